Context: an optimization exercise on an open-source flow, tuned for small area and a short achievable clock period. The choices shown serve that exercise and are no tape-out recipe. At most, simulation tests tie the RTL to the original design; equivalence was not proved. The runs stand in the order in which they began. Some may have run side by side, so a run need not build on the results above it, and the first need not be the original design. Some runs may be left out. An edit can pass the tests and still lose a function that they never use. The RTL of runs 2 to 9, 12, 13, 15 to 32, 34 to 38, 40, 41, 43 and 46 was laid out without a check of its function.

File: design/flow/design.v
`timescale 1ns / 1ps
module pipelined_iir(clk, reset, x, y) ;
output wire signed [31:0] y;
input wire signed [31:0] x;
wire signed [31:0] b1, b2, b3, b4, b5, b6, b7, b8, b9, b10, b11, b12, b13,
                   a2, a3, a4, a5, a6, a7, a8, a9, a10, a11, a12, a13;
input wire clk, reset ;
wire signed [63:0] b1_in, b2_in, b3_in, b4_in, b5_in, b6_in, b7_in, b8_in, b9_in, b10_in, b11_in, b12_in, b13_in;
wire signed [63:0] a2_out, a3_out, a4_out, a5_out, a6_out, a7_out, a8_out, a9_out, a10_out, a11_out, a12_out, a13_out;
reg signed [63:0] f1_n1, f1_n2, f1_n3, f1_n4, f1_n5, f1_n6, f1_n7, f1_n8, f1_n9, f1_n10, f1_n11, f1_n12; 
wire signed [63:0] f1_n1_input, f1_n2_input, f1_n3_input, f1_n4_input, f1_n5_input, f1_n6_input, f1_n7_input, 
                   f1_n8_input, f1_n9_input, f1_n10_input, f1_n11_input, f1_n12_input, f1_n0; 
assign a2 = -8218189;
assign a3 = 32107544;
assign a4 = -81217352;
assign a5 = 147076592;
assign a6 = -199990256;
assign a7 = 208937824;
assign a8 = -168854944;
assign a9 = 104844152;
assign a10 = -48879952;
assign a11 = 16314139;
assign a12 = -3525584;
assign a13 = 379931;
assign b1 = 631178;
assign b2 = -5401947;
assign b3 = 23050644;
assign b4 = -63646908;
assign b5 = 125716872;
assign b6 = -186294288;
assign b7 = 211911376;
assign b8 = -186294288;
assign b9 = 125716872;
assign b10 = -63646908;
assign b11 = 23050644;
assign b12 = -5401947;
assign b13 = 631178;
assign b1_in = b1*x;
assign b2_in = b2*x;
assign b3_in = b3*x;
assign b4_in = b4*x;
assign b5_in = b5*x;
assign b6_in = b6*x;
assign b7_in = b7*x;
assign b8_in = b8*x;
assign b9_in = b9*x;
assign b10_in = b10*x;
assign b11_in = b11*x;
assign b12_in = b12*x;
assign b13_in = b13*x;
assign a2_out = a2*f1_n0;
assign a3_out = a3*f1_n0;
assign a4_out = a4*f1_n0;
assign a5_out = a5*f1_n0;
assign a6_out = a6*f1_n0;
assign a7_out = a7*f1_n0;
assign a8_out = a8*f1_n0;
assign a9_out = a9*f1_n0;
assign a10_out = a10*f1_n0;
assign a11_out = a11*f1_n0;
assign a12_out = a12*f1_n0;
assign a13_out = a13*f1_n0;
assign f1_n1_input = b2_in + f1_n2 - a2_out;
assign f1_n2_input = b3_in + f1_n3 - a3_out;
assign f1_n3_input = b4_in + f1_n4 - a4_out;
assign f1_n4_input = b5_in + f1_n5 - a5_out;
assign f1_n5_input = b6_in + f1_n6 - a6_out;
assign f1_n6_input = b7_in + f1_n7 - a7_out;
assign f1_n7_input = b8_in + f1_n8 - a8_out;
assign f1_n8_input = b9_in + f1_n9 - a9_out;
assign f1_n9_input = b10_in + f1_n10 - a10_out;
assign f1_n10_input = b11_in + f1_n11 - a11_out;
assign f1_n11_input = b12_in + f1_n12 - a12_out;
assign f1_n12_input = b13_in - a13_out;
assign f1_n0 = (f1_n1 + b1_in) >>> 20;
assign y = f1_n0;
always @ (posedge clk) 
begin
    if (reset)
    begin
        f1_n1 <= 0;
        f1_n2 <= 0; 
        f1_n3 <= 0;
        f1_n4 <= 0;
        f1_n5 <= 0;
        f1_n6 <= 0; 
        f1_n7 <= 0;
        f1_n8 <= 0; 
        f1_n9 <= 0;
        f1_n10 <= 0;
        f1_n11 <= 0;
        f1_n12 <= 0;            
    end
    else 
    begin
        f1_n1 <= f1_n1_input;
        f1_n2 <= f1_n2_input;  
        f1_n3 <= f1_n3_input;
        f1_n4 <= f1_n4_input;
        f1_n5 <= f1_n5_input;
        f1_n6 <= f1_n6_input;      
        f1_n7 <= f1_n7_input;
        f1_n8 <= f1_n8_input;  
        f1_n9 <= f1_n9_input;
        f1_n10 <= f1_n10_input;
        f1_n11 <= f1_n11_input;
        f1_n12 <= f1_n12_input;            
    end
end 
endmodule
File: design/flow/run.sh
#!/bin/bash
# synth_recipe.tcl (not shown) runs the flow's synth.tcl, then flattens the netlist and writes it again
# the make line also repeats each setting of config.mk as NAME=value (left out here)
make -C /OpenROAD-flow-scripts/flow DESIGN_CONFIG=/design/flow/config.mk WORK_HOME=/design/flow/orfs CLKGATE_MAP_FILE= SYNTH_SCRIPT=/design/flow/synth_recipe.tcl finish
File: design/flow/config.mk
export PLATFORM = sky130hd
export DESIGN_NAME = pipelined_iir
export DESIGN_NICKNAME = pipelined_iir
export VERILOG_FILES = /design/flow/design.v
export SDC_FILE = /design/flow/constraint.sdc
export NUM_CORES = 8
export LEC_CHECK = 0
export CAP_MARGIN = 40
export CORE_MARGIN = 2
export CORE_UTILIZATION = 35
export SLEW_MARGIN = 40
File: design/flow/constraint.sdc
create_clock -name core_clock -period 32.0 [get_ports {clk}]
set_input_delay 6.4000 -clock core_clock [delete_from_list [all_inputs] [get_ports {clk}]]
set_output_delay 6.4000 -clock core_clock [all_outputs]
set_load 0.01 [all_outputs]
==> flow_metrics.py, run 1 <==
metrics = {
    "run_status": {
        "run_status": "finished clean",
    },
    "flow_run": {
        "drv_cap": 0,
    },
    "setup_path": {
        "timing.critical_path.slowest_cell_delay_ns": 0.75,
        "timing.critical_path.from": "x[30]",
        "setup.worst_path.class": "in -> reg",
        "crit_path_max_fanout": 18,
        "timing.rr.start": "f1_n1[13]",
        "critical_path.slowest_cell": "sky130_fd_sc_hd__ha_1",
        "timing.critical_path.arrival_ns": 30.49,
        "cp.required_ns": 32.91,
        "setup_crit_end_kind": "flip-flop",
        "setup.worst_path.start_class": "input port",
    },
    "synth": {
        "yosysSeqAreaShare": 0.0444,
        "post_syn_area_per_cell_um2": 9.46,
        "commonest_register_cell_after_synthesis": "sky130_fd_sc_hd__dfxtp_1",
        "synth_top_cell_by_area": "sky130_fd_sc_hd__fa_1",
        "synth-compound-area-share": 0.0910,
        "ys_ff_latch": 767,
        "synth_enable_flop_cells": 0,
        "synth-xor-area-share": 0.0481,
        "synth_top_family_by_area": "adder cells",
        "synth_adder_area_share": 0.627,
        "portion_of_synthesized_cell_area_occupied_by_the_leading_cell_type": 0.445,
        "yosysWarnings": 1,
        "synth.area.top_cells": "sky130_fd_sc_hd__fa_1, sky130_fd_sc_hd__ha_1, sky130_fd_sc_hd__inv_1",
        "synth-async-reset-ratio": 0,
        "post_synth_num_cell_types": 110,
        "post_synthesis_cell_count": 36582,
        "synth_area_um2": 346000,
        "synth_simple_gate_area_frac": 0.0562,
        "synth.area.mux_share": 0.00106,
    },
    "global_routing": {
        "grt_pass1_wl_um": 2780000,
        "maximum_number_of_pins_on_one_net_before_global_route_repair": 133,
        "globalRoute.totalOverflow": 0,
        "globalRouteTotalUtil": 0.428,
        "grt_pass1_vias": 281888,
        "grt_antenna_before_repair": 240,
    },
    "place": {
        "dp_hpwl_um": 1880000,
        "placed_area_um2": 376000,
        "place_congestion": 1.15,
        "buffer_ports.inserted": 65,
    },
    "floorplan": {
        "initial_core_util": 0.351,
        "num_io_pins": 66,
        "placement_rows": 365,
        "dieArea_um2": 996000,
        "die-height_um": 998,
        "die_x_um": 998,
        "core_region_area_um2": 986000,
    },
    "finish": {
        "utilization": 0.387,
        "num-nets-final": 50534,
        "layout-area-overhead-vs-synth_pct": 10.3,
        "design_area_um2": 382000,
        "share_of_final_layout_standard_cells_stronger_than_drive_strength_1": 0.0607,
    },
    "clock_tree": {
        "clock_tree.htree_level_count": 3,
        "clkLatencyLatePin_ns": 1.03,
        "cts_resized": 0,
        "postCtsHoldBufs": 0,
        "tritoncts_clock_tree": "yes",
        "clkSinkCount": 767,
        "post-cts-setup-buffers": 0,
        "clkSlewWorstSetupHoldPaths_ns": 0.06,
        "cts_made_buffers": 121,
        "cts-root-buf": "sky130_fd_sc_hd__clkbuf_16",
        "clock_path_buffers": 4,
    },
    "hold_path": {
        "worstHoldPathType": "reg -> reg",
        "holdCritStartpoint": "f1_n4[0]",
    },
    "sta": {
        "report.final.hold_viol_count": 0,
        "finalClockSkew_ns": 0.120,
        "crit_path_time_final_ns": 29.58,
        "fmax_mhz": 33.8,
        "timing.hold.ws_ns": 0.443,
        "max_slew.worst_pin.slew_ns": 1.11,
        "post-route-period-util": 0.924,
        "timing.setup.tns_ns": 0,
        "timing.final.setup_violations": 0,
        "timing.final.max_slew_violations": 0,
        "grt_setup_unrepaired": "no",
        "maxSlewHeadroom": 0.259,
    },
    "route": {
        "via_count": 281521,
        "routed_wire_length_per_instance_um": 41.8,
        "post_drt_via_cell_ratio": 5.48,
        "detailedRoute.firstIterationViolations": 35195,
        "finalWirelength_um": 2150000,
        "drt-pass1-iter-count": 10,
        "drc": 0,
        "post_route_ant_nets": 0,
    },
}
per-stage QoR:
stage	cells	setup WS, ns
after floorplan	36582	5.53
final	51342	2.42
after global placement	50655	0.237
after CTS	50908	3.30
after detailed placement	50688	2.37
after global routing	51237	2.37
sequential cells by signal, indices dropped and copies added (netlist names):
name / count
f1_n4: 64
f1_n10: 64
f1_n5: 64
f1_n6: 64
f1_n9: 64
f1_n11: 64
f1_n12: 64
f1_n1: 63
f1_n8: 64
f1_n7: 64
f1_n3: 64
f1_n2: 64
cell usage after synthesis (18+ instances only):
cell / instances
sky130_fd_sc_hd__a2111oi_0: 34
sky130_fd_sc_hd__a211o_1: 49
sky130_fd_sc_hd__a211oi_1: 140
sky130_fd_sc_hd__a21boi_0: 33
sky130_fd_sc_hd__a21o_1: 1025
sky130_fd_sc_hd__a21oi_1: 1544
sky130_fd_sc_hd__a221o_1: 28
sky130_fd_sc_hd__a221oi_1: 43
sky130_fd_sc_hd__a311oi_1: 22
sky130_fd_sc_hd__a31o_2: 42
sky130_fd_sc_hd__a31oi_1: 141
sky130_fd_sc_hd__a41oi_1: 27
sky130_fd_sc_hd__and2_1: 127
sky130_fd_sc_hd__and3_1: 176
sky130_fd_sc_hd__and4_1: 47
sky130_fd_sc_hd__clkbuf_1: 254
sky130_fd_sc_hd__dfxtp_1: 767
sky130_fd_sc_hd__fa_1: 7694
sky130_fd_sc_hd__ha_1: 5016
sky130_fd_sc_hd__inv_1: 11911
sky130_fd_sc_hd__mux2i_1: 31
sky130_fd_sc_hd__nand2_1: 895
sky130_fd_sc_hd__nand2b_1: 259
sky130_fd_sc_hd__nand3_1: 276
sky130_fd_sc_hd__nand3b_1: 18
sky130_fd_sc_hd__nand4_1: 173
sky130_fd_sc_hd__nor2_1: 1441
sky130_fd_sc_hd__nor2b_1: 221
sky130_fd_sc_hd__nor3_1: 208
sky130_fd_sc_hd__nor3b_1: 28
sky130_fd_sc_hd__nor4_1: 40
sky130_fd_sc_hd__o2111ai_1: 35
sky130_fd_sc_hd__o211a_1: 20
sky130_fd_sc_hd__o211ai_1: 95
sky130_fd_sc_hd__o21a_1: 225
sky130_fd_sc_hd__o21ai_0: 823
sky130_fd_sc_hd__o21ai_1: 33
sky130_fd_sc_hd__o21bai_1: 248
sky130_fd_sc_hd__o22ai_1: 19
sky130_fd_sc_hd__o31a_1: 35
sky130_fd_sc_hd__o31ai_1: 64
sky130_fd_sc_hd__or2_2: 70
sky130_fd_sc_hd__or3_1: 65
sky130_fd_sc_hd__xnor2_1: 1162
sky130_fd_sc_hd__xor2_1: 702
cell families after synthesis:
group,Yosys count
xor gates and xnor gates,1878
muxes,36
DFF,767
buffers and inverters,12197
and+or+nand+nor,4094
AOI/OAI and AO/OA,4896
adders and majority gates,12714
worst max-delay path, delay by kind of cell:
kind                     cells  cell delay (ns)
AO/OA/AOI/OAI               13             4.33
XOR/XNOR                     6             1.31
adder cells (fa/ha/maj)     18             9.01
buffers and inverters       19             5.34
AND/OR/NAND/NOR             14             3.85
layout make-up:
cell class / instances / area, um2
fillers: 100544 / 605000
multi-input cells: 23618 / 289000
inverters: 11915 / 44800
well taps: 13028 / 16300
flip-flops and latches: 767 / 15400
repair buffers: 1367 / 11000
clock buffers: 140 / 3230
diodes: 427 / 1070
clock inverters: 80 / 1020
cell usage in the layout, fill, tap and decap left out, drive strengths merged, types with 65 or more instances in the layout:
| cell | n |
|---|---|
| xor2 | 702 |
| o21a | 226 |
| clkbuf | 141 |
| inv | 11918 |
| and2 | 130 |
| nand4 | 173 |
| xnor2 | 1168 |
| o211ai | 96 |
| a211oi | 142 |
| nand2 | 895 |
| o31ai | 68 |
| nor2 | 1442 |
| a31oi | 143 |
| a21o | 1025 |
| nor3 | 209 |
| nor2b | 221 |
| ha | 5016 |
| nand3 | 276 |
| o21bai | 248 |
| and3 | 176 |
| or3 | 65 |
| or2 | 72 |
| a21oi | 1547 |
| o21ai | 856 |
| nand2b | 259 |
| fa | 7694 |
| diode | 427 |
| buf | 1334 |
| dfxtp | 767 |
per-layer routing:
| metal | share of wire | global-route usage | vias up |
|---|---|---|---|
| li1 | - | - | 113424 |
| met1 | 0.38 | 0.528 | 145977 |
| met2 | 0.40 | 0.595 | 17316 |
| met3 | 0.098 | 0.112 | 4746 |
| met4 | 0.13 | 0.425 | 58 |
| met5 | 0.00026 | 0 | - |
final timing paths:
path | endpoint | slack [ns] | cells after the start
worst max register to register | f1_n3[63] | 13.79 | 55
worst min register to register | f1_n3[0] | 0.44 | 1
worst max-delay path | f1_n9[63] | 2.42 | 70
worst min-delay path | f1_n3[0] | 0.44 | 1
Power of run 1 is left out: the tool's default activity adds up to more than one toggle a clock period on the data nets, which glitch-free logic cannot reach.
## Run 2: large edit since run 1, in outline
design/flow/design.v: 110 -> 6226 lines; modules unchanged: 0
  iir_fa: new, 4 lines
  iir_ha: new, 4 lines
  pipelined_iir: edited, 109 -> 6218 lines, not shown
  code outside the modules changed too, not shown
==> module iir_fa as of run 2 <==
module iir_fa(input wire a, input wire b, input wire c, output wire s, output wire co);
  assign s = a ^ b ^ c;
  assign co = (a & b) | (a & c) | (b & c);
endmodule
==> module iir_ha as of run 2 <==
module iir_ha(input wire a, input wire b, output wire s, output wire co);
  assign s = a ^ b;
  assign co = a & b;
endmodule
--- a/design/flow/config.mk
+++ b/design/flow/config.mk
@@ -9,3 +9,5 @@
 export CORE_MARGIN = 2
 export CORE_UTILIZATION = 35
 export SLEW_MARGIN = 40
+export SYNTH_HIERARCHICAL = 1
+export SYNTH_MINIMUM_KEEP_SIZE = 0
==> flow_metrics.py, run 2 <==
metrics = {
    "run_status": {
        "run_status": "finished clean",
    },
    "floorplan": {
        "die-height_um": 645,
        "placement_rows": 235,
        "dieArea_um2": 416000,
        "initial_core_util": 0.351,
        "num_io_pins": 66,
        "core_region_area_um2": 410000,
        "die_x_um": 645,
    },
    "setup_path": {
        "worst-path-buf-inv": 4,
        "cp.required_ns": 25.60,
        "timing.critical_path.mode_cell": "sky130_fd_sc_hd__fa_1",
        "crit_path_max_fanout": 14,
        "critical_path.slowest_cell": "sky130_fd_sc_hd__dfxtp_2",
        "critical_path.top_delay_family": "adder cells",
        "timing.critical_path.slowest_cell_delay_ns": 0.77,
        "setup_crit_end_kind": "primary output",
        "setup.worst_path.start_class": "flip-flop",
        "setup.worst_path.class": "reg -> out",
        "timing.critical_path.arrival_ns": 18.27,
    },
    "finish": {
        "final_cell_count_no_fill": 16883,
        "filler_cell_count_in_the_final_layout": 38741,
        "utilization": 0.395,
        "share_of_final_layout_standard_cells_stronger_than_drive_strength_1": 0.140,
        "layout-area-overhead-vs-synth_pct": 12.3,
        "final_cell_mix": "sky130_fd_sc_hd__fa_1, sky130_fd_sc_hd__inv_1, sky130_fd_sc_hd__dfxtp_1, sky130_fd_sc_hd__ha_1, sky130_fd_sc_hd__buf_4",
        "final-seq-area_um2": 16400,
        "num-nets-final": 16730,
        "combined_area_of_the_multi_input_logic_cells_um2": 125000,
        "layout_commonest_cell": "sky130_fd_sc_hd__fa_1",
        "design_area_um2": 162000,
    },
    "route": {
        "routed_wire_length_per_instance_um": 39.3,
        "drt-pass1-iter-count": 10,
        "post_route_ant_nets": 0,
        "drc": 0,
        "post_drt_via_cell_ratio": 5.67,
        "detailedRoute.firstIterationViolations": 10635,
        "finalWirelength_um": 663000,
        "via_count": 95696,
    },
    "global_routing": {
        "globalRouteTotalUtil": 0.328,
        "globalRoute.totalOverflow": 0,
        "grt_antenna_before_repair": 52,
        "grt_pass1_wl_um": 907000,
        "maximum_number_of_pins_on_one_net_before_global_route_repair": 90,
        "grt_pass1_vias": 102707,
    },
    "synth": {
        "yosysSeqAreaShare": 0.113,
        "synth_top_cells_by_count": "sky130_fd_sc_hd__fa_1, sky130_fd_sc_hd__inv_1, sky130_fd_sc_hd__dfxtp_1, sky130_fd_sc_hd__ha_1, sky130_fd_sc_hd__nor2b_1",
        "post_synth_num_cell_types": 85,
        "portion_of_synthesized_cell_area_occupied_by_the_leading_cell_type": 0.650,
        "synth.area.top_cells": "sky130_fd_sc_hd__fa_1, sky130_fd_sc_hd__dfxtp_1, sky130_fd_sc_hd__ha_1",
        "commonest_register_cell_after_synthesis": "sky130_fd_sc_hd__dfxtp_1",
        "synth-async-reset-ratio": 0,
        "synth_enable_flop_cells": 0,
        "post_synthesis_cell_count": 10676,
        "post_syn_area_per_cell_um2": 13.5,
        "synthMostInstantiatedCell": "sky130_fd_sc_hd__fa_1",
        "yosysWarnings": 7,
        "synth_area_um2": 144000,
        "ys_ff_latch": 813,
        "synth_top_cell_by_area": "sky130_fd_sc_hd__fa_1",
    },
    "place": {
        "buffer_ports.inserted": 65,
        "placed_area_um2": 158000,
        "pre_cts_ws_ns": 7.74,
        "dp_cells": 16636,
        "dp_hpwl_um": 523000,
        "place_congestion": 1.05,
    },
    "sta": {
        "crit_path_time_final_ns": 24.67,
        "layout_setup_ws_ns": 7.33,
        "timing.hold.ws_ns": 0.400,
        "timing.setup.tns_ns": 0,
        "finalClockSkew_ns": 0.0692,
        "fmax_mhz": 40.5,
        "report.final.hold_viol_count": 0,
        "timing.final.max_slew_violations": 0,
        "grt_setup_unrepaired": "no",
        "timing.final.setup_violations": 0,
        "max_slew.worst_pin.slew_ns": 0.985,
        "post-route-period-util": 0.771,
        "maxSlewHeadroom": 0.343,
    },
    "clock_tree": {
        "clock_tree.htree_level_count": 3,
        "tritoncts_clock_tree": "yes",
        "clkSinkCount": 813,
        "cts_resized": 0,
        "cts_made_buffers": 106,
        "clkLatencyLatePin_ns": 0.88,
        "cts-root-buf": "sky130_fd_sc_hd__clkbuf_16",
        "postCtsHoldBufs": 0,
        "post-cts-setup-buffers": 0,
        "clkSlewWorstSetupHoldPaths_ns": 0.06,
        "clock_path_buffers": 3,
    },
    "flow_run": {
        "drv_cap": 0,
    },
    "hold_path": {
        "worstHoldPathType": "reg -> reg",
    },
}
## run 2: changes by cell type in the layout (fill, tap and decap cells not counted), sizes merged, moves of 691 or more
cell    delta
a21o     -776
a21oi   -1212
buf      -691
fa      -3023
ha      -4284
inv    -10783
nand2    -701
nor2    -1223
o21ai    -697
xnor2    -906
## run 2: worst paths after layout
kind / start / end / slack, ns / depth (start not counted)
worst min register to register: w2[1] / w1[1] / 0.40 / 1
worst max-delay path: qr[6] / y[31] / 7.33 / 48
worst min-delay path: w2[1] / w1[1] / 0.40 / 1
worst max register to register: qr[0] / w6[63] / 10.93 / 60
## run 2: worst reg2reg max path: cells and delay by family (launching register included)
family / cells / cell delay, ns
AO/OA/AOI/OAI: 5 / 2.32
AND/OR/NAND/NOR: 1 / 0.27
flip-flops: 1 / 0.68
adder cells (fa/ha/maj): 47 / 16.32
XOR/XNOR: 1 / 0.08
buffers and inverters: 6 / 1.24
## run 2: area by class of cell
cell class                 instances  area share
antenna                           47    0.000727
inverter                        1130      0.0262
clock buffer                     146      0.0183
multi-input combinational       8537       0.772
timing repair buffer             705      0.0343
sequential                       813       0.101
tap                             5451      0.0422
clock inverter                    54     0.00441
## run 2: kinds of logic (layout without fill, tap and decap cells)
kind of cell / Yosys count / count (layout) / synth area share
compound gates: 1124 / 1124 / 0.0516
xor+xnor: 402 / 402 / 0.0245
fa+ha+maj: 5403 / 5403 / 0.713
buf+inv: 1326 / 2035 / 0.0354
flops: 813 / 813 / 0.113
mux: 4 / 4 / 0.000296
other cells: 0 / 47 / 0
simple gates: 1604 / 1604 / 0.0620
## run 2: routing by layer
metal | GRT usage | part of all wire | routed length (um)
met2 | 0.467 | 0.42 | 277000
met3 | 0.124 | 0.12 | 80200
met1 | 0.378 | 0.34 | 223000
met4 | 0.311 | 0.12 | 82600
met5 | 0 | 0.00028 | 187
## run 2: per-module statistics from Yosys, one instance, submodules excluded
module         flip-flops and latches  cells  copies in the design  cell area [um2]
iir_ha                              0      1                   331             12.5
pipelined_iir                     813   5682                     1            46500
iir_fa                              0      1                  4663             20.0
Power of run 2 is left out for the same reason.
--- run 3: outline of the changes from run 2 ---
design/flow/design.v: 6226 -> 6695 lines; modules unchanged: 2
  iir_hb: new, 4 lines
  pipelined_iir: edited, 6218 -> 6683 lines, shown in part
==> module iir_hb as of run 3 <==
module iir_hb(input wire a, input wire b, output wire s, output wire co);
  assign s = ~(a ^ b);
  assign co = a | b;
endmodule
==> module pipelined_iir, changes in run 3, first 12 of 12824 lines <==
@@ -26,6193 +26,6658 @@
   reg [2:0] wc2;  
   reg [63:0] w1;   
   reg [2:0] wc1;  
-  wire signed [46:0] fq5 = ($signed(qr) <<< 0) + ($signed(qr) <<< 2);
-  wire signed [47:0] fq11 = ($signed(qr) <<< 0) + ($signed(fq5) <<< 1);
-  wire signed [47:0] fq13 = ($signed(qr) <<< 3) + ($signed(fq5) <<< 0);
-  wire signed [47:0] fq15 = ($signed(qr) <<< 4) - ($signed(qr) <<< 0);
-  wire signed [49:0] fq37 = ($signed(qr) <<< 5) + ($signed(fq5) <<< 0);
+  wire signed [45:0] fq3 = ($signed(qr) <<< 0) + ($signed(qr) <<< 1);
+  wire signed [48:0] fq23 = ($signed(fq3) <<< 3) - ($signed(qr) <<< 0);
+  wire signed [48:0] fq25 = ($signed(qr) <<< 0) + ($signed(fq3) <<< 3);
--- a/design/flow/config.mk
+++ b/design/flow/config.mk
@@ -7,7 +7,7 @@
 export LEC_CHECK = 0
 export CAP_MARGIN = 40
 export CORE_MARGIN = 2
-export CORE_UTILIZATION = 35
+export CORE_UTILIZATION = 60
 export SLEW_MARGIN = 40
 export SYNTH_HIERARCHICAL = 1
 export SYNTH_MINIMUM_KEEP_SIZE = 0
==> flow_metrics.py, run 3 <==
metrics = {
    "run_status": {
        "run_status": "finished clean",
    },
    "setup_path": {
        "setup.worst_path.class": "in -> out",
        "capture_instance_of_the_worst_register_to_register_path": "w2[63]",
        "r2r_setup_slack_ns": 13.44,
        "setup.worst_path.start_class": "input port",
        "timing.critical_path.arrival_ns": 13.47,
        "worst-r2r-cell-count": 49,
        "cp.required_ns": 25.60,
        "crit_path_max_fanout": 9,
        "timing.rr.start": "qr[9]",
        "timing.critical_path.from": "x[15]",
        "setup_crit_end_kind": "primary output",
    },
    "clock_tree": {
        "clock_tree.htree_level_count": 3,
        "cts_resized": 0,
        "clkSlewWorstSetupHoldPaths_ns": 0.06,
        "post-cts-setup-buffers": 0,
        "clkSinkCount": 813,
        "cts_made_buffers": 114,
        "postCtsHoldBufs": 0,
        "clock_path_buffers": 3,
        "cts-root-buf": "sky130_fd_sc_hd__clkbuf_16",
        "tritoncts_clock_tree": "yes",
        "clkLatencyLatePin_ns": 0.86,
    },
    "sta": {
        "max_slew.worst_pin.slew_ns": 1.00,
        "timing.final.setup_violations": 0,
        "crit_path_time_final_ns": 19.87,
        "fmax_mhz": 50.3,
        "maxSlewHeadroom": 0.332,
        "finalClockSkew_ns": 0.0407,
        "timing.final.max_slew_violations": 0,
        "timing.setup.tns_ns": 0,
        "post-route-period-util": 0.621,
        "report.final.hold_viol_count": 0,
        "grt_setup_unrepaired": "no",
        "layout_setup_ws_ns": 12.13,
    },
    "floorplan": {
        "core_region_area_um2": 249000,
        "initial_core_util": 0.604,
        "dieArea_um2": 255000,
        "die-height_um": 505,
        "placement_rows": 183,
        "die_x_um": 505,
        "num_io_pins": 66,
    },
    "hold_path": {
        "worstHoldPathType": "reg -> reg",
        "hold_depth": 1,
        "holdCritStartpoint": "w5[1]",
        "min_to": "w4[1]",
    },
    "global_routing": {
        "globalRoute.totalOverflow": 0,
        "globalRouteTotalUtil": 0.519,
        "grt_antenna_before_repair": 52,
        "grt_pass1_wl_um": 885000,
        "maximum_number_of_pins_on_one_net_before_global_route_repair": 213,
        "grt_pass1_vias": 112791,
    },
    "finish": {
        "design_area_um2": 165000,
        "num-nets-final": 18159,
        "layout-area-overhead-vs-synth_pct": 9.73,
        "final-seq-area_um2": 16400,
        "combined_area_of_the_multi_input_logic_cells_um2": 126000,
        "filler_cell_count_in_the_final_layout": 18820,
        "layout_commonest_cell": "sky130_fd_sc_hd__fa_1",
        "final_cell_mix": "sky130_fd_sc_hd__fa_1, sky130_fd_sc_hd__inv_1, sky130_fd_sc_hd__ha_1, sky130_fd_sc_hd__dfxtp_1, sky130_fd_sc_hd__buf_4",
        "share_of_final_layout_standard_cells_stronger_than_drive_strength_1": 0.118,
        "utilization": 0.663,
    },
    "place": {
        "pre_cts_ws_ns": 11.64,
        "place_congestion": 1.07,
        "buffer_ports.inserted": 65,
        "dp_hpwl_um": 485000,
        "placed_area_um2": 161000,
    },
    "route": {
        "detailedRoute.firstIterationViolations": 11272,
        "finalWirelength_um": 629000,
        "routed_wire_length_per_instance_um": 39.3,
        "post_route_ant_nets": 0,
        "drc": 0,
        "drt-pass1-iter-count": 8,
        "via_count": 101943,
        "post_drt_via_cell_ratio": 6.36,
    },
    "flow_run": {
        "drv_cap": 0,
    },
    "synth": {
        "yosysWarnings": 7,
        "synth_area_um2": 150000,
        "post_syn_area_per_cell_um2": 12.5,
        "post_synthesis_cell_count": 12050,
    },
}
-- run 3: worst max-delay path by stage --
stage,end,slack [ns],depth (start not counted)
3_5_place_dp,y[29],11.64,18
4_1_cts,y[29],11.61,18
6_report,y[29],12.13,19
3_3_place_gp,y[29],11.54,18
2_1_floorplan,w9[63],14.00,50
5_1_grt,y[29],11.91,19
-- run 3: per-layer routing --
layer	track usage	wire length, um	up-vias
li1	-	-	36934
met3	0.232	89000	3393
met4	0.499	84900	32
met1	0.589	192000	53515
met5	0.0120	428	-
met2	0.722	263000	8069
-- run 3: stage by stage --
stage	cells	hold slack (ns)
6_report	16026	0.409
5_1_grt	15986	0.422
4_1_cts	15976	0.412
3_5_place_dp	15760	0.395
3_3_place_gp	15759	0.392
2_1_floorplan	12050	0.389
-- run 3: final cells by class --
class,count,share of cell area
multi-input combinational,8382,0.762
sequential,813,0.0994
inverter,2664,0.0606
timing repair buffer,576,0.0275
tap,3330,0.0252
clock buffer,150,0.0192
clock inverter,66,0.00591
antenna,45,0.000682
-- run 3: critical path, stage by stage --
cell and delay (ns):
sky130_fd_sc_hd__clkdlybuf4s50_1 0.47, sky130_fd_sc_hd__buf_4 0.26, sky130_fd_sc_hd__fa_1 0.47, sky130_fd_sc_hd__fa_1 0.40, sky130_fd_sc_hd__fa_1 0.40, sky130_fd_sc_hd__inv_1 0.09, sky130_fd_sc_hd__fa_1 0.43, sky130_fd_sc_hd__fa_1 0.45
sky130_fd_sc_hd__ha_1 0.39, sky130_fd_sc_hd__a21o_1 0.24, sky130_fd_sc_hd__a211oi_1 0.58, sky130_fd_sc_hd__o221ai_1 0.26, sky130_fd_sc_hd__nor3b_2 0.47, sky130_fd_sc_hd__o31ai_2 0.24, sky130_fd_sc_hd__a22oi_1 0.44, sky130_fd_sc_hd__nand2_1 0.24
sky130_fd_sc_hd__a311oi_1 0.42, sky130_fd_sc_hd__xnor2_1 0.22, sky130_fd_sc_hd__clkdlybuf4s50_1 0.59
Power of run 3 is left out for the same reason.
==> inputs of run 4 (changes only) <==
--- a/design/flow/config.mk
+++ b/design/flow/config.mk
@@ -7,7 +7,7 @@
 export LEC_CHECK = 0
 export CAP_MARGIN = 40
 export CORE_MARGIN = 2
-export CORE_UTILIZATION = 60
+export CORE_UTILIZATION = 35
 export SLEW_MARGIN = 40
 export SYNTH_HIERARCHICAL = 1
 export SYNTH_MINIMUM_KEEP_SIZE = 0
==> flow_metrics.py, run 4 <==
metrics = {
    "clock_tree": {
        "clkLatencyLatePin_ns": 0.88,
        "clock_tree.htree_level_count": 3,
        "clkSlewWorstSetupHoldPaths_ns": 0.06,
        "tritoncts_clock_tree": "yes",
        "cts-root-buf": "sky130_fd_sc_hd__clkbuf_16",
        "post-cts-setup-buffers": 0,
        "cts_made_buffers": 112,
        "postCtsHoldBufs": 0,
        "cts_resized": 0,
        "clkSinkCount": 813,
        "clock_path_buffers": 3,
    },
    "route": {
        "drc": 0,
        "finalWirelength_um": 614000,
        "post_drt_via_cell_ratio": 5.23,
        "routed_wire_length_per_instance_um": 33.5,
        "dr.max_layer_used": "met5",
        "post_route_ant_nets": 0,
        "detailedRoute.firstIterationViolations": 8582,
        "wl_met3_um": 59600,
        "wirelength_met1_um": 217000,
        "drt-pass1-iter-count": 7,
        "via_count": 95892,
        "wl_met2_um": 271000,
    },
    "global_routing": {
        "maximum_number_of_pins_on_one_net_before_global_route_repair": 112,
        "grt_pass1_wl_um": 866000,
        "globalRouteTotalUtil": 0.293,
        "globalRoute.totalOverflow": 0,
        "grt_pass1_vias": 107171,
        "grt_antenna_before_repair": 20,
    },
    "hold_path": {
        "worstHoldPathType": "reg -> reg",
        "hold_depth": 1,
    },
    "setup_path": {
        "setup.worst_path.start_class": "input port",
        "worst-r2r-cell-count": 51,
        "cp.required_ns": 25.60,
        "timing.critical_path.arrival_ns": 14.01,
        "setup.worst_path.class": "in -> out",
        "setup_crit_end_kind": "primary output",
        "crit_path_max_fanout": 9,
    },
    "synth": {
        "post_synthesis_cell_count": 12050,
        "post_syn_area_per_cell_um2": 12.5,
        "yosysWarnings": 7,
        "synth_area_um2": 150000,
    },
    "place": {
        "buffer_ports.inserted": 65,
        "place_congestion": 1.02,
        "dp_cells": 18116,
        "dp_hpwl_um": 484000,
        "placed_area_um2": 164000,
    },
    "finish": {
        "filler_cell_count_in_the_final_layout": 41143,
        "design_area_um2": 168000,
        "final_cell_mix": "sky130_fd_sc_hd__fa_1, sky130_fd_sc_hd__inv_1, sky130_fd_sc_hd__ha_1, sky130_fd_sc_hd__dfxtp_1, sky130_fd_sc_hd__buf_4",
        "layout-area-overhead-vs-synth_pct": 11.5,
        "num-nets-final": 18152,
        "layout_commonest_cell": "sky130_fd_sc_hd__fa_1",
        "final_cell_count_no_fill": 18347,
        "share_of_final_layout_standard_cells_stronger_than_drive_strength_1": 0.117,
    },
    "floorplan": {
        "die-height_um": 660,
        "die_x_um": 660,
        "num_io_pins": 66,
        "dieArea_um2": 435000,
        "initial_core_util": 0.352,
        "placement_rows": 240,
        "core_region_area_um2": 428000,
    },
    "run_status": {
        "run_status": "finished clean",
    },
    "sta": {
        "fmax_mhz": 49.0,
        "timing.final.max_slew_violations": 0,
        "grt_setup_unrepaired": "no",
        "post-route-period-util": 0.638,
        "maxSlewHeadroom": 0.331,
        "timing.setup.tns_ns": 0,
        "report.final.hold_viol_count": 0,
        "max_slew.worst_pin.slew_ns": 1.00,
        "crit_path_time_final_ns": 20.41,
        "timing.final.setup_violations": 0,
        "finalClockSkew_ns": 0.0959,
    },
    "flow_run": {
        "drv_cap": 0,
    },
}
## run 4: metal layers
metal,vias up,track usage
li1,36909,-
met1,51640,0.348
met2,5188,0.445
met3,2149,0.0821
met4,6,0.236
met5,-,0.00211
## run 4: cell type report
cell class              count  area, um2  share of cell area
diodes                     19       47.5            0.000283
multi-input cells        8382     126000               0.749
repair buffers            571       4480              0.0267
flip-flops and latches    813      16400              0.0980
clock inverters            63        905             0.00539
clock buffers             148       3100              0.0185
inverters                2664      10000              0.0596
well taps                5687       7120              0.0424
## run 4: worst max-delay path, cell delays in order
cell and delay [ns]:
sky130_fd_sc_hd__clkdlybuf4s50_1 0.45, sky130_fd_sc_hd__buf_4 0.27, sky130_fd_sc_hd__fa_1 0.50, sky130_fd_sc_hd__fa_1 0.46
sky130_fd_sc_hd__fa_1 0.37, sky130_fd_sc_hd__inv_1 0.08, sky130_fd_sc_hd__fa_1 0.42, sky130_fd_sc_hd__fa_1 0.44
sky130_fd_sc_hd__ha_1 0.40, sky130_fd_sc_hd__a21o_1 0.23, sky130_fd_sc_hd__a211oi_1 0.65, sky130_fd_sc_hd__o221ai_1 0.26
sky130_fd_sc_hd__nor3b_1 0.79, sky130_fd_sc_hd__o31ai_2 0.31, sky130_fd_sc_hd__a22oi_1 0.37, sky130_fd_sc_hd__nand2_1 0.20
sky130_fd_sc_hd__a21oi_1 0.32, sky130_fd_sc_hd__xnor2_1 0.22, sky130_fd_sc_hd__clkdlybuf4s50_1 0.85
## run 4: worst paths after layout
| check | slack, ns | endpoint | start |
|---|---|---|---|
| setup / recovery | 11.59 | y[26] | x[16] |
| hold / removal | 0.40 | w3[0] | w4[0] |
| setup reg to reg | 13.52 | w2[63] | qr[2] |
| hold reg to reg | 0.40 | w3[0] | w4[0] |
## run 4: through the flow
| step | setup slack [ns] | utilization | hold slack, ns |
|---|---|---|---|
| after floorplan | 14.00 | - | 0.389 |
| after global placement | 11.35 | 0.382 | 0.394 |
| after CTS | 11.62 | 0.392 | 0.406 |
| final | 11.59 | 0.392 | 0.404 |
| after detailed placement | 11.65 | 0.383 | 0.393 |
| after global routing | 11.30 | 0.392 | 0.421 |
Power of run 4 is left out for the same reason.
--- run 5: outline of the changes from run 4 ---
design/flow/design.v: 6695 -> 6691 lines; modules unchanged: 3
  pipelined_iir: edited, 6683 -> 6679 lines, shown in part
==> module pipelined_iir, changes in run 5, first 11 of 4722 lines <==
@@ -42,7 +42,7 @@
   wire n10, n11; iir_fa un10 (.a(fq27[9]), .b(fx11[8]), .c(n9), .s(n10), .co(n11));
   wire n12, n13; iir_fa un12 (.a(fq3[0]), .b(fq27[10]), .c(fx11[9]), .s(n12), .co(n13));
   wire n14 = ~fx13[5];
-  wire n15, n16; iir_hb un15 (.a(n14), .b(n12), .s(n15), .co(n16));
+  wire n15, n16; iir_ha un15 (.a(n14), .b(n12), .s(n15), .co(n16));
   wire n17, n18; iir_fa un17 (.a(fq3[1]), .b(fq27[11]), .c(fx11[10]), .s(n17), .co(n18));
   wire n19 = ~fx13[6];
   wire n20, n21; iir_fa un20 (.a(n19), .b(n13), .c(n17), .s(n20), .co(n21));
@@ -178,7 +178,7 @@
   wire n268, n269; iir_fa un268 (.a(n254), .b(n264), .c(n258), .s(n268), .co(n269));
removed: design/flow/run.sh
==> design/flow/flow/run.sh (new file) <==
#!/bin/bash
set -euo pipefail
export SETUP_SLACK_MARGIN=14
bash standard.sh > standard.log 2>&1
==> design/flow/standard.sh (new file) <==
#!/bin/bash
# synth_recipe.tcl (not shown) runs the flow's synth.tcl, then flattens the netlist and writes it again
# the make line also repeats each setting of config.mk as NAME=value (left out here)
make -C /OpenROAD-flow-scripts/flow DESIGN_CONFIG=/design/flow/config.mk WORK_HOME=/design/flow/orfs CLKGATE_MAP_FILE= SYNTH_SCRIPT=/design/flow/synth_recipe.tcl "${@:-finish}"
==> flow_metrics.py, run 5 <==
metrics = {
    "run_status": {
        "run_status": "finished clean",
    },
    "sta": {
        "timing.final.setup_violations": 0,
        "layout_setup_ws_ns": 14.14,
        "crit_path_time_final_ns": 17.86,
        "finalClockSkew_ns": 0.0976,
        "fmax_mhz": 56.0,
        "maxSlewHeadroom": 0.321,
        "report.final.hold_viol_count": 0,
        "timing.setup.tns_ns": 0,
        "grt_setup_unrepaired": "yes",
        "max_slew.worst_pin.slew_ns": 1.01,
        "post-route-period-util": 0.558,
        "timing.final.max_slew_violations": 0,
    },
    "clock_tree": {
        "clkSlewWorstSetupHoldPaths_ns": 0.05,
        "clkLatencyLatePin_ns": 0.93,
        "cts_made_buffers": 112,
        "postCtsHoldBufs": 0,
        "tritoncts_clock_tree": "yes",
        "clock_tree.htree_level_count": 3,
        "clkSinkCount": 813,
        "cts-root-buf": "sky130_fd_sc_hd__clkbuf_16",
        "clock_path_buffers": 3,
    },
    "floorplan": {
        "dieArea_um2": 426000,
        "placement_rows": 238,
        "initial_core_util": 0.351,
        "core_region_area_um2": 420000,
        "die-height_um": 653,
        "die_x_um": 653,
        "num_io_pins": 66,
    },
    "route": {
        "detailedRoute.firstIterationViolations": 10026,
        "drt-pass1-iter-count": 6,
        "finalWirelength_um": 630000,
        "post_route_ant_nets": 0,
        "post_drt_via_cell_ratio": 5.51,
        "drc": 0,
        "routed_wire_length_per_instance_um": 36.5,
        "via_count": 95120,
    },
    "finish": {
        "final-seq-area_um2": 16400,
        "layout_commonest_cell": "sky130_fd_sc_hd__fa_1",
        "layout-area-overhead-vs-synth_pct": 12.2,
        "num-nets-final": 17246,
        "final_cell_mix": "sky130_fd_sc_hd__fa_1, sky130_fd_sc_hd__inv_1, sky130_fd_sc_hd__ha_1, sky130_fd_sc_hd__dfxtp_1, sky130_fd_sc_hd__buf_4",
        "share_of_final_layout_standard_cells_stronger_than_drive_strength_1": 0.137,
        "filler_cell_count_in_the_final_layout": 39625,
        "utilization": 0.394,
        "combined_area_of_the_multi_input_logic_cells_um2": 127000,
    },
    "synth": {
        "yosysWarnings": 7,
        "synth_top_cells_by_count": "sky130_fd_sc_hd__fa_1, sky130_fd_sc_hd__inv_1, sky130_fd_sc_hd__dfxtp_1, sky130_fd_sc_hd__ha_1, sky130_fd_sc_hd__nor2b_1",
        "post_synth_num_cell_types": 100,
        "ys_ff_latch": 813,
        "post_synthesis_cell_count": 11125,
        "commonest_register_cell_after_synthesis": "sky130_fd_sc_hd__dfxtp_1",
        "synth-async-reset-ratio": 0,
        "synth_enable_flop_cells": 0,
        "synth_area_um2": 147000,
        "portion_of_synthesized_cell_area_occupied_by_the_leading_cell_type": 0.648,
        "yosysSeqAreaShare": 0.110,
        "synth_top_cell_by_area": "sky130_fd_sc_hd__fa_1",
        "post_syn_area_per_cell_um2": 13.2,
        "synth.area.top_cells": "sky130_fd_sc_hd__fa_1, sky130_fd_sc_hd__dfxtp_1, sky130_fd_sc_hd__ha_1",
        "synthMostInstantiatedCell": "sky130_fd_sc_hd__fa_1",
    },
    "setup_path": {
        "crit_path_max_fanout": 8,
        "setup.worst_path.class": "in -> out",
        "crit_chain": "buf_4 > fa_1 > fa_1 > fa_1 > fa_1 > ha_2 > and4_1 > nand3_1 > or2_2 > o2111ai_2 > a41oi_2 > buf_4 > o31ai_1 > xor2_1 > clkdlybuf4s50_1",
        "setup.worst_path.start_class": "input port",
        "critical_path.top_delay_family": "adder cells",
        "cp.required_ns": 25.60,
        "worst-path-buf-inv": 3,
        "timing.critical_path.mode_cell": "sky130_fd_sc_hd__fa_1",
        "critical_path.slowest_cell": "sky130_fd_sc_hd__clkdlybuf4s50_1",
        "timing.critical_path.slowest_cell_delay_ns": 0.57,
        "setup_crit_end_kind": "primary output",
        "timing.critical_path.arrival_ns": 11.46,
    },
    "global_routing": {
        "grt_pass1_wl_um": 877000,
        "globalRouteTotalUtil": 0.306,
        "globalRoute.totalOverflow": 0,
        "grt_antenna_before_repair": 34,
        "grt_pass1_vias": 104573,
        "maximum_number_of_pins_on_one_net_before_global_route_repair": 85,
    },
    "flow_run": {
        "drv_cap": 0,
    },
    "place": {
        "dp_hpwl_um": 494000,
        "place_congestion": 1.04,
        "pre_cts_ws_ns": 12.41,
        "buffer_ports.inserted": 65,
    },
    "hold_path": {
        "worstHoldPathType": "reg -> reg",
    },
}
## run 5: worst register-to-register path: cells and delay by family, from the launching register on
family	cells	cell delay (ns)
flip-flops	1	0.67
AND/OR/NAND/NOR	6	1.14
buffers and inverters	5	1.37
adder cells (fa/ha/maj)	26	10.53
XOR/XNOR	2	0.51
AO/OA/AOI/OAI	11	3.24
## run 5: per-module statistics from Yosys, one instance, submodules excluded
module | flip-flops and latches | cell area, um2 | copies in the design
iir_fa | 0 | 20.0 | 4763
iir_ha | 0 | 12.5 | 408
iir_hb | 0 | 27.5 | 26
pipelined_iir | 813 | 46200 | 1
## run 5: layer usage
| layer | share of wire | track usage | wire length, um |
|---|---|---|---|
| met2 | 0.43 | 0.446 | 270000 |
| met4 | 0.11 | 0.253 | 69200 |
| met5 | 0.00047 | 0 | 294 |
| met1 | 0.36 | 0.371 | 224000 |
| met3 | 0.11 | 0.0949 | 66600 |
## run 5: path summary, 6_finish.rpt
check | start | endpoint | slack (ns) | cells past startpoint
hold reg to reg | w7[2] | w6[2] | 0.41 | 1
setup reg to reg | qr[15] | w2[63] | 14.34 | 50
hold / removal | w7[2] | w6[2] | 0.41 | 1
setup / recovery | x[11] | y[8] | 14.14 | 15
## run 5: final cells by class
| cell class | instances | share of cell area |
|---|---|---|
| well taps | 5520 | 0.0418 |
| inverters | 1514 | 0.0344 |
| diodes | 19 | 0.000287 |
| clock inverters | 59 | 0.00474 |
| clock buffers | 153 | 0.0194 |
| multi-input cells | 8587 | 0.771 |
| repair buffers | 613 | 0.0295 |
| flip-flops and latches | 813 | 0.0993 |
## run 5: repair_timing
item	CTS	global route
setup endpoints to repair	32	28
cloned	1	0
gates resized for setup	186	70
pin swaps	24	20
buffers inserted	16	11
## run 5: cells by family (layout without fill, tap and decap cells)
kind of cell,Yosys count,in the layout,share of synthesized area
adders and majority gates,5571,5571,0.716
buffers and inverters,1725,2339,0.0451
AOI/OAI and AO/OA,1095,1095,0.0486
muxes,7,7,0.000492
and+or+nand+nor,1582,1582,0.0598
other,0,19,0
xor gates and xnor gates,332,332,0.0197
DFF,813,813,0.110
## run 5: metrics by stage
stage / hold slack, ns / area (um2) / instances
5_1_grt: 0.432 / 165000 / 17260
3_3_place_gp: 0.395 / 160000 / 17011
6_report: 0.411 / 165000 / 17278
2_1_floorplan: 0.389 / 147000 / 11125
4_1_cts: 0.417 / 165000 / 17247
3_5_place_dp: 0.399 / 160000 / 17018
Power of run 5 is left out for the same reason.
==> inputs of run 6 (changes only) <==
==> design/flow/flow/run.sh (replaced) <==
#!/bin/bash
set -euo pipefail
export SETUP_SLACK_MARGIN=15
bash standard.sh MATCH_CELL_FOOTPRINT=0 finish > standard.log 2>&1
==> flow_metrics.py, run 6 <==
metrics = {
    "floorplan": {
        "dieArea_um2": 426000,
        "placement_rows": 238,
        "initial_core_util": 0.351,
        "die_x_um": 653,
        "num_io_pins": 66,
        "die-height_um": 653,
        "core_region_area_um2": 420000,
    },
    "finish": {
        "layout-area-overhead-vs-synth_pct": 13.5,
        "share_of_final_layout_standard_cells_stronger_than_drive_strength_1": 0.155,
        "combined_area_of_the_multi_input_logic_cells_um2": 128000,
        "final_cell_mix": "sky130_fd_sc_hd__fa_1, sky130_fd_sc_hd__inv_1, sky130_fd_sc_hd__ha_1, sky130_fd_sc_hd__dfxtp_1, sky130_fd_sc_hd__buf_4",
        "layout_commonest_cell": "sky130_fd_sc_hd__fa_1",
        "num-nets-final": 17377,
        "final-seq-area_um2": 16400,
        "filler_cell_count_in_the_final_layout": 39680,
    },
    "route": {
        "detailedRoute.firstIterationViolations": 9497,
        "post_route_ant_nets": 0,
        "wl_met3_um": 66100,
        "dr.max_layer_used": "met5",
        "drt-pass1-iter-count": 10,
        "wl_met2_um": 278000,
        "post_drt_via_cell_ratio": 5.49,
        "drc": 0,
        "routed_wire_length_per_instance_um": 36.9,
        "wirelength_met1_um": 227000,
        "finalWirelength_um": 642000,
        "via_count": 95658,
    },
    "synth": {
        "synth-async-reset-ratio": 0,
        "yosysSeqAreaShare": 0.110,
        "post_syn_area_per_cell_um2": 13.2,
        "synthMostInstantiatedCell": "sky130_fd_sc_hd__fa_1",
        "synth_top_cell_by_area": "sky130_fd_sc_hd__fa_1",
        "synth_area_um2": 147000,
        "yosysWarnings": 7,
        "synth.area.top_cells": "sky130_fd_sc_hd__fa_1, sky130_fd_sc_hd__dfxtp_1, sky130_fd_sc_hd__ha_1",
        "synth_enable_flop_cells": 0,
        "post_synth_num_cell_types": 100,
        "post_synthesis_cell_count": 11125,
        "ys_ff_latch": 813,
        "portion_of_synthesized_cell_area_occupied_by_the_leading_cell_type": 0.648,
        "commonest_register_cell_after_synthesis": "sky130_fd_sc_hd__dfxtp_1",
        "synth_top_cells_by_count": "sky130_fd_sc_hd__fa_1, sky130_fd_sc_hd__inv_1, sky130_fd_sc_hd__dfxtp_1, sky130_fd_sc_hd__ha_1, sky130_fd_sc_hd__nor2b_1",
    },
    "sta": {
        "max_slew.worst_pin.slew_ns": 0.950,
        "timing.final.max_slew_violations": 0,
        "post-route-period-util": 0.553,
        "timing.final.setup_violations": 0,
        "finalClockSkew_ns": 0.101,
        "fmax_mhz": 56.5,
        "grt_setup_unrepaired": "yes",
        "timing.setup.tns_ns": 0,
        "report.final.hold_viol_count": 0,
        "maxSlewHeadroom": 0.364,
        "crit_path_time_final_ns": 17.69,
    },
    "setup_path": {
        "timing.critical_path.slowest_cell_delay_ns": 0.56,
        "critical_path.slowest_cell": "sky130_fd_sc_hd__fa_2",
        "cp.required_ns": 25.60,
        "setup.worst_path.start_class": "input port",
        "timing.critical_path.arrival_ns": 11.29,
        "timing.critical_path.mode_cell": "sky130_fd_sc_hd__fa_2",
        "setup_crit_end_kind": "primary output",
        "worst-path-buf-inv": 6,
        "setup.worst_path.class": "in -> out",
        "crit_chain": "buf_8 > buf_12 > buf_4 > fa_1 > fa_2 > fa_1 > inv_1 > fa_2 > fa_2 > ha_4 > a21o_1 > a21o_1 > a2111oi_4 > o21ai_2 > a221oi_2 > buf_4 > o221ai_4 > xnor2_2 > buf_2",
        "r2r_setup_slack_ns": 15.37,
        "crit_path_max_fanout": 4,
        "critical_path.top_delay_family": "adder cells",
    },
    "place": {
        "place_congestion": 1.05,
        "dp_hpwl_um": 505000,
        "buffer_ports.inserted": 65,
    },
    "clock_tree": {
        "postCtsHoldBufs": 0,
        "clock_tree.htree_level_count": 3,
        "clock_path_buffers": 4,
        "clkLatencyLatePin_ns": 1.02,
        "cts-root-buf": "sky130_fd_sc_hd__clkbuf_16",
        "tritoncts_clock_tree": "yes",
        "cts_made_buffers": 118,
        "clkSinkCount": 813,
        "clkSlewWorstSetupHoldPaths_ns": 0.06,
    },
    "global_routing": {
        "globalRouteTotalUtil": 0.310,
        "grt_antenna_before_repair": 28,
        "maximum_number_of_pins_on_one_net_before_global_route_repair": 98,
        "globalRoute.totalOverflow": 0,
        "grt_pass1_wl_um": 888000,
        "grt_pass1_vias": 104956,
    },
    "flow_run": {
        "drv_cap": 0,
    },
    "hold_path": {
        "worstHoldPathType": "reg -> reg",
    },
    "run_status": {
        "run_status": "finished clean",
    },
}
[run 6: logic make-up after synthesis]
group / share of synthesized area
buffers and inverters: 0.0451
AOI/OAI and AO/OA: 0.0486
xor gates and xnor gates: 0.0197
and+or+nand+nor: 0.0598
muxes: 0.000492
DFF: 0.110
adders and majority gates: 0.716
[run 6: per-module statistics from Yosys (local to each module, per instance)]
module	copies in the design	flops+latches
iir_hb	26	0
iir_ha	408	0
iir_fa	4763	0
pipelined_iir	1	813
[run 6: layout make-up]
cell class                 count  share of cell area
inverter                    1514              0.0341
clock inverter                51             0.00390
multi-input combinational   8587               0.766
antenna                       23            0.000344
sequential                   813              0.0983
timing repair buffer         738              0.0358
tap                         5520              0.0413
clock buffer                 165              0.0203
[run 6: per-stage QoR]
step / util / std cells / instance area [um2] / hold slack (ns) / worst slack (ns)
after floorplan: - / 11125 / 147000 / 0.389 / 14.97
after global placement: 0.382 / 17032 / 160000 / 0.396 / 12.58
after detailed placement: 0.383 / 17035 / 160000 / 0.402 / 12.62
after CTS: 0.396 / 17331 / 166000 / 0.415 / 14.27
after global routing: 0.398 / 17389 / 167000 / 0.423 / 14.19
final: 0.398 / 17411 / 167000 / 0.411 / 14.31
[run 6: path summary, 6_finish.rpt]
path | start | endpoint | cells after the start
setup / recovery | x[16] | y[23] | 19
hold / removal | w7[2] | w6[2] | 1
setup reg to reg | qr[2] | w5[47] | 50
hold reg to reg | w7[2] | w6[2] | 1
[run 6: worst reg2reg max path, delay by kind of cell, from the launching register on]
family	cells	cell delay, ns
buffers and inverters	7	1.76
and+or+nand+nor	4	0.82
xor gates and xnor gates	2	0.74
AOI/OAI and AO/OA	10	2.11
DFF	1	0.54
adders and majority gates	27	10.54
[run 6: timing repair]
| action | in CTS | in global routing |
|---|---|---|
| setup buffers | 77 | 57 |
| pin swaps | 64 | 66 |
| cloned | 3 | 0 |
| gates resized for setup | 371 | 110 |
| setup endpoints to repair | 36 | 46 |
[run 6: per-layer routing]
| metal | track usage | up-vias |
|---|---|---|
| met5 | 0.00158 | - |
| met4 | 0.260 | 19 |
| met3 | 0.0895 | 2152 |
| met2 | 0.456 | 5532 |
| met1 | 0.376 | 52145 |
| li1 | - | 35810 |
Power of run 6 is left out for the same reason.
==> inputs of run 7 (changes only) <==
--- a/design/flow/config.mk
+++ b/design/flow/config.mk
@@ -7,7 +7,7 @@
 export LEC_CHECK = 0
 export CAP_MARGIN = 40
 export CORE_MARGIN = 2
-export CORE_UTILIZATION = 35
+export CORE_UTILIZATION = 60
 export SLEW_MARGIN = 40
 export SYNTH_HIERARCHICAL = 1
 export SYNTH_MINIMUM_KEEP_SIZE = 0
==> flow_metrics.py, run 7 <==
metrics = {
    "floorplan": {
        "die-height_um": 500,
        "die_x_um": 500,
        "initial_core_util": 0.605,
        "dieArea_um2": 250000,
        "core_region_area_um2": 244000,
        "placement_rows": 181,
        "num_io_pins": 66,
    },
    "synth": {
        "synthMostInstantiatedCell": "sky130_fd_sc_hd__fa_1",
        "synth_top_cells_by_count": "sky130_fd_sc_hd__fa_1, sky130_fd_sc_hd__inv_1, sky130_fd_sc_hd__dfxtp_1, sky130_fd_sc_hd__ha_1, sky130_fd_sc_hd__nor2b_1",
        "synth_top_cell_by_area": "sky130_fd_sc_hd__fa_1",
        "commonest_register_cell_after_synthesis": "sky130_fd_sc_hd__dfxtp_1",
        "synth_enable_flop_cells": 0,
        "post_synthesis_cell_count": 11125,
        "synth-async-reset-ratio": 0,
        "yosysSeqAreaShare": 0.110,
        "yosysWarnings": 7,
        "synth_area_um2": 147000,
        "ys_ff_latch": 813,
        "post_synth_num_cell_types": 100,
        "portion_of_synthesized_cell_area_occupied_by_the_leading_cell_type": 0.648,
        "synth.area.top_cells": "sky130_fd_sc_hd__fa_1, sky130_fd_sc_hd__dfxtp_1, sky130_fd_sc_hd__ha_1",
        "post_syn_area_per_cell_um2": 13.2,
    },
    "place": {
        "buffer_ports.inserted": 65,
        "place_congestion": 1.05,
        "dp_hpwl_um": 490000,
    },
    "setup_path": {
        "critical_path.slowest_cell": "sky130_fd_sc_hd__fa_1",
        "setup_crit_end_kind": "primary output",
        "setup.worst_path.class": "in -> out",
        "crit_path_max_fanout": 5,
        "critical_path.top_delay_family": "adder cells",
        "setup.worst_path.start_class": "input port",
        "cp.required_ns": 25.60,
        "crit_chain": "buf_6 > buf_12 > fa_1 > fa_1 > inv_1 > fa_2 > fa_1 > fa_1 > ha_4 > a21oi_4 > o21ai_4 > a21oi_4 > nor3_4 > a2111oi_4 > o21ai_4 > a221oi_4 > buf_4 > o221ai_4 > xnor2_2 > buf_2",
        "timing.critical_path.arrival_ns": 11.24,
        "timing.critical_path.mode_cell": "sky130_fd_sc_hd__fa_1",
        "timing.critical_path.slowest_cell_delay_ns": 0.55,
        "worst-path-buf-inv": 5,
    },
    "route": {
        "drt-pass1-iter-count": 7,
        "detailedRoute.firstIterationViolations": 11796,
        "post_drt_via_cell_ratio": 6.75,
        "finalWirelength_um": 647000,
        "routed_wire_length_per_instance_um": 42.9,
        "post_route_ant_nets": 0,
        "drc": 0,
        "via_count": 101687,
    },
    "clock_tree": {
        "cts-root-buf": "sky130_fd_sc_hd__clkbuf_16",
        "clkLatencyLatePin_ns": 0.87,
        "clock_tree.htree_level_count": 3,
        "cts_made_buffers": 112,
        "clkSinkCount": 813,
        "clkSlewWorstSetupHoldPaths_ns": 0.06,
        "tritoncts_clock_tree": "yes",
        "clock_path_buffers": 3,
    },
    "flow_run": {
        "drv_cap": 0,
    },
    "hold_path": {
        "worstHoldPathType": "reg -> reg",
    },
    "finish": {
        "share_of_final_layout_standard_cells_stronger_than_drive_strength_1": 0.156,
        "layout-area-overhead-vs-synth_pct": 11.4,
        "final_cell_mix": "sky130_fd_sc_hd__fa_1, sky130_fd_sc_hd__inv_1, sky130_fd_sc_hd__ha_1, sky130_fd_sc_hd__dfxtp_1, sky130_fd_sc_hd__buf_4",
        "filler_cell_count_in_the_final_layout": 17406,
        "num-nets-final": 17331,
        "layout_commonest_cell": "sky130_fd_sc_hd__fa_1",
    },
    "global_routing": {
        "maximum_number_of_pins_on_one_net_before_global_route_repair": 188,
        "grt_antenna_before_repair": 60,
        "globalRouteTotalUtil": 0.545,
        "grt_pass1_wl_um": 904000,
        "grt_pass1_vias": 112787,
        "globalRoute.totalOverflow": 0,
    },
    "sta": {
        "post-route-period-util": 0.551,
        "finalClockSkew_ns": 0.0430,
        "timing.setup.tns_ns": 0,
        "grt_setup_unrepaired": "yes",
        "max_slew.worst_pin.slew_ns": 1.03,
        "fmax_mhz": 56.7,
        "maxSlewHeadroom": 0.313,
        "report.final.hold_viol_count": 0,
        "crit_path_time_final_ns": 17.64,
        "timing.final.max_slew_violations": 0,
        "timing.final.setup_violations": 0,
    },
    "run_status": {
        "run_status": "finished clean",
    },
}
run 7: kinds of logic (layout without fill, tap and decap cells):
logic type	Yosys count	after routing	synth area share
fa+ha+maj	5571	5571	0.716
mux	7	7	0.000492
other cells	0	45	0
simple gates	1582	1582	0.0598
xor+xnor	332	332	0.0197
compound gates	1095	1095	0.0486
flops	813	813	0.110
buf+inv	1725	2423	0.0451
run 7: final timing paths:
check / endpoint / cells past startpoint / start / slack (ns)
worst max register to register: w2[63] / 50 / xr[2] / 15.21
worst min-delay path: w6[2] / 1 / w7[2] / 0.41
worst max-delay path: y[23] / 20 / x[14] / 14.36
worst min register to register: w6[2] / 1 / w7[2] / 0.41
run 7: area by class of cell:
| type | instances | area (um2) | area share |
|---|---|---|---|
| multi-input combinational | 8587 | 128000 | 0.781 |
| sequential | 813 | 16400 | 0.100 |
| timing repair buffer | 698 | 5820 | 0.0354 |
| inverter | 1514 | 5700 | 0.0347 |
| tap | 3202 | 4010 | 0.0244 |
| clock buffer | 147 | 3150 | 0.0192 |
| clock inverter | 64 | 759 | 0.00463 |
| antenna | 45 | 113 | 0.000686 |
run 7: routing by layer:
metal,vias to the layer above,part of all wire,track usage
li1,35711,-,-
met1,53469,0.30,0.619
met2,8854,0.41,0.738
met3,3601,0.15,0.275
met4,52,0.13,0.515
met5,-,0.0012,0.0160
run 7: worst reg2reg max path: cells and delay by family (launching register included):
kind                       cells  cell delay [ns]
adders and majority gates     26            10.16
DFF                            1             0.55
xor gates and xnor gates       1             0.16
AOI/OAI and AO/OA             13             3.58
and+or+nand+nor                5             0.72
buffers and inverters          5             1.49
run 7: per-module statistics from Yosys (local to each module, per instance):
module,times used,cells
iir_fa,4763,1
iir_ha,408,1
iir_hb,26,5
pipelined_iir,1,5824
run 7: timing repair:
action / in CTS / in global routing
gates resized for setup: 380 / 158
setup endpoints to repair: 45 / 46
pin swaps: 64 / 83
hold buffers: 0 / 0
buffers inserted: 63 / 71
gates cloned: 1 / 0
run 7: metrics by stage:
step | utilization | hold WS (ns) | setup slack (ns) | instance area, um2 | std cells
after floorplan | - | 0.389 | 14.97 | 147000 | 11125
after global placement | 0.644 | 0.402 | 12.47 | 157000 | 14670
after detailed placement | 0.646 | 0.399 | 12.52 | 157000 | 14672
after CTS | 0.668 | 0.416 | 14.18 | 163000 | 14947
after global routing | 0.673 | 0.431 | 14.21 | 164000 | 15030
final | 0.674 | 0.415 | 14.36 | 164000 | 15070
Power of run 7 is left out for the same reason.
==> run 8: too many edits to list; what changed since run 7 <==
design/flow/design.v: 6691 -> 10938 lines; modules unchanged: 2
  iir_xn: new, 3 lines
  iir_or: new, 3 lines
  pipelined_iir: edited, 6679 -> 10924 lines, shown in part
  removed: iir_hb
==> module iir_xn as of run 8 <==
module iir_xn(input wire a, input wire b, output wire y);
  assign y = ~(a ^ b);
endmodule
==> module iir_or as of run 8 <==
module iir_or(input wire a, input wire b, output wire y);
  assign y = a | b;
endmodule
==> module pipelined_iir as of run 8, first 21 of 10924 lines <==
module pipelined_iir(clk, reset, x, y);
  input wire clk, reset;
  input wire signed [31:0] x;
  output wire signed [31:0] y;
  reg [31:0] xr;    
  reg [43:0] qr;    
  wire [63:0] t;
  wire [43:0] q = t[63:20];
  reg [63:0] w11;   
  reg [2:0] wc11;  
  reg [63:0] w10;   
  reg [2:0] wc10;  
  reg [63:0] w9;   
  reg [2:0] wc9;  
  reg [63:0] w8;   
  reg [2:0] wc8;  
  reg [63:0] w7;   
  reg [2:0] wc7;  
  reg [63:0] w6;   
  reg [2:0] wc6;  
  reg [63:0] w5;   
==> design/flow/flow/run.sh (replaced) <==
#!/bin/bash
set -euo pipefail
export SETUP_SLACK_MARGIN=16
bash standard.sh MATCH_CELL_FOOTPRINT=0 finish > standard.log 2>&1
--- a/design/flow/config.mk
+++ b/design/flow/config.mk
@@ -7,7 +7,7 @@
 export LEC_CHECK = 0
 export CAP_MARGIN = 40
 export CORE_MARGIN = 2
-export CORE_UTILIZATION = 60
+export CORE_UTILIZATION = 45
 export SLEW_MARGIN = 40
 export SYNTH_HIERARCHICAL = 1
 export SYNTH_MINIMUM_KEEP_SIZE = 0
==> flow_metrics.py, run 8 <==
metrics = {
    "finish": {
        "final-seq-area_um2": 16300,
        "filler_cell_count_in_the_final_layout": 27943,
        "combined_area_of_the_multi_input_logic_cells_um2": 124000,
        "layout_commonest_cell": "sky130_fd_sc_hd__fa_1",
        "share_of_final_layout_standard_cells_stronger_than_drive_strength_1": 0.123,
        "layout-area-overhead-vs-synth_pct": 13.5,
        "final_cell_mix": "sky130_fd_sc_hd__fa_1, sky130_fd_sc_hd__inv_1, sky130_fd_sc_hd__ha_1, sky130_fd_sc_hd__dfxtp_1, sky130_fd_sc_hd__buf_4",
        "num-nets-final": 17643,
        "utilization": 0.513,
    },
    "setup_path": {
        "critical_path.top_delay_family": "adder cells",
        "r2r_setup_slack_ns": 16.02,
        "critical_path.slowest_cell": "sky130_fd_sc_hd__fa_1",
        "worst-path-buf-inv": 12,
        "timing.critical_path.mode_cell": "sky130_fd_sc_hd__buf_6",
        "timing.critical_path.from": "x[15]",
        "worst-r2r-cell-count": 47,
        "setup.worst_path.class": "in -> out",
        "crit_path_max_fanout": 6,
        "timing.critical_path.slowest_cell_delay_ns": 0.53,
        "capture_instance_of_the_worst_register_to_register_path": "s1[62]",
        "timing.critical_path.arrival_ns": 11.56,
        "crit_cells": 27,
        "cp.required_ns": 25.60,
        "setup_crit_end_kind": "primary output",
        "timing.rr.start": "xr[7]",
        "setup.worst_path.start_class": "input port",
    },
    "sta": {
        "grt_setup_unrepaired": "yes",
        "timing.setup.tns_ns": 0,
        "report.final.hold_viol_count": 0,
        "max_slew.worst_pin.slew_ns": 0.929,
        "timing.final.setup_violations": 0,
        "post-route-period-util": 0.561,
        "timing.hold.ws_ns": 0.376,
        "crit_path_time_final_ns": 17.96,
        "finalClockSkew_ns": 0.0724,
        "timing.final.max_slew_violations": 0,
        "fmax_mhz": 55.7,
        "maxSlewHeadroom": 0.377,
    },
    "synth": {
        "synth-async-reset-ratio": 0,
        "synth.area.mux_share": 0.000461,
        "post_synth_num_cell_types": 70,
        "synthMostInstantiatedCell": "sky130_fd_sc_hd__fa_1",
        "post_synthesis_cell_count": 11180,
        "synth_enable_flop_cells": 0,
        "synth_adder_area_share": 0.735,
        "post_syn_area_per_cell_um2": 13.1,
        "ys_ff_latch": 809,
        "synth-compound-area-share": 0.0270,
        "synth_simple_gate_area_frac": 0.0449,
        "synth.area.top_cells": "sky130_fd_sc_hd__fa_1, sky130_fd_sc_hd__dfxtp_1, sky130_fd_sc_hd__ha_1",
        "synth-xor-area-share": 0.0173,
        "commonest_register_cell_after_synthesis": "sky130_fd_sc_hd__dfxtp_1",
        "yosysWarnings": 7,
        "synth_top_cell_by_area": "sky130_fd_sc_hd__fa_1",
        "yosysSeqAreaShare": 0.111,
        "synth_area_um2": 146000,
        "synth_top_family_by_area": "adder cells",
        "synth_top_cells_by_count": "sky130_fd_sc_hd__fa_1, sky130_fd_sc_hd__inv_1, sky130_fd_sc_hd__ha_1, sky130_fd_sc_hd__dfxtp_1, sky130_fd_sc_hd__nor2_1",
        "portion_of_synthesized_cell_area_occupied_by_the_leading_cell_type": 0.665,
    },
    "route": {
        "drc": 0,
        "post_drt_via_cell_ratio": 5.75,
        "routed_wire_length_per_instance_um": 37.5,
        "drt-pass1-iter-count": 6,
        "detailedRoute.firstIterationViolations": 8910,
        "post_route_ant_nets": 0,
        "finalWirelength_um": 614000,
        "via_count": 94054,
    },
    "clock_tree": {
        "clock_path_buffers": 4,
        "clock_tree.htree_level_count": 3,
        "postCtsHoldBufs": 0,
        "clkLatencyLatePin_ns": 0.97,
        "clkSinkCount": 809,
        "clkSlewWorstSetupHoldPaths_ns": 0.06,
        "cts-root-buf": "sky130_fd_sc_hd__clkbuf_16",
        "cts_made_buffers": 121,
        "tritoncts_clock_tree": "yes",
    },
    "global_routing": {
        "maximum_number_of_pins_on_one_net_before_global_route_repair": 101,
        "globalRouteTotalUtil": 0.390,
        "globalRoute.totalOverflow": 0,
        "grt_antenna_before_repair": 43,
        "grt_pass1_vias": 108650,
        "grt_pass1_wl_um": 867000,
    },
    "flow_run": {
        "drv_cap": 0,
    },
    "floorplan": {
        "die-height_um": 575,
        "dieArea_um2": 330000,
        "die_x_um": 575,
        "num_io_pins": 66,
        "placement_rows": 209,
        "initial_core_util": 0.452,
        "core_region_area_um2": 324000,
    },
    "hold_path": {
        "hold_depth": 1,
        "worstHoldPathType": "reg -> reg",
        "holdCritStartpoint": "w8[1]",
        "min_to": "w7[1]",
    },
    "place": {
        "place_congestion": 1.01,
        "dp_hpwl_um": 466000,
        "buffer_ports.inserted": 65,
    },
    "run_status": {
        "run_status": "finished clean",
    },
}
-- run 8: worst max-delay path by stage --
| stage | endpoint | slack, ns |
|---|---|---|
| after floorplan | y[28] | 14.58 |
| after global placement | y[27] | 12.12 |
| after detailed placement | y[27] | 12.08 |
| after CTS | y[28] | 14.06 |
| after global routing | y[20] | 13.91 |
| final | y[25] | 14.04 |
-- run 8: worst reg2reg max path: cells and delay by family (launching register included) --
family                     cells  cell delay [ns]
adders and majority gates     17             8.04
xor gates and xnor gates       1             0.42
DFF                            1             0.88
AOI/OAI and AO/OA             15             4.06
buffers and inverters          9             1.93
and+or+nand+nor                5             0.58
-- run 8: repair_timing --
item,in CTS,in global routing
gates cloned,4,0
gates resized for setup,569,142
buffers inserted,203,53
endpoints found under the setup margin,79,74
pin swaps,118,94
-- run 8: cells by family after synthesis --
kind of cell               Yosys count
muxes                                6
and+or+nand+nor                   1289
DFF                                809
xor gates and xnor gates           290
buffers and inverters             2512
adders and majority gates         5682
AOI/OAI and AO/OA                  592
-- run 8: metal layers --
metal | global-route usage | wire length, um
met4 | 0.321 | 67500
met2 | 0.583 | 272000
met5 | 0.00803 | 554
met3 | 0.125 | 65800
met1 | 0.461 | 208000
-- run 8: metrics by stage --
stage                     cells  worst slack [ns]  cell area (um2)
after floorplan           11180             14.58           147000
after global placement    15865             12.12           157000
after detailed placement  15868             12.08           157000
after CTS                 16295             14.06           165000
after global routing      16354             13.91           166000
final                     16371             14.04           166000
-- run 8: area by class of cell --
cell class                 instances  share of cell area
antenna                           22            0.000331
clock buffer                     169              0.0212
inverter                        2365              0.0541
timing repair buffer             771              0.0425
clock inverter                    51             0.00489
sequential                       809              0.0979
tap                             4325              0.0325
multi-input combinational       7859               0.747
-- run 8: per-module statistics from Yosys (local to each module, per instance) --
module	copies in the design	cell area [um2]	flip-flops and latches	cells
iir_or	70	6.26	0	1
pipelined_iir	1	46600	809	5951
iir_xn	72	8.76	0	1
iir_ha	406	12.5	0	1
iir_fa	4681	20.0	0	1
Power of run 8 is left out for the same reason.
==> inputs of run 9 (changes only) <==
==> design/flow/flow/run.sh (replaced) <==
#!/bin/bash
set -euo pipefail
export SETUP_SLACK_MARGIN=15
bash standard.sh MATCH_CELL_FOOTPRINT=0 finish > standard.log 2>&1
==> flow_metrics.py, run 9 <==
metrics = {
    "run_status": {
        "run_status": "finished clean",
    },
    "finish": {
        "layout_commonest_cell": "sky130_fd_sc_hd__fa_1",
        "final_cell_mix": "sky130_fd_sc_hd__fa_1, sky130_fd_sc_hd__inv_1, sky130_fd_sc_hd__ha_1, sky130_fd_sc_hd__dfxtp_1, sky130_fd_sc_hd__buf_4",
        "design_area_um2": 165000,
        "utilization": 0.509,
        "layout-area-overhead-vs-synth_pct": 12.5,
        "share_of_final_layout_standard_cells_stronger_than_drive_strength_1": 0.112,
        "final_cell_count_no_fill": 16344,
        "num-nets-final": 17614,
    },
    "route": {
        "routed_wire_length_per_instance_um": 37.4,
        "drc": 0,
        "finalWirelength_um": 612000,
        "post_route_ant_nets": 0,
        "drt-pass1-iter-count": 7,
        "detailedRoute.firstIterationViolations": 9257,
        "via_count": 94642,
        "post_drt_via_cell_ratio": 5.79,
    },
    "sta": {
        "fmax_mhz": 55.7,
        "layout_setup_ws_ns": 14.05,
        "post-route-period-util": 0.561,
        "crit_path_time_final_ns": 17.95,
        "timing.final.setup_violations": 0,
        "max_slew.worst_pin.slew_ns": 0.986,
        "grt_setup_unrepaired": "yes",
        "timing.hold.ws_ns": 0.379,
        "maxSlewHeadroom": 0.338,
        "finalClockSkew_ns": 0.0974,
        "report.final.hold_viol_count": 0,
        "timing.final.max_slew_violations": 0,
        "timing.setup.tns_ns": 0,
    },
    "synth": {
        "post_synth_num_cell_types": 70,
        "synthMostInstantiatedCell": "sky130_fd_sc_hd__fa_1",
        "yosysWarnings": 7,
        "ys_ff_latch": 809,
        "post_syn_area_per_cell_um2": 13.1,
        "synth_top_cell_by_area": "sky130_fd_sc_hd__fa_1",
        "synth_adder_area_share": 0.735,
        "synth_top_family_by_area": "adder cells",
        "synth_enable_flop_cells": 0,
        "synth.area.mux_share": 0.000461,
        "synth-compound-area-share": 0.0270,
        "synth-async-reset-ratio": 0,
        "commonest_register_cell_after_synthesis": "sky130_fd_sc_hd__dfxtp_1",
        "yosysSeqAreaShare": 0.111,
        "synth_simple_gate_area_frac": 0.0449,
        "post_synthesis_cell_count": 11180,
        "synth-xor-area-share": 0.0173,
        "portion_of_synthesized_cell_area_occupied_by_the_leading_cell_type": 0.665,
        "synth_area_um2": 146000,
        "synth_top_cells_by_count": "sky130_fd_sc_hd__fa_1, sky130_fd_sc_hd__inv_1, sky130_fd_sc_hd__ha_1, sky130_fd_sc_hd__dfxtp_1, sky130_fd_sc_hd__nor2_1",
        "synth.area.top_cells": "sky130_fd_sc_hd__fa_1, sky130_fd_sc_hd__dfxtp_1, sky130_fd_sc_hd__ha_1",
    },
    "flow_run": {
        "drv_cap": 0,
    },
    "clock_tree": {
        "cts-root-buf": "sky130_fd_sc_hd__clkbuf_16",
        "tritoncts_clock_tree": "yes",
        "clkLatencyLatePin_ns": 0.96,
        "cts_made_buffers": 121,
        "post-cts-setup-buffers": 164,
        "clkSlewWorstSetupHoldPaths_ns": 0.06,
        "clkSinkCount": 809,
        "postCtsHoldBufs": 0,
        "clock_path_buffers": 4,
        "clock_tree.htree_level_count": 3,
        "cts_resized": 393,
    },
    "global_routing": {
        "globalRoute.totalOverflow": 0,
        "grt_antenna_before_repair": 50,
        "grt_pass1_wl_um": 863000,
        "globalRouteTotalUtil": 0.387,
        "maximum_number_of_pins_on_one_net_before_global_route_repair": 103,
        "grt_pass1_vias": 108896,
    },
    "setup_path": {
        "crit_path_max_fanout": 19,
        "timing.critical_path.arrival_ns": 11.55,
        "setup.worst_path.class": "in -> out",
        "setup.worst_path.start_class": "input port",
        "cp.required_ns": 25.60,
        "setup_crit_end_kind": "primary output",
    },
    "place": {
        "dp_hpwl_um": 464000,
        "buffer_ports.inserted": 65,
        "pre_cts_ws_ns": 12.04,
        "placed_area_um2": 157000,
        "dp_cells": 15878,
        "place_congestion": 1.02,
    },
    "floorplan": {
        "dieArea_um2": 330000,
        "core_region_area_um2": 324000,
        "placement_rows": 209,
        "die_x_um": 575,
        "die-height_um": 575,
        "initial_core_util": 0.452,
        "num_io_pins": 66,
    },
    "hold_path": {
        "worstHoldPathType": "reg -> reg",
    },
}
## run 9: cell types whose count changed in the layout (fill, tap and decap cells not counted), moves of 6 or more
cell	change
sky130_fd_sc_hd__fa_2	-34
sky130_fd_sc_hd__o21ai_0	+7
sky130_fd_sc_hd__ha_4	-14
sky130_fd_sc_hd__buf_6	-19
sky130_fd_sc_hd__a21oi_1	+15
sky130_fd_sc_hd__buf_12	-12
sky130_fd_sc_hd__xnor2_4	-10
sky130_fd_sc_hd__clkbuf_8	-16
sky130_fd_sc_hd__fa_1	+34
sky130_fd_sc_hd__diode_2	+6
sky130_fd_sc_hd__a21oi_4	-11
sky130_fd_sc_hd__ha_1	+10
sky130_fd_sc_hd__xnor2_1	+7
sky130_fd_sc_hd__clkinv_2	+8
## run 9: worst paths after layout
path | start | to | slack [ns] | cells after the start
worst min register to register | w4[2] | w3[2] | 0.38 | 1
worst min-delay path | w4[2] | w3[2] | 0.38 | 1
worst max register to register | qr[8] | w2[63] | 15.13 | 48
worst max-delay path | x[21] | y[28] | 14.05 | 19
## run 9: per-layer routing
metal,share of wire,global-route usage,up-vias
li1,-,-,34470
met1,0.33,0.455,51599
met2,0.45,0.586,5952
met3,0.11,0.121,2585
met4,0.11,0.321,36
met5,0.00072,0.00330,-
## run 9: area by class of cell
type	count	area, um2
fill	28045	159000
multi-input combinational	7859	123000
sequential	809	16300
inverter	2365	8940
timing repair buffer	742	6600
tap	4325	5410
clock buffer	154	3340
clock inverter	62	878
antenna	28	70.1
## run 9: worst max-delay path: stages
cell                        delay (ns)
sky130_fd_sc_hd__buf_2            0.11
sky130_fd_sc_hd__buf_12           0.22
sky130_fd_sc_hd__fa_1             0.47
sky130_fd_sc_hd__fa_1             0.47
sky130_fd_sc_hd__fa_1             0.51
sky130_fd_sc_hd__fa_1             0.52
sky130_fd_sc_hd__ha_4             0.32
sky130_fd_sc_hd__nand3_4          0.08
sky130_fd_sc_hd__nor2_4           0.10
sky130_fd_sc_hd__nand4_1          0.15
sky130_fd_sc_hd__a21oi_4          0.18
sky130_fd_sc_hd__buf_12           0.14
sky130_fd_sc_hd__o2111ai_4        0.17
sky130_fd_sc_hd__a21boi_4         0.25
sky130_fd_sc_hd__a31oi_4          0.17
sky130_fd_sc_hd__o2111a_2         0.32
sky130_fd_sc_hd__o41a_1           0.41
sky130_fd_sc_hd__xnor2_4          0.30
sky130_fd_sc_hd__buf_2            0.18
Power of run 9 is left out for the same reason.
==> inputs of run 10 (changes only) <==
--- a/design/flow/design.v
+++ b/design/flow/design.v
@@ -6,6 +6,13 @@
   assign s = a ^ b;
   assign co = a & b;
 endmodule
+module iir_gp(input wire gh, input wire ph, input wire gl, input wire pl, output wire g, output wire p);
+  assign g = gh | (ph & gl);
+  assign p = ph & pl;
+endmodule
+module iir_g(input wire gh, input wire ph, input wire gl, output wire g);
+  assign g = gh | (ph & gl);
+endmodule
 module iir_xn(input wire a, input wire b, output wire y);
   assign y = ~(a ^ b);
 endmodule
@@ -10882,7 +10889,326 @@
   wire n15989, n15990; iir_xn un15989 (.a(s1[50]), .b(x[31]), .y(n15989)); iir_or vn15989 (.a(s1[50]), .b(x[31]), .y(n15990));
   wire [63:0] ta = {~s1[63], ~s1[62], ~s1[61], ~s1[60], ~s1[59], ~s1[58], ~s1[57], ~s1[56], ~s1[55], ~s1[54], ~s1[53], ~s1[52], ~s1[51], ~n15989, n15987, n15982, n15979, n15976, ~n15973, n15970, n15969, n15964, ~n15961, n15958, ~n15955, ~n15952, n15949, n15946, n15943, n15940, n15937, n15934, n15931, n15928, n15925, n15922, n15919, n15916, n15913, n15910, n15907, n15904, ~n15901, n15898, n15895, ~n15892, n15889, n15886, n15883, ~n15880, ~n15877, ~n15874, n15871, ~n15868, ~n15865, n15862, n15859, n15856, n15853, n15850, x[2], ~s1[2], ~s1[1], ~s1[0]};
   wire [63:0] tb = {1'b0, 1'b0, 1'b0, 1'b0, 1'b0, 1'b0, 1'b0, 1'b0, 1'b0, 1'b0, 1'b0, 1'b0, ~n15990, n15988, n15985, n15984, n15981, n15978, n15975, ~n15972, n15967, n15966, n15963, ~n15960, n15957, ~n15954, ~n15951, n15948, n15945, n15942, n15939, n15936, n15933, n15930, n15927, n15924, n15921, n15918, n15915, n15912, n15909, n15906, n15903, ~n15900, n15897, n15894, ~n15891, n15888, n15885, n15882, ~n15879, ~n15876, ~n15873, n15870, ~n15867, ~n15864, n15861, n15858, n15855, n15852, n15849, x[1], x[0], 1'b0};
-  assign t = ta + tb;
+  wire n115991, n115992; iir_ha un115991 (.a(ta[0]), .b(tb[0]), .s(n115991), .co(n115992));
+  wire n115993, n115994; iir_ha un115993 (.a(ta[1]), .b(tb[1]), .s(n115993), .co(n115994));
+  wire n115995, n115996; iir_ha un115995 (.a(ta[2]), .b(tb[2]), .s(n115995), .co(n115996));
+  wire n115997, n115998; iir_ha un115997 (.a(ta[3]), .b(tb[3]), .s(n115997), .co(n115998));
+  wire n115999, n116000; iir_ha un115999 (.a(ta[4]), .b(tb[4]), .s(n115999), .co(n116000));
+  wire n116001, n116002; iir_ha un116001 (.a(ta[5]), .b(tb[5]), .s(n116001), .co(n116002));
+  wire n116003, n116004; iir_ha un116003 (.a(ta[6]), .b(tb[6]), .s(n116003), .co(n116004));
+  wire n116005, n116006; iir_ha un116005 (.a(ta[7]), .b(tb[7]), .s(n116005), .co(n116006));
+  wire n116007, n116008; iir_ha un116007 (.a(ta[8]), .b(tb[8]), .s(n116007), .co(n116008));
+  wire n116009, n116010; iir_ha un116009 (.a(ta[9]), .b(tb[9]), .s(n116009), .co(n116010));
+  wire n116011, n116012; iir_ha un116011 (.a(ta[10]), .b(tb[10]), .s(n116011), .co(n116012));
+  wire n116013, n116014; iir_ha un116013 (.a(ta[11]), .b(tb[11]), .s(n116013), .co(n116014));
+  wire n116015, n116016; iir_ha un116015 (.a(ta[12]), .b(tb[12]), .s(n116015), .co(n116016));
+  wire n116017, n116018; iir_ha un116017 (.a(ta[13]), .b(tb[13]), .s(n116017), .co(n116018));
+  wire n116019, n116020; iir_ha un116019 (.a(ta[14]), .b(tb[14]), .s(n116019), .co(n116020));
+  wire n116021, n116022; iir_ha un116021 (.a(ta[15]), .b(tb[15]), .s(n116021), .co(n116022));
+  wire n116023, n116024; iir_ha un116023 (.a(ta[16]), .b(tb[16]), .s(n116023), .co(n116024));
+  wire n116025, n116026; iir_ha un116025 (.a(ta[17]), .b(tb[17]), .s(n116025), .co(n116026));
+  wire n116027, n116028; iir_ha un116027 (.a(ta[18]), .b(tb[18]), .s(n116027), .co(n116028));
+  wire n116029, n116030; iir_ha un116029 (.a(ta[19]), .b(tb[19]), .s(n116029), .co(n116030));
+  wire n116031, n116032; iir_ha un116031 (.a(ta[20]), .b(tb[20]), .s(n116031), .co(n116032));
+  wire n116033, n116034; iir_ha un116033 (.a(ta[21]), .b(tb[21]), .s(n116033), .co(n116034));
+  wire n116035, n116036; iir_ha un116035 (.a(ta[22]), .b(tb[22]), .s(n116035), .co(n116036));
+  wire n116037, n116038; iir_ha un116037 (.a(ta[23]), .b(tb[23]), .s(n116037), .co(n116038));
+  wire n116039, n116040; iir_ha un116039 (.a(ta[24]), .b(tb[24]), .s(n116039), .co(n116040));
+  wire n116041, n116042; iir_ha un116041 (.a(ta[25]), .b(tb[25]), .s(n116041), .co(n116042));
+  wire n116043, n116044; iir_ha un116043 (.a(ta[26]), .b(tb[26]), .s(n116043), .co(n116044));
+  wire n116045, n116046; iir_ha un116045 (.a(ta[27]), .b(tb[27]), .s(n116045), .co(n116046));
+  wire n116047, n116048; iir_ha un116047 (.a(ta[28]), .b(tb[28]), .s(n116047), .co(n116048));
+  wire n116049, n116050; iir_ha un116049 (.a(ta[29]), .b(tb[29]), .s(n116049), .co(n116050));
+  wire n116051, n116052; iir_ha un116051 (.a(ta[30]), .b(tb[30]), .s(n116051), .co(n116052));
+  wire n116053, n116054; iir_ha un116053 (.a(ta[31]), .b(tb[31]), .s(n116053), .co(n116054));
+  wire n116055, n116056; iir_ha un116055 (.a(ta[32]), .b(tb[32]), .s(n116055), .co(n116056));
+  wire n116057, n116058; iir_ha un116057 (.a(ta[33]), .b(tb[33]), .s(n116057), .co(n116058));
+  wire n116059, n116060; iir_ha un116059 (.a(ta[34]), .b(tb[34]), .s(n116059), .co(n116060));
+  wire n116061, n116062; iir_ha un116061 (.a(ta[35]), .b(tb[35]), .s(n116061), .co(n116062));
+  wire n116063, n116064; iir_ha un116063 (.a(ta[36]), .b(tb[36]), .s(n116063), .co(n116064));
+  wire n116065, n116066; iir_ha un116065 (.a(ta[37]), .b(tb[37]), .s(n116065), .co(n116066));
+  wire n116067, n116068; iir_ha un116067 (.a(ta[38]), .b(tb[38]), .s(n116067), .co(n116068));
+  wire n116069, n116070; iir_ha un116069 (.a(ta[39]), .b(tb[39]), .s(n116069), .co(n116070));
+  wire n116071, n116072; iir_ha un116071 (.a(ta[40]), .b(tb[40]), .s(n116071), .co(n116072));
+  wire n116073, n116074; iir_ha un116073 (.a(ta[41]), .b(tb[41]), .s(n116073), .co(n116074));
+  wire n116075, n116076; iir_ha un116075 (.a(ta[42]), .b(tb[42]), .s(n116075), .co(n116076));
+  wire n116077, n116078; iir_ha un116077 (.a(ta[43]), .b(tb[43]), .s(n116077), .co(n116078));
+  wire n116079, n116080; iir_ha un116079 (.a(ta[44]), .b(tb[44]), .s(n116079), .co(n116080));
+  wire n116081, n116082; iir_ha un116081 (.a(ta[45]), .b(tb[45]), .s(n116081), .co(n116082));
+  wire n116083, n116084; iir_ha un116083 (.a(ta[46]), .b(tb[46]), .s(n116083), .co(n116084));
+  wire n116085, n116086; iir_ha un116085 (.a(ta[47]), .b(tb[47]), .s(n116085), .co(n116086));
+  wire n116087, n116088; iir_ha un116087 (.a(ta[48]), .b(tb[48]), .s(n116087), .co(n116088));
+  wire n116089, n116090; iir_ha un116089 (.a(ta[49]), .b(tb[49]), .s(n116089), .co(n116090));
+  wire n116091, n116092; iir_ha un116091 (.a(ta[50]), .b(tb[50]), .s(n116091), .co(n116092));
+  wire n116093, n116094; iir_ha un116093 (.a(ta[51]), .b(tb[51]), .s(n116093), .co(n116094));
+  wire n116095, n116096; iir_ha un116095 (.a(ta[52]), .b(tb[52]), .s(n116095), .co(n116096));
+  wire n116097, n116098; iir_ha un116097 (.a(ta[53]), .b(tb[53]), .s(n116097), .co(n116098));
+  wire n116099, n116100; iir_ha un116099 (.a(ta[54]), .b(tb[54]), .s(n116099), .co(n116100));
+  wire n116101, n116102; iir_ha un116101 (.a(ta[55]), .b(tb[55]), .s(n116101), .co(n116102));
+  wire n116103, n116104; iir_ha un116103 (.a(ta[56]), .b(tb[56]), .s(n116103), .co(n116104));
+  wire n116105, n116106; iir_ha un116105 (.a(ta[57]), .b(tb[57]), .s(n116105), .co(n116106));
+  wire n116107, n116108; iir_ha un116107 (.a(ta[58]), .b(tb[58]), .s(n116107), .co(n116108));
+  wire n116109, n116110; iir_ha un116109 (.a(ta[59]), .b(tb[59]), .s(n116109), .co(n116110));
+  wire n116111, n116112; iir_ha un116111 (.a(ta[60]), .b(tb[60]), .s(n116111), .co(n116112));
+  wire n116113, n116114; iir_ha un116113 (.a(ta[61]), .b(tb[61]), .s(n116113), .co(n116114));
+  wire n116115, n116116; iir_ha un116115 (.a(ta[62]), .b(tb[62]), .s(n116115), .co(n116116));
+  wire n116117, n116118; iir_ha un116117 (.a(ta[63]), .b(tb[63]), .s(n116117), .co(n116118));
+  wire n116119; iir_g un116119 (.gh(n115994), .ph(n115993), .gl(n115992), .g(n116119));
+  wire n116121, n116122; iir_gp un116121 (.gh(n115998), .ph(n115997), .gl(n115996), .pl(n115995), .g(n116121), .p(n116122));
+  wire n116123, n116124; iir_gp un116123 (.gh(n116002), .ph(n116001), .gl(n116000), .pl(n115999), .g(n116123), .p(n116124));
+  wire n116125, n116126; iir_gp un116125 (.gh(n116006), .ph(n116005), .gl(n116004), .pl(n116003), .g(n116125), .p(n116126));
+  wire n116127, n116128; iir_gp un116127 (.gh(n116010), .ph(n116009), .gl(n116008), .pl(n116007), .g(n116127), .p(n116128));
+  wire n116129, n116130; iir_gp un116129 (.gh(n116014), .ph(n116013), .gl(n116012), .pl(n116011), .g(n116129), .p(n116130));
+  wire n116131, n116132; iir_gp un116131 (.gh(n116018), .ph(n116017), .gl(n116016), .pl(n116015), .g(n116131), .p(n116132));
+  wire n116133, n116134; iir_gp un116133 (.gh(n116022), .ph(n116021), .gl(n116020), .pl(n116019), .g(n116133), .p(n116134));
+  wire n116135, n116136; iir_gp un116135 (.gh(n116026), .ph(n116025), .gl(n116024), .pl(n116023), .g(n116135), .p(n116136));
+  wire n116137, n116138; iir_gp un116137 (.gh(n116030), .ph(n116029), .gl(n116028), .pl(n116027), .g(n116137), .p(n116138));
+  wire n116139, n116140; iir_gp un116139 (.gh(n116034), .ph(n116033), .gl(n116032), .pl(n116031), .g(n116139), .p(n116140));
+  wire n116141, n116142; iir_gp un116141 (.gh(n116038), .ph(n116037), .gl(n116036), .pl(n116035), .g(n116141), .p(n116142));
+  wire n116143, n116144; iir_gp un116143 (.gh(n116042), .ph(n116041), .gl(n116040), .pl(n116039), .g(n116143), .p(n116144));
+  wire n116145, n116146; iir_gp un116145 (.gh(n116046), .ph(n116045), .gl(n116044), .pl(n116043), .g(n116145), .p(n116146));
+  wire n116147, n116148; iir_gp un116147 (.gh(n116050), .ph(n116049), .gl(n116048), .pl(n116047), .g(n116147), .p(n116148));
+  wire n116149, n116150; iir_gp un116149 (.gh(n116054), .ph(n116053), .gl(n116052), .pl(n116051), .g(n116149), .p(n116150));
+  wire n116151, n116152; iir_gp un116151 (.gh(n116058), .ph(n116057), .gl(n116056), .pl(n116055), .g(n116151), .p(n116152));
+  wire n116153, n116154; iir_gp un116153 (.gh(n116062), .ph(n116061), .gl(n116060), .pl(n116059), .g(n116153), .p(n116154));
+  wire n116155, n116156; iir_gp un116155 (.gh(n116066), .ph(n116065), .gl(n116064), .pl(n116063), .g(n116155), .p(n116156));
+  wire n116157, n116158; iir_gp un116157 (.gh(n116070), .ph(n116069), .gl(n116068), .pl(n116067), .g(n116157), .p(n116158));
+  wire n116159, n116160; iir_gp un116159 (.gh(n116074), .ph(n116073), .gl(n116072), .pl(n116071), .g(n116159), .p(n116160));
+  wire n116161, n116162; iir_gp un116161 (.gh(n116078), .ph(n116077), .gl(n116076), .pl(n116075), .g(n116161), .p(n116162));
+  wire n116163, n116164; iir_gp un116163 (.gh(n116082), .ph(n116081), .gl(n116080), .pl(n116079), .g(n116163), .p(n116164));
+  wire n116165, n116166; iir_gp un116165 (.gh(n116086), .ph(n116085), .gl(n116084), .pl(n116083), .g(n116165), .p(n116166));
+  wire n116167, n116168; iir_gp un116167 (.gh(n116090), .ph(n116089), .gl(n116088), .pl(n116087), .g(n116167), .p(n116168));
+  wire n116169, n116170; iir_gp un116169 (.gh(n116094), .ph(n116093), .gl(n116092), .pl(n116091), .g(n116169), .p(n116170));
+  wire n116171, n116172; iir_gp un116171 (.gh(n116098), .ph(n116097), .gl(n116096), .pl(n116095), .g(n116171), .p(n116172));
+  wire n116173, n116174; iir_gp un116173 (.gh(n116102), .ph(n116101), .gl(n116100), .pl(n116099), .g(n116173), .p(n116174));
+  wire n116175, n116176; iir_gp un116175 (.gh(n116106), .ph(n116105), .gl(n116104), .pl(n116103), .g(n116175), .p(n116176));
+  wire n116177, n116178; iir_gp un116177 (.gh(n116110), .ph(n116109), .gl(n116108), .pl(n116107), .g(n116177), .p(n116178));
+  wire n116179, n116180; iir_gp un116179 (.gh(n116114), .ph(n116113), .gl(n116112), .pl(n116111), .g(n116179), .p(n116180));
+  wire n116181, n116182; iir_gp un116181 (.gh(n116118), .ph(n116117), .gl(n116116), .pl(n116115), .g(n116181), .p(n116182));
+  wire n116183; iir_g un116183 (.gh(n115996), .ph(n115995), .gl(n116119), .g(n116183));
+  wire n116185; iir_g un116185 (.gh(n116121), .ph(n116122), .gl(n116119), .g(n116185));
+  wire n116187, n116188; iir_gp un116187 (.gh(n116004), .ph(n116003), .gl(n116123), .pl(n116124), .g(n116187), .p(n116188));
+  wire n116189, n116190; iir_gp un116189 (.gh(n116125), .ph(n116126), .gl(n116123), .pl(n116124), .g(n116189), .p(n116190));
+  wire n116191, n116192; iir_gp un116191 (.gh(n116012), .ph(n116011), .gl(n116127), .pl(n116128), .g(n116191), .p(n116192));
+  wire n116193, n116194; iir_gp un116193 (.gh(n116129), .ph(n116130), .gl(n116127), .pl(n116128), .g(n116193), .p(n116194));
+  wire n116195, n116196; iir_gp un116195 (.gh(n116020), .ph(n116019), .gl(n116131), .pl(n116132), .g(n116195), .p(n116196));
+  wire n116197, n116198; iir_gp un116197 (.gh(n116133), .ph(n116134), .gl(n116131), .pl(n116132), .g(n116197), .p(n116198));
+  wire n116199, n116200; iir_gp un116199 (.gh(n116028), .ph(n116027), .gl(n116135), .pl(n116136), .g(n116199), .p(n116200));
+  wire n116201, n116202; iir_gp un116201 (.gh(n116137), .ph(n116138), .gl(n116135), .pl(n116136), .g(n116201), .p(n116202));
+  wire n116203, n116204; iir_gp un116203 (.gh(n116036), .ph(n116035), .gl(n116139), .pl(n116140), .g(n116203), .p(n116204));
+  wire n116205, n116206; iir_gp un116205 (.gh(n116141), .ph(n116142), .gl(n116139), .pl(n116140), .g(n116205), .p(n116206));
+  wire n116207, n116208; iir_gp un116207 (.gh(n116044), .ph(n116043), .gl(n116143), .pl(n116144), .g(n116207), .p(n116208));
+  wire n116209, n116210; iir_gp un116209 (.gh(n116145), .ph(n116146), .gl(n116143), .pl(n116144), .g(n116209), .p(n116210));
+  wire n116211, n116212; iir_gp un116211 (.gh(n116052), .ph(n116051), .gl(n116147), .pl(n116148), .g(n116211), .p(n116212));
+  wire n116213, n116214; iir_gp un116213 (.gh(n116149), .ph(n116150), .gl(n116147), .pl(n116148), .g(n116213), .p(n116214));
+  wire n116215, n116216; iir_gp un116215 (.gh(n116060), .ph(n116059), .gl(n116151), .pl(n116152), .g(n116215), .p(n116216));
+  wire n116217, n116218; iir_gp un116217 (.gh(n116153), .ph(n116154), .gl(n116151), .pl(n116152), .g(n116217), .p(n116218));
+  wire n116219, n116220; iir_gp un116219 (.gh(n116068), .ph(n116067), .gl(n116155), .pl(n116156), .g(n116219), .p(n116220));
+  wire n116221, n116222; iir_gp un116221 (.gh(n116157), .ph(n116158), .gl(n116155), .pl(n116156), .g(n116221), .p(n116222));
+  wire n116223, n116224; iir_gp un116223 (.gh(n116076), .ph(n116075), .gl(n116159), .pl(n116160), .g(n116223), .p(n116224));
+  wire n116225, n116226; iir_gp un116225 (.gh(n116161), .ph(n116162), .gl(n116159), .pl(n116160), .g(n116225), .p(n116226));
+  wire n116227, n116228; iir_gp un116227 (.gh(n116084), .ph(n116083), .gl(n116163), .pl(n116164), .g(n116227), .p(n116228));
+  wire n116229, n116230; iir_gp un116229 (.gh(n116165), .ph(n116166), .gl(n116163), .pl(n116164), .g(n116229), .p(n116230));
+  wire n116231, n116232; iir_gp un116231 (.gh(n116092), .ph(n116091), .gl(n116167), .pl(n116168), .g(n116231), .p(n116232));
+  wire n116233, n116234; iir_gp un116233 (.gh(n116169), .ph(n116170), .gl(n116167), .pl(n116168), .g(n116233), .p(n116234));
+  wire n116235, n116236; iir_gp un116235 (.gh(n116100), .ph(n116099), .gl(n116171), .pl(n116172), .g(n116235), .p(n116236));
+  wire n116237, n116238; iir_gp un116237 (.gh(n116173), .ph(n116174), .gl(n116171), .pl(n116172), .g(n116237), .p(n116238));
+  wire n116239, n116240; iir_gp un116239 (.gh(n116108), .ph(n116107), .gl(n116175), .pl(n116176), .g(n116239), .p(n116240));
+  wire n116241, n116242; iir_gp un116241 (.gh(n116177), .ph(n116178), .gl(n116175), .pl(n116176), .g(n116241), .p(n116242));
+  wire n116243, n116244; iir_gp un116243 (.gh(n116116), .ph(n116115), .gl(n116179), .pl(n116180), .g(n116243), .p(n116244));
+  wire n116245, n116246; iir_gp un116245 (.gh(n116181), .ph(n116182), .gl(n116179), .pl(n116180), .g(n116245), .p(n116246));
+  wire n116247; iir_g un116247 (.gh(n116000), .ph(n115999), .gl(n116185), .g(n116247));
+  wire n116249; iir_g un116249 (.gh(n116123), .ph(n116124), .gl(n116185), .g(n116249));
+  wire n116251; iir_g un116251 (.gh(n116187), .ph(n116188), .gl(n116185), .g(n116251));
+  wire n116253; iir_g un116253 (.gh(n116189), .ph(n116190), .gl(n116185), .g(n116253));
+  wire n116255, n116256; iir_gp un116255 (.gh(n116016), .ph(n116015), .gl(n116193), .pl(n116194), .g(n116255), .p(n116256));
+  wire n116257, n116258; iir_gp un116257 (.gh(n116131), .ph(n116132), .gl(n116193), .pl(n116194), .g(n116257), .p(n116258));
+  wire n116259, n116260; iir_gp un116259 (.gh(n116195), .ph(n116196), .gl(n116193), .pl(n116194), .g(n116259), .p(n116260));
+  wire n116261, n116262; iir_gp un116261 (.gh(n116197), .ph(n116198), .gl(n116193), .pl(n116194), .g(n116261), .p(n116262));
+  wire n116263, n116264; iir_gp un116263 (.gh(n116032), .ph(n116031), .gl(n116201), .pl(n116202), .g(n116263), .p(n116264));
+  wire n116265, n116266; iir_gp un116265 (.gh(n116139), .ph(n116140), .gl(n116201), .pl(n116202), .g(n116265), .p(n116266));
+  wire n116267, n116268; iir_gp un116267 (.gh(n116203), .ph(n116204), .gl(n116201), .pl(n116202), .g(n116267), .p(n116268));
+  wire n116269, n116270; iir_gp un116269 (.gh(n116205), .ph(n116206), .gl(n116201), .pl(n116202), .g(n116269), .p(n116270));
+  wire n116271, n116272; iir_gp un116271 (.gh(n116048), .ph(n116047), .gl(n116209), .pl(n116210), .g(n116271), .p(n116272));
+  wire n116273, n116274; iir_gp un116273 (.gh(n116147), .ph(n116148), .gl(n116209), .pl(n116210), .g(n116273), .p(n116274));
+  wire n116275, n116276; iir_gp un116275 (.gh(n116211), .ph(n116212), .gl(n116209), .pl(n116210), .g(n116275), .p(n116276));
+  wire n116277, n116278; iir_gp un116277 (.gh(n116213), .ph(n116214), .gl(n116209), .pl(n116210), .g(n116277), .p(n116278));
+  wire n116279, n116280; iir_gp un116279 (.gh(n116064), .ph(n116063), .gl(n116217), .pl(n116218), .g(n116279), .p(n116280));
+  wire n116281, n116282; iir_gp un116281 (.gh(n116155), .ph(n116156), .gl(n116217), .pl(n116218), .g(n116281), .p(n116282));
+  wire n116283, n116284; iir_gp un116283 (.gh(n116219), .ph(n116220), .gl(n116217), .pl(n116218), .g(n116283), .p(n116284));
+  wire n116285, n116286; iir_gp un116285 (.gh(n116221), .ph(n116222), .gl(n116217), .pl(n116218), .g(n116285), .p(n116286));
+  wire n116287, n116288; iir_gp un116287 (.gh(n116080), .ph(n116079), .gl(n116225), .pl(n116226), .g(n116287), .p(n116288));
+  wire n116289, n116290; iir_gp un116289 (.gh(n116163), .ph(n116164), .gl(n116225), .pl(n116226), .g(n116289), .p(n116290));
+  wire n116291, n116292; iir_gp un116291 (.gh(n116227), .ph(n116228), .gl(n116225), .pl(n116226), .g(n116291), .p(n116292));
+  wire n116293, n116294; iir_gp un116293 (.gh(n116229), .ph(n116230), .gl(n116225), .pl(n116226), .g(n116293), .p(n116294));
+  wire n116295, n116296; iir_gp un116295 (.gh(n116096), .ph(n116095), .gl(n116233), .pl(n116234), .g(n116295), .p(n116296));
+  wire n116297, n116298; iir_gp un116297 (.gh(n116171), .ph(n116172), .gl(n116233), .pl(n116234), .g(n116297), .p(n116298));
+  wire n116299, n116300; iir_gp un116299 (.gh(n116235), .ph(n116236), .gl(n116233), .pl(n116234), .g(n116299), .p(n116300));
+  wire n116301, n116302; iir_gp un116301 (.gh(n116237), .ph(n116238), .gl(n116233), .pl(n116234), .g(n116301), .p(n116302));
+  wire n116303, n116304; iir_gp un116303 (.gh(n116112), .ph(n116111), .gl(n116241), .pl(n116242), .g(n116303), .p(n116304));
+  wire n116305, n116306; iir_gp un116305 (.gh(n116179), .ph(n116180), .gl(n116241), .pl(n116242), .g(n116305), .p(n116306));
+  wire n116307, n116308; iir_gp un116307 (.gh(n116243), .ph(n116244), .gl(n116241), .pl(n116242), .g(n116307), .p(n116308));
+  wire n116309, n116310; iir_gp un116309 (.gh(n116245), .ph(n116246), .gl(n116241), .pl(n116242), .g(n116309), .p(n116310));
+  wire n116311; iir_g un116311 (.gh(n116008), .ph(n116007), .gl(n116253), .g(n116311));
+  wire n116313; iir_g un116313 (.gh(n116127), .ph(n116128), .gl(n116253), .g(n116313));
+  wire n116315; iir_g un116315 (.gh(n116191), .ph(n116192), .gl(n116253), .g(n116315));
+  wire n116317; iir_g un116317 (.gh(n116193), .ph(n116194), .gl(n116253), .g(n116317));
+  wire n116319; iir_g un116319 (.gh(n116255), .ph(n116256), .gl(n116253), .g(n116319));
+  wire n116321; iir_g un116321 (.gh(n116257), .ph(n116258), .gl(n116253), .g(n116321));
+  wire n116323; iir_g un116323 (.gh(n116259), .ph(n116260), .gl(n116253), .g(n116323));
+  wire n116325; iir_g un116325 (.gh(n116261), .ph(n116262), .gl(n116253), .g(n116325));
+  wire n116327, n116328; iir_gp un116327 (.gh(n116040), .ph(n116039), .gl(n116269), .pl(n116270), .g(n116327), .p(n116328));
+  wire n116329, n116330; iir_gp un116329 (.gh(n116143), .ph(n116144), .gl(n116269), .pl(n116270), .g(n116329), .p(n116330));
+  wire n116331, n116332; iir_gp un116331 (.gh(n116207), .ph(n116208), .gl(n116269), .pl(n116270), .g(n116331), .p(n116332));
+  wire n116333, n116334; iir_gp un116333 (.gh(n116209), .ph(n116210), .gl(n116269), .pl(n116270), .g(n116333), .p(n116334));
+  wire n116335, n116336; iir_gp un116335 (.gh(n116271), .ph(n116272), .gl(n116269), .pl(n116270), .g(n116335), .p(n116336));
+  wire n116337, n116338; iir_gp un116337 (.gh(n116273), .ph(n116274), .gl(n116269), .pl(n116270), .g(n116337), .p(n116338));
+  wire n116339, n116340; iir_gp un116339 (.gh(n116275), .ph(n116276), .gl(n116269), .pl(n116270), .g(n116339), .p(n116340));
+  wire n116341, n116342; iir_gp un116341 (.gh(n116277), .ph(n116278), .gl(n116269), .pl(n116270), .g(n116341), .p(n116342));
+  wire n116343, n116344; iir_gp un116343 (.gh(n116072), .ph(n116071), .gl(n116285), .pl(n116286), .g(n116343), .p(n116344));
+  wire n116345, n116346; iir_gp un116345 (.gh(n116159), .ph(n116160), .gl(n116285), .pl(n116286), .g(n116345), .p(n116346));
+  wire n116347, n116348; iir_gp un116347 (.gh(n116223), .ph(n116224), .gl(n116285), .pl(n116286), .g(n116347), .p(n116348));
+  wire n116349, n116350; iir_gp un116349 (.gh(n116225), .ph(n116226), .gl(n116285), .pl(n116286), .g(n116349), .p(n116350));
+  wire n116351, n116352; iir_gp un116351 (.gh(n116287), .ph(n116288), .gl(n116285), .pl(n116286), .g(n116351), .p(n116352));
+  wire n116353, n116354; iir_gp un116353 (.gh(n116289), .ph(n116290), .gl(n116285), .pl(n116286), .g(n116353), .p(n116354));
+  wire n116355, n116356; iir_gp un116355 (.gh(n116291), .ph(n116292), .gl(n116285), .pl(n116286), .g(n116355), .p(n116356));
+  wire n116357, n116358; iir_gp un116357 (.gh(n116293), .ph(n116294), .gl(n116285), .pl(n116286), .g(n116357), .p(n116358));
+  wire n116359, n116360; iir_gp un116359 (.gh(n116104), .ph(n116103), .gl(n116301), .pl(n116302), .g(n116359), .p(n116360));
+  wire n116361, n116362; iir_gp un116361 (.gh(n116175), .ph(n116176), .gl(n116301), .pl(n116302), .g(n116361), .p(n116362));
+  wire n116363, n116364; iir_gp un116363 (.gh(n116239), .ph(n116240), .gl(n116301), .pl(n116302), .g(n116363), .p(n116364));
+  wire n116365, n116366; iir_gp un116365 (.gh(n116241), .ph(n116242), .gl(n116301), .pl(n116302), .g(n116365), .p(n116366));
+  wire n116367, n116368; iir_gp un116367 (.gh(n116303), .ph(n116304), .gl(n116301), .pl(n116302), .g(n116367), .p(n116368));
+  wire n116369, n116370; iir_gp un116369 (.gh(n116305), .ph(n116306), .gl(n116301), .pl(n116302), .g(n116369), .p(n116370));
+  wire n116371, n116372; iir_gp un116371 (.gh(n116307), .ph(n116308), .gl(n116301), .pl(n116302), .g(n116371), .p(n116372));
+  wire n116373, n116374; iir_gp un116373 (.gh(n116309), .ph(n116310), .gl(n116301), .pl(n116302), .g(n116373), .p(n116374));
+  wire n116375; iir_g un116375 (.gh(n116024), .ph(n116023), .gl(n116325), .g(n116375));
+  wire n116377; iir_g un116377 (.gh(n116135), .ph(n116136), .gl(n116325), .g(n116377));
+  wire n116379; iir_g un116379 (.gh(n116199), .ph(n116200), .gl(n116325), .g(n116379));
+  wire n116381; iir_g un116381 (.gh(n116201), .ph(n116202), .gl(n116325), .g(n116381));
+  wire n116383; iir_g un116383 (.gh(n116263), .ph(n116264), .gl(n116325), .g(n116383));
+  wire n116385; iir_g un116385 (.gh(n116265), .ph(n116266), .gl(n116325), .g(n116385));
+  wire n116387; iir_g un116387 (.gh(n116267), .ph(n116268), .gl(n116325), .g(n116387));
+  wire n116389; iir_g un116389 (.gh(n116269), .ph(n116270), .gl(n116325), .g(n116389));
+  wire n116391; iir_g un116391 (.gh(n116327), .ph(n116328), .gl(n116325), .g(n116391));
+  wire n116393; iir_g un116393 (.gh(n116329), .ph(n116330), .gl(n116325), .g(n116393));
+  wire n116395; iir_g un116395 (.gh(n116331), .ph(n116332), .gl(n116325), .g(n116395));
+  wire n116397; iir_g un116397 (.gh(n116333), .ph(n116334), .gl(n116325), .g(n116397));
+  wire n116399; iir_g un116399 (.gh(n116335), .ph(n116336), .gl(n116325), .g(n116399));
+  wire n116401; iir_g un116401 (.gh(n116337), .ph(n116338), .gl(n116325), .g(n116401));
+  wire n116403; iir_g un116403 (.gh(n116339), .ph(n116340), .gl(n116325), .g(n116403));
+  wire n116405; iir_g un116405 (.gh(n116341), .ph(n116342), .gl(n116325), .g(n116405));
+  wire n116407, n116408; iir_gp un116407 (.gh(n116088), .ph(n116087), .gl(n116357), .pl(n116358), .g(n116407), .p(n116408));
+  wire n116409, n116410; iir_gp un116409 (.gh(n116167), .ph(n116168), .gl(n116357), .pl(n116358), .g(n116409), .p(n116410));
+  wire n116411, n116412; iir_gp un116411 (.gh(n116231), .ph(n116232), .gl(n116357), .pl(n116358), .g(n116411), .p(n116412));
+  wire n116413, n116414; iir_gp un116413 (.gh(n116233), .ph(n116234), .gl(n116357), .pl(n116358), .g(n116413), .p(n116414));
+  wire n116415, n116416; iir_gp un116415 (.gh(n116295), .ph(n116296), .gl(n116357), .pl(n116358), .g(n116415), .p(n116416));
+  wire n116417, n116418; iir_gp un116417 (.gh(n116297), .ph(n116298), .gl(n116357), .pl(n116358), .g(n116417), .p(n116418));
+  wire n116419, n116420; iir_gp un116419 (.gh(n116299), .ph(n116300), .gl(n116357), .pl(n116358), .g(n116419), .p(n116420));
+  wire n116421, n116422; iir_gp un116421 (.gh(n116301), .ph(n116302), .gl(n116357), .pl(n116358), .g(n116421), .p(n116422));
+  wire n116423, n116424; iir_gp un116423 (.gh(n116359), .ph(n116360), .gl(n116357), .pl(n116358), .g(n116423), .p(n116424));
+  wire n116425, n116426; iir_gp un116425 (.gh(n116361), .ph(n116362), .gl(n116357), .pl(n116358), .g(n116425), .p(n116426));
+  wire n116427, n116428; iir_gp un116427 (.gh(n116363), .ph(n116364), .gl(n116357), .pl(n116358), .g(n116427), .p(n116428));
+  wire n116429, n116430; iir_gp un116429 (.gh(n116365), .ph(n116366), .gl(n116357), .pl(n116358), .g(n116429), .p(n116430));
+  wire n116431, n116432; iir_gp un116431 (.gh(n116367), .ph(n116368), .gl(n116357), .pl(n116358), .g(n116431), .p(n116432));
+  wire n116433, n116434; iir_gp un116433 (.gh(n116369), .ph(n116370), .gl(n116357), .pl(n116358), .g(n116433), .p(n116434));
+  wire n116435, n116436; iir_gp un116435 (.gh(n116371), .ph(n116372), .gl(n116357), .pl(n116358), .g(n116435), .p(n116436));
+  wire n116437, n116438; iir_gp un116437 (.gh(n116373), .ph(n116374), .gl(n116357), .pl(n116358), .g(n116437), .p(n116438));
+  wire n116439; iir_g un116439 (.gh(n116056), .ph(n116055), .gl(n116405), .g(n116439));
+  wire n116441; iir_g un116441 (.gh(n116151), .ph(n116152), .gl(n116405), .g(n116441));
+  wire n116443; iir_g un116443 (.gh(n116215), .ph(n116216), .gl(n116405), .g(n116443));
+  wire n116445; iir_g un116445 (.gh(n116217), .ph(n116218), .gl(n116405), .g(n116445));
+  wire n116447; iir_g un116447 (.gh(n116279), .ph(n116280), .gl(n116405), .g(n116447));
+  wire n116449; iir_g un116449 (.gh(n116281), .ph(n116282), .gl(n116405), .g(n116449));
+  wire n116451; iir_g un116451 (.gh(n116283), .ph(n116284), .gl(n116405), .g(n116451));
+  wire n116453; iir_g un116453 (.gh(n116285), .ph(n116286), .gl(n116405), .g(n116453));
+  wire n116455; iir_g un116455 (.gh(n116343), .ph(n116344), .gl(n116405), .g(n116455));
+  wire n116457; iir_g un116457 (.gh(n116345), .ph(n116346), .gl(n116405), .g(n116457));
+  wire n116459; iir_g un116459 (.gh(n116347), .ph(n116348), .gl(n116405), .g(n116459));
+  wire n116461; iir_g un116461 (.gh(n116349), .ph(n116350), .gl(n116405), .g(n116461));
+  wire n116463; iir_g un116463 (.gh(n116351), .ph(n116352), .gl(n116405), .g(n116463));
+  wire n116465; iir_g un116465 (.gh(n116353), .ph(n116354), .gl(n116405), .g(n116465));
+  wire n116467; iir_g un116467 (.gh(n116355), .ph(n116356), .gl(n116405), .g(n116467));
+  wire n116469; iir_g un116469 (.gh(n116357), .ph(n116358), .gl(n116405), .g(n116469));
+  wire n116471; iir_g un116471 (.gh(n116407), .ph(n116408), .gl(n116405), .g(n116471));
+  wire n116473; iir_g un116473 (.gh(n116409), .ph(n116410), .gl(n116405), .g(n116473));
+  wire n116475; iir_g un116475 (.gh(n116411), .ph(n116412), .gl(n116405), .g(n116475));
+  wire n116477; iir_g un116477 (.gh(n116413), .ph(n116414), .gl(n116405), .g(n116477));
+  wire n116479; iir_g un116479 (.gh(n116415), .ph(n116416), .gl(n116405), .g(n116479));
+  wire n116481; iir_g un116481 (.gh(n116417), .ph(n116418), .gl(n116405), .g(n116481));
+  wire n116483; iir_g un116483 (.gh(n116419), .ph(n116420), .gl(n116405), .g(n116483));
+  wire n116485; iir_g un116485 (.gh(n116421), .ph(n116422), .gl(n116405), .g(n116485));
+  wire n116487; iir_g un116487 (.gh(n116423), .ph(n116424), .gl(n116405), .g(n116487));
+  wire n116489; iir_g un116489 (.gh(n116425), .ph(n116426), .gl(n116405), .g(n116489));
+  wire n116491; iir_g un116491 (.gh(n116427), .ph(n116428), .gl(n116405), .g(n116491));
+  wire n116493; iir_g un116493 (.gh(n116429), .ph(n116430), .gl(n116405), .g(n116493));
+  wire n116495; iir_g un116495 (.gh(n116431), .ph(n116432), .gl(n116405), .g(n116495));
+  wire n116497; iir_g un116497 (.gh(n116433), .ph(n116434), .gl(n116405), .g(n116497));
+  wire n116499; iir_g un116499 (.gh(n116435), .ph(n116436), .gl(n116405), .g(n116499));
+  wire n116501; iir_g un116501 (.gh(n116437), .ph(n116438), .gl(n116405), .g(n116501));
+  wire n116503 = n115993 ^ n115992;
+  wire n116504 = n115995 ^ n116119;
+  wire n116505 = n115997 ^ n116183;
+  wire n116506 = n115999 ^ n116185;
+  wire n116507 = n116001 ^ n116247;
+  wire n116508 = n116003 ^ n116249;
+  wire n116509 = n116005 ^ n116251;
+  wire n116510 = n116007 ^ n116253;
+  wire n116511 = n116009 ^ n116311;
+  wire n116512 = n116011 ^ n116313;
+  wire n116513 = n116013 ^ n116315;
+  wire n116514 = n116015 ^ n116317;
+  wire n116515 = n116017 ^ n116319;
+  wire n116516 = n116019 ^ n116321;
+  wire n116517 = n116021 ^ n116323;
+  wire n116518 = n116023 ^ n116325;
+  wire n116519 = n116025 ^ n116375;
+  wire n116520 = n116027 ^ n116377;
+  wire n116521 = n116029 ^ n116379;
+  wire n116522 = n116031 ^ n116381;
+  wire n116523 = n116033 ^ n116383;
+  wire n116524 = n116035 ^ n116385;
+  wire n116525 = n116037 ^ n116387;
+  wire n116526 = n116039 ^ n116389;
+  wire n116527 = n116041 ^ n116391;
+  wire n116528 = n116043 ^ n116393;
+  wire n116529 = n116045 ^ n116395;
+  wire n116530 = n116047 ^ n116397;
+  wire n116531 = n116049 ^ n116399;
+  wire n116532 = n116051 ^ n116401;
+  wire n116533 = n116053 ^ n116403;
+  wire n116534 = n116055 ^ n116405;
+  wire n116535 = n116057 ^ n116439;
+  wire n116536 = n116059 ^ n116441;
+  wire n116537 = n116061 ^ n116443;
+  wire n116538 = n116063 ^ n116445;
+  wire n116539 = n116065 ^ n116447;
+  wire n116540 = n116067 ^ n116449;
+  wire n116541 = n116069 ^ n116451;
+  wire n116542 = n116071 ^ n116453;
+  wire n116543 = n116073 ^ n116455;
+  wire n116544 = n116075 ^ n116457;
+  wire n116545 = n116077 ^ n116459;
+  wire n116546 = n116079 ^ n116461;
+  wire n116547 = n116081 ^ n116463;
+  wire n116548 = n116083 ^ n116465;
+  wire n116549 = n116085 ^ n116467;
+  wire n116550 = n116087 ^ n116469;
+  wire n116551 = n116089 ^ n116471;
+  wire n116552 = n116091 ^ n116473;
+  wire n116553 = n116093 ^ n116475;
+  wire n116554 = n116095 ^ n116477;
+  wire n116555 = n116097 ^ n116479;
+  wire n116556 = n116099 ^ n116481;
+  wire n116557 = n116101 ^ n116483;
+  wire n116558 = n116103 ^ n116485;
+  wire n116559 = n116105 ^ n116487;
+  wire n116560 = n116107 ^ n116489;
+  wire n116561 = n116109 ^ n116491;
+  wire n116562 = n116111 ^ n116493;
+  wire n116563 = n116113 ^ n116495;
+  wire n116564 = n116115 ^ n116497;
+  wire n116565 = n116117 ^ n116499;
+  assign t = {n116565, n116564, n116563, n116562, n116561, n116560, n116559, n116558, n116557, n116556, n116555, n116554, n116553, n116552, n116551, n116550, n116549, n116548, n116547, n116546, n116545, n116544, n116543, n116542, n116541, n116540, n116539, n116538, n116537, n116536, n116535, n116534, n116533, n116532, n116531, n116530, n116529, n116528, n116527, n116526, n116525, n116524, n116523, n116522, n116521, n116520, n116519, n116518, n116517, n116516, n116515, n116514, n116513, n116512, n116511, n116510, n116509, n116508, n116507, n116506, n116505, n116504, n116503, n115991};
   assign y = t[51:20];
   always @(posedge clk) begin
     if (reset) begin
==> flow_metrics.py, run 10 <==
metrics = {
    "run_status": {
        "run_status": "finished clean",
    },
    "synth": {
        "post_syn_area_per_cell_um2": 13.1,
        "synth-async-reset-ratio": 0,
        "synthMostInstantiatedCell": "sky130_fd_sc_hd__fa_1",
        "synth_top_cell_by_area": "sky130_fd_sc_hd__fa_1",
        "yosysWarnings": 7,
        "synth_area_um2": 147000,
        "ys_ff_latch": 810,
        "synth.area.top_cells": "sky130_fd_sc_hd__fa_1, sky130_fd_sc_hd__dfxtp_1, sky130_fd_sc_hd__ha_1",
        "yosysSeqAreaShare": 0.110,
        "synth_enable_flop_cells": 0,
        "commonest_register_cell_after_synthesis": "sky130_fd_sc_hd__dfxtp_1",
        "synth_top_cells_by_count": "sky130_fd_sc_hd__fa_1, sky130_fd_sc_hd__inv_1, sky130_fd_sc_hd__ha_1, sky130_fd_sc_hd__dfxtp_1, sky130_fd_sc_hd__nor2_1",
        "post_synth_num_cell_types": 78,
        "portion_of_synthesized_cell_area_occupied_by_the_leading_cell_type": 0.661,
        "post_synthesis_cell_count": 11217,
    },
    "sta": {
        "max_slew.worst_pin.slew_ns": 0.996,
        "report.final.hold_viol_count": 0,
        "fmax_mhz": 57.6,
        "timing.hold.ws_ns": 0.377,
        "timing.setup.tns_ns": 0,
        "timing.final.setup_violations": 0,
        "finalClockSkew_ns": 0.0567,
        "timing.final.max_slew_violations": 0,
        "maxSlewHeadroom": 0.332,
        "crit_path_time_final_ns": 17.37,
        "grt_setup_unrepaired": "yes",
        "layout_setup_ws_ns": 14.63,
        "post-route-period-util": 0.543,
    },
    "setup_path": {
        "cp.required_ns": 25.60,
        "timing.critical_path.slowest_cell_delay_ns": 0.57,
        "timing.rr.start": "qr[1]",
        "crit_chain": "buf_6 > buf_12 > fa_1 > fa_2 > fa_2 > inv_2 > fa_1 > inv_2 > ha_4 > and2_4 > and2_4 > a21o_4 > a21o_4 > a21o_4 > buf_6 > buf_6 > a21o_1 > xnor2_2 > bufinv_8 > buf_6",
        "setup_crit_end_kind": "primary output",
        "timing.critical_path.mode_cell": "sky130_fd_sc_hd__buf_6",
        "critical_path.slowest_cell": "sky130_fd_sc_hd__fa_1",
        "crit_path_max_fanout": 7,
        "setup.worst_path.start_class": "input port",
        "timing.critical_path.from": "x[17]",
        "critical_path.top_delay_family": "adder cells",
        "setup.worst_path.class": "in -> out",
        "timing.critical_path.arrival_ns": 10.97,
        "worst-path-buf-inv": 8,
    },
    "clock_tree": {
        "tritoncts_clock_tree": "yes",
        "clock_tree.htree_level_count": 3,
        "cts_made_buffers": 121,
        "clkSlewWorstSetupHoldPaths_ns": 0.06,
        "clock_path_buffers": 4,
        "postCtsHoldBufs": 0,
        "cts-root-buf": "sky130_fd_sc_hd__clkbuf_16",
        "clkLatencyLatePin_ns": 0.94,
        "clkSinkCount": 810,
    },
    "global_routing": {
        "maximum_number_of_pins_on_one_net_before_global_route_repair": 110,
        "grt_pass1_vias": 107968,
        "globalRouteTotalUtil": 0.385,
        "grt_antenna_before_repair": 44,
        "grt_pass1_wl_um": 861000,
        "globalRoute.totalOverflow": 0,
    },
    "finish": {
        "layout_commonest_cell": "sky130_fd_sc_hd__fa_1",
        "design_area_um2": 165000,
        "num-nets-final": 17664,
        "layout-area-overhead-vs-synth_pct": 12.1,
        "share_of_final_layout_standard_cells_stronger_than_drive_strength_1": 0.105,
        "final_cell_mix": "sky130_fd_sc_hd__fa_1, sky130_fd_sc_hd__inv_1, sky130_fd_sc_hd__ha_1, sky130_fd_sc_hd__dfxtp_1, sky130_fd_sc_hd__buf_4",
        "utilization": 0.506,
        "final_cell_count_no_fill": 16402,
    },
    "hold_path": {
        "worstHoldPathType": "reg -> reg",
        "holdCritStartpoint": "w8[0]",
    },
    "route": {
        "drt-pass1-iter-count": 6,
        "finalWirelength_um": 609000,
        "routed_wire_length_per_instance_um": 37.1,
        "post_drt_via_cell_ratio": 5.76,
        "post_route_ant_nets": 0,
        "detailedRoute.firstIterationViolations": 8438,
        "drc": 0,
        "via_count": 94478,
    },
    "place": {
        "dp_hpwl_um": 464000,
        "place_congestion": 1.02,
        "dp_cells": 15979,
        "placed_area_um2": 158000,
        "buffer_ports.inserted": 65,
        "pre_cts_ws_ns": 12.53,
    },
    "flow_run": {
        "drv_cap": 0,
    },
    "floorplan": {
        "num_io_pins": 66,
        "core_region_area_um2": 326000,
        "dieArea_um2": 332000,
        "die_x_um": 576,
        "die-height_um": 576,
        "initial_core_util": 0.451,
        "placement_rows": 210,
    },
}
==> run 10: changes by cell type in the layout (fill, tap and decap cells not counted), sizes merged, moves of 15 or more <==
cell,before,now
a21o,151,308
a21oi,183,146
and2,9,124
buf,726,696
ha,818,833
nor2,519,476
nor2b,79,64
nor3,36,17
o21ai,72,56
xor2,109,129
==> run 10: final timing paths <==
kind	slack (ns)	endpoint	depth (start not counted)
setup / recovery	14.63	y[31]	20
setup reg to reg	15.10	w2[47]	43
hold reg to reg	0.38	w7[0]	1
hold / removal	0.38	w7[0]	1
==> run 10: what timing repair did <==
action | 4_1_cts | 5_1_grt
resized for setup | 369 | 80
pin swaps | 80 | 50
setup buffers | 145 | 24
setup endpoints to repair | 57 | 45
gates cloned | 7 | 0
==> run 10: cells by family (layout without fill, tap and decap cells) <==
| group | Yosys count | count (layout) | share of synthesized area |
|---|---|---|---|
| fa+ha+maj | 5697 | 5697 | 0.732 |
| simple gates | 1275 | 1275 | 0.0451 |
| xor+xnor | 297 | 297 | 0.0177 |
| flops | 810 | 810 | 0.110 |
| buf+inv | 2499 | 3294 | 0.0647 |
| compound gates | 638 | 641 | 0.0301 |
| other cells | 1 | 42 | 0.0000255 |
==> run 10: routing by layer <==
layer | vias up | track usage | wire length, um
met2 | 5925 | 0.577 | 271000
met4 | 34 | 0.329 | 68900
li1 | 34481 | - | -
met5 | - | 0.000717 | 225
met1 | 51462 | 0.453 | 203000
met3 | 2576 | 0.122 | 65900
==> run 10: worst reg2reg max path, delay by kind of cell (launching register included) <==
| kind | cells | cell delay (ns) |
|---|---|---|
| compound gates | 11 | 3.19 |
| xor+xnor | 1 | 0.43 |
| fa+ha+maj | 23 | 9.99 |
| buf+inv | 5 | 1.85 |
| flops | 1 | 0.52 |
| simple gates | 3 | 0.79 |
==> run 10: cell type report <==
class                   instances  area (um2)
well taps                    4346        5440
clock buffers                 166        3440
repair buffers                714        6370
fillers                     28586      161000
inverters                    2363        8920
clock inverters                51         677
diodes                         29        72.6
multi-input cells            7923      124000
flip-flops and latches        810       16300
==> run 10: modules after synthesis, one instance, submodules excluded <==
module / cells inside / area, um2
iir_g: 1 / 7.51
iir_fa: 1 / 20.0
pipelined_iir: 5642 / 44600
iir_or: 1 / 6.26
iir_gp: 2 / 13.8
iir_ha: 1 / 12.5
iir_xn: 1 / 8.76
Power of run 10 is left out for the same reason.
==> inputs of run 11 (changes only) <==
--- a/design/flow/config.mk
+++ b/design/flow/config.mk
@@ -8,6 +8,7 @@
 export CAP_MARGIN = 40
 export CORE_MARGIN = 2
 export CORE_UTILIZATION = 45
+export CTS_BUF_LIST = sky130_fd_sc_hd__clkbuf_4 sky130_fd_sc_hd__clkbuf_8
 export SLEW_MARGIN = 40
 export SYNTH_HIERARCHICAL = 1
 export SYNTH_MINIMUM_KEEP_SIZE = 0
==> flow_metrics.py, run 11 <==
metrics = {
    "clock_tree": {
        "clock_path_buffers": 4,
        "clkSinkCount": 810,
        "tritoncts_clock_tree": "yes",
        "clkLatencyLatePin_ns": 1.10,
        "postCtsHoldBufs": 0,
        "clkSlewWorstSetupHoldPaths_ns": 0.06,
        "cts_made_buffers": 186,
        "clock_tree.htree_level_count": 4,
        "cts-root-buf": "sky130_fd_sc_hd__clkbuf_8",
    },
    "floorplan": {
        "initial_core_util": 0.451,
        "die-height_um": 576,
        "core_region_area_um2": 326000,
        "placement_rows": 210,
        "dieArea_um2": 332000,
        "num_io_pins": 66,
        "die_x_um": 576,
    },
    "setup_path": {
        "crit_chain": "buf_6 > buf_12 > fa_1 > fa_2 > fa_2 > inv_2 > fa_1 > inv_2 > ha_4 > and2_4 > and2_4 > a21o_4 > a21o_4 > a21o_4 > buf_6 > buf_6 > a21o_1 > xnor2_2 > bufinv_8 > buf_6",
        "crit_path_max_fanout": 7,
        "timing.critical_path.slowest_cell_delay_ns": 0.57,
        "critical_path.slowest_cell": "sky130_fd_sc_hd__fa_1",
        "worst-r2r-cell-count": 43,
        "timing.critical_path.mode_cell": "sky130_fd_sc_hd__buf_6",
        "cp.required_ns": 25.60,
        "capture_instance_of_the_worst_register_to_register_path": "w2[47]",
        "timing.critical_path.arrival_ns": 10.96,
        "r2r_setup_slack_ns": 15.22,
        "timing.rr.start": "qr[1]",
        "setup_crit_end_kind": "primary output",
        "setup.worst_path.start_class": "input port",
        "setup.worst_path.class": "in -> out",
    },
    "global_routing": {
        "grt_pass1_vias": 108689,
        "grt_pass1_wl_um": 863000,
        "global_route.peak_usage_layer": "met2",
        "maximum_number_of_pins_on_one_net_before_global_route_repair": 110,
        "globalRoute.totalOverflow": 0,
        "globalRouteTotalUtil": 0.386,
        "grt_util_met1": 0.450,
        "grt_util_met2": 0.576,
        "grt_util_met3": 0.128,
        "grt_antenna_before_repair": 43,
    },
    "synth": {
        "synth_enable_flop_cells": 0,
        "ys_ff_latch": 810,
        "synth_top_cells_by_count": "sky130_fd_sc_hd__fa_1, sky130_fd_sc_hd__inv_1, sky130_fd_sc_hd__ha_1, sky130_fd_sc_hd__dfxtp_1, sky130_fd_sc_hd__nor2_1",
        "synth_area_um2": 147000,
        "post_synthesis_cell_count": 11217,
        "post_syn_area_per_cell_um2": 13.1,
        "commonest_register_cell_after_synthesis": "sky130_fd_sc_hd__dfxtp_1",
        "synth-async-reset-ratio": 0,
        "yosysWarnings": 7,
        "synth.area.top_cells": "sky130_fd_sc_hd__fa_1, sky130_fd_sc_hd__dfxtp_1, sky130_fd_sc_hd__ha_1",
        "post_synth_num_cell_types": 78,
        "synthMostInstantiatedCell": "sky130_fd_sc_hd__fa_1",
        "yosysSeqAreaShare": 0.110,
        "portion_of_synthesized_cell_area_occupied_by_the_leading_cell_type": 0.661,
        "synth_top_cell_by_area": "sky130_fd_sc_hd__fa_1",
    },
    "sta": {
        "max_slew.worst_pin.slew_ns": 1.03,
        "report.final.hold_viol_count": 0,
        "timing.setup.tns_ns": 0,
        "grt_setup_unrepaired": "yes",
        "fmax_mhz": 57.6,
        "post-route-period-util": 0.543,
        "finalClockSkew_ns": 0.0858,
        "timing.final.max_slew_violations": 0,
        "timing.final.setup_violations": 0,
        "crit_path_time_final_ns": 17.36,
        "maxSlewHeadroom": 0.308,
    },
    "finish": {
        "share_of_final_layout_standard_cells_stronger_than_drive_strength_1": 0.115,
        "layout_commonest_cell": "sky130_fd_sc_hd__fa_1",
        "num-nets-final": 17729,
        "layout-area-overhead-vs-synth_pct": 12.1,
        "filler_cell_count_in_the_final_layout": 28650,
        "utilization": 0.506,
        "final_cell_mix": "sky130_fd_sc_hd__fa_1, sky130_fd_sc_hd__inv_1, sky130_fd_sc_hd__ha_1, sky130_fd_sc_hd__dfxtp_1, sky130_fd_sc_hd__buf_4",
    },
    "hold_path": {
        "worstHoldPathType": "reg -> reg",
        "min_to": "w7[0]",
        "holdCritStartpoint": "w8[0]",
        "hold_depth": 1,
    },
    "route": {
        "post_drt_via_cell_ratio": 5.72,
        "routed_wire_length_per_instance_um": 37.0,
        "drc": 0,
        "drt-pass1-iter-count": 6,
        "finalWirelength_um": 611000,
        "post_route_ant_nets": 0,
        "detailedRoute.firstIterationViolations": 8688,
        "via_count": 94532,
    },
    "run_status": {
        "run_status": "finished clean",
    },
    "place": {
        "place_congestion": 1.02,
        "dp_hpwl_um": 464000,
        "buffer_ports.inserted": 65,
    },
    "flow_run": {
        "drv_cap": 0,
    },
}
## run 11: cell families (layout without fill, tap and decap cells)
family          after synthesis  after routing  synth area share
buf+inv                    2499           3408            0.0647
compound gates              638            641            0.0301
simple gates               1275           1275            0.0451
fa+ha+maj                  5697           5697             0.732
xor+xnor                    297            297            0.0177
other cells                   1             40         0.0000255
flops                       810            810             0.110
## run 11: Yosys stat by module (local to each module, per instance)
module,cells,cell area (um2)
iir_or,1,6.26
iir_fa,1,20.0
iir_g,1,7.51
pipelined_iir,5642,44600
iir_ha,1,12.5
iir_gp,2,13.8
iir_xn,1,8.76
## run 11: how the worst max path moves through the flow
stage	startpoint	end	slack, ns	depth (start not counted)
6_report	x[17]	y[31]	14.64	20
5_1_grt	x[17]	y[31]	14.54	20
4_1_cts	x[14]	y[22]	14.66	18
3_5_place_dp	x[31]	y[29]	12.53	18
3_3_place_gp	x[31]	y[29]	12.58	16
2_1_floorplan	x[31]	y[31]	15.00	17
## run 11: what timing repair did
item / in CTS / in global routing
cloned: 7 / 0
pin swaps: 80 / 50
buffers inserted: 145 / 24
resized for setup: 369 / 79
setup endpoints to repair: 56 / 48
## run 11: cell type report
class	count	area, um2	share of cell area
tap	4346	5440	0.0329
timing repair buffer	714	6370	0.0386
antenna	27	67.6	0.000409
inverter	2363	8920	0.0541
sequential	810	16300	0.0986
multi-input combinational	7923	124000	0.750
clock buffer	287	3620	0.0219
clock inverter	44	492	0.00298
## run 11: metal layers
layer / vias to the layer above / wire, um
met2: 5804 / 271000
met5: - / 263
met4: 32 / 69100
met3: 2663 / 66800
met1: 51417 / 203000
li1: 34616 / -
## run 11: through the flow
step	hold slack [ns]	instance area [um2]	cells	setup slack [ns]
after global placement	0.359	158000	15974	12.58
after detailed placement	0.365	158000	15979	12.53
after global routing	0.385	165000	16488	14.54
after floorplan	0.356	148000	11229	15.00
after CTS	0.382	164000	16462	14.66
final	0.377	165000	16514	14.64
## run 11: worst max-delay path, delay by kind of cell
kind                       cells  cell delay [ns]
buffers and inverters          8             0.89
and+or+nand+nor                2             0.30
adders and majority gates      5             2.27
xor gates and xnor gates       1             0.18
AOI/OAI and AO/OA              4             0.89
Power of run 11 is left out for the same reason.
--- run 12: outline of the changes from run 11 ---
design/flow/design.v: 11264 -> 11315 lines; modules unchanged: 6
  pipelined_iir: edited, 11243 -> 11294 lines, not shown
==> design/flow/flow/run.sh (replaced) <==
#!/bin/bash
set -euo pipefail
export SETUP_SLACK_MARGIN=16
bash standard.sh MATCH_CELL_FOOTPRINT=0 finish > standard.log 2>&1
--- a/design/flow/config.mk
+++ b/design/flow/config.mk
@@ -8,7 +8,6 @@
 export CAP_MARGIN = 40
 export CORE_MARGIN = 2
 export CORE_UTILIZATION = 45
-export CTS_BUF_LIST = sky130_fd_sc_hd__clkbuf_4 sky130_fd_sc_hd__clkbuf_8
 export SLEW_MARGIN = 40
 export SYNTH_HIERARCHICAL = 1
 export SYNTH_MINIMUM_KEEP_SIZE = 0
==> flow_metrics.py, run 12 <==
metrics = {
    "run_status": {
        "run_status": "finished clean",
    },
    "setup_path": {
        "cp.required_ns": 25.60,
        "setup.worst_path.class": "in -> out",
        "worst-r2r-cell-count": 57,
        "crit_path_max_fanout": 5,
        "setup_crit_end_kind": "primary output",
        "worst-path-buf-inv": 7,
        "timing.critical_path.slowest_cell_delay_ns": 0.58,
        "timing.critical_path.arrival_ns": 10.98,
        "timing.critical_path.mode_cell": "sky130_fd_sc_hd__a21o_4",
        "r2r_setup_slack_ns": 16.06,
        "crit_chain": "buf_8 > buf_12 > fa_2 > fa_2 > fa_1 > inv_2 > fa_2 > inv_2 > ha_4 > and2_4 > and2_4 > a21o_4 > a21o_4 > buf_4 > buf_8 > a21o_4 > a21o_4 > xor2_4 > buf_6",
        "timing.rr.start": "xr[2]",
        "setup.worst_path.start_class": "input port",
        "critical_path.top_delay_family": "adder cells",
        "critical_path.slowest_cell": "sky130_fd_sc_hd__fa_2",
        "capture_instance_of_the_worst_register_to_register_path": "s1[63]",
    },
    "route": {
        "via_count": 94797,
        "detailedRoute.firstIterationViolations": 8436,
        "post_route_ant_nets": 0,
        "routed_wire_length_per_instance_um": 36.8,
        "finalWirelength_um": 607000,
        "post_drt_via_cell_ratio": 5.74,
        "drc": 0,
        "drt-pass1-iter-count": 6,
    },
    "clock_tree": {
        "clkLatencyLatePin_ns": 0.91,
        "tritoncts_clock_tree": "yes",
        "clkSlewWorstSetupHoldPaths_ns": 0.06,
        "clock_path_buffers": 3,
        "clkSinkCount": 829,
        "cts-root-buf": "sky130_fd_sc_hd__clkbuf_16",
        "cts_made_buffers": 114,
        "clock_tree.htree_level_count": 3,
    },
    "sta": {
        "finalClockSkew_ns": 0.105,
        "timing.setup.tns_ns": 0,
        "crit_path_time_final_ns": 17.38,
        "max_slew.worst_pin.slew_ns": 1.00,
        "report.final.hold_viol_count": 0,
        "timing.hold.ws_ns": 0.375,
        "grt_setup_unrepaired": "yes",
        "timing.final.setup_violations": 0,
        "maxSlewHeadroom": 0.331,
        "post-route-period-util": 0.543,
        "timing.final.max_slew_violations": 0,
        "fmax_mhz": 57.5,
    },
    "synth": {
        "ys_ff_latch": 829,
        "synth.area.top_cells": "sky130_fd_sc_hd__fa_1, sky130_fd_sc_hd__dfxtp_1, sky130_fd_sc_hd__ha_1",
        "synth_top_cells_by_count": "sky130_fd_sc_hd__fa_1, sky130_fd_sc_hd__inv_1, sky130_fd_sc_hd__ha_1, sky130_fd_sc_hd__dfxtp_1, sky130_fd_sc_hd__nor2_1",
        "synth_area_um2": 148000,
        "synthMostInstantiatedCell": "sky130_fd_sc_hd__fa_1",
        "post_synthesis_cell_count": 11304,
        "synth_enable_flop_cells": 0,
        "post_syn_area_per_cell_um2": 13.1,
        "yosysWarnings": 7,
        "synth_top_cell_by_area": "sky130_fd_sc_hd__fa_1",
        "yosysSeqAreaShare": 0.112,
        "portion_of_synthesized_cell_area_occupied_by_the_leading_cell_type": 0.658,
        "synth-async-reset-ratio": 0,
        "post_synth_num_cell_types": 65,
        "commonest_register_cell_after_synthesis": "sky130_fd_sc_hd__dfxtp_1",
    },
    "global_routing": {
        "globalRouteTotalUtil": 0.383,
        "grt_pass1_wl_um": 859000,
        "grt_util_met2": 0.570,
        "grt_util_met1": 0.449,
        "maximum_number_of_pins_on_one_net_before_global_route_repair": 161,
        "global_route.peak_usage_layer": "met2",
        "globalRoute.totalOverflow": 0,
        "grt_util_met3": 0.124,
        "grt_antenna_before_repair": 37,
        "grt_pass1_vias": 109227,
    },
    "finish": {
        "design_area_um2": 167000,
        "utilization": 0.509,
        "final_cell_mix": "sky130_fd_sc_hd__fa_1, sky130_fd_sc_hd__inv_1, sky130_fd_sc_hd__ha_1, sky130_fd_sc_hd__dfxtp_1, sky130_fd_sc_hd__buf_4",
        "layout_commonest_cell": "sky130_fd_sc_hd__fa_1",
        "num-nets-final": 17806,
        "layout-area-overhead-vs-synth_pct": 12.5,
        "share_of_final_layout_standard_cells_stronger_than_drive_strength_1": 0.110,
    },
    "floorplan": {
        "initial_core_util": 0.452,
        "core_region_area_um2": 327000,
        "num_io_pins": 66,
        "dieArea_um2": 334000,
        "die-height_um": 578,
        "placement_rows": 210,
        "die_x_um": 578,
    },
    "hold_path": {
        "min_to": "w3[0]",
        "worstHoldPathType": "reg -> reg",
        "holdCritStartpoint": "w4[0]",
        "hold_depth": 1,
    },
    "place": {
        "placed_area_um2": 159000,
        "buffer_ports.inserted": 65,
        "dp_hpwl_um": 458000,
        "place_congestion": 1.00,
    },
    "flow_run": {
        "drv_cap": 0,
    },
}
## run 12: cells by family after synthesis
logic type | count (synthesis) | synth area share
adders and majority gates | 5714 | 0.730
buffers and inverters | 2522 | 0.0648
and+or+nand+nor | 1293 | 0.0455
DFF | 829 | 0.112
AOI/OAI and AO/OA | 644 | 0.0300
xor gates and xnor gates | 301 | 0.0178
other | 1 | 0.0000253
## run 12: how the worst max path moves through the flow
stage                     startpoint  endpoint  slack (ns)  cells after the start
after floorplan                x[31]     y[29]       15.09                     16
after global placement         x[31]     y[31]       12.88                     19
after detailed placement       x[31]     y[31]       12.81                     19
after CTS                      x[16]     y[31]       14.67                     18
after global routing           x[11]     y[31]       14.57                     20
final                          x[11]     y[18]       14.62                     19
## run 12: modules after synthesis, one instance, submodules excluded
| module | cells inside | copies in the design | area [um2] | flops+latches |
|---|---|---|---|---|
| iir_ha | 1 | 478 | 12.5 | 0 |
| iir_g | 1 | 48 | 7.51 | 0 |
| iir_gp | 2 | 117 | 13.8 | 0 |
| iir_xn | 1 | 76 | 8.76 | 0 |
| pipelined_iir | 5709 | 1 | 45200 | 829 |
| iir_fa | 1 | 4686 | 20.0 | 0 |
| iir_or | 1 | 73 | 6.26 | 0 |
## run 12: through the flow
step,instances,setup slack [ns]
after global placement,16044,12.88
after CTS,16418,14.67
after global routing,16503,14.57
after floorplan,11316,15.09
after detailed placement,16048,12.81
final,16524,14.62
## run 12: worst reg2reg max path, delay by kind of cell, from the launching register on
kind                     cells  cell delay [ns]
AO/OA/AOI/OAI               19             4.09
flip-flops                   1             0.32
buffers and inverters       11             1.68
XOR/XNOR                     1             0.16
adder cells (fa/ha/maj)     20             8.79
AND/OR/NAND/NOR              6             0.80
## run 12: area by class of cell
cell class / instances / area, um2
clock inverters: 58 / 802
repair buffers: 756 / 6870
fillers: 28676 / 161000
clock buffers: 154 / 3140
diodes: 24 / 60.1
multi-input cells: 7966 / 124000
inverters: 2391 / 9120
flip-flops and latches: 829 / 16700
well taps: 4346 / 5440
## run 12: what timing repair did
action,in CTS,in global routing
resized for setup,431,153
endpoints found under the setup margin,65,54
pin swaps,62,83
endpoints found under the hold margin,0,0
gates cloned,8,1
setup buffers,150,79
hold buffers,0,0
## run 12: routing by layer
layer / routed length [um] / vias up
li1: - / 34811
met1: 204000 / 51646
met2: 267000 / 5742
met3: 65100 / 2570
met4: 70200 / 28
met5: 255 / -
Power of run 12 is left out for the same reason.
==> inputs of run 13 (changes only) <==
==> design/flow/flow/run.sh (replaced) <==
#!/bin/bash
set -euo pipefail
export SETUP_SLACK_MARGIN=15
bash standard.sh MATCH_CELL_FOOTPRINT=0 finish > standard.log 2>&1
==> flow_metrics.py, run 13 <==
metrics = {
    "run_status": {
        "run_status": "finished clean",
    },
    "setup_path": {
        "worst-r2r-cell-count": 55,
        "critical_path.slowest_cell": "sky130_fd_sc_hd__fa_1",
        "capture_instance_of_the_worst_register_to_register_path": "s1[63]",
        "cp.required_ns": 25.60,
        "setup.worst_path.start_class": "input port",
        "crit_path_max_fanout": 7,
        "r2r_setup_slack_ns": 15.19,
        "worst-path-buf-inv": 6,
        "timing.critical_path.arrival_ns": 10.95,
        "crit_chain": "buf_16 > buf_16 > fa_1 > fa_1 > fa_1 > fa_1 > ha_4 > a21o_1 > a21o_1 > a21o_1 > a21o_4 > a21o_4 > buf_6 > buf_6 > a21o_1 > xor2_4 > buf_12 > buf_6",
        "timing.critical_path.slowest_cell_delay_ns": 0.61,
        "setup.worst_path.class": "in -> out",
        "timing.rr.start": "qr[6]",
        "critical_path.top_delay_family": "adder cells",
        "setup_crit_end_kind": "primary output",
    },
    "route": {
        "via_count": 94248,
        "post_route_ant_nets": 0,
        "finalWirelength_um": 601000,
        "detailedRoute.firstIterationViolations": 8607,
        "routed_wire_length_per_instance_um": 36.5,
        "post_drt_via_cell_ratio": 5.72,
        "drc": 0,
        "drt-pass1-iter-count": 6,
    },
    "sta": {
        "crit_path_time_final_ns": 17.36,
        "layout_setup_ws_ns": 14.65,
        "timing.final.max_slew_violations": 0,
        "report.final.hold_viol_count": 0,
        "finalClockSkew_ns": 0.103,
        "maxSlewHeadroom": 0.219,
        "fmax_mhz": 57.6,
        "max_slew.worst_pin.slew_ns": 1.17,
        "grt_setup_unrepaired": "yes",
        "timing.setup.tns_ns": 0,
        "post-route-period-util": 0.542,
        "timing.final.setup_violations": 0,
        "timing.hold.ws_ns": 0.376,
    },
    "place": {
        "dp_hpwl_um": 454000,
        "place_congestion": 1.00,
        "buffer_ports.inserted": 65,
        "pre_cts_ws_ns": 12.80,
    },
    "finish": {
        "final_cell_mix": "sky130_fd_sc_hd__fa_1, sky130_fd_sc_hd__inv_1, sky130_fd_sc_hd__ha_1, sky130_fd_sc_hd__dfxtp_1, sky130_fd_sc_hd__buf_4",
        "layout-area-overhead-vs-synth_pct": 12.0,
        "share_of_final_layout_standard_cells_stronger_than_drive_strength_1": 0.103,
        "num-nets-final": 17771,
        "filler_cell_count_in_the_final_layout": 28579,
        "layout_commonest_cell": "sky130_fd_sc_hd__fa_1",
        "utilization": 0.506,
        "combined_area_of_the_multi_input_logic_cells_um2": 124000,
        "final-seq-area_um2": 16700,
    },
    "global_routing": {
        "maximum_number_of_pins_on_one_net_before_global_route_repair": 164,
        "grt_pass1_wl_um": 850000,
        "grt_pass1_vias": 108469,
        "globalRouteTotalUtil": 0.378,
        "grt_antenna_before_repair": 39,
        "globalRoute.totalOverflow": 0,
    },
    "synth": {
        "synth-async-reset-ratio": 0,
        "post_syn_area_per_cell_um2": 13.1,
        "yosysSeqAreaShare": 0.112,
        "synth_top_cells_by_count": "sky130_fd_sc_hd__fa_1, sky130_fd_sc_hd__inv_1, sky130_fd_sc_hd__ha_1, sky130_fd_sc_hd__dfxtp_1, sky130_fd_sc_hd__nor2_1",
        "post_synth_num_cell_types": 65,
        "synth_area_um2": 148000,
        "synth_top_cell_by_area": "sky130_fd_sc_hd__fa_1",
        "synth.area.top_cells": "sky130_fd_sc_hd__fa_1, sky130_fd_sc_hd__dfxtp_1, sky130_fd_sc_hd__ha_1",
        "portion_of_synthesized_cell_area_occupied_by_the_leading_cell_type": 0.658,
        "synth_enable_flop_cells": 0,
        "commonest_register_cell_after_synthesis": "sky130_fd_sc_hd__dfxtp_1",
        "ys_ff_latch": 829,
        "yosysWarnings": 7,
        "post_synthesis_cell_count": 11304,
        "synthMostInstantiatedCell": "sky130_fd_sc_hd__fa_1",
    },
    "clock_tree": {
        "postCtsHoldBufs": 0,
        "clock_tree.htree_level_count": 3,
        "clock_path_buffers": 4,
        "tritoncts_clock_tree": "yes",
        "cts-root-buf": "sky130_fd_sc_hd__clkbuf_16",
        "clkLatencyLatePin_ns": 0.98,
        "cts_made_buffers": 122,
        "clkSinkCount": 829,
        "clkSlewWorstSetupHoldPaths_ns": 0.06,
    },
    "floorplan": {
        "num_io_pins": 66,
        "placement_rows": 210,
        "die_x_um": 578,
        "core_region_area_um2": 327000,
        "dieArea_um2": 334000,
        "initial_core_util": 0.452,
        "die-height_um": 578,
    },
    "hold_path": {
        "hold_depth": 1,
        "min_to": "w7[1]",
        "worstHoldPathType": "reg -> reg",
        "holdCritStartpoint": "w8[1]",
    },
    "flow_run": {
        "drv_cap": 0,
    },
}
-- run 13: Yosys stat by module (local to each module, per instance) --
module	times used	cells inside	area (um2)	flip-flops and latches
iir_g	48	1	7.51	0
iir_or	73	1	6.26	0
pipelined_iir	1	5709	45200	829
iir_ha	478	1	12.5	0
iir_xn	76	1	8.76	0
iir_gp	117	2	13.8	0
iir_fa	4686	1	20.0	0
-- run 13: final cells by class --
class / instances / area share
timing repair buffer: 710 / 0.0382
tap: 4346 / 0.0328
clock buffer: 166 / 0.0209
antenna: 17 / 0.000257
clock inverter: 55 / 0.00438
multi-input combinational: 7969 / 0.749
sequential: 829 / 0.101
inverter: 2391 / 0.0544
-- run 13: metal layers --
| layer | up-vias | part of all wire | track usage |
|---|---|---|---|
| li1 | 34727 | - | - |
| met1 | 51379 | 0.33 | 0.442 |
| met2 | 5673 | 0.44 | 0.564 |
| met3 | 2429 | 0.11 | 0.129 |
| met4 | 40 | 0.11 | 0.316 |
| met5 | - | 0.00047 | 0 |
-- run 13: kinds of logic (layout without fill, tap and decap cells) --
family,after synthesis,count (layout),synth area share
flip-flops,829,829,0.112
AND/OR/NAND/NOR,1293,1293,0.0455
XOR/XNOR,301,301,0.0178
buffers and inverters,2522,3322,0.0648
other,1,30,0.0000253
AO/OA/AOI/OAI,644,648,0.0300
adder cells (fa/ha/maj),5714,5714,0.730
-- run 13: what timing repair did --
item                                    CTS  global route
gates cloned                              4             3
resized for setup                       341           111
endpoints found under the setup margin   54            51
setup buffers                           130            63
pin swaps                                64            44
-- run 13: worst max-delay path by stage --
stage,end,slack (ns),startpoint,cells after the start
after global routing,y[31],14.55,x[22],18
after floorplan,y[20],15.02,x[11],15
final,y[24],14.65,x[22],18
after global placement,y[30],12.83,x[31],19
after detailed placement,y[30],12.80,x[31],19
after CTS,y[24],14.63,x[20],18
-- run 13: through the flow --
stage | instance area (um2) | std cells
floorplan | 148000 | 11316
global placement | 158000 | 16038
detailed placement | 159000 | 16044
CTS | 165000 | 16399
global route | 166000 | 16468
finish | 166000 | 16483
Power of run 13 is left out for the same reason.
==> inputs of run 14 (changes only) <==
==> design/flow/design.v: back to that of run 10 <==
==> flow_metrics.py, run 14 <==
metrics = {
    "sta": {
        "post-route-period-util": 0.543,
        "max_slew.worst_pin.slew_ns": 0.996,
        "finalClockSkew_ns": 0.0567,
        "grt_setup_unrepaired": "yes",
        "timing.setup.tns_ns": 0,
        "report.final.hold_viol_count": 0,
        "layout_setup_ws_ns": 14.63,
        "fmax_mhz": 57.6,
        "timing.final.max_slew_violations": 0,
        "timing.final.setup_violations": 0,
        "crit_path_time_final_ns": 17.37,
        "maxSlewHeadroom": 0.332,
    },
    "finish": {
        "utilization": 0.506,
        "filler_cell_count_in_the_final_layout": 28586,
        "final_cell_mix": "sky130_fd_sc_hd__fa_1, sky130_fd_sc_hd__inv_1, sky130_fd_sc_hd__ha_1, sky130_fd_sc_hd__dfxtp_1, sky130_fd_sc_hd__buf_4",
        "num-nets-final": 17664,
        "layout_commonest_cell": "sky130_fd_sc_hd__fa_1",
        "layout-area-overhead-vs-synth_pct": 12.1,
        "share_of_final_layout_standard_cells_stronger_than_drive_strength_1": 0.105,
    },
    "synth": {
        "synth_top_family_by_area": "adder cells",
        "synth_simple_gate_area_frac": 0.0451,
        "synth.area.mux_share": 0,
        "synth-async-reset-ratio": 0,
        "commonest_register_cell_after_synthesis": "sky130_fd_sc_hd__dfxtp_1",
        "yosysWarnings": 7,
        "synth_top_cells_by_count": "sky130_fd_sc_hd__fa_1, sky130_fd_sc_hd__inv_1, sky130_fd_sc_hd__ha_1, sky130_fd_sc_hd__dfxtp_1, sky130_fd_sc_hd__nor2_1",
        "synthMostInstantiatedCell": "sky130_fd_sc_hd__fa_1",
        "post_syn_area_per_cell_um2": 13.1,
        "synth-compound-area-share": 0.0301,
        "synth-xor-area-share": 0.0177,
        "portion_of_synthesized_cell_area_occupied_by_the_leading_cell_type": 0.661,
        "post_synthesis_cell_count": 11217,
        "yosysSeqAreaShare": 0.110,
        "synth_enable_flop_cells": 0,
        "synth_adder_area_share": 0.732,
        "synth_top_cell_by_area": "sky130_fd_sc_hd__fa_1",
        "synth_area_um2": 147000,
        "ys_ff_latch": 810,
        "synth.area.top_cells": "sky130_fd_sc_hd__fa_1, sky130_fd_sc_hd__dfxtp_1, sky130_fd_sc_hd__ha_1",
        "post_synth_num_cell_types": 78,
    },
    "run_status": {
        "run_status": "finished clean",
    },
    "route": {
        "routed_wire_length_per_instance_um": 37.1,
        "post_route_ant_nets": 0,
        "via_count": 94478,
        "post_drt_via_cell_ratio": 5.76,
        "finalWirelength_um": 609000,
        "drc": 0,
        "detailedRoute.firstIterationViolations": 8438,
        "drt-pass1-iter-count": 6,
    },
    "setup_path": {
        "timing.critical_path.from": "x[17]",
        "cp.required_ns": 25.60,
        "setup.worst_path.start_class": "input port",
        "crit_path_max_fanout": 7,
        "timing.critical_path.arrival_ns": 10.97,
        "setup.worst_path.class": "in -> out",
        "worst-r2r-cell-count": 43,
        "timing.rr.start": "qr[1]",
        "setup_crit_end_kind": "primary output",
    },
    "floorplan": {
        "placement_rows": 210,
        "initial_core_util": 0.451,
        "core_region_area_um2": 326000,
        "die-height_um": 576,
        "dieArea_um2": 332000,
        "die_x_um": 576,
        "num_io_pins": 66,
    },
    "hold_path": {
        "worstHoldPathType": "reg -> reg",
        "holdCritStartpoint": "w8[0]",
        "hold_depth": 1,
    },
    "place": {
        "pre_cts_ws_ns": 12.53,
        "buffer_ports.inserted": 65,
        "dp_hpwl_um": 464000,
        "place_congestion": 1.02,
    },
    "clock_tree": {
        "clkLatencyLatePin_ns": 0.94,
        "clock_tree.htree_level_count": 3,
        "clock_path_buffers": 4,
        "postCtsHoldBufs": 0,
        "cts_made_buffers": 121,
        "clkSinkCount": 810,
        "tritoncts_clock_tree": "yes",
        "cts-root-buf": "sky130_fd_sc_hd__clkbuf_16",
        "clkSlewWorstSetupHoldPaths_ns": 0.06,
    },
    "global_routing": {
        "grt_pass1_vias": 107968,
        "globalRouteTotalUtil": 0.385,
        "grt_antenna_before_repair": 44,
        "globalRoute.totalOverflow": 0,
        "grt_pass1_wl_um": 861000,
        "maximum_number_of_pins_on_one_net_before_global_route_repair": 110,
    },
    "flow_run": {
        "drv_cap": 0,
    },
}
run 14: layout make-up:
type,instances,area (um2),share of cell area
multi-input cells,7923,124000,0.750
flip-flops and latches,810,16300,0.0986
repair buffers,714,6370,0.0386
well taps,4346,5440,0.0329
inverters,2363,8920,0.0541
clock buffers,166,3440,0.0208
diodes,29,72.6,0.000440
clock inverters,51,677,0.00410
run 14: critical path, cell delays in order:
cell and delay (ns):
sky130_fd_sc_hd__buf_6 0.10, sky130_fd_sc_hd__buf_12 0.14, sky130_fd_sc_hd__fa_1 0.57, sky130_fd_sc_hd__fa_2 0.45, sky130_fd_sc_hd__fa_2 0.54, sky130_fd_sc_hd__inv_2 0.04, sky130_fd_sc_hd__fa_1 0.48, sky130_fd_sc_hd__inv_2 0.05
sky130_fd_sc_hd__ha_4 0.23, sky130_fd_sc_hd__and2_4 0.14, sky130_fd_sc_hd__and2_4 0.16, sky130_fd_sc_hd__a21o_4 0.23, sky130_fd_sc_hd__a21o_4 0.26, sky130_fd_sc_hd__a21o_4 0.21, sky130_fd_sc_hd__buf_6 0.13, sky130_fd_sc_hd__buf_6 0.11
sky130_fd_sc_hd__a21o_1 0.18, sky130_fd_sc_hd__xnor2_2 0.18, sky130_fd_sc_hd__bufinv_8 0.21, sky130_fd_sc_hd__buf_6 0.11
run 14: worst paths after layout:
check	endpoint	slack, ns
worst max-delay path	y[31]	14.63
worst min-delay path	w7[0]	0.38
worst max register to register	w2[47]	15.10
worst min register to register	w7[0]	0.38
run 14: metrics by stage:
step,hold slack [ns],instances,instance area (um2)
global placement,0.359,15974,158000
finish,0.377,16402,165000
floorplan,0.356,11229,148000
global route,0.387,16375,165000
CTS,0.380,16348,164000
detailed placement,0.365,15979,158000
run 14: cells by family (layout without fill, tap and decap cells):
family,count (synthesis),after routing
AO/OA/AOI/OAI,638,641
XOR/XNOR,297,297
adder cells (fa/ha/maj),5697,5697
buffers and inverters,2499,3294
flip-flops,810,810
other,1,42
AND/OR/NAND/NOR,1275,1275
run 14: routing by layer:
| layer | global-route usage | share of wire |
|---|---|---|
| met1 | 0.453 | 0.33 |
| met2 | 0.577 | 0.45 |
| met3 | 0.122 | 0.11 |
| met4 | 0.329 | 0.11 |
| met5 | 0.000717 | 0.00037 |
run 14: timing repair:
action | CTS | global route
buffers inserted | 145 | 24
resized for setup | 369 | 80
cloned | 7 | 0
endpoints found under the setup margin | 57 | 45
pin swaps | 80 | 50
Power of run 14 is left out for the same reason.
--- run 15: outline of the changes from run 14 ---
design/flow/design.v: 11264 -> 10947 lines; modules unchanged: 6
  iir_gpn: new, 4 lines, not shown
  iir_gn: new, 3 lines
  iir_gpi: new, 4 lines, not shown
  iir_gi: new, 3 lines
  iir_xo: new, 3 lines
  pipelined_iir: edited, 11243 -> 10909 lines, not shown
==> module iir_gn as of run 15 <==
module iir_gn(input wire gh, input wire ph, input wire gl, output wire g);
  assign g = ~(gh | (ph & gl));
endmodule
==> module iir_gi as of run 15 <==
module iir_gi(input wire gh, input wire ph, input wire gl, output wire g);
  assign g = ~(gh & (ph | gl));
endmodule
==> module iir_xo as of run 15 <==
module iir_xo(input wire a, input wire b, output wire y);
  assign y = a ^ b;
endmodule
==> design/flow/flow/run.sh (replaced) <==
#!/bin/bash
set -euo pipefail
export SETUP_SLACK_MARGIN=16
bash standard.sh MATCH_CELL_FOOTPRINT=0 finish > standard.log 2>&1
==> flow_metrics.py, run 15 <==
metrics = {
    "synth": {
        "synthMostInstantiatedCell": "sky130_fd_sc_hd__fa_1",
        "yosysSeqAreaShare": 0.110,
        "post_synth_num_cell_types": 67,
        "portion_of_synthesized_cell_area_occupied_by_the_leading_cell_type": 0.643,
        "synth_top_cells_by_count": "sky130_fd_sc_hd__fa_1, sky130_fd_sc_hd__inv_1, sky130_fd_sc_hd__ha_1, sky130_fd_sc_hd__dfxtp_1, sky130_fd_sc_hd__nor2_1",
        "commonest_register_cell_after_synthesis": "sky130_fd_sc_hd__dfxtp_1",
        "synth_enable_flop_cells": 0,
        "synth-async-reset-ratio": 0,
        "synth_area_um2": 150000,
        "synth_top_cell_by_area": "sky130_fd_sc_hd__fa_1",
        "ys_ff_latch": 829,
        "post_syn_area_per_cell_um2": 13.0,
        "synth.area.top_cells": "sky130_fd_sc_hd__fa_1, sky130_fd_sc_hd__dfxtp_1, sky130_fd_sc_hd__ha_1",
        "post_synthesis_cell_count": 11586,
        "yosysWarnings": 7,
    },
    "finish": {
        "n_clock_buffer": 166,
        "final_cell_count_no_fill": 16825,
        "bufAreaShareNonClock": 0.0363,
        "final-seq-area_um2": 16700,
        "seq_cells": 829,
        "layout.non_clock_buffers": 720,
        "share_of_final_layout_standard_cells_stronger_than_drive_strength_1": 0.161,
        "multi_input_comb_cells": 8666,
        "layout_commonest_cell": "sky130_fd_sc_hd__fa_1",
        "layout.clock.cell_area_share": 0.0241,
        "combined_area_of_the_multi_input_logic_cells_um2": 130000,
        "num_antenna_cells": 32,
        "dominant_cells": "multi-input combinational cells",
        "layout-area-overhead-vs-synth_pct": 13.0,
        "non_clock_inverter_count": 1972,
        "design_area_um2": 170000,
        "filler_cell_count_in_the_final_layout": 28949,
        "utilization": 0.510,
        "num-nets-final": 18038,
        "multi_input_gate_share_of_the_layout_cell_area": 0.765,
        "final_cell_mix": "sky130_fd_sc_hd__fa_1, sky130_fd_sc_hd__inv_1, sky130_fd_sc_hd__ha_1, sky130_fd_sc_hd__dfxtp_1, sky130_fd_sc_hd__nor2_1",
        "seqAreaFraction": 0.0982,
    },
    "floorplan": {
        "initial_core_util": 0.451,
        "num_io_pins": 66,
        "core_region_area_um2": 333000,
        "die_x_um": 582,
        "nWellTaps": 4387,
        "dieArea_um2": 339000,
        "die-height_um": 582,
        "placement_rows": 212,
    },
    "route": {
        "drt-pass1-iter-count": 9,
        "post_drt_via_cell_ratio": 5.92,
        "via_count": 99650,
        "routed_wire_length_per_instance_um": 39.4,
        "drc": 0,
        "finalWirelength_um": 662000,
        "detailedRoute.firstIterationViolations": 10449,
        "post_route_ant_nets": 0,
    },
    "hold_path": {
        "hold_depth": 1,
        "min_to": "w3[0]",
        "holdCritStartpoint": "w4[0]",
        "worstHoldPathType": "reg -> reg",
    },
    "setup_path": {
        "timing.critical_path.arrival_ns": 10.41,
        "worst-r2r-cell-count": 49,
        "timing.rr.start": "qr[5]",
        "capture_instance_of_the_worst_register_to_register_path": "s1[58]",
        "setup.worst_path.class": "in -> out",
        "cp.required_ns": 25.60,
        "crit_path_max_fanout": 4,
        "r2r_setup_slack_ns": 16.37,
        "setup.worst_path.start_class": "input port",
        "setup_crit_end_kind": "primary output",
    },
    "clock_tree": {
        "clkSlewWorstSetupHoldPaths_ns": 0.06,
        "clkSinkCount": 829,
        "clkLatencyLatePin_ns": 0.97,
        "cts-root-buf": "sky130_fd_sc_hd__clkbuf_16",
        "tritoncts_clock_tree": "yes",
        "postCtsHoldBufs": 0,
        "clock_tree.htree_level_count": 3,
        "clock_path_buffers": 4,
        "cts_made_buffers": 121,
    },
    "place": {
        "pre_cts_ws_ns": 13.44,
        "dp_cells": 16376,
        "place_congestion": 1.02,
        "dp_hpwl_um": 516000,
        "buffer_ports.inserted": 65,
        "placed_area_um2": 162000,
    },
    "sta": {
        "crit_path_time_final_ns": 16.81,
        "layout_setup_ws_ns": 15.19,
        "finalClockSkew_ns": 0.102,
        "timing.final.setup_violations": 0,
        "max_slew.worst_pin.slew_ns": 0.966,
        "grt_setup_unrepaired": "yes",
        "maxSlewHeadroom": 0.356,
        "timing.setup.tns_ns": 0,
        "report.final.hold_viol_count": 0,
        "post-route-period-util": 0.525,
        "timing.final.max_slew_violations": 0,
        "timing.hold.ws_ns": 0.376,
        "fmax_mhz": 59.5,
    },
    "global_routing": {
        "grt_pass1_vias": 112229,
        "globalRouteTotalUtil": 0.408,
        "grt_pass1_wl_um": 926000,
        "globalRoute.totalOverflow": 0,
        "maximum_number_of_pins_on_one_net_before_global_route_repair": 159,
        "grt_antenna_before_repair": 41,
    },
    "flow_run": {
        "drv_cap": 0,
    },
    "run_status": {
        "run_status": "finished clean",
    },
}
## run 15: changes by cell type after synthesis, sizes merged, moves of 17 or more
cell and change:
inv -391, a21oi +308, o21ai +292, nand2 +276
a21o -226, nor2 +216, and2 -113, or2 -42
fa -34, xnor2 +33, ha +31, nand2b +23
dfxtp +19, nor2b +17
## run 15: critical path: stages
cell and delay, ns:
sky130_fd_sc_hd__buf_2 0.11, sky130_fd_sc_hd__buf_12 0.13, sky130_fd_sc_hd__clkinvlp_4 0.07, sky130_fd_sc_hd__buf_6 0.13, sky130_fd_sc_hd__fa_2 0.45, sky130_fd_sc_hd__fa_2 0.35
sky130_fd_sc_hd__fa_1 0.51, sky130_fd_sc_hd__fa_1 0.46, sky130_fd_sc_hd__ha_4 0.38, sky130_fd_sc_hd__nand2_4 0.08, sky130_fd_sc_hd__buf_4 0.14, sky130_fd_sc_hd__nor2_4 0.17
sky130_fd_sc_hd__nand2_2 0.20, sky130_fd_sc_hd__nor2_4 0.16, sky130_fd_sc_hd__nand2_1 0.10, sky130_fd_sc_hd__o21ai_4 0.21, sky130_fd_sc_hd__xor2_1 0.18, sky130_fd_sc_hd__buf_2 0.15
## run 15: timing repair
action	CTS	global route
pin swaps	171	109
setup endpoints to repair	54	61
hold endpoints to repair	0	0
gates resized for setup	524	95
setup buffers	158	36
## run 15: how the worst max path moves through the flow
stage / startpoint / end
after floorplan: x[10] / y[17]
after global placement: x[19] / y[29]
after detailed placement: x[31] / y[29]
after CTS: x[12] / y[22]
after global routing: x[13] / y[22]
final: x[31] / y[19]
## run 15: routing by layer
| metal | vias to the layer above | routed length [um] | GRT usage | share of wire |
|---|---|---|---|---|
| met4 | 26 | 63200 | 0.295 | 0.095 |
| met2 | 6414 | 275000 | 0.568 | 0.42 |
| met5 | - | 226 | 0 | 0.00034 |
| met1 | 54414 | 240000 | 0.516 | 0.36 |
| li1 | 36381 | - | - | - |
| met3 | 2415 | 83400 | 0.162 | 0.13 |
## run 15: cells by family after synthesis
group           Yosys count  synth area share
simple gates           1626            0.0505
flops                   829             0.110
buf+inv                2105            0.0534
xor+xnor                328            0.0191
fa+ha+maj              5694             0.715
compound gates         1003            0.0511
other cells               1         0.0000250
Power of run 15 is left out for the same reason.
==> inputs of run 16 (changes only) <==
==> design/flow/flow/run.sh (replaced) <==
#!/bin/bash
set -euo pipefail
export SETUP_SLACK_MARGIN=15
bash standard.sh MATCH_CELL_FOOTPRINT=0 finish > standard.log 2>&1
==> flow_metrics.py, run 16 <==
metrics = {
    "setup_path": {
        "timing.critical_path.mode_cell": "sky130_fd_sc_hd__fa_1",
        "timing.critical_path.arrival_ns": 10.62,
        "critical_path.slowest_cell": "sky130_fd_sc_hd__fa_1",
        "crit_path_max_fanout": 7,
        "setup.worst_path.class": "in -> out",
        "timing.critical_path.slowest_cell_delay_ns": 0.52,
        "setup.worst_path.start_class": "input port",
        "crit_chain": "buf_2 > buf_12 > buf_12 > fa_1 > fa_1 > fa_1 > fa_1 > ha_4 > nand2_4 > o21ai_4 > a21oi_4 > o21ai_4 > buf_4 > a21oi_2 > o21ai_4 > xor2_4 > clkbuf_2",
        "setup_crit_end_kind": "primary output",
        "cp.required_ns": 25.60,
    },
    "synth": {
        "synth-async-reset-ratio": 0,
        "portion_of_synthesized_cell_area_occupied_by_the_leading_cell_type": 0.643,
        "post_synthesis_cell_count": 11586,
        "synth-xor-area-share": 0.0191,
        "synthMostInstantiatedCell": "sky130_fd_sc_hd__fa_1",
        "commonest_register_cell_after_synthesis": "sky130_fd_sc_hd__dfxtp_1",
        "synth_enable_flop_cells": 0,
        "synth_top_cells_by_count": "sky130_fd_sc_hd__fa_1, sky130_fd_sc_hd__inv_1, sky130_fd_sc_hd__ha_1, sky130_fd_sc_hd__dfxtp_1, sky130_fd_sc_hd__nor2_1",
        "synth.area.top_cells": "sky130_fd_sc_hd__fa_1, sky130_fd_sc_hd__dfxtp_1, sky130_fd_sc_hd__ha_1",
        "yosysSeqAreaShare": 0.110,
        "synth_adder_area_share": 0.715,
        "ys_ff_latch": 829,
        "synth-compound-area-share": 0.0511,
        "post_syn_area_per_cell_um2": 13.0,
        "synth_top_cell_by_area": "sky130_fd_sc_hd__fa_1",
        "synth_top_family_by_area": "adder cells",
        "post_synth_num_cell_types": 67,
        "synth.area.mux_share": 0,
        "synth_simple_gate_area_frac": 0.0505,
        "yosysWarnings": 7,
        "synth_area_um2": 150000,
    },
    "floorplan": {
        "die_x_um": 582,
        "die-height_um": 582,
        "core_region_area_um2": 333000,
        "initial_core_util": 0.451,
        "num_io_pins": 66,
        "placement_rows": 212,
        "dieArea_um2": 339000,
    },
    "finish": {
        "filler_cell_count_in_the_final_layout": 28932,
        "combined_area_of_the_multi_input_logic_cells_um2": 130000,
        "num-nets-final": 18029,
        "share_of_final_layout_standard_cells_stronger_than_drive_strength_1": 0.155,
        "final_cell_mix": "sky130_fd_sc_hd__fa_1, sky130_fd_sc_hd__inv_1, sky130_fd_sc_hd__ha_1, sky130_fd_sc_hd__dfxtp_1, sky130_fd_sc_hd__nor2_1",
        "layout-area-overhead-vs-synth_pct": 12.9,
        "layout_commonest_cell": "sky130_fd_sc_hd__fa_1",
        "final-seq-area_um2": 16700,
    },
    "sta": {
        "timing.hold.ws_ns": 0.378,
        "max_slew.worst_pin.slew_ns": 0.942,
        "crit_path_time_final_ns": 17.02,
        "finalClockSkew_ns": 0.0653,
        "timing.final.setup_violations": 0,
        "grt_setup_unrepaired": "yes",
        "timing.final.max_slew_violations": 0,
        "post-route-period-util": 0.532,
        "fmax_mhz": 58.8,
        "report.final.hold_viol_count": 0,
        "timing.setup.tns_ns": 0,
        "maxSlewHeadroom": 0.368,
    },
    "clock_tree": {
        "clkSinkCount": 829,
        "tritoncts_clock_tree": "yes",
        "clock_path_buffers": 4,
        "postCtsHoldBufs": 0,
        "clkSlewWorstSetupHoldPaths_ns": 0.06,
        "clkLatencyLatePin_ns": 0.97,
        "clock_tree.htree_level_count": 3,
        "cts_made_buffers": 125,
        "cts-root-buf": "sky130_fd_sc_hd__clkbuf_16",
    },
    "hold_path": {
        "worstHoldPathType": "reg -> reg",
    },
    "flow_run": {
        "drv_cap": 0,
    },
    "route": {
        "drc": 0,
        "post_route_ant_nets": 0,
        "detailedRoute.firstIterationViolations": 10127,
        "finalWirelength_um": 679000,
        "via_count": 99339,
        "drt-pass1-iter-count": 8,
        "post_drt_via_cell_ratio": 5.91,
        "routed_wire_length_per_instance_um": 40.4,
    },
    "global_routing": {
        "grt_antenna_before_repair": 26,
        "grt_pass1_wl_um": 943000,
        "globalRouteTotalUtil": 0.418,
        "maximum_number_of_pins_on_one_net_before_global_route_repair": 180,
        "grt_pass1_vias": 111978,
        "globalRoute.totalOverflow": 0,
    },
    "place": {
        "dp_hpwl_um": 529000,
        "place_congestion": 1.04,
        "buffer_ports.inserted": 65,
    },
    "run_status": {
        "run_status": "finished clean",
    },
}
==> run 16: path summary, 6_finish.rpt <==
check / endpoint / slack (ns) / cells past startpoint / start
worst min-delay path: w5[1] / 0.38 / 1 / w6[1]
worst min register to register: w5[1] / 0.38 / 1 / w6[1]
worst max-delay path: y[26] / 14.98 / 17 / x[13]
worst max register to register: s1[58] / 15.19 / 50 / qr[9]
==> run 16: final cells by class <==
| class | count | share of cell area |
|---|---|---|
| Timing Repair Buffer | 707 | 0.0359 |
| Clock inverter | 60 | 0.00418 |
| Clock buffer | 166 | 0.0210 |
| Sequential cell | 829 | 0.0982 |
| Antenna cell | 30 | 0.000442 |
| Multi-Input combinational cell | 8666 | 0.764 |
| Inverter | 1972 | 0.0437 |
| Tap cell | 4387 | 0.0323 |
==> run 16: logic make-up after synthesis <==
group                    Yosys count
other                              1
buffers and inverters           2105
adder cells (fa/ha/maj)         5694
flip-flops                       829
XOR/XNOR                         328
AO/OA/AOI/OAI                   1003
AND/OR/NAND/NOR                 1626
==> run 16: metrics by stage <==
stage / cells / setup WS (ns) / area, um2 / utilization
CTS: 16716 / 14.92 / 169000 / 0.507
global route: 16788 / 14.94 / 170000 / 0.510
finish: 16817 / 14.98 / 170000 / 0.510
detailed placement: 16385 / 12.62 / 161000 / 0.484
global placement: 16379 / 12.52 / 161000 / 0.482
floorplan: 11600 / 15.64 / 150000 / -
==> run 16: routing by layer <==
layer / vias to the layer above / global-route usage / share of wire
met5: - / 0.00709 / 0.00093
met4: 22 / 0.296 / 0.094
met3: 2336 / 0.154 / 0.12
met2: 6272 / 0.577 / 0.41
met1: 54333 / 0.544 / 0.37
li1: 36376 / - / -
==> run 16: Yosys stat by module, one instance, submodules excluded <==
module / flip-flops and latches / copies in the design
iir_fa: 0 / 4679
iir_gi: 0 / 82
iir_gn: 0 / 42
iir_gpi: 0 / 212
iir_gpn: 0 / 294
iir_ha: 0 / 558
iir_or: 0 / 38
iir_xn: 0 / 53
iir_xo: 0 / 19
pipelined_iir: 829 / 1
==> run 16: repair_timing <==
action	CTS	global route
setup buffers	105	69
endpoints found under the hold margin	0	0
gates resized for setup	578	76
endpoints found under the setup margin	43	40
pin swaps	104	72
==> run 16: worst max-delay path, delay by kind of cell <==
family | cells | cell delay, ns
xor+xnor | 1 | 0.22
compound gates | 5 | 0.90
fa+ha+maj | 5 | 2.22
simple gates | 1 | 0.11
buf+inv | 5 | 0.75
Power of run 16 is left out for the same reason.
--- run 17: outline of the changes from run 16 ---
design/flow/design.v: 10947 -> 10987 lines; modules unchanged: 11
  pipelined_iir: edited, 10909 -> 10949 lines, not shown
==> design/flow/flow/run.sh (replaced) <==
#!/bin/bash
set -euo pipefail
export SETUP_SLACK_MARGIN=16
bash standard.sh MATCH_CELL_FOOTPRINT=0 finish > standard.log 2>&1
==> flow_metrics.py, run 17 <==
metrics = {
    "run_status": {
        "run_status": "finished clean",
    },
    "sta": {
        "maxSlewHeadroom": 0.349,
        "timing.final.setup_violations": 0,
        "grt_setup_unrepaired": "yes",
        "report.final.hold_viol_count": 0,
        "max_slew.worst_pin.slew_ns": 0.970,
        "post-route-period-util": 0.529,
        "timing.setup.tns_ns": 0,
        "finalClockSkew_ns": 0.0571,
        "crit_path_time_final_ns": 16.93,
        "fmax_mhz": 59.1,
        "timing.final.max_slew_violations": 0,
    },
    "setup_path": {
        "critical_path.top_delay_family": "adder cells",
        "timing.critical_path.arrival_ns": 10.53,
        "worst-path-buf-inv": 8,
        "crit_path_max_fanout": 6,
        "setup.worst_path.start_class": "input port",
        "crit_chain": "buf_2 > buf_12 > fa_1 > fa_2 > fa_2 > fa_1 > ha_4 > nand2_2 > nor2_2 > buf_4 > a21oi_2 > o21ai_4 > a21oi_4 > buf_4 > buf_6 > clkbuf_16 > buf_8 > o21ai_4 > xor2_1 > buf_2",
        "critical_path.slowest_cell": "sky130_fd_sc_hd__fa_2",
        "setup_crit_end_kind": "primary output",
        "cp.required_ns": 25.60,
        "setup.worst_path.class": "in -> out",
        "timing.rr.start": "qr[19]",
        "timing.critical_path.from": "x[24]",
        "timing.critical_path.slowest_cell_delay_ns": 0.55,
    },
    "synth": {
        "synth.area.top_cells": "sky130_fd_sc_hd__fa_1, sky130_fd_sc_hd__dfxtp_1, sky130_fd_sc_hd__ha_1",
        "post_syn_area_per_cell_um2": 13.4,
        "synth_top_cells_by_count": "sky130_fd_sc_hd__fa_1, sky130_fd_sc_hd__inv_1, sky130_fd_sc_hd__ha_1, sky130_fd_sc_hd__dfxtp_1, sky130_fd_sc_hd__nor2_1",
        "post_synth_num_cell_types": 73,
        "synth_enable_flop_cells": 0,
        "synth-async-reset-ratio": 0,
        "synth_area_um2": 146000,
        "ys_ff_latch": 810,
        "portion_of_synthesized_cell_area_occupied_by_the_leading_cell_type": 0.667,
        "commonest_register_cell_after_synthesis": "sky130_fd_sc_hd__dfxtp_1",
        "synth_top_cell_by_area": "sky130_fd_sc_hd__fa_1",
        "yosysWarnings": 7,
        "synthMostInstantiatedCell": "sky130_fd_sc_hd__fa_1",
        "post_synthesis_cell_count": 10918,
        "yosysSeqAreaShare": 0.111,
    },
    "clock_tree": {
        "clock_tree.htree_level_count": 3,
        "clkSlewWorstSetupHoldPaths_ns": 0.06,
        "clock_path_buffers": 3,
        "cts_made_buffers": 112,
        "tritoncts_clock_tree": "yes",
        "cts-root-buf": "sky130_fd_sc_hd__clkbuf_16",
        "clkSinkCount": 810,
        "clkLatencyLatePin_ns": 0.88,
    },
    "place": {
        "place_congestion": 1.00,
        "dp_hpwl_um": 445000,
        "buffer_ports.inserted": 65,
    },
    "floorplan": {
        "num_io_pins": 66,
        "placement_rows": 209,
        "core_region_area_um2": 324000,
        "die_x_um": 574,
        "die-height_um": 574,
        "initial_core_util": 0.451,
        "dieArea_um2": 329000,
    },
    "hold_path": {
        "holdCritStartpoint": "w6[3]",
        "worstHoldPathType": "reg -> reg",
    },
    "route": {
        "drt-pass1-iter-count": 6,
        "drc": 0,
        "post_drt_via_cell_ratio": 5.74,
        "detailedRoute.firstIterationViolations": 8332,
        "routed_wire_length_per_instance_um": 36.3,
        "post_route_ant_nets": 0,
        "finalWirelength_um": 583000,
        "via_count": 92165,
    },
    "flow_run": {
        "drv_cap": 0,
    },
    "global_routing": {
        "globalRoute.totalOverflow": 0,
        "grt_antenna_before_repair": 30,
        "maximum_number_of_pins_on_one_net_before_global_route_repair": 127,
        "grt_pass1_vias": 106309,
        "grt_pass1_wl_um": 830000,
        "globalRouteTotalUtil": 0.371,
    },
    "finish": {
        "share_of_final_layout_standard_cells_stronger_than_drive_strength_1": 0.123,
        "num-nets-final": 17388,
        "layout-area-overhead-vs-synth_pct": 12.2,
        "layout_commonest_cell": "sky130_fd_sc_hd__fa_1",
        "final_cell_mix": "sky130_fd_sc_hd__fa_1, sky130_fd_sc_hd__inv_1, sky130_fd_sc_hd__ha_1, sky130_fd_sc_hd__dfxtp_1, sky130_fd_sc_hd__buf_4",
    },
}
[run 17: area by class of cell]
class | instances | area [um2]
Multi-Input combinational cell | 7953 | 124000
Fill cell | 28165 | 160000
Antenna cell | 28 | 70.1
Sequential cell | 810 | 16300
Clock inverter | 59 | 866
Timing Repair Buffer | 711 | 6120
Inverter | 2033 | 7690
Tap cell | 4325 | 5410
Clock buffer | 147 | 3100
[run 17: modules after synthesis (local to each module, per instance)]
module         times used  area, um2  flops+latches
iir_fa               4686       20.0              0
iir_gi                 23       5.00              0
iir_gn                 25       8.76              0
iir_gpi                45       12.5              0
iir_gpn                72       12.5              0
iir_ha                501       12.5              0
iir_or                 41       6.26              0
iir_xn                 58       8.76              0
iir_xo                 15       8.76              0
pipelined_iir           1      43300            810
[run 17: timing repair]
item                                    4_1_cts  5_1_grt
hold buffers                                  0        0
buffers inserted                            117       50
endpoints found under the setup margin       89       62
cloned                                        2        0
gates resized for setup                     395      119
pin swaps                                    59       36
[run 17: path summary, 6_finish.rpt]
check             slack (ns)  cells past startpoint      to
setup / recovery       15.07                     20   y[29]
hold / removal          0.38                      1   w5[3]
setup reg to reg       16.26                     47  w2[63]
hold reg to reg         0.38                      1   w5[3]
[run 17: cells by family (layout without fill, tap and decap cells)]
| family | count (synthesis) | count (layout) | share of synthesized area |
|---|---|---|---|
| adders and majority gates | 5733 | 5733 | 0.741 |
| buffers and inverters | 2168 | 2950 | 0.0565 |
| and+or+nand+nor | 1281 | 1281 | 0.0435 |
| DFF | 810 | 810 | 0.111 |
| AOI/OAI and AO/OA | 627 | 627 | 0.0300 |
| xor gates and xnor gates | 298 | 298 | 0.0179 |
| other | 1 | 42 | 0.0000257 |
[run 17: layer usage]
layer,part of all wire,GRT usage
met5,0.00045,0.00330
met4,0.11,0.309
met3,0.11,0.121
met2,0.44,0.547
met1,0.34,0.443
[run 17: stage by stage]
step,instances,area [um2],hold slack [ns],util,setup slack [ns]
floorplan,10931,146000,0.356,-,15.19
global placement,15661,157000,0.365,0.484,13.11
detailed placement,15662,157000,0.365,0.484,13.10
CTS,15987,163000,0.379,0.503,15.15
global route,16041,164000,0.388,0.506,14.98
finish,16066,164000,0.379,0.506,15.07
Power of run 17 is left out for the same reason.
--- run 18: outline of the changes from run 17 ---
design/flow/design.v: 10987 -> 10771 lines; modules unchanged: 11
  pipelined_iir: edited, 10949 -> 10733 lines, shown in part
==> module pipelined_iir, changes in run 18, first 40 of 15342 lines <==
@@ -7,25 +7,25 @@
   wire [63:0] t;
   wire [43:0] q = t[63:20];
   reg [63:0] w11;   
-  reg [2:0] wc11;  
+  reg [4:0] wc11;  
   reg [63:0] w10;   
-  reg [2:0] wc10;  
+  reg [4:0] wc10;  
   reg [63:0] w9;   
-  reg [2:0] wc9;  
+  reg [4:0] wc9;  
   reg [63:0] w8;   
-  reg [2:0] wc8;  
+  reg [4:0] wc8;  
   reg [63:0] w7;   
-  reg [2:0] wc7;  
+  reg [4:0] wc7;  
   reg [63:0] w6;   
-  reg [2:0] wc6;  
+  reg [4:0] wc6;  
   reg [63:0] w5;   
-  reg [2:0] wc5;  
+  reg [4:0] wc5;  
   reg [63:0] w4;   
-  reg [2:0] wc4;  
+  reg [4:0] wc4;  
   reg [63:0] w3;   
-  reg [2:0] wc3;  
+  reg [4:0] wc3;  
   reg [63:0] w2;   
-  reg [2:0] wc2;  
+  reg [4:0] wc2;  
   reg [63:0] s1;    
   wire n1 = qr[1] ^ qr[0];
   wire n2 = qr[2] ^ qr[1];
@@ -3112,13 +3112,13 @@
   wire n3269, n3270; iir_fa un3269 (.a(n3120), .b(n3122), .c(n3268), .s(n3269), .co(n3270));
   wire n3271, n3272; iir_fa un3271 (.a(n3123), .b(n3125), .c(n3270), .s(n3271), .co(n3272));
   wire n3273, n3274; iir_fa un3273 (.a(n3126), .b(n3128), .c(n3272), .s(n3273), .co(n3274));
==> flow_metrics.py, run 18 <==
metrics = {
    "synth": {
        "synth.area.mux_share": 0,
        "synth_top_family_by_area": "adder cells",
        "post_synthesis_cell_count": 11119,
        "post_syn_area_per_cell_um2": 13.2,
        "synth_top_cell_by_area": "sky130_fd_sc_hd__fa_1",
        "synth-async-reset-ratio": 0,
        "synthMostInstantiatedCell": "sky130_fd_sc_hd__fa_1",
        "yosysSeqAreaShare": 0.113,
        "commonest_register_cell_after_synthesis": "sky130_fd_sc_hd__dfxtp_1",
        "synth-compound-area-share": 0.0377,
        "yosysWarnings": 7,
        "synth_enable_flop_cells": 0,
        "synth_area_um2": 146000,
        "ys_ff_latch": 829,
        "synth.area.top_cells": "sky130_fd_sc_hd__fa_1, sky130_fd_sc_hd__dfxtp_1, sky130_fd_sc_hd__ha_1",
        "synth_adder_area_share": 0.734,
        "post_synth_num_cell_types": 76,
        "synth-xor-area-share": 0.0196,
        "portion_of_synthesized_cell_area_occupied_by_the_leading_cell_type": 0.660,
        "synth_simple_gate_area_frac": 0.0387,
        "synth_top_cells_by_count": "sky130_fd_sc_hd__fa_1, sky130_fd_sc_hd__inv_1, sky130_fd_sc_hd__ha_1, sky130_fd_sc_hd__dfxtp_1, sky130_fd_sc_hd__nor2_1",
    },
    "place": {
        "placed_area_um2": 157000,
        "buffer_ports.inserted": 65,
        "pre_cts_ws_ns": 13.10,
        "dp_cells": 15841,
        "dp_hpwl_um": 446000,
        "place_congestion": 1.00,
    },
    "sta": {
        "grt_setup_unrepaired": "yes",
        "post-route-period-util": 0.528,
        "max_slew.worst_pin.slew_ns": 1.02,
        "report.final.hold_viol_count": 0,
        "fmax_mhz": 59.2,
        "timing.final.max_slew_violations": 0,
        "crit_path_time_final_ns": 16.89,
        "layout_setup_ws_ns": 15.11,
        "timing.hold.ws_ns": 0.361,
        "finalClockSkew_ns": 0.0892,
        "timing.final.setup_violations": 0,
        "maxSlewHeadroom": 0.314,
        "timing.setup.tns_ns": 0,
    },
    "clock_tree": {
        "clkSinkCount": 829,
        "tritoncts_clock_tree": "yes",
        "clkLatencyLatePin_ns": 0.87,
        "cts-root-buf": "sky130_fd_sc_hd__clkbuf_16",
        "cts_made_buffers": 117,
        "clkSlewWorstSetupHoldPaths_ns": 0.06,
        "clock_tree.htree_level_count": 3,
        "clock_path_buffers": 3,
    },
    "floorplan": {
        "die-height_um": 575,
        "dieArea_um2": 330000,
        "core_region_area_um2": 324000,
        "num_io_pins": 66,
        "initial_core_util": 0.452,
        "die_x_um": 575,
        "placement_rows": 209,
    },
    "finish": {
        "layout-area-overhead-vs-synth_pct": 11.8,
        "design_area_um2": 164000,
        "filler_cell_count_in_the_final_layout": 28085,
        "share_of_final_layout_standard_cells_stronger_than_drive_strength_1": 0.130,
        "layout_commonest_cell": "sky130_fd_sc_hd__fa_1",
        "final_cell_count_no_fill": 16226,
        "final_cell_mix": "sky130_fd_sc_hd__fa_1, sky130_fd_sc_hd__inv_1, sky130_fd_sc_hd__ha_1, sky130_fd_sc_hd__dfxtp_1, sky130_fd_sc_hd__nor2_1",
        "num-nets-final": 17507,
        "utilization": 0.505,
    },
    "global_routing": {
        "grt_util_met2": 0.557,
        "grt_pass1_wl_um": 841000,
        "grt_util_met3": 0.119,
        "grt_pass1_vias": 108195,
        "grt_util_met1": 0.444,
        "globalRouteTotalUtil": 0.375,
        "globalRoute.totalOverflow": 0,
        "global_route.peak_usage_layer": "met2",
        "maximum_number_of_pins_on_one_net_before_global_route_repair": 111,
        "grt_antenna_before_repair": 29,
    },
    "route": {
        "post_drt_via_cell_ratio": 5.77,
        "drt-pass1-iter-count": 6,
        "wl_met3_um": 63900,
        "finalWirelength_um": 588000,
        "routed_wire_length_per_instance_um": 36.2,
        "drc": 0,
        "dr.max_layer_used": "met5",
        "wirelength_met1_um": 198000,
        "via_count": 93586,
        "post_route_ant_nets": 0,
        "detailedRoute.firstIterationViolations": 8377,
        "wl_met2_um": 260000,
    },
    "run_status": {
        "run_status": "finished clean",
    },
    "setup_path": {
        "setup.worst_path.class": "in -> out",
        "timing.rr.start": "qr[2]",
        "cp.required_ns": 25.60,
        "r2r_setup_slack_ns": 16.40,
        "timing.critical_path.arrival_ns": 10.49,
        "setup_crit_end_kind": "primary output",
        "crit_path_max_fanout": 11,
        "capture_instance_of_the_worst_register_to_register_path": "s1[57]",
        "worst-r2r-cell-count": 43,
        "setup.worst_path.start_class": "input port",
    },
    "hold_path": {
        "worstHoldPathType": "reg -> reg",
        "min_to": "w5[0]",
        "holdCritStartpoint": "w6[0]",
        "hold_depth": 1,
    },
    "flow_run": {
        "drv_cap": 0,
    },
}
## run 18: cell types whose count changed after synthesis, moves of 44 or more
cell                       previous run  this run
sky130_fd_sc_hd__a21oi_2             98       207
sky130_fd_sc_hd__nor2b_1             96        51
sky130_fd_sc_hd__nand2_1            141       550
sky130_fd_sc_hd__nand2b_1           365        16
sky130_fd_sc_hd__nor2_1             519       563
sky130_fd_sc_hd__o21ai_2             45        94
## run 18: area by class of cell
cell class	instances	area, um2	area share
multi-input combinational	8123	124000	0.757
sequential	829	16700	0.102
inverter	2050	7740	0.0473
timing repair buffer	658	5540	0.0338
tap	4325	5410	0.0330
clock buffer	146	3250	0.0198
clock inverter	77	1120	0.00683
antenna	18	45.0	0.000275
## run 18: repair_timing
action,in CTS,in global routing
pin swaps,84,25
hold buffers,0,0
gates resized for setup,372,54
endpoints found under the setup margin,62,52
gates cloned,2,0
buffers inserted,110,30
## run 18: worst max-delay path by stage
stage | from | to | slack [ns] | cells past startpoint
global route | x[17] | y[30] | 14.99 | 18
global placement | x[13] | y[22] | 13.11 | 15
finish | x[17] | y[30] | 15.11 | 18
floorplan | x[4] | y[13] | 15.19 | 14
detailed placement | x[1] | y[30] | 13.10 | 15
CTS | x[17] | y[30] | 15.18 | 18
## run 18: critical path: stages
cell	delay, ns
sky130_fd_sc_hd__buf_8	0.11
sky130_fd_sc_hd__buf_12	0.14
sky130_fd_sc_hd__fa_2	0.40
sky130_fd_sc_hd__fa_2	0.58
sky130_fd_sc_hd__fa_1	0.43
sky130_fd_sc_hd__fa_1	0.57
sky130_fd_sc_hd__ha_4	0.23
sky130_fd_sc_hd__a21oi_4	0.16
sky130_fd_sc_hd__o21ai_2	0.10
sky130_fd_sc_hd__a21oi_4	0.18
sky130_fd_sc_hd__o21ai_2	0.11
sky130_fd_sc_hd__a21oi_4	0.19
sky130_fd_sc_hd__buf_6	0.13
sky130_fd_sc_hd__clkinvlp_4	0.08
sky130_fd_sc_hd__buf_12	0.17
sky130_fd_sc_hd__a21oi_4	0.18
sky130_fd_sc_hd__xnor2_1	0.13
sky130_fd_sc_hd__buf_2	0.16
## run 18: Yosys stat by module, one instance, submodules excluded, a selection
module | times used | flops+latches
iir_fa | 4679 | 0
iir_gi | 53 | 0
iir_gn | 57 | 0
iir_gpn | 149 | 0
iir_ha | 558 | 0
iir_xn | 57 | 0
iir_xo | 15 | 0
pipelined_iir | 1 | 829
Power of run 18 is left out for the same reason.
==> inputs of run 19 (changes only) <==
--- a/design/flow/config.mk
+++ b/design/flow/config.mk
@@ -8,6 +8,7 @@
 export CAP_MARGIN = 40
 export CORE_MARGIN = 2
 export CORE_UTILIZATION = 45
+export PLACE_DENSITY = 0.75
 export SLEW_MARGIN = 40
 export SYNTH_HIERARCHICAL = 1
 export SYNTH_MINIMUM_KEEP_SIZE = 0
==> flow_metrics.py, run 19 <==
metrics = {
    "hold_path": {
        "min_to": "w4[2]",
        "holdCritStartpoint": "w5[2]",
        "hold_depth": 1,
        "worstHoldPathType": "reg -> reg",
    },
    "synth": {
        "post_synth_num_cell_types": 76,
        "yosysSeqAreaShare": 0.113,
        "synth.area.top_cells": "sky130_fd_sc_hd__fa_1, sky130_fd_sc_hd__dfxtp_1, sky130_fd_sc_hd__ha_1",
        "synth-async-reset-ratio": 0,
        "synth_enable_flop_cells": 0,
        "synth_top_cells_by_count": "sky130_fd_sc_hd__fa_1, sky130_fd_sc_hd__inv_1, sky130_fd_sc_hd__ha_1, sky130_fd_sc_hd__dfxtp_1, sky130_fd_sc_hd__nor2_1",
        "commonest_register_cell_after_synthesis": "sky130_fd_sc_hd__dfxtp_1",
        "synth_area_um2": 146000,
        "portion_of_synthesized_cell_area_occupied_by_the_leading_cell_type": 0.660,
        "yosysWarnings": 7,
        "ys_ff_latch": 829,
        "post_syn_area_per_cell_um2": 13.2,
        "synthMostInstantiatedCell": "sky130_fd_sc_hd__fa_1",
        "post_synthesis_cell_count": 11119,
        "synth_top_cell_by_area": "sky130_fd_sc_hd__fa_1",
    },
    "global_routing": {
        "grt_antenna_before_repair": 52,
        "globalRouteTotalUtil": 0.348,
        "grt_pass1_vias": 106590,
        "grt_pass1_wl_um": 790000,
        "maximum_number_of_pins_on_one_net_before_global_route_repair": 89,
        "globalRoute.totalOverflow": 0,
    },
    "finish": {
        "share_of_final_layout_standard_cells_stronger_than_drive_strength_1": 0.125,
        "layout_commonest_cell": "sky130_fd_sc_hd__fa_1",
        "final_cell_mix": "sky130_fd_sc_hd__fa_1, sky130_fd_sc_hd__inv_1, sky130_fd_sc_hd__ha_1, sky130_fd_sc_hd__dfxtp_1, sky130_fd_sc_hd__nor2_1",
        "design_area_um2": 163000,
        "layout-area-overhead-vs-synth_pct": 11.3,
        "num-nets-final": 17471,
    },
    "place": {
        "buffer_ports.inserted": 65,
        "place_congestion": 1.05,
        "dp_hpwl_um": 404000,
        "placed_area_um2": 157000,
    },
    "setup_path": {
        "r2r_setup_slack_ns": 16.32,
        "timing.critical_path.mode_cell": "sky130_fd_sc_hd__buf_12",
        "cp.required_ns": 25.60,
        "setup_crit_end_kind": "primary output",
        "crit_path_max_fanout": 7,
        "worst-r2r-cell-count": 49,
        "timing.critical_path.slowest_cell_delay_ns": 0.55,
        "timing.rr.start": "xr[9]",
        "capture_instance_of_the_worst_register_to_register_path": "s1[60]",
        "crit_chain": "buf_2 > buf_12 > fa_2 > fa_2 > fa_1 > fa_1 > ha_4 > nand2_2 > nor2_4 > nand2_2 > o21ai_2 > a21oi_4 > buf_12 > buf_12 > clkbuf_16 > buf_4 > o21ai_4 > xor2_1 > buf_2",
        "setup.worst_path.class": "in -> out",
        "setup.worst_path.start_class": "input port",
        "critical_path.slowest_cell": "sky130_fd_sc_hd__fa_2",
        "timing.critical_path.arrival_ns": 10.50,
    },
    "sta": {
        "crit_path_time_final_ns": 16.90,
        "fmax_mhz": 59.2,
        "post-route-period-util": 0.528,
        "grt_setup_unrepaired": "yes",
        "max_slew.worst_pin.slew_ns": 1.02,
        "maxSlewHeadroom": 0.316,
        "timing.final.setup_violations": 0,
        "timing.setup.tns_ns": 0,
        "timing.final.max_slew_violations": 0,
        "report.final.hold_viol_count": 0,
        "finalClockSkew_ns": 0.0732,
        "timing.hold.ws_ns": 0.360,
    },
    "floorplan": {
        "num_io_pins": 66,
        "die_x_um": 575,
        "initial_core_util": 0.452,
        "die-height_um": 575,
        "core_region_area_um2": 324000,
        "dieArea_um2": 330000,
        "placement_rows": 209,
    },
    "route": {
        "via_count": 95725,
        "detailedRoute.firstIterationViolations": 10570,
        "post_drt_via_cell_ratio": 5.91,
        "routed_wire_length_per_instance_um": 34.0,
        "drc": 0,
        "post_route_ant_nets": 0,
        "finalWirelength_um": 550000,
        "drt-pass1-iter-count": 8,
    },
    "clock_tree": {
        "clock_path_buffers": 3,
        "tritoncts_clock_tree": "yes",
        "clkLatencyLatePin_ns": 0.84,
        "clock_tree.htree_level_count": 3,
        "cts-root-buf": "sky130_fd_sc_hd__clkbuf_16",
        "clkSlewWorstSetupHoldPaths_ns": 0.07,
        "clkSinkCount": 829,
        "cts_made_buffers": 107,
    },
    "run_status": {
        "run_status": "finished clean",
    },
    "flow_run": {
        "drv_cap": 0,
    },
}
==> run 19: cell counts after synthesis <==
Identical to the previous run, type by type.
==> run 19: worst max-delay path by stage <==
stage,cells after the start,to,start
3_3_place_gp,15,y[31],x[19]
2_1_floorplan,14,y[13],x[4]
5_1_grt,19,y[30],x[6]
3_5_place_dp,15,y[31],x[13]
4_1_cts,18,y[31],x[0]
6_report,19,y[26],x[24]
==> run 19: what timing repair did <==
action	in CTS	in global routing
setup buffers	101	38
setup endpoints to repair	58	53
gates cloned	2	0
resized for setup	384	67
pin swaps	66	41
hold buffers	0	0
==> run 19: kinds of logic after synthesis <==
kind of cell,count (synthesis),synth area share
XOR/XNOR,328,0.0196
other,1,0.0000256
AND/OR/NAND/NOR,1349,0.0387
buffers and inverters,2181,0.0568
flip-flops,829,0.113
AO/OA/AOI/OAI,737,0.0377
adder cells (fa/ha/maj),5694,0.734
==> run 19: area by class of cell <==
cell class | instances | area (um2)
Sequential cell | 829 | 16700
Clock inverter | 56 | 698
Fill cell | 27021 | 161000
Clock buffer | 143 | 3010
Tap cell | 4325 | 5410
Timing Repair Buffer | 632 | 5410
Antenna cell | 31 | 77.6
Multi-Input combinational cell | 8123 | 124000
Inverter | 2050 | 7740
==> run 19: modules after synthesis, one instance, submodules excluded, excerpt <==
module | flip-flops and latches | copies in the design | cells
iir_fa | 0 | 4679 | 1
iir_gi | 0 | 53 | 1
iir_gn | 0 | 57 | 1
iir_gpi | 0 | 92 | 2
iir_gpn | 0 | 149 | 2
iir_ha | 0 | 558 | 1
iir_xn | 0 | 57 | 1
iir_xo | 0 | 15 | 1
pipelined_iir | 829 | 1 | 5180
==> run 19: worst max-delay path, delay by kind of cell <==
kind / cells / cell delay (ns)
buffers and inverters: 7 / 0.99
xor gates and xnor gates: 1 / 0.16
adders and majority gates: 5 / 2.23
and+or+nand+nor: 3 / 0.32
AOI/OAI and AO/OA: 3 / 0.37
==> run 19: per-stage QoR <==
stage                util  cells  setup WS (ns)
floorplan               -  11133          15.19
global placement    0.483  15815          12.73
detailed placement  0.484  15817          12.72
CTS                 0.501  16119          15.11
global route        0.503  16160          15.01
finish              0.503  16189          15.10
==> run 19: metal layers <==
| metal | global-route usage | share of wire | wire, um |
|---|---|---|---|
| met5 | 0.0135 | 0.0016 | 875 |
| met3 | 0.188 | 0.17 | 91900 |
| met2 | 0.480 | 0.41 | 224000 |
| met1 | 0.391 | 0.30 | 167000 |
| met4 | 0.300 | 0.12 | 66000 |
Power of run 19 is left out for the same reason.
==> inputs of run 20 (changes only) <==
==> design/flow/flow/run.sh (replaced) <==
#!/bin/bash
set -euo pipefail
export SETUP_SLACK_MARGIN=17
bash standard.sh MATCH_CELL_FOOTPRINT=0 finish > standard.log 2>&1
--- a/design/flow/config.mk
+++ b/design/flow/config.mk
@@ -8,7 +8,6 @@
 export CAP_MARGIN = 40
 export CORE_MARGIN = 2
 export CORE_UTILIZATION = 45
-export PLACE_DENSITY = 0.75
 export SLEW_MARGIN = 40
 export SYNTH_HIERARCHICAL = 1
 export SYNTH_MINIMUM_KEEP_SIZE = 0
==> flow_metrics.py, run 20 <==
metrics = {
    "run_status": {
        "run_status": "finished clean",
    },
    "synth": {
        "post_synthesis_cell_count": 11119,
        "yosysWarnings": 7,
        "synth_area_um2": 146000,
        "synth.area.top_cells": "sky130_fd_sc_hd__fa_1, sky130_fd_sc_hd__dfxtp_1, sky130_fd_sc_hd__ha_1",
        "portion_of_synthesized_cell_area_occupied_by_the_leading_cell_type": 0.660,
        "synth_adder_area_share": 0.734,
        "synth_simple_gate_area_frac": 0.0387,
        "yosysSeqAreaShare": 0.113,
        "synth_enable_flop_cells": 0,
        "commonest_register_cell_after_synthesis": "sky130_fd_sc_hd__dfxtp_1",
        "synth_top_cells_by_count": "sky130_fd_sc_hd__fa_1, sky130_fd_sc_hd__inv_1, sky130_fd_sc_hd__ha_1, sky130_fd_sc_hd__dfxtp_1, sky130_fd_sc_hd__nor2_1",
        "post_syn_area_per_cell_um2": 13.2,
        "synth_top_family_by_area": "adder cells",
        "synthMostInstantiatedCell": "sky130_fd_sc_hd__fa_1",
        "post_synth_num_cell_types": 76,
        "synth-compound-area-share": 0.0377,
        "synth-xor-area-share": 0.0196,
        "synth_top_cell_by_area": "sky130_fd_sc_hd__fa_1",
        "synth-async-reset-ratio": 0,
        "synth.area.mux_share": 0,
        "ys_ff_latch": 829,
    },
    "clock_tree": {
        "clock_path_buffers": 3,
        "cts_made_buffers": 114,
        "clkSlewWorstSetupHoldPaths_ns": 0.06,
        "clkLatencyLatePin_ns": 0.88,
        "cts-root-buf": "sky130_fd_sc_hd__clkbuf_16",
        "clock_tree.htree_level_count": 3,
        "tritoncts_clock_tree": "yes",
        "clkSinkCount": 829,
    },
    "route": {
        "post_drt_via_cell_ratio": 5.76,
        "dr.max_layer_used": "met5",
        "routed_wire_length_per_instance_um": 36.5,
        "detailedRoute.firstIterationViolations": 8537,
        "drt-pass1-iter-count": 6,
        "wl_met2_um": 261000,
        "drc": 0,
        "finalWirelength_um": 594000,
        "via_count": 93900,
        "wirelength_met1_um": 200000,
        "post_route_ant_nets": 0,
        "wl_met3_um": 63800,
    },
    "setup_path": {
        "crit_end": "y[30]",
        "timing.critical_path.arrival_ns": 10.47,
        "cp.required_ns": 25.60,
        "setup_crit_end_kind": "primary output",
        "crit_path_max_fanout": 10,
        "r2r_setup_slack_ns": 17.23,
        "worst-r2r-cell-count": 49,
        "setup.worst_path.start_class": "input port",
        "timing.rr.start": "xr[13]",
        "timing.critical_path.from": "x[25]",
        "setup.worst_path.class": "in -> out",
        "capture_instance_of_the_worst_register_to_register_path": "s1[56]",
    },
    "sta": {
        "max_slew.worst_pin.slew_ns": 0.984,
        "maxSlewHeadroom": 0.339,
        "crit_path_time_final_ns": 16.87,
        "post-route-period-util": 0.527,
        "timing.setup.tns_ns": 0,
        "timing.hold.ws_ns": 0.368,
        "layout_setup_ws_ns": 15.13,
        "timing.final.setup_violations": 0,
        "timing.final.max_slew_violations": 0,
        "grt_setup_unrepaired": "yes",
        "fmax_mhz": 59.3,
        "finalClockSkew_ns": 0.0837,
        "report.final.hold_viol_count": 0,
    },
    "floorplan": {
        "die_x_um": 575,
        "core_region_area_um2": 324000,
        "placement_rows": 209,
        "num_io_pins": 66,
        "die-height_um": 575,
        "initial_core_util": 0.452,
        "dieArea_um2": 330000,
    },
    "global_routing": {
        "maximum_number_of_pins_on_one_net_before_global_route_repair": 66,
        "global_route.peak_usage_layer": "met2",
        "grt_antenna_before_repair": 34,
        "grt_pass1_vias": 108256,
        "grt_util_met2": 0.560,
        "grt_pass1_wl_um": 845000,
        "grt_util_met3": 0.122,
        "grt_util_met1": 0.446,
        "globalRoute.totalOverflow": 0,
        "globalRouteTotalUtil": 0.377,
    },
    "place": {
        "buffer_ports.inserted": 65,
        "place_congestion": 1.01,
        "placed_area_um2": 157000,
        "dp_cells": 15841,
        "dp_hpwl_um": 450000,
        "pre_cts_ws_ns": 13.07,
    },
    "finish": {
        "combined_area_of_the_multi_input_logic_cells_um2": 125000,
        "filler_cell_count_in_the_final_layout": 27987,
        "share_of_final_layout_standard_cells_stronger_than_drive_strength_1": 0.137,
        "final_cell_mix": "sky130_fd_sc_hd__fa_1, sky130_fd_sc_hd__inv_1, sky130_fd_sc_hd__ha_1, sky130_fd_sc_hd__dfxtp_1, sky130_fd_sc_hd__buf_4",
        "design_area_um2": 165000,
        "utilization": 0.509,
        "layout_commonest_cell": "sky130_fd_sc_hd__fa_1",
        "final-seq-area_um2": 16700,
        "num-nets-final": 17570,
        "layout-area-overhead-vs-synth_pct": 12.5,
        "final_cell_count_no_fill": 16289,
    },
    "flow_run": {
        "drv_cap": 0,
    },
    "hold_path": {
        "holdCritStartpoint": "w5[2]",
        "worstHoldPathType": "reg -> reg",
        "hold_depth": 1,
        "min_to": "w4[2]",
    },
}
## run 20: cell families (layout without fill, tap and decap cells)
| family | count (synthesis) | after routing |
|---|---|---|
| other | 1 | 37 |
| flip-flops | 829 | 829 |
| buffers and inverters | 2181 | 2990 |
| XOR/XNOR | 328 | 328 |
| adder cells (fa/ha/maj) | 5694 | 5694 |
| AO/OA/AOI/OAI | 737 | 737 |
| AND/OR/NAND/NOR | 1349 | 1349 |
## run 20: critical path, cell delays in order
cell	delay, ns
sky130_fd_sc_hd__buf_2	0.11
sky130_fd_sc_hd__buf_12	0.14
sky130_fd_sc_hd__fa_1	0.44
sky130_fd_sc_hd__fa_1	0.51
sky130_fd_sc_hd__fa_1	0.43
sky130_fd_sc_hd__fa_1	0.58
sky130_fd_sc_hd__ha_4	0.25
sky130_fd_sc_hd__a21oi_4	0.16
sky130_fd_sc_hd__o21ai_2	0.09
sky130_fd_sc_hd__a21oi_2	0.17
sky130_fd_sc_hd__o21ai_4	0.09
sky130_fd_sc_hd__a21oi_4	0.17
sky130_fd_sc_hd__buf_6	0.13
sky130_fd_sc_hd__clkinvlp_4	0.09
sky130_fd_sc_hd__buf_12	0.17
sky130_fd_sc_hd__a21oi_4	0.21
sky130_fd_sc_hd__xnor2_2	0.13
sky130_fd_sc_hd__buf_2	0.15
## run 20: modules after synthesis (local to each module, per instance)
| module | flops+latches | area [um2] | cells inside |
|---|---|---|---|
| pipelined_iir | 829 | 41200 | 5180 |
| iir_fa | 0 | 20.0 | 1 |
| iir_gpi | 0 | 12.5 | 2 |
| iir_gpn | 0 | 12.5 | 2 |
| iir_ha | 0 | 12.5 | 1 |
| iir_gn | 0 | 8.76 | 1 |
| iir_xn | 0 | 8.76 | 1 |
| iir_xo | 0 | 8.76 | 1 |
| iir_or | 0 | 6.26 | 1 |
| iir_gi | 0 | 5.00 | 1 |
## run 20: repair_timing
item | 4_1_cts | 5_1_grt
gates resized for setup | 438 | 142
pin swaps | 80 | 33
hold buffers | 0 | 0
buffers inserted | 132 | 76
cloned | 1 | 0
endpoints found under the hold margin | 0 | 0
setup endpoints to repair | 83 | 62
## run 20: layout make-up
| cell class | instances | area share |
|---|---|---|
| antenna | 22 | 0.000334 |
| clock buffer | 157 | 0.0194 |
| clock inverter | 59 | 0.00525 |
| inverter | 2050 | 0.0473 |
| multi-input combinational | 8123 | 0.756 |
| sequential | 829 | 0.101 |
| tap | 4325 | 0.0328 |
| timing repair buffer | 724 | 0.0381 |
Power of run 20 is left out for the same reason.
--- run 21: outline of the changes from run 20 ---
design/flow/design.v: 10771 -> 11075 lines; modules unchanged: 11
  pipelined_iir: edited, 10733 -> 11037 lines, not shown
==> design/flow/flow/run.sh (replaced) <==
#!/bin/bash
set -euo pipefail
export SETUP_SLACK_MARGIN=16
bash standard.sh MATCH_CELL_FOOTPRINT=0 finish > standard.log 2>&1
==> flow_metrics.py, run 21 <==
metrics = {
    "run_status": {
        "run_status": "finished clean",
    },
    "synth": {
        "synth_top_cells_by_count": "sky130_fd_sc_hd__fa_1, sky130_fd_sc_hd__inv_1, sky130_fd_sc_hd__ha_1, sky130_fd_sc_hd__dfxtp_1, sky130_fd_sc_hd__nor2_1",
        "ys_ff_latch": 810,
        "synth-async-reset-ratio": 0,
        "synthMostInstantiatedCell": "sky130_fd_sc_hd__fa_1",
        "post_synth_num_cell_types": 70,
        "yosysSeqAreaShare": 0.110,
        "post_syn_area_per_cell_um2": 13.2,
        "synth.area.top_cells": "sky130_fd_sc_hd__fa_1, sky130_fd_sc_hd__dfxtp_1, sky130_fd_sc_hd__ha_1",
        "portion_of_synthesized_cell_area_occupied_by_the_leading_cell_type": 0.659,
        "synth_top_cell_by_area": "sky130_fd_sc_hd__fa_1",
        "synth_enable_flop_cells": 0,
        "yosysWarnings": 7,
        "commonest_register_cell_after_synthesis": "sky130_fd_sc_hd__dfxtp_1",
        "synth_area_um2": 148000,
        "post_synthesis_cell_count": 11187,
    },
    "sta": {
        "finalClockSkew_ns": 0.114,
        "post-route-period-util": 0.524,
        "grt_setup_unrepaired": "yes",
        "report.final.hold_viol_count": 0,
        "layout_setup_ws_ns": 15.23,
        "max_slew.worst_pin.slew_ns": 1.03,
        "maxSlewHeadroom": 0.307,
        "timing.setup.tns_ns": 0,
        "fmax_mhz": 59.6,
        "timing.final.max_slew_violations": 0,
        "crit_path_time_final_ns": 16.77,
        "timing.final.setup_violations": 0,
    },
    "route": {
        "via_count": 95836,
        "routed_wire_length_per_instance_um": 37.8,
        "drt-pass1-iter-count": 6,
        "post_route_ant_nets": 0,
        "finalWirelength_um": 621000,
        "drc": 0,
        "post_drt_via_cell_ratio": 5.82,
        "detailedRoute.firstIterationViolations": 9328,
    },
    "finish": {
        "final_cell_mix": "sky130_fd_sc_hd__fa_1, sky130_fd_sc_hd__inv_1, sky130_fd_sc_hd__ha_1, sky130_fd_sc_hd__dfxtp_1, sky130_fd_sc_hd__buf_4",
        "share_of_final_layout_standard_cells_stronger_than_drive_strength_1": 0.154,
        "layout-area-overhead-vs-synth_pct": 13.8,
        "filler_cell_count_in_the_final_layout": 28236,
        "num-nets-final": 17761,
        "layout_commonest_cell": "sky130_fd_sc_hd__fa_1",
        "design_area_um2": 168000,
    },
    "clock_tree": {
        "clkLatencyLatePin_ns": 0.95,
        "cts_made_buffers": 118,
        "clock_path_buffers": 4,
        "postCtsHoldBufs": 0,
        "tritoncts_clock_tree": "yes",
        "cts-root-buf": "sky130_fd_sc_hd__clkbuf_16",
        "clkSlewWorstSetupHoldPaths_ns": 0.06,
        "clock_tree.htree_level_count": 3,
        "clkSinkCount": 810,
    },
    "place": {
        "placed_area_um2": 159000,
        "place_congestion": 1.02,
        "pre_cts_ws_ns": 13.80,
        "buffer_ports.inserted": 65,
        "dp_hpwl_um": 480000,
    },
    "setup_path": {
        "cp.required_ns": 25.60,
        "crit_path_max_fanout": 15,
        "r2r_setup_slack_ns": 16.22,
        "setup.worst_path.class": "in -> out",
        "timing.critical_path.slowest_cell_delay_ns": 0.56,
        "worst-r2r-cell-count": 49,
        "setup.worst_path.start_class": "input port",
        "critical_path.slowest_cell": "sky130_fd_sc_hd__fa_2",
        "timing.rr.start": "qr[2]",
        "capture_instance_of_the_worst_register_to_register_path": "w9[63]",
        "worst-path-buf-inv": 4,
        "crit_chain": "buf_2 > buf_12 > fa_2 > fa_2 > fa_1 > fa_1 > ha_4 > nand2_8 > nor2_4 > nand2_4 > nor2_4 > buf_4 > a21oi_2 > o21ai_4 > xor2_2 > buf_2",
        "setup_crit_end_kind": "primary output",
        "critical_path.top_delay_family": "adder cells",
        "timing.critical_path.arrival_ns": 10.37,
    },
    "floorplan": {
        "die-height_um": 577,
        "core_region_area_um2": 327000,
        "num_io_pins": 66,
        "placement_rows": 210,
        "dieArea_um2": 333000,
        "die_x_um": 577,
        "initial_core_util": 0.452,
    },
    "global_routing": {
        "maximum_number_of_pins_on_one_net_before_global_route_repair": 109,
        "globalRoute.totalOverflow": 0,
        "globalRouteTotalUtil": 0.390,
        "grt_pass1_vias": 109612,
        "grt_pass1_wl_um": 874000,
        "grt_antenna_before_repair": 28,
    },
    "hold_path": {
        "worstHoldPathType": "reg -> reg",
        "hold_depth": 1,
        "holdCritStartpoint": "w6[1]",
        "min_to": "w5[1]",
    },
    "flow_run": {
        "drv_cap": 0,
    },
}
-- run 21: layout make-up --
type | instances | area (um2) | area share
multi-input cells | 8251 | 128000 | 0.761
clock inverters | 45 | 484 | 0.00288
clock buffers | 169 | 3440 | 0.0204
diodes | 19 | 47.5 | 0.000283
repair buffers | 808 | 7020 | 0.0417
flip-flops and latches | 810 | 16300 | 0.0968
inverters | 2005 | 7570 | 0.0450
well taps | 4346 | 5440 | 0.0323
-- run 21: what timing repair did --
item / in CTS / in global routing
endpoints found under the setup margin: 71 / 62
pin swaps: 189 / 123
gates cloned: 4 / 0
setup buffers: 201 / 88
resized for setup: 621 / 180
endpoints found under the hold margin: 0 / 0
-- run 21: through the flow --
stage	hold WS (ns)	cells	utilization
4_1_cts	0.378	16346	0.510
5_1_grt	0.389	16436	0.514
6_report	0.373	16453	0.514
2_1_floorplan	0.356	11200	-
3_3_place_gp	0.365	15922	0.485
3_5_place_dp	0.363	15927	0.486
-- run 21: routing by layer --
metal,part of all wire,vias to the layer above,track usage
met5,0.00098,-,0.0106
li1,-,35111,-
met1,0.35,52362,0.483
met3,0.12,2262,0.130
met4,0.097,25,0.283
met2,0.43,6076,0.571
-- run 21: worst max path at each step --
stage                      from  endpoint  cells past startpoint
after global routing      x[10]     y[15]                     16
after CTS                  x[8]     y[15]                     16
after detailed placement  x[31]     y[15]                     16
after global placement     x[7]     y[15]                     14
final                     x[28]     y[15]                     16
after floorplan           x[31]     y[25]                     14
-- run 21: Yosys stat by module, one instance, submodules excluded, excerpt --
| module | cells | flops+latches |
|---|---|---|
| iir_xn | 1 | 0 |
| iir_ha | 1 | 0 |
| iir_fa | 1 | 0 |
| iir_gpn | 2 | 0 |
| iir_gn | 1 | 0 |
| iir_gi | 1 | 0 |
-- run 21: logic make-up after synthesis --
family,share of synthesized area
AND/OR/NAND/NOR,0.0472
AO/OA/AOI/OAI,0.0378
XOR/XNOR,0.0177
other,0.0000254
buffers and inverters,0.0552
flip-flops,0.110
adder cells (fa/ha/maj),0.732
Power of run 21 is left out for the same reason.
==> inputs of run 22 (changes only) <==
==> design/flow/design.v: back to that of run 18 <==
--- a/design/flow/config.mk
+++ b/design/flow/config.mk
@@ -8,6 +8,7 @@
 export CAP_MARGIN = 40
 export CORE_MARGIN = 2
 export CORE_UTILIZATION = 45
+export PLACE_DENSITY = 0.85
 export SLEW_MARGIN = 40
 export SYNTH_HIERARCHICAL = 1
 export SYNTH_MINIMUM_KEEP_SIZE = 0
==> flow_metrics.py, run 22 <==
metrics = {
    "clock_tree": {
        "cts_made_buffers": 104,
        "postCtsHoldBufs": 0,
        "clkSlewWorstSetupHoldPaths_ns": 0.06,
        "clkLatencyLatePin_ns": 0.86,
        "tritoncts_clock_tree": "yes",
        "clkSinkCount": 829,
        "clock_path_buffers": 3,
        "clock_tree.htree_level_count": 3,
        "cts-root-buf": "sky130_fd_sc_hd__clkbuf_16",
    },
    "global_routing": {
        "globalRoute.totalOverflow": 0,
        "grt_util_met2": 0.503,
        "grt_util_met1": 0.390,
        "global_route.peak_usage_layer": "met2",
        "grt_antenna_before_repair": 66,
        "globalRouteTotalUtil": 0.376,
        "grt_util_met3": 0.248,
        "grt_pass1_vias": 112554,
        "grt_pass1_wl_um": 847000,
        "maximum_number_of_pins_on_one_net_before_global_route_repair": 127,
    },
    "setup_path": {
        "timing.critical_path.arrival_ns": 11.10,
        "crit_path_max_fanout": 7,
        "setup.worst_path.class": "in -> out",
        "capture_instance_of_the_worst_register_to_register_path": "s1[51]",
        "setup.worst_path.start_class": "input port",
        "crit_cells": 20,
        "crit_end": "y[16]",
        "timing.rr.start": "xr[8]",
        "timing.critical_path.slowest_cell_delay_ns": 0.66,
        "worst-path-buf-inv": 8,
        "critical_path.top_delay_family": "adder cells",
        "r2r_setup_slack_ns": 16.10,
        "worst-r2r-cell-count": 50,
        "setup_crit_end_kind": "primary output",
        "timing.critical_path.mode_cell": "sky130_fd_sc_hd__buf_12",
        "cp.required_ns": 25.60,
        "crit_chain": "buf_6 > buf_12 > buf_6 > fa_2 > fa_2 > fa_1 > fa_1 > ha_4 > nand2_4 > nor2_4 > nand2_4 > o21ai_4 > a21oi_4 > buf_12 > clkinvlp_4 > buf_12 > buf_8 > a21oi_4 > xnor2_4 > buf_2",
        "timing.critical_path.from": "x[21]",
        "critical_path.slowest_cell": "sky130_fd_sc_hd__xnor2_4",
    },
    "synth": {
        "yosysSeqAreaShare": 0.113,
        "synth-xor-area-share": 0.0196,
        "post_synthesis_cell_count": 11119,
        "yosysWarnings": 7,
        "synth_simple_gate_area_frac": 0.0387,
        "synth-async-reset-ratio": 0,
        "synth_area_um2": 146000,
        "commonest_register_cell_after_synthesis": "sky130_fd_sc_hd__dfxtp_1",
        "synth-compound-area-share": 0.0377,
        "synth.area.top_cells": "sky130_fd_sc_hd__fa_1, sky130_fd_sc_hd__dfxtp_1, sky130_fd_sc_hd__ha_1",
        "post_synth_num_cell_types": 76,
        "synth_adder_area_share": 0.734,
        "synth_top_cell_by_area": "sky130_fd_sc_hd__fa_1",
        "synth.area.mux_share": 0,
        "synth_top_family_by_area": "adder cells",
        "post_syn_area_per_cell_um2": 13.2,
        "synthMostInstantiatedCell": "sky130_fd_sc_hd__fa_1",
        "portion_of_synthesized_cell_area_occupied_by_the_leading_cell_type": 0.660,
        "ys_ff_latch": 829,
        "synth_top_cells_by_count": "sky130_fd_sc_hd__fa_1, sky130_fd_sc_hd__inv_1, sky130_fd_sc_hd__ha_1, sky130_fd_sc_hd__dfxtp_1, sky130_fd_sc_hd__nor2_1",
        "synth_enable_flop_cells": 0,
    },
    "flow_run": {
        "drv_cap": 0,
    },
    "sta": {
        "fmax_mhz": 57.2,
        "crit_path_time_final_ns": 17.50,
        "timing.setup.tns_ns": 0,
        "report.final.hold_viol_count": 0,
        "timing.final.setup_violations": 0,
        "maxSlewHeadroom": 0.269,
        "finalClockSkew_ns": 0.0973,
        "max_slew.worst_pin.slew_ns": 1.10,
        "post-route-period-util": 0.547,
        "grt_setup_unrepaired": "yes",
        "timing.final.max_slew_violations": 0,
    },
    "floorplan": {
        "num_io_pins": 66,
        "placement_rows": 209,
        "die_x_um": 575,
        "die-height_um": 575,
        "core_region_area_um2": 324000,
        "initial_core_util": 0.452,
        "dieArea_um2": 330000,
    },
    "finish": {
        "share_of_final_layout_standard_cells_stronger_than_drive_strength_1": 0.144,
        "num-nets-final": 17629,
        "layout_commonest_cell": "sky130_fd_sc_hd__fa_1",
        "layout-area-overhead-vs-synth_pct": 13.1,
        "final_cell_mix": "sky130_fd_sc_hd__fa_1, sky130_fd_sc_hd__inv_1, sky130_fd_sc_hd__ha_1, sky130_fd_sc_hd__dfxtp_1, sky130_fd_sc_hd__buf_4",
    },
    "route": {
        "post_drt_via_cell_ratio": 6.22,
        "post_route_ant_nets": 0,
        "detailedRoute.firstIterationViolations": 13370,
        "drc": 0,
        "via_count": 101863,
        "finalWirelength_um": 602000,
        "routed_wire_length_per_instance_um": 36.8,
        "drt-pass1-iter-count": 9,
    },
    "run_status": {
        "run_status": "finished clean",
    },
    "place": {
        "buffer_ports.inserted": 65,
        "dp_hpwl_um": 437000,
        "place_congestion": 1.12,
    },
    "hold_path": {
        "worstHoldPathType": "reg -> reg",
    },
}
-- run 22: cell types whose count changed after synthesis, moves of 28 or more --
cell,previous run,this run
sky130_fd_sc_hd__nand2_1,220,550
sky130_fd_sc_hd__nor2b_1,93,51
sky130_fd_sc_hd__fa_1,4868,4830
sky130_fd_sc_hd__xnor2_1,176,204
sky130_fd_sc_hd__nand2b_1,365,16
sky130_fd_sc_hd__a21oi_1,146,114
sky130_fd_sc_hd__a21oi_2,169,207
sky130_fd_sc_hd__and2_1,4,32
sky130_fd_sc_hd__inv_1,2005,2049
-- run 22: metal layers --
| metal | vias to the layer above | share of wire |
|---|---|---|
| met2 | 10317 | 0.40 |
| met5 | - | 0.0058 |
| met1 | 52296 | 0.28 |
| li1 | 34817 | - |
| met4 | 102 | 0.13 |
| met3 | 4331 | 0.19 |
-- run 22: final cells by class --
type,instances,area [um2]
antenna,69,173
clock buffer,139,2930
clock inverter,58,902
fill,25871,158000
inverter,2050,7750
multi-input combinational,8123,125000
sequential,829,16700
tap,4325,5410
timing repair buffer,793,6910
-- run 22: logic make-up after synthesis --
group	Yosys count
buf+inv	2181
xor+xnor	328
flops	829
compound gates	737
other cells	1
fa+ha+maj	5694
simple gates	1349
-- run 22: timing repair --
action                                  in CTS  in global routing
gates resized for setup                    518                107
endpoints found under the setup margin      68                 59
pin swaps                                  169                108
cloned                                       1                  1
setup buffers                              176                103
-- run 22: how the worst min path moves through the flow --
| stage | end | cells past startpoint | from | slack (ns) |
|---|---|---|---|---|
| 2_1_floorplan | w3[0] | 1 | w4[0] | 0.34 |
| 3_3_place_gp | w6[2] | 1 | w7[2] | 0.35 |
| 3_5_place_dp | w5[3] | 1 | w6[3] | 0.35 |
| 4_1_cts | w5[3] | 1 | w6[3] | 0.37 |
| 5_1_grt | w3[1] | 1 | w4[1] | 0.38 |
| 6_report | w6[2] | 1 | w7[2] | 0.37 |
-- run 22: through the flow --
stage | hold slack [ns] | std cells | worst slack (ns) | util | instance area, um2
6_report | 0.368 | 16386 | 14.50 | 0.511 | 166000
5_1_grt | 0.380 | 16329 | 14.55 | 0.511 | 166000
4_1_cts | 0.371 | 16209 | 14.78 | 0.506 | 164000
3_5_place_dp | 0.350 | 15835 | 12.46 | 0.485 | 157000
3_3_place_gp | 0.348 | 15833 | 12.41 | 0.483 | 157000
2_1_floorplan | 0.343 | 11133 | 15.19 | - | 147000
Power of run 22 is left out for the same reason.
## Run 23: large edit since run 22, in outline
design/flow/design.v: 10771 -> 11515 lines; modules unchanged: 11
  iir_nor: new, 3 lines
  iir_nand: new, 3 lines
  iir_andn: new, 3 lines
  pipelined_iir: edited, 10733 -> 11468 lines, not shown
==> module iir_nor as of run 23 <==
module iir_nor(input wire a, input wire b, output wire y);
  assign y = ~(a | b);
endmodule
==> module iir_nand as of run 23 <==
module iir_nand(input wire a, input wire b, output wire y);
  assign y = ~(a & b);
endmodule
==> module iir_andn as of run 23 <==
module iir_andn(input wire a, input wire b, output wire y);
  assign y = ~a & b;
endmodule
--- a/design/flow/config.mk
+++ b/design/flow/config.mk
@@ -8,7 +8,7 @@
 export CAP_MARGIN = 40
 export CORE_MARGIN = 2
 export CORE_UTILIZATION = 45
-export PLACE_DENSITY = 0.85
+export PLACE_DENSITY = 0.75
 export SLEW_MARGIN = 40
 export SYNTH_HIERARCHICAL = 1
 export SYNTH_MINIMUM_KEEP_SIZE = 0
==> flow_metrics.py, run 23 <==
metrics = {
    "clock_tree": {
        "cts-root-buf": "sky130_fd_sc_hd__clkbuf_16",
        "cts_made_buffers": 107,
        "clock_tree.htree_level_count": 3,
        "clkSlewWorstSetupHoldPaths_ns": 0.06,
        "clkLatencyLatePin_ns": 0.89,
        "clkSinkCount": 829,
        "tritoncts_clock_tree": "yes",
        "clock_path_buffers": 3,
        "postCtsHoldBufs": 0,
    },
    "hold_path": {
        "hold_depth": 1,
        "min_to": "w6[2]",
        "worstHoldPathType": "reg -> reg",
        "holdCritStartpoint": "w7[2]",
    },
    "sta": {
        "post-route-period-util": 0.533,
        "timing.final.max_slew_violations": 0,
        "layout_setup_ws_ns": 14.93,
        "max_slew.worst_pin.slew_ns": 1.04,
        "maxSlewHeadroom": 0.306,
        "fmax_mhz": 58.6,
        "finalClockSkew_ns": 0.0896,
        "report.final.hold_viol_count": 0,
        "grt_setup_unrepaired": "yes",
        "timing.final.setup_violations": 0,
        "timing.hold.ws_ns": 0.365,
        "crit_path_time_final_ns": 17.07,
        "timing.setup.tns_ns": 0,
    },
    "global_routing": {
        "grt_pass1_wl_um": 787000,
        "maximum_number_of_pins_on_one_net_before_global_route_repair": 137,
        "grt_antenna_before_repair": 39,
        "globalRoute.totalOverflow": 0,
        "grt_pass1_vias": 104999,
        "globalRouteTotalUtil": 0.350,
    },
    "setup_path": {
        "timing.critical_path.slowest_cell_delay_ns": 0.57,
        "r2r_setup_slack_ns": 16.40,
        "setup.worst_path.start_class": "input port",
        "critical_path.slowest_cell": "sky130_fd_sc_hd__fa_1",
        "critical_path.top_delay_family": "adder cells",
        "cp.required_ns": 25.60,
        "timing.rr.start": "qr[4]",
        "setup.worst_path.class": "in -> out",
        "crit_chain": "buf_12 > buf_12 > fa_1 > fa_2 > fa_2 > fa_1 > ha_4 > a21oi_4 > o21ai_4 > a21oi_4 > o21ai_2 > a21oi_4 > buf_6 > buf_12 > clkbuf_16 > buf_8 > o21ai_4 > xor2_4 > buf_6",
        "worst-r2r-cell-count": 51,
        "setup_crit_end_kind": "primary output",
        "crit_path_max_fanout": 5,
        "capture_instance_of_the_worst_register_to_register_path": "s1[63]",
        "timing.critical_path.arrival_ns": 10.67,
        "worst-path-buf-inv": 7,
    },
    "synth": {
        "synthMostInstantiatedCell": "sky130_fd_sc_hd__fa_1",
        "synth_top_cell_by_area": "sky130_fd_sc_hd__fa_1",
        "ys_ff_latch": 829,
        "synth-async-reset-ratio": 0,
        "post_synthesis_cell_count": 11049,
        "commonest_register_cell_after_synthesis": "sky130_fd_sc_hd__dfxtp_1",
        "yosysWarnings": 7,
        "yosysSeqAreaShare": 0.113,
        "synth.area.top_cells": "sky130_fd_sc_hd__fa_1, sky130_fd_sc_hd__dfxtp_1, sky130_fd_sc_hd__ha_1",
        "synth_enable_flop_cells": 0,
        "synth_top_cells_by_count": "sky130_fd_sc_hd__fa_1, sky130_fd_sc_hd__inv_1, sky130_fd_sc_hd__ha_1, sky130_fd_sc_hd__dfxtp_1, sky130_fd_sc_hd__nand2_1",
        "synth_area_um2": 146000,
        "post_synth_num_cell_types": 64,
        "portion_of_synthesized_cell_area_occupied_by_the_leading_cell_type": 0.661,
        "post_syn_area_per_cell_um2": 13.2,
    },
    "finish": {
        "layout-area-overhead-vs-synth_pct": 11.3,
        "num-nets-final": 17453,
        "design_area_um2": 163000,
        "layout_commonest_cell": "sky130_fd_sc_hd__fa_1",
        "share_of_final_layout_standard_cells_stronger_than_drive_strength_1": 0.125,
        "filler_cell_count_in_the_final_layout": 27015,
        "final_cell_count_no_fill": 16165,
        "final_cell_mix": "sky130_fd_sc_hd__fa_1, sky130_fd_sc_hd__inv_1, sky130_fd_sc_hd__ha_1, sky130_fd_sc_hd__dfxtp_1, sky130_fd_sc_hd__nand2_1",
        "utilization": 0.503,
    },
    "route": {
        "routed_wire_length_per_instance_um": 34.2,
        "detailedRoute.firstIterationViolations": 10909,
        "finalWirelength_um": 553000,
        "drt-pass1-iter-count": 25,
        "via_count": 95142,
        "post_route_ant_nets": 0,
        "drc": 0,
        "post_drt_via_cell_ratio": 5.89,
    },
    "place": {
        "dp_hpwl_um": 403000,
        "dp_cells": 15830,
        "place_congestion": 1.04,
        "pre_cts_ws_ns": 12.99,
        "placed_area_um2": 157000,
        "buffer_ports.inserted": 65,
    },
    "floorplan": {
        "die_x_um": 574,
        "die-height_um": 574,
        "dieArea_um2": 330000,
        "placement_rows": 209,
        "num_io_pins": 66,
        "core_region_area_um2": 324000,
        "initial_core_util": 0.452,
    },
    "flow_run": {
        "drv_cap": 0,
    },
    "run_status": {
        "run_status": "finished clean",
    },
}
[run 23: cell types whose count changed in the layout (fill, tap and decap cells not counted), sizes merged, moves of 8 or more]
cell and change:
buf -185, nor2b +27, and2 +8, o21ai +13
or2 +23, nor2 -24, a21o -28, diode -44
nand4 +8, a21oi +18, clkbuf +8
[run 23: per-layer routing]
layer	global-route usage	wire, um	vias to the layer above
li1	-	-	34393
met1	0.399	171000	50196
met2	0.485	228000	7690
met3	0.181	89000	2808
met4	0.292	64100	55
met5	0.0123	891	-
[run 23: final cells by class]
class | instances | area, um2 | area share
Inverter | 2049 | 7730 | 0.0474
Clock buffer | 145 | 2990 | 0.0184
Timing Repair Buffer | 612 | 5200 | 0.0319
Multi-Input combinational cell | 8129 | 124000 | 0.762
Tap cell | 4325 | 5410 | 0.0332
Sequential cell | 829 | 16700 | 0.102
Clock inverter | 51 | 678 | 0.00416
Antenna cell | 25 | 62.6 | 0.000384
[run 23: logic make-up (layout without fill, tap and decap cells)]
logic type / after synthesis / after routing / share of synthesized area
other: 1 / 40 / 0.0000256
AOI/OAI and AO/OA: 725 / 725 / 0.0360
xor gates and xnor gates: 328 / 328 / 0.0196
DFF: 829 / 829 / 0.113
and+or+nand+nor: 1370 / 1370 / 0.0420
adders and majority gates: 5691 / 5691 / 0.734
buffers and inverters: 2105 / 2857 / 0.0548
[run 23: worst max path at each step]
stage	slack [ns]	start	cells past startpoint	end
after floorplan	15.19	x[4]	14	y[13]
after global placement	13.01	x[19]	15	y[31]
after detailed placement	12.99	x[31]	17	y[31]
after CTS	14.95	x[21]	16	y[31]
after global routing	14.78	x[15]	19	y[29]
final	14.93	x[15]	19	y[29]
[run 23: worst register-to-register path, delay by kind of cell (launching register included)]
| family | cells | cell delay, ns |
|---|---|---|
| buf+inv | 9 | 1.50 |
| xor+xnor | 2 | 0.36 |
| flops | 1 | 0.60 |
| simple gates | 9 | 1.71 |
| fa+ha+maj | 18 | 8.27 |
| compound gates | 13 | 2.98 |
[run 23: timing repair]
action / CTS / global route
setup endpoints to repair: 52 / 59
gates cloned: 2 / 0
gates resized for setup: 329 / 58
pin swaps: 57 / 24
setup buffers: 77 / 31
Power of run 23 is left out for the same reason.
--- run 24: outline of the changes from run 23 ---
design/flow/design.v: 11515 -> 11692 lines; modules unchanged: 14
  pipelined_iir: edited, 11468 -> 11645 lines, shown in part
==> module pipelined_iir, changes in run 24, first 11 of 5531 lines <==
@@ -8072,2612 +8072,2789 @@
   wire n11790, n11791; iir_fa un11790 (.a(n11644), .b(n11645), .c(n11789), .s(n11790), .co(n11791));
   wire n11792, n11793; iir_fa un11792 (.a(n11647), .b(n11646), .c(n11791), .s(n11792), .co(n11793));
   wire n11794, n11795; iir_fa un11794 (.a(n11648), .b(n11649), .c(n11793), .s(n11794), .co(n11795));
-  wire n11796, n11797; iir_fa un11796 (.a(w2[22]), .b(w2[23]), .c(xr[9]), .s(n11796), .co(n11797));
-  wire n11798, n11799; iir_fa un11798 (.a(fq3[4]), .b(fx5[21]), .c(fx11[2]), .s(n11798), .co(n11799));
-  wire n11800, n11801; iir_fa un11800 (.a(fq3[20]), .b(fq3[8]), .c(fq27[13]), .s(n11800), .co(n11801));
-  wire n11802, n11803; iir_fa un11802 (.a(w2[24]), .b(fq3[5]), .c(fx5[22]), .s(n11802), .co(n11803));
-  wire n11804, n11805; iir_fa un11804 (.a(wc2[1]), .b(xr[10]), .c(fq3[21]), .s(n11804), .co(n11805));
-  wire n11806, n11807; iir_fa un11806 (.a(fq3[9]), .b(fq27[14]), .c(fx13[17]), .s(n11806), .co(n11807));
-  wire n11808, n11809; iir_fa un11808 (.a(w2[25]), .b(qr[0]), .c(xr[11]), .s(n11808), .co(n11809));
==> flow_metrics.py, run 24 <==
metrics = {
    "run_status": {
        "run_status": "finished clean",
    },
    "finish": {
        "utilization": 0.516,
        "multi_input_comb_cells": 8166,
        "layout.clock.cell_area_share": 0.0250,
        "non_clock_inverter_count": 2080,
        "num_antenna_cells": 32,
        "layout.non_clock_buffers": 784,
        "final-seq-area_um2": 16700,
        "n_clock_buffer": 164,
        "multi_input_gate_share_of_the_layout_cell_area": 0.752,
        "design_area_um2": 166000,
        "seq_cells": 829,
        "dominant_cells": "multi-input combinational cells",
        "num-nets-final": 17642,
        "share_of_final_layout_standard_cells_stronger_than_drive_strength_1": 0.149,
        "seqAreaFraction": 0.100,
        "filler_cell_count_in_the_final_layout": 27048,
        "final_cell_count_no_fill": 16413,
        "bufAreaShareNonClock": 0.0426,
        "layout-area-overhead-vs-synth_pct": 13.8,
        "final_cell_mix": "sky130_fd_sc_hd__fa_1, sky130_fd_sc_hd__inv_1, sky130_fd_sc_hd__ha_1, sky130_fd_sc_hd__dfxtp_1, sky130_fd_sc_hd__buf_4",
        "layout_commonest_cell": "sky130_fd_sc_hd__fa_1",
        "combined_area_of_the_multi_input_logic_cells_um2": 125000,
    },
    "global_routing": {
        "grt_pass1_vias": 107613,
        "maximum_number_of_pins_on_one_net_before_global_route_repair": 95,
        "globalRoute.totalOverflow": 0,
        "grt_pass1_wl_um": 855000,
        "globalRouteTotalUtil": 0.384,
        "grt_antenna_before_repair": 40,
    },
    "floorplan": {
        "core_region_area_um2": 322000,
        "nWellTaps": 4305,
        "die_x_um": 573,
        "initial_core_util": 0.453,
        "num_io_pins": 66,
        "die-height_um": 573,
        "dieArea_um2": 328000,
        "placement_rows": 208,
    },
    "place": {
        "placed_area_um2": 157000,
        "buffer_ports.inserted": 65,
        "place_congestion": 1.06,
        "dp_hpwl_um": 467000,
        "dp_cells": 15924,
        "pre_cts_ws_ns": 12.49,
    },
    "setup_path": {
        "crit_path_max_fanout": 5,
        "setup.worst_path.class": "in -> out",
        "setup_crit_end_kind": "primary output",
        "cp.required_ns": 25.60,
        "setup.worst_path.start_class": "input port",
        "r2r_setup_slack_ns": 16.25,
        "timing.critical_path.arrival_ns": 10.93,
    },
    "clock_tree": {
        "clock_tree.htree_level_count": 3,
        "clkSlewWorstSetupHoldPaths_ns": 0.06,
        "clock_path_buffers": 4,
        "postCtsHoldBufs": 0,
        "cts-root-buf": "sky130_fd_sc_hd__clkbuf_16",
        "cts_made_buffers": 120,
        "tritoncts_clock_tree": "yes",
        "clkLatencyLatePin_ns": 0.99,
        "clkSinkCount": 829,
    },
    "synth": {
        "commonest_register_cell_after_synthesis": "sky130_fd_sc_hd__dfxtp_1",
        "ys_ff_latch": 829,
        "post_syn_area_per_cell_um2": 13.1,
        "portion_of_synthesized_cell_area_occupied_by_the_leading_cell_type": 0.650,
        "synth.area.mux_share": 0,
        "synth_area_um2": 146000,
        "synth_top_cell_by_area": "sky130_fd_sc_hd__fa_1",
        "yosysSeqAreaShare": 0.114,
        "synth_enable_flop_cells": 0,
        "synth-async-reset-ratio": 0,
        "synth_top_cells_by_count": "sky130_fd_sc_hd__fa_1, sky130_fd_sc_hd__inv_1, sky130_fd_sc_hd__ha_1, sky130_fd_sc_hd__dfxtp_1, sky130_fd_sc_hd__nand2_1",
        "synth_top_family_by_area": "adder cells",
        "synth_simple_gate_area_frac": 0.0443,
        "post_synth_num_cell_types": 75,
        "synth-compound-area-share": 0.0389,
        "synth.area.top_cells": "sky130_fd_sc_hd__fa_1, sky130_fd_sc_hd__dfxtp_1, sky130_fd_sc_hd__ha_1",
        "post_synthesis_cell_count": 11112,
        "synth_adder_area_share": 0.727,
        "synthMostInstantiatedCell": "sky130_fd_sc_hd__fa_1",
        "synth-xor-area-share": 0.0203,
        "yosysWarnings": 7,
    },
    "sta": {
        "timing.setup.tns_ns": 0,
        "finalClockSkew_ns": 0.148,
        "grt_setup_unrepaired": "yes",
        "timing.final.max_slew_violations": 0,
        "report.final.hold_viol_count": 0,
        "crit_path_time_final_ns": 17.33,
        "timing.final.setup_violations": 0,
        "layout_setup_ws_ns": 14.67,
        "maxSlewHeadroom": 0.348,
        "timing.hold.ws_ns": 0.370,
        "post-route-period-util": 0.541,
        "max_slew.worst_pin.slew_ns": 0.972,
        "fmax_mhz": 57.7,
    },
    "route": {
        "wl_met2_um": 249000,
        "routed_wire_length_per_instance_um": 37.1,
        "wl_met3_um": 97600,
        "via_count": 96723,
        "post_drt_via_cell_ratio": 5.89,
        "post_route_ant_nets": 0,
        "dr.max_layer_used": "met5",
        "drc": 0,
        "wirelength_met1_um": 192000,
        "detailedRoute.firstIterationViolations": 11392,
        "finalWirelength_um": 610000,
        "drt-pass1-iter-count": 7,
    },
    "hold_path": {
        "worstHoldPathType": "reg -> reg",
    },
    "flow_run": {
        "drv_cap": 0,
    },
}
==> run 24: changes by cell type in the layout (fill, tap and decap cells not counted), moves of 18 or more <==
cell and delta:
sky130_fd_sc_hd__inv_1 +38, sky130_fd_sc_hd__clkbuf_16 +24, sky130_fd_sc_hd__ha_1 +27, sky130_fd_sc_hd__fa_1 -163, sky130_fd_sc_hd__buf_12 +22, sky130_fd_sc_hd__buf_2 -19
sky130_fd_sc_hd__a21o_1 +43, sky130_fd_sc_hd__fa_2 +65, sky130_fd_sc_hd__xnor2_1 -22, sky130_fd_sc_hd__xor2_4 +18, sky130_fd_sc_hd__buf_6 +23, sky130_fd_sc_hd__buf_4 +129
==> run 24: timing repair <==
| action | in CTS | in global routing |
|---|---|---|
| endpoints found under the hold margin | 0 | 0 |
| endpoints found under the setup margin | 63 | 59 |
| setup buffers | 187 | 35 |
| pin swaps | 181 | 120 |
| cloned | 13 | 0 |
| resized for setup | 579 | 113 |
==> run 24: logic make-up after synthesis <==
logic type | count (synthesis)
adder cells (fa/ha/maj) | 5627
buffers and inverters | 2131
flip-flops | 829
AO/OA/AOI/OAI | 770
XOR/XNOR | 337
AND/OR/NAND/NOR | 1417
other | 1
==> run 24: critical path, cell delays in order <==
cell	delay, ns
sky130_fd_sc_hd__buf_12	0.13
sky130_fd_sc_hd__buf_12	0.16
sky130_fd_sc_hd__buf_6	0.13
sky130_fd_sc_hd__fa_2	0.38
sky130_fd_sc_hd__fa_1	0.50
sky130_fd_sc_hd__fa_1	0.55
sky130_fd_sc_hd__fa_1	0.45
sky130_fd_sc_hd__ha_4	0.31
sky130_fd_sc_hd__nand2_4	0.06
sky130_fd_sc_hd__o21ai_4	0.21
sky130_fd_sc_hd__a21oi_4	0.11
sky130_fd_sc_hd__o21ai_4	0.26
sky130_fd_sc_hd__clkinvlp_4	0.17
sky130_fd_sc_hd__o21ai_2	0.19
sky130_fd_sc_hd__a21oi_4	0.07
sky130_fd_sc_hd__xnor2_4	0.55
sky130_fd_sc_hd__buf_2	0.25
==> run 24: final timing paths <==
kind	startpoint	endpoint	cells after the start
worst min register to register	w6[0]	w5[0]	1
worst min-delay path	w6[0]	w5[0]	1
worst max register to register	qr[8]	s1[57]	51
worst max-delay path	x[21]	y[30]	17
==> run 24: per-layer routing <==
layer	GRT usage	up-vias
met5	0.0107	-
met4	0.326	40
met3	0.194	2739
met2	0.535	7718
met1	0.438	51179
li1	-	35047
Power of run 24 is left out for the same reason.
==> inputs of run 25 (changes only) <==
--- a/design/flow/config.mk
+++ b/design/flow/config.mk
@@ -5,10 +5,10 @@
 export SDC_FILE = /design/flow/constraint.sdc
 export NUM_CORES = 8
 export LEC_CHECK = 0
-export CAP_MARGIN = 40
+export CAP_MARGIN = 15
 export CORE_MARGIN = 2
 export CORE_UTILIZATION = 45
 export PLACE_DENSITY = 0.75
-export SLEW_MARGIN = 40
+export SLEW_MARGIN = 15
 export SYNTH_HIERARCHICAL = 1
 export SYNTH_MINIMUM_KEEP_SIZE = 0
==> flow_metrics.py, run 25 <==
metrics = {
    "synth": {
        "post_syn_area_per_cell_um2": 13.1,
        "synth_top_cells_by_count": "sky130_fd_sc_hd__fa_1, sky130_fd_sc_hd__inv_1, sky130_fd_sc_hd__ha_1, sky130_fd_sc_hd__dfxtp_1, sky130_fd_sc_hd__nand2_1",
        "synth-async-reset-ratio": 0,
        "yosysSeqAreaShare": 0.114,
        "post_synth_num_cell_types": 75,
        "commonest_register_cell_after_synthesis": "sky130_fd_sc_hd__dfxtp_1",
        "portion_of_synthesized_cell_area_occupied_by_the_leading_cell_type": 0.650,
        "synth_enable_flop_cells": 0,
        "yosysWarnings": 7,
        "synth.area.top_cells": "sky130_fd_sc_hd__fa_1, sky130_fd_sc_hd__dfxtp_1, sky130_fd_sc_hd__ha_1",
        "synth_area_um2": 146000,
        "synth_top_cell_by_area": "sky130_fd_sc_hd__fa_1",
        "synthMostInstantiatedCell": "sky130_fd_sc_hd__fa_1",
        "post_synthesis_cell_count": 11112,
        "ys_ff_latch": 829,
    },
    "setup_path": {
        "cp.required_ns": 25.60,
        "timing.rr.start": "qr[6]",
        "crit_chain": "buf_12 > buf_12 > buf_12 > fa_1 > fa_2 > fa_1 > fa_2 > ha_4 > nand2_2 > nor2_4 > nand2_2 > o21ai_4 > clkinvlp_4 > buf_6 > o21ai_2 > a21oi_2 > xnor2_4 > buf_6",
        "critical_path.slowest_cell": "sky130_fd_sc_hd__fa_1",
        "timing.critical_path.slowest_cell_delay_ns": 0.50,
        "timing.critical_path.arrival_ns": 10.93,
        "critical_path.top_delay_family": "adder cells",
        "setup_crit_end_kind": "primary output",
        "timing.critical_path.mode_cell": "sky130_fd_sc_hd__buf_12",
        "worst-path-buf-inv": 6,
        "r2r_setup_slack_ns": 16.19,
        "worst-r2r-cell-count": 37,
        "setup.worst_path.class": "in -> out",
        "crit_path_max_fanout": 4,
        "setup.worst_path.start_class": "input port",
        "capture_instance_of_the_worst_register_to_register_path": "w9[59]",
    },
    "global_routing": {
        "globalRouteTotalUtil": 0.385,
        "grt_pass1_wl_um": 855000,
        "maximum_number_of_pins_on_one_net_before_global_route_repair": 95,
        "grt_pass1_vias": 107776,
        "grt_antenna_before_repair": 50,
        "globalRoute.totalOverflow": 0,
    },
    "finish": {
        "layout-area-overhead-vs-synth_pct": 13.5,
        "final_cell_count_no_fill": 16396,
        "share_of_final_layout_standard_cells_stronger_than_drive_strength_1": 0.145,
        "filler_cell_count_in_the_final_layout": 27157,
        "layout_commonest_cell": "sky130_fd_sc_hd__fa_1",
        "num-nets-final": 17622,
        "final_cell_mix": "sky130_fd_sc_hd__fa_1, sky130_fd_sc_hd__inv_1, sky130_fd_sc_hd__ha_1, sky130_fd_sc_hd__dfxtp_1, sky130_fd_sc_hd__buf_4",
    },
    "clock_tree": {
        "cts-root-buf": "sky130_fd_sc_hd__clkbuf_16",
        "clkSlewWorstSetupHoldPaths_ns": 0.06,
        "postCtsHoldBufs": 0,
        "clkSinkCount": 829,
        "clkLatencyLatePin_ns": 0.98,
        "tritoncts_clock_tree": "yes",
        "clock_path_buffers": 4,
        "cts_made_buffers": 118,
        "clock_tree.htree_level_count": 3,
    },
    "sta": {
        "finalClockSkew_ns": 0.124,
        "crit_path_time_final_ns": 17.33,
        "max_slew.worst_pin.slew_ns": 1.38,
        "timing.setup.tns_ns": 0,
        "report.final.hold_viol_count": 0,
        "maxSlewHeadroom": 0.0761,
        "grt_setup_unrepaired": "yes",
        "fmax_mhz": 57.7,
        "timing.final.setup_violations": 0,
        "timing.final.max_slew_violations": 0,
        "post-route-period-util": 0.542,
    },
    "hold_path": {
        "hold_depth": 1,
        "holdCritStartpoint": "w7[2]",
        "min_to": "w6[2]",
        "worstHoldPathType": "reg -> reg",
    },
    "place": {
        "place_congestion": 1.06,
        "dp_hpwl_um": 467000,
        "buffer_ports.inserted": 65,
        "dp_cells": 15919,
    },
    "route": {
        "routed_wire_length_per_instance_um": 37.3,
        "finalWirelength_um": 611000,
        "detailedRoute.firstIterationViolations": 11648,
        "post_route_ant_nets": 0,
        "via_count": 97420,
        "drt-pass1-iter-count": 9,
        "wirelength_met1_um": 193000,
        "dr.max_layer_used": "met5",
        "wl_met2_um": 249000,
        "drc": 0,
        "wl_met3_um": 97800,
        "post_drt_via_cell_ratio": 5.94,
    },
    "floorplan": {
        "core_region_area_um2": 322000,
        "dieArea_um2": 328000,
        "die-height_um": 573,
        "initial_core_util": 0.453,
        "num_io_pins": 66,
        "placement_rows": 208,
        "die_x_um": 573,
    },
    "run_status": {
        "run_status": "finished clean",
    },
    "flow_run": {
        "drv_cap": 0,
    },
}
run 25: worst max-delay path by stage:
| stage | start | to | slack [ns] | depth (start not counted) |
|---|---|---|---|---|
| 5_1_grt | x[23] | y[31] | 14.61 | 18 |
| 2_1_floorplan | x[4] | y[13] | 15.19 | 14 |
| 6_report | x[19] | y[31] | 14.67 | 18 |
| 4_1_cts | x[17] | y[30] | 14.72 | 17 |
| 3_5_place_dp | x[16] | y[31] | 11.90 | 16 |
| 3_3_place_gp | x[16] | y[31] | 11.92 | 16 |
run 25: worst register-to-register path, delay by kind of cell (launching register included):
family	cells	cell delay, ns
xor gates and xnor gates	2	1.33
DFF	1	0.31
and+or+nand+nor	3	1.16
buffers and inverters	7	2.44
AOI/OAI and AO/OA	6	2.86
adders and majority gates	19	7.68
run 25: cell families (layout without fill, tap and decap cells):
| kind of cell | after synthesis | in the layout | synth area share |
|---|---|---|---|
| fa+ha+maj | 5627 | 5627 | 0.727 |
| xor+xnor | 337 | 337 | 0.0203 |
| buf+inv | 2131 | 3064 | 0.0558 |
| compound gates | 770 | 770 | 0.0389 |
| other cells | 1 | 47 | 0.0000257 |
| simple gates | 1417 | 1417 | 0.0443 |
| flops | 829 | 829 | 0.114 |
run 25: stage by stage:
stage | area (um2) | util | worst slack [ns] | hold WS, ns
2_1_floorplan | 146000 | - | 15.19 | 0.343
3_3_place_gp | 157000 | 0.487 | 11.92 | 0.351
3_5_place_dp | 157000 | 0.487 | 11.90 | 0.349
4_1_cts | 165000 | 0.512 | 14.72 | 0.367
5_1_grt | 165000 | 0.514 | 14.61 | 0.378
6_report | 165000 | 0.514 | 14.67 | 0.366
run 25: per-layer routing:
| layer | vias to the layer above | global-route usage |
|---|---|---|
| met5 | - | 0.0126 |
| met4 | 69 | 0.327 |
| met3 | 2918 | 0.190 |
| met2 | 7887 | 0.534 |
| met1 | 51508 | 0.442 |
| li1 | 35038 | - |
run 25: timing repair:
item	CTS	global route
endpoints found under the setup margin	72	63
gates resized for setup	618	92
setup buffers	178	34
cloned	14	0
pin swaps	172	71
run 25: area by class of cell:
class	instances	area (um2)	share of cell area
Antenna cell	32	80.1	0.000484
Tap cell	4305	5390	0.0326
Sequential cell	829	16700	0.101
Clock buffer	162	3390	0.0205
Inverter	2080	7850	0.0475
Clock inverter	56	798	0.00483
Multi-Input combinational cell	8166	124000	0.752
Timing Repair Buffer	766	6860	0.0415
Power of run 25 is left out for the same reason.
==> inputs of run 26 (changes only) <==
==> design/flow/design.v: back to that of run 23 <==
==> design/flow/config.mk (replaced) <==
export PLATFORM = sky130hd
export DESIGN_NAME = pipelined_iir
export DESIGN_NICKNAME = pipelined_iir
export VERILOG_FILES = /design/flow/design.v
export SDC_FILE = /design/flow/constraint.sdc
export NUM_CORES = 8
export LEC_CHECK = 0
export CAP_MARGIN = 40
export CORE_MARGIN = 2
export CORE_UTILIZATION = 60
export PLACE_DENSITY = 0.8
export SLEW_MARGIN = 40
export SYNTH_HIERARCHICAL = 1
export SYNTH_MINIMUM_KEEP_SIZE = 0
==> flow_metrics.py, run 26 <==
metrics = {
    "floorplan": {
        "initial_core_util": 0.602,
        "dieArea_um2": 248000,
        "core_region_area_um2": 243000,
        "num_io_pins": 66,
        "placement_rows": 181,
        "die-height_um": 498,
        "die_x_um": 498,
    },
    "clock_tree": {
        "post-cts-setup-buffers": 119,
        "clkLatencyLatePin_ns": 0.89,
        "clkSinkCount": 829,
        "clock_tree.htree_level_count": 3,
        "cts_made_buffers": 110,
        "tritoncts_clock_tree": "yes",
        "postCtsHoldBufs": 0,
        "clkSlewWorstSetupHoldPaths_ns": 0.06,
        "cts-root-buf": "sky130_fd_sc_hd__clkbuf_16",
        "cts_resized": 427,
        "clock_path_buffers": 3,
    },
    "hold_path": {
        "holdCritStartpoint": "w8[0]",
        "min_to": "w7[0]",
        "hold_depth": 1,
        "worstHoldPathType": "reg -> reg",
    },
    "finish": {
        "layout-area-overhead-vs-synth_pct": 11.1,
        "final_cell_mix": "sky130_fd_sc_hd__fa_1, sky130_fd_sc_hd__inv_1, sky130_fd_sc_hd__ha_1, sky130_fd_sc_hd__dfxtp_1, sky130_fd_sc_hd__buf_4",
        "combined_area_of_the_multi_input_logic_cells_um2": 124000,
        "utilization": 0.669,
        "share_of_final_layout_standard_cells_stronger_than_drive_strength_1": 0.132,
        "filler_cell_count_in_the_final_layout": 17254,
        "design_area_um2": 163000,
        "num-nets-final": 17517,
        "final-seq-area_um2": 16700,
        "layout_commonest_cell": "sky130_fd_sc_hd__fa_1",
    },
    "setup_path": {
        "capture_instance_of_the_worst_register_to_register_path": "s1[60]",
        "setup.worst_path.class": "in -> out",
        "cp.required_ns": 25.60,
        "crit_path_max_fanout": 10,
        "timing.rr.start": "qr[14]",
        "setup.worst_path.start_class": "input port",
        "r2r_setup_slack_ns": 16.26,
        "crit_chain": "buf_6 > buf_12 > fa_2 > fa_1 > fa_1 > fa_1 > ha_4 > a21oi_4 > o21ai_4 > a21oi_2 > o21ai_2 > a21oi_4 > clkinvlp_4 > buf_12 > a21oi_4 > xnor2_1 > buf_2",
        "setup_crit_end_kind": "primary output",
        "timing.critical_path.arrival_ns": 10.52,
        "worst-r2r-cell-count": 50,
        "critical_path.slowest_cell": "sky130_fd_sc_hd__fa_1",
        "timing.critical_path.slowest_cell_delay_ns": 0.59,
    },
    "synth": {
        "synth-async-reset-ratio": 0,
        "synth_area_um2": 146000,
        "post_synthesis_cell_count": 11049,
        "post_syn_area_per_cell_um2": 13.2,
        "yosysWarnings": 7,
        "post_synth_num_cell_types": 64,
        "synth_top_cells_by_count": "sky130_fd_sc_hd__fa_1, sky130_fd_sc_hd__inv_1, sky130_fd_sc_hd__ha_1, sky130_fd_sc_hd__dfxtp_1, sky130_fd_sc_hd__nand2_1",
        "synth_enable_flop_cells": 0,
        "synth_top_cell_by_area": "sky130_fd_sc_hd__fa_1",
        "ys_ff_latch": 829,
        "synth.area.top_cells": "sky130_fd_sc_hd__fa_1, sky130_fd_sc_hd__dfxtp_1, sky130_fd_sc_hd__ha_1",
        "yosysSeqAreaShare": 0.113,
        "synthMostInstantiatedCell": "sky130_fd_sc_hd__fa_1",
        "commonest_register_cell_after_synthesis": "sky130_fd_sc_hd__dfxtp_1",
        "portion_of_synthesized_cell_area_occupied_by_the_leading_cell_type": 0.661,
    },
    "place": {
        "placed_area_um2": 156000,
        "place_congestion": 1.06,
        "buffer_ports.inserted": 65,
        "dp_hpwl_um": 435000,
    },
    "route": {
        "finalWirelength_um": 581000,
        "post_drt_via_cell_ratio": 6.50,
        "drt-pass1-iter-count": 8,
        "post_route_ant_nets": 0,
        "detailedRoute.firstIterationViolations": 11180,
        "drc": 0,
        "routed_wire_length_per_instance_um": 38.4,
        "via_count": 98305,
    },
    "sta": {
        "timing.final.setup_violations": 0,
        "grt_setup_unrepaired": "yes",
        "fmax_mhz": 59.1,
        "crit_path_time_final_ns": 16.92,
        "timing.final.max_slew_violations": 0,
        "finalClockSkew_ns": 0.0622,
        "maxSlewHeadroom": 0.356,
        "timing.setup.tns_ns": 0,
        "report.final.hold_viol_count": 0,
        "post-route-period-util": 0.529,
        "max_slew.worst_pin.slew_ns": 0.965,
    },
    "global_routing": {
        "globalRoute.totalOverflow": 0,
        "grt_pass1_wl_um": 831000,
        "grt_antenna_before_repair": 50,
        "grt_pass1_vias": 111494,
        "globalRouteTotalUtil": 0.496,
        "maximum_number_of_pins_on_one_net_before_global_route_repair": 135,
    },
    "run_status": {
        "run_status": "finished clean",
    },
    "flow_run": {
        "drv_cap": 0,
    },
}
==> run 26: layer usage <==
metal / GRT usage / up-vias / share of wire
li1: - / 34523 / -
met1: 0.554 / 51588 / 0.30
met2: 0.687 / 8484 / 0.42
met3: 0.255 / 3672 / 0.15
met4: 0.453 / 38 / 0.13
met5: 0.0123 / - / 0.00088
==> run 26: logic make-up after synthesis <==
logic type | count (synthesis) | share of synthesized area
fa+ha+maj | 5691 | 0.734
buf+inv | 2105 | 0.0548
simple gates | 1370 | 0.0420
flops | 829 | 0.113
compound gates | 725 | 0.0360
xor+xnor | 328 | 0.0196
other cells | 1 | 0.0000256
==> run 26: stage by stage <==
stage,hold WS [ns],worst slack (ns),instances
after global placement,0.349,13.20,14697
after detailed placement,0.347,13.22,14702
after CTS,0.362,15.23,15028
final,0.364,15.08,15133
after global routing,0.369,15.01,15092
after floorplan,0.343,15.19,11063
==> run 26: how the worst max path moves through the flow <==
stage	startpoint	end	slack (ns)	cells after the start
floorplan	x[4]	y[13]	15.19	14
global placement	x[12]	y[22]	13.20	15
detailed placement	x[7]	y[30]	13.22	15
CTS	x[4]	y[19]	15.23	17
global route	x[21]	y[22]	15.01	17
finish	x[21]	y[22]	15.08	17
==> run 26: per-module statistics from Yosys (local to each module, per instance) <==
module / times used / cell area, um2 / cells inside
pipelined_iir: 1 / 37800 / 4357
iir_fa: 4679 / 20.0 / 1
iir_andn: 39 / 13.8 / 1
iir_gpi: 92 / 12.5 / 2
iir_gpn: 149 / 12.5 / 2
iir_ha: 558 / 12.5 / 1
iir_gn: 57 / 8.76 / 1
iir_xn: 57 / 8.76 / 1
iir_xo: 15 / 8.76 / 1
iir_or: 63 / 6.26 / 1
iir_gi: 53 / 5.00 / 1
iir_nand: 333 / 3.75 / 1
iir_nor: 356 / 3.75 / 1
==> run 26: layout make-up <==
cell class | count | area share
antenna | 44 | 0.000677
clock buffer | 157 | 0.0197
clock inverter | 50 | 0.00416
inverter | 2049 | 0.0477
multi-input combinational | 8129 | 0.765
sequential | 829 | 0.102
tap | 3202 | 0.0246
timing repair buffer | 673 | 0.0356
==> run 26: critical path: cells and delay by family <==
kind	cells	cell delay (ns)
adders and majority gates	5	2.22
xor gates and xnor gates	1	0.16
buffers and inverters	5	0.79
AOI/OAI and AO/OA	6	0.94
Power of run 26 is left out for the same reason.
==> inputs of run 27 (changes only) <==
--- a/design/flow/config.mk
+++ b/design/flow/config.mk
@@ -7,7 +7,7 @@
 export LEC_CHECK = 0
 export CAP_MARGIN = 40
 export CORE_MARGIN = 2
-export CORE_UTILIZATION = 60
+export CORE_UTILIZATION = 70
 export PLACE_DENSITY = 0.8
 export SLEW_MARGIN = 40
 export SYNTH_HIERARCHICAL = 1
==> flow_metrics.py, run 27 <==
metrics = {
    "setup_path": {
        "worst-path-buf-inv": 6,
        "capture_instance_of_the_worst_register_to_register_path": "s1[60]",
        "setup.worst_path.class": "in -> out",
        "timing.rr.start": "xr[0]",
        "worst-r2r-cell-count": 50,
        "timing.critical_path.arrival_ns": 10.42,
        "critical_path.top_delay_family": "adder cells",
        "critical_path.slowest_cell": "sky130_fd_sc_hd__fa_1",
        "setup_crit_end_kind": "primary output",
        "cp.required_ns": 25.60,
        "crit_path_max_fanout": 4,
        "timing.critical_path.slowest_cell_delay_ns": 0.59,
        "r2r_setup_slack_ns": 16.18,
        "crit_chain": "buf_2 > buf_12 > buf_6 > fa_2 > fa_2 > fa_1 > fa_1 > ha_4 > nand2_4 > o21ai_4 > a21oi_4 > buf_4 > o21ai_4 > clkinvlp_4 > o21ai_2 > a21oi_4 > xnor2_1 > buf_2",
        "setup.worst_path.start_class": "input port",
    },
    "finish": {
        "filler_cell_count_in_the_final_layout": 12274,
        "num-nets-final": 17503,
        "layout_commonest_cell": "sky130_fd_sc_hd__fa_1",
        "share_of_final_layout_standard_cells_stronger_than_drive_strength_1": 0.129,
        "final_cell_mix": "sky130_fd_sc_hd__fa_1, sky130_fd_sc_hd__inv_1, sky130_fd_sc_hd__ha_1, sky130_fd_sc_hd__dfxtp_1, sky130_fd_sc_hd__buf_4",
        "layout-area-overhead-vs-synth_pct": 10.6,
    },
    "route": {
        "wl_met3_um": 102000,
        "post_drt_via_cell_ratio": 6.87,
        "routed_wire_length_per_instance_um": 39.8,
        "dr.max_layer_used": "met5",
        "drt-pass1-iter-count": 9,
        "via_count": 101002,
        "detailedRoute.firstIterationViolations": 12589,
        "wirelength_met1_um": 169000,
        "wl_met2_um": 236000,
        "finalWirelength_um": 586000,
        "drc": 0,
        "post_route_ant_nets": 0,
    },
    "global_routing": {
        "grt_pass1_wl_um": 833000,
        "global_route.peak_usage_layer": "met2",
        "globalRoute.totalOverflow": 0,
        "globalRouteTotalUtil": 0.588,
        "grt_util_met3": 0.366,
        "grt_util_met2": 0.773,
        "grt_util_met1": 0.651,
        "grt_antenna_before_repair": 46,
        "maximum_number_of_pins_on_one_net_before_global_route_repair": 122,
        "grt_pass1_vias": 112557,
    },
    "flow_run": {
        "drv_cap": 0,
    },
    "synth": {
        "post_synth_num_cell_types": 64,
        "post_syn_area_per_cell_um2": 13.2,
        "ys_ff_latch": 829,
        "commonest_register_cell_after_synthesis": "sky130_fd_sc_hd__dfxtp_1",
        "post_synthesis_cell_count": 11049,
        "synth-async-reset-ratio": 0,
        "synth_area_um2": 146000,
        "synth_top_cell_by_area": "sky130_fd_sc_hd__fa_1",
        "synthMostInstantiatedCell": "sky130_fd_sc_hd__fa_1",
        "synth.area.top_cells": "sky130_fd_sc_hd__fa_1, sky130_fd_sc_hd__dfxtp_1, sky130_fd_sc_hd__ha_1",
        "synth_enable_flop_cells": 0,
        "yosysSeqAreaShare": 0.113,
        "yosysWarnings": 7,
        "portion_of_synthesized_cell_area_occupied_by_the_leading_cell_type": 0.661,
        "synth_top_cells_by_count": "sky130_fd_sc_hd__fa_1, sky130_fd_sc_hd__inv_1, sky130_fd_sc_hd__ha_1, sky130_fd_sc_hd__dfxtp_1, sky130_fd_sc_hd__nand2_1",
    },
    "clock_tree": {
        "cts-root-buf": "sky130_fd_sc_hd__clkbuf_16",
        "clkSinkCount": 829,
        "clkSlewWorstSetupHoldPaths_ns": 0.06,
        "clock_path_buffers": 3,
        "clkLatencyLatePin_ns": 0.87,
        "tritoncts_clock_tree": "yes",
        "cts_made_buffers": 109,
        "clock_tree.htree_level_count": 3,
        "postCtsHoldBufs": 0,
    },
    "place": {
        "dp_hpwl_um": 430000,
        "buffer_ports.inserted": 65,
        "place_congestion": 1.08,
    },
    "sta": {
        "max_slew.worst_pin.slew_ns": 0.982,
        "fmax_mhz": 59.4,
        "finalClockSkew_ns": 0.0625,
        "timing.final.setup_violations": 0,
        "timing.setup.tns_ns": 0,
        "maxSlewHeadroom": 0.345,
        "report.final.hold_viol_count": 0,
        "crit_path_time_final_ns": 16.82,
        "timing.final.max_slew_violations": 0,
        "grt_setup_unrepaired": "yes",
        "post-route-period-util": 0.526,
    },
    "run_status": {
        "run_status": "finished clean",
    },
    "floorplan": {
        "num_io_pins": 66,
        "die_x_um": 461,
        "die-height_um": 461,
        "initial_core_util": 0.706,
        "placement_rows": 167,
        "dieArea_um2": 213000,
        "core_region_area_um2": 207000,
    },
    "hold_path": {
        "holdCritStartpoint": "w5[2]",
        "worstHoldPathType": "reg -> reg",
        "hold_depth": 1,
        "min_to": "w4[2]",
    },
}
==> run 27: Yosys stat by module (local to each module, per instance), excerpt <==
module / copies in the design / area (um2) / flops+latches
iir_xn: 57 / 8.76 / 0
iir_gn: 57 / 8.76 / 0
iir_gi: 53 / 5.00 / 0
iir_nor: 356 / 3.75 / 0
iir_gpn: 149 / 12.5 / 0
iir_fa: 4679 / 20.0 / 0
iir_or: 63 / 6.26 / 0
iir_andn: 39 / 13.8 / 0
iir_xo: 15 / 8.76 / 0
pipelined_iir: 1 / 37800 / 829
iir_gpi: 92 / 12.5 / 0
==> run 27: worst max-delay path by stage <==
stage                     startpoint    end  slack (ns)  depth (start not counted)
after floorplan                 x[4]  y[13]       15.19                         14
after global placement         x[31]  y[31]       13.44                         17
after detailed placement       x[31]  y[31]       13.34                         17
after CTS                      x[21]  y[23]       15.15                         19
after global routing           x[11]  y[22]       15.04                         17
final                          x[29]  y[31]       15.18                         18
==> run 27: cells by family (layout without fill, tap and decap cells) <==
logic type | after synthesis | count (layout) | synth area share
fa+ha+maj | 5691 | 5691 | 0.734
xor+xnor | 328 | 328 | 0.0196
buf+inv | 2105 | 2914 | 0.0548
flops | 829 | 829 | 0.113
compound gates | 725 | 725 | 0.0360
simple gates | 1370 | 1370 | 0.0420
other cells | 1 | 61 | 0.0000256
==> run 27: cell type report <==
class | instances | area, um2 | share of cell area
Multi-Input combinational cell | 8129 | 124000 | 0.768
Tap cell | 2788 | 3490 | 0.0215
Sequential cell | 829 | 16700 | 0.103
Clock inverter | 49 | 682 | 0.00421
Timing Repair Buffer | 660 | 5710 | 0.0353
Clock buffer | 156 | 3240 | 0.0200
Antenna cell | 46 | 115 | 0.000711
Inverter | 2049 | 7720 | 0.0477
==> run 27: metrics by stage <==
stage	util	std cells	worst slack [ns]	hold slack, ns	instance area (um2)
2_1_floorplan	-	11063	15.19	0.343	147000
3_3_place_gp	0.746	14280	13.44	0.353	155000
3_5_place_dp	0.747	14284	13.34	0.358	155000
4_1_cts	0.774	14571	15.15	0.376	161000
5_1_grt	0.780	14662	15.04	0.383	162000
6_report	0.780	14706	15.18	0.373	162000
==> run 27: repair_timing <==
| action | CTS | global route |
|---|---|---|
| endpoints found under the setup margin | 55 | 57 |
| gates resized for setup | 354 | 123 |
| setup buffers | 82 | 87 |
| endpoints found under the hold margin | 0 | 0 |
| pin swaps | 71 | 106 |
| gates cloned | 0 | 0 |
Power of run 27 is left out for the same reason.
==> inputs of run 28 (changes only) <==
==> design/flow/flow/run.sh (replaced) <==
#!/bin/bash
set -euo pipefail
export SETUP_SLACK_MARGIN=16
bash standard.sh MATCH_CELL_FOOTPRINT=0 IO_CONSTRAINTS=$PWD/flow/io.tcl  finish > standard.log 2>&1
==> design/flow/flow/io.tcl (new file) <==
# keep the data pins together on one edge, so that the input-to-output logic sits next to both
set_io_pin_constraint -pin_names {x[*] y[*]} -region bottom:*
--- a/design/flow/config.mk
+++ b/design/flow/config.mk
@@ -7,8 +7,8 @@
 export LEC_CHECK = 0
 export CAP_MARGIN = 40
 export CORE_MARGIN = 2
-export CORE_UTILIZATION = 70
-export PLACE_DENSITY = 0.8
+export CORE_UTILIZATION = 45
+export PLACE_DENSITY = 0.75
 export SLEW_MARGIN = 40
 export SYNTH_HIERARCHICAL = 1
 export SYNTH_MINIMUM_KEEP_SIZE = 0
==> flow_metrics.py, run 28 <==
metrics = {
    "finish": {
        "num-nets-final": 17524,
        "utilization": 0.506,
        "layout_commonest_cell": "sky130_fd_sc_hd__fa_1",
        "layout-area-overhead-vs-synth_pct": 12.1,
        "final_cell_mix": "sky130_fd_sc_hd__fa_1, sky130_fd_sc_hd__inv_1, sky130_fd_sc_hd__ha_1, sky130_fd_sc_hd__dfxtp_1, sky130_fd_sc_hd__buf_4",
        "design_area_um2": 164000,
        "share_of_final_layout_standard_cells_stronger_than_drive_strength_1": 0.133,
    },
    "place": {
        "place_congestion": 1.03,
        "dp_hpwl_um": 412000,
        "placed_area_um2": 157000,
        "buffer_ports.inserted": 65,
    },
    "synth": {
        "synth_area_um2": 146000,
        "commonest_register_cell_after_synthesis": "sky130_fd_sc_hd__dfxtp_1",
        "synth-async-reset-ratio": 0,
        "post_synthesis_cell_count": 11049,
        "synth_top_cell_by_area": "sky130_fd_sc_hd__fa_1",
        "post_synth_num_cell_types": 64,
        "synthMostInstantiatedCell": "sky130_fd_sc_hd__fa_1",
        "synth_top_cells_by_count": "sky130_fd_sc_hd__fa_1, sky130_fd_sc_hd__inv_1, sky130_fd_sc_hd__ha_1, sky130_fd_sc_hd__dfxtp_1, sky130_fd_sc_hd__nand2_1",
        "ys_ff_latch": 829,
        "yosysSeqAreaShare": 0.113,
        "portion_of_synthesized_cell_area_occupied_by_the_leading_cell_type": 0.661,
        "yosysWarnings": 7,
        "synth_enable_flop_cells": 0,
        "synth.area.top_cells": "sky130_fd_sc_hd__fa_1, sky130_fd_sc_hd__dfxtp_1, sky130_fd_sc_hd__ha_1",
        "post_syn_area_per_cell_um2": 13.2,
    },
    "clock_tree": {
        "clkSlewWorstSetupHoldPaths_ns": 0.06,
        "clkLatencyLatePin_ns": 0.92,
        "tritoncts_clock_tree": "yes",
        "postCtsHoldBufs": 0,
        "cts_made_buffers": 110,
        "clock_path_buffers": 3,
        "cts-root-buf": "sky130_fd_sc_hd__clkbuf_16",
        "clkSinkCount": 829,
        "clock_tree.htree_level_count": 3,
    },
    "sta": {
        "maxSlewHeadroom": 0.333,
        "timing.hold.ws_ns": 0.364,
        "timing.final.max_slew_violations": 0,
        "post-route-period-util": 0.530,
        "report.final.hold_viol_count": 0,
        "grt_setup_unrepaired": "yes",
        "max_slew.worst_pin.slew_ns": 0.990,
        "finalClockSkew_ns": 0.0796,
        "crit_path_time_final_ns": 16.97,
        "timing.final.setup_violations": 0,
        "timing.setup.tns_ns": 0,
        "fmax_mhz": 58.9,
    },
    "global_routing": {
        "grt_antenna_before_repair": 37,
        "grt_pass1_vias": 106956,
        "grt_util_met3": 0.177,
        "global_route.peak_usage_layer": "met2",
        "grt_util_met1": 0.389,
        "grt_util_met2": 0.497,
        "grt_pass1_wl_um": 796000,
        "maximum_number_of_pins_on_one_net_before_global_route_repair": 146,
        "globalRouteTotalUtil": 0.353,
        "globalRoute.totalOverflow": 0,
    },
    "setup_path": {
        "setup.worst_path.start_class": "input port",
        "timing.critical_path.slowest_cell_delay_ns": 0.53,
        "crit_chain": "buf_8 > buf_12 > buf_6 > fa_2 > fa_2 > fa_1 > fa_1 > ha_4 > a21oi_4 > o21ai_4 > a21oi_4 > o21ai_2 > a21oi_4 > clkinvlp_4 > clkbuf_16 > a21oi_4 > xnor2_2 > buf_2",
        "timing.critical_path.mode_cell": "sky130_fd_sc_hd__a21oi_4",
        "critical_path.top_delay_family": "adder cells",
        "timing.critical_path.arrival_ns": 10.57,
        "worst-path-buf-inv": 6,
        "setup.worst_path.class": "in -> out",
        "cp.required_ns": 25.60,
        "crit_path_max_fanout": 5,
        "setup_crit_end_kind": "primary output",
        "critical_path.slowest_cell": "sky130_fd_sc_hd__fa_1",
    },
    "floorplan": {
        "placement_rows": 209,
        "initial_core_util": 0.452,
        "num_io_pins": 66,
        "die-height_um": 574,
        "core_region_area_um2": 324000,
        "dieArea_um2": 330000,
        "die_x_um": 574,
    },
    "route": {
        "post_drt_via_cell_ratio": 5.89,
        "routed_wire_length_per_instance_um": 34.3,
        "finalWirelength_um": 557000,
        "drc": 0,
        "post_route_ant_nets": 0,
        "drt-pass1-iter-count": 8,
        "via_count": 95698,
        "detailedRoute.firstIterationViolations": 10497,
    },
    "run_status": {
        "run_status": "finished clean",
    },
    "flow_run": {
        "drv_cap": 0,
    },
    "hold_path": {
        "worstHoldPathType": "reg -> reg",
    },
}
==> run 28: cell counts after synthesis <==
No cell type changed its count.
==> run 28: final cells by class <==
cell class              instances  area, um2
diodes                         28       70.1
clock buffers                 139       3030
well taps                    4325       5410
fillers                     26994     160000
clock inverters                63        886
flip-flops and latches        829      16700
inverters                    2049       7740
repair buffers                680       5810
multi-input cells            8129     124000
==> run 28: path summary, 6_finish.rpt <==
check	from	cells past startpoint	endpoint	slack [ns]
hold reg to reg	w6[0]	1	w5[0]	0.36
hold / removal	w6[0]	1	w5[0]	0.36
setup / recovery	x[17]	18	y[16]	15.03
setup reg to reg	xr[10]	46	s1[53]	16.40
==> run 28: cells by family (layout without fill, tap and decap cells) <==
kind of cell,count (synthesis),after routing,synth area share
compound gates,725,725,0.0360
xor+xnor,328,328,0.0196
fa+ha+maj,5691,5691,0.734
buf+inv,2105,2931,0.0548
flops,829,829,0.113
other cells,1,43,0.0000256
simple gates,1370,1370,0.0420
==> run 28: modules after synthesis (local to each module, per instance) <==
| module | flip-flops and latches | copies in the design | cells | area, um2 |
|---|---|---|---|---|
| iir_nor | 0 | 356 | 1 | 3.75 |
| iir_andn | 0 | 39 | 1 | 13.8 |
| pipelined_iir | 829 | 1 | 4357 | 37800 |
| iir_gpi | 0 | 92 | 2 | 12.5 |
| iir_gn | 0 | 57 | 1 | 8.76 |
| iir_nand | 0 | 333 | 1 | 3.75 |
| iir_fa | 0 | 4679 | 1 | 20.0 |
| iir_ha | 0 | 558 | 1 | 12.5 |
| iir_gpn | 0 | 149 | 2 | 12.5 |
| iir_xo | 0 | 15 | 1 | 8.76 |
| iir_or | 0 | 63 | 1 | 6.26 |
| iir_gi | 0 | 53 | 1 | 5.00 |
| iir_xn | 0 | 57 | 1 | 8.76 |
==> run 28: what timing repair did <==
action	CTS	global route
pin swaps	66	72
setup endpoints to repair	71	59
gates cloned	4	1
resized for setup	390	111
buffers inserted	96	84
==> run 28: layer usage <==
metal / share of wire / wire length, um
met5: 0.0014 / 760
met4: 0.12 / 68800
met3: 0.16 / 87500
met2: 0.42 / 232000
met1: 0.30 / 168000
==> run 28: per-stage QoR <==
| step | instances | setup WS, ns |
|---|---|---|
| 3_5_place_dp | 15822 | 13.01 |
| 4_1_cts | 16124 | 15.07 |
| 2_1_floorplan | 11063 | 15.19 |
| 5_1_grt | 16216 | 14.98 |
| 3_3_place_gp | 15819 | 13.11 |
| 6_report | 16242 | 15.03 |
Power of run 28 is left out for the same reason.
==> run 29: too many edits to list; what changed since run 28 <==
design/flow/design.v: 11515 -> 11647 lines; modules unchanged: 14
  iir_gpa: new, 4 lines
  iir_ga: new, 3 lines
  pipelined_iir: edited, 11468 -> 11593 lines, shown in part
==> module iir_gpa as of run 29 <==
module iir_gpa(input wire gh, input wire ph, input wire gl, input wire pl, output wire g, output wire p);
  assign g = gh & (ph | gl);
  assign p = ph | pl;
endmodule
==> module iir_ga as of run 29 <==
module iir_ga(input wire gh, input wire ph, input wire gl, output wire g);
  assign g = gh & (ph | gl);
endmodule
==> module pipelined_iir, changes in run 29, first 7 of 5479 lines <==
@@ -8072,2612 +8072,2737 @@
   wire n11790, n11791; iir_fa un11790 (.a(n11644), .b(n11645), .c(n11789), .s(n11790), .co(n11791));
   wire n11792, n11793; iir_fa un11792 (.a(n11647), .b(n11646), .c(n11791), .s(n11792), .co(n11793));
   wire n11794, n11795; iir_fa un11794 (.a(n11648), .b(n11649), .c(n11793), .s(n11794), .co(n11795));
-  wire n11796, n11797; iir_fa un11796 (.a(w2[22]), .b(w2[23]), .c(xr[9]), .s(n11796), .co(n11797));
-  wire n11798, n11799; iir_fa un11798 (.a(fq3[4]), .b(fx5[21]), .c(fx11[2]), .s(n11798), .co(n11799));
-  wire n11800, n11801; iir_fa un11800 (.a(fq3[20]), .b(fq3[8]), .c(fq27[13]), .s(n11800), .co(n11801));
removed: design/flow/flow/io.tcl
==> design/flow/flow/run.sh (replaced) <==
#!/bin/bash
set -euo pipefail
export SETUP_SLACK_MARGIN=16
bash standard.sh MATCH_CELL_FOOTPRINT=0   finish > standard.log 2>&1
==> flow_metrics.py, run 29 <==
metrics = {
    "run_status": {
        "run_status": "finished clean",
    },
    "route": {
        "finalWirelength_um": 606000,
        "post_route_ant_nets": 0,
        "routed_wire_length_per_instance_um": 36.9,
        "via_count": 98442,
        "drc": 0,
        "post_drt_via_cell_ratio": 6.00,
        "drt-pass1-iter-count": 9,
        "detailedRoute.firstIterationViolations": 11579,
    },
    "synth": {
        "yosysWarnings": 7,
        "yosysSeqAreaShare": 0.114,
        "post_synthesis_cell_count": 11093,
        "commonest_register_cell_after_synthesis": "sky130_fd_sc_hd__dfxtp_1",
        "synth.area.top_cells": "sky130_fd_sc_hd__fa_1, sky130_fd_sc_hd__dfxtp_1, sky130_fd_sc_hd__ha_1",
        "ys_ff_latch": 829,
        "post_synth_num_cell_types": 81,
        "post_syn_area_per_cell_um2": 13.2,
        "synth_top_cells_by_count": "sky130_fd_sc_hd__fa_1, sky130_fd_sc_hd__inv_1, sky130_fd_sc_hd__ha_1, sky130_fd_sc_hd__dfxtp_1, sky130_fd_sc_hd__nand2_1",
        "synth_area_um2": 146000,
        "portion_of_synthesized_cell_area_occupied_by_the_leading_cell_type": 0.649,
        "synth_enable_flop_cells": 0,
        "synth_top_cell_by_area": "sky130_fd_sc_hd__fa_1",
        "synthMostInstantiatedCell": "sky130_fd_sc_hd__fa_1",
        "synth-async-reset-ratio": 0,
    },
    "setup_path": {
        "setup.worst_path.start_class": "input port",
        "critical_path.slowest_cell": "sky130_fd_sc_hd__fa_1",
        "crit_path_max_fanout": 6,
        "capture_instance_of_the_worst_register_to_register_path": "s1[62]",
        "r2r_setup_slack_ns": 16.34,
        "setup.worst_path.class": "in -> out",
        "timing.critical_path.slowest_cell_delay_ns": 0.53,
        "timing.rr.start": "qr[5]",
        "worst-r2r-cell-count": 44,
        "crit_chain": "buf_4 > buf_12 > buf_12 > fa_2 > fa_1 > fa_1 > fa_1 > ha_4 > nand2_4 > o21ai_4 > a21oi_4 > o21a_4 > buf_4 > o21ai_4 > a21oi_4 > xnor2_4 > buf_6",
        "timing.critical_path.arrival_ns": 10.69,
        "setup_crit_end_kind": "primary output",
        "cp.required_ns": 25.60,
        "timing.critical_path.mode_cell": "sky130_fd_sc_hd__fa_1",
        "worst-path-buf-inv": 5,
        "critical_path.top_delay_family": "adder cells",
    },
    "sta": {
        "grt_setup_unrepaired": "yes",
        "finalClockSkew_ns": 0.117,
        "fmax_mhz": 58.5,
        "timing.final.setup_violations": 0,
        "maxSlewHeadroom": 0.308,
        "report.final.hold_viol_count": 0,
        "post-route-period-util": 0.534,
        "timing.setup.tns_ns": 0,
        "max_slew.worst_pin.slew_ns": 1.03,
        "timing.final.max_slew_violations": 0,
        "crit_path_time_final_ns": 17.09,
    },
    "global_routing": {
        "grt_pass1_wl_um": 853000,
        "globalRouteTotalUtil": 0.382,
        "globalRoute.totalOverflow": 0,
        "grt_antenna_before_repair": 46,
        "grt_pass1_vias": 109472,
        "maximum_number_of_pins_on_one_net_before_global_route_repair": 118,
    },
    "clock_tree": {
        "tritoncts_clock_tree": "yes",
        "clkSinkCount": 829,
        "clkLatencyLatePin_ns": 0.96,
        "clock_tree.htree_level_count": 3,
        "clkSlewWorstSetupHoldPaths_ns": 0.06,
        "clock_path_buffers": 4,
        "cts_made_buffers": 115,
        "cts-root-buf": "sky130_fd_sc_hd__clkbuf_16",
    },
    "finish": {
        "final_cell_mix": "sky130_fd_sc_hd__fa_1, sky130_fd_sc_hd__inv_1, sky130_fd_sc_hd__ha_1, sky130_fd_sc_hd__dfxtp_1, sky130_fd_sc_hd__buf_4",
        "layout-area-overhead-vs-synth_pct": 13.8,
        "share_of_final_layout_standard_cells_stronger_than_drive_strength_1": 0.149,
        "layout_commonest_cell": "sky130_fd_sc_hd__fa_1",
        "filler_cell_count_in_the_final_layout": 27001,
        "num-nets-final": 17608,
    },
    "floorplan": {
        "initial_core_util": 0.451,
        "die_x_um": 574,
        "dieArea_um2": 329000,
        "num_io_pins": 66,
        "placement_rows": 209,
        "die-height_um": 574,
        "core_region_area_um2": 323000,
    },
    "hold_path": {
        "min_to": "w5[3]",
        "holdCritStartpoint": "w6[3]",
        "hold_depth": 1,
        "worstHoldPathType": "reg -> reg",
    },
    "place": {
        "buffer_ports.inserted": 65,
        "place_congestion": 1.05,
        "dp_hpwl_um": 459000,
    },
    "flow_run": {
        "drv_cap": 0,
    },
}
-- run 29: changes by cell type after synthesis, moves of 18 or more --
cell / previous run / this run
sky130_fd_sc_hd__o21ai_0: 59 / 32
sky130_fd_sc_hd__a21o_1: 53 / 125
sky130_fd_sc_hd__and2_1: 40 / 74
sky130_fd_sc_hd__inv_1: 2049 / 1985
sky130_fd_sc_hd__ha_1: 861 / 895
sky130_fd_sc_hd__o21ai_1: 54 / 72
sky130_fd_sc_hd__fa_1: 4830 / 4732
-- run 29: area by class of cell --
cell class / count / area (um2) / share of cell area
Clock buffer: 153 / 3260 / 0.0196
Tap cell: 4325 / 5410 / 0.0326
Clock inverter: 58 / 846 / 0.00509
Timing Repair Buffer: 777 / 6970 / 0.0420
Sequential cell: 829 / 16700 / 0.100
Antenna cell: 45 / 113 / 0.000678
Inverter: 1987 / 7480 / 0.0450
Multi-Input combinational cell: 8237 / 125000 / 0.755
-- run 29: timing repair --
item	4_1_cts	5_1_grt
hold buffers	0	0
endpoints found under the setup margin	59	63
pin swaps	182	88
cloned	14	0
setup buffers	194	31
resized for setup	563	72
-- run 29: worst max path at each step --
stage / end / slack [ns] / start / cells after the start
after global placement: y[29] / 12.69 / x[31] / 16
after detailed placement: y[31] / 13.02 / x[31] / 16
final: y[31] / 14.91 / x[18] / 17
after CTS: y[22] / 14.92 / x[15] / 18
after global routing: y[30] / 14.84 / x[13] / 18
after floorplan: y[30] / 15.69 / x[31] / 14
-- run 29: layer usage --
metal,vias up,GRT usage,share of wire
li1,35169,-,-
met1,51757,0.424,0.31
met2,8407,0.522,0.40
met3,3067,0.216,0.17
met4,42,0.330,0.12
met5,-,0.0109,0.0016
-- run 29: per-stage QoR --
stage | utilization | cell area [um2] | instances | setup WS [ns] | hold slack, ns
final | 0.514 | 166000 | 16411 | 14.91 | 0.366
after global routing | 0.513 | 166000 | 16371 | 14.84 | 0.379
after detailed placement | 0.487 | 158000 | 15913 | 13.02 | 0.349
after global placement | 0.486 | 157000 | 15913 | 12.69 | 0.345
after CTS | 0.511 | 165000 | 16332 | 14.92 | 0.367
after floorplan | - | 147000 | 11107 | 15.69 | 0.343
-- run 29: kinds of logic (layout without fill, tap and decap cells) --
family          after synthesis  in the layout  share of synthesized area
buf+inv                    2041           2975                     0.0533
xor+xnor                    337            337                     0.0202
flops                       829            829                      0.114
simple gates               1428           1428                     0.0451
other cells                   1             60                  0.0000257
fa+ha+maj                  5627           5627                      0.726
compound gates              830            830                     0.0421
Power of run 29 is left out for the same reason.
==> inputs of run 30 (changes only) <==
--- a/design/flow/config.mk
+++ b/design/flow/config.mk
@@ -7,8 +7,8 @@
 export LEC_CHECK = 0
 export CAP_MARGIN = 40
 export CORE_MARGIN = 2
-export CORE_UTILIZATION = 45
-export PLACE_DENSITY = 0.75
+export CORE_UTILIZATION = 70
+export PLACE_DENSITY = 0.8
 export SLEW_MARGIN = 40
 export SYNTH_HIERARCHICAL = 1
 export SYNTH_MINIMUM_KEEP_SIZE = 0
==> flow_metrics.py, run 30 <==
metrics = {
    "global_routing": {
        "global_route.peak_usage_layer": "met2",
        "globalRoute.totalOverflow": 0,
        "grt_util_met2": 0.793,
        "maximum_number_of_pins_on_one_net_before_global_route_repair": 135,
        "grt_pass1_vias": 114980,
        "globalRouteTotalUtil": 0.605,
        "grt_pass1_wl_um": 855000,
        "grt_util_met1": 0.663,
        "grt_util_met3": 0.389,
        "grt_antenna_before_repair": 52,
    },
    "sta": {
        "post-route-period-util": 0.525,
        "timing.final.max_slew_violations": 0,
        "max_slew.worst_pin.slew_ns": 1.09,
        "timing.hold.ws_ns": 0.370,
        "timing.final.setup_violations": 0,
        "report.final.hold_viol_count": 0,
        "layout_setup_ws_ns": 15.19,
        "maxSlewHeadroom": 0.269,
        "crit_path_time_final_ns": 16.81,
        "finalClockSkew_ns": 0.0387,
        "fmax_mhz": 59.5,
        "grt_setup_unrepaired": "yes",
        "timing.setup.tns_ns": 0,
    },
    "finish": {
        "layout-area-overhead-vs-synth_pct": 11.7,
        "final_cell_mix": "sky130_fd_sc_hd__fa_1, sky130_fd_sc_hd__inv_1, sky130_fd_sc_hd__ha_1, sky130_fd_sc_hd__dfxtp_1, sky130_fd_sc_hd__buf_4",
        "num-nets-final": 17573,
        "layout_commonest_cell": "sky130_fd_sc_hd__fa_1",
        "combined_area_of_the_multi_input_logic_cells_um2": 125000,
        "share_of_final_layout_standard_cells_stronger_than_drive_strength_1": 0.144,
        "final-seq-area_um2": 16700,
        "utilization": 0.787,
        "filler_cell_count_in_the_final_layout": 12236,
        "design_area_um2": 163000,
        "final_cell_count_no_fill": 14850,
    },
    "route": {
        "routed_wire_length_per_instance_um": 40.4,
        "dr.max_layer_used": "met5",
        "post_route_ant_nets": 0,
        "wl_met3_um": 108000,
        "wl_met2_um": 240000,
        "post_drt_via_cell_ratio": 6.94,
        "drt-pass1-iter-count": 9,
        "finalWirelength_um": 600000,
        "via_count": 103124,
        "drc": 0,
        "wirelength_met1_um": 171000,
        "detailedRoute.firstIterationViolations": 13478,
    },
    "setup_path": {
        "setup.worst_path.start_class": "input port",
        "critical_path.top_delay_family": "adder cells",
        "setup_crit_end_kind": "primary output",
        "cp.required_ns": 25.60,
        "worst-path-buf-inv": 6,
        "crit_path_max_fanout": 7,
        "critical_path.slowest_cell": "sky130_fd_sc_hd__fa_2",
        "crit_chain": "dlymetal6s2s_1 > buf_12 > fa_2 > fa_2 > fa_1 > fa_1 > ha_4 > nand2_4 > nor2_4 > buf_6 > a21oi_4 > o21ai_4 > buf_4 > a21o_4 > buf_6 > a21oi_4 > xnor2_1 > buf_2",
        "timing.critical_path.arrival_ns": 10.41,
        "timing.critical_path.slowest_cell_delay_ns": 0.55,
        "setup.worst_path.class": "in -> out",
    },
    "run_status": {
        "run_status": "finished clean",
    },
    "place": {
        "dp_hpwl_um": 436000,
        "dp_cells": 14361,
        "pre_cts_ws_ns": 13.75,
        "place_congestion": 1.11,
        "buffer_ports.inserted": 65,
        "placed_area_um2": 155000,
    },
    "synth": {
        "yosysWarnings": 7,
        "ys_ff_latch": 829,
        "synth_area_um2": 146000,
        "synthMostInstantiatedCell": "sky130_fd_sc_hd__fa_1",
        "post_synthesis_cell_count": 11093,
        "synth_top_cell_by_area": "sky130_fd_sc_hd__fa_1",
        "synth_enable_flop_cells": 0,
        "synth_top_cells_by_count": "sky130_fd_sc_hd__fa_1, sky130_fd_sc_hd__inv_1, sky130_fd_sc_hd__ha_1, sky130_fd_sc_hd__dfxtp_1, sky130_fd_sc_hd__nand2_1",
        "post_syn_area_per_cell_um2": 13.2,
        "synth-async-reset-ratio": 0,
        "commonest_register_cell_after_synthesis": "sky130_fd_sc_hd__dfxtp_1",
        "synth.area.top_cells": "sky130_fd_sc_hd__fa_1, sky130_fd_sc_hd__dfxtp_1, sky130_fd_sc_hd__ha_1",
        "yosysSeqAreaShare": 0.114,
        "post_synth_num_cell_types": 81,
        "portion_of_synthesized_cell_area_occupied_by_the_leading_cell_type": 0.649,
    },
    "flow_run": {
        "drv_cap": 0,
    },
    "clock_tree": {
        "cts_made_buffers": 111,
        "clock_path_buffers": 3,
        "tritoncts_clock_tree": "yes",
        "clkSinkCount": 829,
        "cts-root-buf": "sky130_fd_sc_hd__clkbuf_16",
        "clock_tree.htree_level_count": 3,
        "clkLatencyLatePin_ns": 0.86,
        "clkSlewWorstSetupHoldPaths_ns": 0.06,
        "postCtsHoldBufs": 0,
    },
    "floorplan": {
        "placement_rows": 167,
        "die-height_um": 461,
        "die_x_um": 461,
        "num_io_pins": 66,
        "dieArea_um2": 212000,
        "core_region_area_um2": 207000,
        "initial_core_util": 0.704,
    },
    "hold_path": {
        "worstHoldPathType": "reg -> reg",
    },
}
[run 30: cell types whose count changed in the layout (fill, tap and decap cells not counted), sizes merged]
cell / delta
buf: -28
diode: +9
dlymetal6s2s: -9
bufinv: +3
clkinv: -3
inv: +3
a21o: +1
[run 30: cell families after synthesis]
kind of cell | count (synthesis) | synth area share
compound gates | 830 | 0.0421
flops | 829 | 0.114
buf+inv | 2041 | 0.0533
simple gates | 1428 | 0.0451
other cells | 1 | 0.0000257
fa+ha+maj | 5627 | 0.726
xor+xnor | 337 | 0.0202
[run 30: worst reg2reg max path: cells and delay by family (launching register included)]
kind / cells / cell delay (ns)
buffers and inverters: 6 / 2.00
AND/OR/NAND/NOR: 9 / 2.78
flip-flops: 1 / 0.80
AO/OA/AOI/OAI: 9 / 1.72
adder cells (fa/ha/maj): 20 / 8.61
[run 30: final timing paths]
| kind | from | end | slack (ns) | cells past startpoint |
|---|---|---|---|---|
| worst min-delay path | w7[2] | w6[2] | 0.37 | 1 |
| worst max-delay path | x[22] | y[30] | 15.19 | 18 |
| worst min register to register | w7[2] | w6[2] | 0.37 | 1 |
| worst max register to register | qr[13] | w7[59] | 15.98 | 44 |
[run 30: Yosys stat by module (local to each module, per instance), excerpt]
| module | flip-flops and latches | area, um2 |
|---|---|---|
| iir_andn | 0 | 13.8 |
| iir_xo | 0 | 8.76 |
| iir_ha | 0 | 12.5 |
| iir_nand | 0 | 3.75 |
| iir_fa | 0 | 20.0 |
| iir_gpi | 0 | 12.5 |
| iir_gn | 0 | 8.76 |
| iir_nor | 0 | 3.75 |
| pipelined_iir | 829 | 39000 |
| iir_gpn | 0 | 12.5 |
| iir_or | 0 | 6.26 |
| iir_xn | 0 | 8.76 |
| iir_gpa | 0 | 13.8 |
| iir_ga | 0 | 7.51 |
[run 30: final cells by class]
class | count | share of cell area
Multi-Input combinational cell | 8238 | 0.765
Sequential cell | 829 | 0.102
Inverter | 1987 | 0.0459
Timing Repair Buffer | 745 | 0.0390
Tap cell | 2788 | 0.0214
Clock buffer | 148 | 0.0194
Clock inverter | 61 | 0.00596
Antenna cell | 54 | 0.000829
[run 30: timing repair]
item / 4_1_cts / 5_1_grt
gates resized for setup: 440 / 75
buffers inserted: 179 / 34
gates cloned: 8 / 0
pin swaps: 185 / 97
endpoints found under the setup margin: 64 / 69
Power of run 30 is left out for the same reason.
==> run 31: too many edits to list; what changed since run 30 <==
design/flow/design.v: 11647 -> 11478 lines; modules unchanged: 16
  pipelined_iir: edited, 11593 -> 11424 lines, shown in part
==> module pipelined_iir, changes in run 31, first 19 of 5433 lines <==
@@ -8072,2737 +8072,2568 @@
   wire n11790, n11791; iir_fa un11790 (.a(n11644), .b(n11645), .c(n11789), .s(n11790), .co(n11791));
   wire n11792, n11793; iir_fa un11792 (.a(n11647), .b(n11646), .c(n11791), .s(n11792), .co(n11793));
   wire n11794, n11795; iir_fa un11794 (.a(n11648), .b(n11649), .c(n11793), .s(n11794), .co(n11795));
-  wire n11796 = x[2] ^ x[0];
-  wire n11797 = x[3] ^ x[1];
-  wire n11798 = x[4] ^ x[2];
-  wire n11799 = x[5] ^ x[3];
-  wire n11800 = x[6] ^ x[4];
-  wire n11801 = x[7] ^ x[5];
-  wire n11802 = x[8] ^ x[6];
-  wire n11803 = x[9] ^ x[7];
-  wire n11804 = x[10] ^ x[8];
-  wire n11805 = x[11] ^ x[9];
-  wire n11806 = x[12] ^ x[10];
-  wire n11807 = x[13] ^ x[11];
-  wire n11808 = x[14] ^ x[12];
-  wire n11809 = x[15] ^ x[13];
-  wire n11810 = x[16] ^ x[14];
--- a/design/flow/config.mk
+++ b/design/flow/config.mk
@@ -7,8 +7,8 @@
 export LEC_CHECK = 0
 export CAP_MARGIN = 40
 export CORE_MARGIN = 2
-export CORE_UTILIZATION = 70
-export PLACE_DENSITY = 0.8
+export CORE_UTILIZATION = 45
+export PLACE_DENSITY = 0.75
 export SLEW_MARGIN = 40
 export SYNTH_HIERARCHICAL = 1
 export SYNTH_MINIMUM_KEEP_SIZE = 0
==> flow_metrics.py, run 31 <==
metrics = {
    "route": {
        "post_route_ant_nets": 0,
        "wl_met2_um": 231000,
        "detailedRoute.firstIterationViolations": 10504,
        "wirelength_met1_um": 174000,
        "routed_wire_length_per_instance_um": 34.6,
        "via_count": 95129,
        "dr.max_layer_used": "met5",
        "drc": 0,
        "finalWirelength_um": 558000,
        "drt-pass1-iter-count": 8,
        "wl_met3_um": 85500,
        "post_drt_via_cell_ratio": 5.90,
    },
    "floorplan": {
        "initial_core_util": 0.452,
        "num_io_pins": 66,
        "die-height_um": 574,
        "placement_rows": 209,
        "core_region_area_um2": 324000,
        "dieArea_um2": 330000,
        "die_x_um": 574,
    },
    "place": {
        "dp_cells": 15756,
        "buffer_ports.inserted": 65,
        "dp_hpwl_um": 418000,
        "pre_cts_ws_ns": 12.80,
        "place_congestion": 1.04,
        "placed_area_um2": 157000,
    },
    "sta": {
        "timing.setup.tns_ns": 0,
        "timing.final.max_slew_violations": 0,
        "crit_path_time_final_ns": 16.99,
        "max_slew.worst_pin.slew_ns": 1.00,
        "timing.final.setup_violations": 0,
        "post-route-period-util": 0.531,
        "timing.hold.ws_ns": 0.364,
        "layout_setup_ws_ns": 15.01,
        "maxSlewHeadroom": 0.327,
        "report.final.hold_viol_count": 0,
        "finalClockSkew_ns": 0.0741,
        "grt_setup_unrepaired": "yes",
        "fmax_mhz": 58.8,
    },
    "global_routing": {
        "grt_util_met1": 0.401,
        "maximum_number_of_pins_on_one_net_before_global_route_repair": 120,
        "globalRoute.totalOverflow": 0,
        "grt_pass1_vias": 106989,
        "global_route.peak_usage_layer": "met2",
        "grt_antenna_before_repair": 27,
        "grt_util_met3": 0.172,
        "grt_util_met2": 0.496,
        "globalRouteTotalUtil": 0.354,
        "grt_pass1_wl_um": 801000,
    },
    "synth": {
        "ys_ff_latch": 829,
        "synth_enable_flop_cells": 0,
        "synth_area_um2": 146000,
        "yosysWarnings": 7,
        "synthMostInstantiatedCell": "sky130_fd_sc_hd__fa_1",
        "portion_of_synthesized_cell_area_occupied_by_the_leading_cell_type": 0.661,
        "synth_top_cell_by_area": "sky130_fd_sc_hd__fa_1",
        "commonest_register_cell_after_synthesis": "sky130_fd_sc_hd__dfxtp_1",
        "synth.area.top_cells": "sky130_fd_sc_hd__fa_1, sky130_fd_sc_hd__dfxtp_1, sky130_fd_sc_hd__ha_1",
        "post_syn_area_per_cell_um2": 13.3,
        "yosysSeqAreaShare": 0.113,
        "post_synth_num_cell_types": 70,
        "synth_top_cells_by_count": "sky130_fd_sc_hd__fa_1, sky130_fd_sc_hd__inv_1, sky130_fd_sc_hd__ha_1, sky130_fd_sc_hd__dfxtp_1, sky130_fd_sc_hd__nand2_1",
        "synth-async-reset-ratio": 0,
        "post_synthesis_cell_count": 10972,
    },
    "clock_tree": {
        "clkSlewWorstSetupHoldPaths_ns": 0.06,
        "cts-root-buf": "sky130_fd_sc_hd__clkbuf_16",
        "post-cts-setup-buffers": 106,
        "cts_resized": 384,
        "tritoncts_clock_tree": "yes",
        "clock_path_buffers": 3,
        "postCtsHoldBufs": 0,
        "clock_tree.htree_level_count": 3,
        "clkSinkCount": 829,
        "cts_made_buffers": 108,
        "clkLatencyLatePin_ns": 0.87,
    },
    "setup_path": {
        "cp.required_ns": 25.60,
        "timing.rr.start": "qr[5]",
        "setup.worst_path.start_class": "input port",
        "timing.critical_path.from": "x[3]",
        "crit_path_max_fanout": 7,
        "setup.worst_path.class": "in -> out",
        "setup_crit_end_kind": "primary output",
        "timing.critical_path.arrival_ns": 10.59,
    },
    "finish": {
        "layout_commonest_cell": "sky130_fd_sc_hd__fa_1",
        "filler_cell_count_in_the_final_layout": 27171,
        "design_area_um2": 164000,
        "utilization": 0.505,
        "num-nets-final": 17407,
        "final_cell_count_no_fill": 16126,
        "layout-area-overhead-vs-synth_pct": 11.8,
        "final_cell_mix": "sky130_fd_sc_hd__fa_1, sky130_fd_sc_hd__inv_1, sky130_fd_sc_hd__ha_1, sky130_fd_sc_hd__dfxtp_1, sky130_fd_sc_hd__buf_4",
        "share_of_final_layout_standard_cells_stronger_than_drive_strength_1": 0.131,
    },
    "run_status": {
        "run_status": "finished clean",
    },
    "hold_path": {
        "worstHoldPathType": "reg -> reg",
        "holdCritStartpoint": "w4[0]",
    },
    "flow_run": {
        "drv_cap": 0,
    },
}
## run 31: cell types whose count changed after synthesis, sizes merged, moves of 15 or more
| cell | before | now |
|---|---|---|
| fa | 4732 | 4831 |
| and2 | 75 | 33 |
| xor2 | 137 | 122 |
| a21o | 127 | 100 |
| a21oi | 353 | 321 |
| ha | 895 | 853 |
## run 31: layout make-up
cell class                      instances  area, um2  area share
Multi-Input combinational cell       8118     125000       0.762
Sequential cell                       829      16700       0.102
Inverter                             1985       7500      0.0459
Timing Repair Buffer                  647       5420      0.0332
Tap cell                             4325       5410      0.0331
Clock buffer                          148       3070      0.0188
Clock inverter                         54        871     0.00533
Antenna cell                           20       50.0    0.000306
## run 31: cells by family after synthesis
| group | synth area share |
|---|---|
| other cells | 0.0000256 |
| buf+inv | 0.0532 |
| simple gates | 0.0415 |
| xor+xnor | 0.0199 |
| compound gates | 0.0376 |
| flops | 0.113 |
| fa+ha+maj | 0.734 |
## run 31: Yosys stat by module (local to each module, per instance), a selection
module         cells inside  flip-flops and latches  times used  cell area [um2]
iir_andn                  1                       0          39             13.8
iir_fa                    1                       0        4680             20.0
iir_ha                    1                       0         551             12.5
iir_nor                   1                       0         356             3.75
iir_or                    1                       0          70             6.26
pipelined_iir          4274                     829           1            37700
## run 31: final timing paths
check | slack, ns | depth (start not counted) | endpoint
max | 15.01 | 18 | y[28]
min | 0.36 | 1 | w3[0]
max reg2reg | 16.25 | 47 | s1[63]
min reg2reg | 0.36 | 1 | w3[0]
## run 31: worst max-delay path: stages
cell and delay, ns:
sky130_fd_sc_hd__buf_2 0.11, sky130_fd_sc_hd__buf_12 0.15, sky130_fd_sc_hd__fa_1 0.54, sky130_fd_sc_hd__fa_2 0.46, sky130_fd_sc_hd__fa_2 0.38, sky130_fd_sc_hd__fa_1 0.55, sky130_fd_sc_hd__ha_4 0.22, sky130_fd_sc_hd__a21oi_4 0.18
sky130_fd_sc_hd__o21ai_4 0.09, sky130_fd_sc_hd__a21oi_4 0.24, sky130_fd_sc_hd__o21ai_4 0.08, sky130_fd_sc_hd__a21oi_4 0.16, sky130_fd_sc_hd__buf_12 0.14, sky130_fd_sc_hd__clkinvlp_4 0.09, sky130_fd_sc_hd__buf_12 0.16, sky130_fd_sc_hd__a21oi_4 0.24
sky130_fd_sc_hd__xnor2_4 0.22, sky130_fd_sc_hd__buf_6 0.16
Power of run 31 is left out for the same reason.
--- run 32: outline of the changes from run 31 ---
design/flow/design.v: 11478 -> 11426 lines; modules unchanged: 16
  pipelined_iir: edited, 11424 -> 11372 lines, shown in part
==> module pipelined_iir, changes in run 32, first 11 of 402 lines <==
@@ -9675,117 +9675,95 @@
   wire n14654, n14655; iir_gpn un14654 (.gh(n14588), .ph(n14587), .gl(n14586), .pl(n14585), .g(n14654), .p(n14655));
   wire n14656, n14657; iir_gpn un14656 (.gh(n14592), .ph(n14591), .gl(n14590), .pl(n14589), .g(n14656), .p(n14657));
   wire n14658, n14659; iir_gpn un14658 (.gh(n14596), .ph(n14595), .gl(n14594), .pl(n14593), .g(n14658), .p(n14659));
-  wire n14660 = ~n14597;
+  wire n14660; iir_g cn14660 (.gh(n14472), .ph(n14471), .gl(n14470), .g(n14660));
   wire n14661; iir_gn un14661 (.gh(n14474), .ph(n14473), .gl(n14660), .g(n14661));
   wire n14662; iir_gi un14662 (.gh(n14598), .ph(n14599), .gl(n14597), .g(n14662));
-  wire n14663 = ~n14600;
-  wire n14664 = ~n14601;
+  wire n14663, n14664; iir_gp cn14663 (.gh(n14480), .ph(n14479), .gl(n14478), .pl(n14477), .g(n14663), .p(n14664));
--- a/design/flow/config.mk
+++ b/design/flow/config.mk
@@ -8,6 +8,7 @@
 export CAP_MARGIN = 40
 export CORE_MARGIN = 2
 export CORE_UTILIZATION = 45
+export GPL_TIMING_DRIVEN = 0
 export PLACE_DENSITY = 0.75
 export SLEW_MARGIN = 40
 export SYNTH_HIERARCHICAL = 1
==> flow_metrics.py, run 32 <==
metrics = {
    "synth": {
        "commonest_register_cell_after_synthesis": "sky130_fd_sc_hd__dfxtp_1",
        "synth_simple_gate_area_frac": 0.0438,
        "yosysWarnings": 7,
        "portion_of_synthesized_cell_area_occupied_by_the_leading_cell_type": 0.660,
        "synth.area.top_cells": "sky130_fd_sc_hd__fa_1, sky130_fd_sc_hd__dfxtp_1, sky130_fd_sc_hd__ha_1",
        "ys_ff_latch": 829,
        "synth_top_cells_by_count": "sky130_fd_sc_hd__fa_1, sky130_fd_sc_hd__inv_1, sky130_fd_sc_hd__ha_1, sky130_fd_sc_hd__dfxtp_1, sky130_fd_sc_hd__nand2_1",
        "synth-async-reset-ratio": 0,
        "synth-compound-area-share": 0.0401,
        "synth.area.mux_share": 0,
        "post_synthesis_cell_count": 10982,
        "yosysSeqAreaShare": 0.113,
        "post_syn_area_per_cell_um2": 13.4,
        "synth_top_family_by_area": "adder cells",
        "synth_area_um2": 147000,
        "synth-xor-area-share": 0.0199,
        "post_synth_num_cell_types": 71,
        "synth_top_cell_by_area": "sky130_fd_sc_hd__fa_1",
        "synth_enable_flop_cells": 0,
        "synth_adder_area_share": 0.732,
        "synthMostInstantiatedCell": "sky130_fd_sc_hd__fa_1",
    },
    "sta": {
        "layout_setup_ws_ns": 14.49,
        "fmax_mhz": 57.1,
        "crit_path_time_final_ns": 17.51,
        "timing.final.setup_violations": 0,
        "max_slew.worst_pin.slew_ns": 1.01,
        "grt_setup_unrepaired": "yes",
        "maxSlewHeadroom": 0.324,
        "timing.final.max_slew_violations": 0,
        "post-route-period-util": 0.547,
        "timing.hold.ws_ns": 0.366,
        "timing.setup.tns_ns": 0,
        "finalClockSkew_ns": 0.0876,
        "report.final.hold_viol_count": 0,
    },
    "floorplan": {
        "placement_rows": 209,
        "num_io_pins": 66,
        "core_region_area_um2": 324000,
        "die-height_um": 575,
        "dieArea_um2": 330000,
        "initial_core_util": 0.452,
        "die_x_um": 575,
    },
    "route": {
        "post_route_ant_nets": 0,
        "detailedRoute.firstIterationViolations": 12297,
        "drt-pass1-iter-count": 12,
        "dr.max_layer_used": "met5",
        "routed_wire_length_per_instance_um": 36.1,
        "finalWirelength_um": 591000,
        "wirelength_met1_um": 177000,
        "drc": 0,
        "via_count": 98609,
        "post_drt_via_cell_ratio": 6.03,
        "wl_met2_um": 235000,
        "wl_met3_um": 103000,
    },
    "finish": {
        "utilization": 0.527,
        "num-nets-final": 17617,
        "layout-area-overhead-vs-synth_pct": 16.6,
        "final_cell_mix": "sky130_fd_sc_hd__fa_1, sky130_fd_sc_hd__inv_1, sky130_fd_sc_hd__ha_1, sky130_fd_sc_hd__dfxtp_1, sky130_fd_sc_hd__nand2_1",
        "share_of_final_layout_standard_cells_stronger_than_drive_strength_1": 0.164,
        "layout_commonest_cell": "sky130_fd_sc_hd__fa_1",
        "design_area_um2": 171000,
        "final_cell_count_no_fill": 16354,
    },
    "place": {
        "pre_cts_ws_ns": 13.08,
        "dp_hpwl_um": 464000,
        "place_congestion": 1.05,
        "dp_cells": 15916,
        "buffer_ports.inserted": 65,
        "placed_area_um2": 163000,
    },
    "global_routing": {
        "grt_util_met2": 0.498,
        "globalRouteTotalUtil": 0.371,
        "grt_antenna_before_repair": 35,
        "maximum_number_of_pins_on_one_net_before_global_route_repair": 66,
        "globalRoute.totalOverflow": 0,
        "grt_pass1_vias": 109887,
        "grt_util_met1": 0.409,
        "global_route.peak_usage_layer": "met2",
        "grt_pass1_wl_um": 835000,
        "grt_util_met3": 0.218,
    },
    "setup_path": {
        "cp.required_ns": 25.60,
        "timing.critical_path.arrival_ns": 11.11,
        "capture_instance_of_the_worst_register_to_register_path": "s1[63]",
        "setup_crit_end_kind": "primary output",
        "setup.worst_path.start_class": "input port",
        "timing.rr.start": "qr[1]",
        "setup.worst_path.class": "in -> out",
        "r2r_setup_slack_ns": 16.62,
        "crit_path_max_fanout": 7,
        "worst-r2r-cell-count": 43,
    },
    "hold_path": {
        "min_to": "w6[2]",
        "holdCritStartpoint": "w7[2]",
        "hold_depth": 1,
        "worstHoldPathType": "reg -> reg",
    },
    "clock_tree": {
        "clock_tree.htree_level_count": 3,
        "clkSlewWorstSetupHoldPaths_ns": 0.06,
        "cts_made_buffers": 103,
        "clock_path_buffers": 3,
        "cts-root-buf": "sky130_fd_sc_hd__clkbuf_16",
        "tritoncts_clock_tree": "yes",
        "clkSinkCount": 829,
        "clkLatencyLatePin_ns": 0.85,
    },
    "flow_run": {
        "drv_cap": 0,
    },
    "run_status": {
        "run_status": "finished clean",
    },
}
==> run 32: cell type report <==
cell class,count,area [um2]
antenna,41,103
buffer,54,453
clock buffer,145,3060
clock inverter,49,718
fill,25892,153000
inverter,1888,7150
multi-input combinational,8226,127000
sequential,829,16900
tap,4325,5410
timing repair buffer,797,10300
==> run 32: how the worst max path moves through the flow <==
stage,start,end,cells past startpoint
floorplan,x[4],y[26],13
global placement,reset,w7[24],4
detailed placement,x[31],y[30],17
CTS,x[12],y[15],20
global route,x[12],y[29],20
finish,x[12],y[21],21
==> run 32: critical path: stages <==
cell	delay [ns]
sky130_fd_sc_hd__buf_12	0.14
sky130_fd_sc_hd__buf_16	0.16
sky130_fd_sc_hd__fa_2	0.39
sky130_fd_sc_hd__fa_1	0.47
sky130_fd_sc_hd__fa_1	0.49
sky130_fd_sc_hd__fa_1	0.57
sky130_fd_sc_hd__ha_4	0.24
sky130_fd_sc_hd__buf_12	0.13
sky130_fd_sc_hd__a21oi_4	0.17
sky130_fd_sc_hd__o21ai_4	0.08
sky130_fd_sc_hd__a21oi_4	0.20
sky130_fd_sc_hd__o21ai_4	0.09
sky130_fd_sc_hd__buf_6	0.12
sky130_fd_sc_hd__a21oi_4	0.13
sky130_fd_sc_hd__buf_12	0.14
sky130_fd_sc_hd__buf_12	0.13
sky130_fd_sc_hd__buf_4	0.12
sky130_fd_sc_hd__o21ai_4	0.07
sky130_fd_sc_hd__xor2_4	0.56
sky130_fd_sc_hd__buf_6	0.18
sky130_fd_sc_hd__buf_6	0.09
==> run 32: per-module statistics from Yosys (local to each module, per instance), a selection <==
module,times used,cells,flip-flops and latches
pipelined_iir,1,4183,829
iir_fa,4680,1,0
iir_gpa,15,2,0
iir_gp,32,2,0
iir_andn,39,1,0
iir_ha,551,1,0
iir_gn,57,1,0
iir_xo,15,1,0
iir_g,4,1,0
iir_ga,3,1,0
iir_gi,53,1,0
iir_nor,356,1,0
==> run 32: logic make-up after synthesis <==
group | after synthesis
xor+xnor | 333
flops | 829
fa+ha+maj | 5684
compound gates | 789
buf+inv | 1942
simple gates | 1404
other cells | 1
==> run 32: timing repair <==
action / in CTS / in global routing
cloned: 5 / 4
setup endpoints to repair: 53 / 48
buffers inserted: 121 / 66
pin swaps: 127 / 111
hold buffers: 0 / 0
endpoints found under the hold margin: 0 / 0
gates resized for setup: 364 / 107
Power of run 32 is left out for the same reason.
--- run 33: outline of the changes from run 32 ---
design/flow/design.v: 11426 -> 11522 lines; modules unchanged: 16
  pipelined_iir: edited, 11372 -> 11468 lines, shown in part
==> module pipelined_iir, changes in run 33, first 7 of 5250 lines <==
@@ -8073,2515 +8073,2611 @@
   wire n11792, n11793; iir_fa un11792 (.a(n11647), .b(n11646), .c(n11791), .s(n11792), .co(n11793));
   wire n11794, n11795; iir_fa un11794 (.a(n11648), .b(n11649), .c(n11793), .s(n11794), .co(n11795));
   wire n11796, n11797; iir_fa un11796 (.a(w2[22]), .b(w2[23]), .c(xr[9]), .s(n11796), .co(n11797));
-  wire n11798, n11799; iir_fa un11798 (.a(w2[25]), .b(qr[0]), .c(xr[11]), .s(n11798), .co(n11799));
-  wire n11800, n11801; iir_fa un11800 (.a(w2[25]), .b(qr[1]), .c(xr[12]), .s(n11800), .co(n11801));
-  wire n11802 = ~qr[2];
==> design/flow/flow/run.sh (replaced) <==
#!/bin/bash
set -euo pipefail
export SETUP_SLACK_MARGIN=16
bash standard.sh MATCH_CELL_FOOTPRINT=0 finish > standard.log 2>&1
--- a/design/flow/config.mk
+++ b/design/flow/config.mk
@@ -7,9 +7,8 @@
 export LEC_CHECK = 0
 export CAP_MARGIN = 40
 export CORE_MARGIN = 2
-export CORE_UTILIZATION = 45
-export GPL_TIMING_DRIVEN = 0
-export PLACE_DENSITY = 0.75
+export CORE_UTILIZATION = 70
+export PLACE_DENSITY = 0.8
 export SLEW_MARGIN = 40
 export SYNTH_HIERARCHICAL = 1
 export SYNTH_MINIMUM_KEEP_SIZE = 0
==> flow_metrics.py, run 33 <==
metrics = {
    "synth": {
        "post_synth_num_cell_types": 70,
        "commonest_register_cell_after_synthesis": "sky130_fd_sc_hd__dfxtp_1",
        "synth-xor-area-share": 0.0196,
        "synth_top_cell_by_area": "sky130_fd_sc_hd__fa_1",
        "post_synthesis_cell_count": 11017,
        "synth.area.top_cells": "sky130_fd_sc_hd__fa_1, sky130_fd_sc_hd__dfxtp_1, sky130_fd_sc_hd__ha_1",
        "synth_simple_gate_area_frac": 0.0416,
        "synth_area_um2": 146000,
        "synthMostInstantiatedCell": "sky130_fd_sc_hd__fa_1",
        "post_syn_area_per_cell_um2": 13.3,
        "synth_adder_area_share": 0.734,
        "synth_enable_flop_cells": 0,
        "yosysSeqAreaShare": 0.113,
        "synth.area.mux_share": 0,
        "ys_ff_latch": 829,
        "synth_top_family_by_area": "adder cells",
        "yosysWarnings": 7,
        "synth-compound-area-share": 0.0371,
        "portion_of_synthesized_cell_area_occupied_by_the_leading_cell_type": 0.660,
        "synth_top_cells_by_count": "sky130_fd_sc_hd__fa_1, sky130_fd_sc_hd__inv_1, sky130_fd_sc_hd__ha_1, sky130_fd_sc_hd__dfxtp_1, sky130_fd_sc_hd__nor2_1",
        "synth-async-reset-ratio": 0,
    },
    "setup_path": {
        "crit_chain": "buf_2 > buf_12 > buf_4 > fa_2 > ha_1 > fa_1 > fa_1 > ha_4 > nand2_2 > o21ai_2 > a21oi_4 > buf_6 > o21ai_4 > clkinvlp_4 > o21ai_4 > a21oi_4 > xnor2_1 > buf_2",
        "critical_path.slowest_cell": "sky130_fd_sc_hd__fa_1",
        "setup.worst_path.class": "in -> out",
        "crit_path_max_fanout": 6,
        "critical_path.top_delay_family": "adder cells",
        "timing.critical_path.arrival_ns": 10.46,
        "timing.critical_path.slowest_cell_delay_ns": 0.65,
        "cp.required_ns": 25.60,
        "setup.worst_path.start_class": "input port",
        "setup_crit_end_kind": "primary output",
        "worst-path-buf-inv": 6,
    },
    "floorplan": {
        "initial_core_util": 0.706,
        "placement_rows": 167,
        "dieArea_um2": 213000,
        "die-height_um": 461,
        "num_io_pins": 66,
        "core_region_area_um2": 207000,
        "die_x_um": 461,
    },
    "route": {
        "post_route_ant_nets": 0,
        "routed_wire_length_per_instance_um": 38.6,
        "detailedRoute.firstIterationViolations": 12917,
        "post_drt_via_cell_ratio": 6.88,
        "finalWirelength_um": 566000,
        "drc": 0,
        "drt-pass1-iter-count": 10,
        "via_count": 100940,
    },
    "place": {
        "buffer_ports.inserted": 65,
        "pre_cts_ws_ns": 13.14,
        "dp_hpwl_um": 413000,
        "dp_cells": 14245,
        "place_congestion": 1.09,
    },
    "sta": {
        "timing.final.setup_violations": 0,
        "grt_setup_unrepaired": "yes",
        "maxSlewHeadroom": 0.326,
        "max_slew.worst_pin.slew_ns": 1.01,
        "finalClockSkew_ns": 0.0613,
        "post-route-period-util": 0.527,
        "timing.final.max_slew_violations": 0,
        "crit_path_time_final_ns": 16.86,
        "timing.setup.tns_ns": 0,
        "timing.hold.ws_ns": 0.369,
        "report.final.hold_viol_count": 0,
        "layout_setup_ws_ns": 15.14,
        "fmax_mhz": 59.3,
    },
    "global_routing": {
        "grt_antenna_before_repair": 47,
        "grt_pass1_wl_um": 813000,
        "maximum_number_of_pins_on_one_net_before_global_route_repair": 138,
        "globalRouteTotalUtil": 0.570,
        "grt_pass1_vias": 112964,
        "globalRoute.totalOverflow": 0,
    },
    "clock_tree": {
        "clock_path_buffers": 3,
        "postCtsHoldBufs": 0,
        "clkSlewWorstSetupHoldPaths_ns": 0.06,
        "cts_made_buffers": 110,
        "tritoncts_clock_tree": "yes",
        "cts-root-buf": "sky130_fd_sc_hd__clkbuf_16",
        "clkSinkCount": 829,
        "clkLatencyLatePin_ns": 0.87,
        "clock_tree.htree_level_count": 3,
    },
    "finish": {
        "final_cell_count_no_fill": 14676,
        "layout-area-overhead-vs-synth_pct": 10.6,
        "final_cell_mix": "sky130_fd_sc_hd__fa_1, sky130_fd_sc_hd__inv_1, sky130_fd_sc_hd__ha_1, sky130_fd_sc_hd__dfxtp_1, sky130_fd_sc_hd__buf_4",
        "combined_area_of_the_multi_input_logic_cells_um2": 125000,
        "num-nets-final": 17465,
        "final-seq-area_um2": 16600,
        "filler_cell_count_in_the_final_layout": 12287,
        "layout_commonest_cell": "sky130_fd_sc_hd__fa_1",
        "share_of_final_layout_standard_cells_stronger_than_drive_strength_1": 0.130,
    },
    "hold_path": {
        "worstHoldPathType": "reg -> reg",
    },
    "run_status": {
        "run_status": "finished clean",
    },
    "flow_run": {
        "drv_cap": 0,
    },
}
## run 33: cell count changes after synthesis, sizes merged, moves of 13 or more
| cell | delta |
|---|---|
| and2 | -33 |
| a21o | -37 |
| inv | +151 |
| or2 | -22 |
| o21a | -29 |
| nor2 | +13 |
## run 33: path summary, 6_finish.rpt
check,from,to,slack (ns),cells after the start
setup / recovery,x[18],y[30],15.14,18
hold reg to reg,w8[0],w7[0],0.37,1
hold / removal,w8[0],w7[0],0.37,1
setup reg to reg,qr[2],s1[57],16.11,49
## run 33: routing by layer
| layer | track usage | wire (um) | up-vias |
|---|---|---|---|
| met5 | 0.0737 | 1940 | - |
| met4 | 0.506 | 75700 | 54 |
| met3 | 0.362 | 100000 | 4509 |
| met2 | 0.751 | 229000 | 9840 |
| met1 | 0.624 | 159000 | 52085 |
| li1 | - | - | 34452 |
## run 33: timing repair
action	4_1_cts	5_1_grt
gates cloned	1	0
setup buffers	104	61
gates resized for setup	411	90
pin swaps	70	60
setup endpoints to repair	57	57
## run 33: per-module statistics from Yosys, one instance, submodules excluded, a selection
module         flip-flops and latches  cells inside
pipelined_iir                     829          4325
iir_fa                              0             1
iir_andn                            0             1
iir_xn                              0             1
iir_gn                              0             1
iir_gi                              0             1
## run 33: cell families (layout without fill, tap and decap cells)
kind of cell             after synthesis  in the layout
adder cells (fa/ha/maj)             5691           5691
buffers and inverters               2086           2888
AND/OR/NAND/NOR                     1351           1351
flip-flops                           829            829
AO/OA/AOI/OAI                        731            731
XOR/XNOR                             328            328
other                                  1             70
## run 33: per-stage QoR
stage          area [um2]  utilization
6_report           162000        0.780
5_1_grt            162000        0.780
3_5_place_dp       155000        0.747
2_1_floorplan      147000            -
4_1_cts            161000        0.775
3_3_place_gp       155000        0.746
## run 33: final cells by class
class,instances,share of cell area
sequential,829,0.103
tap,2788,0.0215
multi-input combinational,8116,0.769
timing repair buffer,644,0.0350
clock inverter,55,0.00389
clock buffer,150,0.0192
inverter,2039,0.0475
antenna,55,0.000850
## run 33: worst register-to-register path: cells and delay by family, from the launching register on
family / cells / cell delay (ns)
compound gates: 11 / 2.54
xor+xnor: 2 / 0.39
fa+ha+maj: 19 / 8.67
buf+inv: 8 / 1.72
flops: 1 / 0.50
simple gates: 9 / 1.96
Power of run 33 is left out for the same reason.
==> inputs of run 34 (changes only) <==
==> design/flow/design.v: back to that of run 32 <==
==> design/flow/flow/run.sh (replaced) <==
#!/bin/bash
set -euo pipefail
export SETUP_SLACK_MARGIN=16
bash standard.sh MATCH_CELL_FOOTPRINT=0   finish > standard.log 2>&1
==> flow_metrics.py, run 34 <==
metrics = {
    "floorplan": {
        "dieArea_um2": 213000,
        "num_io_pins": 66,
        "placement_rows": 167,
        "core_region_area_um2": 208000,
        "nWellTaps": 2788,
        "initial_core_util": 0.706,
        "die-height_um": 462,
        "die_x_um": 462,
    },
    "finish": {
        "layout-area-overhead-vs-synth_pct": 10.6,
        "share_of_final_layout_standard_cells_stronger_than_drive_strength_1": 0.131,
        "combined_area_of_the_multi_input_logic_cells_um2": 125000,
        "bufAreaShareNonClock": 0.0337,
        "num-nets-final": 17411,
        "multi_input_comb_cells": 8225,
        "layout_commonest_cell": "sky130_fd_sc_hd__fa_1",
        "final_cell_mix": "sky130_fd_sc_hd__fa_1, sky130_fd_sc_hd__inv_1, sky130_fd_sc_hd__ha_1, sky130_fd_sc_hd__dfxtp_1, sky130_fd_sc_hd__buf_4",
        "n_clock_buffer": 140,
        "non_clock_inverter_count": 1888,
        "utilization": 0.780,
        "final_cell_count_no_fill": 14641,
        "filler_cell_count_in_the_final_layout": 12074,
        "multi_input_gate_share_of_the_layout_cell_area": 0.773,
        "design_area_um2": 162000,
        "final-seq-area_um2": 16600,
        "layout.non_clock_buffers": 641,
        "layout.clock.cell_area_share": 0.0238,
        "num_antenna_cells": 70,
        "seqAreaFraction": 0.103,
    },
    "route": {
        "routed_wire_length_per_instance_um": 42.7,
        "drt-pass1-iter-count": 15,
        "finalWirelength_um": 625000,
        "post_route_ant_nets": 0,
        "detailedRoute.firstIterationViolations": 15643,
        "post_drt_via_cell_ratio": 7.12,
        "drc": 0,
        "via_count": 104313,
    },
    "sta": {
        "grt_setup_unrepaired": "yes",
        "maxSlewHeadroom": 0.291,
        "timing.final.setup_violations": 0,
        "timing.hold.ws_ns": 0.378,
        "fmax_mhz": 59.8,
        "timing.setup.tns_ns": 0,
        "timing.final.max_slew_violations": 0,
        "crit_path_time_final_ns": 16.73,
        "layout_setup_ws_ns": 15.27,
        "finalClockSkew_ns": 0.0409,
    },
    "global_routing": {
        "maximum_number_of_pins_on_one_net_before_global_route_repair": 84,
        "globalRoute.totalOverflow": 0,
        "grt_pass1_vias": 116543,
        "grt_antenna_before_repair": 55,
        "globalRouteTotalUtil": 0.628,
        "grt_pass1_wl_um": 885000,
    },
    "clock_tree": {
        "clkLatencyLatePin_ns": 0.87,
        "tritoncts_clock_tree": "yes",
        "clock_path_buffers": 3,
        "cts-root-buf": "sky130_fd_sc_hd__clkbuf_16",
        "clkSlewWorstSetupHoldPaths_ns": 0.06,
        "clock_tree.htree_level_count": 3,
        "clkSinkCount": 829,
        "cts_made_buffers": 108,
    },
    "setup_path": {
        "r2r_setup_slack_ns": 16.15,
        "worst-path-buf-inv": 5,
        "timing.rr.start": "qr[1]",
        "setup.worst_path.start_class": "input port",
        "timing.critical_path.arrival_ns": 10.33,
        "worst-r2r-cell-count": 47,
        "timing.critical_path.slowest_cell_delay_ns": 0.56,
        "timing.critical_path.from": "x[3]",
        "crit_path_max_fanout": 5,
        "cp.required_ns": 25.60,
        "setup_crit_end_kind": "primary output",
        "critical_path.slowest_cell": "sky130_fd_sc_hd__fa_1",
        "crit_cells": 17,
        "crit_chain": "buf_2 > buf_12 > fa_2 > fa_2 > fa_2 > fa_1 > ha_4 > a21oi_4 > o21ai_4 > a21oi_4 > o21ai_4 > a21o_4 > buf_12 > buf_12 > a21oi_4 > xnor2_1 > buf_2",
        "setup.worst_path.class": "in -> out",
        "critical_path.top_delay_family": "adder cells",
        "crit_end": "y[30]",
        "capture_instance_of_the_worst_register_to_register_path": "s1[60]",
    },
    "synth": {
        "synth-async-reset-ratio": 0,
        "synthMostInstantiatedCell": "sky130_fd_sc_hd__fa_1",
        "synth_top_cells_by_count": "sky130_fd_sc_hd__fa_1, sky130_fd_sc_hd__inv_1, sky130_fd_sc_hd__ha_1, sky130_fd_sc_hd__dfxtp_1, sky130_fd_sc_hd__nand2_1",
        "synth.area.top_cells": "sky130_fd_sc_hd__fa_1, sky130_fd_sc_hd__dfxtp_1, sky130_fd_sc_hd__ha_1",
        "portion_of_synthesized_cell_area_occupied_by_the_leading_cell_type": 0.660,
        "commonest_register_cell_after_synthesis": "sky130_fd_sc_hd__dfxtp_1",
        "synth_area_um2": 147000,
        "post_synthesis_cell_count": 10982,
        "ys_ff_latch": 829,
        "yosysSeqAreaShare": 0.113,
        "post_syn_area_per_cell_um2": 13.4,
        "post_synth_num_cell_types": 71,
        "synth_enable_flop_cells": 0,
        "synth_top_cell_by_area": "sky130_fd_sc_hd__fa_1",
        "yosysWarnings": 7,
    },
    "place": {
        "place_congestion": 1.11,
        "placed_area_um2": 156000,
        "pre_cts_ws_ns": 13.90,
        "dp_hpwl_um": 449000,
        "dp_cells": 14223,
        "buffer_ports.inserted": 65,
    },
    "run_status": {
        "run_status": "finished clean",
    },
    "flow_run": {
        "drv_cap": 0,
    },
    "hold_path": {
        "worstHoldPathType": "reg -> reg",
    },
}
run 34: cell count changes in the layout (fill, tap and decap cells not counted), sizes merged, moves of 8 or more:
cell | previous run | this run
bufinv | 9 | 18
and2 | 32 | 65
nand3 | 13 | 21
or2 | 65 | 87
ha | 861 | 853
nor2 | 541 | 528
o21a | 16 | 45
xnor2 | 201 | 211
clkbuf | 159 | 140
a21o | 95 | 132
diode | 55 | 70
inv | 2039 | 1890
nand2 | 522 | 532
run 34: Yosys stat by module, one instance, submodules excluded, a selection:
module         copies in the design  cells  flip-flops and latches
pipelined_iir                     1   4183                     829
iir_fa                         4680      1                       0
iir_gp                           32      2                       0
iir_andn                         39      1                       0
iir_gpa                          15      2                       0
iir_ha                          551      1                       0
iir_g                             4      1                       0
iir_ga                            3      1                       0
iir_nand                        333      1                       0
iir_nor                         356      1                       0
run 34: logic make-up (layout without fill, tap and decap cells):
group,after synthesis,after routing,share of synthesized area
adder cells (fa/ha/maj),5684,5684,0.732
AND/OR/NAND/NOR,1404,1404,0.0438
flip-flops,829,829,0.113
other,1,85,0.0000256
AO/OA/AOI/OAI,789,789,0.0401
buffers and inverters,1942,2729,0.0506
XOR/XNOR,333,333,0.0199
run 34: worst min-delay path by stage:
stage / start / to / slack (ns) / depth (start not counted)
final: w6[3] / w5[3] / 0.38 / 1
after CTS: w6[3] / w5[3] / 0.37 / 1
after detailed placement: w8[0] / w7[0] / 0.36 / 1
after global routing: w8[0] / w7[0] / 0.39 / 1
after floorplan: w4[0] / w3[0] / 0.34 / 1
after global placement: w5[2] / w4[2] / 0.35 / 1
run 34: worst reg2reg max path, delay by kind of cell, from the launching register on:
| kind | cells | cell delay (ns) |
|---|---|---|
| compound gates | 9 | 2.19 |
| xor+xnor | 2 | 0.85 |
| fa+ha+maj | 15 | 7.22 |
| buf+inv | 9 | 2.89 |
| flops | 1 | 0.32 |
| simple gates | 12 | 2.24 |
run 34: layer usage:
layer | part of all wire | vias to the layer above | global-route usage
met2 | 0.39 | 11387 | 0.807
met1 | 0.28 | 53123 | 0.665
met5 | 0.0041 | - | 0.124
met3 | 0.18 | 5208 | 0.434
met4 | 0.14 | 80 | 0.591
li1 | - | 34515 | -
run 34: what timing repair did:
action	in CTS	in global routing
gates resized for setup	362	70
pin swaps	93	72
hold buffers	0	0
setup endpoints to repair	63	32
buffers inserted	105	39
Power of run 34 is left out for the same reason.
## Run 35: large edit since run 34, in outline
design/flow/design.v: 11426 -> 11441 lines; modules unchanged: 16
  iir_mj: new, 3 lines
  iir_mx: new, 3 lines
  iir_fg: new, 6 lines, not shown
  iir_an: new, 3 lines
  pipelined_iir: edited, 11372 -> 11372 lines, shown in part
==> module iir_mj as of run 35 <==
module iir_mj(input wire a, input wire b, input wire c, output wire y);
  assign y = (a & b) | (a & c) | (b & c);
endmodule
==> module iir_mx as of run 35 <==
module iir_mx(input wire a, input wire b, input wire s, output wire y);
  assign y = s ? b : a;
endmodule
==> module iir_an as of run 35 <==
module iir_an(input wire a, input wire b, output wire y);
  assign y = a & b;
endmodule
==> module pipelined_iir, changes in run 35, first 6 of 446 lines <==
@@ -9929,239 +9929,239 @@
   wire n15035 = n14591 ^ n14971;
   wire n15036 = ~(n14593 ^ n14972);
   wire n15037 = ~(n14595 ^ n14973);
-  wire n15038, n15039; iir_fa un15038 (.a(s1[15]), .b(x[0]), .c(x[12]), .s(n15038), .co(n15039));
-  wire n15040, n15041; iir_fa un15040 (.a(x[14]), .b(x[2]), .c(x[7]), .s(n15040), .co(n15041));
--- a/design/flow/config.mk
+++ b/design/flow/config.mk
@@ -7,8 +7,8 @@
 export LEC_CHECK = 0
 export CAP_MARGIN = 40
 export CORE_MARGIN = 2
-export CORE_UTILIZATION = 70
-export PLACE_DENSITY = 0.8
+export CORE_UTILIZATION = 45
+export PLACE_DENSITY = 0.75
 export SLEW_MARGIN = 40
 export SYNTH_HIERARCHICAL = 1
 export SYNTH_MINIMUM_KEEP_SIZE = 0
==> flow_metrics.py, run 35 <==
metrics = {
    "sta": {
        "crit_path_time_final_ns": 16.81,
        "grt_setup_unrepaired": "yes",
        "max_slew.worst_pin.slew_ns": 1.00,
        "finalClockSkew_ns": 0.105,
        "report.final.hold_viol_count": 0,
        "timing.final.max_slew_violations": 0,
        "post-route-period-util": 0.525,
        "timing.final.setup_violations": 0,
        "maxSlewHeadroom": 0.332,
        "fmax_mhz": 59.5,
        "timing.setup.tns_ns": 0,
    },
    "place": {
        "dp_hpwl_um": 466000,
        "place_congestion": 1.09,
        "placed_area_um2": 159000,
        "buffer_ports.inserted": 65,
    },
    "route": {
        "detailedRoute.firstIterationViolations": 12448,
        "post_drt_via_cell_ratio": 6.03,
        "finalWirelength_um": 622000,
        "via_count": 101162,
        "post_route_ant_nets": 0,
        "routed_wire_length_per_instance_um": 37.1,
        "drc": 0,
        "drt-pass1-iter-count": 8,
    },
    "global_routing": {
        "globalRouteTotalUtil": 0.384,
        "maximum_number_of_pins_on_one_net_before_global_route_repair": 130,
        "grt_pass1_wl_um": 866000,
        "grt_antenna_before_repair": 52,
        "globalRoute.totalOverflow": 0,
        "grt_pass1_vias": 110604,
    },
    "setup_path": {
        "crit_path_max_fanout": 6,
        "crit_chain": "buf_12 > buf_16 > buf_6 > xor2_1 > xor2_1 > maj3_2 > maj3_2 > xor2_2 > xor2_2 > ha_4 > nand2_4 > nor2_4 > a21oi_4 > o21ai_4 > buf_12 > a21oi_4 > buf_12 > buf_4 > o21ai_4 > xor2_4 > buf_6",
        "setup.worst_path.class": "in -> out",
        "setup.worst_path.start_class": "input port",
        "setup_crit_end_kind": "primary output",
        "critical_path.top_delay_family": "XOR/XNOR gates",
        "timing.critical_path.arrival_ns": 10.41,
        "worst-path-buf-inv": 7,
        "timing.critical_path.slowest_cell_delay_ns": 0.46,
        "critical_path.slowest_cell": "sky130_fd_sc_hd__xor2_4",
        "cp.required_ns": 25.60,
        "timing.critical_path.mode_cell": "sky130_fd_sc_hd__buf_12",
    },
    "clock_tree": {
        "clkLatencyLatePin_ns": 0.88,
        "clkSinkCount": 829,
        "tritoncts_clock_tree": "yes",
        "clkSlewWorstSetupHoldPaths_ns": 0.06,
        "cts_made_buffers": 109,
        "clock_tree.htree_level_count": 3,
        "postCtsHoldBufs": 0,
        "clock_path_buffers": 3,
        "cts-root-buf": "sky130_fd_sc_hd__clkbuf_16",
    },
    "synth": {
        "portion_of_synthesized_cell_area_occupied_by_the_leading_cell_type": 0.624,
        "post_syn_area_per_cell_um2": 13.0,
        "synth_area_um2": 148000,
        "synth_top_cell_by_area": "sky130_fd_sc_hd__fa_1",
        "synth-async-reset-ratio": 0,
        "synth.area.top_cells": "sky130_fd_sc_hd__fa_1, sky130_fd_sc_hd__dfxtp_1, sky130_fd_sc_hd__ha_1",
        "yosysWarnings": 7,
        "ys_ff_latch": 829,
        "post_synthesis_cell_count": 11415,
        "synth_top_cells_by_count": "sky130_fd_sc_hd__fa_1, sky130_fd_sc_hd__inv_1, sky130_fd_sc_hd__ha_1, sky130_fd_sc_hd__dfxtp_1, sky130_fd_sc_hd__nand2_1",
        "commonest_register_cell_after_synthesis": "sky130_fd_sc_hd__dfxtp_1",
        "post_synth_num_cell_types": 66,
        "synthMostInstantiatedCell": "sky130_fd_sc_hd__fa_1",
        "yosysSeqAreaShare": 0.112,
        "synth_enable_flop_cells": 0,
    },
    "finish": {
        "filler_cell_count_in_the_final_layout": 27492,
        "layout_commonest_cell": "sky130_fd_sc_hd__fa_1",
        "design_area_um2": 169000,
        "final-seq-area_um2": 16700,
        "layout-area-overhead-vs-synth_pct": 13.7,
        "share_of_final_layout_standard_cells_stronger_than_drive_strength_1": 0.153,
        "num-nets-final": 17782,
        "combined_area_of_the_multi_input_logic_cells_um2": 128000,
        "final_cell_mix": "sky130_fd_sc_hd__fa_1, sky130_fd_sc_hd__inv_1, sky130_fd_sc_hd__ha_1, sky130_fd_sc_hd__dfxtp_1, sky130_fd_sc_hd__buf_4",
    },
    "flow_run": {
        "drv_cap": 0,
    },
    "floorplan": {
        "core_region_area_um2": 328000,
        "num_io_pins": 66,
        "dieArea_um2": 334000,
        "initial_core_util": 0.453,
        "placement_rows": 210,
        "die_x_um": 578,
        "die-height_um": 578,
    },
    "run_status": {
        "run_status": "finished clean",
    },
    "hold_path": {
        "worstHoldPathType": "reg -> reg",
    },
}
[run 35: layout make-up]
cell class                 count  area share
tap                         4346      0.0322
clock inverter                62     0.00573
antenna                       55    0.000816
clock buffer                 142      0.0181
sequential                   829      0.0988
inverter                    1895      0.0422
timing repair buffer         780      0.0445
multi-input combinational   8655       0.758
[run 35: path summary, 6_finish.rpt]
| check | startpoint | to | slack [ns] | cells past startpoint |
|---|---|---|---|---|
| max reg2reg | qr[5] | w3[59] | 16.15 | 41 |
| max | x[20] | y[21] | 15.19 | 21 |
| min reg2reg | w6[1] | w5[1] | 0.37 | 1 |
| min | w6[1] | w5[1] | 0.37 | 1 |
[run 35: per-module statistics from Yosys, one instance, submodules excluded, excerpt]
module	times used	flops+latches	cells
iir_g	4	0	1
iir_gi	53	0	1
iir_gn	57	0	1
iir_gp	32	0	2
iir_gpa	15	0	2
iir_xo	427	0	1
[run 35: metrics by stage]
stage | instances | hold slack (ns) | utilization | setup WS (ns)
detailed placement | 16246 | 0.356 | 0.486 | 13.06
global placement | 16241 | 0.348 | 0.485 | 13.08
global route | 16724 | 0.376 | 0.515 | 15.16
floorplan | 11429 | 0.343 | - | 15.98
CTS | 16634 | 0.367 | 0.511 | 15.36
finish | 16764 | 0.367 | 0.515 | 15.19
[run 35: kinds of logic (layout without fill, tap and decap cells)]
family	after synthesis	after routing	synth area share
other	1	70	0.0000253
AOI/OAI and AO/OA	789	790	0.0389
DFF	829	829	0.112
xor gates and xnor gates	745	745	0.0440
and+or+nand+nor	1421	1421	0.0438
adders and majority gates	5684	5684	0.711
buffers and inverters	1946	2879	0.0500
[run 35: layer usage]
| layer | global-route usage | wire length [um] | vias to the layer above |
|---|---|---|---|
| li1 | - | - | 36314 |
| met3 | 0.195 | 98700 | 3298 |
| met2 | 0.532 | 254000 | 8470 |
| met5 | 0.0339 | 1520 | - |
| met4 | 0.350 | 76400 | 40 |
| met1 | 0.427 | 192000 | 53040 |
[run 35: what timing repair did]
action                                  4_1_cts  5_1_grt
cloned                                       30        4
pin swaps                                   179      133
gates resized for setup                     520       87
endpoints found under the setup margin       33       38
buffers inserted                            154       65
Power of run 35 is left out for the same reason.
==> inputs of run 36 (changes only) <==
--- a/design/flow/config.mk
+++ b/design/flow/config.mk
@@ -12,3 +12,4 @@
 export SLEW_MARGIN = 40
 export SYNTH_HIERARCHICAL = 1
 export SYNTH_MINIMUM_KEEP_SIZE = 0
+export TNS_END_PERCENT = 5
==> flow_metrics.py, run 36 <==
metrics = {
    "sta": {
        "max_slew.worst_pin.slew_ns": 1.12,
        "fmax_mhz": 59.5,
        "maxSlewHeadroom": 0.251,
        "report.final.hold_viol_count": 0,
        "grt_setup_unrepaired": "yes",
        "timing.setup.tns_ns": 0,
        "finalClockSkew_ns": 0.0775,
        "post-route-period-util": 0.525,
        "timing.hold.ws_ns": 0.365,
        "crit_path_time_final_ns": 16.81,
        "timing.final.setup_violations": 0,
        "timing.final.max_slew_violations": 0,
    },
    "setup_path": {
        "setup.worst_path.class": "in -> out",
        "setup_crit_end_kind": "primary output",
        "timing.critical_path.slowest_cell_delay_ns": 0.35,
        "worst-path-buf-inv": 5,
        "critical_path.slowest_cell": "sky130_fd_sc_hd__maj3_2",
        "cp.required_ns": 25.60,
        "crit_chain": "buf_4 > buf_12 > xor2_1 > xor2_1 > maj3_2 > maj3_2 > xor2_2 > xor2_1 > ha_2 > a21oi_4 > o21ai_4 > a21oi_2 > o21ai_4 > a21o_2 > buf_12 > buf_12 > a21oi_4 > xnor2_4 > buf_2",
        "setup.worst_path.start_class": "input port",
        "crit_path_max_fanout": 13,
        "timing.critical_path.arrival_ns": 10.41,
        "critical_path.top_delay_family": "adder cells",
    },
    "global_routing": {
        "grt_pass1_wl_um": 873000,
        "globalRouteTotalUtil": 0.388,
        "globalRoute.totalOverflow": 0,
        "grt_pass1_vias": 110154,
        "maximum_number_of_pins_on_one_net_before_global_route_repair": 130,
        "grt_antenna_before_repair": 46,
    },
    "route": {
        "detailedRoute.firstIterationViolations": 12321,
        "routed_wire_length_per_instance_um": 38.0,
        "drt-pass1-iter-count": 7,
        "drc": 0,
        "via_count": 101132,
        "post_route_ant_nets": 0,
        "finalWirelength_um": 633000,
        "post_drt_via_cell_ratio": 6.07,
    },
    "synth": {
        "synth-compound-area-share": 0.0389,
        "yosysWarnings": 7,
        "synth.area.mux_share": 0,
        "commonest_register_cell_after_synthesis": "sky130_fd_sc_hd__dfxtp_1",
        "post_synth_num_cell_types": 66,
        "synth_top_family_by_area": "adder cells",
        "synth_adder_area_share": 0.711,
        "ys_ff_latch": 829,
        "portion_of_synthesized_cell_area_occupied_by_the_leading_cell_type": 0.624,
        "synth-async-reset-ratio": 0,
        "yosysSeqAreaShare": 0.112,
        "synth_top_cell_by_area": "sky130_fd_sc_hd__fa_1",
        "post_synthesis_cell_count": 11415,
        "synthMostInstantiatedCell": "sky130_fd_sc_hd__fa_1",
        "synth-xor-area-share": 0.0440,
        "post_syn_area_per_cell_um2": 13.0,
        "synth_enable_flop_cells": 0,
        "synth_area_um2": 148000,
        "synth_top_cells_by_count": "sky130_fd_sc_hd__fa_1, sky130_fd_sc_hd__inv_1, sky130_fd_sc_hd__ha_1, sky130_fd_sc_hd__dfxtp_1, sky130_fd_sc_hd__nand2_1",
        "synth_simple_gate_area_frac": 0.0438,
        "synth.area.top_cells": "sky130_fd_sc_hd__fa_1, sky130_fd_sc_hd__dfxtp_1, sky130_fd_sc_hd__ha_1",
    },
    "clock_tree": {
        "clock_tree.htree_level_count": 3,
        "clkSlewWorstSetupHoldPaths_ns": 0.06,
        "cts-root-buf": "sky130_fd_sc_hd__clkbuf_16",
        "clock_path_buffers": 3,
        "tritoncts_clock_tree": "yes",
        "clkSinkCount": 829,
        "cts_made_buffers": 106,
        "clkLatencyLatePin_ns": 0.89,
    },
    "finish": {
        "layout-area-overhead-vs-synth_pct": 12.1,
        "layout_commonest_cell": "sky130_fd_sc_hd__fa_1",
        "share_of_final_layout_standard_cells_stronger_than_drive_strength_1": 0.139,
        "num-nets-final": 17685,
        "final_cell_mix": "sky130_fd_sc_hd__fa_1, sky130_fd_sc_hd__inv_1, sky130_fd_sc_hd__ha_1, sky130_fd_sc_hd__dfxtp_1, sky130_fd_sc_hd__buf_4",
    },
    "flow_run": {
        "drv_cap": 0,
    },
    "floorplan": {
        "placement_rows": 210,
        "core_region_area_um2": 328000,
        "initial_core_util": 0.453,
        "die_x_um": 578,
        "die-height_um": 578,
        "num_io_pins": 66,
        "dieArea_um2": 334000,
    },
    "place": {
        "place_congestion": 1.10,
        "dp_hpwl_um": 478000,
        "buffer_ports.inserted": 65,
    },
    "run_status": {
        "run_status": "finished clean",
    },
    "hold_path": {
        "worstHoldPathType": "reg -> reg",
    },
}
## run 36: cell types whose count changed in the layout (fill, tap and decap cells not counted), sizes merged, moves of 9 or more
cell           delta
dlymetal6s2s     +18
clkbuf           -12
clkinv           -19
bufinv            -9
buf             -107
clkdlybuf4s50     +9
## run 36: final cells by class
cell class / count / area, um2
fillers: 27628 / 161000
multi-input cells: 8654 / 127000
flip-flops and latches: 829 / 16700
inverters: 1895 / 7120
repair buffers: 687 / 6350
well taps: 4346 / 5440
clock buffers: 143 / 3050
clock inverters: 45 / 669
diodes: 61 / 153
## run 36: worst paths after layout
kind,cells past startpoint,from,slack [ns],to
max,19,x[24],15.19,y[30]
min,1,w4[1],0.36,w3[1]
max reg2reg,43,xr[10],15.96,s1[54]
min reg2reg,1,w4[1],0.36,w3[1]
## run 36: per-layer routing
layer / GRT usage / part of all wire / wire, um / vias up
met5: 0.0143 / 0.0014 / 866 / -
met4: 0.366 / 0.13 / 82700 / 46
met3: 0.217 / 0.17 / 105000 / 3392
met2: 0.527 / 0.40 / 251000 / 8717
met1: 0.423 / 0.31 / 193000 / 52827
li1: - / - / - / 36150
## run 36: what timing repair did
item / in CTS / in global routing
buffers inserted: 66 / 61
pin swaps: 57 / 54
hold endpoints to repair: 0 / 0
gates cloned: 7 / 15
gates resized for setup: 309 / 71
hold buffers: 0 / 0
setup endpoints to repair: 55 / 38
## run 36: logic make-up after synthesis
family	count (synthesis)
compound gates	789
fa+ha+maj	5684
simple gates	1421
buf+inv	1946
flops	829
xor+xnor	745
other cells	1
## run 36: per-module statistics from Yosys (local to each module, per instance), a selection
| module | flip-flops and latches | area, um2 |
|---|---|---|
| pipelined_iir | 829 | 37300 |
| iir_fa | 0 | 20.0 |
| iir_andn | 0 | 13.8 |
| iir_gpa | 0 | 13.8 |
| iir_gp | 0 | 13.8 |
| iir_gpn | 0 | 12.5 |
| iir_xo | 0 | 8.76 |
| iir_gn | 0 | 8.76 |
| iir_xn | 0 | 8.76 |
| iir_ga | 0 | 7.51 |
| iir_or | 0 | 6.26 |
| iir_gi | 0 | 5.00 |
| iir_nor | 0 | 3.75 |
## run 36: metrics by stage
step            util  instances  cell area, um2  worst slack, ns
2_1_floorplan      -      11429          148000            15.96
3_3_place_gp   0.485      16259          159000            12.62
3_5_place_dp   0.486      16261          159000            13.01
4_1_cts        0.504      16522          165000            15.37
5_1_grt        0.507      16609          166000            15.14
6_report       0.508      16660          166000            15.19
Power of run 36 is left out for the same reason.
==> inputs of run 37 (changes only) <==
==> design/flow/design.v: back to that of run 32 <==
--- a/design/flow/config.mk
+++ b/design/flow/config.mk
@@ -7,9 +7,9 @@
 export LEC_CHECK = 0
 export CAP_MARGIN = 40
 export CORE_MARGIN = 2
-export CORE_UTILIZATION = 45
-export PLACE_DENSITY = 0.75
+export CORE_UTILIZATION = 60
+export PLACE_DENSITY = 0.8
 export SLEW_MARGIN = 40
 export SYNTH_HIERARCHICAL = 1
 export SYNTH_MINIMUM_KEEP_SIZE = 0
-export TNS_END_PERCENT = 5
+export TNS_END_PERCENT = 0
==> flow_metrics.py, run 37 <==
metrics = {
    "sta": {
        "max_slew.worst_pin.slew_ns": 0.970,
        "grt_setup_unrepaired": "yes",
        "timing.final.setup_violations": 0,
        "report.final.hold_viol_count": 0,
        "finalClockSkew_ns": 0.0549,
        "post-route-period-util": 0.526,
        "timing.hold.ws_ns": 0.370,
        "timing.setup.tns_ns": 0,
        "fmax_mhz": 59.4,
        "crit_path_time_final_ns": 16.83,
        "timing.final.max_slew_violations": 0,
        "maxSlewHeadroom": 0.352,
    },
    "run_status": {
        "run_status": "finished clean",
    },
    "finish": {
        "num-nets-final": 17362,
        "layout-area-overhead-vs-synth_pct": 10.3,
        "share_of_final_layout_standard_cells_stronger_than_drive_strength_1": 0.121,
        "layout_commonest_cell": "sky130_fd_sc_hd__fa_1",
        "final_cell_count_no_fill": 14967,
        "final_cell_mix": "sky130_fd_sc_hd__fa_1, sky130_fd_sc_hd__inv_1, sky130_fd_sc_hd__ha_1, sky130_fd_sc_hd__dfxtp_1, sky130_fd_sc_hd__nand2_1",
    },
    "route": {
        "post_route_ant_nets": 0,
        "via_count": 97134,
        "finalWirelength_um": 592000,
        "drc": 0,
        "routed_wire_length_per_instance_um": 39.5,
        "post_drt_via_cell_ratio": 6.49,
        "drt-pass1-iter-count": 8,
        "detailedRoute.firstIterationViolations": 11646,
    },
    "floorplan": {
        "dieArea_um2": 248000,
        "initial_core_util": 0.603,
        "placement_rows": 181,
        "die-height_um": 498,
        "core_region_area_um2": 243000,
        "num_io_pins": 66,
        "die_x_um": 498,
    },
    "clock_tree": {
        "cts_made_buffers": 112,
        "clock_tree.htree_level_count": 3,
        "clkLatencyLatePin_ns": 0.88,
        "tritoncts_clock_tree": "yes",
        "clock_path_buffers": 3,
        "clkSlewWorstSetupHoldPaths_ns": 0.06,
        "clkSinkCount": 829,
        "cts-root-buf": "sky130_fd_sc_hd__clkbuf_16",
    },
    "synth": {
        "synth.area.top_cells": "sky130_fd_sc_hd__fa_1, sky130_fd_sc_hd__dfxtp_1, sky130_fd_sc_hd__ha_1",
        "yosysSeqAreaShare": 0.113,
        "synth_area_um2": 147000,
        "post_syn_area_per_cell_um2": 13.4,
        "portion_of_synthesized_cell_area_occupied_by_the_leading_cell_type": 0.660,
        "yosysWarnings": 7,
        "synthMostInstantiatedCell": "sky130_fd_sc_hd__fa_1",
        "ys_ff_latch": 829,
        "commonest_register_cell_after_synthesis": "sky130_fd_sc_hd__dfxtp_1",
        "post_synth_num_cell_types": 71,
        "synth-async-reset-ratio": 0,
        "synth_enable_flop_cells": 0,
        "synth_top_cell_by_area": "sky130_fd_sc_hd__fa_1",
        "post_synthesis_cell_count": 10982,
        "synth_top_cells_by_count": "sky130_fd_sc_hd__fa_1, sky130_fd_sc_hd__inv_1, sky130_fd_sc_hd__ha_1, sky130_fd_sc_hd__dfxtp_1, sky130_fd_sc_hd__nand2_1",
    },
    "setup_path": {
        "timing.critical_path.slowest_cell_delay_ns": 0.59,
        "crit_path_max_fanout": 7,
        "worst-path-buf-inv": 6,
        "critical_path.top_delay_family": "adder cells",
        "setup.worst_path.class": "in -> out",
        "crit_chain": "buf_6 > buf_12 > buf_6 > fa_2 > fa_1 > fa_1 > fa_1 > ha_4 > a21oi_4 > o21ai_2 > a21oi_2 > o21ai_4 > buf_6 > a21o_4 > buf_12 > a21oi_4 > xnor2_2 > buf_2",
        "setup_crit_end_kind": "primary output",
        "critical_path.slowest_cell": "sky130_fd_sc_hd__fa_1",
        "setup.worst_path.start_class": "input port",
        "cp.required_ns": 25.60,
        "timing.critical_path.arrival_ns": 10.43,
    },
    "global_routing": {
        "grt_pass1_wl_um": 843000,
        "grt_antenna_before_repair": 40,
        "globalRouteTotalUtil": 0.504,
        "globalRoute.totalOverflow": 0,
        "grt_pass1_vias": 111471,
        "maximum_number_of_pins_on_one_net_before_global_route_repair": 106,
    },
    "place": {
        "dp_cells": 14643,
        "buffer_ports.inserted": 65,
        "place_congestion": 1.05,
        "dp_hpwl_um": 445000,
    },
    "flow_run": {
        "drv_cap": 0,
    },
    "hold_path": {
        "worstHoldPathType": "reg -> reg",
    },
}
run 37: cell types whose count changed in the layout (fill, tap and decap cells not counted), sizes merged, moves of 10 or more:
cell    previous run  this run
clkinv            24        37
nand2b            19         9
fa              4625      4831
nand2            545       532
diode             61        30
a21oi            339       325
xor2             535       122
inv             1897      1886
a21o             106       133
clkbuf           169       147
buf              633       562
o21a              35        45
maj3             206         0
o21ai            200       189
run 37: worst paths after layout:
| check | slack (ns) | from | cells after the start | to |
|---|---|---|---|---|
| worst max register to register | 16.55 | xr[2] | 46 | s1[61] |
| worst min-delay path | 0.37 | w4[1] | 1 | w3[1] |
| worst max-delay path | 15.17 | x[11] | 18 | y[30] |
| worst min register to register | 0.37 | w4[1] | 1 | w3[1] |
run 37: layout make-up:
| class | instances | area, um2 |
|---|---|---|
| Clock inverter | 61 | 896 |
| Tap cell | 3202 | 4010 |
| Antenna cell | 30 | 75.1 |
| Sequential cell | 829 | 16700 |
| Fill cell | 17344 | 81300 |
| Multi-Input combinational cell | 8226 | 125000 |
| Inverter | 1888 | 7100 |
| Clock buffer | 144 | 3060 |
| Timing Repair Buffer | 587 | 4960 |
run 37: through the flow:
step,util,cell area (um2),setup slack [ns]
after floorplan,-,147000,15.70
after global placement,0.641,156000,13.89
after detailed placement,0.642,156000,13.82
after CTS,0.664,161000,15.23
after global routing,0.665,162000,15.07
final,0.666,162000,15.17
run 37: metal layers:
layer  up-vias  GRT usage  wire length, um
li1      34381          -                -
met4        34      0.464            76000
met5         -     0.0122              575
met2      8000      0.698           246000
met1     51378      0.573           180000
met3      3341      0.245            88800
run 37: what timing repair did:
action,4_1_cts,5_1_grt
hold buffers,0,0
gates resized for setup,291,8
cloned,1,0
buffers inserted,79,4
endpoints found under the setup margin,62,39
pin swaps,64,13
run 37: per-module statistics from Yosys (local to each module, per instance), excerpt:
module / cell area [um2] / flops+latches
pipelined_iir: 37300 / 829
iir_fa: 20.0 / 0
iir_andn: 13.8 / 0
iir_gpi: 12.5 / 0
iir_ha: 12.5 / 0
iir_xo: 8.76 / 0
iir_gn: 8.76 / 0
iir_xn: 8.76 / 0
iir_gi: 5.00 / 0
iir_nand: 3.75 / 0
iir_nor: 3.75 / 0
run 37: cells by family after synthesis:
group | share of synthesized area
adders and majority gates | 0.732
other | 0.0000256
DFF | 0.113
xor gates and xnor gates | 0.0199
buffers and inverters | 0.0506
AOI/OAI and AO/OA | 0.0401
and+or+nand+nor | 0.0438
Power of run 37 is left out for the same reason.
==> inputs of run 38 (changes only) <==
==> design/flow/flow/run.sh (replaced) <==
#!/bin/bash
set -euo pipefail
export SETUP_SLACK_MARGIN=16
bash standard.sh MATCH_CELL_FOOTPRINT=0 IO_CONSTRAINTS=$PWD/flow/io.tcl  finish > standard.log 2>&1
==> design/flow/flow/io.tcl (new file) <==
# data pins in one ordered group on the bottom edge: y[i] next to the x bits that feed it most
set_io_pin_constraint -group -order -region bottom:* -pin_names {x[0] x[1] x[2] x[3] x[4] x[5] x[6] x[7] x[8] x[9] x[10] y[0] x[11] y[1] x[12] y[2] x[13] y[3] x[14] y[4] x[15] y[5] x[16] y[6] x[17] y[7] x[18] y[8] x[19] y[9] x[20] y[10] x[21] y[11] x[22] y[12] x[23] y[13] x[24] y[14] x[25] y[15] x[26] y[16] x[27] y[17] x[28] y[18] x[29] y[19] x[30] y[20] x[31] y[21] y[22] y[23] y[24] y[25] y[26] y[27] y[28] y[29] y[30] y[31]}
==> flow_metrics.py, run 38 <==
metrics = {
    "run_status": {
        "run_status": "finished clean",
    },
    "sta": {
        "finalClockSkew_ns": 0.0805,
        "timing.final.setup_violations": 0,
        "timing.setup.tns_ns": 0,
        "report.final.hold_viol_count": 0,
        "timing.final.max_slew_violations": 0,
        "fmax_mhz": 59.8,
        "layout_setup_ws_ns": 15.27,
        "post-route-period-util": 0.523,
        "crit_path_time_final_ns": 16.73,
        "grt_setup_unrepaired": "yes",
        "maxSlewHeadroom": 0.329,
        "max_slew.worst_pin.slew_ns": 1.00,
    },
    "synth": {
        "yosysSeqAreaShare": 0.113,
        "synth.area.top_cells": "sky130_fd_sc_hd__fa_1, sky130_fd_sc_hd__dfxtp_1, sky130_fd_sc_hd__ha_1",
        "post_synth_num_cell_types": 71,
        "synth_area_um2": 147000,
        "synth_top_cells_by_count": "sky130_fd_sc_hd__fa_1, sky130_fd_sc_hd__inv_1, sky130_fd_sc_hd__ha_1, sky130_fd_sc_hd__dfxtp_1, sky130_fd_sc_hd__nand2_1",
        "post_syn_area_per_cell_um2": 13.4,
        "synth_top_cell_by_area": "sky130_fd_sc_hd__fa_1",
        "post_synthesis_cell_count": 10982,
        "portion_of_synthesized_cell_area_occupied_by_the_leading_cell_type": 0.660,
        "synthMostInstantiatedCell": "sky130_fd_sc_hd__fa_1",
        "synth-async-reset-ratio": 0,
        "ys_ff_latch": 829,
        "yosysWarnings": 7,
        "synth_enable_flop_cells": 0,
        "commonest_register_cell_after_synthesis": "sky130_fd_sc_hd__dfxtp_1",
    },
    "setup_path": {
        "crit_path_max_fanout": 6,
        "timing.critical_path.mode_cell": "sky130_fd_sc_hd__fa_1",
        "cp.required_ns": 25.60,
        "timing.rr.start": "qr[4]",
        "crit_cells": 17,
        "crit_chain": "buf_6 > buf_12 > fa_2 > fa_1 > fa_1 > fa_1 > ha_4 > nand2_4 > nor2_4 > buf_6 > a21oi_4 > o21ai_4 > a21o_4 > buf_4 > a21oi_4 > xnor2_1 > buf_2",
        "timing.critical_path.slowest_cell_delay_ns": 0.60,
        "setup.worst_path.class": "in -> out",
        "timing.critical_path.from": "x[27]",
        "timing.critical_path.arrival_ns": 10.33,
        "setup.worst_path.start_class": "input port",
        "worst-path-buf-inv": 5,
        "setup_crit_end_kind": "primary output",
        "critical_path.slowest_cell": "sky130_fd_sc_hd__fa_1",
        "critical_path.top_delay_family": "adder cells",
        "worst-r2r-cell-count": 44,
    },
    "floorplan": {
        "core_region_area_um2": 243000,
        "num_io_pins": 66,
        "die-height_um": 498,
        "placement_rows": 181,
        "die_x_um": 498,
        "dieArea_um2": 248000,
        "initial_core_util": 0.603,
    },
    "finish": {
        "filler_cell_count_in_the_final_layout": 17527,
        "final_cell_mix": "sky130_fd_sc_hd__fa_1, sky130_fd_sc_hd__inv_1, sky130_fd_sc_hd__ha_1, sky130_fd_sc_hd__dfxtp_1, sky130_fd_sc_hd__buf_4",
        "share_of_final_layout_standard_cells_stronger_than_drive_strength_1": 0.127,
        "num-nets-final": 17389,
        "layout_commonest_cell": "sky130_fd_sc_hd__fa_1",
        "layout-area-overhead-vs-synth_pct": 10.7,
    },
    "route": {
        "drc": 0,
        "drt-pass1-iter-count": 8,
        "via_count": 97421,
        "detailedRoute.firstIterationViolations": 11011,
        "finalWirelength_um": 592000,
        "routed_wire_length_per_instance_um": 39.5,
        "post_drt_via_cell_ratio": 6.49,
        "post_route_ant_nets": 0,
    },
    "clock_tree": {
        "clkLatencyLatePin_ns": 0.90,
        "cts_made_buffers": 112,
        "postCtsHoldBufs": 0,
        "clock_path_buffers": 3,
        "clock_tree.htree_level_count": 3,
        "tritoncts_clock_tree": "yes",
        "clkSinkCount": 829,
        "clkSlewWorstSetupHoldPaths_ns": 0.06,
        "cts-root-buf": "sky130_fd_sc_hd__clkbuf_16",
    },
    "global_routing": {
        "globalRouteTotalUtil": 0.502,
        "maximum_number_of_pins_on_one_net_before_global_route_repair": 90,
        "grt_pass1_vias": 110235,
        "grt_pass1_wl_um": 839000,
        "globalRoute.totalOverflow": 0,
        "grt_antenna_before_repair": 44,
    },
    "hold_path": {
        "hold_depth": 1,
        "worstHoldPathType": "reg -> reg",
        "holdCritStartpoint": "w4[1]",
    },
    "flow_run": {
        "drv_cap": 0,
    },
    "place": {
        "pre_cts_ws_ns": 13.27,
        "buffer_ports.inserted": 65,
        "dp_hpwl_um": 448000,
        "place_congestion": 1.06,
    },
}
[run 38: cell counts after synthesis]
No cell type changed its count.
[run 38: final timing paths]
path,end,slack [ns]
setup / recovery,y[19],15.27
hold / removal,w3[1],0.37
setup reg to reg,s1[55],16.22
hold reg to reg,w3[1],0.37
[run 38: layer usage]
layer / vias up / wire, um / global-route usage
met5: - / 332 / 0.00367
met4: 36 / 71800 / 0.434
met3: 3447 / 91000 / 0.254
met2: 8211 / 246000 / 0.694
met1: 51279 / 183000 / 0.577
li1: 34448 / - / -
[run 38: area by class of cell]
class / count / area (um2) / area share
Antenna cell: 38 / 95.1 / 0.000586
Multi-Input combinational cell: 8225 / 125000 / 0.771
Clock buffer: 151 / 3150 / 0.0194
Inverter: 1888 / 7100 / 0.0438
Timing Repair Buffer: 615 / 5280 / 0.0325
Tap cell: 3202 / 4010 / 0.0247
Clock inverter: 54 / 828 / 0.00510
Sequential cell: 829 / 16700 / 0.103
[run 38: Yosys stat by module (local to each module, per instance), excerpt]
module | flip-flops and latches | cells
iir_nand | 0 | 1
iir_or | 0 | 1
iir_ga | 0 | 1
iir_andn | 0 | 1
iir_fa | 0 | 1
pipelined_iir | 829 | 4183
iir_xn | 0 | 1
iir_gi | 0 | 1
iir_gn | 0 | 1
iir_xo | 0 | 1
iir_g | 0 | 1
iir_gpa | 0 | 2
iir_gp | 0 | 2
iir_gpi | 0 | 2
iir_ha | 0 | 1
iir_gpn | 0 | 2
[run 38: kinds of logic after synthesis]
| group | Yosys count | share of synthesized area |
|---|---|---|
| compound gates | 789 | 0.0401 |
| other cells | 1 | 0.0000256 |
| xor+xnor | 333 | 0.0199 |
| flops | 829 | 0.113 |
| fa+ha+maj | 5684 | 0.732 |
| buf+inv | 1942 | 0.0506 |
| simple gates | 1404 | 0.0438 |
[run 38: timing repair]
action,CTS,global route
pin swaps,75,56
cloned,0,1
gates resized for setup,324,71
buffers inserted,80,30
endpoints found under the setup margin,63,32
[run 38: through the flow]
step | hold WS, ns | utilization | area (um2) | std cells
CTS | 0.368 | 0.665 | 162000 | 14932
global placement | 0.356 | 0.641 | 156000 | 14645
finish | 0.366 | 0.668 | 162000 | 15002
global route | 0.380 | 0.667 | 162000 | 14964
detailed placement | 0.351 | 0.642 | 156000 | 14647
floorplan | 0.343 | - | 147000 | 10996
Power of run 38 is left out for the same reason.
==> inputs of run 39 (changes only) <==
--- a/design/flow/design.v
+++ b/design/flow/design.v
@@ -43,6 +43,21 @@
 module iir_ga(input wire gh, input wire ph, input wire gl, output wire g);
   assign g = gh & (ph | gl);
 endmodule
+module iir_mj(input wire a, input wire b, input wire c, output wire y);
+  assign y = (a & b) | (a & c) | (b & c);
+endmodule
+module iir_mx(input wire a, input wire b, input wire s, output wire y);
+  assign y = s ? b : a;
+endmodule
+module iir_fg(input wire a, input wire b, input wire c, output wire s, output wire co);
+  wire t;
+  iir_xo x0 (.a(a), .b(b), .y(t));
+  iir_xo x1 (.a(t), .b(c), .y(s));
+  iir_mj m0 (.a(a), .b(b), .c(c), .y(co));
+endmodule
+module iir_an(input wire a, input wire b, output wire y);
+  assign y = a & b;
+endmodule
 module iir_xo(input wire a, input wire b, output wire y);
   assign y = a ^ b;
 endmodule
==> design/flow/flow/run.sh (replaced) <==
#!/bin/bash
set -euo pipefail
export SETUP_SLACK_MARGIN=16
bash standard.sh MATCH_CELL_FOOTPRINT=0 IO_CONSTRAINTS=$PWD/flow/io.tcl finish > standard.log 2>&1
==> flow_metrics.py, run 39 <==
metrics = {
    "setup_path": {
        "worst-path-buf-inv": 5,
        "timing.critical_path.arrival_ns": 10.38,
        "crit_path_max_fanout": 6,
        "timing.critical_path.mode_cell": "sky130_fd_sc_hd__a21oi_4",
        "critical_path.slowest_cell": "sky130_fd_sc_hd__fa_2",
        "critical_path.top_delay_family": "adder cells",
        "setup.worst_path.class": "in -> out",
        "timing.critical_path.slowest_cell_delay_ns": 0.56,
        "cp.required_ns": 25.60,
        "setup_crit_end_kind": "primary output",
        "setup.worst_path.start_class": "input port",
        "crit_chain": "clkbuf_2 > buf_12 > buf_6 > fa_2 > fa_1 > fa_2 > fa_1 > ha_4 > a21oi_4 > o21ai_2 > a21oi_4 > buf_12 > o21a_4 > o21ai_4 > a21oi_4 > xnor2_4 > buf_6",
    },
    "synth": {
        "synth_enable_flop_cells": 0,
        "ys_ff_latch": 829,
        "synth.area.top_cells": "sky130_fd_sc_hd__fa_1, sky130_fd_sc_hd__dfxtp_1, sky130_fd_sc_hd__ha_1",
        "synth_top_cell_by_area": "sky130_fd_sc_hd__fa_1",
        "portion_of_synthesized_cell_area_occupied_by_the_leading_cell_type": 0.660,
        "synth_area_um2": 147000,
        "synthMostInstantiatedCell": "sky130_fd_sc_hd__fa_1",
        "yosysWarnings": 7,
        "commonest_register_cell_after_synthesis": "sky130_fd_sc_hd__dfxtp_1",
        "synth-async-reset-ratio": 0,
        "post_synthesis_cell_count": 11003,
        "post_syn_area_per_cell_um2": 13.3,
        "synth_top_cells_by_count": "sky130_fd_sc_hd__fa_1, sky130_fd_sc_hd__inv_1, sky130_fd_sc_hd__ha_1, sky130_fd_sc_hd__dfxtp_1, sky130_fd_sc_hd__nand2_1",
        "yosysSeqAreaShare": 0.113,
        "post_synth_num_cell_types": 65,
    },
    "sta": {
        "timing.final.setup_violations": 0,
        "timing.setup.tns_ns": 0,
        "grt_setup_unrepaired": "yes",
        "maxSlewHeadroom": 0.277,
        "post-route-period-util": 0.524,
        "timing.final.max_slew_violations": 0,
        "finalClockSkew_ns": 0.0523,
        "crit_path_time_final_ns": 16.78,
        "fmax_mhz": 59.6,
        "report.final.hold_viol_count": 0,
        "max_slew.worst_pin.slew_ns": 1.08,
    },
    "clock_tree": {
        "clock_tree.htree_level_count": 3,
        "cts-root-buf": "sky130_fd_sc_hd__clkbuf_16",
        "clkLatencyLatePin_ns": 0.88,
        "cts_made_buffers": 110,
        "clock_path_buffers": 3,
        "postCtsHoldBufs": 0,
        "clkSlewWorstSetupHoldPaths_ns": 0.06,
        "tritoncts_clock_tree": "yes",
        "clkSinkCount": 829,
    },
    "global_routing": {
        "maximum_number_of_pins_on_one_net_before_global_route_repair": 111,
        "globalRouteTotalUtil": 0.502,
        "grt_antenna_before_repair": 52,
        "globalRoute.totalOverflow": 0,
        "grt_pass1_wl_um": 839000,
        "grt_pass1_vias": 110764,
    },
    "floorplan": {
        "core_region_area_um2": 243000,
        "die-height_um": 498,
        "placement_rows": 181,
        "initial_core_util": 0.603,
        "die_x_um": 498,
        "dieArea_um2": 248000,
        "num_io_pins": 66,
    },
    "finish": {
        "share_of_final_layout_standard_cells_stronger_than_drive_strength_1": 0.124,
        "design_area_um2": 162000,
        "final_cell_mix": "sky130_fd_sc_hd__fa_1, sky130_fd_sc_hd__inv_1, sky130_fd_sc_hd__ha_1, sky130_fd_sc_hd__dfxtp_1, sky130_fd_sc_hd__nand2_1",
        "layout-area-overhead-vs-synth_pct": 10.4,
        "layout_commonest_cell": "sky130_fd_sc_hd__fa_1",
        "num-nets-final": 17392,
    },
    "place": {
        "dp_hpwl_um": 447000,
        "buffer_ports.inserted": 65,
        "placed_area_um2": 156000,
        "place_congestion": 1.08,
    },
    "route": {
        "post_drt_via_cell_ratio": 6.50,
        "detailedRoute.firstIterationViolations": 11094,
        "post_route_ant_nets": 0,
        "finalWirelength_um": 591000,
        "drc": 0,
        "routed_wire_length_per_instance_um": 39.4,
        "via_count": 97608,
        "drt-pass1-iter-count": 9,
    },
    "run_status": {
        "run_status": "finished clean",
    },
    "flow_run": {
        "drv_cap": 0,
    },
    "hold_path": {
        "worstHoldPathType": "reg -> reg",
    },
}
run 39: cell types whose count changed after synthesis, moves of 5 or more:
cell / previous run / this run
sky130_fd_sc_hd__nor2b_1: 44 / 38
sky130_fd_sc_hd__inv_1: 1884 / 1895
sky130_fd_sc_hd__a21oi_1: 116 / 133
sky130_fd_sc_hd__o21ai_0: 33 / 46
sky130_fd_sc_hd__o21a_1: 45 / 35
sky130_fd_sc_hd__nand2b_1: 9 / 19
sky130_fd_sc_hd__o211ai_1: 2 / 7
sky130_fd_sc_hd__a21o_1: 132 / 106
sky130_fd_sc_hd__nand2_1: 532 / 545
run 39: area by class of cell:
type | count | area, um2
clock buffer | 145 | 3120
clock inverter | 60 | 688
multi-input combinational | 8242 | 125000
inverter | 1895 | 7130
sequential | 829 | 16700
tap | 3202 | 4010
antenna | 46 | 115
timing repair buffer | 596 | 5140
fill | 17459 | 81100
run 39: per-stage QoR:
stage,hold WS (ns),util,cells,worst slack (ns)
2_1_floorplan,0.343,-,11017,15.70
3_3_place_gp,0.354,0.641,14665,13.33
3_5_place_dp,0.350,0.642,14669,13.29
4_1_cts,0.371,0.664,14947,15.21
5_1_grt,0.374,0.666,14977,15.16
6_report,0.369,0.666,15015,15.22
run 39: routing by layer:
| metal | vias to the layer above | track usage | wire length, um |
|---|---|---|---|
| li1 | 34501 | - | - |
| met1 | 51451 | 0.571 | 180000 |
| met2 | 8195 | 0.692 | 246000 |
| met3 | 3411 | 0.254 | 91300 |
| met4 | 50 | 0.442 | 72700 |
| met5 | - | 0.0353 | 1440 |
run 39: logic make-up after synthesis:
family                     count (synthesis)  synth area share
AOI/OAI and AO/OA                        789            0.0393
xor gates and xnor gates                 333            0.0199
adders and majority gates               5684             0.733
buffers and inverters                   1946            0.0507
DFF                                      829             0.113
other                                      1         0.0000256
and+or+nand+nor                         1421            0.0443
run 39: worst paths after layout:
kind | startpoint | to | slack (ns) | cells past startpoint
hold / removal | w7[2] | w6[2] | 0.37 | 1
setup reg to reg | qr[5] | s1[61] | 16.02 | 47
hold reg to reg | w7[2] | w6[2] | 0.37 | 1
setup / recovery | x[28] | y[31] | 15.22 | 17
run 39: repair_timing:
action | CTS | global route
pin swaps | 79 | 45
setup endpoints to repair | 63 | 32
resized for setup | 300 | 61
setup buffers | 73 | 19
Power of run 39 is left out for the same reason.
==> inputs of run 40 (changes only) <==
--- a/design/flow/design.v
+++ b/design/flow/design.v
@@ -43,21 +43,6 @@
 module iir_ga(input wire gh, input wire ph, input wire gl, output wire g);
   assign g = gh & (ph | gl);
 endmodule
-module iir_mj(input wire a, input wire b, input wire c, output wire y);
-  assign y = (a & b) | (a & c) | (b & c);
-endmodule
-module iir_mx(input wire a, input wire b, input wire s, output wire y);
-  assign y = s ? b : a;
-endmodule
-module iir_fg(input wire a, input wire b, input wire c, output wire s, output wire co);
-  wire t;
-  iir_xo x0 (.a(a), .b(b), .y(t));
-  iir_xo x1 (.a(t), .b(c), .y(s));
-  iir_mj m0 (.a(a), .b(b), .c(c), .y(co));
-endmodule
-module iir_an(input wire a, input wire b, output wire y);
-  assign y = a & b;
-endmodule
 module iir_xo(input wire a, input wire b, output wire y);
   assign y = a ^ b;
 endmodule
==> design/flow/flow/run.sh (replaced) <==
#!/bin/bash
set -euo pipefail
export SETUP_SLACK_MARGIN=17
bash standard.sh MATCH_CELL_FOOTPRINT=0 IO_CONSTRAINTS=$PWD/flow/io.tcl  finish > standard.log 2>&1
==> flow_metrics.py, run 40 <==
metrics = {
    "run_status": {
        "run_status": "finished clean",
    },
    "clock_tree": {
        "clkLatencyLatePin_ns": 0.90,
        "clock_path_buffers": 3,
        "postCtsHoldBufs": 0,
        "tritoncts_clock_tree": "yes",
        "cts-root-buf": "sky130_fd_sc_hd__clkbuf_16",
        "cts_made_buffers": 112,
        "clock_tree.htree_level_count": 3,
        "clkSlewWorstSetupHoldPaths_ns": 0.06,
        "clkSinkCount": 829,
    },
    "sta": {
        "fmax_mhz": 59.8,
        "finalClockSkew_ns": 0.0805,
        "max_slew.worst_pin.slew_ns": 1.00,
        "layout_setup_ws_ns": 15.27,
        "timing.setup.tns_ns": 0,
        "report.final.hold_viol_count": 0,
        "crit_path_time_final_ns": 16.73,
        "timing.final.max_slew_violations": 0,
        "maxSlewHeadroom": 0.329,
        "grt_setup_unrepaired": "yes",
        "post-route-period-util": 0.523,
        "timing.final.setup_violations": 0,
    },
    "route": {
        "wl_met2_um": 246000,
        "post_drt_via_cell_ratio": 6.49,
        "drc": 0,
        "wirelength_met1_um": 183000,
        "finalWirelength_um": 592000,
        "drt-pass1-iter-count": 8,
        "wl_met3_um": 91000,
        "detailedRoute.firstIterationViolations": 11011,
        "routed_wire_length_per_instance_um": 39.5,
        "dr.max_layer_used": "met5",
        "post_route_ant_nets": 0,
        "via_count": 97421,
    },
    "synth": {
        "synth-async-reset-ratio": 0,
        "yosysSeqAreaShare": 0.113,
        "synth_area_um2": 147000,
        "post_syn_area_per_cell_um2": 13.4,
        "synth.area.top_cells": "sky130_fd_sc_hd__fa_1, sky130_fd_sc_hd__dfxtp_1, sky130_fd_sc_hd__ha_1",
        "post_synthesis_cell_count": 10982,
        "portion_of_synthesized_cell_area_occupied_by_the_leading_cell_type": 0.660,
        "synth_enable_flop_cells": 0,
        "synth_top_cells_by_count": "sky130_fd_sc_hd__fa_1, sky130_fd_sc_hd__inv_1, sky130_fd_sc_hd__ha_1, sky130_fd_sc_hd__dfxtp_1, sky130_fd_sc_hd__nand2_1",
        "synth_top_cell_by_area": "sky130_fd_sc_hd__fa_1",
        "ys_ff_latch": 829,
        "yosysWarnings": 7,
        "commonest_register_cell_after_synthesis": "sky130_fd_sc_hd__dfxtp_1",
        "post_synth_num_cell_types": 71,
        "synthMostInstantiatedCell": "sky130_fd_sc_hd__fa_1",
    },
    "setup_path": {
        "timing.critical_path.mode_cell": "sky130_fd_sc_hd__fa_1",
        "crit_chain": "buf_6 > buf_12 > fa_2 > fa_1 > fa_1 > fa_1 > ha_4 > nand2_4 > nor2_4 > buf_6 > a21oi_4 > o21ai_4 > a21o_4 > buf_4 > a21oi_4 > xnor2_1 > buf_2",
        "worst-path-buf-inv": 5,
        "setup.worst_path.start_class": "input port",
        "worst-r2r-cell-count": 44,
        "critical_path.top_delay_family": "adder cells",
        "crit_path_max_fanout": 6,
        "timing.critical_path.arrival_ns": 10.33,
        "setup.worst_path.class": "in -> out",
        "cp.required_ns": 25.60,
        "critical_path.slowest_cell": "sky130_fd_sc_hd__fa_1",
        "r2r_setup_slack_ns": 16.22,
        "timing.critical_path.slowest_cell_delay_ns": 0.60,
        "setup_crit_end_kind": "primary output",
        "timing.rr.start": "qr[4]",
        "capture_instance_of_the_worst_register_to_register_path": "s1[55]",
    },
    "global_routing": {
        "grt_pass1_wl_um": 839000,
        "globalRouteTotalUtil": 0.502,
        "grt_pass1_vias": 110235,
        "globalRoute.totalOverflow": 0,
        "maximum_number_of_pins_on_one_net_before_global_route_repair": 90,
        "grt_antenna_before_repair": 44,
    },
    "finish": {
        "num-nets-final": 17389,
        "layout_commonest_cell": "sky130_fd_sc_hd__fa_1",
        "final_cell_mix": "sky130_fd_sc_hd__fa_1, sky130_fd_sc_hd__inv_1, sky130_fd_sc_hd__ha_1, sky130_fd_sc_hd__dfxtp_1, sky130_fd_sc_hd__buf_4",
        "layout-area-overhead-vs-synth_pct": 10.7,
        "utilization": 0.668,
        "share_of_final_layout_standard_cells_stronger_than_drive_strength_1": 0.127,
    },
    "hold_path": {
        "worstHoldPathType": "reg -> reg",
        "hold_depth": 1,
        "holdCritStartpoint": "w4[1]",
        "min_to": "w3[1]",
    },
    "floorplan": {
        "die_x_um": 498,
        "initial_core_util": 0.603,
        "placement_rows": 181,
        "num_io_pins": 66,
        "core_region_area_um2": 243000,
        "die-height_um": 498,
        "dieArea_um2": 248000,
    },
    "flow_run": {
        "drv_cap": 0,
    },
    "place": {
        "place_congestion": 1.06,
        "pre_cts_ws_ns": 13.27,
        "buffer_ports.inserted": 65,
        "dp_hpwl_um": 448000,
    },
}
run 40: worst reg2reg max path: cells and delay by family, from the launching register on:
kind | cells | cell delay, ns
AOI/OAI and AO/OA | 13 | 3.14
xor gates and xnor gates | 1 | 0.08
adders and majority gates | 16 | 7.52
buffers and inverters | 6 | 2.64
DFF | 1 | 0.31
and+or+nand+nor | 8 | 1.91
run 40: stage by stage:
stage,instances,area (um2),hold WS (ns)
detailed placement,14647,156000,0.351
global route,14964,162000,0.380
finish,15002,162000,0.366
global placement,14645,156000,0.356
CTS,14932,162000,0.368
floorplan,10996,147000,0.343
run 40: worst max path at each step:
stage | startpoint | to | cells past startpoint
3_5_place_dp | x[7] | y[29] | 15
5_1_grt | x[1] | y[15] | 17
4_1_cts | x[0] | y[15] | 17
2_1_floorplan | x[4] | y[26] | 13
3_3_place_gp | x[7] | y[29] | 15
6_report | x[27] | y[19] | 17
run 40: timing repair:
item                                   4_1_cts  5_1_grt
setup endpoints to repair                   82       76
gates resized for setup                    324       71
setup buffers                               80       30
gates cloned                                 0        1
pin swaps                                   75       56
endpoints found under the hold margin        0        0
run 40: cells by family after synthesis:
logic type	count (synthesis)	share of synthesized area
buf+inv	1942	0.0506
compound gates	789	0.0401
simple gates	1404	0.0438
xor+xnor	333	0.0199
fa+ha+maj	5684	0.732
flops	829	0.113
other cells	1	0.0000256
run 40: area by class of cell:
| type | instances | area (um2) |
|---|---|---|
| Fill cell | 17527 | 80700 |
| Clock inverter | 54 | 828 |
| Tap cell | 3202 | 4010 |
| Multi-Input combinational cell | 8225 | 125000 |
| Sequential cell | 829 | 16700 |
| Timing Repair Buffer | 615 | 5280 |
| Inverter | 1888 | 7100 |
| Antenna cell | 38 | 95.1 |
| Clock buffer | 151 | 3150 |
run 40: metal layers:
metal  global-route usage  vias to the layer above
met4                0.434                       36
met1                0.577                    51279
met3                0.254                     3447
li1                     -                    34448
met2                0.694                     8211
met5              0.00367                        -
run 40: per-module statistics from Yosys (local to each module, per instance), a selection:
module / cells / flops+latches / area [um2] / copies in the design
iir_ga: 1 / 0 / 7.51 / 3
iir_gpn: 2 / 0 / 12.5 / 149
iir_gi: 1 / 0 / 5.00 / 53
pipelined_iir: 4183 / 829 / 37300 / 1
iir_xo: 1 / 0 / 8.76 / 15
iir_nand: 1 / 0 / 3.75 / 333
iir_andn: 1 / 0 / 13.8 / 39
iir_or: 1 / 0 / 6.26 / 70
Power of run 40 is left out for the same reason.
## Run 41: large edit since run 40, in outline
design/flow/design.v: 11426 -> 11430 lines; modules unchanged: 16
  iir_mj: new, 3 lines
  iir_mx: new, 3 lines
  iir_fg: new, 6 lines, not shown
  iir_an: new, 3 lines
  pipelined_iir: edited, 11372 -> 11361 lines, not shown
==> module iir_mj as of run 41 <==
module iir_mj(input wire a, input wire b, input wire c, output wire y);
  assign y = (a & b) | (a & c) | (b & c);
endmodule
==> module iir_mx as of run 41 <==
module iir_mx(input wire a, input wire b, input wire s, output wire y);
  assign y = s ? b : a;
endmodule
==> module iir_an as of run 41 <==
module iir_an(input wire a, input wire b, output wire y);
  assign y = a & b;
endmodule
==> design/flow/flow/run.sh (replaced) <==
#!/bin/bash
set -euo pipefail
export SETUP_SLACK_MARGIN=16
bash standard.sh MATCH_CELL_FOOTPRINT=0 IO_CONSTRAINTS=$PWD/flow/io.tcl  finish > standard.log 2>&1
==> flow_metrics.py, run 41 <==
metrics = {
    "run_status": {
        "run_status": "finished clean",
    },
    "setup_path": {
        "critical_path.top_delay_family": "adder cells",
        "critical_path.slowest_cell": "sky130_fd_sc_hd__fa_1",
        "crit_end": "y[28]",
        "capture_instance_of_the_worst_register_to_register_path": "w3[59]",
        "crit_chain": "buf_8 > fa_2 > fa_1 > fa_1 > fa_1 > ha_4 > a21oi_4 > o21ai_2 > a21oi_2 > o21ai_4 > a21o_4 > buf_6 > buf_6 > a21oi_4 > xnor2_2 > buf_6",
        "timing.critical_path.from": "x[29]",
        "cp.required_ns": 25.60,
        "setup.worst_path.start_class": "input port",
        "setup.worst_path.class": "in -> out",
        "setup_crit_end_kind": "primary output",
        "r2r_setup_slack_ns": 16.47,
        "crit_path_max_fanout": 18,
        "worst-path-buf-inv": 4,
        "timing.critical_path.slowest_cell_delay_ns": 0.58,
        "crit_cells": 16,
        "worst-r2r-cell-count": 43,
        "timing.rr.start": "qr[9]",
        "timing.critical_path.arrival_ns": 10.35,
    },
    "finish": {
        "design_area_um2": 162000,
        "final_cell_count_no_fill": 14954,
        "layout-area-overhead-vs-synth_pct": 10.6,
        "layout_commonest_cell": "sky130_fd_sc_hd__fa_1",
        "share_of_final_layout_standard_cells_stronger_than_drive_strength_1": 0.126,
        "utilization": 0.666,
        "filler_cell_count_in_the_final_layout": 17005,
        "final_cell_mix": "sky130_fd_sc_hd__fa_1, sky130_fd_sc_hd__inv_1, sky130_fd_sc_hd__dfxtp_1, sky130_fd_sc_hd__ha_1, sky130_fd_sc_hd__nand2_1",
        "num-nets-final": 17273,
    },
    "clock_tree": {
        "postCtsHoldBufs": 0,
        "clkSinkCount": 829,
        "clkLatencyLatePin_ns": 0.88,
        "tritoncts_clock_tree": "yes",
        "cts-root-buf": "sky130_fd_sc_hd__clkbuf_16",
        "clock_path_buffers": 3,
        "clkSlewWorstSetupHoldPaths_ns": 0.06,
        "clock_tree.htree_level_count": 3,
        "cts_made_buffers": 110,
    },
    "synth": {
        "synth-async-reset-ratio": 0,
        "synth-xor-area-share": 0.0191,
        "synth.area.top_cells": "sky130_fd_sc_hd__fa_1, sky130_fd_sc_hd__dfxtp_1, sky130_fd_sc_hd__ha_1",
        "synth_area_um2": 146000,
        "post_synthesis_cell_count": 10942,
        "ys_ff_latch": 829,
        "synth-compound-area-share": 0.0408,
        "post_syn_area_per_cell_um2": 13.3,
        "synth_simple_gate_area_frac": 0.0436,
        "synth_top_cell_by_area": "sky130_fd_sc_hd__fa_1",
        "yosysSeqAreaShare": 0.114,
        "synthMostInstantiatedCell": "sky130_fd_sc_hd__fa_1",
        "synth_enable_flop_cells": 0,
        "commonest_register_cell_after_synthesis": "sky130_fd_sc_hd__dfxtp_1",
        "synth_adder_area_share": 0.731,
        "synth_top_family_by_area": "adder cells",
        "synth_top_cells_by_count": "sky130_fd_sc_hd__fa_1, sky130_fd_sc_hd__inv_1, sky130_fd_sc_hd__dfxtp_1, sky130_fd_sc_hd__ha_1, sky130_fd_sc_hd__nand2_1",
        "portion_of_synthesized_cell_area_occupied_by_the_leading_cell_type": 0.664,
        "synth.area.mux_share": 0,
        "yosysWarnings": 7,
        "post_synth_num_cell_types": 87,
    },
    "sta": {
        "maxSlewHeadroom": 0.328,
        "timing.final.max_slew_violations": 0,
        "timing.hold.ws_ns": 0.365,
        "post-route-period-util": 0.524,
        "max_slew.worst_pin.slew_ns": 1.00,
        "report.final.hold_viol_count": 0,
        "timing.final.setup_violations": 0,
        "grt_setup_unrepaired": "yes",
        "crit_path_time_final_ns": 16.75,
        "finalClockSkew_ns": 0.0662,
        "fmax_mhz": 59.7,
        "layout_setup_ws_ns": 15.25,
        "timing.setup.tns_ns": 0,
    },
    "place": {
        "dp_hpwl_um": 433000,
        "placed_area_um2": 156000,
        "pre_cts_ws_ns": 13.65,
        "dp_cells": 14602,
        "buffer_ports.inserted": 65,
        "place_congestion": 1.08,
    },
    "route": {
        "post_drt_via_cell_ratio": 6.61,
        "drc": 0,
        "post_route_ant_nets": 0,
        "via_count": 98888,
        "drt-pass1-iter-count": 10,
        "detailedRoute.firstIterationViolations": 12159,
        "finalWirelength_um": 581000,
        "routed_wire_length_per_instance_um": 38.9,
    },
    "global_routing": {
        "grt_util_met1": 0.542,
        "globalRouteTotalUtil": 0.495,
        "globalRoute.totalOverflow": 0,
        "grt_util_met3": 0.286,
        "grt_pass1_vias": 111782,
        "grt_util_met2": 0.675,
        "maximum_number_of_pins_on_one_net_before_global_route_repair": 119,
        "grt_pass1_wl_um": 830000,
        "grt_antenna_before_repair": 50,
        "global_route.peak_usage_layer": "met2",
    },
    "hold_path": {
        "worstHoldPathType": "reg -> reg",
    },
    "floorplan": {
        "core_region_area_um2": 243000,
        "initial_core_util": 0.602,
        "die_x_um": 497,
        "num_io_pins": 66,
        "placement_rows": 181,
        "dieArea_um2": 247000,
        "die-height_um": 497,
    },
    "flow_run": {
        "drv_cap": 0,
    },
}
## run 41: changes by cell type in the layout (fill, tap and decap cells not counted), sizes merged, moves of 12 or more
cell and delta:
buf -29, ha -65, xnor2 -16, nor2 -19
nand2 +17, diode +12, o21a -17, inv +37
## run 41: modules after synthesis, one instance, submodules excluded, a selection
module         cells  area (um2)
pipelined_iir   4231       37600
iir_fa             1        20.0
iir_gp             2        13.8
iir_gpa            2        13.8
iir_andn           1        13.8
iir_gpn            2        12.5
iir_ha             1        12.5
iir_gpi            2        12.5
iir_xn             1        8.76
iir_gn             1        8.76
iir_g              1        7.51
iir_ga             1        7.51
iir_or             1        6.26
iir_gi             1        5.00
iir_nor            1        3.75
iir_nand           1        3.75
## run 41: per-layer routing
metal  wire length [um]  part of all wire  vias up
li1                   -                 -    34196
met3              96100              0.17     3931
met1             170000              0.29    51520
met5               1200            0.0021        -
met2             240000              0.41     9190
met4              73900              0.13       51
## run 41: cells by family (layout without fill, tap and decap cells)
logic type,count (synthesis),count (layout)
AO/OA/AOI/OAI,792,792
XOR/XNOR,319,319
AND/OR/NAND/NOR,1391,1391
buffers and inverters,1981,2727
adder cells (fa/ha/maj),5629,5629
other,1,65
flip-flops,829,829
## run 41: layout make-up
| type | count | area, um2 | share of cell area |
|---|---|---|---|
| multi-input cells | 8146 | 124000 | 0.771 |
| flip-flops and latches | 829 | 16600 | 0.103 |
| inverters | 1935 | 7280 | 0.0451 |
| repair buffers | 588 | 5100 | 0.0316 |
| well taps | 3202 | 4010 | 0.0248 |
| clock buffers | 159 | 3220 | 0.0199 |
| clock inverters | 45 | 677 | 0.00419 |
| diodes | 50 | 125 | 0.000775 |
## run 41: worst min-delay path by stage
| stage | from | end | cells after the start |
|---|---|---|---|
| 2_1_floorplan | w4[0] | w3[0] | 1 |
| 3_3_place_gp | w5[2] | w4[2] | 1 |
| 3_5_place_dp | w4[1] | w3[1] | 1 |
| 4_1_cts | w8[0] | w7[0] | 1 |
| 5_1_grt | w4[1] | w3[1] | 1 |
| 6_report | w7[2] | w6[2] | 1 |
## run 41: repair_timing
item,in CTS,in global routing
setup endpoints to repair,63,32
setup buffers,89,6
gates resized for setup,336,19
pin swaps,87,12
endpoints found under the hold margin,0,0
Power of run 41 is left out for the same reason.
==> run 42: too many edits to list; what changed since run 41 <==
design/flow/design.v: 11430 -> 11430 lines; modules unchanged: 20
  pipelined_iir: edited, 11361 -> 11361 lines, shown in part
==> module pipelined_iir, changes in run 42, first 14 of 446 lines <==
@@ -9918,239 +9918,239 @@
   wire n14950 = n14506 ^ n14886;
   wire n14951 = ~(n14508 ^ n14887);
   wire n14952 = ~(n14510 ^ n14888);
-  wire n14953, n14954; iir_fa un14953 (.a(s1[15]), .b(x[0]), .c(x[12]), .s(n14953), .co(n14954));
-  wire n14955, n14956; iir_fa un14955 (.a(x[14]), .b(x[2]), .c(x[7]), .s(n14955), .co(n14956));
-  wire n14957, n14958; iir_fa un14957 (.a(s1[16]), .b(x[0]), .c(x[13]), .s(n14957), .co(n14958));
-  wire n14959, n14960; iir_fa un14959 (.a(x[15]), .b(x[1]), .c(x[3]), .s(n14959), .co(n14960));
-  wire n14961, n14962; iir_fa un14961 (.a(s1[17]), .b(x[10]), .c(x[14]), .s(n14961), .co(n14962));
-  wire n14963, n14964; iir_fa un14963 (.a(x[16]), .b(x[1]), .c(x[2]), .s(n14963), .co(n14964));
-  wire n14965, n14966; iir_fa un14965 (.a(s1[18]), .b(x[10]), .c(x[11]), .s(n14965), .co(n14966));
-  wire n14967, n14968; iir_fa un14967 (.a(x[15]), .b(x[17]), .c(x[2]), .s(n14967), .co(n14968));
-  wire n14969, n14970; iir_fa un14969 (.a(s1[19]), .b(x[0]), .c(x[11]), .s(n14969), .co(n14970));
-  wire n14971, n14972; iir_fa un14971 (.a(x[12]), .b(x[16]), .c(x[18]), .s(n14971), .co(n14972));
==> flow_metrics.py, run 42 <==
metrics = {
    "floorplan": {
        "dieArea_um2": 250000,
        "die_x_um": 500,
        "die-height_um": 500,
        "initial_core_util": 0.602,
        "num_io_pins": 66,
        "placement_rows": 182,
        "core_region_area_um2": 245000,
    },
    "finish": {
        "combined_area_of_the_multi_input_logic_cells_um2": 126000,
        "share_of_final_layout_standard_cells_stronger_than_drive_strength_1": 0.140,
        "layout-area-overhead-vs-synth_pct": 10.7,
        "final-seq-area_um2": 16700,
        "final_cell_mix": "sky130_fd_sc_hd__fa_1, sky130_fd_sc_hd__inv_1, sky130_fd_sc_hd__dfxtp_1, sky130_fd_sc_hd__ha_1, sky130_fd_sc_hd__nand2_1",
        "design_area_um2": 164000,
        "filler_cell_count_in_the_final_layout": 17379,
        "utilization": 0.667,
        "num-nets-final": 17512,
        "layout_commonest_cell": "sky130_fd_sc_hd__fa_1",
    },
    "global_routing": {
        "maximum_number_of_pins_on_one_net_before_global_route_repair": 122,
        "globalRoute.totalOverflow": 0,
        "grt_pass1_vias": 113550,
        "grt_pass1_wl_um": 849000,
        "grt_antenna_before_repair": 43,
        "globalRouteTotalUtil": 0.502,
    },
    "synth": {
        "portion_of_synthesized_cell_area_occupied_by_the_leading_cell_type": 0.628,
        "synth.area.top_cells": "sky130_fd_sc_hd__fa_1, sky130_fd_sc_hd__dfxtp_1, sky130_fd_sc_hd__ha_1",
        "post_syn_area_per_cell_um2": 13.0,
        "synthMostInstantiatedCell": "sky130_fd_sc_hd__fa_1",
        "yosysWarnings": 7,
        "synth-async-reset-ratio": 0,
        "commonest_register_cell_after_synthesis": "sky130_fd_sc_hd__dfxtp_1",
        "post_synthesis_cell_count": 11354,
        "ys_ff_latch": 829,
        "synth_top_cells_by_count": "sky130_fd_sc_hd__fa_1, sky130_fd_sc_hd__inv_1, sky130_fd_sc_hd__dfxtp_1, sky130_fd_sc_hd__ha_1, sky130_fd_sc_hd__nand2_1",
        "yosysSeqAreaShare": 0.112,
        "post_synth_num_cell_types": 88,
        "synth_enable_flop_cells": 0,
        "synth_top_cell_by_area": "sky130_fd_sc_hd__fa_1",
        "synth_area_um2": 148000,
    },
    "clock_tree": {
        "tritoncts_clock_tree": "yes",
        "clkLatencyLatePin_ns": 0.89,
        "cts_made_buffers": 111,
        "clkSlewWorstSetupHoldPaths_ns": 0.06,
        "clock_tree.htree_level_count": 3,
        "cts-root-buf": "sky130_fd_sc_hd__clkbuf_16",
        "clock_path_buffers": 3,
        "clkSinkCount": 829,
    },
    "setup_path": {
        "critical_path.top_delay_family": "adder cells",
        "timing.critical_path.slowest_cell_delay_ns": 0.36,
        "cp.required_ns": 25.60,
        "critical_path.slowest_cell": "sky130_fd_sc_hd__maj3_2",
        "setup_crit_end_kind": "primary output",
        "crit_chain": "clkbuf_4 > buf_12 > xor2_1 > xor2_1 > maj3_2 > maj3_2 > xor2_1 > xor2_1 > ha_4 > a21oi_2 > o21ai_4 > a21oi_4 > o21ai_2 > a21o_4 > buf_6 > buf_6 > a21oi_4 > xnor2_2 > buf_2",
        "timing.critical_path.arrival_ns": 10.12,
        "timing.critical_path.mode_cell": "sky130_fd_sc_hd__xor2_1",
        "worst-path-buf-inv": 5,
        "setup.worst_path.class": "in -> out",
        "crit_path_max_fanout": 8,
        "setup.worst_path.start_class": "input port",
        "r2r_setup_slack_ns": 16.26,
    },
    "place": {
        "pre_cts_ws_ns": 13.45,
        "dp_hpwl_um": 448000,
        "placed_area_um2": 157000,
        "place_congestion": 1.09,
        "buffer_ports.inserted": 65,
    },
    "flow_run": {
        "drv_cap": 0,
    },
    "sta": {
        "layout_setup_ws_ns": 15.48,
        "timing.setup.tns_ns": 0,
        "maxSlewHeadroom": 0.268,
        "timing.final.max_slew_violations": 0,
        "post-route-period-util": 0.516,
        "timing.final.setup_violations": 0,
        "grt_setup_unrepaired": "yes",
        "finalClockSkew_ns": 0.0664,
        "fmax_mhz": 60.6,
        "max_slew.worst_pin.slew_ns": 1.10,
        "crit_path_time_final_ns": 16.52,
        "report.final.hold_viol_count": 0,
    },
    "route": {
        "finalWirelength_um": 602000,
        "via_count": 100974,
        "detailedRoute.firstIterationViolations": 11965,
        "post_route_ant_nets": 0,
        "drt-pass1-iter-count": 12,
        "routed_wire_length_per_instance_um": 39.1,
        "drc": 0,
        "post_drt_via_cell_ratio": 6.55,
    },
    "run_status": {
        "run_status": "finished clean",
    },
    "hold_path": {
        "worstHoldPathType": "reg -> reg",
    },
}
[run 42: path summary, 6_finish.rpt]
check | cells past startpoint | to | startpoint
worst max-delay path | 19 | y[18] | x[6]
worst min-delay path | 1 | w6[2] | w7[2]
worst max register to register | 42 | w3[59] | qr[2]
worst min register to register | 1 | w6[2] | w7[2]
[run 42: metrics by stage]
stage / hold WS, ns / std cells
global route: 0.375 / 15376
finish: 0.363 / 15406
detailed placement: 0.349 / 15054
global placement: 0.351 / 15051
CTS: 0.366 / 15329
floorplan: 0.343 / 11368
[run 42: cells by family after synthesis]
family / after synthesis / synth area share
adder cells (fa/ha/maj): 5629 / 0.710
buffers and inverters: 1981 / 0.0512
AND/OR/NAND/NOR: 1391 / 0.0431
flip-flops: 829 / 0.112
AO/OA/AOI/OAI: 792 / 0.0403
XOR/XNOR: 731 / 0.0433
other: 1 / 0.0000254
[run 42: layout make-up]
| cell class | instances | share of cell area |
|---|---|---|
| repair buffers | 620 | 0.0332 |
| multi-input cells | 8558 | 0.771 |
| clock buffers | 153 | 0.0196 |
| well taps | 3220 | 0.0246 |
| diodes | 36 | 0.000550 |
| clock inverters | 55 | 0.00465 |
| flip-flops and latches | 829 | 0.102 |
| inverters | 1935 | 0.0444 |
[run 42: repair_timing]
action	in CTS	in global routing
buffers inserted	58	33
cloned	9	4
gates resized for setup	307	52
hold buffers	0	0
endpoints found under the setup margin	55	32
pin swaps	44	55
[run 42: per-module statistics from Yosys (local to each module, per instance), excerpt]
module,cells,copies in the design,flops+latches,area (um2)
iir_fa,1,4484,0,20.0
iir_ga,1,3,0,7.51
iir_gp,2,32,0,13.8
iir_gpa,2,15,0,13.8
iir_mj,1,206,0,11.3
iir_nor,1,335,0,3.75
iir_xn,1,48,0,8.76
iir_xo,1,427,0,8.76
[run 42: routing by layer]
metal | vias up | part of all wire | global-route usage
li1 | 35723 | - | -
met1 | 52805 | 0.30 | 0.558
met2 | 8682 | 0.41 | 0.696
met3 | 3715 | 0.16 | 0.262
met4 | 49 | 0.13 | 0.445
met5 | - | 0.0024 | 0.0486
Power of run 42 is left out for the same reason.
## Run 43: large edit since run 42, in outline
design/flow/design.v: 11430 -> 11430 lines; modules unchanged: 20
  pipelined_iir: edited, 11361 -> 11361 lines, shown in part
==> module pipelined_iir, changes in run 43, first 14 of 270 lines <==
@@ -9568,70 +9568,70 @@
   wire n14379, n14380; iir_ha un14379 (.a(n14378), .b(n14188), .s(n14379), .co(n14380));
   wire n14381 = ~n14191;
   wire n14382, n14383; iir_ha un14382 (.a(n14381), .b(n14193), .s(n14382), .co(n14383));
-  wire n14384, n14385; iir_ha un14384 (.a(n14195), .b(1'b0), .s(n14384), .co(n14385));
-  wire n14386, n14387; iir_ha un14386 (.a(n14196), .b(n14198), .s(n14386), .co(n14387));
-  wire n14388, n14389; iir_ha un14388 (.a(n14199), .b(~n14201), .s(n14388), .co(n14389));
-  wire n14390, n14391; iir_ha un14390 (.a(~n14202), .b(~n14204), .s(n14390), .co(n14391));
-  wire n14392, n14393; iir_ha un14392 (.a(~n14205), .b(n14206), .s(n14392), .co(n14393));
-  wire n14394, n14395; iir_ha un14394 (.a(n14207), .b(n14209), .s(n14394), .co(n14395));
-  wire n14396, n14397; iir_ha un14396 (.a(n14210), .b(n14211), .s(n14396), .co(n14397));
-  wire n14398, n14399; iir_ha un14398 (.a(n14212), .b(n14214), .s(n14398), .co(n14399));
-  wire n14400, n14401; iir_ha un14400 (.a(n14215), .b(n14217), .s(n14400), .co(n14401));
-  wire n14402, n14403; iir_ha un14402 (.a(n14218), .b(~n14220), .s(n14402), .co(n14403));
==> flow_metrics.py, run 43 <==
metrics = {
    "run_status": {
        "run_status": "finished clean",
    },
    "route": {
        "via_count": 101793,
        "detailedRoute.firstIterationViolations": 11729,
        "post_drt_via_cell_ratio": 6.53,
        "drc": 0,
        "drt-pass1-iter-count": 12,
        "routed_wire_length_per_instance_um": 39.5,
        "post_route_ant_nets": 0,
        "finalWirelength_um": 616000,
    },
    "global_routing": {
        "grt_antenna_before_repair": 49,
        "grt_util_met1": 0.573,
        "globalRouteTotalUtil": 0.515,
        "grt_util_met3": 0.273,
        "global_route.peak_usage_layer": "met2",
        "grt_pass1_wl_um": 867000,
        "globalRoute.totalOverflow": 0,
        "grt_pass1_vias": 114078,
        "maximum_number_of_pins_on_one_net_before_global_route_repair": 90,
        "grt_util_met2": 0.711,
    },
    "sta": {
        "maxSlewHeadroom": 0.319,
        "timing.setup.tns_ns": 0,
        "timing.final.max_slew_violations": 0,
        "fmax_mhz": 60.3,
        "max_slew.worst_pin.slew_ns": 1.02,
        "report.final.hold_viol_count": 0,
        "timing.final.setup_violations": 0,
        "grt_setup_unrepaired": "yes",
        "finalClockSkew_ns": 0.0550,
        "post-route-period-util": 0.518,
        "crit_path_time_final_ns": 16.59,
    },
    "synth": {
        "yosysWarnings": 7,
        "post_synth_num_cell_types": 88,
        "synth_enable_flop_cells": 0,
        "post_syn_area_per_cell_um2": 12.9,
        "synth_top_cells_by_count": "sky130_fd_sc_hd__fa_1, sky130_fd_sc_hd__inv_1, sky130_fd_sc_hd__dfxtp_1, sky130_fd_sc_hd__xor2_1, sky130_fd_sc_hd__ha_1",
        "synth_top_cell_by_area": "sky130_fd_sc_hd__fa_1",
        "post_synthesis_cell_count": 11481,
        "synthMostInstantiatedCell": "sky130_fd_sc_hd__fa_1",
        "synth.area.top_cells": "sky130_fd_sc_hd__fa_1, sky130_fd_sc_hd__dfxtp_1, sky130_fd_sc_hd__ha_1",
        "synth-async-reset-ratio": 0,
        "portion_of_synthesized_cell_area_occupied_by_the_leading_cell_type": 0.626,
        "synth_area_um2": 148000,
        "ys_ff_latch": 829,
        "yosysSeqAreaShare": 0.112,
        "commonest_register_cell_after_synthesis": "sky130_fd_sc_hd__dfxtp_1",
    },
    "clock_tree": {
        "clock_tree.htree_level_count": 3,
        "clkSlewWorstSetupHoldPaths_ns": 0.06,
        "tritoncts_clock_tree": "yes",
        "cts-root-buf": "sky130_fd_sc_hd__clkbuf_16",
        "clkLatencyLatePin_ns": 0.89,
        "cts_made_buffers": 114,
        "clock_path_buffers": 3,
        "clkSinkCount": 829,
    },
    "hold_path": {
        "hold_depth": 1,
        "min_to": "w5[1]",
        "worstHoldPathType": "reg -> reg",
        "holdCritStartpoint": "w6[1]",
    },
    "setup_path": {
        "timing.critical_path.arrival_ns": 10.19,
        "setup_crit_end_kind": "primary output",
        "capture_instance_of_the_worst_register_to_register_path": "w2[59]",
        "crit_path_max_fanout": 12,
        "setup.worst_path.start_class": "input port",
        "crit_chain": "clkbuf_4 > buf_12 > maj3_2 > xor2_1 > xor2_1 > xor2_1 > xor2_1 > maj3_2 > xor2_2 > nand2_2 > o21ai_4 > a21oi_4 > buf_6 > o21ai_4 > a21oi_4 > o21ai_4 > xor2_2 > buf_2",
        "timing.critical_path.slowest_cell_delay_ns": 0.36,
        "timing.critical_path.mode_cell": "sky130_fd_sc_hd__xor2_1",
        "timing.rr.start": "qr[9]",
        "cp.required_ns": 25.60,
        "setup.worst_path.class": "in -> out",
        "critical_path.slowest_cell": "sky130_fd_sc_hd__xor2_1",
        "worst-r2r-cell-count": 43,
        "r2r_setup_slack_ns": 15.61,
    },
    "finish": {
        "combined_area_of_the_multi_input_logic_cells_um2": 127000,
        "final-seq-area_um2": 16700,
        "share_of_final_layout_standard_cells_stronger_than_drive_strength_1": 0.143,
        "layout-area-overhead-vs-synth_pct": 11.2,
        "filler_cell_count_in_the_final_layout": 17502,
        "num-nets-final": 17568,
        "final_cell_mix": "sky130_fd_sc_hd__fa_1, sky130_fd_sc_hd__inv_1, sky130_fd_sc_hd__dfxtp_1, sky130_fd_sc_hd__ha_1, sky130_fd_sc_hd__buf_4",
        "layout_commonest_cell": "sky130_fd_sc_hd__fa_1",
    },
    "floorplan": {
        "initial_core_util": 0.603,
        "die_x_um": 501,
        "placement_rows": 182,
        "core_region_area_um2": 246000,
        "die-height_um": 501,
        "dieArea_um2": 251000,
        "num_io_pins": 66,
    },
    "place": {
        "dp_hpwl_um": 456000,
        "place_congestion": 1.07,
        "buffer_ports.inserted": 65,
    },
    "flow_run": {
        "drv_cap": 0,
    },
}
## run 43: changes by cell type after synthesis, sizes merged, moves of 5 or more
cell	previous run	this run
ha	788	660
xor2	536	663
and2	64	187
a21oi	328	320
buf	34	39
clkbuf	12	7
nand2b	13	8
o21a	28	33
o21ai	199	194
## run 43: worst max path at each step
| stage | start | slack [ns] | end | cells after the start |
|---|---|---|---|---|
| detailed placement | x[31] | 13.41 | y[30] | 17 |
| CTS | x[24] | 15.60 | y[30] | 18 |
| global route | x[24] | 15.31 | y[29] | 18 |
| global placement | x[31] | 13.42 | y[30] | 17 |
| finish | x[24] | 15.41 | y[29] | 18 |
| floorplan | x[23] | 15.98 | y[13] | 15 |
## run 43: worst max-delay path, delay by kind of cell
kind	cells	cell delay, ns
buffers and inverters	4	0.68
adders and majority gates	2	0.66
xor gates and xnor gates	6	1.48
AOI/OAI and AO/OA	5	0.77
and+or+nand+nor	1	0.15
## run 43: layout make-up
| class | count | area share |
|---|---|---|
| multi-input combinational | 8695 | 0.769 |
| sequential | 829 | 0.101 |
| inverter | 1939 | 0.0443 |
| timing repair buffer | 660 | 0.0349 |
| tap | 3220 | 0.0245 |
| clock buffer | 145 | 0.0194 |
| clock inverter | 67 | 0.00584 |
| antenna | 44 | 0.000668 |
## run 43: stage by stage
step	setup WS, ns	util	hold slack [ns]	std cells	area, um2
floorplan	15.98	-	0.343	11508	148000
global placement	13.42	0.640	0.350	15197	157000
detailed placement	13.41	0.641	0.356	15202	158000
CTS	15.60	0.667	0.370	15524	164000
global route	15.31	0.670	0.381	15558	165000
finish	15.41	0.671	0.367	15599	165000
## run 43: layer usage
layer	wire length, um	up-vias
li1	-	36077
met1	185000	53242
met2	255000	8696
met3	98800	3717
met4	76000	61
met5	1130	-
## run 43: kinds of logic after synthesis
kind of cell	synth area share
simple gates	0.0482
fa+ha+maj	0.698
buf+inv	0.0514
xor+xnor	0.0507
flops	0.112
other cells	0.0000253
compound gates	0.0398
## run 43: per-module statistics from Yosys (local to each module, per instance), excerpt
module / area [um2] / cells inside
pipelined_iir: 37600 / 4233
iir_gpa: 13.8 / 2
iir_ha: 12.5 / 1
iir_mj: 11.3 / 1
iir_xo: 8.76 / 1
iir_or: 6.26 / 1
iir_an: 6.26 / 1
iir_nand: 3.75 / 1
## run 43: what timing repair did
item,CTS,global route
gates resized for setup,318,50
setup endpoints to repair,55,42
gates cloned,12,2
hold buffers,0,0
pin swaps,97,42
setup buffers,98,24
Power of run 43 is left out for the same reason.
==> inputs of run 44 (changes only) <==
==> design/flow/design.v: back to that of run 42 <==
==> design/flow/flow/run.sh (replaced) <==
#!/bin/bash
set -euo pipefail
export SETUP_SLACK_MARGIN=16
bash standard.sh MATCH_CELL_FOOTPRINT=0 IO_CONSTRAINTS=$PWD/flow/io.tcl finish > standard.log 2>&1
==> flow_metrics.py, run 44 <==
metrics = {
    "sta": {
        "max_slew.worst_pin.slew_ns": 1.10,
        "timing.hold.ws_ns": 0.363,
        "post-route-period-util": 0.516,
        "timing.final.setup_violations": 0,
        "grt_setup_unrepaired": "yes",
        "fmax_mhz": 60.6,
        "timing.setup.tns_ns": 0,
        "report.final.hold_viol_count": 0,
        "maxSlewHeadroom": 0.268,
        "timing.final.max_slew_violations": 0,
        "finalClockSkew_ns": 0.0664,
        "crit_path_time_final_ns": 16.52,
    },
    "setup_path": {
        "critical_path.top_delay_family": "adder cells",
        "crit_chain": "clkbuf_4 > buf_12 > xor2_1 > xor2_1 > maj3_2 > maj3_2 > xor2_1 > xor2_1 > ha_4 > a21oi_2 > o21ai_4 > a21oi_4 > o21ai_2 > a21o_4 > buf_6 > buf_6 > a21oi_4 > xnor2_2 > buf_2",
        "setup_crit_end_kind": "primary output",
        "capture_instance_of_the_worst_register_to_register_path": "w3[59]",
        "crit_path_max_fanout": 8,
        "worst-path-buf-inv": 5,
        "setup.worst_path.start_class": "input port",
        "setup.worst_path.class": "in -> out",
        "crit_cells": 19,
        "timing.critical_path.arrival_ns": 10.12,
        "timing.critical_path.from": "x[6]",
        "critical_path.slowest_cell": "sky130_fd_sc_hd__maj3_2",
        "r2r_setup_slack_ns": 16.26,
        "crit_end": "y[18]",
        "timing.critical_path.mode_cell": "sky130_fd_sc_hd__xor2_1",
        "cp.required_ns": 25.60,
        "timing.critical_path.slowest_cell_delay_ns": 0.36,
        "timing.rr.start": "qr[2]",
        "worst-r2r-cell-count": 42,
    },
    "synth": {
        "ys_ff_latch": 829,
        "yosysSeqAreaShare": 0.112,
        "synth_enable_flop_cells": 0,
        "post_synthesis_cell_count": 11354,
        "synth_top_cell_by_area": "sky130_fd_sc_hd__fa_1",
        "yosysWarnings": 7,
        "portion_of_synthesized_cell_area_occupied_by_the_leading_cell_type": 0.628,
        "post_synth_num_cell_types": 88,
        "post_syn_area_per_cell_um2": 13.0,
        "synth-async-reset-ratio": 0,
        "synthMostInstantiatedCell": "sky130_fd_sc_hd__fa_1",
        "commonest_register_cell_after_synthesis": "sky130_fd_sc_hd__dfxtp_1",
        "synth_area_um2": 148000,
        "synth_top_cells_by_count": "sky130_fd_sc_hd__fa_1, sky130_fd_sc_hd__inv_1, sky130_fd_sc_hd__dfxtp_1, sky130_fd_sc_hd__ha_1, sky130_fd_sc_hd__nand2_1",
        "synth.area.top_cells": "sky130_fd_sc_hd__fa_1, sky130_fd_sc_hd__dfxtp_1, sky130_fd_sc_hd__ha_1",
    },
    "global_routing": {
        "grt_pass1_wl_um": 849000,
        "globalRoute.totalOverflow": 0,
        "globalRouteTotalUtil": 0.502,
        "maximum_number_of_pins_on_one_net_before_global_route_repair": 122,
        "grt_pass1_vias": 113550,
        "grt_antenna_before_repair": 43,
    },
    "floorplan": {
        "die-height_um": 500,
        "initial_core_util": 0.602,
        "core_region_area_um2": 245000,
        "num_io_pins": 66,
        "dieArea_um2": 250000,
        "die_x_um": 500,
        "placement_rows": 182,
    },
    "place": {
        "placed_area_um2": 157000,
        "buffer_ports.inserted": 65,
        "place_congestion": 1.09,
        "dp_hpwl_um": 448000,
    },
    "clock_tree": {
        "tritoncts_clock_tree": "yes",
        "clkSinkCount": 829,
        "postCtsHoldBufs": 0,
        "cts_made_buffers": 111,
        "clkLatencyLatePin_ns": 0.89,
        "clkSlewWorstSetupHoldPaths_ns": 0.06,
        "clock_path_buffers": 3,
        "cts-root-buf": "sky130_fd_sc_hd__clkbuf_16",
        "clock_tree.htree_level_count": 3,
    },
    "finish": {
        "final_cell_mix": "sky130_fd_sc_hd__fa_1, sky130_fd_sc_hd__inv_1, sky130_fd_sc_hd__dfxtp_1, sky130_fd_sc_hd__ha_1, sky130_fd_sc_hd__nand2_1",
        "design_area_um2": 164000,
        "share_of_final_layout_standard_cells_stronger_than_drive_strength_1": 0.140,
        "num-nets-final": 17512,
        "layout-area-overhead-vs-synth_pct": 10.7,
        "layout_commonest_cell": "sky130_fd_sc_hd__fa_1",
    },
    "route": {
        "drc": 0,
        "drt-pass1-iter-count": 12,
        "post_route_ant_nets": 0,
        "routed_wire_length_per_instance_um": 39.1,
        "via_count": 100974,
        "finalWirelength_um": 602000,
        "detailedRoute.firstIterationViolations": 11965,
        "post_drt_via_cell_ratio": 6.55,
    },
    "flow_run": {
        "drv_cap": 0,
    },
    "hold_path": {
        "worstHoldPathType": "reg -> reg",
    },
    "run_status": {
        "run_status": "finished clean",
    },
}
## run 44: cell count changes after synthesis, sizes merged, moves of 5 or more
cell / change
o21a: -5
ha: +128
buf: -5
a21oi: +8
o21ai: +5
nand2b: +5
clkbuf: +5
and2: -123
xor2: -127
## run 44: cells by family (layout without fill, tap and decap cells)
kind of cell / after synthesis / in the layout / synth area share
DFF: 829 / 829 / 0.112
AOI/OAI and AO/OA: 792 / 792 / 0.0403
buffers and inverters: 1981 / 2763 / 0.0512
xor gates and xnor gates: 731 / 731 / 0.0433
adders and majority gates: 5629 / 5629 / 0.710
other: 1 / 51 / 0.0000254
and+or+nand+nor: 1391 / 1391 / 0.0431
## run 44: repair_timing
item	in CTS	in global routing
hold endpoints to repair	0	0
pin swaps	44	55
endpoints found under the setup margin	55	32
gates resized for setup	307	52
cloned	9	4
setup buffers	58	33
## run 44: worst min path at each step
stage | endpoint | cells after the start | slack (ns) | startpoint
after floorplan | w3[0] | 1 | 0.34 | w4[0]
after global placement | w5[3] | 1 | 0.35 | w6[3]
after detailed placement | w7[0] | 1 | 0.35 | w8[0]
after CTS | w6[2] | 1 | 0.37 | w7[2]
after global routing | w6[2] | 1 | 0.38 | w7[2]
final | w6[2] | 1 | 0.36 | w7[2]
## run 44: cell type report
type | count | area (um2)
multi-input combinational | 8558 | 126000
fill | 17379 | 81700
sequential | 829 | 16700
inverter | 1935 | 7280
timing repair buffer | 620 | 5440
tap | 3220 | 4030
clock buffer | 153 | 3220
clock inverter | 55 | 761
antenna | 36 | 90.1
## run 44: metrics by stage
step / cells / utilization / setup slack (ns)
after floorplan: 11368 / - / 15.96
after global placement: 15051 / 0.639 / 13.54
after detailed placement: 15054 / 0.640 / 13.45
after CTS: 15329 / 0.664 / 15.58
after global routing: 15376 / 0.667 / 15.36
final: 15406 / 0.667 / 15.48
## run 44: worst reg2reg max path, delay by kind of cell, from the launching register on
| family | cells | cell delay (ns) |
|---|---|---|
| fa+ha+maj | 20 | 8.26 |
| compound gates | 11 | 3.26 |
| buf+inv | 6 | 1.97 |
| simple gates | 4 | 0.88 |
| flops | 1 | 0.80 |
| xor+xnor | 1 | 0.49 |
## run 44: metal layers
| layer | GRT usage | vias to the layer above | wire, um |
|---|---|---|---|
| met5 | 0.0486 | - | 1470 |
| met4 | 0.445 | 49 | 75600 |
| met3 | 0.262 | 3715 | 96500 |
| met2 | 0.696 | 8682 | 249000 |
| met1 | 0.558 | 52805 | 179000 |
| li1 | - | 35723 | - |
Power of run 44 is left out for the same reason.
==> inputs of run 45 (changes only) <==
==> design/flow/flow/run.sh (replaced) <==
#!/bin/bash
set -euo pipefail
export SETUP_SLACK_MARGIN=16
bash standard.sh MATCH_CELL_FOOTPRINT=0 IO_CONSTRAINTS=$PWD/flow/io.tcl  finish > standard.log 2>&1
--- a/design/flow/config.mk
+++ b/design/flow/config.mk
@@ -7,8 +7,8 @@
 export LEC_CHECK = 0
 export CAP_MARGIN = 40
 export CORE_MARGIN = 2
-export CORE_UTILIZATION = 60
-export PLACE_DENSITY = 0.8
+export CORE_UTILIZATION = 70
+export PLACE_DENSITY = 0.85
 export SLEW_MARGIN = 40
 export SYNTH_HIERARCHICAL = 1
 export SYNTH_MINIMUM_KEEP_SIZE = 0
==> flow_metrics.py, run 45 <==
metrics = {
    "synth": {
        "synth-async-reset-ratio": 0,
        "yosysSeqAreaShare": 0.112,
        "synth_area_um2": 148000,
        "synth_enable_flop_cells": 0,
        "portion_of_synthesized_cell_area_occupied_by_the_leading_cell_type": 0.628,
        "post_synth_num_cell_types": 88,
        "post_syn_area_per_cell_um2": 13.0,
        "commonest_register_cell_after_synthesis": "sky130_fd_sc_hd__dfxtp_1",
        "synth_top_cell_by_area": "sky130_fd_sc_hd__fa_1",
        "synthMostInstantiatedCell": "sky130_fd_sc_hd__fa_1",
        "synth_top_cells_by_count": "sky130_fd_sc_hd__fa_1, sky130_fd_sc_hd__inv_1, sky130_fd_sc_hd__dfxtp_1, sky130_fd_sc_hd__ha_1, sky130_fd_sc_hd__nand2_1",
        "synth.area.top_cells": "sky130_fd_sc_hd__fa_1, sky130_fd_sc_hd__dfxtp_1, sky130_fd_sc_hd__ha_1",
        "yosysWarnings": 7,
        "post_synthesis_cell_count": 11354,
        "ys_ff_latch": 829,
    },
    "floorplan": {
        "initial_core_util": 0.705,
        "num_io_pins": 66,
        "die-height_um": 464,
        "core_region_area_um2": 210000,
        "dieArea_um2": 215000,
        "die_x_um": 464,
        "placement_rows": 168,
    },
    "setup_path": {
        "critical_path.top_delay_family": "adder cells",
        "r2r_setup_slack_ns": 15.89,
        "timing.critical_path.arrival_ns": 10.10,
        "timing.rr.start": "qr[9]",
        "setup_crit_end_kind": "primary output",
        "crit_path_max_fanout": 9,
        "critical_path.slowest_cell": "sky130_fd_sc_hd__maj3_2",
        "worst-r2r-cell-count": 42,
        "worst-path-buf-inv": 6,
        "crit_chain": "buf_4 > buf_12 > maj3_2 > xor2_1 > xor2_1 > buf_4 > maj3_2 > maj3_2 > ha_4 > nand2_2 > nor2_4 > nand2_2 > o21ai_4 > a21oi_4 > buf_12 > buf_6 > o21ai_4 > xor2_2 > buf_2",
        "timing.critical_path.mode_cell": "sky130_fd_sc_hd__maj3_2",
        "timing.critical_path.slowest_cell_delay_ns": 0.35,
        "capture_instance_of_the_worst_register_to_register_path": "w2[47]",
        "setup.worst_path.start_class": "input port",
        "cp.required_ns": 25.60,
        "setup.worst_path.class": "in -> out",
    },
    "route": {
        "drc": 0,
        "dr.max_layer_used": "met5",
        "routed_wire_length_per_instance_um": 41.0,
        "drt-pass1-iter-count": 11,
        "wl_met3_um": 114000,
        "post_drt_via_cell_ratio": 7.13,
        "via_count": 107128,
        "post_route_ant_nets": 0,
        "finalWirelength_um": 616000,
        "detailedRoute.firstIterationViolations": 16003,
        "wl_met2_um": 245000,
        "wirelength_met1_um": 170000,
    },
    "sta": {
        "timing.setup.tns_ns": 0,
        "maxSlewHeadroom": 0.281,
        "grt_setup_unrepaired": "yes",
        "timing.final.setup_violations": 0,
        "timing.final.max_slew_violations": 0,
        "max_slew.worst_pin.slew_ns": 1.07,
        "finalClockSkew_ns": 0.112,
        "fmax_mhz": 60.6,
        "layout_setup_ws_ns": 15.50,
        "crit_path_time_final_ns": 16.50,
        "post-route-period-util": 0.516,
        "report.final.hold_viol_count": 0,
    },
    "clock_tree": {
        "cts-root-buf": "sky130_fd_sc_hd__clkbuf_16",
        "clkSlewWorstSetupHoldPaths_ns": 0.06,
        "clkSinkCount": 829,
        "clock_path_buffers": 3,
        "clock_tree.htree_level_count": 3,
        "tritoncts_clock_tree": "yes",
        "postCtsHoldBufs": 0,
        "cts_made_buffers": 109,
        "clkLatencyLatePin_ns": 0.93,
    },
    "place": {
        "place_congestion": 1.10,
        "pre_cts_ws_ns": 13.61,
        "buffer_ports.inserted": 65,
        "dp_hpwl_um": 439000,
    },
    "global_routing": {
        "grt_pass1_wl_um": 873000,
        "grt_antenna_before_repair": 66,
        "grt_pass1_vias": 118406,
        "globalRoute.totalOverflow": 0,
        "globalRouteTotalUtil": 0.602,
        "maximum_number_of_pins_on_one_net_before_global_route_repair": 107,
    },
    "hold_path": {
        "holdCritStartpoint": "w5[2]",
        "hold_depth": 1,
        "min_to": "w4[2]",
        "worstHoldPathType": "reg -> reg",
    },
    "finish": {
        "share_of_final_layout_standard_cells_stronger_than_drive_strength_1": 0.139,
        "final_cell_mix": "sky130_fd_sc_hd__fa_1, sky130_fd_sc_hd__inv_1, sky130_fd_sc_hd__dfxtp_1, sky130_fd_sc_hd__ha_1, sky130_fd_sc_hd__nand2_1",
        "layout_commonest_cell": "sky130_fd_sc_hd__fa_1",
        "layout-area-overhead-vs-synth_pct": 10.7,
        "num-nets-final": 17513,
        "filler_cell_count_in_the_final_layout": 12266,
    },
    "run_status": {
        "run_status": "finished clean",
    },
    "flow_run": {
        "drv_cap": 0,
    },
}
==> run 45: area by class of cell <==
| class | instances | area, um2 | area share |
|---|---|---|---|
| tap | 2805 | 3510 | 0.0214 |
| timing repair buffer | 623 | 5650 | 0.0345 |
| clock inverter | 52 | 857 | 0.00524 |
| multi-input combinational | 8558 | 126000 | 0.772 |
| clock buffer | 150 | 3120 | 0.0191 |
| antenna | 80 | 200 | 0.00122 |
| inverter | 1935 | 7270 | 0.0445 |
| sequential | 829 | 16600 | 0.102 |
==> run 45: metrics by stage <==
stage           util  instance area (um2)  instances  hold slack, ns
4_1_cts        0.776               163000      14923           0.368
2_1_floorplan      -               148000      11368           0.343
6_report       0.780               164000      15032           0.369
3_3_place_gp   0.744               156000      14614           0.349
3_5_place_dp   0.746               157000      14620           0.348
5_1_grt        0.779               163000      14973           0.373
==> run 45: worst max-delay path by stage <==
stage                     startpoint    end  slack (ns)  depth (start not counted)
after global routing            x[2]  y[24]       15.41                         19
after detailed placement       x[31]  y[29]       13.61                         17
after global placement         x[31]  y[29]       13.70                         17
final                           x[3]  y[17]       15.50                         19
after CTS                      x[12]  y[30]       15.61                         19
after floorplan                x[31]  y[29]       15.96                         14
==> run 45: repair_timing <==
item                                    4_1_cts  5_1_grt
gates cloned                                 17        0
setup buffers                                84       21
gates resized for setup                     337       58
endpoints found under the setup margin       40       32
pin swaps                                    73       42
==> run 45: kinds of logic after synthesis <==
group	after synthesis	share of synthesized area
fa+ha+maj	5629	0.710
buf+inv	1981	0.0512
simple gates	1391	0.0431
flops	829	0.112
compound gates	792	0.0403
xor+xnor	731	0.0433
other cells	1	0.0000254
==> run 45: per-layer routing <==
metal	up-vias	GRT usage
met5	-	0.146
met4	91	0.542
met3	5340	0.406
met2	11911	0.789
met1	53985	0.637
li1	35801	-
==> run 45: per-module statistics from Yosys (local to each module, per instance), excerpt <==
module         cells  flops+latches
iir_andn           1              0
iir_fa             1              0
iir_gpa            2              0
iir_mj             1              0
iir_nand           1              0
iir_xo             1              0
pipelined_iir   4231            829
Power of run 45 is left out for the same reason.
--- run 46: outline of the changes from run 45 ---
design/flow/design.v: 11430 -> 10703 lines; modules unchanged: 20
  pipelined_iir: edited, 11361 -> 10634 lines, not shown
--- a/design/flow/config.mk
+++ b/design/flow/config.mk
@@ -7,8 +7,8 @@
 export LEC_CHECK = 0
 export CAP_MARGIN = 40
 export CORE_MARGIN = 2
-export CORE_UTILIZATION = 70
-export PLACE_DENSITY = 0.85
+export CORE_UTILIZATION = 60
+export PLACE_DENSITY = 0.8
 export SLEW_MARGIN = 40
 export SYNTH_HIERARCHICAL = 1
 export SYNTH_MINIMUM_KEEP_SIZE = 0
==> flow_metrics.py, run 46 <==
metrics = {
    "synth": {
        "post_syn_area_per_cell_um2": 13.4,
        "portion_of_synthesized_cell_area_occupied_by_the_leading_cell_type": 0.627,
        "synth_top_cell_by_area": "sky130_fd_sc_hd__fa_1",
        "post_synth_num_cell_types": 80,
        "synth.area.top_cells": "sky130_fd_sc_hd__fa_1, sky130_fd_sc_hd__dfxtp_1, sky130_fd_sc_hd__ha_1",
        "yosysSeqAreaShare": 0.123,
        "ys_ff_latch": 905,
        "commonest_register_cell_after_synthesis": "sky130_fd_sc_hd__dfxtp_1",
        "post_synthesis_cell_count": 11008,
        "synth_top_cells_by_count": "sky130_fd_sc_hd__fa_1, sky130_fd_sc_hd__inv_1, sky130_fd_sc_hd__dfxtp_1, sky130_fd_sc_hd__ha_1, sky130_fd_sc_hd__nor2_1",
        "synth_area_um2": 148000,
        "synthMostInstantiatedCell": "sky130_fd_sc_hd__fa_1",
        "synth_enable_flop_cells": 0,
        "synth-async-reset-ratio": 0,
        "yosysWarnings": 7,
    },
    "route": {
        "post_route_ant_nets": 0,
        "finalWirelength_um": 596000,
        "drt-pass1-iter-count": 9,
        "drc": 0,
        "post_drt_via_cell_ratio": 6.60,
        "detailedRoute.firstIterationViolations": 11022,
        "routed_wire_length_per_instance_um": 39.3,
        "via_count": 100113,
    },
    "global_routing": {
        "grt_pass1_vias": 112114,
        "grt_pass1_wl_um": 843000,
        "grt_antenna_before_repair": 45,
        "globalRouteTotalUtil": 0.499,
        "globalRoute.totalOverflow": 0,
        "maximum_number_of_pins_on_one_net_before_global_route_repair": 78,
    },
    "setup_path": {
        "setup.worst_path.start_class": "input port",
        "setup.worst_path.class": "in -> out",
        "crit_path_max_fanout": 28,
        "worst-r2r-cell-count": 40,
        "timing.rr.start": "qr[7]",
        "cp.required_ns": 25.60,
        "timing.critical_path.arrival_ns": 10.14,
        "capture_instance_of_the_worst_register_to_register_path": "w4[59]",
        "setup_crit_end_kind": "primary output",
        "r2r_setup_slack_ns": 16.42,
        "timing.critical_path.from": "x[28]",
    },
    "flow_run": {
        "drv_cap": 0,
    },
    "finish": {
        "final_cell_count_no_fill": 15163,
        "layout_commonest_cell": "sky130_fd_sc_hd__fa_1",
        "combined_area_of_the_multi_input_logic_cells_um2": 126000,
        "final-seq-area_um2": 18200,
        "layout-area-overhead-vs-synth_pct": 11.3,
        "final_cell_mix": "sky130_fd_sc_hd__fa_1, sky130_fd_sc_hd__inv_1, sky130_fd_sc_hd__dfxtp_1, sky130_fd_sc_hd__ha_1, sky130_fd_sc_hd__buf_4",
        "share_of_final_layout_standard_cells_stronger_than_drive_strength_1": 0.146,
        "num-nets-final": 17229,
        "filler_cell_count_in_the_final_layout": 17239,
        "design_area_um2": 164000,
        "utilization": 0.670,
    },
    "sta": {
        "layout_setup_ws_ns": 15.46,
        "fmax_mhz": 60.4,
        "timing.final.setup_violations": 0,
        "grt_setup_unrepaired": "yes",
        "maxSlewHeadroom": 0.126,
        "finalClockSkew_ns": 0.0598,
        "max_slew.worst_pin.slew_ns": 1.30,
        "timing.final.max_slew_violations": 0,
        "timing.setup.tns_ns": 0,
        "report.final.hold_viol_count": 0,
        "post-route-period-util": 0.517,
        "crit_path_time_final_ns": 16.54,
        "timing.hold.ws_ns": 0.367,
    },
    "place": {
        "placed_area_um2": 157000,
        "buffer_ports.inserted": 65,
        "dp_hpwl_um": 442000,
        "place_congestion": 1.08,
        "pre_cts_ws_ns": 13.32,
        "dp_cells": 14713,
    },
    "clock_tree": {
        "clkLatencyLatePin_ns": 0.87,
        "clkSlewWorstSetupHoldPaths_ns": 0.06,
        "cts_made_buffers": 116,
        "clock_tree.htree_level_count": 3,
        "postCtsHoldBufs": 0,
        "clock_path_buffers": 3,
        "tritoncts_clock_tree": "yes",
        "clkSinkCount": 905,
        "cts-root-buf": "sky130_fd_sc_hd__clkbuf_16",
    },
    "hold_path": {
        "hold_depth": 1,
        "min_to": "w5[0]",
        "worstHoldPathType": "reg -> reg",
        "holdCritStartpoint": "w6[0]",
    },
    "floorplan": {
        "die_x_um": 500,
        "initial_core_util": 0.602,
        "num_io_pins": 66,
        "die-height_um": 500,
        "dieArea_um2": 250000,
        "core_region_area_um2": 245000,
        "placement_rows": 182,
    },
    "run_status": {
        "run_status": "finished clean",
    },
}
==> run 46: kinds of logic after synthesis <==
kind of cell               share of synthesized area
and+or+nand+nor                               0.0461
other                                      0.0000254
adders and majority gates                      0.708
AOI/OAI and AO/OA                             0.0407
buffers and inverters                         0.0375
xor gates and xnor gates                      0.0446
DFF                                            0.123
==> run 46: timing repair <==
| action | in CTS | in global routing |
|---|---|---|
| gates resized for setup | 331 | 67 |
| pin swaps | 89 | 67 |
| setup buffers | 102 | 51 |
| endpoints found under the hold margin | 0 | 0 |
| endpoints found under the setup margin | 64 | 32 |
| cloned | 20 | 6 |
==> run 46: final cells by class <==
class,instances,share of cell area
clock inverter,57,0.00485
clock buffer,158,0.0196
multi-input combinational,8675,0.768
antenna,54,0.000822
sequential,905,0.111
timing repair buffer,716,0.0402
inverter,1378,0.0315
tap,3220,0.0245
==> run 46: how the worst max path moves through the flow <==
| stage | depth (start not counted) | end | slack, ns |
|---|---|---|---|
| 5_1_grt | 18 | y[29] | 15.32 |
| 6_report | 17 | y[30] | 15.46 |
| 2_1_floorplan | 15 | y[29] | 16.03 |
| 3_3_place_gp | 17 | y[31] | 13.32 |
| 4_1_cts | 20 | y[22] | 15.50 |
| 3_5_place_dp | 17 | y[31] | 13.32 |
==> run 46: worst max-delay path, stage by stage <==
cell and delay, ns:
sky130_fd_sc_hd__buf_2 0.11, sky130_fd_sc_hd__buf_12 0.24, sky130_fd_sc_hd__xor2_1 0.22, sky130_fd_sc_hd__xor2_1 0.30, sky130_fd_sc_hd__maj3_2 0.31, sky130_fd_sc_hd__xor2_1 0.21, sky130_fd_sc_hd__xor2_1 0.15, sky130_fd_sc_hd__maj3_2 0.35
sky130_fd_sc_hd__ha_4 0.31, sky130_fd_sc_hd__nand2_1 0.15, sky130_fd_sc_hd__nor2_4 0.25, sky130_fd_sc_hd__nand2_4 0.12, sky130_fd_sc_hd__or2_4 0.29, sky130_fd_sc_hd__nor2_2 0.13, sky130_fd_sc_hd__a21oi_4 0.10, sky130_fd_sc_hd__xnor2_4 0.31
sky130_fd_sc_hd__buf_6 0.16
==> run 46: layer usage <==
layer | vias up | routed length [um] | GRT usage
met5 | - | 797 | 0.0164
met2 | 8714 | 252000 | 0.699
li1 | 35487 | - | -
met1 | 52208 | 179000 | 0.555
met3 | 3670 | 88900 | 0.251
met4 | 34 | 75700 | 0.453
Power of run 46 is left out for the same reason.
==> run 47: too many edits to list; what changed since run 46 <==
design/flow/design.v: 10703 -> 10553 lines; modules unchanged: 20
  pipelined_iir: edited, 10634 -> 10484 lines, shown in part
==> module pipelined_iir, changes in run 47, first 15 of 5094 lines <==
@@ -7289,2557 +7289,2407 @@
   wire n10941, n10942; iir_fa un10941 (.a(n10760), .b(n10763), .c(n10940), .s(n10941), .co(n10942));
   wire n10943, n10944; iir_fa un10943 (.a(w2[13]), .b(w2[14]), .c(xr[0]), .s(n10943), .co(n10944));
   wire n10945, n10946; iir_fa un10945 (.a(w2[15]), .b(w2[16]), .c(xr[2]), .s(n10945), .co(n10946));
-  wire n10947, n10948; iir_fa un10947 (.a(w2[19]), .b(w2[22]), .c(xr[8]), .s(n10947), .co(n10948));
-  wire n10949, n10950; iir_fa un10949 (.a(w2[23]), .b(wc2[1]), .c(xr[10]), .s(n10949), .co(n10950));
-  wire n10951, n10952; iir_fa un10951 (.a(w2[25]), .b(qr[0]), .c(xr[11]), .s(n10951), .co(n10952));
-  wire n10953, n10954; iir_fa un10953 (.a(w2[25]), .b(qr[1]), .c(xr[12]), .s(n10953), .co(n10954));
-  wire n10955 = ~qr[2];
-  wire n10956, n10957; iir_fa un10956 (.a(w2[25]), .b(w2[27]), .c(n10955), .s(n10956), .co(n10957));
-  wire n10958 = ~w2[28];
-  wire n10959, n10960; iir_fa un10959 (.a(n10958), .b(qr[3]), .c(xr[14]), .s(n10959), .co(n10960));
-  wire n10961 = ~w2[29];
-  wire n10962, n10963; iir_fa un10962 (.a(n10961), .b(qr[4]), .c(xr[15]), .s(n10962), .co(n10963));
-  wire n10964 = ~w2[30];
==> flow_metrics.py, run 47 <==
metrics = {
    "synth": {
        "post_synthesis_cell_count": 10898,
        "yosysWarnings": 7,
        "post_syn_area_per_cell_um2": 13.3,
        "portion_of_synthesized_cell_area_occupied_by_the_leading_cell_type": 0.621,
        "synthMostInstantiatedCell": "sky130_fd_sc_hd__fa_1",
        "synth_simple_gate_area_frac": 0.0466,
        "synth-async-reset-ratio": 0,
        "synth_adder_area_share": 0.704,
        "synth_top_cells_by_count": "sky130_fd_sc_hd__fa_1, sky130_fd_sc_hd__inv_1, sky130_fd_sc_hd__dfxtp_1, sky130_fd_sc_hd__ha_1, sky130_fd_sc_hd__nand2_1",
        "synth_enable_flop_cells": 0,
        "synth_top_cell_by_area": "sky130_fd_sc_hd__fa_1",
        "synth-xor-area-share": 0.0454,
        "synth.area.mux_share": 0,
        "ys_ff_latch": 905,
        "synth.area.top_cells": "sky130_fd_sc_hd__fa_1, sky130_fd_sc_hd__dfxtp_1, sky130_fd_sc_hd__ha_1",
        "yosysSeqAreaShare": 0.125,
        "commonest_register_cell_after_synthesis": "sky130_fd_sc_hd__dfxtp_1",
        "synth_top_family_by_area": "adder cells",
        "post_synth_num_cell_types": 70,
        "synth_area_um2": 145000,
        "synth-compound-area-share": 0.0397,
    },
    "floorplan": {
        "dieArea_um2": 246000,
        "num_io_pins": 66,
        "die_x_um": 496,
        "die-height_um": 496,
        "initial_core_util": 0.603,
        "core_region_area_um2": 241000,
        "placement_rows": 180,
    },
    "setup_path": {
        "timing.critical_path.mode_cell": "sky130_fd_sc_hd__maj3_2",
        "setup.worst_path.start_class": "input port",
        "timing.critical_path.arrival_ns": 10.03,
        "setup_crit_end_kind": "primary output",
        "timing.critical_path.slowest_cell_delay_ns": 0.35,
        "critical_path.slowest_cell": "sky130_fd_sc_hd__maj3_2",
        "cp.required_ns": 25.60,
        "crit_chain": "buf_8 > buf_12 > maj3_2 > maj3_2 > maj3_2 > xor2_1 > xor2_1 > ha_1 > a21oi_2 > o21ai_4 > a21oi_4 > o21ai_4 > a21o_4 > buf_12 > a21oi_4 > xnor2_1 > buf_4",
        "setup.worst_path.class": "in -> out",
        "crit_path_max_fanout": 8,
    },
    "sta": {
        "crit_path_time_final_ns": 16.43,
        "max_slew.worst_pin.slew_ns": 1.00,
        "post-route-period-util": 0.513,
        "grt_setup_unrepaired": "yes",
        "finalClockSkew_ns": 0.0880,
        "timing.setup.tns_ns": 0,
        "maxSlewHeadroom": 0.329,
        "layout_setup_ws_ns": 15.57,
        "timing.final.setup_violations": 0,
        "timing.final.max_slew_violations": 0,
        "report.final.hold_viol_count": 0,
        "fmax_mhz": 60.9,
    },
    "place": {
        "place_congestion": 1.09,
        "pre_cts_ws_ns": 13.62,
        "dp_hpwl_um": 437000,
        "buffer_ports.inserted": 65,
    },
    "route": {
        "drt-pass1-iter-count": 9,
        "wirelength_met1_um": 180000,
        "via_count": 99113,
        "dr.max_layer_used": "met5",
        "post_drt_via_cell_ratio": 6.60,
        "post_route_ant_nets": 0,
        "detailedRoute.firstIterationViolations": 11873,
        "drc": 0,
        "wl_met3_um": 95000,
        "finalWirelength_um": 594000,
        "routed_wire_length_per_instance_um": 39.6,
        "wl_met2_um": 245000,
    },
    "clock_tree": {
        "clock_path_buffers": 3,
        "clkSlewWorstSetupHoldPaths_ns": 0.06,
        "tritoncts_clock_tree": "yes",
        "clkSinkCount": 905,
        "clock_tree.htree_level_count": 3,
        "clkLatencyLatePin_ns": 0.91,
        "postCtsHoldBufs": 0,
        "cts-root-buf": "sky130_fd_sc_hd__clkbuf_16",
        "cts_made_buffers": 117,
    },
    "finish": {
        "layout-area-overhead-vs-synth_pct": 12.0,
        "share_of_final_layout_standard_cells_stronger_than_drive_strength_1": 0.151,
        "num-nets-final": 17018,
        "final_cell_mix": "sky130_fd_sc_hd__fa_1, sky130_fd_sc_hd__inv_1, sky130_fd_sc_hd__dfxtp_1, sky130_fd_sc_hd__ha_1, sky130_fd_sc_hd__buf_4",
        "utilization": 0.676,
        "filler_cell_count_in_the_final_layout": 16577,
        "layout_commonest_cell": "sky130_fd_sc_hd__fa_1",
    },
    "hold_path": {
        "worstHoldPathType": "reg -> reg",
    },
    "global_routing": {
        "grt_antenna_before_repair": 35,
        "grt_pass1_vias": 110641,
        "maximum_number_of_pins_on_one_net_before_global_route_repair": 90,
        "globalRoute.totalOverflow": 0,
        "grt_pass1_wl_um": 836000,
        "globalRouteTotalUtil": 0.507,
    },
    "flow_run": {
        "drv_cap": 0,
    },
    "run_status": {
        "run_status": "finished clean",
    },
}
[run 47: per-layer routing]
layer,up-vias,track usage
li1,35051,-
met1,51578,0.563
met2,8625,0.695
met3,3800,0.279
met4,59,0.449
met5,-,0.0564
[run 47: what timing repair did]
| action | CTS | global route |
|---|---|---|
| gates cloned | 43 | 1 |
| gates resized for setup | 482 | 48 |
| endpoints found under the setup margin | 67 | 68 |
| buffers inserted | 133 | 21 |
| pin swaps | 103 | 47 |
[run 47: Yosys stat by module (local to each module, per instance), a selection]
| module | flip-flops and latches | cells | copies in the design | area [um2] |
|---|---|---|---|---|
| pipelined_iir | 905 | 3874 | 1 | 37300 |
| iir_fa | 0 | 1 | 4357 | 20.0 |
| iir_andn | 0 | 1 | 39 | 13.8 |
| iir_gpa | 0 | 2 | 15 | 13.8 |
| iir_ha | 0 | 1 | 476 | 12.5 |
| iir_gpn | 0 | 2 | 149 | 12.5 |
| iir_xo | 0 | 1 | 427 | 8.76 |
| iir_xn | 0 | 1 | 66 | 8.76 |
| iir_gn | 0 | 1 | 57 | 8.76 |
| iir_ga | 0 | 1 | 3 | 7.51 |
| iir_or | 0 | 1 | 71 | 6.26 |
| iir_gi | 0 | 1 | 53 | 5.00 |
| iir_nand | 0 | 1 | 365 | 3.75 |
| iir_nor | 0 | 1 | 324 | 3.75 |
[run 47: critical path: cells and delay by family]
family,cells,cell delay (ns)
buf+inv,4,0.63
xor+xnor,3,0.61
fa+ha+maj,4,1.34
compound gates,6,1.02
[run 47: layout make-up]
class | instances | area, um2 | share of cell area
Multi-Input combinational cell | 8532 | 124000 | 0.760
Clock buffer | 159 | 3290 | 0.0202
Clock inverter | 57 | 948 | 0.00583
Tap cell | 3185 | 3990 | 0.0245
Inverter | 1412 | 5320 | 0.0327
Sequential cell | 905 | 18200 | 0.112
Timing Repair Buffer | 734 | 7170 | 0.0441
Antenna cell | 38 | 95.1 | 0.000585
[run 47: worst paths after layout]
kind              startpoint     end  slack, ns  cells after the start
hold / removal         w6[1]   w5[1]       0.36                      1
hold reg to reg        w6[1]   w5[1]       0.36                      1
setup / recovery        x[1]   y[23]      15.57                     17
setup reg to reg      qr[10]  w9[47]      17.17                     38
[run 47: through the flow]
stage	instances	hold WS, ns	instance area (um2)
6_report	15022	0.363	163000
3_5_place_dp	14565	0.348	154000
2_1_floorplan	10912	0.343	145000
5_1_grt	14990	0.376	163000
4_1_cts	14957	0.364	162000
3_3_place_gp	14561	0.351	154000
Power of run 47 is left out for the same reason.
==> inputs of run 48 (changes only) <==
==> design/flow/flow/run.sh (replaced) <==
#!/bin/bash
set -euo pipefail
export SETUP_SLACK_MARGIN=16
bash standard.sh MATCH_CELL_FOOTPRINT=0 IO_CONSTRAINTS=$PWD/flow/io.tcl finish > standard.log 2>&1
==> flow_metrics.py, run 48 <==
metrics = {
    "run_status": {
        "run_status": "finished clean",
    },
    "route": {
        "via_count": 99113,
        "drt-pass1-iter-count": 9,
        "drc": 0,
        "detailedRoute.firstIterationViolations": 11873,
        "routed_wire_length_per_instance_um": 39.6,
        "finalWirelength_um": 594000,
        "post_route_ant_nets": 0,
        "post_drt_via_cell_ratio": 6.60,
    },
    "clock_tree": {
        "tritoncts_clock_tree": "yes",
        "clock_tree.htree_level_count": 3,
        "clkSinkCount": 905,
        "postCtsHoldBufs": 0,
        "clkLatencyLatePin_ns": 0.91,
        "cts_made_buffers": 117,
        "clkSlewWorstSetupHoldPaths_ns": 0.06,
        "cts-root-buf": "sky130_fd_sc_hd__clkbuf_16",
        "clock_path_buffers": 3,
    },
    "global_routing": {
        "globalRouteTotalUtil": 0.507,
        "maximum_number_of_pins_on_one_net_before_global_route_repair": 90,
        "grt_pass1_vias": 110641,
        "grt_antenna_before_repair": 35,
        "grt_pass1_wl_um": 836000,
        "globalRoute.totalOverflow": 0,
    },
    "setup_path": {
        "critical_path.slowest_cell": "sky130_fd_sc_hd__maj3_2",
        "r2r_setup_slack_ns": 17.17,
        "setup_crit_end_kind": "primary output",
        "timing.critical_path.arrival_ns": 10.03,
        "setup.worst_path.class": "in -> out",
        "crit_path_max_fanout": 8,
        "timing.rr.start": "qr[10]",
        "setup.worst_path.start_class": "input port",
        "timing.critical_path.slowest_cell_delay_ns": 0.35,
        "crit_chain": "buf_8 > buf_12 > maj3_2 > maj3_2 > maj3_2 > xor2_1 > xor2_1 > ha_1 > a21oi_2 > o21ai_4 > a21oi_4 > o21ai_4 > a21o_4 > buf_12 > a21oi_4 > xnor2_1 > buf_4",
        "timing.critical_path.from": "x[1]",
        "cp.required_ns": 25.60,
        "capture_instance_of_the_worst_register_to_register_path": "w9[47]",
        "worst-r2r-cell-count": 38,
        "timing.critical_path.mode_cell": "sky130_fd_sc_hd__maj3_2",
        "crit_end": "y[23]",
    },
    "synth": {
        "synth-async-reset-ratio": 0,
        "synth.area.top_cells": "sky130_fd_sc_hd__fa_1, sky130_fd_sc_hd__dfxtp_1, sky130_fd_sc_hd__ha_1",
        "yosysWarnings": 7,
        "portion_of_synthesized_cell_area_occupied_by_the_leading_cell_type": 0.621,
        "post_syn_area_per_cell_um2": 13.3,
        "synth_top_cell_by_area": "sky130_fd_sc_hd__fa_1",
        "synth_top_cells_by_count": "sky130_fd_sc_hd__fa_1, sky130_fd_sc_hd__inv_1, sky130_fd_sc_hd__dfxtp_1, sky130_fd_sc_hd__ha_1, sky130_fd_sc_hd__nand2_1",
        "commonest_register_cell_after_synthesis": "sky130_fd_sc_hd__dfxtp_1",
        "post_synthesis_cell_count": 10898,
        "yosysSeqAreaShare": 0.125,
        "ys_ff_latch": 905,
        "post_synth_num_cell_types": 70,
        "synthMostInstantiatedCell": "sky130_fd_sc_hd__fa_1",
        "synth_area_um2": 145000,
        "synth_enable_flop_cells": 0,
    },
    "sta": {
        "timing.hold.ws_ns": 0.363,
        "timing.setup.tns_ns": 0,
        "finalClockSkew_ns": 0.0880,
        "post-route-period-util": 0.513,
        "max_slew.worst_pin.slew_ns": 1.00,
        "maxSlewHeadroom": 0.329,
        "crit_path_time_final_ns": 16.43,
        "timing.final.max_slew_violations": 0,
        "timing.final.setup_violations": 0,
        "fmax_mhz": 60.9,
        "layout_setup_ws_ns": 15.57,
        "grt_setup_unrepaired": "yes",
        "report.final.hold_viol_count": 0,
    },
    "floorplan": {
        "initial_core_util": 0.603,
        "core_region_area_um2": 241000,
        "num_io_pins": 66,
        "dieArea_um2": 246000,
        "die-height_um": 496,
        "placement_rows": 180,
        "die_x_um": 496,
    },
    "place": {
        "place_congestion": 1.09,
        "dp_cells": 14565,
        "placed_area_um2": 154000,
        "buffer_ports.inserted": 65,
        "pre_cts_ws_ns": 13.62,
        "dp_hpwl_um": 437000,
    },
    "finish": {
        "num-nets-final": 17018,
        "final_cell_count_no_fill": 15022,
        "design_area_um2": 163000,
        "layout_commonest_cell": "sky130_fd_sc_hd__fa_1",
        "filler_cell_count_in_the_final_layout": 16577,
        "utilization": 0.676,
        "share_of_final_layout_standard_cells_stronger_than_drive_strength_1": 0.151,
        "layout-area-overhead-vs-synth_pct": 12.0,
        "final_cell_mix": "sky130_fd_sc_hd__fa_1, sky130_fd_sc_hd__inv_1, sky130_fd_sc_hd__dfxtp_1, sky130_fd_sc_hd__ha_1, sky130_fd_sc_hd__buf_4",
    },
    "flow_run": {
        "drv_cap": 0,
    },
    "hold_path": {
        "worstHoldPathType": "reg -> reg",
    },
}
run 48: routing by layer:
layer,part of all wire,track usage,vias to the layer above
met5,0.0032,0.0564,-
met4,0.12,0.449,59
met3,0.16,0.279,3800
met2,0.41,0.695,8625
met1,0.30,0.563,51578
li1,-,-,35051
run 48: worst min-delay path by stage:
stage          slack (ns)  endpoint   from  cells after the start
2_1_floorplan        0.34     w3[0]  w4[0]                      1
3_3_place_gp         0.35     w7[2]  w8[2]                      1
3_5_place_dp         0.35     w3[2]  w4[2]                      1
4_1_cts              0.36     w3[0]  w4[0]                      1
5_1_grt              0.38     w5[1]  w6[1]                      1
6_report             0.36     w5[1]  w6[1]                      1
run 48: cell families (layout without fill, tap and decap cells):
kind of cell               Yosys count  in the layout  share of synthesized area
adders and majority gates         5488           5488                      0.704
and+or+nand+nor                   1496           1496                     0.0466
buffers and inverters             1476           2362                     0.0390
DFF                                905            905                      0.125
AOI/OAI and AO/OA                  780            781                     0.0397
xor gates and xnor gates           752            752                     0.0454
other                                1             53                  0.0000258
run 48: repair_timing:
item / CTS / global route
cloned: 43 / 1
setup endpoints to repair: 67 / 68
pin swaps: 103 / 47
buffers inserted: 133 / 21
gates resized for setup: 482 / 48
run 48: layout make-up:
class                   instances  area (um2)  share of cell area
diodes                         38        95.1            0.000585
clock buffers                 159        3290              0.0202
well taps                    3185        3990              0.0245
multi-input cells            8532      124000               0.760
inverters                    1412        5320              0.0327
flip-flops and latches        905       18200               0.112
repair buffers                734        7170              0.0441
clock inverters                57         948             0.00583
run 48: critical path, delay by kind of cell:
family	cells	cell delay (ns)
xor gates and xnor gates	3	0.61
buffers and inverters	4	0.63
adders and majority gates	4	1.34
AOI/OAI and AO/OA	6	1.02
run 48: per-module statistics from Yosys (local to each module, per instance), a selection:
| module | times used | flip-flops and latches |
|---|---|---|
| pipelined_iir | 1 | 905 |
| iir_fa | 4357 | 0 |
| iir_andn | 39 | 0 |
| iir_gpa | 15 | 0 |
| iir_gpi | 92 | 0 |
| iir_mj | 206 | 0 |
| iir_xn | 66 | 0 |
| iir_gn | 57 | 0 |
| iir_xo | 427 | 0 |
| iir_or | 71 | 0 |
| iir_nor | 324 | 0 |
| iir_nand | 365 | 0 |
Power of run 48 is left out for the same reason.
==> inputs of run 49 (changes only) <==
==> design/flow/flow/run.sh (replaced) <==
#!/bin/bash
set -euo pipefail
export SETUP_SLACK_MARGIN=16
bash standard.sh MATCH_CELL_FOOTPRINT=0 IO_CONSTRAINTS=$PWD/flow/io.tcl  finish > standard.log 2>&1
--- a/design/flow/config.mk
+++ b/design/flow/config.mk
@@ -8,6 +8,8 @@
 export CAP_MARGIN = 40
 export CORE_MARGIN = 2
 export CORE_UTILIZATION = 60
+export CTS_CLUSTER_DIAMETER = 100
+export CTS_CLUSTER_SIZE = 20
 export PLACE_DENSITY = 0.8
 export SLEW_MARGIN = 40
 export SYNTH_HIERARCHICAL = 1
==> flow_metrics.py, run 49 <==
metrics = {
    "route": {
        "post_drt_via_cell_ratio": 6.59,
        "finalWirelength_um": 589000,
        "drt-pass1-iter-count": 10,
        "via_count": 98379,
        "drc": 0,
        "routed_wire_length_per_instance_um": 39.5,
        "detailedRoute.firstIterationViolations": 11492,
        "post_route_ant_nets": 0,
    },
    "setup_path": {
        "worst-path-buf-inv": 7,
        "timing.rr.start": "qr[14]",
        "crit_path_max_fanout": 5,
        "timing.critical_path.slowest_cell_delay_ns": 0.36,
        "cp.required_ns": 25.60,
        "capture_instance_of_the_worst_register_to_register_path": "w4[59]",
        "worst-r2r-cell-count": 41,
        "critical_path.slowest_cell": "sky130_fd_sc_hd__ha_1",
        "setup.worst_path.class": "in -> out",
        "setup.worst_path.start_class": "input port",
        "timing.critical_path.arrival_ns": 10.00,
        "timing.critical_path.from": "x[31]",
        "r2r_setup_slack_ns": 16.95,
        "setup_crit_end_kind": "primary output",
        "crit_chain": "clkbuf_2 > buf_12 > clkinvlp_4 > buf_6 > maj3_2 > maj3_2 > maj3_2 > xor2_1 > xor2_1 > ha_1 > a21oi_2 > o21ai_4 > a21oi_4 > buf_6 > o21ai_4 > buf_4 > a21oi_4 > xnor2_2 > buf_6",
        "critical_path.top_delay_family": "adder cells",
    },
    "finish": {
        "num-nets-final": 16964,
        "final_cell_count_no_fill": 14923,
        "final_cell_mix": "sky130_fd_sc_hd__fa_1, sky130_fd_sc_hd__inv_1, sky130_fd_sc_hd__dfxtp_1, sky130_fd_sc_hd__ha_1, sky130_fd_sc_hd__nand2_1",
        "layout-area-overhead-vs-synth_pct": 10.7,
        "utilization": 0.668,
        "design_area_um2": 161000,
        "layout_commonest_cell": "sky130_fd_sc_hd__fa_1",
        "share_of_final_layout_standard_cells_stronger_than_drive_strength_1": 0.144,
    },
    "sta": {
        "timing.final.setup_violations": 0,
        "layout_setup_ws_ns": 15.60,
        "max_slew.worst_pin.slew_ns": 1.00,
        "finalClockSkew_ns": 0.0458,
        "timing.final.max_slew_violations": 0,
        "fmax_mhz": 61.0,
        "crit_path_time_final_ns": 16.40,
        "timing.setup.tns_ns": 0,
        "post-route-period-util": 0.513,
        "report.final.hold_viol_count": 0,
        "grt_setup_unrepaired": "yes",
        "timing.hold.ws_ns": 0.357,
        "maxSlewHeadroom": 0.329,
    },
    "floorplan": {
        "core_region_area_um2": 241000,
        "dieArea_um2": 246000,
        "die-height_um": 496,
        "die_x_um": 496,
        "placement_rows": 180,
        "initial_core_util": 0.603,
        "num_io_pins": 66,
    },
    "synth": {
        "synth_top_cell_by_area": "sky130_fd_sc_hd__fa_1",
        "portion_of_synthesized_cell_area_occupied_by_the_leading_cell_type": 0.621,
        "post_synth_num_cell_types": 70,
        "post_synthesis_cell_count": 10898,
        "synth.area.top_cells": "sky130_fd_sc_hd__fa_1, sky130_fd_sc_hd__dfxtp_1, sky130_fd_sc_hd__ha_1",
        "synth-async-reset-ratio": 0,
        "synth_enable_flop_cells": 0,
        "commonest_register_cell_after_synthesis": "sky130_fd_sc_hd__dfxtp_1",
        "synth_area_um2": 145000,
        "yosysWarnings": 7,
        "synthMostInstantiatedCell": "sky130_fd_sc_hd__fa_1",
        "ys_ff_latch": 905,
        "synth_top_cells_by_count": "sky130_fd_sc_hd__fa_1, sky130_fd_sc_hd__inv_1, sky130_fd_sc_hd__dfxtp_1, sky130_fd_sc_hd__ha_1, sky130_fd_sc_hd__nand2_1",
        "post_syn_area_per_cell_um2": 13.3,
        "yosysSeqAreaShare": 0.125,
    },
    "global_routing": {
        "maximum_number_of_pins_on_one_net_before_global_route_repair": 90,
        "globalRoute.totalOverflow": 0,
        "grt_pass1_wl_um": 829000,
        "globalRouteTotalUtil": 0.504,
        "grt_pass1_vias": 109506,
        "grt_antenna_before_repair": 47,
    },
    "run_status": {
        "run_status": "finished clean",
    },
    "clock_tree": {
        "tritoncts_clock_tree": "yes",
        "cts-root-buf": "sky130_fd_sc_hd__clkbuf_16",
        "clkLatencyLatePin_ns": 0.82,
        "clkSinkCount": 905,
        "clock_path_buffers": 3,
        "cts_made_buffers": 74,
        "clkSlewWorstSetupHoldPaths_ns": 0.09,
        "clock_tree.htree_level_count": 3,
        "postCtsHoldBufs": 0,
    },
    "place": {
        "pre_cts_ws_ns": 13.62,
        "buffer_ports.inserted": 65,
        "dp_cells": 14565,
        "dp_hpwl_um": 437000,
        "placed_area_um2": 154000,
        "place_congestion": 1.09,
    },
    "hold_path": {
        "min_to": "w5[1]",
        "hold_depth": 1,
        "holdCritStartpoint": "w6[1]",
        "worstHoldPathType": "reg -> reg",
    },
    "flow_run": {
        "drv_cap": 0,
    },
}
## run 49: logic make-up after synthesis
family | synth area share
AOI/OAI and AO/OA | 0.0397
xor gates and xnor gates | 0.0454
adders and majority gates | 0.704
buffers and inverters | 0.0390
DFF | 0.125
other | 0.0000258
and+or+nand+nor | 0.0466
## run 49: worst max-delay path by stage
stage                     endpoint  slack, ns  cells past startpoint
final                        y[28]      15.60                     19
after global routing        s1[36]      15.43                     41
after CTS                    y[31]      15.68                     18
after detailed placement     y[29]      13.62                     17
after global placement       y[29]      13.70                     17
after floorplan              y[20]      15.94                     15
## run 49: routing by layer
metal / vias up / track usage / share of wire
met5: - / 0.0346 / 0.0021
met4: 47 / 0.444 / 0.13
met3: 3679 / 0.272 / 0.16
met2: 8565 / 0.692 / 0.41
met1: 51193 / 0.563 / 0.30
li1: 34895 / - / -
## run 49: final cells by class
class	instances	area (um2)
fillers	16993	79900
clock inverters	49	504
multi-input cells	8532	123000
clock buffers	79	1900
well taps	3185	3990
repair buffers	723	7120
inverters	1412	5320
flip-flops and latches	905	18200
diodes	38	95.1
## run 49: what timing repair did
| action | CTS | global route |
|---|---|---|
| buffers inserted | 128 | 12 |
| cloned | 46 | 1 |
| gates resized for setup | 482 | 25 |
| setup endpoints to repair | 68 | 67 |
| pin swaps | 97 | 20 |
## run 49: Yosys stat by module, one instance, submodules excluded, excerpt
| module | cells inside | copies in the design | flip-flops and latches | cell area [um2] |
|---|---|---|---|---|
| pipelined_iir | 3874 | 1 | 905 | 37300 |
| iir_gp | 2 | 32 | 0 | 13.8 |
| iir_gpa | 2 | 15 | 0 | 13.8 |
| iir_andn | 1 | 39 | 0 | 13.8 |
| iir_ha | 1 | 476 | 0 | 12.5 |
| iir_xn | 1 | 66 | 0 | 8.76 |
| iir_ga | 1 | 3 | 0 | 7.51 |
| iir_gi | 1 | 53 | 0 | 5.00 |
| iir_nor | 1 | 324 | 0 | 3.75 |
## run 49: worst register-to-register path, delay by kind of cell, from the launching register on
family | cells | cell delay, ns
adder cells (fa/ha/maj) | 30 | 11.55
AO/OA/AOI/OAI | 5 | 0.95
buffers and inverters | 2 | 0.89
AND/OR/NAND/NOR | 4 | 0.80
flip-flops | 1 | 0.73
Power of run 49 is left out for the same reason.
==> inputs of run 50 (changes only) <==
--- a/design/flow/config.mk
+++ b/design/flow/config.mk
@@ -9,7 +9,7 @@
 export CORE_MARGIN = 2
 export CORE_UTILIZATION = 60
 export CTS_CLUSTER_DIAMETER = 100
-export CTS_CLUSTER_SIZE = 20
+export CTS_CLUSTER_SIZE = 24
 export PLACE_DENSITY = 0.8
 export SLEW_MARGIN = 40
 export SYNTH_HIERARCHICAL = 1
==> flow_metrics.py, run 50 <==
metrics = {
    "run_status": {
        "run_status": "finished clean",
    },
    "floorplan": {
        "initial_core_util": 0.603,
        "die_x_um": 496,
        "placement_rows": 180,
        "dieArea_um2": 246000,
        "core_region_area_um2": 241000,
        "die-height_um": 496,
        "num_io_pins": 66,
    },
    "sta": {
        "timing.final.max_slew_violations": 0,
        "layout_setup_ws_ns": 15.60,
        "finalClockSkew_ns": 0.0675,
        "fmax_mhz": 61.0,
        "post-route-period-util": 0.512,
        "crit_path_time_final_ns": 16.40,
        "grt_setup_unrepaired": "yes",
        "max_slew.worst_pin.slew_ns": 1.01,
        "timing.final.setup_violations": 0,
        "report.final.hold_viol_count": 0,
        "timing.hold.ws_ns": 0.361,
        "timing.setup.tns_ns": 0,
        "maxSlewHeadroom": 0.328,
    },
    "route": {
        "drc": 0,
        "post_route_ant_nets": 0,
        "finalWirelength_um": 591000,
        "routed_wire_length_per_instance_um": 39.6,
        "detailedRoute.firstIterationViolations": 11540,
        "via_count": 98620,
        "post_drt_via_cell_ratio": 6.61,
        "drt-pass1-iter-count": 8,
    },
    "synth": {
        "commonest_register_cell_after_synthesis": "sky130_fd_sc_hd__dfxtp_1",
        "portion_of_synthesized_cell_area_occupied_by_the_leading_cell_type": 0.621,
        "post_synth_num_cell_types": 70,
        "yosysSeqAreaShare": 0.125,
        "post_synthesis_cell_count": 10898,
        "post_syn_area_per_cell_um2": 13.3,
        "synth-async-reset-ratio": 0,
        "synth.area.top_cells": "sky130_fd_sc_hd__fa_1, sky130_fd_sc_hd__dfxtp_1, sky130_fd_sc_hd__ha_1",
        "synth_enable_flop_cells": 0,
        "ys_ff_latch": 905,
        "yosysWarnings": 7,
        "synth_top_cells_by_count": "sky130_fd_sc_hd__fa_1, sky130_fd_sc_hd__inv_1, sky130_fd_sc_hd__dfxtp_1, sky130_fd_sc_hd__ha_1, sky130_fd_sc_hd__nand2_1",
        "synth_top_cell_by_area": "sky130_fd_sc_hd__fa_1",
        "synth_area_um2": 145000,
        "synthMostInstantiatedCell": "sky130_fd_sc_hd__fa_1",
    },
    "clock_tree": {
        "cts_made_buffers": 71,
        "clkSlewWorstSetupHoldPaths_ns": 0.10,
        "clock_tree.htree_level_count": 3,
        "clkSinkCount": 905,
        "postCtsHoldBufs": 0,
        "tritoncts_clock_tree": "yes",
        "cts-root-buf": "sky130_fd_sc_hd__clkbuf_16",
        "clkLatencyLatePin_ns": 0.84,
        "clock_path_buffers": 3,
    },
    "place": {
        "pre_cts_ws_ns": 13.62,
        "buffer_ports.inserted": 65,
        "placed_area_um2": 154000,
        "dp_cells": 14565,
        "dp_hpwl_um": 437000,
        "place_congestion": 1.09,
    },
    "finish": {
        "num-nets-final": 16960,
        "final_cell_mix": "sky130_fd_sc_hd__fa_1, sky130_fd_sc_hd__inv_1, sky130_fd_sc_hd__dfxtp_1, sky130_fd_sc_hd__ha_1, sky130_fd_sc_hd__nand2_1",
        "layout-area-overhead-vs-synth_pct": 10.7,
        "final_cell_count_no_fill": 14919,
        "utilization": 0.668,
        "design_area_um2": 161000,
        "share_of_final_layout_standard_cells_stronger_than_drive_strength_1": 0.144,
        "layout_commonest_cell": "sky130_fd_sc_hd__fa_1",
    },
    "setup_path": {
        "setup.worst_path.start_class": "input port",
        "setup.worst_path.class": "in -> out",
        "crit_path_max_fanout": 10,
        "setup_crit_end_kind": "primary output",
        "cp.required_ns": 25.60,
        "timing.critical_path.arrival_ns": 10.00,
    },
    "flow_run": {
        "drv_cap": 0,
    },
    "global_routing": {
        "globalRouteTotalUtil": 0.504,
        "grt_pass1_wl_um": 830000,
        "grt_pass1_vias": 109570,
        "maximum_number_of_pins_on_one_net_before_global_route_repair": 90,
        "grt_antenna_before_repair": 46,
        "globalRoute.totalOverflow": 0,
    },
    "hold_path": {
        "worstHoldPathType": "reg -> reg",
    },
}
==> run 50: what timing repair did <==
item | in CTS | in global routing
endpoints found under the setup margin | 68 | 67
hold endpoints to repair | 0 | 0
gates cloned | 46 | 1
gates resized for setup | 482 | 25
setup buffers | 128 | 11
pin swaps | 98 | 16
==> run 50: cell families after synthesis <==
group,count (synthesis),synth area share
AOI/OAI and AO/OA,780,0.0397
xor gates and xnor gates,752,0.0454
adders and majority gates,5488,0.704
buffers and inverters,1476,0.0390
DFF,905,0.125
other,1,0.0000258
and+or+nand+nor,1496,0.0466
==> run 50: final cells by class <==
cell class / instances / area (um2)
timing repair buffer: 722 / 7110
inverter: 1412 / 5320
multi-input combinational: 8532 / 123000
fill: 16922 / 79900
sequential: 905 / 18200
tap: 3185 / 3990
antenna: 35 / 87.6
clock inverter: 54 / 664
clock buffer: 74 / 1800
==> run 50: metal layers <==
metal	vias to the layer above	part of all wire	track usage
met5	-	0.0022	0.0322
met4	59	0.12	0.440
met3	3819	0.16	0.274
met2	8587	0.41	0.695
met1	51260	0.30	0.561
li1	34895	-	-
==> run 50: path summary, 6_finish.rpt <==
| path | from | to | slack [ns] | depth (start not counted) |
|---|---|---|---|---|
| setup reg to reg | qr[14] | w4[59] | 16.80 | 41 |
| hold reg to reg | w4[0] | w3[0] | 0.36 | 1 |
| setup / recovery | x[28] | y[31] | 15.60 | 18 |
| hold / removal | w4[0] | w3[0] | 0.36 | 1 |
==> run 50: critical path, stage by stage <==
cell	delay, ns
sky130_fd_sc_hd__clkbuf_4	0.18
sky130_fd_sc_hd__buf_12	0.18
sky130_fd_sc_hd__maj3_2	0.33
sky130_fd_sc_hd__maj3_2	0.35
sky130_fd_sc_hd__xor2_1	0.18
sky130_fd_sc_hd__xor2_1	0.29
sky130_fd_sc_hd__xor2_1	0.22
sky130_fd_sc_hd__ha_2	0.31
sky130_fd_sc_hd__buf_4	0.16
sky130_fd_sc_hd__a21oi_2	0.15
sky130_fd_sc_hd__o21ai_2	0.08
sky130_fd_sc_hd__a21oi_2	0.16
sky130_fd_sc_hd__o21ai_4	0.10
sky130_fd_sc_hd__a21o_4	0.25
sky130_fd_sc_hd__buf_12	0.17
sky130_fd_sc_hd__a21oi_4	0.16
sky130_fd_sc_hd__xnor2_1	0.14
sky130_fd_sc_hd__buf_4	0.19
Power of run 50 is left out for the same reason.
==> inputs of run 51 (changes only) <==
--- a/design/flow/config.mk
+++ b/design/flow/config.mk
@@ -8,8 +8,8 @@
 export CAP_MARGIN = 40
 export CORE_MARGIN = 2
 export CORE_UTILIZATION = 60
-export CTS_CLUSTER_DIAMETER = 100
-export CTS_CLUSTER_SIZE = 24
+export CTS_CLUSTER_DIAMETER = 140
+export CTS_CLUSTER_SIZE = 20
 export PLACE_DENSITY = 0.8
 export SLEW_MARGIN = 40
 export SYNTH_HIERARCHICAL = 1
==> flow_metrics.py, run 51 <==
metrics = {
    "sta": {
        "fmax_mhz": 60.9,
        "timing.final.max_slew_violations": 0,
        "timing.setup.tns_ns": 0,
        "crit_path_time_final_ns": 16.42,
        "max_slew.worst_pin.slew_ns": 1.02,
        "timing.final.setup_violations": 0,
        "layout_setup_ws_ns": 15.58,
        "post-route-period-util": 0.513,
        "maxSlewHeadroom": 0.316,
        "finalClockSkew_ns": 0.0704,
        "grt_setup_unrepaired": "yes",
        "report.final.hold_viol_count": 0,
    },
    "finish": {
        "combined_area_of_the_multi_input_logic_cells_um2": 124000,
        "share_of_final_layout_standard_cells_stronger_than_drive_strength_1": 0.141,
        "layout_commonest_cell": "sky130_fd_sc_hd__fa_1",
        "final-seq-area_um2": 18200,
        "filler_cell_count_in_the_final_layout": 17022,
        "final_cell_count_no_fill": 14865,
        "final_cell_mix": "sky130_fd_sc_hd__fa_1, sky130_fd_sc_hd__inv_1, sky130_fd_sc_hd__dfxtp_1, sky130_fd_sc_hd__ha_1, sky130_fd_sc_hd__nand2_1",
        "layout-area-overhead-vs-synth_pct": 10.1,
        "num-nets-final": 16945,
    },
    "global_routing": {
        "globalRouteTotalUtil": 0.501,
        "grt_antenna_before_repair": 46,
        "maximum_number_of_pins_on_one_net_before_global_route_repair": 90,
        "globalRoute.totalOverflow": 0,
        "grt_pass1_vias": 109016,
        "grt_pass1_wl_um": 826000,
    },
    "floorplan": {
        "core_region_area_um2": 241000,
        "initial_core_util": 0.603,
        "num_io_pins": 66,
        "die_x_um": 496,
        "dieArea_um2": 246000,
        "placement_rows": 180,
        "die-height_um": 496,
    },
    "clock_tree": {
        "clkLatencyLatePin_ns": 0.87,
        "clkSinkCount": 905,
        "tritoncts_clock_tree": "yes",
        "clock_tree.htree_level_count": 2,
        "postCtsHoldBufs": 0,
        "clkSlewWorstSetupHoldPaths_ns": 0.08,
        "clock_path_buffers": 3,
        "cts_made_buffers": 53,
        "cts-root-buf": "sky130_fd_sc_hd__clkbuf_16",
    },
    "route": {
        "routed_wire_length_per_instance_um": 39.5,
        "via_count": 98814,
        "detailedRoute.firstIterationViolations": 11140,
        "post_drt_via_cell_ratio": 6.65,
        "drt-pass1-iter-count": 10,
        "post_route_ant_nets": 0,
        "drc": 0,
        "finalWirelength_um": 588000,
    },
    "place": {
        "dp_cells": 14565,
        "buffer_ports.inserted": 65,
        "place_congestion": 1.09,
        "dp_hpwl_um": 437000,
        "pre_cts_ws_ns": 13.62,
    },
    "setup_path": {
        "setup.worst_path.class": "in -> out",
        "crit_end": "y[31]",
        "timing.critical_path.mode_cell": "sky130_fd_sc_hd__xor2_1",
        "r2r_setup_slack_ns": 16.92,
        "setup.worst_path.start_class": "input port",
        "timing.critical_path.slowest_cell_delay_ns": 0.35,
        "capture_instance_of_the_worst_register_to_register_path": "w4[59]",
        "timing.critical_path.from": "x[28]",
        "timing.critical_path.arrival_ns": 10.02,
        "crit_path_max_fanout": 10,
        "worst-r2r-cell-count": 41,
        "cp.required_ns": 25.60,
        "crit_chain": "buf_2 > buf_12 > maj3_2 > maj3_2 > xor2_1 > xor2_1 > xor2_1 > ha_2 > buf_4 > a21oi_2 > o21ai_2 > a21oi_2 > o21ai_4 > a21o_4 > buf_12 > a21oi_4 > xnor2_1 > buf_4",
        "setup_crit_end_kind": "primary output",
        "critical_path.slowest_cell": "sky130_fd_sc_hd__maj3_2",
        "timing.rr.start": "qr[14]",
    },
    "hold_path": {
        "worstHoldPathType": "reg -> reg",
    },
    "synth": {
        "synth_enable_flop_cells": 0,
        "post_synthesis_cell_count": 10898,
        "yosysWarnings": 7,
        "commonest_register_cell_after_synthesis": "sky130_fd_sc_hd__dfxtp_1",
        "post_syn_area_per_cell_um2": 13.3,
        "yosysSeqAreaShare": 0.125,
        "synthMostInstantiatedCell": "sky130_fd_sc_hd__fa_1",
        "portion_of_synthesized_cell_area_occupied_by_the_leading_cell_type": 0.621,
        "synth-async-reset-ratio": 0,
        "synth.area.top_cells": "sky130_fd_sc_hd__fa_1, sky130_fd_sc_hd__dfxtp_1, sky130_fd_sc_hd__ha_1",
        "synth_area_um2": 145000,
        "synth_top_cells_by_count": "sky130_fd_sc_hd__fa_1, sky130_fd_sc_hd__inv_1, sky130_fd_sc_hd__dfxtp_1, sky130_fd_sc_hd__ha_1, sky130_fd_sc_hd__nand2_1",
        "ys_ff_latch": 905,
        "synth_top_cell_by_area": "sky130_fd_sc_hd__fa_1",
        "post_synth_num_cell_types": 70,
    },
    "flow_run": {
        "drv_cap": 0,
    },
    "run_status": {
        "run_status": "finished clean",
    },
}
-- run 51: per-stage QoR --
stage               hold slack, ns  instance area (um2)  utilization
finish                       0.368               160000        0.665
CTS                          0.370               159000        0.662
global placement             0.351               154000        0.640
detailed placement           0.348               154000        0.642
floorplan                    0.343               145000            -
global route                 0.383               160000        0.664
-- run 51: per-layer routing --
layer | global-route usage | vias to the layer above | part of all wire
met4 | 0.435 | 39 | 0.12
met1 | 0.565 | 51478 | 0.30
met5 | 0.0228 | - | 0.0012
li1 | - | 34796 | -
met2 | 0.692 | 8769 | 0.41
met3 | 0.263 | 3732 | 0.16
-- run 51: repair_timing --
action                                 4_1_cts  5_1_grt
setup endpoints to repair                   68       67
resized for setup                          482       34
endpoints found under the hold margin        0        0
pin swaps                                   98       28
setup buffers                              127       12
gates cloned                                48        1
-- run 51: worst min-delay path by stage --
stage,start,to,slack (ns),cells after the start
floorplan,w4[0],w3[0],0.34,1
global placement,w8[2],w7[2],0.35,1
detailed placement,w4[2],w3[2],0.35,1
CTS,w4[0],w3[0],0.37,1
global route,w6[1],w5[1],0.38,1
finish,w4[0],w3[0],0.37,1
-- run 51: modules after synthesis, one instance, submodules excluded, a selection --
module	cells	flops+latches
iir_fa	1	0
iir_gp	2	0
iir_gpn	2	0
iir_gpi	2	0
iir_ha	1	0
iir_mj	1	0
iir_xn	1	0
iir_gn	1	0
iir_ga	1	0
iir_gi	1	0
iir_nand	1	0
-- run 51: cell type report --
cell class	count	share of cell area
Antenna cell	36	0.000564
Clock buffer	58	0.00861
Clock inverter	12	0.00117
Inverter	1412	0.0332
Multi-Input combinational cell	8532	0.773
Sequential cell	905	0.114
Tap cell	3185	0.0249
Timing Repair Buffer	725	0.0447
-- run 51: kinds of logic (layout without fill, tap and decap cells) --
logic type,after synthesis,after routing,share of synthesized area
adders and majority gates,5488,5488,0.704
and+or+nand+nor,1496,1496,0.0466
DFF,905,905,0.125
xor gates and xnor gates,752,752,0.0454
other,1,51,0.0000258
buffers and inverters,1476,2207,0.0390
AOI/OAI and AO/OA,780,781,0.0397
-- run 51: critical path, delay by kind of cell --
kind	cells	cell delay, ns
AOI/OAI and AO/OA	6	0.88
xor gates and xnor gates	4	0.84
adders and majority gates	3	0.99
buffers and inverters	5	0.88
Power of run 51 is left out for the same reason.
==> inputs of run 52 (changes only) <==
==> design/flow/flow/run.sh (replaced) <==
#!/bin/bash
set -euo pipefail
export SETUP_SLACK_MARGIN=16
bash standard.sh MATCH_CELL_FOOTPRINT=0 IO_CONSTRAINTS=$PWD/flow/io.tcl finish > standard.log 2>&1
--- a/design/flow/config.mk
+++ b/design/flow/config.mk
@@ -8,7 +8,7 @@
 export CAP_MARGIN = 40
 export CORE_MARGIN = 2
 export CORE_UTILIZATION = 60
-export CTS_CLUSTER_DIAMETER = 140
+export CTS_CLUSTER_DIAMETER = 100
 export CTS_CLUSTER_SIZE = 20
 export PLACE_DENSITY = 0.8
 export SLEW_MARGIN = 40
==> flow_metrics.py, run 52 <==
metrics = {
    "route": {
        "dr.max_layer_used": "met5",
        "post_drt_via_cell_ratio": 6.59,
        "routed_wire_length_per_instance_um": 39.5,
        "wl_met2_um": 242000,
        "detailedRoute.firstIterationViolations": 11492,
        "finalWirelength_um": 589000,
        "drc": 0,
        "via_count": 98379,
        "post_route_ant_nets": 0,
        "wl_met3_um": 93600,
        "drt-pass1-iter-count": 10,
        "wirelength_met1_um": 179000,
    },
    "setup_path": {
        "timing.critical_path.arrival_ns": 10.00,
        "critical_path.slowest_cell": "sky130_fd_sc_hd__ha_1",
        "crit_path_max_fanout": 5,
        "crit_chain": "clkbuf_2 > buf_12 > clkinvlp_4 > buf_6 > maj3_2 > maj3_2 > maj3_2 > xor2_1 > xor2_1 > ha_1 > a21oi_2 > o21ai_4 > a21oi_4 > buf_6 > o21ai_4 > buf_4 > a21oi_4 > xnor2_2 > buf_6",
        "worst-path-buf-inv": 7,
        "critical_path.top_delay_family": "adder cells",
        "cp.required_ns": 25.60,
        "timing.critical_path.slowest_cell_delay_ns": 0.36,
        "setup.worst_path.class": "in -> out",
        "setup.worst_path.start_class": "input port",
        "setup_crit_end_kind": "primary output",
    },
    "global_routing": {
        "globalRoute.totalOverflow": 0,
        "maximum_number_of_pins_on_one_net_before_global_route_repair": 90,
        "grt_pass1_wl_um": 829000,
        "grt_pass1_vias": 109506,
        "grt_antenna_before_repair": 47,
        "globalRouteTotalUtil": 0.504,
    },
    "sta": {
        "timing.final.max_slew_violations": 0,
        "fmax_mhz": 61.0,
        "crit_path_time_final_ns": 16.40,
        "grt_setup_unrepaired": "yes",
        "finalClockSkew_ns": 0.0458,
        "report.final.hold_viol_count": 0,
        "post-route-period-util": 0.513,
        "timing.setup.tns_ns": 0,
        "maxSlewHeadroom": 0.329,
        "max_slew.worst_pin.slew_ns": 1.00,
        "timing.final.setup_violations": 0,
        "timing.hold.ws_ns": 0.357,
    },
    "synth": {
        "yosysSeqAreaShare": 0.125,
        "portion_of_synthesized_cell_area_occupied_by_the_leading_cell_type": 0.621,
        "synthMostInstantiatedCell": "sky130_fd_sc_hd__fa_1",
        "post_syn_area_per_cell_um2": 13.3,
        "synth.area.top_cells": "sky130_fd_sc_hd__fa_1, sky130_fd_sc_hd__dfxtp_1, sky130_fd_sc_hd__ha_1",
        "post_synthesis_cell_count": 10898,
        "synth_area_um2": 145000,
        "synth_top_cell_by_area": "sky130_fd_sc_hd__fa_1",
        "ys_ff_latch": 905,
        "post_synth_num_cell_types": 70,
        "synth_enable_flop_cells": 0,
        "yosysWarnings": 7,
        "synth_top_cells_by_count": "sky130_fd_sc_hd__fa_1, sky130_fd_sc_hd__inv_1, sky130_fd_sc_hd__dfxtp_1, sky130_fd_sc_hd__ha_1, sky130_fd_sc_hd__nand2_1",
        "commonest_register_cell_after_synthesis": "sky130_fd_sc_hd__dfxtp_1",
        "synth-async-reset-ratio": 0,
    },
    "place": {
        "placed_area_um2": 154000,
        "dp_hpwl_um": 437000,
        "dp_cells": 14565,
        "buffer_ports.inserted": 65,
        "place_congestion": 1.09,
    },
    "floorplan": {
        "die_x_um": 496,
        "num_io_pins": 66,
        "dieArea_um2": 246000,
        "core_region_area_um2": 241000,
        "placement_rows": 180,
        "initial_core_util": 0.603,
        "die-height_um": 496,
    },
    "finish": {
        "share_of_final_layout_standard_cells_stronger_than_drive_strength_1": 0.144,
        "filler_cell_count_in_the_final_layout": 16993,
        "final_cell_count_no_fill": 14923,
        "final_cell_mix": "sky130_fd_sc_hd__fa_1, sky130_fd_sc_hd__inv_1, sky130_fd_sc_hd__dfxtp_1, sky130_fd_sc_hd__ha_1, sky130_fd_sc_hd__nand2_1",
        "num-nets-final": 16964,
        "design_area_um2": 161000,
        "layout-area-overhead-vs-synth_pct": 10.7,
        "layout_commonest_cell": "sky130_fd_sc_hd__fa_1",
    },
    "clock_tree": {
        "cts_made_buffers": 74,
        "clock_path_buffers": 3,
        "cts-root-buf": "sky130_fd_sc_hd__clkbuf_16",
        "tritoncts_clock_tree": "yes",
        "clkLatencyLatePin_ns": 0.82,
        "clkSinkCount": 905,
        "clkSlewWorstSetupHoldPaths_ns": 0.09,
        "clock_tree.htree_level_count": 3,
    },
    "run_status": {
        "run_status": "finished clean",
    },
    "hold_path": {
        "worstHoldPathType": "reg -> reg",
    },
    "flow_run": {
        "drv_cap": 0,
    },
}
==> run 52: cell counts after synthesis <==
No cell type changed its count.
==> run 52: layout make-up <==
class	count	area, um2	share of cell area
Multi-Input combinational cell	8532	123000	0.769
Clock inverter	49	504	0.00314
Sequential cell	905	18200	0.113
Inverter	1412	5320	0.0331
Tap cell	3185	3990	0.0248
Antenna cell	38	95.1	0.000592
Timing Repair Buffer	723	7120	0.0443
Clock buffer	79	1900	0.0118
==> run 52: cells by family (layout without fill, tap and decap cells) <==
kind of cell,Yosys count,after routing,synth area share
adders and majority gates,5488,5488,0.704
and+or+nand+nor,1496,1496,0.0466
buffers and inverters,1476,2263,0.0390
DFF,905,905,0.125
AOI/OAI and AO/OA,780,781,0.0397
xor gates and xnor gates,752,752,0.0454
other,1,53,0.0000258
==> run 52: final timing paths <==
kind               start     end  slack, ns  cells after the start
setup reg to reg  qr[14]  w4[59]      16.95                     41
hold / removal     w6[1]   w5[1]       0.36                      1
setup / recovery   x[31]   y[28]      15.60                     19
hold reg to reg    w6[1]   w5[1]       0.36                      1
==> run 52: repair_timing <==
| action | in CTS | in global routing |
|---|---|---|
| resized for setup | 482 | 25 |
| pin swaps | 97 | 20 |
| gates cloned | 46 | 1 |
| endpoints found under the setup margin | 68 | 67 |
| hold buffers | 0 | 0 |
| hold endpoints to repair | 0 | 0 |
| setup buffers | 128 | 12 |
==> run 52: modules after synthesis, one instance, submodules excluded, excerpt <==
module,flip-flops and latches,copies in the design,cells,area [um2]
iir_gn,0,57,1,8.76
iir_g,0,4,1,7.51
iir_gp,0,32,2,13.8
iir_gpn,0,149,2,12.5
iir_gpi,0,92,2,12.5
iir_fa,0,4357,1,20.0
iir_or,0,71,1,6.26
iir_xn,0,66,1,8.76
iir_ha,0,476,1,12.5
iir_nand,0,365,1,3.75
iir_nor,0,324,1,3.75
==> run 52: layer usage <==
layer	GRT usage	vias to the layer above
met5	0.0346	-
met4	0.444	47
met3	0.272	3679
met2	0.692	8565
met1	0.563	51193
li1	-	34895
==> run 52: worst reg2reg max path, delay by kind of cell, from the launching register on <==
kind | cells | cell delay, ns
adders and majority gates | 30 | 11.55
AOI/OAI and AO/OA | 5 | 0.95
buffers and inverters | 2 | 0.89
and+or+nand+nor | 4 | 0.80
DFF | 1 | 0.73
==> run 52: through the flow <==
step,worst slack [ns],utilization
global placement,13.70,0.640
detailed placement,13.62,0.642
CTS,15.68,0.666
floorplan,15.94,-
finish,15.60,0.668
global route,15.43,0.667
Power of run 52 is left out for the same reason.
==> inputs of run 53 (changes only) <==
==> design/flow/flow/run.sh (replaced) <==
#!/bin/bash
set -euo pipefail
export SETUP_SLACK_MARGIN=16
bash standard.sh MATCH_CELL_FOOTPRINT=0 IO_CONSTRAINTS=$PWD/flow/io.tcl  finish > standard.log 2>&1
--- a/design/flow/config.mk
+++ b/design/flow/config.mk
@@ -10,7 +10,7 @@
 export CORE_UTILIZATION = 60
 export CTS_CLUSTER_DIAMETER = 100
 export CTS_CLUSTER_SIZE = 20
-export PLACE_DENSITY = 0.8
+export PLACE_DENSITY = 0.7
 export SLEW_MARGIN = 40
 export SYNTH_HIERARCHICAL = 1
 export SYNTH_MINIMUM_KEEP_SIZE = 0
==> flow_metrics.py, run 53 <==
metrics = {
    "finish": {
        "share_of_final_layout_standard_cells_stronger_than_drive_strength_1": 0.151,
        "final_cell_mix": "sky130_fd_sc_hd__fa_1, sky130_fd_sc_hd__inv_1, sky130_fd_sc_hd__dfxtp_1, sky130_fd_sc_hd__ha_1, sky130_fd_sc_hd__buf_4",
        "layout_commonest_cell": "sky130_fd_sc_hd__fa_1",
        "num-nets-final": 17003,
        "utilization": 0.670,
        "combined_area_of_the_multi_input_logic_cells_um2": 124000,
        "final-seq-area_um2": 18200,
        "layout-area-overhead-vs-synth_pct": 11.1,
        "final_cell_count_no_fill": 14976,
        "filler_cell_count_in_the_final_layout": 17730,
        "design_area_um2": 161000,
    },
    "route": {
        "post_drt_via_cell_ratio": 6.50,
        "post_route_ant_nets": 0,
        "wl_met3_um": 85700,
        "routed_wire_length_per_instance_um": 40.5,
        "drt-pass1-iter-count": 6,
        "wl_met2_um": 258000,
        "wirelength_met1_um": 191000,
        "dr.max_layer_used": "met5",
        "detailedRoute.firstIterationViolations": 10430,
        "drc": 0,
        "via_count": 97299,
        "finalWirelength_um": 607000,
    },
    "sta": {
        "finalClockSkew_ns": 0.0575,
        "max_slew.worst_pin.slew_ns": 0.969,
        "timing.hold.ws_ns": 0.366,
        "layout_setup_ws_ns": 15.60,
        "post-route-period-util": 0.513,
        "crit_path_time_final_ns": 16.40,
        "timing.final.setup_violations": 0,
        "timing.final.max_slew_violations": 0,
        "timing.setup.tns_ns": 0,
        "grt_setup_unrepaired": "yes",
        "maxSlewHeadroom": 0.354,
        "fmax_mhz": 61.0,
        "report.final.hold_viol_count": 0,
    },
    "floorplan": {
        "die_x_um": 496,
        "die-height_um": 496,
        "core_region_area_um2": 241000,
        "dieArea_um2": 246000,
        "placement_rows": 180,
        "initial_core_util": 0.603,
        "num_io_pins": 66,
    },
    "synth": {
        "synthMostInstantiatedCell": "sky130_fd_sc_hd__fa_1",
        "synth_enable_flop_cells": 0,
        "synth_simple_gate_area_frac": 0.0466,
        "synth_area_um2": 145000,
        "synth.area.top_cells": "sky130_fd_sc_hd__fa_1, sky130_fd_sc_hd__dfxtp_1, sky130_fd_sc_hd__ha_1",
        "synth_top_cells_by_count": "sky130_fd_sc_hd__fa_1, sky130_fd_sc_hd__inv_1, sky130_fd_sc_hd__dfxtp_1, sky130_fd_sc_hd__ha_1, sky130_fd_sc_hd__nand2_1",
        "synth.area.mux_share": 0,
        "yosysWarnings": 7,
        "synth-xor-area-share": 0.0454,
        "post_syn_area_per_cell_um2": 13.3,
        "synth_top_cell_by_area": "sky130_fd_sc_hd__fa_1",
        "synth_top_family_by_area": "adder cells",
        "portion_of_synthesized_cell_area_occupied_by_the_leading_cell_type": 0.621,
        "synth-async-reset-ratio": 0,
        "ys_ff_latch": 905,
        "synth-compound-area-share": 0.0397,
        "post_synth_num_cell_types": 70,
        "synth_adder_area_share": 0.704,
        "post_synthesis_cell_count": 10898,
        "commonest_register_cell_after_synthesis": "sky130_fd_sc_hd__dfxtp_1",
        "yosysSeqAreaShare": 0.125,
    },
    "global_routing": {
        "globalRoute.totalOverflow": 0,
        "grt_pass1_vias": 108106,
        "maximum_number_of_pins_on_one_net_before_global_route_repair": 130,
        "grt_pass1_wl_um": 848000,
        "global_route.peak_usage_layer": "met2",
        "grt_util_met2": 0.733,
        "globalRouteTotalUtil": 0.519,
        "grt_util_met1": 0.593,
        "grt_util_met3": 0.243,
        "grt_antenna_before_repair": 56,
    },
    "clock_tree": {
        "clkLatencyLatePin_ns": 0.81,
        "tritoncts_clock_tree": "yes",
        "cts_made_buffers": 73,
        "cts_resized": 485,
        "clock_path_buffers": 3,
        "cts-root-buf": "sky130_fd_sc_hd__clkbuf_16",
        "postCtsHoldBufs": 0,
        "clkSlewWorstSetupHoldPaths_ns": 0.08,
        "clkSinkCount": 905,
        "post-cts-setup-buffers": 132,
        "clock_tree.htree_level_count": 3,
    },
    "setup_path": {
        "worst-r2r-cell-count": 42,
        "setup_crit_end_kind": "primary output",
        "cp.required_ns": 25.60,
        "timing.critical_path.arrival_ns": 10.00,
        "crit_path_max_fanout": 8,
        "setup.worst_path.start_class": "input port",
        "setup.worst_path.class": "in -> out",
    },
    "place": {
        "placed_area_um2": 155000,
        "place_congestion": 1.10,
        "pre_cts_ws_ns": 13.61,
        "dp_cells": 14591,
        "buffer_ports.inserted": 65,
        "dp_hpwl_um": 462000,
    },
    "hold_path": {
        "hold_depth": 1,
        "worstHoldPathType": "reg -> reg",
    },
    "flow_run": {
        "drv_cap": 0,
    },
    "run_status": {
        "run_status": "finished clean",
    },
}
[run 53: cell counts after synthesis]
Identical to the previous run, type by type.
[run 53: critical path, stage by stage]
cell and delay, ns:
sky130_fd_sc_hd__buf_4 0.16, sky130_fd_sc_hd__buf_12 0.16, sky130_fd_sc_hd__xor2_1 0.14, sky130_fd_sc_hd__xor2_1 0.18
sky130_fd_sc_hd__maj3_2 0.34, sky130_fd_sc_hd__maj3_2 0.35, sky130_fd_sc_hd__xor2_2 0.20, sky130_fd_sc_hd__xor2_2 0.29
sky130_fd_sc_hd__ha_4 0.28, sky130_fd_sc_hd__a21oi_4 0.15, sky130_fd_sc_hd__o21ai_4 0.09, sky130_fd_sc_hd__a21oi_4 0.23
sky130_fd_sc_hd__o21ai_4 0.11, sky130_fd_sc_hd__a21o_4 0.26, sky130_fd_sc_hd__buf_12 0.17, sky130_fd_sc_hd__a21oi_4 0.16
sky130_fd_sc_hd__xnor2_1 0.14, sky130_fd_sc_hd__buf_4 0.18
[run 53: final timing paths]
path              endpoint  slack (ns)  start
hold reg to reg      w5[2]        0.37  w6[2]
hold / removal       w5[2]        0.37  w6[2]
setup / recovery     y[25]       15.60   x[5]
setup reg to reg    w4[59]       16.79  qr[8]
[run 53: per-module statistics from Yosys (local to each module, per instance), excerpt]
module         flip-flops and latches  cell area, um2  cells  copies in the design
iir_ha                              0            12.5      1                   476
iir_gpn                             0            12.5      2                   149
iir_nor                             0            3.75      1                   324
iir_xo                              0            8.76      1                   427
iir_xn                              0            8.76      1                    66
iir_mj                              0            11.3      1                   206
iir_gn                              0            8.76      1                    57
iir_nand                            0            3.75      1                   365
pipelined_iir                     905           37300   3874                     1
iir_fa                              0            20.0      1                  4357
[run 53: logic make-up after synthesis]
kind of cell | after synthesis
other | 1
XOR/XNOR | 752
adder cells (fa/ha/maj) | 5488
buffers and inverters | 1476
AO/OA/AOI/OAI | 780
flip-flops | 905
AND/OR/NAND/NOR | 1496
[run 53: final cells by class]
| cell class | instances | area share |
|---|---|---|
| inverters | 1412 | 0.0330 |
| diodes | 51 | 0.000792 |
| clock buffers | 83 | 0.0118 |
| repair buffers | 764 | 0.0449 |
| flip-flops and latches | 905 | 0.113 |
| multi-input cells | 8531 | 0.768 |
| clock inverters | 45 | 0.00390 |
| well taps | 3185 | 0.0247 |
Power of run 53 is left out for the same reason.

==> port drivers added, routing unchanged <==
How much do the figures lean on ideal ports? The routed layouts below were timed once more, with nothing changed but the port constraints. Step 1, drivers: a clkbuf_16 drives clk and a buf_2 each remaining input, both assumed. Step 2 times the ports against the registers' clock, not the clock port: input delays grow and output delays shrink by t, the midpoint of the rising clock arrivals with the driver on. Three values: ideal, step 1, step 2; two values: the first two.
run | t (ns) | setup slack, ns | worst slew at a driven data input, ns
run 1 | 1.128 | 2.418 / 2.554 / 1.426 | 0.13
run 2 | 0.965 | 7.332 / 7.207 / 7.927 | 0.05
run 3 | 0.953 | 12.132 / 12.099 / 12.099 | 0.05
run 4 | 0.939 | 11.589 / 11.565 / 11.565 | 0.05
run 5 | 0.981 | 14.136 / 14.077 / 14.077 | 0.10
run 6 | 1.067 | 14.313 / 14.260 / 14.260 | 0.11
run 7 | 0.967 | 14.361 / 14.317 / 14.317 | 0.10
run 8 | 1.030 | 14.039 / 13.994 / 13.994 | 0.12
run 9 | 1.015 | 14.049 / 14.003 / 14.003 | 0.12
run 10 | 1.024 | 14.629 / 14.568 / 14.362 | 0.13
run 11 | 1.167 | 14.640 / 14.580 / 14.394 | 0.13
run 12 | 0.968 | 14.619 / 14.580 / 14.580 | 0.10
run 13 | 1.043 | 14.645 / 14.584 / 14.523 | 0.23
run 14 | 1.024 | 14.629 / 14.568 / 14.362 | 0.13
run 15 | 1.036 | 15.186 / 15.123 / 15.123 | 0.13
run 16 | 1.040 | 14.980 / 14.951 / 14.852 | 0.11
run 17 | 0.944 | 15.068 / 15.010 / 15.010 | 0.09
run 18 | 0.931 | 15.112 / 15.070 / 15.070 | 0.09
run 19 | 0.914 | 15.103 / 15.008 / 15.008 | 0.17
run 20 | 0.945 | 15.126 / 15.067 / 15.067 | 0.10
run 21 | 0.999 | 15.229 / 15.192 / 15.154 | 0.07
run 22 | 0.920 | 14.504 / 14.410 / 14.410 | 0.27
run 23 | 0.962 | 14.930 / 14.838 / 14.838 | 0.16
run 24 | 1.024 | 14.673 / 14.615 / 14.615 | 0.12
run 25 | 1.022 | 14.666 / 14.599 / 14.599 | 0.12
run 26 | 0.961 | 15.077 / 15.005 / 15.005 | 0.12
run 27 | 0.943 | 15.178 / 15.094 / 15.094 | 0.16
run 28 | 0.982 | 15.033 / 14.995 / 14.995 | 0.08
run 29 | 1.008 | 14.912 / 14.843 / 14.843 | 0.24
run 30 | 0.948 | 15.192 / 15.146 / 15.146 | 0.07
run 31 | 0.926 | 15.007 / 14.940 / 14.940 | 0.16
run 32 | 0.907 | 14.495 / 14.213 / 14.213 | 0.39
run 33 | 0.941 | 15.137 / 15.087 / 15.087 | 0.13
run 34 | 0.970 | 15.272 / 15.222 / 15.222 | 0.10
run 35 | 0.932 | 15.188 / 15.011 / 15.011 | 0.29
run 36 | 0.962 | 15.194 / 15.151 / 15.151 | 0.10
run 37 | 0.954 | 15.166 / 15.106 / 15.106 | 0.08
run 38 | 0.961 | 15.274 / 15.217 / 15.217 | 0.12
run 39 | 0.956 | 15.217 / 15.167 / 15.167 | 0.11
run 40 | 0.961 | 15.274 / 15.217 / 15.217 | 0.12
run 41 | 0.948 | 15.248 / 15.172 / 15.172 | 0.11
run 42 | 0.957 | 15.485 / 15.452 / 15.452 | 0.10
run 43 | 0.971 | 15.412 / 15.386 / 15.386 | 0.09
run 44 | 0.957 | 15.485 / 15.452 / 15.452 | 0.10
run 45 | 0.983 | 15.500 / 15.467 / 15.467 | 0.09
run 46 | 0.946 | 15.456 / 15.400 / 15.400 | 0.09
run 47 | 0.965 | 15.571 / 15.523 / 14.882 | 0.11
run 48 | 0.965 | 15.571 / 15.523 / 14.882 | 0.11
run 49 | 0.903 | 15.600 / 15.567 / 14.841 | 0.11
run 50 | 0.904 | 15.600 / 15.549 / 14.875 | 0.10
run 51 | 0.935 | 15.584 / 15.542 / 14.831 | 0.11
run 52 | 0.903 | 15.600 / 15.567 / 14.841 | 0.11
run 53 | 0.891 | 15.595 / 15.521 / 14.938 | 0.14
After both steps setup and hold are still met in every run listed. For run 1, which loses most, drivers alone change the setup slack by +0.136 ns; drivers and shift together by -0.992 ns.
